This design comes from an exercise in tuning for small area, a short achievable clock period and few clock cycles on the open sky130 flow, not from production work.
RTL that was checked went through simulation tests only; none was proved equivalent to the original.
Order is by start time. A run may have started before the one above it ended, and the first run may already hold edits.
Not every run is shown, and edits may drop behaviour that the tests do not exercise.
Only the layout flow was run in runs 3, 4, 6, 9, 10, 14, 15, 19, 20 and 22; the RTL was not checked for function there.
Power and IR drop assume default switching activity.

===== flow/run.sh =====
#!/bin/bash
# synth_recipe.tcl (not shown) runs the flow's synth.tcl, then flattens the netlist and writes it again
# the make line also repeats each setting of config.mk as NAME=value (left out here)
make -C /OpenROAD-flow-scripts/flow DESIGN_CONFIG=/design/flow/config.mk WORK_HOME=/design/flow/orfs CLKGATE_MAP_FILE= SYNTH_SCRIPT=/design/flow/synth_recipe.tcl finish

===== flow/config.mk =====
export PLATFORM = sky130hd
export DESIGN_NAME = sccpu
export DESIGN_NICKNAME = sccpu
export VERILOG_FILES = /design/flow/design.v
export SDC_FILE = /design/flow/constraint.sdc
export NUM_CORES = 8
export LEC_CHECK = 0
export CAP_MARGIN = 20
export CORE_MARGIN = 2
export CORE_UTILIZATION = 40
export SLEW_MARGIN = 20

===== flow/constraint.sdc =====
create_clock -name core_clock -period 15.0 [get_ports {clk}]
set_input_delay 3.0000 -clock core_clock [delete_from_list [all_inputs] [get_ports {clk}]]
set_output_delay 3.0000 -clock core_clock [all_outputs]
set_load 0.01 [all_outputs]

===== flow/design.v =====
module EXT( Imm16, EXTOp, Imm32 );
   input  [15:0] Imm16;
   input         EXTOp;
   output [31:0] Imm32;
   assign Imm32 = (EXTOp) ? {{16{Imm16[15]}}, Imm16} : {16'd0, Imm16};  
endmodule
module NPC(PC, NPCOp, PCJR, IMM, NPC);   
   input  [31:0] PC;         
   input  [1:0]  NPCOp;      
   input  [25:0] IMM;        
   input  [31:0] PCJR;
   output reg [31:0] NPC;    
   wire [31:0] PCPLUS4;
   assign PCPLUS4 = PC + 4;  
   always @(*) begin
      case (NPCOp)
          2'b00:  NPC = PCPLUS4;
          2'b01: NPC = PCPLUS4 + {{14{IMM[15]}}, IMM[15:0], 2'b00};
          2'b10:   NPC = {PCPLUS4[31:28], IMM[25:0], 2'b00};
		  2'b11:    NPC = PCJR;
          default:     NPC = PCPLUS4;
      endcase
   end  
endmodule
module PC( clk, rst, NPC, PC );
  input              clk;
  input              rst;
  input       [31:0] NPC;
  output reg  [31:0] PC;
  always @(posedge clk, posedge rst)
    if (rst) 
      PC <= 32'h0000_0000;
    else
      PC <= NPC;
endmodule
  module RF(   input         clk, 
               input         rst,
               input         RFWr, 
               input  [4:0]  A1, A2, A3, 
               input  [31:0] WD, 
               output [31:0] RD1, RD2);
  reg [31:0] rf[31:0];
  integer i;
  always @(posedge clk, posedge rst)
    if (rst) begin     
      for (i=1; i<32; i=i+1)
        rf[i] <= 0;  
    end
    else 
      if (RFWr) begin
        rf[A3] <= WD;
      end
  assign RD1 = (A1 != 0) ? rf[A1] : 0;
  assign RD2 = (A2 != 0) ? rf[A2] : 0;
endmodule 
module alu(A, B, ALUOp, C, Zero);
   input  signed [31:0] A, B;
   input         [3:0]  ALUOp;
   output signed [31:0] C;
   output Zero;
   reg signed [31:0] C;
   integer    i;
   always @( * ) begin
      case ( ALUOp )
          4'b0000:  C = A;                           
          4'b0001:  C = A + B;                       
          4'b0010:  C = A - B;                       
          4'b0011:  C = A & B;                       
          4'b0100:   C = A | B;                       
          4'b0101:  C = (A < B) ? 32'd1 : 32'd0;     
          4'b0110: C = ({1'b0, A} < {1'b0, B}) ? 32'd1 : 32'd0;
		  4'b0111:  C = ~(A | B);                    
		  4'b1000:  C = B << A; 	 	   			  
		  4'b1001:  C = B >> A;					  
		  4'b1010:  C = B >>> A;           		  
		  4'b1011: C = B << A[4:0];					  
		  4'b1100: C = B >> A[4:0]; 					  
		  4'b1101: C = B << 16; 					  
          default:   C = A;                           
      endcase
   end  
   assign Zero = (C == 32'b0);
endmodule
module ctrl(Op, Funct, Zero, 
            RegWrite, MemWrite,
            EXTOp, ALUOp, NPCOp, 
            ALUSrc, GPRSel, WDSel , ARegSel
            );
   input  [5:0] Op;        
   input  [5:0] Funct;     
   input        Zero;
   output       RegWrite;  
   output       MemWrite;  
   output       EXTOp;     
   output [3:0] ALUOp;     
   output [1:0] NPCOp;     
   output       ALUSrc;    
   output       ARegSel;
   output [1:0] GPRSel;    
   output [1:0] WDSel;     
   wire rtype  = ~|Op;
   wire i_add  = rtype& Funct[5]&~Funct[4]&~Funct[3]&~Funct[2]&~Funct[1]&~Funct[0];  
   wire i_sub  = rtype& Funct[5]&~Funct[4]&~Funct[3]&~Funct[2]& Funct[1]&~Funct[0];  
   wire i_and  = rtype& Funct[5]&~Funct[4]&~Funct[3]& Funct[2]&~Funct[1]&~Funct[0];  
   wire i_or   = rtype& Funct[5]&~Funct[4]&~Funct[3]& Funct[2]&~Funct[1]& Funct[0];  
   wire i_slt  = rtype& Funct[5]&~Funct[4]& Funct[3]&~Funct[2]& Funct[1]&~Funct[0];  
   wire i_sltu = rtype& Funct[5]&~Funct[4]& Funct[3]&~Funct[2]& Funct[1]& Funct[0];  
   wire i_addu = rtype& Funct[5]&~Funct[4]&~Funct[3]&~Funct[2]&~Funct[1]& Funct[0];  
   wire i_subu = rtype& Funct[5]&~Funct[4]&~Funct[3]&~Funct[2]& Funct[1]& Funct[0];  
   wire i_jr   = rtype&~Funct[5]&~Funct[4]& Funct[3]&~Funct[2]&~Funct[1]&~Funct[0];  
   wire i_jalr = rtype&~Funct[5]&~Funct[4]& Funct[3]&~Funct[2]&~Funct[1]& Funct[0];  
   wire i_nor  = rtype& Funct[5]&~Funct[4]&~Funct[3]& Funct[2]& Funct[1]& Funct[0];  
   wire i_sll  = rtype&~Funct[5]&~Funct[4]&~Funct[3]&~Funct[2]&~Funct[1]&~Funct[0];  
   wire i_srl  = rtype&~Funct[5]&~Funct[4]&~Funct[3]&~Funct[2]& Funct[1]&~Funct[0];  
   wire i_sra  = rtype&~Funct[5]&~Funct[4]&~Funct[3]&~Funct[2]& Funct[1]& Funct[0];  
   wire i_sllv = rtype&~Funct[5]&~Funct[4]&~Funct[3]& Funct[2]&~Funct[1]&~Funct[0];  
   wire i_srlv = rtype&~Funct[5]&~Funct[4]&~Funct[3]& Funct[2]& Funct[1]&~Funct[0];  
   wire i_addi = ~Op[5]&~Op[4]& Op[3]&~Op[2]&~Op[1]&~Op[0];  
   wire i_ori  = ~Op[5]&~Op[4]& Op[3]& Op[2]&~Op[1]& Op[0];  
   wire i_lw   =  Op[5]&~Op[4]&~Op[3]&~Op[2]& Op[1]& Op[0];  
   wire i_sw   =  Op[5]&~Op[4]& Op[3]&~Op[2]& Op[1]& Op[0];  
   wire i_beq  = ~Op[5]&~Op[4]&~Op[3]& Op[2]&~Op[1]&~Op[0];  
   wire i_bne  = ~Op[5]&~Op[4]&~Op[3]& Op[2]&~Op[1]& Op[0];  
   wire i_slti = ~Op[5]&~Op[4]& Op[3]&~Op[2]& Op[1]&~Op[0];  
   wire i_lui  = ~Op[5]&~Op[4]& Op[3]& Op[2]& Op[1]& Op[0];  
   wire i_andi = ~Op[5]&~Op[4]& Op[3]& Op[2]&~Op[1]&~Op[0];  
   wire i_j    = ~Op[5]&~Op[4]&~Op[3]&~Op[2]& Op[1]&~Op[0];   
   wire i_jal  = ~Op[5]&~Op[4]&~Op[3]&~Op[2]& Op[1]& Op[0];   
  assign RegWrite   = rtype | i_lw | i_addi | i_ori | i_jal | i_jalr | i_slti | i_lui | i_andi;  
  assign MemWrite   = i_sw;                            
  assign ALUSrc     = i_lw | i_sw | i_addi | i_ori | i_slti | i_lui | i_andi;    
  assign EXTOp      = i_addi | i_lw | i_sw | i_slti |i_lui;            
  assign ARegSel  = i_sll | i_srl | i_sra ;
  assign GPRSel[0] = i_lw | i_addi | i_ori | i_lui | i_andi | i_slti;
  assign GPRSel[1] = i_jal | i_jalr;
  assign WDSel[0] = i_lw;
  assign WDSel[1] = i_jal | i_jalr;
  assign NPCOp[0] = (i_beq & Zero) | (i_bne & ~Zero) | i_jr | i_jalr;
  assign NPCOp[1] = i_j | i_jal | i_jr | i_jalr;
  assign ALUOp[0] = i_add | i_lw | i_sw | i_addi | i_and | i_slt | i_addu | i_nor | i_srl | i_sllv | i_slti | i_lui | i_andi;
  assign ALUOp[1] = i_sub | i_beq | i_and | i_sltu | i_subu | i_bne | i_nor | i_sra | i_sllv | i_andi;
  assign ALUOp[2] = i_or | i_ori | i_slt | i_sltu | i_nor | i_srlv | i_slti | i_lui;
  assign ALUOp[3] = i_sll | i_sra | i_srl | i_sllv | i_srlv | i_lui;
endmodule
module mux2 #(parameter WIDTH = 8)
             (d0, d1,
              s, y);
    input  [WIDTH-1:0] d0, d1;
    input              s;
    output [WIDTH-1:0] y;
    assign y = ( s == 1'b1 ) ? d1:d0;
endmodule
module mux4 #(parameter WIDTH = 8)
             (d0, d1, d2, d3,
              s, y);
    input  [WIDTH-1:0] d0, d1, d2, d3;
    input  [1:0] s;
    output [WIDTH-1:0] y;
    reg [WIDTH-1:0] y_r;
    always @( * ) begin
        case ( s )
            2'b00: y_r = d0;
            2'b01: y_r = d1;
            2'b10: y_r = d2;
            2'b11: y_r = d3;
            default: ;
        endcase
    end  
    assign y = y_r;
endmodule
module mux8 #(parameter WIDTH = 8)
             (d0, d1, d2, d3,
              d4, d5, d6, d7,
              s, y);
    input  [WIDTH-1:0] d0, d1, d2, d3;
    input  [WIDTH-1:0] d4, d5, d6, d7;
    input  [2:0]       s;
    output [WIDTH-1:0] y;
    reg [WIDTH-1:0] y_r;
    always @( * ) begin
        case ( s )
            3'd0: y_r = d0;
            3'd1: y_r = d1;
            3'd2: y_r = d2;
            3'd3: y_r = d3;
            3'd4: y_r = d4;
            3'd5: y_r = d5;
            3'd6: y_r = d6;
            3'd7: y_r = d7;
            default: ;
        endcase
    end  
    assign y = y_r;
endmodule
module mux16 #(parameter WIDTH = 8)
             (d0, d1, d2, d3,
              d4, d5, d6, d7,
              d8, d9, d10, d11,
              d12, d13, d14, d15,
              s, y);
    input [WIDTH-1:0] d0, d1, d2, d3;
    input [WIDTH-1:0] d4, d5, d6, d7;
    input [WIDTH-1:0] d8, d9, d10, d11;
    input [WIDTH-1:0] d12, d13, d14, d15;
    input [3:0] s;
    output [WIDTH-1:0] y;
    reg [WIDTH-1:0] y_r;
    always @( * ) begin
        case ( s )
            4'd0:  y_r = d0;
            4'd1:  y_r = d1;
            4'd2:  y_r = d2;
            4'd3:  y_r = d3;
            4'd4:  y_r = d4;
            4'd5:  y_r = d5;
            4'd6:  y_r = d6;
            4'd7:  y_r = d7;
            4'd8:  y_r = d8;
            4'd9:  y_r = d9;
            4'd10: y_r = d10;
            4'd11: y_r = d11;
            4'd12: y_r = d12;
            4'd13: y_r = d13;
            4'd14: y_r = d14;
            4'd15: y_r = d15;
            default: ;
        endcase
    end  
    assign y = y_r;
endmodule
module sccpu( clk, rst, instr, readdata, PC, MemWrite, aluout, writedata);
   input      clk;           
   input      rst;           
   input [31:0]  instr;      
   input [31:0]  readdata;   
   output [31:0] PC;         
   output        MemWrite;   
   output [31:0] aluout;     
   output [31:0] writedata;  
   wire        RegWrite;     
   wire        EXTOp;        
   wire [3:0]  ALUOp;        
   wire [1:0]  NPCOp;        
   wire [1:0]  WDSel;        
   wire [1:0]  GPRSel;       
   wire        ALUSrc;       
   wire		   ARegSel;
   wire        Zero;         
   wire [31:0] NPC;          
   wire [4:0]  rs;           
   wire [4:0]  rt;           
   wire [4:0]  rd;           
   wire [5:0]  Op;           
   wire [5:0]  Funct;        
   wire [31:0] shamt;   
   wire [15:0] Imm16;        
   wire [31:0] Imm32;        
   wire [25:0] IMM;          
   wire [4:0]  A3;           
   wire [31:0] WD;           
   wire [31:0] RD1;          
   wire [31:0] B;            
   wire [31:0] A;
   assign Op = instr[31:26];   
   assign Funct = instr[5:0];  
   assign rs = instr[25:21];   
   assign rt = instr[20:16];   
   assign rd = instr[15:11];   
   assign shamt = {27'b0,instr[10:6]};
   assign Imm16 = instr[15:0]; 
   assign IMM = instr[25:0];   
   ctrl U_CTRL ( 
      .Op(Op), .Funct(Funct), .Zero(Zero),
      .RegWrite(RegWrite), .MemWrite(MemWrite),
      .EXTOp(EXTOp), .ALUOp(ALUOp), .NPCOp(NPCOp), 
      .ALUSrc(ALUSrc), .GPRSel(GPRSel), .WDSel(WDSel), .ARegSel(ARegSel)
   );
   PC U_PC (
      .clk(clk), .rst(rst), .NPC(NPC), .PC(PC)
   ); 
   NPC U_NPC ( 
      .PC(PC), .NPCOp(NPCOp), .PCJR(RD1), .IMM(IMM), .NPC(NPC) 
   );
   RF U_RF (
      .clk(clk), .rst(rst), .RFWr(RegWrite), 
      .A1(rs), .A2(rt), .A3(A3), 
      .WD(WD), 
      .RD1(RD1), .RD2(writedata)
   );
   mux4 #(5) U_MUX4_GPR_A3 (
      .d0(rd), .d1(rt), .d2(5'b11111), .d3(5'b0), .s(GPRSel), .y(A3)
   );
   mux4 #(32) U_MUX4_GPR_WD (
      .d0(aluout), .d1(readdata), .d2(PC + 4), .d3(32'b0), .s(WDSel), .y(WD)
   );
   EXT U_EXT ( 
      .Imm16(Imm16), .EXTOp(EXTOp), .Imm32(Imm32) 
   );
   mux2 #(32) U_MUX_ALU_B (
      .d0(writedata), .d1(Imm32), .s(ALUSrc), .y(B)
   );   
   mux2 #(32) U_MUX_ALU_A (
	  .d0(RD1), .d1(shamt), .s(ARegSel), .y(A)
   );
   alu U_ALU ( 
      .A(A), .B(B), .ALUOp(ALUOp), .C(aluout), .Zero(Zero)
   );
endmodule

==> flow_metrics.py, run 1 <==
metrics = {
    "outcome": {
        "status": "timing/DRC/antenna clean",
    },
    "timing": {
        "finClkSkew_ns": 0.0741,
        "hold_viol_final": 0,
        "rsz0062_at_grt": "false",
        "relSlewSlack_pct": 5.93,
        "worst_pin_slew_ns": 1.41,
        "drv_slew": 0,
        "period_needed_ns": 14.57,
        "setup_ws_ns": 0.433,
        "setup_viol": 0,
        "max_freq_mhz": 68.7,
        "fin_crit_sh_pct": 97.1,
    },
    "floorplan": {
        "die_area_um2": 166000,
        "start_util_pct": 40.2,
        "num_rows": 148,
        "core_um2": 162000,
        "dieHeight_um": 408,
        "die_w_um": 408,
        "ios": 163,
    },
    "placed_design": {
        "placed_cells": 9998,
        "portBuffers": 162,
        "place_congestion": 1.09,
        "post-place-ws_ns": 0.829,
        "dp_hpwl_um": 312000,
    },
    "worst_setup_path": {
        "path_max_fanout": 16,
        "crit_type": "in2out",
        "r2r_end": "U_PC.PC[23]",
        "worst-r2r-setup-slack_ns": 5.05,
        "reg2reg_from": "U_RF.rf[19][4]",
        "startpoint": "instr[24]",
        "start_kind": "input port",
        "critical_path.endpoint": "aluout[27]",
        "crit_path_end_kind": "output pin",
        "arrival_ns": 11.57,
        "required_ns": 12.00,
        "reg2regPathDepth": 28,
    },
    "detailed_routing": {
        "drc_errors": 0,
        "drtPass1Iterations": 9,
        "initialDrtViolationCount": 13600,
        "wl_um": 452000,
        "ant_nets": 0,
        "viasPerCell": 7.35,
        "vias": 75500,
        "wire_per_inst_um": 44.0,
    },
    "layout": {
        "nFillCells": 16100,
        "num-nets-final": 8139,
        "final_common_cell": "nand2_1",
        "mostFrequentLayoutCells": "nand2_1 (1453), o21ai_0 (1083), dfrtp_1 (1024), and3_1 (770), buf_4 (394)",
        "areaGrowthSynthToFinish_pct": 15.1,
        "seqCellArea_um2": 25600,
        "multiInputGateArea_um2": 37200,
        "utilization_pct": 46.2,
        "final_cells": 10300,
        "drive_above_1_share_pct": 10.8,
    },
    "yosys": {
        "synth_area_um2": 65200,
        "synth-edff-count": 0,
        "yosysSeqAreaShare_pct": 39.3,
        "ys_warn_count": 7,
        "synth_cell_types": 104,
        "ys_async_sr_fraction_pct": 100,
        "synth.avg_cell_area_um2": 8.14,
        "ys.flop_type": "dfrtp_1",
        "syn_inst": 8014,
        "ys_ff_latch": 1024,
    },
    "global_routing": {
        "grt_overflow": 0,
        "antenna_found_initial": 67,
        "grt_pass1_vias": 68400,
        "grt_pass1_wl_um": 606000,
        "grt_max_degree": 184,
        "grt_use_total_pct": 52.8,
    },
    "clock_tree": {
        "post_cts_resized": 0,
        "cts-root-buf": "clkbuf_16",
        "h-tree-depth": 3,
        "hold_buffers": 0,
        "clock_sinks": 1024,
        "numCtsBuffers": 113,
        "cts_setup_buffers": 0,
        "cts_buffer_depth": 3,
        "cts.clk_slew.worst_paths_ns": 0.06,
        "cts_tree": "done",
        "insertion_delay_ns": 0.83,
    },
    "pwr": {
        "p_leak_nw": 34.8,
        "ir_drop_mv": 0.103,
        "power_w": 0.00928,
        "power_density_nw_per_um2": 124,
    },
    "min_path": {
        "hp-class": "reg2reg",
    },
    "flow_run": {
        "cap_violations": 0,
    },
}
per-stage QoR:
stage	hold WS (ns)	area (µm²)	setup TNS (ns)
detailed placement	0.479	70800	0
CTS	0.493	74800	0
global placement	0.467	70800	0
floorplan	0.450	65200	-2164.67
finish	0.501	75100	0
global route	0.517	74900	0
logic make-up (layout without fill, tap and decap cells):
group,Yosys count,count (layout),synth area share [%]
multiplexers,145,145,2.42
XOR/XNOR,85,85,1.14
adder cells (fa/ha/maj),129,129,2.51
flip-flops,1024,1024,39.3
AO/OA/AOI/OAI,2439,2439,24.5
other,0,65,0
AND/OR/NAND/NOR,3298,3298,24.8
buffers and inverters,894,915,5.36
state kept, by name, indices dropped and copies added, names as in the netlist:
name and flops:
U_RF.rf 992, U_PC.PC 32
cells in the mapped netlist (44+ instances only):
| cell type | instances | area (µm²) |
|---|---|---|
| mux2i_1 | 114 | 1140 |
| dfrtp_1 | 1024 | 25600 |
| inv_1 | 128 | 480 |
| a21oi_1 | 169 | 846 |
| a22oi_1 | 342 | 2570 |
| nor2_1 | 313 | 1170 |
| o21ai_0 | 1094 | 5480 |
| nand4_1 | 102 | 638 |
| buf_2 | 44 | 220 |
| ha_1 | 126 | 1580 |
| a2111oi_0 | 194 | 1700 |
| and3_1 | 772 | 4830 |
| xnor2_1 | 48 | 420 |
| clkbuf_1 | 674 | 2530 |
| nor3_1 | 67 | 335 |
| and4_1 | 46 | 403 |
| o211ai_1 | 55 | 413 |
| nand3_1 | 228 | 1140 |
| nand2_1 | 1465 | 5500 |
| a221oi_1 | 93 | 815 |
cell type report:
type | count | share of cell area, %
Clock buffer | 153 | 4.21
Timing Repair Buffer | 575 | 6.52
Clock inverter | 53 | 1.09
Inverter | 134 | 0.681
Tap cell | 2175 | 3.62
Antenna cell | 65 | 0.217
Multi-Input combinational cell | 6096 | 49.5
Sequential cell | 1024 | 34.1
worst max-delay path, stage by stage:
cell and delay (ns):
clkdlybuf4s50_1 0.91, or3b_1 0.45, nor2_4 0.16, buf_4 0.34, a2111oi_0 0.74, and4_1 0.31, nand4_1 0.48, nand2_1 0.33
inv_1 0.09, ha_1 0.54, inv_1 0.24, a21oi_1 0.16, o41ai_1 0.11, buf_4 0.19, o211ai_1 0.30, nand2_1 0.21
o22ai_1 0.20, buf_4 0.16, a211oi_1 0.09, o21a_1 0.22, o41ai_1 0.60, a21o_1 0.21, a21oi_1 0.16, xnor2_1 0.24
a22oi_1 0.11, a31o_2 0.32, inv_1 0.11, clkdlybuf4s50_1 0.55
how the worst min path moves through the flow:
stage / endpoint / slack, ns / cells after the start / from
after floorplan: U_RF.rf[10][8] / 0.45 / 2 / U_RF.rf[10][8]
after global placement: U_RF.rf[10][8] / 0.47 / 2 / U_RF.rf[10][8]
after detailed placement: U_RF.rf[10][25] / 0.48 / 2 / U_RF.rf[10][25]
after CTS: U_RF.rf[10][25] / 0.49 / 2 / U_RF.rf[10][25]
after global routing: U_RF.rf[8][7] / 0.52 / 2 / U_RF.rf[8][7]
final: U_RF.rf[8][28] / 0.50 / 2 / U_RF.rf[8][28]
power by group:
group	switching, W	internal, W	total (W)
sequential	0.000312	0.00301	0.00332
combinational	0.00204	0.000858	0.00290
clock	0.00129	0.00177	0.00306
layer usage:
layer  up-vias  track usage, %  share of wire (%)
met5         -               0               0.13
met4        34            46.1                 11
met3      2404            22.1                 14
met2      7253            73.2                 40
met1     36500            62.3                 35
li1      29400               -                  -
Testbench counts, summed over its fixed seeds: cycles 63,280.
==> run 2: changes to the inputs <==
==> flow/design.v (replaced) <==
module RF(
   input         clk,
   input         rst,
   input         we,         
   input  [4:0]  A1, A2, A3,
   input  [31:0] WD,
   output reg [31:0] RD1, RD2
);
   wire [31:0] q [0:31];
   reg  [31:1] vld;
   assign q[0] = 32'd0;
   genvar g;
   generate
      for (g = 1; g < 32; g = g + 1) begin : r
         reg [31:0] d;
         always @(posedge clk)
            if (we && A3 == g)
               d <= WD;
         always @(posedge clk, posedge rst)
            if (rst)
               vld[g] <= 1'b0;
            else if (we && A3 == g)
               vld[g] <= 1'b1;
         assign q[g] = d;
      end
   endgenerate
   wire [31:0] s1 = (32'd1 << A1) & {vld, 1'b0};
   wire [31:0] s2 = (32'd1 << A2) & {vld, 1'b0};
   integer i;
   always @(*) begin
      RD1 = 32'd0;
      RD2 = 32'd0;
      for (i = 1; i < 32; i = i + 1) begin
         RD1 = RD1 | ({32{s1[i]}} & q[i]);
         RD2 = RD2 | ({32{s2[i]}} & q[i]);
      end
   end
endmodule
module sccpu( clk, rst, instr, readdata, PC, MemWrite, aluout, writedata);
   input         clk;
   input         rst;
   input  [31:0] instr;
   input  [31:0] readdata;
   output [31:0] PC;
   output        MemWrite;
   output [31:0] aluout;
   output [31:0] writedata;
   reg  [31:0] pc_r;
   reg         d_v;           
   reg  [31:0] d_ir;
   reg  [31:0] d_pc4;
   reg         e_we, e_ld, e_st, e_br, e_bne, e_pred, e_jr;
   reg  [4:0]  e_dst;
   reg  [31:0] e_a, e_b, e_sd, e_alt;
   reg  [4:0]  e_shamt;
   reg         e_shv;         
   reg         e_fa, e_fb, e_fsd;    
   reg         r_add, r_sub, r_and, r_or, r_nor, r_slt, r_sltu,
               r_sll, r_srl, r_sra, r_pb, r_pa;
   reg         m_we, m_ld, m_st;
   reg  [4:0]  m_dst;
   reg  [31:0] m_res, m_wd;
   assign PC = pc_r;
   wire [31:0] pc4 = pc_r + 32'd4;
   wire        f_j = (instr[31:27] == 5'b00001);           
   wire [31:0] f_jt = {pc4[31:28], instr[25:0], 2'b00};
   wire [5:0]  op = d_ir[31:26];
   wire [5:0]  fn = d_ir[5:0];
   wire [4:0]  rs = d_ir[25:21];
   wire [4:0]  rt = d_ir[20:16];
   wire [4:0]  rd = d_ir[15:11];
   wire [15:0] imm = d_ir[15:0];
   wire rtype  = (op == 6'h00);
   wire f_add  = rtype & (fn == 6'h20 | fn == 6'h21);
   wire f_sub  = rtype & (fn == 6'h22 | fn == 6'h23);
   wire f_and  = rtype & (fn == 6'h24);
   wire f_or   = rtype & (fn == 6'h25);
   wire f_nor  = rtype & (fn == 6'h27);
   wire f_slt  = rtype & (fn == 6'h2a);
   wire f_sltu = rtype & (fn == 6'h2b);
   wire f_sll  = rtype & (fn == 6'h00);
   wire f_srl  = rtype & (fn == 6'h02);
   wire f_sra  = rtype & (fn == 6'h03);
   wire f_sllv = rtype & (fn == 6'h04);
   wire f_srlv = rtype & (fn == 6'h06);
   wire f_jr   = rtype & (fn == 6'h08);
   wire f_jalr = rtype & (fn == 6'h09);
   wire f_pa   = rtype & ~(f_add | f_sub | f_and | f_or | f_nor | f_slt | f_sltu |
                           f_sll | f_srl | f_sra | f_sllv | f_srlv | f_jalr);
   wire i_addi = (op == 6'h08);
   wire i_andi = (op == 6'h0c);
   wire i_ori  = (op == 6'h0d);
   wire i_slti = (op == 6'h0a);
   wire i_lui  = (op == 6'h0f);
   wire i_lw   = (op == 6'h23);
   wire i_sw   = (op == 6'h2b);
   wire i_beq  = (op == 6'h04);
   wire i_bne  = (op == 6'h05);
   wire i_jal  = (op == 6'h03);
   wire use_imm  = i_addi | i_andi | i_ori | i_slti | i_lui | i_lw | i_sw;
   wire use_link = i_jal | f_jalr;
   wire sext     = i_addi | i_slti | i_lw | i_sw;
   wire wr_rt    = i_addi | i_andi | i_ori | i_slti | i_lui | i_lw;
   wire wr_31    = i_jal | f_jalr;
   wire regwr    = rtype | wr_rt | i_jal;
   wire [4:0] dst = wr_31 ? 5'd31 : (wr_rt ? rt : rd);
   wire rd_rs = ~(i_lui | i_jal | f_sll | f_srl | f_sra) &
                (rtype | use_imm | i_beq | i_bne);
   wire rd_rt = (rtype & ~(f_pa | f_jalr)) | i_sw | i_beq | i_bne;
   wire [31:0] rf1, rf2;
   wire [31:0] wval = m_ld ? readdata : m_res;
   RF U_RF (.clk(clk), .rst(rst), .we(m_we), .A1(rs), .A2(rt), .A3(m_dst),
            .WD(wval), .RD1(rf1), .RD2(rf2));
   wire [31:0] rsv = (m_we && m_dst == rs) ? wval : rf1;
   wire [31:0] rtv = (m_we && m_dst == rt) ? wval : rf2;
   wire [31:0] immx = i_lui ? {imm, 16'd0} :
                      sext  ? {{16{imm[15]}}, imm} : {16'd0, imm};
   wire [31:0] bsel = use_link ? d_pc4 : immx;
   wire [31:0] bval = (use_imm | use_link) ? bsel : rtv;
   wire        d_isbr = i_beq | i_bne;
   wire [31:0] d_bt   = d_pc4 + {{14{imm[15]}}, imm, 2'b00};
   wire stall = d_v & e_ld & ((rd_rs & e_dst == rs) | (rd_rt & e_dst == rt));
   wire [31:0] a  = e_fa  ? m_res : e_a;
   wire [31:0] b  = e_fb  ? m_res : e_b;
   wire [31:0] sd = e_fsd ? m_res : e_sd;
   wire [31:0] sum  = a + b;
   wire [32:0] dif  = {1'b0, a} - {1'b0, b};
   wire        ltu  = dif[32];
   wire        lts  = (a[31] ^ b[31]) ? a[31] : dif[31];
   wire [4:0]  sh   = e_shv ? a[4:0] : e_shamt;
   wire [31:0] shl  = b << sh;
   wire [31:0] shr  = b >> sh;
   wire signed [31:0] bs = b;
   wire [31:0] sra_ = bs >>> sh;
   wire [31:0] res = ({32{r_add}}  & sum)
                   | ({32{r_sub}}  & dif[31:0])
                   | ({32{r_and}}  & (a & b))
                   | ({32{r_or}}   & (a | b))
                   | ({32{r_nor}}  & ~(a | b))
                   | {31'd0, (r_slt & lts) | (r_sltu & ltu)}
                   | ({32{r_sll}}  & shl)
                   | ({32{r_srl}}  & shr)
                   | ({32{r_sra}}  & sra_)
                   | ({32{r_pb}}   & b)
                   | ({32{r_pa}}   & a);
   wire        taken    = (a == b) ^ e_bne;
   wire        mispred  = e_br & (taken ^ e_pred);
   wire        e_redir  = mispred | e_jr;
   wire [31:0] e_target = e_jr ? a : e_alt;
   wire        d_redir  = d_v & d_isbr & imm[15] & ~stall & ~e_redir;
   assign aluout    = m_res;
   assign writedata = m_wd;
   assign MemWrite  = m_st;
   always @(posedge clk, posedge rst)
      if (rst)
         pc_r <= 32'd0;
      else if (e_redir)
         pc_r <= e_target;
      else if (stall)
         pc_r <= pc_r;
      else if (d_redir)
         pc_r <= d_bt;
      else if (f_j)
         pc_r <= f_jt;
      else
         pc_r <= pc4;
   always @(posedge clk, posedge rst)
      if (rst)
         d_v <= 1'b0;
      else if (!stall)
         d_v <= ~(e_redir | d_redir);
   always @(posedge clk)
      if (!stall) begin
         d_ir  <= instr;
         d_pc4 <= pc4;
      end
   wire go = d_v & ~stall & ~e_redir;      
   always @(posedge clk, posedge rst)
      if (rst) begin
         e_we <= 1'b0; e_ld <= 1'b0; e_st <= 1'b0; e_br <= 1'b0; e_jr <= 1'b0;
      end else begin
         e_we <= go & regwr & (dst != 5'd0);
         e_ld <= go & i_lw;
         e_st <= go & i_sw;
         e_br <= go & d_isbr;
         e_jr <= go & (f_jr | f_jalr);
      end
   always @(posedge clk) begin
      e_dst   <= dst;
      e_bne   <= i_bne;
      e_pred  <= imm[15];
      e_alt   <= imm[15] ? d_pc4 : d_bt;
      e_a     <= rsv;
      e_b     <= bval;
      e_sd    <= rtv;
      e_shamt <= d_ir[10:6];
      e_shv   <= f_sllv | f_srlv;
      e_fa    <= e_we & (e_dst == rs);
      e_fb    <= e_we & (e_dst == rt) & ~(use_imm | use_link);
      e_fsd   <= e_we & (e_dst == rt);
      r_add   <= f_add | i_addi | i_lw | i_sw;
      r_sub   <= f_sub;
      r_and   <= f_and | i_andi;
      r_or    <= f_or | i_ori;
      r_nor   <= f_nor;
      r_slt   <= f_slt | i_slti;
      r_sltu  <= f_sltu;
      r_sll   <= f_sll | f_sllv;
      r_srl   <= f_srl | f_srlv;
      r_sra   <= f_sra;
      r_pb    <= i_lui | use_link;
      r_pa    <= f_pa;
   end
   always @(posedge clk, posedge rst)
      if (rst) begin
         m_we <= 1'b0; m_ld <= 1'b0; m_st <= 1'b0;
      end else begin
         m_we <= e_we;
         m_ld <= e_ld;
         m_st <= e_st;
      end
   always @(posedge clk) begin
      m_dst <= e_dst;
      m_res <= res;
      m_wd  <= sd;
   end
endmodule
==> run 2 against run 1 <==
  * Via count shrank 24%
  * Power grew 13%
  * Global-route usage shrank 15 points
  * Largest power group unchanged
  * Utilization shrank 0.19 points
  * Critical path type is now reg2reg
  * Fmax grew 120%
  * Critical path depth shrank 8
  * Final cell count shrank 25%
  * Die area grew 0.78%
==> flow_metrics.py, run 2 <==
metrics = {
    "timing": {
        "fin_tns_setup_ns": 0,
        "period_needed_ns": 6.53,
        "hold_viol_final": 0,
        "setup_ws_ns": 8.47,
        "max_freq_mhz": 153,
        "fin_crit_sh_pct": 43.5,
        "rsz0062_at_grt": "false",
        "drv_slew": 0,
        "setup_viol": 0,
        "finClkSkew_ns": 0.0403,
        "relSlewSlack_pct": 13.7,
        "worst_pin_slew_ns": 1.28,
    },
    "min_path": {
        "holdPathStages": 0,
        "hp-class": "reg2reg",
        "hold-path-endpoint": "m_st",
        "hp-start": "e_st",
    },
    "pwr": {
        "p_sw_w": 0.00317,
        "power_density_nw_per_um2": 140,
        "combinationalPowerShare_pct": 18.2,
        "intPower_w": 0.00734,
        "ir_drop_mv": 0.0960,
        "seq_power_share_pct": 44.8,
        "swShare_pct": 30.2,
        "p_leak_nw": 26.6,
        "power_frac_clock_pct": 37.1,
    },
    "worst_setup_path": {
        "crit_type": "reg2reg",
        "required_ns": 15.67,
        "crit_chain": "buf_4, mux2i_1, ha_1, nor2_1, a221oi_1, o21ai_0, a31oi_1, a31o_2, o21a_1, o21ai_0, or2_2, a21oi_1, o21bai_1, fa_1, a22oi_1, nand3_1, a221oi_1, o21ai_0, a21oi_1, o31ai_1",
        "reg2reg_from": "e_fb",
        "critical-path-max-stage-delay_ns": 0.74,
        "critical_path.top_delay_family": "compound AO/OA/AOI/OAI gates",
        "crit_path_end_kind": "flip-flop",
        "r2r_end": "m_res[31]",
        "arrival_ns": 7.20,
        "crit_slowest_cell": "mux2i_1",
        "reg2regPathDepth": 20,
        "cp_num_buf_inv": 1,
        "start_kind": "flip-flop",
        "worst-r2r-setup-slack_ns": 8.47,
        "path_common_cell": "o21ai_0",
        "path_max_fanout": 23,
    },
    "clock_tree": {
        "clock_sinks": 1353,
        "numCtsBuffers": 149,
        "cts_buffer_depth": 3,
        "cts_setup_buffers": 0,
        "cts_tree": "done",
        "cts.clk_slew.worst_paths_ns": 0.06,
        "cts-root-buf": "clkbuf_16",
        "post_cts_resized": 0,
        "insertion_delay_ns": 0.83,
        "hold_buffers": 0,
        "h-tree-depth": 4,
    },
    "detailed_routing": {
        "wl_um": 329000,
        "viasPerCell": 7.46,
        "drc_errors": 0,
        "vias": 57600,
        "wire_per_inst_um": 42.6,
        "initialDrtViolationCount": 11700,
        "drtPass1Iterations": 15,
        "ant_nets": 0,
    },
    "yosys": {
        "synth_area_um2": 65700,
        "ys_warn_count": 2,
        "synth_cell_types": 102,
        "syn_inst": 5389,
        "ys.flop_type": "edfxtp_1",
        "synth.avg_cell_area_um2": 12.2,
        "yosysSeqAreaShare_pct": 57.8,
        "synth_top_cell_by_area": "edfxtp_1",
        "ys_async_sr_fraction_pct": 5.32,
        "synth_most_common_cell": "edfxtp_1",
        "ys_ff_latch": 1353,
        "synth_area_leaders": "edfxtp_1 (48%), dfxtp_1 (6.9%), a221oi_1 (6.7%), a22o_1 (6.1%), dfrtp_1 (2.7%)",
        "synthTopCellsByCount": "edfxtp_1 (1056), a221oi_1 (505), a22o_1 (455), clkbuf_1 (381), nand2_1 (267)",
        "synth_top_area_share_pct": 48.2,
        "synth-edff-count": 1056,
    },
    "floorplan": {
        "die_area_um2": 168000,
        "dieHeight_um": 409,
        "ios": 163,
        "core_um2": 163000,
        "die_w_um": 409,
        "start_util_pct": 40.3,
        "num_rows": 148,
    },
    "placed_design": {
        "portBuffers": 162,
        "place_congestion": 1.01,
        "post-place-ws_ns": 8.71,
        "placed_cells": 7426,
        "dp_hpwl_um": 197000,
    },
    "layout": {
        "utilization_pct": 46.1,
        "mostFrequentLayoutCells": "edfxtp_1 (1056), a221oi_1 (505), a22o_1 (455), nand2_1 (267), a21oi_1 (248)",
        "final_common_cell": "edfxtp_1",
        "final_cells": 7721,
        "areaGrowthSynthToFinish_pct": 14.2,
        "largest-register": "U_RF.r.d",
        "largest_register_ffs": 992,
        "drive_above_1_share_pct": 12.4,
        "num-nets-final": 5599,
    },
    "global_routing": {
        "grt_pass1_vias": 53900,
        "grt_overflow": 0,
        "grt_use_total_pct": 37.9,
        "grt_pass1_wl_um": 445000,
        "antenna_found_initial": 16,
        "grt_max_degree": 72,
    },
    "flow_run": {
        "cap_violations": 0,
    },
    "outcome": {
        "status": "timing/DRC/antenna clean",
    },
}
## run 2: stage by stage
step,power (W),instance area (µm²),hold WS (ns)
detailed placement,0.00660,69900,0.387
floorplan,0.00576,65700,0.331
global placement,0.00659,69900,0.391
global route,0.0108,75000,0.405
CTS,0.0104,75000,0.391
finish,0.0105,75100,0.399
## run 2: layout make-up
class	instances	area (µm²)
Sequential cell	1353	38000
Fill cell	14600	87900
Clock inverter	101	1170
Antenna cell	18	45.0
Inverter	154	579
Timing Repair Buffer	330	2880
Clock buffer	175	3930
Tap cell	2175	2720
Multi-Input combinational cell	3415	25700
## run 2: logic make-up (layout without fill, tap and decap cells)
group                      count (synthesis)  in the layout  synth area share, %
other                                      0             18                    0
xor gates and xnor gates                  80             80                 1.07
and+or+nand+nor                         1105           1105                 8.49
DFF                                     1353           1353                 57.8
adders and majority gates                131            131                 2.54
buffers and inverters                    621            760                 3.75
AOI/OAI and AO/OA                       1823           1823                 21.8
muxes                                    276            276                 4.54
## run 2: power groups by stage
stage | combinational [W] | sequential (W) | clock (W)
after floorplan | 0.00112 | 0.00464 | 0
after global placement | 0.00182 | 0.00477 | 0
after detailed placement | 0.00183 | 0.00477 | 0
after CTS | 0.00184 | 0.00470 | 0.00388
after global routing | 0.00203 | 0.00472 | 0.00403
final | 0.00191 | 0.00471 | 0.00390
## run 2: worst max-delay path by stage
stage | start | to | slack [ns] | cells after the start
floorplan | e_fa | m_res[31] | 10.01 | 23
global placement | e_fa | pc_r[13] | 8.57 | 14
detailed placement | e_fb | m_res[31] | 8.71 | 20
CTS | e_fb | m_res[31] | 8.64 | 20
global route | e_fb | m_res[31] | 8.13 | 20
finish | e_fb | m_res[31] | 8.47 | 20
## run 2: per-layer routing
layer	up-vias	wire (µm)	global-route usage (%)
met3	1842	50800	15.4
li1	21900	-	-
met2	5872	135000	54.7
met5	-	373	1.12
met4	28	32600	28.4
met1	28000	111000	45.2
Testbench counts for the RTL of run 2, summed over its fixed seeds: cycles 79,578.
==> run 3: changes to the inputs <==
--- a/flow/design.v
+++ b/flow/design.v
@@ -51,12 +51,12 @@
    reg  [31:0] d_pc4;
    reg         e_we, e_ld, e_st, e_br, e_bne, e_pred, e_jr;
    reg  [4:0]  e_dst;
-   reg  [31:0] e_a, e_b, e_sd, e_alt;
+   reg  [31:0] e_a, e_b, e_sd;
    reg  [4:0]  e_shamt;
    reg         e_shv;         
    reg         e_fa, e_fb, e_fsd;    
    reg         r_add, r_sub, r_and, r_or, r_nor, r_slt, r_sltu,
-               r_sll, r_srl, r_sra, r_pb, r_pa;
+               r_sll, r_sh, r_sra, r_pb, r_pa;
    reg         m_we, m_ld, m_st;
    reg  [4:0]  m_dst;
    reg  [31:0] m_res, m_wd;
@@ -115,10 +115,12 @@
    wire [31:0] rtv = (m_we && m_dst == rt) ? wval : rf2;
    wire [31:0] immx = i_lui ? {imm, 16'd0} :
                       sext  ? {{16{imm[15]}}, imm} : {16'd0, imm};
-   wire [31:0] bsel = use_link ? d_pc4 : immx;
-   wire [31:0] bval = (use_imm | use_link) ? bsel : rtv;
    wire        d_isbr = i_beq | i_bne;
    wire [31:0] d_bt   = d_pc4 + {{14{imm[15]}}, imm, 2'b00};
+   wire [31:0] d_alt  = imm[15] ? d_pc4 : d_bt;
+   wire        use_rt = ~(use_imm | use_link | d_isbr);
+   wire [31:0] bsel = d_isbr ? d_alt : (use_link ? d_pc4 : immx);
+   wire [31:0] bval = use_rt ? rtv : bsel;
    wire stall = d_v & e_ld & ((rd_rs & e_dst == rs) | (rd_rt & e_dst == rt));
    wire [31:0] a  = e_fa  ? m_res : e_a;
    wire [31:0] b  = e_fb  ? m_res : e_b;
@@ -128,25 +130,31 @@
    wire        ltu  = dif[32];
    wire        lts  = (a[31] ^ b[31]) ? a[31] : dif[31];
    wire [4:0]  sh   = e_shv ? a[4:0] : e_shamt;
-   wire [31:0] shl  = b << sh;
-   wire [31:0] shr  = b >> sh;
-   wire signed [31:0] bs = b;
-   wire [31:0] sra_ = bs >>> sh;
+   wire [31:0] brev, srev, shr;
+   wire [31:0] shin = r_sll ? brev : b;
+   wire [63:0] shx  = {{32{r_sra & b[31]}}, shin} >> sh;
+   assign shr = shx[31:0];
+   genvar k;
+   generate
+      for (k = 0; k < 32; k = k + 1) begin : rv
+         assign brev[k] = b[31-k];
+         assign srev[k] = shr[31-k];
+      end
+   endgenerate
+   wire [31:0] shres = r_sll ? srev : shr;
    wire [31:0] res = ({32{r_add}}  & sum)
                    | ({32{r_sub}}  & dif[31:0])
                    | ({32{r_and}}  & (a & b))
                    | ({32{r_or}}   & (a | b))
                    | ({32{r_nor}}  & ~(a | b))
                    | {31'd0, (r_slt & lts) | (r_sltu & ltu)}
-                   | ({32{r_sll}}  & shl)
-                   | ({32{r_srl}}  & shr)
-                   | ({32{r_sra}}  & sra_)
+                   | ({32{r_sh}}   & shres)
                    | ({32{r_pb}}   & b)
                    | ({32{r_pa}}   & a);
-   wire        taken    = (a == b) ^ e_bne;
+   wire        taken    = (a == sd) ^ e_bne;
    wire        mispred  = e_br & (taken ^ e_pred);
    wire        e_redir  = mispred | e_jr;
-   wire [31:0] e_target = e_jr ? a : e_alt;
+   wire [31:0] e_target = e_jr ? a : e_b;
    wire        d_redir  = d_v & d_isbr & imm[15] & ~stall & ~e_redir;
    assign aluout    = m_res;
    assign writedata = m_wd;
@@ -189,14 +197,13 @@
       e_dst   <= dst;
       e_bne   <= i_bne;
       e_pred  <= imm[15];
-      e_alt   <= imm[15] ? d_pc4 : d_bt;
       e_a     <= rsv;
       e_b     <= bval;
       e_sd    <= rtv;
       e_shamt <= d_ir[10:6];
       e_shv   <= f_sllv | f_srlv;
       e_fa    <= e_we & (e_dst == rs);
-      e_fb    <= e_we & (e_dst == rt) & ~(use_imm | use_link);
+      e_fb    <= e_we & (e_dst == rt) & use_rt;
       e_fsd   <= e_we & (e_dst == rt);
       r_add   <= f_add | i_addi | i_lw | i_sw;
       r_sub   <= f_sub;
@@ -206,7 +213,7 @@
       r_slt   <= f_slt | i_slti;
       r_sltu  <= f_sltu;
       r_sll   <= f_sll | f_sllv;
-      r_srl   <= f_srl | f_srlv;
+      r_sh    <= f_sll | f_sllv | f_srl | f_srlv | f_sra;
       r_sra   <= f_sra;
       r_pb    <= i_lui | use_link;
       r_pa    <= f_pa;
==> flow/flow/run.sh (new file) <==
#!/bin/bash
# Own layout flow: the standard flow (standard.sh) unchanged, except that
# timing repair aims for a setup slack of MARGIN ns at the design's clock
# period, so the layout is optimised for a shorter period than 15 ns. The
# synthesis is the standard one, run first and on its own.
set -euo pipefail
MARGIN=10.5
bash standard.sh synth > synth.log 2>&1
bash standard.sh SETUP_SLACK_MARGIN=$MARGIN finish > layout.log 2>&1
==> flow/standard.sh (new file) <==
#!/bin/bash
# synth_recipe.tcl (not shown) runs the flow's synth.tcl, then flattens the netlist and writes it again
# the make line also repeats each setting of config.mk as NAME=value (left out here)
make -C /OpenROAD-flow-scripts/flow DESIGN_CONFIG=/design/flow/config.mk WORK_HOME=/design/flow/orfs CLKGATE_MAP_FILE= SYNTH_SCRIPT=/design/flow/synth_recipe.tcl "${@:-finish}"
removed: flow/run.sh
==> run 3 against run 2 <==
  * Area after synthesis is 1.1% lower
  * Largest power group unchanged
  * Critical endpoint unchanged
  * Register-to-register slack better by 1.6 ns
  * Worst setup slack better by 1.6 ns
  * First-iteration DRC count up 0.11%
  * Die area down 1.1%
  * Power increased by 2.0%
  * Combinational power up about 30%
  * Global-route usage increased by 1.5 points
  * Final cell count grew 0.44%
  * Utilization increased by 0.90 points
  * Clock power down 5%
  * Sequential share of layout area decreased by 1.0 points
==> flow_metrics.py, run 3 <==
metrics = {
    "outcome": {
        "status": "timing/DRC/antenna clean",
    },
    "yosys": {
        "synth-edff-count": 1056,
        "synth_top_cell_by_area": "edfxtp_1",
        "ys_warn_count": 2,
        "ys_async_sr_fraction_pct": 5.45,
        "synth_area_um2": 65000,
        "synth_top_area_share_pct": 48.8,
        "synth_most_common_cell": "edfxtp_1",
        "ys_ff_latch": 1321,
        "ys.flop_type": "edfxtp_1",
        "synth.avg_cell_area_um2": 12.2,
        "synthTopCellsByCount": "edfxtp_1 (1056), clkbuf_1 (352), a22oi_1 (323), a221oi_1 (316), nor2_1 (314)",
        "yosysSeqAreaShare_pct": 57.5,
        "synth_cell_types": 96,
        "synth_area_leaders": "edfxtp_1 (49%), dfxtp_1 (5.9%), a221oi_1 (4.3%), a22oi_1 (3.7%), a22o_1 (3.6%)",
        "syn_inst": 5337,
    },
    "worst_setup_path": {
        "crit_type": "reg2reg",
        "path_max_fanout": 6,
        "crit_path_end_kind": "flip-flop",
        "crit_slowest_cell": "fa_2",
        "startpoint": "e_fa",
        "reg2regPathDepth": 21,
        "arrival_ns": 5.48,
        "r2r_end": "m_res[31]",
        "crit_chain": "buf_12, buf_12, mux2i_4, buf_6, ha_4, nor2_2, o311a_4, nor4b_4, o21a_2, nor4_4, o41ai_2, buf_4, o41ai_4, a21oi_2, nor2_2, o41a_1, fa_2, a221oi_2, o221ai_1, a221oi_1, o221ai_1",
        "reg2reg_from": "e_fa",
        "start_kind": "flip-flop",
        "worst-r2r-setup-slack_ns": 10.11,
        "critical-path-max-stage-delay_ns": 0.43,
        "critical_path.endpoint": "m_res[31]",
        "required_ns": 15.59,
    },
    "layout": {
        "largest-register": "U_RF.r.d",
        "areaGrowthSynthToFinish_pct": 16.3,
        "utilization_pct": 47.0,
        "final_common_cell": "edfxtp_1",
        "num-nets-final": 5663,
        "fin_area_um2": 75600,
        "drive_above_1_share_pct": 17.2,
        "nFillCells": 14400,
        "largest_register_ffs": 992,
        "mostFrequentLayoutCells": "edfxtp_1 (1056), a22oi_1 (321), a221oi_1 (315), nor2_1 (280), a22o_1 (264)",
    },
    "placed_design": {
        "portBuffers": 162,
        "dp_hpwl_um": 199000,
        "place_congestion": 1.00,
        "place_area_um2": 69200,
    },
    "detailed_routing": {
        "viasPerCell": 7.49,
        "ant_nets": 0,
        "wl_um": 336000,
        "drtPass1Iterations": 11,
        "vias": 58100,
        "initialDrtViolationCount": 11700,
        "wire_per_inst_um": 43.3,
        "drc_errors": 0,
    },
    "floorplan": {
        "die_area_um2": 166000,
        "core_um2": 161000,
        "die_w_um": 407,
        "dieHeight_um": 407,
        "ios": 163,
        "num_rows": 147,
        "start_util_pct": 40.4,
    },
    "pwr": {
        "p_leak_nw": 26.7,
        "ir_drop_mv": 0.104,
        "seq_power_share_pct": 42.4,
        "p_sw_w": 0.00344,
        "intPower_w": 0.00729,
        "power_frac_clock_pct": 34.5,
        "combinationalPowerShare_pct": 23.1,
        "power_density_nw_per_um2": 142,
        "swShare_pct": 32.0,
    },
    "timing": {
        "fin_crit_sh_pct": 32.6,
        "drv_slew": 0,
        "hold_viol_final": 0,
        "max_freq_mhz": 204,
        "setup_viol": 0,
        "period_needed_ns": 4.89,
        "fin_tns_setup_ns": 0,
        "fin_hold_ws_ns": 0.348,
        "rsz0062_at_grt": "true",
        "worst_pin_slew_ns": 1.32,
        "finClkSkew_ns": 0.0650,
        "relSlewSlack_pct": 11.2,
    },
    "min_path": {
        "hp-class": "reg2reg",
    },
    "global_routing": {
        "grt_use_total_pct": 39.4,
        "grt_pass1_vias": 53400,
        "grt_max_degree": 73,
        "antenna_found_initial": 21,
        "grt_overflow": 0,
        "grt_pass1_wl_um": 448000,
    },
    "clock_tree": {
        "cts-root-buf": "clkbuf_16",
        "cts.clk_slew.worst_paths_ns": 0.06,
        "insertion_delay_ns": 0.82,
        "numCtsBuffers": 142,
        "clock_sinks": 1321,
        "h-tree-depth": 4,
        "cts_tree": "done",
        "cts_buffer_depth": 3,
        "hold_buffers": 0,
    },
    "flow_run": {
        "cap_violations": 0,
    },
}
-- run 3: worst max-delay path, delay by kind of cell (launching register included) --
kind / cells / cell delay, ns
and+or+nand+nor: 4 / 0.49
AOI/OAI and AO/OA: 10 / 2.31
muxes: 1 / 0.19
adders and majority gates: 2 / 0.68
DFF: 1 / 0.36
buffers and inverters: 4 / 0.61
-- run 3: cells by family (layout without fill, tap and decap cells) --
| logic type | after synthesis | in the layout | synth area share (%) |
|---|---|---|---|
| xor gates and xnor gates | 173 | 173 | 2.33 |
| adders and majority gates | 130 | 130 | 2.55 |
| muxes | 251 | 251 | 4.81 |
| DFF | 1321 | 1321 | 57.5 |
| AOI/OAI and AO/OA | 1717 | 1717 | 20.3 |
| and+or+nand+nor | 1169 | 1169 | 8.84 |
| buffers and inverters | 576 | 819 | 3.68 |
| other | 0 | 15 | 0 |
-- run 3: layout make-up --
cell class | instances | area [µm²] | share of cell area, %
clock buffers | 171 | 3810 | 5.04
multi-input cells | 3440 | 26400 | 34.9
repair buffers | 415 | 3520 | 4.66
well taps | 2160 | 2700 | 3.58
clock inverters | 86 | 1000 | 1.33
inverters | 147 | 561 | 0.742
diodes | 15 | 37.5 | 0.0497
flip-flops and latches | 1321 | 37500 | 49.7
-- run 3: metrics by stage --
| stage | power (W) | std cells | setup WS (ns) |
|---|---|---|---|
| after floorplan | 0.00581 | 5337 | 10.18 |
| after global placement | 0.00681 | 7392 | 8.84 |
| after detailed placement | 0.00682 | 7392 | 8.79 |
| after CTS | 0.0105 | 7725 | 9.98 |
| after global routing | 0.0110 | 7743 | 10.04 |
| final | 0.0107 | 7755 | 10.11 |
-- run 3: power by group through the flow --
| stage | registers [W] | clock network, W | logic (W) |
|---|---|---|---|
| 2_1_floorplan | 0.00451 | 0 | 0.00130 |
| 3_3_place_gp | 0.00465 | 0 | 0.00216 |
| 3_5_place_dp | 0.00465 | 0 | 0.00217 |
| 4_1_cts | 0.00453 | 0.00368 | 0.00234 |
| 5_1_grt | 0.00455 | 0.00382 | 0.00259 |
| 6_report | 0.00455 | 0.00370 | 0.00248 |
-- run 3: worst min-delay path by stage --
stage	start	end	slack, ns	cells past startpoint
floorplan	e_st	m_st	0.33	0
global placement	e_st	m_st	0.34	0
detailed placement	e_st	m_st	0.34	0
CTS	e_st	m_st	0.35	0
global route	e_st	m_st	0.37	0
finish	e_st	m_st	0.35	0
-- run 3: per-layer routing --
layer	share of wire, %	track usage (%)	up-vias
met5	0.11	0.297	-
met4	9.7	28.1	26
met3	16	15.9	1911
met2	41	56.4	6178
met1	33	47.9	28200
li1	-	-	21800
-- run 3: repair_timing --
| item | in CTS | in global routing |
|---|---|---|
| gates resized for setup | 370 | 93 |
| cloned | 4 | 1 |
| setup buffers | 72 | 12 |
| pin swaps | 13 | 11 |
| setup endpoints to repair | 147 | 62 |
==> run 4: changes to the inputs <==
--- a/flow/design.v
+++ b/flow/design.v
@@ -49,21 +49,29 @@
    reg         d_v;           
    reg  [31:0] d_ir;
    reg  [31:0] d_pc4;
+   reg         d_btb;         
    reg         e_we, e_ld, e_st, e_br, e_bne, e_pred, e_jr;
    reg  [4:0]  e_dst;
    reg  [31:0] e_a, e_b, e_sd;
    reg  [4:0]  e_shamt;
    reg         e_shv;         
-   reg         e_fa, e_fb, e_fsd;    
+   reg         e_fas, e_fbs, e_fsds;    
+   reg         e_fao, e_fbo, e_fsdo;    
    reg         r_add, r_sub, r_and, r_or, r_nor, r_slt, r_sltu,
                r_sll, r_sh, r_sra, r_pb, r_pa;
    reg         m_we, m_ld, m_st;
    reg  [4:0]  m_dst;
-   reg  [31:0] m_res, m_wd;
+   reg         m_add;         
+   reg  [31:0] m_sum, m_oth, m_wd;
    assign PC = pc_r;
    wire [31:0] pc4 = pc_r + 32'd4;
    wire        f_j = (instr[31:27] == 5'b00001);           
    wire [31:0] f_jt = {pc4[31:28], instr[25:0], 2'b00};
+   reg         btb_v;
+   reg  [9:0]  btb_tag;
+   reg  [13:0] btb_tl;
+   wire        f_hit = btb_v & (pc4[11:2] == btb_tag);
+   wire [31:0] f_bt  = {pc_r[31:14], btb_tl};
    wire [5:0]  op = d_ir[31:26];
    wire [5:0]  fn = d_ir[5:0];
    wire [4:0]  rs = d_ir[25:21];
@@ -104,27 +112,42 @@
    wire wr_31    = i_jal | f_jalr;
    wire regwr    = rtype | wr_rt | i_jal;
    wire [4:0] dst = wr_31 ? 5'd31 : (wr_rt ? rt : rd);
-   wire rd_rs = ~(i_lui | i_jal | f_sll | f_srl | f_sra) &
-                (rtype | use_imm | i_beq | i_bne);
-   wire rd_rt = (rtype & ~(f_pa | f_jalr)) | i_sw | i_beq | i_bne;
    wire [31:0] rf1, rf2;
+   wire [31:0] m_res = m_add ? m_sum : m_oth;
    wire [31:0] wval = m_ld ? readdata : m_res;
    RF U_RF (.clk(clk), .rst(rst), .we(m_we), .A1(rs), .A2(rt), .A3(m_dst),
             .WD(wval), .RD1(rf1), .RD2(rf2));
-   wire [31:0] rsv = (m_we && m_dst == rs) ? wval : rf1;
-   wire [31:0] rtv = (m_we && m_dst == rt) ? wval : rf2;
+   wire        m_rs = m_we && m_dst == rs;
+   wire        m_rt = m_we && m_dst == rt;
+   wire [31:0] rsv_r = (m_rs & ~m_ld) ? m_res : rf1;
+   wire [31:0] rtv_r = (m_rt & ~m_ld) ? m_res : rf2;
+   wire [31:0] rsv = (m_rs & m_ld) ? readdata : rsv_r;
+   wire [31:0] rtv = (m_rt & m_ld) ? readdata : rtv_r;
    wire [31:0] immx = i_lui ? {imm, 16'd0} :
                       sext  ? {{16{imm[15]}}, imm} : {16'd0, imm};
    wire        d_isbr = i_beq | i_bne;
    wire [31:0] d_bt   = d_pc4 + {{14{imm[15]}}, imm, 2'b00};
+   wire        d_bb   = d_isbr & imm[15];         
+   wire [31:0] d_nx   = d_bb ? d_bt : d_pc4;      
    wire [31:0] d_alt  = imm[15] ? d_pc4 : d_bt;
    wire        use_rt = ~(use_imm | use_link | d_isbr);
    wire [31:0] bsel = d_isbr ? d_alt : (use_link ? d_pc4 : immx);
-   wire [31:0] bval = use_rt ? rtv : bsel;
-   wire stall = d_v & e_ld & ((rd_rs & e_dst == rs) | (rd_rt & e_dst == rt));
-   wire [31:0] a  = e_fa  ? m_res : e_a;
-   wire [31:0] b  = e_fb  ? m_res : e_b;
-   wire [31:0] sd = e_fsd ? m_res : e_sd;
+   wire [31:0] bval = (use_rt & m_rt & m_ld) ? readdata : (use_rt ? rtv_r : bsel);
+   wire [5:0] fop = instr[31:26];
+   wire [5:0] ffn = instr[5:0];
+   wire f_rtype = (fop == 6'h00);
+   wire f_shimm = f_rtype & (ffn == 6'h00 | ffn == 6'h02 | ffn == 6'h03);
+   wire f_rdrt  = f_rtype & (ffn == 6'h20 | ffn == 6'h21 | ffn == 6'h22 | ffn == 6'h23 |
+                             ffn == 6'h24 | ffn == 6'h25 | ffn == 6'h27 | ffn == 6'h2a |
+                             ffn == 6'h2b | ffn == 6'h00 | ffn == 6'h02 | ffn == 6'h03 |
+                             ffn == 6'h04 | ffn == 6'h06);
+   wire f_uses_rs = (f_rtype & ~f_shimm) | fop == 6'h08 | fop == 6'h0c | fop == 6'h0d |
+                    fop == 6'h0a | fop == 6'h23 | fop == 6'h2b | fop == 6'h04 | fop == 6'h05;
+   wire f_uses_rt = f_rdrt | fop == 6'h2b | fop == 6'h04 | fop == 6'h05;
+   reg  stall;
+   wire [31:0] a  = e_fas  ? m_sum : e_fao  ? m_oth : e_a;
+   wire [31:0] b  = e_fbs  ? m_sum : e_fbo  ? m_oth : e_b;
+   wire [31:0] sd = e_fsds ? m_sum : e_fsdo ? m_oth : e_sd;
    wire [31:0] sum  = a + b;
    wire [32:0] dif  = {1'b0, a} - {1'b0, b};
    wire        ltu  = dif[32];
@@ -142,36 +165,34 @@
       end
    endgenerate
    wire [31:0] shres = r_sll ? srev : shr;
-   wire [31:0] res = ({32{r_add}}  & sum)
-                   | ({32{r_sub}}  & dif[31:0])
-                   | ({32{r_and}}  & (a & b))
-                   | ({32{r_or}}   & (a | b))
-                   | ({32{r_nor}}  & ~(a | b))
+   wire [31:0] res_o = ({32{r_and}}  & (a & b))
+                     | ({32{r_or}}   & (a | b))
+                     | ({32{r_nor}}  & ~(a | b))
+                     | ({32{r_sh}}   & shres)
+                     | ({32{r_pb}}   & b)
+                     | ({32{r_pa}}   & a);
+   wire [31:0] oth = ({32{r_sub}} & dif[31:0])
                    | {31'd0, (r_slt & lts) | (r_sltu & ltu)}
-                   | ({32{r_sh}}   & shres)
-                   | ({32{r_pb}}   & b)
-                   | ({32{r_pa}}   & a);
+                   | res_o;
    wire        taken    = (a == sd) ^ e_bne;
    wire        mispred  = e_br & (taken ^ e_pred);
    wire        e_redir  = mispred | e_jr;
    wire [31:0] e_target = e_jr ? a : e_b;
-   wire        d_redir  = d_v & d_isbr & imm[15] & ~stall & ~e_redir;
-   assign aluout    = m_res;
+   assign aluout    = m_sum;
    assign writedata = m_wd;
    assign MemWrite  = m_st;
+   wire        d_btbok = d_bb & (pc_r == d_bt);
+   wire        d_redir = d_v & ~stall & ~e_redir & (d_btb ? ~d_btbok : d_bb);
+   wire [31:0] pc_nj = e_redir ? e_target :
+                       stall   ? pc_r :
+                       d_redir ? d_nx :
+                       f_hit   ? f_bt : pc4;
+   wire        take_j = f_j & ~(e_redir | stall | d_redir);
    always @(posedge clk, posedge rst)
       if (rst)
          pc_r <= 32'd0;
-      else if (e_redir)
-         pc_r <= e_target;
-      else if (stall)
-         pc_r <= pc_r;
-      else if (d_redir)
-         pc_r <= d_bt;
-      else if (f_j)
-         pc_r <= f_jt;
       else
-         pc_r <= pc4;
+         pc_r <= take_j ? f_jt : pc_nj;
    always @(posedge clk, posedge rst)
       if (rst)
          d_v <= 1'b0;
@@ -181,8 +202,15 @@
       if (!stall) begin
          d_ir  <= instr;
          d_pc4 <= pc4;
+         d_btb <= f_hit & ~f_j;
       end
    wire go = d_v & ~stall & ~e_redir;      
+   always @(posedge clk, posedge rst)
+      if (rst)
+         stall <= 1'b0;
+      else
+         stall <= go & i_lw & (rt != 5'd0) &
+                  ((f_uses_rs & instr[25:21] == rt) | (f_uses_rt & instr[20:16] == rt));
    always @(posedge clk, posedge rst)
       if (rst) begin
          e_we <= 1'b0; e_ld <= 1'b0; e_st <= 1'b0; e_br <= 1'b0; e_jr <= 1'b0;
@@ -202,9 +230,12 @@
       e_sd    <= rtv;
       e_shamt <= d_ir[10:6];
       e_shv   <= f_sllv | f_srlv;
-      e_fa    <= e_we & (e_dst == rs);
-      e_fb    <= e_we & (e_dst == rt) & use_rt;
-      e_fsd   <= e_we & (e_dst == rt);
+      e_fas   <= e_we & (e_dst == rs) & r_add;
+      e_fbs   <= e_we & (e_dst == rt) & use_rt & r_add;
+      e_fsds  <= e_we & (e_dst == rt) & r_add;
+      e_fao   <= e_we & (e_dst == rs) & ~r_add;
+      e_fbo   <= e_we & (e_dst == rt) & use_rt & ~r_add;
+      e_fsdo  <= e_we & (e_dst == rt) & ~r_add;
       r_add   <= f_add | i_addi | i_lw | i_sw;
       r_sub   <= f_sub;
       r_and   <= f_and | i_andi;
@@ -228,7 +259,19 @@
       end
    always @(posedge clk) begin
       m_dst <= e_dst;
-      m_res <= res;
+      m_add <= r_add;
+      m_sum <= sum;
+      m_oth <= oth;
       m_wd  <= sd;
    end
+   always @(posedge clk, posedge rst)
+      if (rst)
+         btb_v <= 1'b0;
+      else if (go & d_bb)
+         btb_v <= 1'b1;
+   always @(posedge clk)
+      if (go & d_bb) begin
+         btb_tag <= d_pc4[11:2];
+         btb_tl  <= d_bt[13:0];
+      end
 endmodule
==> flow/flow/run.sh (replaced) <==
#!/bin/bash
# Own layout flow: the standard flow (standard.sh), with the standard
# synthesis run first and on its own. For the layout steps it changes only
# how timing is repaired:
#  - timing repair aims for a setup slack of MARGIN ns at the design's clock
#    period, so the layout is optimised for a shorter period than 15 ns;
#  - every port still gets a buffer, but a plain buffer rather than the delay
#    cell buffer_ports picks by default;
#  - gate sizing may use any cell of the same function, not only cells of the
#    same footprint.
set -euo pipefail
MARGIN=10.7
bash standard.sh synth > synth.log 2>&1
bash standard.sh SETUP_SLACK_MARGIN=$MARGIN MATCH_CELL_FOOTPRINT=0 \
   "BUFFER_PORTS_ARGS=-buffer_cell sky130_fd_sc_hd__buf_4" finish > layout.log 2>&1
--- a/flow/config.mk
+++ b/flow/config.mk
@@ -7,5 +7,5 @@
 export LEC_CHECK = 0
 export CAP_MARGIN = 20
 export CORE_MARGIN = 2
-export CORE_UTILIZATION = 40
+export CORE_UTILIZATION = 55
 export SLEW_MARGIN = 20
==> run 4 against run 3 <==
  * Final cell count rose by 1.2%
  * First-iteration DRC count increased by 13%
  * Die area down 22%
  * Worst setup slack improved by 0.14 ns
  * Clock skew decreased by 0.025 ns
  * Largest cell class unchanged
==> flow_metrics.py, run 4 <==
metrics = {
    "outcome": {
        "status": "timing/DRC/antenna clean",
    },
    "yosys": {
        "ys_ff_latch": 1384,
        "ys.flop_type": "edfxtp_1",
        "synth_top_area_share_pct": 46.8,
        "synth_area_um2": 69300,
        "synth_most_common_cell": "edfxtp_1",
        "ys_async_sr_fraction_pct": 5.35,
        "synth-edff-count": 1081,
        "ys_warn_count": 2,
        "synthTopCellsByCount": "edfxtp_1 (1081), clkbuf_1 (395), nand2_1 (378), a22oi_1 (346), nor2_1 (333)",
        "synth_area_leaders": "edfxtp_1 (47%), dfxtp_1 (6.6%), a221oi_1 (4.1%), a22oi_1 (3.7%), a22o_1 (3.6%)",
        "synth_top_cell_by_area": "edfxtp_1",
        "synth_cell_types": 101,
        "yosysSeqAreaShare_pct": 56.1,
        "syn_inst": 5888,
        "synth.avg_cell_area_um2": 11.8,
    },
    "timing": {
        "fin_tns_setup_ns": 0,
        "rsz0062_at_grt": "true",
        "relSlewSlack_pct": 15.8,
        "worst_pin_slew_ns": 1.25,
        "hold_viol_final": 0,
        "setup_ws_ns": 10.24,
        "finClkSkew_ns": 0.0403,
        "max_freq_mhz": 210,
        "setup_viol": 0,
        "fin_crit_sh_pct": 31.7,
        "drv_slew": 0,
        "period_needed_ns": 4.76,
        "fin_hold_ws_ns": 0.357,
    },
    "floorplan": {
        "ios": 163,
        "core_um2": 125000,
        "start_util_pct": 55.3,
        "num_rows": 130,
        "die_w_um": 359,
        "dieHeight_um": 359,
        "die_area_um2": 129000,
    },
    "global_routing": {
        "antenna_found_initial": 24,
        "grt_use_total_pct": 52.1,
        "grt_pass1_vias": 57700,
        "grt_max_degree": 71,
        "grt_overflow": 0,
        "grt_pass1_wl_um": 466000,
    },
    "clock_tree": {
        "cts-root-buf": "clkbuf_16",
        "cts_buffer_depth": 3,
        "cts_tree": "done",
        "numCtsBuffers": 149,
        "cts.clk_slew.worst_paths_ns": 0.06,
        "hold_buffers": 0,
        "clock_sinks": 1384,
        "insertion_delay_ns": 0.84,
        "h-tree-depth": 4,
    },
    "pwr": {
        "p_sw_w": 0.00366,
        "power_frac_clock_pct": 33.7,
        "ir_drop_mv": 0.129,
        "seq_power_share_pct": 40.9,
        "p_leak_nw": 28.7,
        "power_density_nw_per_um2": 140,
        "combinationalPowerShare_pct": 25.4,
        "swShare_pct": 32.3,
        "intPower_w": 0.00767,
    },
    "worst_setup_path": {
        "crit_type": "reg2reg",
        "crit_path_end_kind": "flip-flop",
        "arrival_ns": 5.47,
        "required_ns": 15.71,
        "start_kind": "flip-flop",
        "path_max_fanout": 6,
    },
    "detailed_routing": {
        "vias": 62800,
        "ant_nets": 0,
        "viasPerCell": 8.00,
        "wire_per_inst_um": 44.3,
        "drtPass1Iterations": 12,
        "initialDrtViolationCount": 13200,
        "drc_errors": 0,
        "wl_um": 347000,
    },
    "layout": {
        "num-nets-final": 6258,
        "largest-register": "U_RF.r.d",
        "largest_register_ffs": 992,
        "multiInputGateArea_um2": 29500,
        "areaGrowthSynthToFinish_pct": 16.5,
        "mostFrequentLayoutCells": "edfxtp_1 (1081), buf_4 (384), nand2_1 (373), a22oi_1 (344), a221oi_1 (323)",
        "seqCellArea_um2": 39100,
        "drive_above_1_share_pct": 21.0,
        "nFillCells": 9711,
        "final_common_cell": "edfxtp_1",
        "utilization_pct": 64.5,
    },
    "min_path": {
        "hp-class": "reg2reg",
    },
    "placed_design": {
        "dp_hpwl_um": 210000,
        "place_congestion": 1.03,
        "portBuffers": 162,
        "post-place-ws_ns": 9.24,
    },
    "flow_run": {
        "cap_violations": 0,
    },
}
run 4: cell types whose count changed after synthesis, sizes merged, moves of 25 or more:
| cell | before | now |
|---|---|---|
| nand2 | 220 | 378 |
| mux2i | 119 | 241 |
| o21ai | 149 | 235 |
| nand4 | 109 | 163 |
| mux2 | 100 | 52 |
| nand3 | 167 | 121 |
| dfxtp | 193 | 229 |
| clkbuf | 363 | 395 |
| o21a | 26 | 58 |
| buf | 66 | 97 |
| xnor2 | 109 | 140 |
| edfxtp | 1056 | 1081 |
run 4: critical path, cell delays in order, from the launching register on:
cell       delay [ns]
dfxtp_4          0.39
buf_12           0.17
mux2i_4          0.18
o21ai_2          0.22
inv_2            0.08
ha_4             0.23
o21bai_4         0.14
a21oi_2          0.09
o211ai_1         0.24
a21oi_2          0.09
buf_6            0.13
a2111oi_4        0.45
a21oi_2          0.14
o21ai_2          0.21
a21o_1           0.19
a311oi_2         0.13
o21bai_2         0.24
a21boi_1         0.10
o21bai_1         0.19
fa_2             0.47
a22oi_2          0.16
nand3_1          0.10
a221o_1          0.27
run 4: worst paths after layout:
check / from / end / cells after the start / slack (ns)
worst max-delay path: e_fao / m_oth[31] / 22 / 10.24
worst min-delay path: e_st / m_st / 0 / 0.36
worst max register to register: e_fao / m_oth[31] / 22 / 10.24
worst min register to register: e_st / m_st / 0 / 0.36
max in group asynchronous: rst / pc_r[11] / 3 / 11.51
min in group asynchronous: rst / U_RF.vld[7] / 2 / 2.32
run 4: what timing repair did:
action / in CTS / in global routing
endpoints found under the setup margin: 183 / 128
resized for setup: 321 / 136
setup buffers: 109 / 43
pin swaps: 29 / 73
cloned: 5 / 6
run 4: area by class of cell:
class                   count  share of cell area [%]
diodes                     11                  0.0341
clock inverters            89                    1.15
clock buffers             185                    4.99
flip-flops and latches   1384                    48.5
inverters                 131                   0.614
well taps                1650                    2.56
repair buffers            512                    5.66
multi-input cells        3884                    36.5
run 4: cell families (layout without fill, tap and decap cells):
group / after synthesis / in the layout / synth area share, %
AO/OA/AOI/OAI: 1817 / 1819 / 19.8
AND/OR/NAND/NOR: 1403 / 1404 / 9.93
flip-flops: 1384 / 1384 / 56.1
buffers and inverters: 623 / 917 / 3.57
multiplexers: 324 / 324 / 5.34
XOR/XNOR: 207 / 207 / 2.80
adder cells (fa/ha/maj): 130 / 130 / 2.39
other: 0 / 11 / 0
run 4: per-layer routing:
metal | share of wire (%) | global-route usage [%]
met2 | 40 | 73.3
met5 | 0.085 | 0.666
met3 | 17 | 23.0
met4 | 10 | 38.7
met1 | 32 | 63.0
run 4: per-stage QoR:
stage	std cells	area (µm²)	total power, W
final	7846	80700	0.0113
after global routing	7835	80700	0.0115
after CTS	7784	79500	0.0111
after detailed placement	7396	72700	0.00703
after global placement	7394	72600	0.00702
after floorplan	5888	69500	0.00609
run 4: power groups by stage:
stage / clock (W) / sequential [W] / combinational [W]
4_1_cts: 0.00379 / 0.00461 / 0.00267
3_5_place_dp: 0 / 0.00476 / 0.00227
5_1_grt: 0.00394 / 0.00463 / 0.00298
3_3_place_gp: 0 / 0.00476 / 0.00226
2_1_floorplan: 0 / 0.00458 / 0.00151
6_report: 0.00382 / 0.00463 / 0.00288
==> run 5: changes to the inputs <==
--- a/flow/design.v
+++ b/flow/design.v
@@ -49,29 +49,21 @@
    reg         d_v;           
    reg  [31:0] d_ir;
    reg  [31:0] d_pc4;
-   reg         d_btb;         
    reg         e_we, e_ld, e_st, e_br, e_bne, e_pred, e_jr;
    reg  [4:0]  e_dst;
    reg  [31:0] e_a, e_b, e_sd;
    reg  [4:0]  e_shamt;
    reg         e_shv;         
-   reg         e_fas, e_fbs, e_fsds;    
-   reg         e_fao, e_fbo, e_fsdo;    
+   reg         e_fa, e_fb, e_fsd;    
    reg         r_add, r_sub, r_and, r_or, r_nor, r_slt, r_sltu,
                r_sll, r_sh, r_sra, r_pb, r_pa;
    reg         m_we, m_ld, m_st;
    reg  [4:0]  m_dst;
-   reg         m_add;         
-   reg  [31:0] m_sum, m_oth, m_wd;
+   reg  [31:0] m_res, m_wd;
    assign PC = pc_r;
    wire [31:0] pc4 = pc_r + 32'd4;
    wire        f_j = (instr[31:27] == 5'b00001);           
    wire [31:0] f_jt = {pc4[31:28], instr[25:0], 2'b00};
-   reg         btb_v;
-   reg  [9:0]  btb_tag;
-   reg  [13:0] btb_tl;
-   wire        f_hit = btb_v & (pc4[11:2] == btb_tag);
-   wire [31:0] f_bt  = {pc_r[31:14], btb_tl};
    wire [5:0]  op = d_ir[31:26];
    wire [5:0]  fn = d_ir[5:0];
    wire [4:0]  rs = d_ir[25:21];
@@ -112,8 +104,10 @@
    wire wr_31    = i_jal | f_jalr;
    wire regwr    = rtype | wr_rt | i_jal;
    wire [4:0] dst = wr_31 ? 5'd31 : (wr_rt ? rt : rd);
+   wire rd_rs = ~(i_lui | i_jal | f_sll | f_srl | f_sra) &
+                (rtype | use_imm | i_beq | i_bne);
+   wire rd_rt = (rtype & ~(f_pa | f_jalr)) | i_sw | i_beq | i_bne;
    wire [31:0] rf1, rf2;
-   wire [31:0] m_res = m_add ? m_sum : m_oth;
    wire [31:0] wval = m_ld ? readdata : m_res;
    RF U_RF (.clk(clk), .rst(rst), .we(m_we), .A1(rs), .A2(rt), .A3(m_dst),
             .WD(wval), .RD1(rf1), .RD2(rf2));
@@ -127,27 +121,14 @@
                       sext  ? {{16{imm[15]}}, imm} : {16'd0, imm};
    wire        d_isbr = i_beq | i_bne;
    wire [31:0] d_bt   = d_pc4 + {{14{imm[15]}}, imm, 2'b00};
-   wire        d_bb   = d_isbr & imm[15];         
-   wire [31:0] d_nx   = d_bb ? d_bt : d_pc4;      
    wire [31:0] d_alt  = imm[15] ? d_pc4 : d_bt;
    wire        use_rt = ~(use_imm | use_link | d_isbr);
    wire [31:0] bsel = d_isbr ? d_alt : (use_link ? d_pc4 : immx);
    wire [31:0] bval = (use_rt & m_rt & m_ld) ? readdata : (use_rt ? rtv_r : bsel);
-   wire [5:0] fop = instr[31:26];
-   wire [5:0] ffn = instr[5:0];
-   wire f_rtype = (fop == 6'h00);
-   wire f_shimm = f_rtype & (ffn == 6'h00 | ffn == 6'h02 | ffn == 6'h03);
-   wire f_rdrt  = f_rtype & (ffn == 6'h20 | ffn == 6'h21 | ffn == 6'h22 | ffn == 6'h23 |
-                             ffn == 6'h24 | ffn == 6'h25 | ffn == 6'h27 | ffn == 6'h2a |
-                             ffn == 6'h2b | ffn == 6'h00 | ffn == 6'h02 | ffn == 6'h03 |
-                             ffn == 6'h04 | ffn == 6'h06);
-   wire f_uses_rs = (f_rtype & ~f_shimm) | fop == 6'h08 | fop == 6'h0c | fop == 6'h0d |
-                    fop == 6'h0a | fop == 6'h23 | fop == 6'h2b | fop == 6'h04 | fop == 6'h05;
-   wire f_uses_rt = f_rdrt | fop == 6'h2b | fop == 6'h04 | fop == 6'h05;
-   reg  stall;
-   wire [31:0] a  = e_fas  ? m_sum : e_fao  ? m_oth : e_a;
-   wire [31:0] b  = e_fbs  ? m_sum : e_fbo  ? m_oth : e_b;
-   wire [31:0] sd = e_fsds ? m_sum : e_fsdo ? m_oth : e_sd;
+   wire stall = d_v & e_ld & ((rd_rs & e_dst == rs) | (rd_rt & e_dst == rt));
+   wire [31:0] a  = e_fa  ? m_res : e_a;
+   wire [31:0] b  = e_fb  ? m_res : e_b;
+   wire [31:0] sd = e_fsd ? m_res : e_sd;
    wire [31:0] sum  = a + b;
    wire [32:0] dif  = {1'b0, a} - {1'b0, b};
    wire        ltu  = dif[32];
@@ -171,22 +152,21 @@
                      | ({32{r_sh}}   & shres)
                      | ({32{r_pb}}   & b)
                      | ({32{r_pa}}   & a);
-   wire [31:0] oth = ({32{r_sub}} & dif[31:0])
+   wire [31:0] res = ({32{r_add}} & sum)
+                   | ({32{r_sub}} & dif[31:0])
                    | {31'd0, (r_slt & lts) | (r_sltu & ltu)}
                    | res_o;
    wire        taken    = (a == sd) ^ e_bne;
    wire        mispred  = e_br & (taken ^ e_pred);
    wire        e_redir  = mispred | e_jr;
    wire [31:0] e_target = e_jr ? a : e_b;
-   assign aluout    = m_sum;
+   wire        d_redir  = d_v & d_isbr & imm[15] & ~stall & ~e_redir;
+   assign aluout    = m_res;
    assign writedata = m_wd;
    assign MemWrite  = m_st;
-   wire        d_btbok = d_bb & (pc_r == d_bt);
-   wire        d_redir = d_v & ~stall & ~e_redir & (d_btb ? ~d_btbok : d_bb);
    wire [31:0] pc_nj = e_redir ? e_target :
                        stall   ? pc_r :
-                       d_redir ? d_nx :
-                       f_hit   ? f_bt : pc4;
+                       d_redir ? d_bt : pc4;
    wire        take_j = f_j & ~(e_redir | stall | d_redir);
    always @(posedge clk, posedge rst)
       if (rst)
@@ -202,15 +182,8 @@
       if (!stall) begin
          d_ir  <= instr;
          d_pc4 <= pc4;
-         d_btb <= f_hit & ~f_j;
       end
    wire go = d_v & ~stall & ~e_redir;      
-   always @(posedge clk, posedge rst)
-      if (rst)
-         stall <= 1'b0;
-      else
-         stall <= go & i_lw & (rt != 5'd0) &
-                  ((f_uses_rs & instr[25:21] == rt) | (f_uses_rt & instr[20:16] == rt));
    always @(posedge clk, posedge rst)
       if (rst) begin
          e_we <= 1'b0; e_ld <= 1'b0; e_st <= 1'b0; e_br <= 1'b0; e_jr <= 1'b0;
@@ -230,12 +203,9 @@
       e_sd    <= rtv;
       e_shamt <= d_ir[10:6];
       e_shv   <= f_sllv | f_srlv;
-      e_fas   <= e_we & (e_dst == rs) & r_add;
-      e_fbs   <= e_we & (e_dst == rt) & use_rt & r_add;
-      e_fsds  <= e_we & (e_dst == rt) & r_add;
-      e_fao   <= e_we & (e_dst == rs) & ~r_add;
-      e_fbo   <= e_we & (e_dst == rt) & use_rt & ~r_add;
-      e_fsdo  <= e_we & (e_dst == rt) & ~r_add;
+      e_fa    <= e_we & (e_dst == rs);
+      e_fb    <= e_we & (e_dst == rt) & use_rt;
+      e_fsd   <= e_we & (e_dst == rt);
       r_add   <= f_add | i_addi | i_lw | i_sw;
       r_sub   <= f_sub;
       r_and   <= f_and | i_andi;
@@ -259,19 +229,7 @@
       end
    always @(posedge clk) begin
       m_dst <= e_dst;
-      m_add <= r_add;
-      m_sum <= sum;
-      m_oth <= oth;
+      m_res <= res;
       m_wd  <= sd;
    end
-   always @(posedge clk, posedge rst)
-      if (rst)
-         btb_v <= 1'b0;
-      else if (go & d_bb)
-         btb_v <= 1'b1;
-   always @(posedge clk)
-      if (go & d_bb) begin
-         btb_tag <= d_pc4[11:2];
-         btb_tl  <= d_bt[13:0];
-      end
 endmodule
==> run 5 against run 4 <==
  * Still clean
  * Die area fell by 5.3%
  * Synthesized cell count fell by 7.4%
  * Fmax grew 3.0%
  * Wire length decreased by 2.0%
  * Critical path depth decreased by 4
  * Clock power fell by 3%
  * Non-clock buffer count is 12 lower
  * Via count fell by 2.3%
==> flow_metrics.py, run 5 <==
metrics = {
    "clock_tree": {
        "h-tree-depth": 4,
        "cts-root-buf": "clkbuf_16",
        "cts.clk_slew.worst_paths_ns": 0.06,
        "clock_sinks": 1321,
        "insertion_delay_ns": 0.83,
        "cts_tree": "done",
        "cts_buffer_depth": 3,
        "numCtsBuffers": 141,
        "hold_buffers": 0,
    },
    "pwr": {
        "p_leak_nw": 27.7,
        "ir_drop_mv": 0.129,
        "power_density_nw_per_um2": 135,
    },
    "global_routing": {
        "grt_overflow": 0,
        "grt_pass1_wl_um": 457000,
        "grt_max_degree": 72,
        "grt_use_total_pct": 54.7,
        "antenna_found_initial": 35,
        "grt_pass1_vias": 55700,
    },
    "yosys": {
        "ys_async_sr_fraction_pct": 5.45,
        "ys_ff_latch": 1321,
        "synth-edff-count": 1056,
        "synth.avg_cell_area_um2": 12.0,
        "ys_warn_count": 2,
        "synth_most_common_cell": "edfxtp_1",
        "synth_top_area_share_pct": 48.4,
        "ys.flop_type": "edfxtp_1",
        "synth_top_cell_by_area": "edfxtp_1",
        "synth_area_leaders": "edfxtp_1 (48%), dfxtp_1 (5.9%), a221oi_1 (4.5%), a22oi_1 (4.2%), a22o_1 (3.6%)",
        "yosysSeqAreaShare_pct": 57.0,
        "synth_cell_types": 100,
        "synthTopCellsByCount": "edfxtp_1 (1056), a22oi_1 (365), clkbuf_1 (365), a221oi_1 (335), nor2_1 (279)",
        "syn_inst": 5454,
        "synth_area_um2": 65500,
    },
    "worst_setup_path": {
        "crit_slowest_cell": "fa_2",
        "arrival_ns": 5.27,
        "path_max_fanout": 5,
        "crit_chain": "clkbuf_16, mux2i_4, ha_4, o21bai_4, a21oi_2, o311ai_4, a21oi_4, a2111oi_4, o21ai_2, o41ai_4, buf_4, a21oi_2, o221ai_2, fa_2, a221oi_2, o21ai_1, a221oi_2, o221ai_1",
        "required_ns": 15.65,
        "start_kind": "flip-flop",
        "critical-path-max-stage-delay_ns": 0.48,
        "worst-r2r-setup-slack_ns": 10.38,
        "cp_num_buf_inv": 2,
        "crit_type": "reg2reg",
        "critical_path.top_delay_family": "compound AO/OA/AOI/OAI gates",
        "crit_path_end_kind": "flip-flop",
    },
    "timing": {
        "setup_ws_ns": 10.38,
        "period_needed_ns": 4.62,
        "hold_viol_final": 0,
        "fin_hold_ws_ns": 0.356,
        "finClkSkew_ns": 0.0583,
        "fin_tns_setup_ns": 0,
        "rsz0062_at_grt": "true",
        "max_freq_mhz": 216,
        "relSlewSlack_pct": 12.5,
        "drv_slew": 0,
        "worst_pin_slew_ns": 1.30,
        "setup_viol": 0,
        "fin_crit_sh_pct": 30.8,
    },
    "placed_design": {
        "dp_hpwl_um": 204000,
        "post-place-ws_ns": 8.40,
        "place_congestion": 1.05,
        "place_area_um2": 68900,
        "portBuffers": 162,
    },
    "layout": {
        "areaGrowthSynthToFinish_pct": 16.5,
        "mostFrequentLayoutCells": "edfxtp_1 (1056), buf_4 (416), a22oi_1 (365), a221oi_1 (333), a22o_1 (273)",
        "drive_above_1_share_pct": 20.0,
        "fin_area_um2": 76300,
        "largest_register_ffs": 992,
        "largest-register": "U_RF.r.d",
        "utilization_pct": 64.7,
        "num-nets-final": 5852,
        "final_common_cell": "edfxtp_1",
    },
    "floorplan": {
        "num_rows": 126,
        "die_area_um2": 122000,
        "core_um2": 118000,
        "ios": 163,
        "die_w_um": 349,
        "start_util_pct": 55.5,
        "dieHeight_um": 349,
    },
    "detailed_routing": {
        "vias": 61300,
        "drc_errors": 0,
        "drtPass1Iterations": 14,
        "wire_per_inst_um": 46.4,
        "wl_um": 340000,
        "viasPerCell": 8.36,
        "initialDrtViolationCount": 12800,
        "ant_nets": 0,
    },
    "min_path": {
        "hp-class": "reg2reg",
    },
    "outcome": {
        "status": "timing/DRC/antenna clean",
    },
    "flow_run": {
        "cap_violations": 0,
    },
}
-- run 5: changes by cell type after synthesis, sizes merged, moves of 27 or more --
cell | previous run | this run
nor2b | 35 | 71
o21a | 58 | 25
a21o | 21 | 75
mux2i | 241 | 123
nor2 | 334 | 280
o221ai | 4 | 33
o21ai | 235 | 174
dfxtp | 229 | 193
nand2 | 378 | 251
clkbuf | 395 | 366
o211ai | 18 | 45
-- run 5: timing repair --
| action | in CTS | in global routing |
|---|---|---|
| gates cloned | 5 | 2 |
| pin swaps | 16 | 18 |
| endpoints found under the setup margin | 133 | 111 |
| gates resized for setup | 254 | 47 |
| setup buffers | 111 | 33 |
-- run 5: metrics by stage --
stage	power, W	cells
final	0.0103	7337
after global routing	0.0105	7310
after global placement	0.00631	6897
after floorplan	0.00555	5454
after detailed placement	0.00631	6897
after CTS	0.0101	7273
-- run 5: worst paths after layout --
kind / from / end / cells past startpoint
min in group asynchronous: rst / pc_r[12] / 2
worst min register to register: e_st / m_st / 0
worst min-delay path: e_st / m_st / 0
max in group asynchronous: rst / m_ld / 3
worst max-delay path: e_fa / m_res[31] / 18
worst max register to register: e_fa / m_res[31] / 18
-- run 5: where the power goes --
group | switching (W) | internal [W]
Sequential | 0.000191 | 0.00422
Combinational | 0.00136 | 0.000858
Clock | 0.00160 | 0.00209
Total | 0.00315 | 0.00717
-- run 5: logic make-up (layout without fill, tap and decap cells) --
| family | after synthesis | in the layout | synth area share, % |
|---|---|---|---|
| buffers and inverters | 580 | 897 | 3.47 |
| and+or+nand+nor | 1202 | 1204 | 9.22 |
| xor gates and xnor gates | 172 | 172 | 2.30 |
| AOI/OAI and AO/OA | 1831 | 1831 | 21.4 |
| other | 0 | 28 | 0 |
| muxes | 218 | 218 | 4.09 |
| DFF | 1321 | 1321 | 57.0 |
| adders and majority gates | 130 | 130 | 2.53 |
-- run 5: area by class of cell --
class / count / area (µm²)
fill: 9049 / 41700
sequential: 1321 / 37500
multi-input combinational: 3555 / 27200
timing repair buffer: 500 / 4260
clock buffer: 173 / 3770
tap: 1536 / 1920
clock inverter: 87 / 1050
inverter: 137 / 527
antenna: 28 / 70.1
-- run 5: routing by layer --
metal / vias to the layer above / share of wire (%) / wire length, µm / GRT usage, %
met5: - / 0.26 / 899 / 1.92
met4: 57 / 12 / 40200 / 45.2
met3: 2465 / 17 / 59600 / 27.0
met2: 7237 / 39 / 134000 / 75.4
met1: 29100 / 31 / 106000 / 63.5
li1: 22400 / - / - / -
Testbench counts for the RTL of run 5, summed over its fixed seeds: cycles 79,578.
==> run 6: changes to the inputs <==
==> flow/design.v (replaced) <==
module RF(
   input         clk,
   input         rst,
   input         we,         
   input  [4:0]  A1, A2, A3,
   input  [31:0] WD,
   input         BP1, BP2,     
   input  [31:0] BV,
   output [31:0] RD1, RD2
);
   wire [31:0] q [0:31];
   reg  [31:1] vld;
   assign q[0] = 32'd0;
   genvar g;
   generate
      for (g = 1; g < 32; g = g + 1) begin : r
         reg [31:0] d;
         always @(posedge clk)
            if (we && A3 == g)
               d <= WD;
         always @(posedge clk, posedge rst)
            if (rst)
               vld[g] <= 1'b0;
            else if (we && A3 == g)
               vld[g] <= 1'b1;
         assign q[g] = d;
      end
   endgenerate
   wire [31:0] s1 = BP1 ? 32'd1 : ((32'd1 << A1) & {vld, 1'b0});
   wire [31:0] s2 = BP2 ? 32'd1 : ((32'd1 << A2) & {vld, 1'b0});
   genvar j;
   generate
      for (j = 0; j < 32; j = j + 1) begin : rdb
         wire [31:0] col;
         assign col[0] = BV[j];
         for (g = 1; g < 32; g = g + 1) begin : c
            assign col[g] = q[g][j];
         end
         RF_bit U1 (.s(s1), .d(col), .o(RD1[j]));
         RF_bit U2 (.s(s2), .d(col), .o(RD2[j]));
      end
   endgenerate
endmodule
module RF_bit(input [31:0] s, input [31:0] d, output o);
   assign o = |(s & d);
endmodule
module sccpu( clk, rst, instr, readdata, PC, MemWrite, aluout, writedata);
   input         clk;
   input         rst;
   input  [31:0] instr;
   input  [31:0] readdata;
   output [31:0] PC;
   output        MemWrite;
   output [31:0] aluout;
   output [31:0] writedata;
   reg  [31:0] pc_r;
   reg         btb_v;
   reg  [9:0]  btb_tag;       
   reg  [13:0] btb_tl;        
   reg         stall;         
   reg         d_v;           
   reg  [31:0] d_ir;
   reg  [31:0] d_pc4;
   reg         d_btb;         
   reg         e_we, e_ld, e_st, e_br, e_jr;
   reg         e_bne, e_pred;
   reg  [4:0]  e_dst;
   reg  [31:0] e_a, e_b, e_sd;
   reg         e_eq;          
   reg  [4:0]  e_shamt;
   reg         e_shv;         
   reg         e_fa, e_fb, e_fsd;    
   reg         r_as, r_inv, r_and, r_or, r_nor, r_slt, r_sltu,
               r_sll, r_sh, r_sra, r_pb, r_pa;
   reg         m_we, m_ld, m_st;
   reg  [4:0]  m_dst;
   reg  [31:0] m_res, m_wd;
   reg  [31:0] m_addr;        
   assign PC = pc_r;
   wire [31:0] pc4  = pc_r + 32'd4;
   wire        f_j  = (instr[31:27] == 5'b00001);           
   wire [31:0] f_jt = {pc4[31:28], instr[25:0], 2'b00};
   wire        f_hit = btb_v & (pc4[11:2] == btb_tag);
   wire [31:0] f_bt  = {pc_r[31:14], btb_tl};
   wire [5:0] fop = instr[31:26];
   wire [5:0] ffn = instr[5:0];
   wire f_rtype = (fop == 6'h00);
   wire f_shimm = f_rtype & (ffn == 6'h00 | ffn == 6'h02 | ffn == 6'h03);
   wire f_rdrt  = f_rtype & (ffn == 6'h20 | ffn == 6'h21 | ffn == 6'h22 | ffn == 6'h23 |
                             ffn == 6'h24 | ffn == 6'h25 | ffn == 6'h27 | ffn == 6'h2a |
                             ffn == 6'h2b | ffn == 6'h00 | ffn == 6'h02 | ffn == 6'h03 |
                             ffn == 6'h04 | ffn == 6'h06);
   wire f_br    = (fop == 6'h04) | (fop == 6'h05);
   wire f_uses_rs = (f_rtype & ~f_shimm) | fop == 6'h08 | fop == 6'h0c | fop == 6'h0d |
                    fop == 6'h0a | fop == 6'h23 | fop == 6'h2b | f_br;
   wire f_uses_rt = f_rdrt | fop == 6'h2b | f_br;
   wire [5:0]  op  = d_ir[31:26];
   wire [5:0]  fn  = d_ir[5:0];
   wire [4:0]  rs  = d_ir[25:21];
   wire [4:0]  rt  = d_ir[20:16];
   wire [4:0]  rd  = d_ir[15:11];
   wire [15:0] imm = d_ir[15:0];
   wire rtype  = (op == 6'h00);
   wire f_add  = rtype & (fn == 6'h20 | fn == 6'h21);
   wire f_sub  = rtype & (fn == 6'h22 | fn == 6'h23);
   wire f_and  = rtype & (fn == 6'h24);
   wire f_or   = rtype & (fn == 6'h25);
   wire f_nor  = rtype & (fn == 6'h27);
   wire f_slt  = rtype & (fn == 6'h2a);
   wire f_sltu = rtype & (fn == 6'h2b);
   wire f_sll  = rtype & (fn == 6'h00);
   wire f_srl  = rtype & (fn == 6'h02);
   wire f_sra  = rtype & (fn == 6'h03);
   wire f_sllv = rtype & (fn == 6'h04);
   wire f_srlv = rtype & (fn == 6'h06);
   wire f_jr   = rtype & (fn == 6'h08);
   wire f_jalr = rtype & (fn == 6'h09);
   wire f_pa   = rtype & ~(f_add | f_sub | f_and | f_or | f_nor | f_slt | f_sltu |
                           f_sll | f_srl | f_sra | f_sllv | f_srlv | f_jalr);
   wire i_addi = (op == 6'h08);
   wire i_andi = (op == 6'h0c);
   wire i_ori  = (op == 6'h0d);
   wire i_slti = (op == 6'h0a);
   wire i_lui  = (op == 6'h0f);
   wire i_lw   = (op == 6'h23);
   wire i_sw   = (op == 6'h2b);
   wire i_beq  = (op == 6'h04);
   wire i_bne  = (op == 6'h05);
   wire i_jal  = (op == 6'h03);
   wire use_imm  = i_addi | i_andi | i_ori | i_slti | i_lui | i_lw | i_sw;
   wire use_link = i_jal | f_jalr;
   wire sext     = i_addi | i_slti | i_lw | i_sw;
   wire wr_rt    = i_addi | i_andi | i_ori | i_slti | i_lui | i_lw;
   wire wr_31    = i_jal | f_jalr;
   wire regwr    = rtype | wr_rt | i_jal;
   wire [4:0] dst = wr_31 ? 5'd31 : (wr_rt ? rt : rd);
   wire [31:0] rf1, rf2;
   wire [31:0] wval = m_ld ? readdata : m_res;
   wire        m_rs  = m_we && m_dst == rs;
   wire        m_rt  = m_we && m_dst == rt;
   RF U_RF (.clk(clk), .rst(rst), .we(m_we), .A1(rs), .A2(rt), .A3(m_dst),
            .WD(wval), .BP1(m_rs & ~m_ld), .BP2(m_rt & ~m_ld), .BV(m_res),
            .RD1(rf1), .RD2(rf2));
   wire [31:0] rsv_r = rf1;
   wire [31:0] rtv_r = rf2;
   wire [31:0] rsv   = (m_rs & m_ld) ? readdata : rsv_r;
   wire [31:0] rtv   = (m_rt & m_ld) ? readdata : rtv_r;
   wire [31:0] immx = i_lui ? {imm, 16'd0} :
                      sext  ? {{16{imm[15]}}, imm} : {16'd0, imm};
   wire        d_isbr = i_beq | i_bne;
   wire [31:0] d_bt   = d_pc4 + {{14{imm[15]}}, imm, 2'b00};
   wire        d_bb   = d_isbr & imm[15];         
   wire [31:0] d_nx   = d_bb ? d_bt : d_pc4;      
   wire [31:0] d_alt  = imm[15] ? d_pc4 : d_bt;
   wire        use_rt = ~(use_imm | use_link | d_isbr);
   wire [31:0] bsel   = d_isbr ? d_alt : (use_link ? d_pc4 : immx);
   wire [31:0] bval   = (use_rt & m_rt & m_ld) ? readdata : (use_rt ? rtv_r : bsel);
   wire        d_eq;
   EQ32 U_DEQ (.a(rsv_r), .b(rtv_r), .y(d_eq));
   wire [31:0] a  = e_fa  ? m_res : e_a;
   wire [31:0] b  = e_fb  ? m_res : e_b;
   wire [31:0] sd = e_fsd ? m_res : e_sd;
   wire [32:0] s33;
   ADD33 U_ADD (.a(a), .b(b ^ {32{r_inv}}), .ci(r_inv), .s(s33));
   wire        ltu = ~s33[32];
   wire        lts = (a[31] ^ b[31]) ? a[31] : s33[31];
   wire [4:0]  sh  = e_shv ? a[4:0] : e_shamt;
   wire [31:0] brev, srev, shr;
   wire [31:0] shin = r_sll ? brev : b;
   wire [63:0] shx  = {{32{r_sra & b[31]}}, shin} >> sh;
   assign shr = shx[31:0];
   genvar k;
   generate
      for (k = 0; k < 32; k = k + 1) begin : rv
         assign brev[k] = b[31-k];
         assign srev[k] = shr[31-k];
      end
   endgenerate
   wire [31:0] shres = r_sll ? srev : shr;
   wire [31:0] res_o = {31'd0, (r_slt & lts) | (r_sltu & ltu)}
                   | ({32{r_and}} & (a & b))
                   | ({32{r_or}}  & (a | b))
                   | ({32{r_nor}} & ~(a | b))
                   | ({32{r_sh}}  & shres)
                   | ({32{r_pb}}  & b)
                   | ({32{r_pa}}  & a);
   wire [31:0] res;
   MUX32 U_RMUX (.s(r_as), .a(s33[31:0]), .b(res_o), .y(res));
   wire        eq = e_fa  ? (e_fsd ? 1'b1 : (m_res == e_sd)) :
                    e_fsd ? (e_a == m_res) : e_eq;
   wire        taken    = eq ^ e_bne;
   wire        mispred  = e_br & (taken ^ e_pred);
   wire        e_redir  = mispred | e_jr;
   wire [31:0] e_target = e_jr ? a : e_b;
   assign aluout    = m_addr;
   assign writedata = m_wd;
   assign MemWrite  = m_st;
   wire [31:0] ck_b = {{14{imm[15]}}, imm, 2'b00};
   wire [31:0] ck_k = d_pc4 ^ ck_b ^ pc_r;
   wire [31:0] ck_z = {(d_pc4[30:0] & ck_b[30:0]) | ((d_pc4[30:0] ^ ck_b[30:0]) & ~pc_r[30:0]), 1'b0};
   wire        d_btbok = d_bb & (ck_k == ck_z);
   wire        d_redir = d_v & ~stall & ~e_redir & (d_btb ? ~d_btbok : d_bb);
   wire [31:0] pc_nj = e_redir ? e_target :
                       stall   ? pc_r :
                       d_redir ? d_nx :
                       f_hit   ? f_bt : pc4;
   wire        take_j = f_j & ~(e_redir | stall | d_redir);
   wire [31:0] pc_next;
   MUX32 U_PMUX (.s(take_j), .a(f_jt), .b(pc_nj), .y(pc_next));
   always @(posedge clk, posedge rst)
      if (rst)
         pc_r <= 32'd0;
      else
         pc_r <= pc_next;
   always @(posedge clk, posedge rst)
      if (rst)
         d_v <= 1'b0;
      else if (!stall)
         d_v <= ~(e_redir | d_redir);
   always @(posedge clk)
      if (!stall) begin
         d_ir  <= instr;
         d_pc4 <= pc4;
         d_btb <= f_hit & ~f_j;
      end
   wire go = d_v & ~stall & ~e_redir;      
   wire next_br_ld = stall ? (d_isbr & (rs == e_dst | rt == e_dst)) :
                     (~e_redir & ~d_redir & f_br &
                      (instr[25:21] == e_dst | instr[20:16] == e_dst));
   always @(posedge clk, posedge rst)
      if (rst)
         stall <= 1'b0;
      else
         stall <= (go & i_lw & (rt != 5'd0) &
                   ((f_uses_rs & instr[25:21] == rt) | (f_uses_rt & instr[20:16] == rt))) |
                  (e_ld & next_br_ld);
   always @(posedge clk, posedge rst)
      if (rst) begin
         e_we <= 1'b0; e_ld <= 1'b0; e_st <= 1'b0; e_br <= 1'b0; e_jr <= 1'b0;
      end else begin
         e_we <= go & regwr & (dst != 5'd0);
         e_ld <= go & i_lw & (rt != 5'd0);
         e_st <= go & i_sw;
         e_br <= go & d_isbr;
         e_jr <= go & (f_jr | f_jalr);
      end
   always @(posedge clk) begin
      e_dst   <= dst;
      e_bne   <= i_bne;
      e_pred  <= imm[15];
      e_a     <= rsv;
      e_b     <= bval;
      e_sd    <= rtv;
      e_eq    <= d_eq;
      e_shamt <= d_ir[10:6];
      e_shv   <= f_sllv | f_srlv;
      e_fa    <= e_we & (e_dst == rs);
      e_fb    <= e_we & (e_dst == rt) & use_rt;
      e_fsd   <= e_we & (e_dst == rt);
      r_as    <= f_add | i_addi | i_lw | i_sw | f_sub;
      r_inv   <= f_sub | f_slt | i_slti | f_sltu;
      r_and   <= f_and | i_andi;
      r_or    <= f_or | i_ori;
      r_nor   <= f_nor;
      r_slt   <= f_slt | i_slti;
      r_sltu  <= f_sltu;
      r_sll   <= f_sll | f_sllv;
      r_sh    <= f_sll | f_sllv | f_srl | f_srlv | f_sra;
      r_sra   <= f_sra;
      r_pb    <= i_lui | use_link;
      r_pa    <= f_pa;
   end
   always @(posedge clk, posedge rst)
      if (rst) begin
         m_we <= 1'b0; m_ld <= 1'b0; m_st <= 1'b0;
      end else begin
         m_we <= e_we;
         m_ld <= e_ld;
         m_st <= e_st;
      end
   always @(posedge clk) begin
      m_dst <= e_dst;
      m_res <= res;
      m_addr <= s33[31:0];
      m_wd  <= sd;
   end
   wire btb_we = d_v & ~stall & d_bb;
   always @(posedge clk, posedge rst)
      if (rst)
         btb_v <= 1'b0;
      else if (btb_we)
         btb_v <= 1'b1;
   always @(posedge clk)
      if (btb_we) begin
         btb_tag <= d_pc4[11:2];
         btb_tl  <= d_bt[13:0];
      end
endmodule
module MUX32(input s, input [31:0] a, input [31:0] b, output [31:0] y);
   assign y = s ? a : b;
endmodule
module ADD33(input [31:0] a, input [31:0] b, input ci, output [32:0] s);
   assign s = {1'b0, a} + {1'b0, b} + {32'd0, ci};
endmodule
module EQ32(input [31:0] a, input [31:0] b, output y);
   assign y = (a == b);
endmodule
--- a/flow/config.mk
+++ b/flow/config.mk
@@ -8,4 +8,8 @@
 export CAP_MARGIN = 20
 export CORE_MARGIN = 2
 export CORE_UTILIZATION = 55
+export CTS_CLUSTER_DIAMETER = 80
+export CTS_CLUSTER_SIZE = 24
 export SLEW_MARGIN = 20
+export SYNTH_HIERARCHICAL = 1
+export TNS_END_PERCENT = 0
==> run 6 against run 5 <==
  * Combinational power grew 8%
  * Count of clock-buffer cells in the layout shrank 75
  * Global-route usage shrank 12 points
  * Highest routed layer unchanged
  * Critical path depth shrank 3
  * Non-clock buffer count shrank 150
  * Via count shrank 12%
  * Sequential share of layout area grew 2.6 points
  * Worst setup slack lost 0.012 ns
  * Clock power shrank 36%
  * Critical path type unchanged
==> flow_metrics.py, run 6 <==
metrics = {
    "timing": {
        "hold_viol_final": 0,
        "setup_ws_ns": 10.37,
        "worst_pin_slew_ns": 1.17,
        "fin_tns_setup_ns": 0,
        "period_needed_ns": 4.63,
        "drv_slew": 0,
        "relSlewSlack_pct": 21.5,
        "fin_crit_sh_pct": 30.9,
        "finClkSkew_ns": 0.0579,
        "max_freq_mhz": 216,
        "setup_viol": 0,
        "rsz0062_at_grt": "true",
        "fin_hold_ws_ns": 0.356,
    },
    "placed_design": {
        "post-place-ws_ns": 9.12,
        "dp_hpwl_um": 184000,
        "placed_cells": 7081,
        "portBuffers": 162,
        "place_congestion": 1.02,
    },
    "detailed_routing": {
        "wl_um": 274000,
        "vias": 54200,
        "ant_nets": 0,
        "viasPerCell": 7.48,
        "met3_length_um": 35100,
        "drtPass1Iterations": 7,
        "wl_met2_um": 122000,
        "wire_per_inst_um": 37.8,
        "initialDrtViolationCount": 9291,
        "drc_errors": 0,
        "routed.top_layer": "met5",
        "met1Wirelength_um": 99300,
    },
    "global_routing": {
        "antenna_found_initial": 30,
        "grt_pass1_vias": 49800,
        "grt_max_degree": 50,
        "grt_pass1_wl_um": 381000,
        "grt_use_total_pct": 42.4,
        "grt_overflow": 0,
    },
    "yosys": {
        "synth_most_common_cell": "edfxtp_1",
        "synth-edff-count": 1081,
        "ys_warn_count": 8,
        "synth_cell_types": 116,
        "synth_top_area_share_pct": 47.7,
        "synth_area_leaders": "edfxtp_1 (48%), a22oi_1 (11%), dfxtp_1 (6.7%), mux2_2 (2.9%), dfrtp_1 (2.7%)",
        "ys_async_sr_fraction_pct": 5.36,
        "ys_ff_latch": 1381,
        "synthTopCellsByCount": "edfxtp_1 (1081), a22oi_1 (970), nand4_1 (286), nor2_1 (242), dfxtp_1 (226)",
        "synth_area_um2": 68000,
        "synth_top_cell_by_area": "edfxtp_1",
        "synth.avg_cell_area_um2": 12.7,
        "yosysSeqAreaShare_pct": 57.1,
        "ys.flop_type": "edfxtp_1",
        "syn_inst": 5332,
    },
    "floorplan": {
        "num_rows": 128,
        "ios": 163,
        "die_w_um": 356,
        "dieHeight_um": 356,
        "start_util_pct": 55.6,
        "die_area_um2": 126000,
        "core_um2": 122000,
    },
    "clock_tree": {
        "cts_buffer_depth": 3,
        "h-tree-depth": 3,
        "hold_buffers": 0,
        "cts.clk_slew.worst_paths_ns": 0.10,
        "insertion_delay_ns": 0.73,
        "cts-root-buf": "clkbuf_16",
        "cts_tree": "done",
        "clock_sinks": 1381,
        "numCtsBuffers": 75,
    },
    "worst_setup_path": {
        "start_kind": "flip-flop",
        "arrival_ns": 5.28,
        "critical-path-max-stage-delay_ns": 0.83,
        "crit_slowest_cell": "or4_1",
        "crit_chain": "xor2_1, nor4_2, and3_1, nor2b_4, buf_12, and4bb_2, and3_1, buf_6, a22oi_1, nand4_1, or4_1, xor2_1, nor4_1, nand4_1, nor2_1",
        "required_ns": 15.64,
        "crit_type": "reg2reg",
        "crit_path_end_kind": "flip-flop",
        "path_max_fanout": 32,
    },
    "pwr": {
        "p_leak_nw": 26.1,
        "power_density_nw_per_um2": 128,
        "ir_drop_mv": 0.146,
    },
    "flow_run": {
        "cap_violations": 0,
    },
    "layout": {
        "final_common_cell": "edfxtp_1",
        "areaGrowthSynthToFinish_pct": 10.6,
        "largest-register": "U_RF.r.d",
        "mostFrequentLayoutCells": "edfxtp_1 (1081), a22oi_1 (968), buf_4 (318), nand4_1 (286), a21oi_1 (215)",
        "nFillCells": 9494,
        "drive_above_1_share_pct": 17.1,
        "largest_register_ffs": 992,
        "num-nets-final": 5731,
        "final_cells": 7249,
    },
    "outcome": {
        "status": "timing/DRC/antenna clean",
    },
    "min_path": {
        "hp-class": "reg2reg",
    },
}
[run 6: cell types whose count changed after synthesis, moves of 64 or more]
cell | previous run | this run
xor2_1 | 56 | 155
a222oi_1 | 77 | 2
a22oi_1 | 365 | 970
a22o_1 | 273 | 2
clkbuf_1 | 365 | 131
mux2_2 | 63 | 177
nand4_1 | 151 | 286
a221oi_1 | 335 | 7
or4_1 | 3 | 71
a22oi_2 | 0 | 64
[run 6: final cells by class]
class                   instances  area [µm²]  area share, %
clock buffers                  98        2040           2.71
repair buffers                350        3000           3.99
clock inverters                26         355          0.473
well taps                    1625        2030           2.70
diodes                          9        22.5         0.0300
flip-flops and latches       1381       38900           51.7
inverters                      92         345          0.459
multi-input cells            3668       28500           37.9
[run 6: logic make-up after synthesis]
logic type,share of synthesized area [%]
AO/OA/AOI/OAI,18.5
flip-flops,57.1
AND/OR/NAND/NOR,9.41
multiplexers,6.86
XOR/XNOR,3.98
buffers and inverters,1.91
adder cells (fa/ha/maj),2.15
other,0.00552
[run 6: modules after synthesis, one instance, submodules excluded]
module	cells	area [µm²]	flip-flops and latches	copies in the design
EQ32	43	347	0	1
RF_bit	21	158	0	64
MUX32	36	544	0	2
sccpu	2414	22900	358	1
RF	1200	31700	1023	1
ADD33	259	1850	0	1
[run 6: layer usage]
metal / global-route usage (%) / vias up
met4: 22.2 / 16
met3: 10.5 / 878
met1: 56.3 / 26700
met5: 0 / -
li1: - / 22200
met2: 64.5 / 4384
[run 6: per-stage QoR]
step / power, W / instance area, µm² / util [%]
after floorplan: 0.00625 / 68000 / -
after global placement: 0.00723 / 71700 / 58.7
after detailed placement: 0.00724 / 71700 / 58.7
after CTS: 0.00956 / 75000 / 61.4
after global routing: 0.00992 / 75200 / 61.5
final: 0.00966 / 75200 / 61.5
[run 6: worst max-delay path, delay by kind of cell, from the launching register on]
family	cells	cell delay, ns
xor+xnor	2	0.48
flops	1	0.49
compound gates	1	0.27
simple gates	10	2.92
buf+inv	2	0.33
[run 6: what timing repair did]
action	4_1_cts	5_1_grt
hold endpoints to repair	0	0
pin swaps	28	3
cloned	12	0
setup endpoints to repair	185	103
buffers inserted	21	2
resized for setup	128	19
[run 6: where the power goes]
part | switching [W] | internal, W | total, W
Combinational | 0.00149 | 0.000910 | 0.00240
Sequential | 0.000371 | 0.00453 | 0.00490
Clock | 0.00133 | 0.00104 | 0.00237
[run 6: path summary, 6_finish.rpt]
check / slack [ns] / cells past startpoint / from / end
hold reg to reg: 0.36 / 0 / e_st / m_st
setup / recovery: 10.37 / 15 / d_ir[16] / e_eq
min in group asynchronous: 2.42 / 3 / rst / U_RF.vld[28]
max in group asynchronous: 11.98 / 3 / rst / pc_r[5]
setup reg to reg: 10.37 / 15 / d_ir[16] / e_eq
hold / removal: 0.36 / 0 / e_st / m_st
==> run 7: changes to the inputs <==
--- a/flow/design.v
+++ b/flow/design.v
@@ -75,7 +75,6 @@
    reg         m_we, m_ld, m_st;
    reg  [4:0]  m_dst;
    reg  [31:0] m_res, m_wd;
-   reg  [31:0] m_addr;        
    assign PC = pc_r;
    wire [31:0] pc4  = pc_r + 32'd4;
    wire        f_j  = (instr[31:27] == 5'b00001);           
@@ -155,13 +154,10 @@
    wire        use_rt = ~(use_imm | use_link | d_isbr);
    wire [31:0] bsel   = d_isbr ? d_alt : (use_link ? d_pc4 : immx);
    wire [31:0] bval   = (use_rt & m_rt & m_ld) ? readdata : (use_rt ? rtv_r : bsel);
-   wire        d_eq;
-   EQ32 U_DEQ (.a(rsv_r), .b(rtv_r), .y(d_eq));
    wire [31:0] a  = e_fa  ? m_res : e_a;
    wire [31:0] b  = e_fb  ? m_res : e_b;
    wire [31:0] sd = e_fsd ? m_res : e_sd;
-   wire [32:0] s33;
-   ADD33 U_ADD (.a(a), .b(b ^ {32{r_inv}}), .ci(r_inv), .s(s33));
+   wire [32:0] s33 = {1'b0, a} + {1'b0, b ^ {32{r_inv}}} + {32'd0, r_inv};
    wire        ltu = ~s33[32];
    wire        lts = (a[31] ^ b[31]) ? a[31] : s33[31];
    wire [4:0]  sh  = e_shv ? a[4:0] : e_shamt;
@@ -177,22 +173,21 @@
       end
    endgenerate
    wire [31:0] shres = r_sll ? srev : shr;
-   wire [31:0] res_o = {31'd0, (r_slt & lts) | (r_sltu & ltu)}
+   wire [31:0] res = ({32{r_as}}  & s33[31:0])
+                   | {31'd0, (r_slt & lts) | (r_sltu & ltu)}
                    | ({32{r_and}} & (a & b))
                    | ({32{r_or}}  & (a | b))
                    | ({32{r_nor}} & ~(a | b))
                    | ({32{r_sh}}  & shres)
                    | ({32{r_pb}}  & b)
                    | ({32{r_pa}}  & a);
-   wire [31:0] res;
-   MUX32 U_RMUX (.s(r_as), .a(s33[31:0]), .b(res_o), .y(res));
    wire        eq = e_fa  ? (e_fsd ? 1'b1 : (m_res == e_sd)) :
                     e_fsd ? (e_a == m_res) : e_eq;
    wire        taken    = eq ^ e_bne;
    wire        mispred  = e_br & (taken ^ e_pred);
    wire        e_redir  = mispred | e_jr;
    wire [31:0] e_target = e_jr ? a : e_b;
-   assign aluout    = m_addr;
+   assign aluout    = m_res;
    assign writedata = m_wd;
    assign MemWrite  = m_st;
    wire [31:0] ck_b = {{14{imm[15]}}, imm, 2'b00};
@@ -205,13 +200,11 @@
                        d_redir ? d_nx :
                        f_hit   ? f_bt : pc4;
    wire        take_j = f_j & ~(e_redir | stall | d_redir);
-   wire [31:0] pc_next;
-   MUX32 U_PMUX (.s(take_j), .a(f_jt), .b(pc_nj), .y(pc_next));
    always @(posedge clk, posedge rst)
       if (rst)
          pc_r <= 32'd0;
       else
-         pc_r <= pc_next;
+         pc_r <= take_j ? f_jt : pc_nj;
    always @(posedge clk, posedge rst)
       if (rst)
          d_v <= 1'b0;
@@ -251,7 +244,7 @@
       e_a     <= rsv;
       e_b     <= bval;
       e_sd    <= rtv;
-      e_eq    <= d_eq;
+      e_eq    <= (rsv_r == rtv_r);
       e_shamt <= d_ir[10:6];
       e_shv   <= f_sllv | f_srlv;
       e_fa    <= e_we & (e_dst == rs);
@@ -281,27 +274,16 @@
    always @(posedge clk) begin
       m_dst <= e_dst;
       m_res <= res;
-      m_addr <= s33[31:0];
       m_wd  <= sd;
    end
-   wire btb_we = d_v & ~stall & d_bb;
    always @(posedge clk, posedge rst)
       if (rst)
          btb_v <= 1'b0;
-      else if (btb_we)
+      else if (go & d_bb)
          btb_v <= 1'b1;
    always @(posedge clk)
-      if (btb_we) begin
+      if (go & d_bb) begin
          btb_tag <= d_pc4[11:2];
          btb_tl  <= d_bt[13:0];
       end
 endmodule
-module MUX32(input s, input [31:0] a, input [31:0] b, output [31:0] y);
-   assign y = s ? a : b;
-endmodule
-module ADD33(input [31:0] a, input [31:0] b, input ci, output [32:0] s);
-   assign s = {1'b0, a} + {1'b0, b} + {32'd0, ci};
-endmodule
-module EQ32(input [31:0] a, input [31:0] b, output y);
-   assign y = (a == b);
-endmodule
==> run 7 against run 6 <==
  * Global-route usage down 0.58 points
  * Clock skew down 0.016 ns
  * First-iteration DRC count down 3.3%
  * Area after synthesis down 1.2%
  * Synthesized cell count up 0.17%
==> flow_metrics.py, run 7 <==
metrics = {
    "timing": {
        "fin_hold_ws_ns": 0.359,
        "fin_tns_setup_ns": 0,
        "fin_crit_sh_pct": 29.8,
        "hold_viol_final": 0,
        "finClkSkew_ns": 0.0420,
        "drv_slew": 0,
        "worst_pin_slew_ns": 1.12,
        "rsz0062_at_grt": "true",
        "max_freq_mhz": 223,
        "setup_ws_ns": 10.52,
        "relSlewSlack_pct": 24.7,
        "setup_viol": 0,
        "period_needed_ns": 4.48,
    },
    "layout": {
        "drive_above_1_share_pct": 16.7,
        "final_common_cell": "edfxtp_1",
        "num-nets-final": 5725,
        "areaGrowthSynthToFinish_pct": 10.3,
        "largest_register_ffs": 992,
        "final_cells": 7230,
        "fin_area_um2": 74100,
        "largest-register": "U_RF.r.d",
        "nFillCells": 9776,
        "mostFrequentLayoutCells": "edfxtp_1 (1081), a22oi_1 (957), buf_4 (316), nand4_1 (290), nor2_1 (207)",
    },
    "yosys": {
        "ys_warn_count": 8,
        "synth_simple_gate_area_share_pct": 9.66,
        "ys_async_sr_fraction_pct": 5.49,
        "ys.flop_type": "edfxtp_1",
        "yosysSeqAreaShare_pct": 56.9,
        "ys_ff_latch": 1349,
        "synth_cell_types": 106,
        "synth.area.mux_share_pct": 5.67,
        "synth_top_area_share_pct": 48.3,
        "synth.avg_cell_area_um2": 12.6,
        "synth_area_um2": 67200,
        "synth_compound_area_share_pct": 20.2,
        "synth_top_family_by_area": "compound AO/OA/AOI/OAI gates",
        "synth-edff-count": 1081,
        "synth_top_cell_by_area": "edfxtp_1",
        "synth-adder-area-share_pct": 2.13,
        "synth_area_leaders": "edfxtp_1 (48%), a22oi_1 (11%), dfxtp_1 (5.8%), mux2_2 (3.4%), dfrtp_1 (2.8%)",
        "synth_most_common_cell": "edfxtp_1",
        "synth_xor_area_share_pct": 3.72,
        "synthTopCellsByCount": "edfxtp_1 (1081), a22oi_1 (965), nand4_1 (290), nor2_1 (245), mux2_2 (204)",
        "syn_inst": 5341,
    },
    "clock_tree": {
        "cts_buffer_depth": 3,
        "cts_tree": "done",
        "cts-root-buf": "clkbuf_16",
        "h-tree-depth": 3,
        "hold_buffers": 0,
        "clock_sinks": 1349,
        "insertion_delay_ns": 0.69,
        "numCtsBuffers": 74,
        "cts.clk_slew.worst_paths_ns": 0.10,
    },
    "placed_design": {
        "place_area_um2": 71100,
        "portBuffers": 162,
        "placed_cells": 7084,
        "post-place-ws_ns": 9.35,
        "place_congestion": 1.04,
        "dp_hpwl_um": 184000,
    },
    "floorplan": {
        "ios": 163,
        "die_w_um": 354,
        "dieHeight_um": 354,
        "num_rows": 128,
        "die_area_um2": 125000,
        "start_util_pct": 55.3,
        "core_um2": 122000,
    },
    "global_routing": {
        "grt_overflow": 0,
        "grt_max_degree": 52,
        "grt_pass1_vias": 50100,
        "grt_pass1_wl_um": 376000,
        "grt_use_total_pct": 41.8,
        "antenna_found_initial": 31,
    },
    "detailed_routing": {
        "wl_um": 269000,
        "viasPerCell": 7.50,
        "drtPass1Iterations": 9,
        "wire_per_inst_um": 37.1,
        "drc_errors": 0,
        "initialDrtViolationCount": 8984,
        "vias": 54200,
        "ant_nets": 0,
    },
    "min_path": {
        "hp-class": "reg2reg",
        "hp-start": "e_st",
    },
    "pwr": {
        "power_density_nw_per_um2": 128,
        "ir_drop_mv": 0.116,
        "p_leak_nw": 25.6,
    },
    "worst_setup_path": {
        "start_kind": "flip-flop",
        "path_max_fanout": 22,
        "startpoint": "m_res[18]",
        "required_ns": 15.58,
        "reg2reg_from": "m_res[18]",
        "arrival_ns": 5.06,
        "crit_path_end_kind": "flip-flop",
        "crit_type": "reg2reg",
    },
    "outcome": {
        "status": "timing/DRC/antenna clean",
    },
    "flow_run": {
        "cap_violations": 0,
    },
}
[run 7: cell types whose count changed after synthesis, moves of 14 or more]
cell      previous run  this run
mux2_2             177       204
a221oi_1             7        21
nor3_1              81        58
mux2_4              60         4
mux2i_1            101        74
inv_1               90        76
dfxtp_1            226       194
o31ai_1             14        32
o21ai_0             90       115
a21oi_1            218       200
o22ai_1              8        27
xnor2_1            144       114
[run 7: power breakdown]
part	switching (W)	internal, W
registers	0.000397	0.00442
logic	0.00155	0.000851
clock network	0.00130	0.000993
[run 7: modules after synthesis, one instance, submodules excluded]
| module | cells | times used | flip-flops and latches | area, µm² |
|---|---|---|---|---|
| RF | 1200 | 1 | 1023 | 31700 |
| RF_bit | 21 | 64 | 0 | 158 |
| sccpu | 2797 | 1 | 326 | 25400 |
[run 7: worst paths after layout]
kind / cells after the start / slack (ns) / end
hold / removal: 0 / 0.36 / m_st
setup / recovery: 10 / 10.52 / pc_r[17]
setup reg to reg: 10 / 10.52 / pc_r[17]
max in group asynchronous: 3 / 12.07 / pc_r[15]
hold reg to reg: 0 / 0.36 / m_st
min in group asynchronous: 2 / 2.35 / e_jr
[run 7: cells by family after synthesis]
kind of cell | after synthesis
adder cells (fa/ha/maj) | 96
flip-flops | 1349
AND/OR/NAND/NOR | 1193
multiplexers | 313
buffers and inverters | 274
XOR/XNOR | 282
AO/OA/AOI/OAI | 1834
[run 7: layer usage]
metal	part of all wire [%]	GRT usage, %	up-vias
met5	0.059	0	-
met4	6.3	21.1	22
met3	13	10.2	688
met2	44	63.6	4187
met1	36	56.1	26900
li1	-	-	22400
[run 7: stage by stage]
| stage | utilization (%) | power (W) |
|---|---|---|
| floorplan | - | 0.00608 |
| global placement | 58.4 | 0.00711 |
| detailed placement | 58.5 | 0.00713 |
| CTS | 60.6 | 0.00937 |
| global route | 61.0 | 0.00976 |
| finish | 61.0 | 0.00951 |
[run 7: critical path, cell delays in order, from the launching register on]
cell and delay [ns]:
dfxtp_2 0.50, xor2_1 0.11, nor4_1 0.96, nand4_1 0.37, o211a_1 0.33, or2_1 0.30
o31ai_4 0.48, buf_4 0.38, or2_2 0.47, o21ai_0 0.20, o32ai_1 0.28
[run 7: final cells by class]
| cell class | count | area, µm² | area share (%) |
|---|---|---|---|
| antenna | 5 | 12.5 | 0.0169 |
| clock buffer | 87 | 1970 | 2.66 |
| clock inverter | 26 | 308 | 0.415 |
| inverter | 78 | 293 | 0.395 |
| multi-input combinational | 3719 | 28500 | 38.4 |
| sequential | 1349 | 38300 | 51.7 |
| tap | 1625 | 2030 | 2.74 |
| timing repair buffer | 341 | 2710 | 3.66 |
[run 7: timing repair]
item | CTS | global route
gates resized for setup | 68 | 77
pin swaps | 6 | 21
buffers inserted | 12 | 11
setup endpoints to repair | 159 | 142
gates cloned | 1 | 1
Testbench counts for the RTL of run 7, summed over its fixed seeds: cycles 75,828.
==> run 8: changes to the inputs <==
--- a/flow/config.mk
+++ b/flow/config.mk
@@ -7,7 +7,7 @@
 export LEC_CHECK = 0
 export CAP_MARGIN = 20
 export CORE_MARGIN = 2
-export CORE_UTILIZATION = 55
+export CORE_UTILIZATION = 62
 export CTS_CLUSTER_DIAMETER = 80
 export CTS_CLUSTER_SIZE = 24
 export SLEW_MARGIN = 20
==> run 8 against run 7 <==
  * Still clean on timing, DRC and antenna
  * Count of clock-buffer cells in the layout up 6
  * Sequential share of layout area fell by 0.11 points
  * Clock skew shrank 0.0042 ns
  * Area after synthesis did not move
  * Power down 1.8%
  * Flip-flop and latch count stayed put
  * Fmax shrank 3.2%
  * Die area fell by 11%
  * Clock power down 5%
  * Utilization up 8.3 points
  * Largest cell class unchanged
==> flow_metrics.py, run 8 <==
metrics = {
    "floorplan": {
        "core_um2": 107000,
        "start_util_pct": 62.7,
        "ios": 163,
        "dieHeight_um": 333,
        "num_rows": 120,
        "die_area_um2": 111000,
        "die_w_um": 333,
    },
    "yosys": {
        "synth-edff-count": 1081,
        "yosysSeqAreaShare_pct": 56.9,
        "synth.avg_cell_area_um2": 12.6,
        "synth_cell_types": 106,
        "synth_top_cell_by_area": "edfxtp_1",
        "ys_async_sr_fraction_pct": 5.49,
        "ys_ff_latch": 1349,
        "synthTopCellsByCount": "edfxtp_1 (1081), a22oi_1 (965), nand4_1 (290), nor2_1 (245), mux2_2 (204)",
        "ys.flop_type": "edfxtp_1",
        "ys_warn_count": 8,
        "synth_area_leaders": "edfxtp_1 (48%), a22oi_1 (11%), dfxtp_1 (5.8%), mux2_2 (3.4%), dfrtp_1 (2.8%)",
        "syn_inst": 5341,
        "synth_area_um2": 67200,
        "synth_top_area_share_pct": 48.3,
        "synth_most_common_cell": "edfxtp_1",
    },
    "layout": {
        "largest_register_ffs": 992,
        "mostFrequentLayoutCells": "edfxtp_1 (1081), a22oi_1 (948), buf_4 (296), nand4_1 (290), nor2_1 (207)",
        "drive_above_1_share_pct": 17.1,
        "num-nets-final": 5729,
        "fin_area_um2": 74300,
        "largest-register": "U_RF.r.d",
        "areaGrowthSynthToFinish_pct": 10.5,
        "final_common_cell": "edfxtp_1",
    },
    "min_path": {
        "hp-start": "e_st",
        "hp-class": "reg2reg",
    },
    "pwr": {
        "p_leak_nw": 25.7,
        "ir_drop_mv": 0.131,
        "swShare_pct": 33.7,
        "intPower_w": 0.00619,
        "seq_power_share_pct": 51.7,
        "p_sw_w": 0.00315,
        "combinationalPowerShare_pct": 25.0,
        "power_frac_clock_pct": 23.3,
        "power_density_nw_per_um2": 126,
    },
    "global_routing": {
        "grt_pass1_wl_um": 377000,
        "grt_max_degree": 52,
        "antenna_found_initial": 29,
        "grt_overflow": 0,
        "grt_use_total_pct": 47.2,
        "grt_pass1_vias": 51100,
    },
    "worst_setup_path": {
        "crit_path_end_kind": "flip-flop",
        "reg2regPathDepth": 15,
        "startpoint": "d_ir[17]",
        "start_kind": "flip-flop",
        "worst-r2r-setup-slack_ns": 10.38,
        "required_ns": 15.62,
        "path_max_fanout": 32,
        "reg2reg_from": "d_ir[17]",
        "r2r_end": "e_eq",
        "crit_type": "reg2reg",
        "critical_path.endpoint": "e_eq",
        "arrival_ns": 5.25,
    },
    "clock_tree": {
        "cts.clk_slew.worst_paths_ns": 0.10,
        "cts-root-buf": "clkbuf_16",
        "cts_buffer_depth": 3,
        "insertion_delay_ns": 0.70,
        "cts_tree": "done",
        "h-tree-depth": 3,
        "hold_buffers": 0,
        "clock_sinks": 1349,
        "numCtsBuffers": 70,
    },
    "detailed_routing": {
        "viasPerCell": 7.99,
        "wire_per_inst_um": 38.9,
        "drc_errors": 0,
        "ant_nets": 0,
        "initialDrtViolationCount": 10600,
        "drtPass1Iterations": 8,
        "vias": 56200,
        "wl_um": 273000,
    },
    "timing": {
        "fin_hold_ws_ns": 0.366,
        "relSlewSlack_pct": 16.9,
        "fin_crit_sh_pct": 30.8,
        "period_needed_ns": 4.62,
        "hold_viol_final": 0,
        "fin_tns_setup_ns": 0,
        "rsz0062_at_grt": "true",
        "finClkSkew_ns": 0.0378,
        "max_freq_mhz": 216,
        "drv_slew": 0,
        "worst_pin_slew_ns": 1.24,
        "setup_viol": 0,
    },
    "outcome": {
        "status": "timing/DRC/antenna clean",
    },
    "placed_design": {
        "dp_hpwl_um": 178000,
        "portBuffers": 162,
        "place_area_um2": 70700,
        "place_congestion": 1.07,
    },
    "flow_run": {
        "cap_violations": 0,
    },
}
## run 8: cell count changes in the layout (fill, tap and decap cells not counted), sizes merged
cell    previous run  this run
buf              339       336
clkinv            11         7
nor2             247       246
diode              5        25
clkbuf            89       107
inv               92        85
bufinv             1         0
## run 8: area by class of cell
class	count	area, µm²
diodes	25	62.6
flip-flops and latches	1349	38300
repair buffers	350	3180
multi-input cells	3718	28600
fillers	7751	32900
clock buffers	93	1900
well taps	1403	1760
clock inverters	14	183
inverters	78	293
## run 8: stage by stage
step / worst slack (ns) / total power [W] / util (%) / instances
6_report: 10.38 / 0.00934 / 69.3 / 7030
5_1_grt: 10.45 / 0.00954 / 69.2 / 7006
4_1_cts: 10.53 / 0.00916 / 68.3 / 6973
3_5_place_dp: 9.26 / 0.00705 / 65.9 / 6855
3_3_place_gp: 9.33 / 0.00702 / 65.9 / 6855
2_1_floorplan: 10.43 / 0.00608 / - / 5341
## run 8: logic make-up (layout without fill, tap and decap cells)
| logic type | Yosys count | count (layout) | synth area share [%] |
|---|---|---|---|
| adders and majority gates | 96 | 96 | 2.13 |
| and+or+nand+nor | 1193 | 1193 | 9.66 |
| buffers and inverters | 274 | 535 | 1.74 |
| DFF | 1349 | 1349 | 56.9 |
| xor gates and xnor gates | 282 | 282 | 3.72 |
| AOI/OAI and AO/OA | 1834 | 1834 | 20.2 |
| other | 0 | 25 | 0 |
| muxes | 313 | 313 | 5.67 |
## run 8: critical path, stage by stage, from the launching register on
cell and delay [ns]:
edfxtp_1 0.49, xor2_2 0.19, nor4_2 0.31, nand3_1 0.19
nor2_4 0.24, buf_12 0.15, and4bb_2 0.26, and3_1 0.20
buf_8 0.20, a22oi_1 0.27, nand4_1 0.30, or4_4 0.65
xor2_1 0.20, nor4_4 0.56, nand4_1 0.17, nor2_1 0.12
## run 8: worst min-delay path by stage
stage	slack (ns)	endpoint	depth (start not counted)
finish	0.37	m_st	0
floorplan	0.33	m_dst[0]	0
global route	0.39	m_st	0
CTS	0.37	m_st	0
global placement	0.34	m_st	0
detailed placement	0.34	m_st	0
## run 8: repair_timing
action / 4_1_cts / 5_1_grt
pin swaps: 12 / 52
cloned: 1 / 11
setup buffers: 10 / 19
resized for setup: 101 / 157
endpoints found under the setup margin: 190 / 128
## run 8: routing by layer
metal  routed length [µm]  up-vias  global-route usage (%)
met3                44700     1046                    15.5
met1                91900    27200                    62.4
met2               116000     5496                    68.9
met5                   64        -                       0
li1                     -    22400                       -
met4                20800       10                    26.2
## run 8: power groups by stage
stage	logic, W	registers, W	clock network (W)
2_1_floorplan	0.00140	0.00468	0
3_3_place_gp	0.00215	0.00486	0
3_5_place_dp	0.00218	0.00487	0
4_1_cts	0.00222	0.00479	0.00215
5_1_grt	0.00244	0.00483	0.00227
6_report	0.00234	0.00483	0.00217
## run 8: Yosys stat by module (local to each module, per instance)
module	times used	flops+latches	cell area, µm²
RF_bit	64	0	158
RF	1	1023	31700
sccpu	1	326	25400
==> run 9: changes to the inputs <==
--- a/flow/design.v
+++ b/flow/design.v
@@ -2,7 +2,9 @@
    input         clk,
    input         rst,
    input         we,         
-   input  [4:0]  A1, A2, A3,
+   input  [31:1] S1, S2,       
+   output [31:1] VN,           
+   input  [4:0]  A3,
    input  [31:0] WD,
    input         BP1, BP2,     
    input  [31:0] BV,
@@ -26,8 +28,10 @@
          assign q[g] = d;
       end
    endgenerate
-   wire [31:0] s1 = BP1 ? 32'd1 : ((32'd1 << A1) & {vld, 1'b0});
-   wire [31:0] s2 = BP2 ? 32'd1 : ((32'd1 << A2) & {vld, 1'b0});
+   wire [31:0] wdec = 32'd1 << A3;
+   assign VN = vld | (wdec[31:1] & {31{we}});
+   wire [31:0] sel1 = {S1, BP1};
+   wire [31:0] sel2 = {S2, BP2};
    genvar j;
    generate
       for (j = 0; j < 32; j = j + 1) begin : rdb
@@ -36,8 +40,8 @@
          for (g = 1; g < 32; g = g + 1) begin : c
             assign col[g] = q[g][j];
          end
-         RF_bit U1 (.s(s1), .d(col), .o(RD1[j]));
-         RF_bit U2 (.s(s2), .d(col), .o(RD2[j]));
+         RF_bit U1 (.s(sel1), .d(col), .o(RD1[j]));
+         RF_bit U2 (.s(sel2), .d(col), .o(RD2[j]));
       end
    endgenerate
 endmodule
@@ -58,6 +62,9 @@
    reg  [9:0]  btb_tag;       
    reg  [13:0] btb_tl;        
    reg         stall;         
+   reg  [31:1] p_s1, p_s2;    
+   reg         p_bp1, p_bp2;  
+   reg         p_ld1, p_ld2;  
    reg         d_v;           
    reg  [31:0] d_ir;
    reg  [31:0] d_pc4;
@@ -66,7 +73,6 @@
    reg         e_bne, e_pred;
    reg  [4:0]  e_dst;
    reg  [31:0] e_a, e_b, e_sd;
-   reg         e_eq;          
    reg  [4:0]  e_shamt;
    reg         e_shv;         
    reg         e_fa, e_fb, e_fsd;    
@@ -75,6 +81,7 @@
    reg         m_we, m_ld, m_st;
    reg  [4:0]  m_dst;
    reg  [31:0] m_res, m_wd;
+   reg  [31:0] m_addr;        
    assign PC = pc_r;
    wire [31:0] pc4  = pc_r + 32'd4;
    wire        f_j  = (instr[31:27] == 5'b00001);           
@@ -135,29 +142,30 @@
    wire [4:0] dst = wr_31 ? 5'd31 : (wr_rt ? rt : rd);
    wire [31:0] rf1, rf2;
    wire [31:0] wval = m_ld ? readdata : m_res;
-   wire        m_rs  = m_we && m_dst == rs;
-   wire        m_rt  = m_we && m_dst == rt;
-   RF U_RF (.clk(clk), .rst(rst), .we(m_we), .A1(rs), .A2(rt), .A3(m_dst),
-            .WD(wval), .BP1(m_rs & ~m_ld), .BP2(m_rt & ~m_ld), .BV(m_res),
+   wire [31:1] vn;
+   RF U_RF (.clk(clk), .rst(rst), .we(m_we), .S1(p_s1), .S2(p_s2), .VN(vn), .A3(m_dst),
+            .WD(wval), .BP1(p_bp1), .BP2(p_bp2), .BV(m_res),
             .RD1(rf1), .RD2(rf2));
    wire [31:0] rsv_r = rf1;
    wire [31:0] rtv_r = rf2;
-   wire [31:0] rsv   = (m_rs & m_ld) ? readdata : rsv_r;
-   wire [31:0] rtv   = (m_rt & m_ld) ? readdata : rtv_r;
+   wire [31:0] rsv   = p_ld1 ? readdata : rsv_r;
+   wire [31:0] rtv   = p_ld2 ? readdata : rtv_r;
    wire [31:0] immx = i_lui ? {imm, 16'd0} :
                       sext  ? {{16{imm[15]}}, imm} : {16'd0, imm};
    wire        d_isbr = i_beq | i_bne;
    wire [31:0] d_bt   = d_pc4 + {{14{imm[15]}}, imm, 2'b00};
    wire        d_bb   = d_isbr & imm[15];         
-   wire [31:0] d_nx   = d_bb ? d_bt : d_pc4;      
    wire [31:0] d_alt  = imm[15] ? d_pc4 : d_bt;
    wire        use_rt = ~(use_imm | use_link | d_isbr);
    wire [31:0] bsel   = d_isbr ? d_alt : (use_link ? d_pc4 : immx);
-   wire [31:0] bval   = (use_rt & m_rt & m_ld) ? readdata : (use_rt ? rtv_r : bsel);
+   wire [31:0] bval   = (use_rt & p_ld2) ? readdata : (use_rt ? rtv_r : bsel);
+   wire        d_eq;
+   EQ32 U_DEQ (.a(rsv_r), .b(rtv_r), .y(d_eq));
    wire [31:0] a  = e_fa  ? m_res : e_a;
    wire [31:0] b  = e_fb  ? m_res : e_b;
    wire [31:0] sd = e_fsd ? m_res : e_sd;
-   wire [32:0] s33 = {1'b0, a} + {1'b0, b ^ {32{r_inv}}} + {32'd0, r_inv};
+   wire [32:0] s33;
+   ADD33 U_ADD (.a(a), .b(b ^ {32{r_inv}}), .ci(r_inv), .s(s33));
    wire        ltu = ~s33[32];
    wire        lts = (a[31] ^ b[31]) ? a[31] : s33[31];
    wire [4:0]  sh  = e_shv ? a[4:0] : e_shamt;
@@ -173,38 +181,44 @@
       end
    endgenerate
    wire [31:0] shres = r_sll ? srev : shr;
-   wire [31:0] res = ({32{r_as}}  & s33[31:0])
-                   | {31'd0, (r_slt & lts) | (r_sltu & ltu)}
-                   | ({32{r_and}} & (a & b))
+   wire [31:0] res_o = ({32{r_and}} & (a & b))
                    | ({32{r_or}}  & (a | b))
                    | ({32{r_nor}} & ~(a | b))
                    | ({32{r_sh}}  & shres)
                    | ({32{r_pb}}  & b)
                    | ({32{r_pa}}  & a);
-   wire        eq = e_fa  ? (e_fsd ? 1'b1 : (m_res == e_sd)) :
-                    e_fsd ? (e_a == m_res) : e_eq;
+   wire [31:0] res_m;
+   MUX32 U_RMUX (.s(r_as), .a(s33[31:0]), .b(res_o), .y(res_m));
+   wire [31:0] res = {res_m[31:1], res_m[0] | (r_slt & lts) | (r_sltu & ltu)};
+   wire        eq = e_fa ? (e_fsd ? 1'b1 : (m_res == e_sd)) : (e_a == m_res);
    wire        taken    = eq ^ e_bne;
    wire        mispred  = e_br & (taken ^ e_pred);
    wire        e_redir  = mispred | e_jr;
    wire [31:0] e_target = e_jr ? a : e_b;
-   assign aluout    = m_res;
+   assign aluout    = m_addr;
    assign writedata = m_wd;
    assign MemWrite  = m_st;
+   wire        d_dep   = e_we & (e_dst == rs | e_dst == rt);
+   wire        d_res   = d_isbr & ~d_dep;
+   wire        want_bt = d_isbr & (d_res ? (d_eq ^ i_bne) : d_bb);
    wire [31:0] ck_b = {{14{imm[15]}}, imm, 2'b00};
    wire [31:0] ck_k = d_pc4 ^ ck_b ^ pc_r;
    wire [31:0] ck_z = {(d_pc4[30:0] & ck_b[30:0]) | ((d_pc4[30:0] ^ ck_b[30:0]) & ~pc_r[30:0]), 1'b0};
-   wire        d_btbok = d_bb & (ck_k == ck_z);
-   wire        d_redir = d_v & ~stall & ~e_redir & (d_btb ? ~d_btbok : d_bb);
-   wire [31:0] pc_nj = e_redir ? e_target :
-                       stall   ? pc_r :
-                       d_redir ? d_nx :
-                       f_hit   ? f_bt : pc4;
-   wire        take_j = f_j & ~(e_redir | stall | d_redir);
+   wire        got_bt  = d_btb & (ck_k == ck_z);
+   wire        d_redir = d_v & ~stall & ~e_redir & (want_bt ? ~got_bt : d_btb);
+   wire [31:0] d_nx    = want_bt ? d_bt : d_pc4;
+   wire        take_j = f_j & ~(e_redir | stall);
+   wire [31:0] pc_nd  = e_redir ? e_target :
+                        stall   ? pc_r :
+                        take_j  ? f_jt :
+                        f_hit   ? f_bt : pc4;
+   wire [31:0] pc_next;
+   MUX32 U_PMUX (.s(d_redir), .a(d_nx), .b(pc_nd), .y(pc_next));
    always @(posedge clk, posedge rst)
       if (rst)
          pc_r <= 32'd0;
       else
-         pc_r <= take_j ? f_jt : pc_nj;
+         pc_r <= pc_next;
    always @(posedge clk, posedge rst)
       if (rst)
          d_v <= 1'b0;
@@ -216,6 +230,20 @@
          d_pc4 <= pc4;
          d_btb <= f_hit & ~f_j;
       end
+   wire [4:0] nrs = stall ? rs : instr[25:21];
+   wire [4:0] nrt = stall ? rt : instr[20:16];
+   wire [31:0] oh1 = 32'd1 << nrs;
+   wire [31:0] oh2 = 32'd1 << nrt;
+   wire        bp1 = e_we & ~e_ld & (e_dst == nrs);
+   wire        bp2 = e_we & ~e_ld & (e_dst == nrt);
+   always @(posedge clk) begin
+      p_s1  <= oh1[31:1] & vn & {31{~bp1}};
+      p_s2  <= oh2[31:1] & vn & {31{~bp2}};
+      p_bp1 <= bp1;
+      p_bp2 <= bp2;
+      p_ld1 <= e_ld & (e_dst == nrs);
+      p_ld2 <= e_ld & (e_dst == nrt);
+      end
    wire go = d_v & ~stall & ~e_redir;      
    wire next_br_ld = stall ? (d_isbr & (rs == e_dst | rt == e_dst)) :
                      (~e_redir & ~d_redir & f_br &
@@ -234,7 +262,7 @@
          e_we <= go & regwr & (dst != 5'd0);
          e_ld <= go & i_lw & (rt != 5'd0);
          e_st <= go & i_sw;
-         e_br <= go & d_isbr;
+         e_br <= go & d_isbr & ~d_res;
          e_jr <= go & (f_jr | f_jalr);
       end
    always @(posedge clk) begin
@@ -244,7 +272,6 @@
       e_a     <= rsv;
       e_b     <= bval;
       e_sd    <= rtv;
-      e_eq    <= (rsv_r == rtv_r);
       e_shamt <= d_ir[10:6];
       e_shv   <= f_sllv | f_srlv;
       e_fa    <= e_we & (e_dst == rs);
@@ -274,16 +301,27 @@
    always @(posedge clk) begin
       m_dst <= e_dst;
       m_res <= res;
+      m_addr <= s33[31:0];
       m_wd  <= sd;
    end
+   wire btb_we = d_v & ~stall & d_bb;
    always @(posedge clk, posedge rst)
       if (rst)
          btb_v <= 1'b0;
-      else if (go & d_bb)
+      else if (btb_we)
          btb_v <= 1'b1;
    always @(posedge clk)
-      if (go & d_bb) begin
+      if (btb_we) begin
          btb_tag <= d_pc4[11:2];
          btb_tl  <= d_bt[13:0];
       end
 endmodule
+module MUX32(input s, input [31:0] a, input [31:0] b, output [31:0] y);
+   assign y = s ? a : b;
+endmodule
+module ADD33(input [31:0] a, input [31:0] b, input ci, output [32:0] s);
+   assign s = {1'b0, a} + {1'b0, b} + {32'd0, ci};
+endmodule
+module EQ32(input [31:0] a, input [31:0] b, output y);
+   assign y = (a == b);
+endmodule
--- a/flow/config.mk
+++ b/flow/config.mk
@@ -7,7 +7,7 @@
 export LEC_CHECK = 0
 export CAP_MARGIN = 20
 export CORE_MARGIN = 2
-export CORE_UTILIZATION = 62
+export CORE_UTILIZATION = 55
 export CTS_CLUSTER_DIAMETER = 80
 export CTS_CLUSTER_SIZE = 24
 export SLEW_MARGIN = 20
==> run 9 against run 8 <==
  * Critical path type unchanged
  * Sequential power grew 5.0%
  * First-iteration DRC count fell by 8.5%
  * Power up 9.6%
  * Largest power group unchanged
  * Fmax is essentially flat
  * Worst hold slack got worse by 0.0047 ns
  * Synthesized cell count grew 5.7%
  * Still clean
  * Non-clock buffer count grew 41
  * Sequential share of layout area is 0.78 points lower
  * Final cell count rose by 8.7%
  * Worst setup slack improved by 0.0020 ns
  * Utilization shrank 7.2 points
==> flow_metrics.py, run 9 <==
metrics = {
    "outcome": {
        "status": "timing/DRC/antenna clean",
    },
    "placed_design": {
        "dp_hpwl_um": 200000,
        "portBuffers": 162,
        "place_congestion": 1.09,
    },
    "worst_setup_path": {
        "reg2regPathDepth": 16,
        "crit_type": "reg2reg",
        "worst-r2r-setup-slack_ns": 10.38,
        "crit_slowest_cell": "or4_4",
        "critical_path.top_delay_family": "simple AND/OR/NAND/NOR gates",
        "required_ns": 15.64,
        "critical-path-max-stage-delay_ns": 0.67,
        "start_kind": "flip-flop",
        "r2r_end": "pc_r[28]",
        "reg2reg_from": "p_s2[17]",
        "arrival_ns": 5.26,
        "crit_chain": "buf_6, a22oi_2, nand4_1, or4_4, xor2_2, nor4_4, nand4_1, nor2_2, xnor2_1, nor2_2, mux2_4, mux2i_4, nor2b_4, buf_12, buf_6, mux2_4",
        "crit_path_end_kind": "flip-flop",
        "startpoint": "p_s2[17]",
        "path_max_fanout": 32,
        "cp_num_buf_inv": 3,
    },
    "yosys": {
        "synth_area_leaders": "edfxtp_1 (46%), a22oi_1 (10%), dfxtp_1 (8.2%), mux2_2 (2.9%), nand4_1 (2.7%)",
        "synth_top_cell_by_area": "edfxtp_1",
        "synth_cell_types": 115,
        "ys_async_sr_fraction_pct": 5.12,
        "ys_warn_count": 8,
        "synth_most_common_cell": "edfxtp_1",
        "ys.flop_type": "edfxtp_1",
        "synth_area_um2": 70700,
        "syn_inst": 5647,
        "ys_ff_latch": 1446,
        "synth-edff-count": 1081,
        "synth_top_area_share_pct": 45.9,
        "synthTopCellsByCount": "edfxtp_1 (1081), a22oi_1 (969), nand2_1 (302), nand4_1 (301), dfxtp_1 (291)",
        "synth.avg_cell_area_um2": 12.5,
        "yosysSeqAreaShare_pct": 56.8,
    },
    "detailed_routing": {
        "viasPerCell": 7.50,
        "ant_nets": 0,
        "vias": 57300,
        "drtPass1Iterations": 10,
        "wire_per_inst_um": 38.5,
        "drc_errors": 0,
        "wl_um": 294000,
        "initialDrtViolationCount": 9707,
    },
    "clock_tree": {
        "cts-root-buf": "clkbuf_16",
        "cts.clk_slew.worst_paths_ns": 0.10,
        "insertion_delay_ns": 0.77,
        "cts_tree": "done",
        "h-tree-depth": 3,
        "numCtsBuffers": 85,
        "hold_buffers": 0,
        "clock_sinks": 1446,
        "cts_buffer_depth": 3,
    },
    "timing": {
        "fin_crit_sh_pct": 30.8,
        "rsz0062_at_grt": "true",
        "worst_pin_slew_ns": 1.20,
        "relSlewSlack_pct": 19.7,
        "finClkSkew_ns": 0.0508,
        "drv_slew": 0,
        "hold_viol_final": 0,
        "setup_viol": 0,
        "period_needed_ns": 4.62,
        "max_freq_mhz": 216,
        "fin_tns_setup_ns": 0,
    },
    "pwr": {
        "ir_drop_mv": 0.0972,
        "p_leak_nw": 27.9,
        "power_w": 0.0102,
        "power_density_nw_per_um2": 129,
    },
    "layout": {
        "drive_above_1_share_pct": 17.5,
        "largest-register": "U_RF.r.d",
        "largest_register_ffs": 992,
        "num-nets-final": 6072,
        "final_common_cell": "edfxtp_1",
        "mostFrequentLayoutCells": "edfxtp_1 (1081), a22oi_1 (952), nand2_1 (302), buf_4 (302), nand4_1 (301)",
        "areaGrowthSynthToFinish_pct": 12.0,
    },
    "floorplan": {
        "dieHeight_um": 362,
        "die_w_um": 362,
        "num_rows": 131,
        "ios": 163,
        "core_um2": 128000,
        "die_area_um2": 131000,
        "start_util_pct": 55.4,
    },
    "min_path": {
        "hp-class": "reg2reg",
        "hold-path-endpoint": "m_st",
        "holdPathStages": 0,
        "hp-start": "e_st",
    },
    "global_routing": {
        "antenna_found_initial": 22,
        "grt_pass1_vias": 53000,
        "grt_max_degree": 60,
        "grt_use_total_pct": 43.3,
        "grt_pass1_wl_um": 404000,
        "grt_overflow": 0,
    },
    "flow_run": {
        "cap_violations": 0,
    },
}
run 9: cell count changes after synthesis, moves of 24 or more:
cell / previous run / this run
nand2_1: 194 / 302
inv_1: 76 / 104
mux2_4: 4 / 61
o21bai_1: 40 / 64
mux2i_1: 74 / 110
xnor2_1: 114 / 143
dfxtp_1: 194 / 291
run 9: timing repair:
| item | 4_1_cts | 5_1_grt |
|---|---|---|
| endpoints found under the setup margin | 131 | 133 |
| gates cloned | 9 | 7 |
| pin swaps | 12 | 40 |
| setup buffers | 9 | 17 |
| gates resized for setup | 104 | 180 |
run 9: cell families (layout without fill, tap and decap cells):
group                      Yosys count  in the layout  share of synthesized area [%]
buffers and inverters              325            647                           2.06
xor gates and xnor gates           293            293                           3.69
adders and majority gates           97             97                           2.06
DFF                               1446           1446                           56.8
other                                0              9                              0
muxes                              380            381                           6.57
AOI/OAI and AO/OA                 1824           1824                           19.3
and+or+nand+nor                   1282           1282                           9.56
run 9: worst register-to-register path: stages (launching register included):
cell	delay, ns
dfxtp_1	0.32
buf_6	0.22
a22oi_2	0.31
nand4_1	0.32
or4_4	0.68
xor2_2	0.23
nor4_4	0.37
nand4_1	0.21
nor2_2	0.20
xnor2_1	0.16
nor2_2	0.09
mux2_4	0.37
mux2i_4	0.23
nor2b_4	0.14
buf_12	0.14
buf_6	0.20
mux2_4	0.32
run 9: layout make-up:
class	count	area [µm²]
fillers	10000	48300
flip-flops and latches	1446	40200
multi-input cells	3877	29800
repair buffers	391	3780
clock buffers	107	2260
well taps	1662	2080
clock inverters	41	596
inverters	108	407
diodes	9	22.5
run 9: Yosys stat by module, one instance, submodules excluded:
module	cells	area, µm²
EQ32	43	347
MUX32	36	544
RF	1149	31400
sccpu	2780	25900
ADD33	259	1850
RF_bit	21	158
run 9: how the worst max path moves through the flow:
stage	endpoint	slack, ns	depth (start not counted)
after CTS	PC[11]	10.46	1
after global routing	pc_r[29]	10.41	15
final	pc_r[28]	10.38	16
after detailed placement	pc_r[29]	9.11	15
after floorplan	pc_r[28]	10.25	8
after global placement	pc_r[31]	9.26	15
run 9: stage by stage:
step / utilization [%] / cells / instance area, µm² / hold WS, ns / setup slack [ns]
after CTS: 61.3 / 7607 / 78200 / 0.366 / 10.46
after detailed placement: 58.6 / 7441 / 74700 / 0.346 / 9.11
after floorplan: - / 5647 / 70700 / 0.329 / 10.25
after global placement: 58.6 / 7441 / 74700 / 0.346 / 9.26
after global routing: 62.1 / 7632 / 79200 / 0.373 / 10.41
final: 62.1 / 7641 / 79200 / 0.361 / 10.38
run 9: per-layer routing:
layer	wire length, µm	vias to the layer above	GRT usage, %
met5	100	-	0.148
li1	-	23400	-
met3	38800	1005	10.9
met4	23800	14	26.5
met1	104000	28100	56.8
met2	128000	4776	65.0
run 9: report_power, final:
group / total (W) / internal [W] / switching, W
logic: 0.00252 / 0.000915 / 0.00160
clock network: 0.00265 / 0.00115 / 0.00150
registers: 0.00507 / 0.00470 / 0.000376
==> run 10: changes to the inputs <==
--- a/flow/design.v
+++ b/flow/design.v
@@ -159,8 +159,7 @@
    wire        use_rt = ~(use_imm | use_link | d_isbr);
    wire [31:0] bsel   = d_isbr ? d_alt : (use_link ? d_pc4 : immx);
    wire [31:0] bval   = (use_rt & p_ld2) ? readdata : (use_rt ? rtv_r : bsel);
-   wire        d_eq;
-   EQ32 U_DEQ (.a(rsv_r), .b(rtv_r), .y(d_eq));
+   wire        d_eq   = (rsv_r == rtv_r);
    wire [31:0] a  = e_fa  ? m_res : e_a;
    wire [31:0] b  = e_fb  ? m_res : e_b;
    wire [31:0] sd = e_fsd ? m_res : e_sd;
@@ -205,15 +204,17 @@
    wire [31:0] ck_k = d_pc4 ^ ck_b ^ pc_r;
    wire [31:0] ck_z = {(d_pc4[30:0] & ck_b[30:0]) | ((d_pc4[30:0] ^ ck_b[30:0]) & ~pc_r[30:0]), 1'b0};
    wire        got_bt  = d_btb & (ck_k == ck_z);
-   wire        d_redir = d_v & ~stall & ~e_redir & (want_bt ? ~got_bt : d_btb);
-   wire [31:0] d_nx    = want_bt ? d_bt : d_pc4;
+   wire        d_ok    = d_v & ~stall & ~e_redir;
+   wire        sel_bt  = d_ok & want_bt & ~got_bt;     
+   wire        sel_p4  = d_ok & ~want_bt & d_btb;      
+   wire        d_redir = sel_bt | sel_p4;
    wire        take_j = f_j & ~(e_redir | stall);
    wire [31:0] pc_nd  = e_redir ? e_target :
                         stall   ? pc_r :
                         take_j  ? f_jt :
                         f_hit   ? f_bt : pc4;
-   wire [31:0] pc_next;
-   MUX32 U_PMUX (.s(d_redir), .a(d_nx), .b(pc_nd), .y(pc_next));
+   wire [31:0] pc_next = ({32{sel_bt}} & d_bt) | ({32{sel_p4}} & d_pc4) |
+                         ({32{~d_redir}} & pc_nd);
    always @(posedge clk, posedge rst)
       if (rst)
          pc_r <= 32'd0;
@@ -322,6 +323,3 @@
 module ADD33(input [31:0] a, input [31:0] b, input ci, output [32:0] s);
    assign s = {1'b0, a} + {1'b0, b} + {32'd0, ci};
 endmodule
-module EQ32(input [31:0] a, input [31:0] b, output y);
-   assign y = (a == b);
-endmodule
==> run 10 against run 9 <==
  * Still clean on timing, DRC and antenna
  * Fmax is 2.6% higher
  * Power is 1.3% lower
  * Worst setup slack better by 0.12 ns
  * First-iteration DRC count is 8.5% lower
  * Largest cell class unchanged
==> flow_metrics.py, run 10 <==
metrics = {
    "timing": {
        "fin_crit_sh_pct": 30.0,
        "relSlewSlack_pct": 12.3,
        "drv_slew": 0,
        "period_needed_ns": 4.50,
        "fin_tns_setup_ns": 0,
        "setup_viol": 0,
        "rsz0062_at_grt": "true",
        "finClkSkew_ns": 0.0404,
        "max_freq_mhz": 222,
        "hold_viol_final": 0,
        "worst_pin_slew_ns": 1.30,
    },
    "layout": {
        "nFillCells": 9992,
        "final_common_cell": "edfxtp_1",
        "seqCellArea_um2": 40200,
        "num-nets-final": 5895,
        "mostFrequentLayoutCells": "edfxtp_1 (1081), a22oi_1 (970), buf_4 (301), nand4_1 (298), dfxtp_1 (276)",
        "largest-register": "U_RF.r.d",
        "areaGrowthSynthToFinish_pct": 11.0,
        "largest_register_ffs": 992,
        "drive_above_1_share_pct": 16.8,
        "multiInputGateArea_um2": 28800,
    },
    "pwr": {
        "ir_drop_mv": 0.0979,
        "p_leak_nw": 26.9,
        "swShare_pct": 33.6,
        "power_frac_clock_pct": 24.4,
        "combinationalPowerShare_pct": 25.1,
        "power_w": 0.0101,
        "seq_power_share_pct": 50.4,
        "p_sw_w": 0.00339,
        "intPower_w": 0.00672,
        "power_density_nw_per_um2": 131,
    },
    "worst_setup_path": {
        "start_kind": "flip-flop",
        "crit_path_end_kind": "flip-flop",
        "arrival_ns": 5.09,
        "path_max_fanout": 31,
        "crit_type": "reg2reg",
        "required_ns": 15.59,
    },
    "placed_design": {
        "portBuffers": 162,
        "dp_hpwl_um": 187000,
        "place_congestion": 1.03,
    },
    "clock_tree": {
        "h-tree-depth": 3,
        "cts_tree": "done",
        "numCtsBuffers": 78,
        "cts-root-buf": "clkbuf_16",
        "hold_buffers": 0,
        "cts.clk_slew.worst_paths_ns": 0.10,
        "cts_buffer_depth": 3,
        "insertion_delay_ns": 0.75,
        "clock_sinks": 1446,
    },
    "outcome": {
        "status": "timing/DRC/antenna clean",
    },
    "floorplan": {
        "core_um2": 126000,
        "dieHeight_um": 360,
        "num_rows": 130,
        "die_area_um2": 129000,
        "ios": 163,
        "die_w_um": 360,
        "start_util_pct": 55.4,
    },
    "detailed_routing": {
        "viasPerCell": 7.43,
        "drtPass1Iterations": 8,
        "vias": 55300,
        "wl_um": 278000,
        "wire_per_inst_um": 37.3,
        "ant_nets": 0,
        "drc_errors": 0,
        "initialDrtViolationCount": 8878,
    },
    "yosys": {
        "synthTopCellsByCount": "edfxtp_1 (1081), a22oi_1 (981), nand4_1 (298), dfxtp_1 (291), nor2_1 (267)",
        "synth-edff-count": 1081,
        "ys_async_sr_fraction_pct": 5.12,
        "synth_area_leaders": "edfxtp_1 (47%), a22oi_1 (11%), dfxtp_1 (8.4%), mux2_2 (2.9%), nand4_1 (2.7%)",
        "synth.avg_cell_area_um2": 12.7,
        "ys.flop_type": "edfxtp_1",
        "yosysSeqAreaShare_pct": 57.7,
        "synth_top_area_share_pct": 46.7,
        "ys_ff_latch": 1446,
        "synth_area_um2": 69500,
        "synth_cell_types": 110,
        "synth_top_cell_by_area": "edfxtp_1",
        "ys_warn_count": 8,
        "synth_most_common_cell": "edfxtp_1",
        "syn_inst": 5487,
    },
    "global_routing": {
        "grt_overflow": 0,
        "grt_pass1_wl_um": 383000,
        "grt_use_total_pct": 41.3,
        "grt_max_degree": 60,
        "antenna_found_initial": 16,
        "grt_pass1_vias": 51100,
    },
    "flow_run": {
        "cap_violations": 0,
    },
    "min_path": {
        "hp-class": "reg2reg",
    },
}
[run 10: kinds of logic after synthesis]
logic type      Yosys count  synth area share, %
buf+inv                 302                 1.84
xor+xnor                298                 3.79
simple gates           1192                 9.13
flops                  1446                 57.7
mux                     344                 6.09
fa+ha+maj                97                 2.09
compound gates         1808                 19.3
[run 10: metal layers]
metal  global-route usage [%]  vias to the layer above  part of all wire (%)
met4                     21.5                        8                   7.0
met2                     64.0                     4224                    45
li1                         -                    22800                     -
met1                     54.2                    27400                    36
met5                        0                        -                 0.015
met3                     9.74                      858                    12
[run 10: power by group through the flow]
stage | combinational [W] | clock (W) | sequential, W
6_report | 0.00254 | 0.00247 | 0.00510
2_1_floorplan | 0.00146 | 0 | 0.00502
3_3_place_gp | 0.00235 | 0 | 0.00518
5_1_grt | 0.00266 | 0.00260 | 0.00510
4_1_cts | 0.00244 | 0.00248 | 0.00508
3_5_place_dp | 0.00237 | 0 | 0.00518
[run 10: final timing paths]
check                      slack (ns)      endpoint     start  cells past startpoint
max                             10.50      pc_r[31]  p_s1[27]                     14
min in group asynchronous        2.35  U_RF.vld[26]       rst                      3
max in group asynchronous       11.97      pc_r[22]       rst                      3
max reg2reg                     10.50      pc_r[31]  p_s1[27]                     14
min                              0.37          m_st      e_st                      0
min reg2reg                      0.37          m_st      e_st                      0
[run 10: through the flow]
stage	worst slack, ns	hold WS (ns)	cell area [µm²]	utilization, %	std cells
final	10.50	0.371	77200	61.5	7443
after detailed placement	9.63	0.355	73600	58.6	7272
after CTS	10.57	0.377	76600	61.0	7415
after floorplan	10.64	0.329	69600	-	5487
after global placement	9.65	0.334	73600	58.6	7272
after global routing	10.49	0.390	77200	61.4	7439
[run 10: critical path: stages (launching register included)]
cell and delay, ns:
dfxtp_1 0.33, buf_4 0.29, a22oi_2 0.26, nand4_1 0.23
or4_4 0.61, xor2_4 0.21, nor4_4 0.44, nand2_2 0.15
or4_4 0.52, and3_4 0.22, nand2b_4 0.16, a21oi_4 0.18
buf_12 0.15, a211oi_1 0.04, or4_1 0.49
[run 10: area by class of cell]
type | instances | share of cell area, %
Antenna cell | 11 | 0.0357
Clock buffer | 102 | 2.72
Clock inverter | 28 | 0.511
Inverter | 101 | 0.493
Multi-Input combinational cell | 3739 | 37.3
Sequential cell | 1446 | 52.1
Tap cell | 1650 | 2.68
Timing Repair Buffer | 366 | 4.19
[run 10: modules after synthesis (local to each module, per instance)]
module / cell area, µm² / copies in the design
ADD33: 1850 / 1
MUX32: 544 / 1
RF: 31400 / 1
RF_bit: 158 / 64
sccpu: 25700 / 1
[run 10: repair_timing]
item	in CTS	in global routing
resized for setup	130	78
buffers inserted	12	10
cloned	1	7
endpoints found under the hold margin	0	0
setup endpoints to repair	106	128
pin swaps	23	26
==> run 11: changes to the inputs <==
==> flow/design.v: back to that of run 7 <==
--- a/flow/flow/run.sh
+++ b/flow/flow/run.sh
@@ -9,7 +9,7 @@
 #  - gate sizing may use any cell of the same function, not only cells of the
 #    same footprint.
 set -euo pipefail
-MARGIN=10.7
+MARGIN=11.0
 bash standard.sh synth > synth.log 2>&1
 bash standard.sh SETUP_SLACK_MARGIN=$MARGIN MATCH_CELL_FOOTPRINT=0 \
    "BUFFER_PORTS_ARGS=-buffer_cell sky130_fd_sc_hd__buf_4" finish > layout.log 2>&1
==> run 11 against run 10 <==
  * Critical path type unchanged
  * Final cell count is 1.7% lower
  * Largest cell class unchanged
  * Fmax is 1.8% lower
  * Power fell by 4.2%
  * Clock power shrank 6%
  * Sequential share of layout area down 1.4 points
  * Clock skew up 0.0023 ns
  * Die area is 3.4% lower
  * Still clean
  * Sequential power shrank 7.1%
  * Synthesized cell count down 2.7%
  * Count of clock-buffer cells in the layout shrank 1
==> flow_metrics.py, run 11 <==
metrics = {
    "global_routing": {
        "met1_usage_pct": 58.8,
        "grt_max_degree": 52,
        "busiest_layer": "met2",
        "grt_overflow": 0,
        "grt_pass1_vias": 50600,
        "antenna_found_initial": 22,
        "use_met3_pct": 12.8,
        "grt_use_total_pct": 43.5,
        "grt_pass1_wl_um": 389000,
        "met2_usage_pct": 64.2,
    },
    "layout": {
        "drive_above_1_share_pct": 19.1,
        "num-nets-final": 5794,
        "largest_register_ffs": 992,
        "multiInputGateArea_um2": 28900,
        "seqCellArea_um2": 38300,
        "largest-register": "U_RF.r.d",
        "nFillCells": 9463,
        "mostFrequentLayoutCells": "edfxtp_1 (1081), a22oi_1 (931), buf_4 (351), nand4_1 (290), nor2_1 (206)",
        "areaGrowthSynthToFinish_pct": 12.5,
        "final_common_cell": "edfxtp_1",
    },
    "placed_design": {
        "place_congestion": 1.05,
        "portBuffers": 162,
        "dp_hpwl_um": 186000,
        "post-place-ws_ns": 9.38,
    },
    "worst_setup_path": {
        "crit_chain": "buf_6, buf_12, xor2_1, nor4_1, nand3_1, nor3_1, o211ai_1, nand3_1, buf_4, nand3_1, o311ai_0, o22ai_1",
        "crit_type": "reg2reg",
        "required_ns": 15.56,
        "arrival_ns": 5.14,
        "crit_slowest_cell": "nor4_1",
        "critical-path-max-stage-delay_ns": 1.12,
        "path_max_fanout": 28,
        "path_common_cell": "nand3_1",
        "start_kind": "flip-flop",
        "crit_path_end_kind": "flip-flop",
    },
    "detailed_routing": {
        "viasPerCell": 7.61,
        "drc_errors": 0,
        "wl_um": 283000,
        "drtPass1Iterations": 6,
        "wire_per_inst_um": 38.7,
        "initialDrtViolationCount": 10300,
        "ant_nets": 0,
        "vias": 55600,
    },
    "clock_tree": {
        "cts_buffer_depth": 3,
        "cts_tree": "done",
        "h-tree-depth": 3,
        "clock_sinks": 1349,
        "cts-root-buf": "clkbuf_16",
        "insertion_delay_ns": 0.72,
        "numCtsBuffers": 75,
        "cts.clk_slew.worst_paths_ns": 0.09,
        "hold_buffers": 0,
    },
    "floorplan": {
        "die_w_um": 354,
        "ios": 163,
        "core_um2": 122000,
        "start_util_pct": 55.3,
        "num_rows": 128,
        "die_area_um2": 125000,
        "dieHeight_um": 354,
    },
    "timing": {
        "worst_pin_slew_ns": 1.34,
        "fin_crit_sh_pct": 30.6,
        "setup_ws_ns": 10.41,
        "relSlewSlack_pct": 9.74,
        "period_needed_ns": 4.59,
        "max_freq_mhz": 218,
        "rsz0062_at_grt": "true",
        "drv_slew": 0,
        "fin_tns_setup_ns": 0,
        "hold_viol_final": 0,
        "setup_viol": 0,
        "finClkSkew_ns": 0.0428,
    },
    "pwr": {
        "p_leak_nw": 26.1,
        "ir_drop_mv": 0.126,
        "power_density_nw_per_um2": 128,
    },
    "yosys": {
        "synth_top_cell_by_area": "edfxtp_1",
        "ys_warn_count": 8,
        "ys_async_sr_fraction_pct": 5.49,
        "synth_area_leaders": "edfxtp_1 (48%), a22oi_1 (11%), dfxtp_1 (5.8%), mux2_2 (3.4%), dfrtp_1 (2.8%)",
        "yosysSeqAreaShare_pct": 56.9,
        "synth_most_common_cell": "edfxtp_1",
        "syn_inst": 5341,
        "synth-edff-count": 1081,
        "synthTopCellsByCount": "edfxtp_1 (1081), a22oi_1 (965), nand4_1 (290), nor2_1 (245), mux2_2 (204)",
        "synth_top_area_share_pct": 48.3,
        "synth_cell_types": 106,
        "ys.flop_type": "edfxtp_1",
        "ys_ff_latch": 1349,
        "synth_area_um2": 67200,
        "synth.avg_cell_area_um2": 12.6,
    },
    "outcome": {
        "status": "timing/DRC/antenna clean",
    },
    "min_path": {
        "hp-class": "reg2reg",
    },
    "flow_run": {
        "cap_violations": 0,
    },
}
## run 11: cell types whose count changed after synthesis, moves of 26 or more
cell / delta
dfxtp_1: -97
mux2_2: +26
mux2_4: -26
mux2i_1: -28
xnor2_1: -70
xor2_1: +54
## run 11: final timing paths
| check | startpoint | to | slack [ns] | cells past startpoint |
|---|---|---|---|---|
| max | m_res[18] | pc_r[7] | 10.41 | 12 |
| min | e_st | m_st | 0.40 | 0 |
| max reg2reg | m_res[18] | pc_r[7] | 10.41 | 12 |
| min reg2reg | e_st | m_st | 0.40 | 0 |
| max in group asynchronous | rst | pc_r[4] | 11.93 | 3 |
| min in group asynchronous | rst | U_RF.vld[19] | 2.41 | 3 |
## run 11: routing by layer
layer / vias up / part of all wire [%]
met4: 22 / 6.8
met5: - / 0.052
met3: 796 / 15
met2: 4769 / 43
met1: 27500 / 36
li1: 22600 / -
## run 11: cell families after synthesis
group	synth area share, %
AO/OA/AOI/OAI	20.2
flip-flops	56.9
AND/OR/NAND/NOR	9.66
adder cells (fa/ha/maj)	2.13
multiplexers	5.67
XOR/XNOR	3.72
buffers and inverters	1.74
## run 11: report_power, final
part           switching, W  total [W]  internal, W
Clock               0.00133    0.00233      0.00100
Combinational       0.00169    0.00262     0.000928
Sequential         0.000309    0.00474      0.00443
Total               0.00333    0.00968      0.00636
## run 11: cell type report
type,count,area share (%)
repair buffers,409,4.82
diodes,8,0.0265
inverters,78,0.387
well taps,1625,2.69
multi-input cells,3719,38.2
flip-flops and latches,1349,50.8
clock buffers,101,2.70
clock inverters,26,0.421
## run 11: metrics by stage
| step | instance area [µm²] | utilization (%) | hold WS, ns | total power, W | instances |
|---|---|---|---|---|---|
| floorplan | 67200 | - | 0.329 | 0.00608 | 5341 |
| global placement | 71100 | 58.5 | 0.368 | 0.00711 | 7089 |
| detailed placement | 71100 | 58.5 | 0.372 | 0.00712 | 7089 |
| CTS | 74600 | 61.3 | 0.405 | 0.00952 | 7286 |
| global route | 75500 | 62.1 | 0.408 | 0.00992 | 7307 |
| finish | 75600 | 62.2 | 0.404 | 0.00968 | 7315 |
## run 11: per-module statistics from Yosys (local to each module, per instance)
module / flops+latches / area, µm² / copies in the design / cells
RF: 1023 / 31700 / 1 / 1200
sccpu: 326 / 25400 / 1 / 2797
RF_bit: 0 / 158 / 64 / 21
## run 11: repair_timing
item	CTS	global route
buffers inserted	65	11
setup endpoints to repair	241	226
gates resized for setup	170	148
pin swaps	16	68
cloned	5	10
## run 11: critical path, delay by kind of cell, from the launching register on
family / cells / cell delay (ns)
DFF: 1 / 0.32
xor gates and xnor gates: 1 / 0.17
buffers and inverters: 3 / 0.58
and+or+nand+nor: 5 / 2.46
AOI/OAI and AO/OA: 3 / 0.89
Testbench counts for the RTL of run 11, summed over its fixed seeds: cycles 75,828.
==> run 12: changes to the inputs <==
--- a/flow/flow/run.sh
+++ b/flow/flow/run.sh
@@ -9,7 +9,7 @@
 #  - gate sizing may use any cell of the same function, not only cells of the
 #    same footprint.
 set -euo pipefail
-MARGIN=11.0
+MARGIN=10.7
 bash standard.sh synth > synth.log 2>&1
 bash standard.sh SETUP_SLACK_MARGIN=$MARGIN MATCH_CELL_FOOTPRINT=0 \
    "BUFFER_PORTS_ARGS=-buffer_cell sky130_fd_sc_hd__buf_4" finish > layout.log 2>&1
--- a/flow/config.mk
+++ b/flow/config.mk
@@ -12,4 +12,3 @@
 export CTS_CLUSTER_SIZE = 24
 export SLEW_MARGIN = 20
 export SYNTH_HIERARCHICAL = 1
-export TNS_END_PERCENT = 0
==> run 12 against run 11 <==
  * Worst hold slack lost 0.050 ns
  * Critical path depth shrank 1
  * Fmax grew 5.0%
  * Largest cell class unchanged
  * Worst setup slack gained 0.22 ns
  * Clock skew grew 0.0034 ns
  * Largest power group unchanged
  * Sequential share of layout area grew 0.093 points
  * Utilization shrank 0.12 points
==> flow_metrics.py, run 12 <==
metrics = {
    "floorplan": {
        "start_util_pct": 55.3,
        "num_rows": 128,
        "ios": 163,
        "die_area_um2": 125000,
        "core_um2": 122000,
        "die_w_um": 354,
        "dieHeight_um": 354,
    },
    "layout": {
        "areaGrowthSynthToFinish_pct": 12.3,
        "final_common_cell": "edfxtp_1",
        "final_cells": 7310,
        "largest-register": "U_RF.r.d",
        "utilization_pct": 62.0,
        "largest_register_ffs": 992,
        "mostFrequentLayoutCells": "edfxtp_1 (1081), a22oi_1 (946), buf_4 (331), nand4_1 (290), nor2_1 (204)",
        "drive_above_1_share_pct": 18.8,
        "num-nets-final": 5791,
    },
    "timing": {
        "max_freq_mhz": 229,
        "fin_tns_setup_ns": 0,
        "rsz0062_at_grt": "true",
        "setup_ws_ns": 10.63,
        "finClkSkew_ns": 0.0462,
        "drv_slew": 0,
        "fin_crit_sh_pct": 29.1,
        "period_needed_ns": 4.37,
        "worst_pin_slew_ns": 1.15,
        "relSlewSlack_pct": 23.2,
        "hold_viol_final": 0,
        "setup_viol": 0,
    },
    "global_routing": {
        "grt_overflow": 0,
        "grt_pass1_wl_um": 385000,
        "grt_use_total_pct": 42.8,
        "grt_max_degree": 52,
        "antenna_found_initial": 27,
        "grt_pass1_vias": 51000,
    },
    "pwr": {
        "p_sw_w": 0.00327,
        "seq_power_share_pct": 49.1,
        "power_density_nw_per_um2": 128,
        "p_leak_nw": 26.1,
        "power_frac_clock_pct": 23.9,
        "ir_drop_mv": 0.127,
        "combinationalPowerShare_pct": 27.0,
        "swShare_pct": 33.9,
        "intPower_w": 0.00636,
    },
    "yosys": {
        "synth-edff-count": 1081,
        "synth_most_common_cell": "edfxtp_1",
        "yosysSeqAreaShare_pct": 56.9,
        "synth_area_leaders": "edfxtp_1 (48%), a22oi_1 (11%), dfxtp_1 (5.8%), mux2_2 (3.4%), dfrtp_1 (2.8%)",
        "synth.avg_cell_area_um2": 12.6,
        "ys_warn_count": 8,
        "ys_async_sr_fraction_pct": 5.49,
        "synth_area_um2": 67200,
        "ys.flop_type": "edfxtp_1",
        "ys_ff_latch": 1349,
        "synthTopCellsByCount": "edfxtp_1 (1081), a22oi_1 (965), nand4_1 (290), nor2_1 (245), mux2_2 (204)",
        "synth_top_cell_by_area": "edfxtp_1",
        "syn_inst": 5341,
        "synth_top_area_share_pct": 48.3,
        "synth_cell_types": 106,
    },
    "outcome": {
        "status": "timing/DRC/antenna clean",
    },
    "detailed_routing": {
        "vias": 55200,
        "viasPerCell": 7.55,
        "drc_errors": 0,
        "wire_per_inst_um": 38.0,
        "wl_um": 277000,
        "ant_nets": 0,
        "drtPass1Iterations": 8,
        "initialDrtViolationCount": 9690,
    },
    "worst_setup_path": {
        "crit_type": "reg2reg",
        "critical-path-max-stage-delay_ns": 0.90,
        "path_common_cell": "buf_4",
        "start_kind": "flip-flop",
        "required_ns": 15.59,
        "crit_slowest_cell": "nor4_1",
        "arrival_ns": 4.96,
        "crit_chain": "buf_4, xor2_1, nor4_1, nand4_1, o211a_1, or2_1, o31ai_4, buf_4, nor2_2, a221o_1, o32a_1",
        "crit_path_end_kind": "flip-flop",
        "path_max_fanout": 17,
    },
    "min_path": {
        "hp-class": "reg2reg",
    },
    "clock_tree": {
        "clock_sinks": 1349,
        "h-tree-depth": 3,
        "hold_buffers": 0,
        "cts.clk_slew.worst_paths_ns": 0.10,
        "cts_tree": "done",
        "cts_buffer_depth": 3,
        "numCtsBuffers": 74,
        "cts-root-buf": "clkbuf_16",
        "insertion_delay_ns": 0.71,
    },
    "placed_design": {
        "post-place-ws_ns": 9.57,
        "place_congestion": 1.06,
        "portBuffers": 162,
        "dp_hpwl_um": 186000,
        "placed_cells": 7084,
    },
    "flow_run": {
        "cap_violations": 0,
    },
}
-- run 12: power by group through the flow --
stage | combinational [W] | clock [W] | sequential, W
3_3_place_gp | 0.00221 | 0 | 0.00488
3_5_place_dp | 0.00222 | 0 | 0.00488
5_1_grt | 0.00273 | 0.00242 | 0.00473
2_1_floorplan | 0.00140 | 0 | 0.00468
6_report | 0.00260 | 0.00230 | 0.00472
4_1_cts | 0.00248 | 0.00230 | 0.00470
-- run 12: cell families (layout without fill, tap and decap cells) --
logic type      Yosys count  after routing  share of synthesized area, %
buf+inv                 274            600                          1.74
mux                     313            313                          5.67
xor+xnor                282            282                          3.72
compound gates         1834           1835                          20.2
simple gates           1193           1194                          9.66
other cells               0             16                             0
flops                  1349           1349                          56.9
fa+ha+maj                96             96                          2.13
-- run 12: per-stage QoR --
step / total power (W) / area, µm² / hold WS, ns
global placement: 0.00708 / 71100 / 0.347
finish: 0.00962 / 75400 / 0.354
CTS: 0.00948 / 74600 / 0.355
detailed placement: 0.00710 / 71100 / 0.336
floorplan: 0.00608 / 67300 / 0.329
global route: 0.00988 / 75400 / 0.360
-- run 12: final timing paths --
path	from	end	slack, ns	cells past startpoint
worst max-delay path	m_res[21]	pc_r[30]	10.63	11
worst min-delay path	e_st	m_st	0.35	0
worst max register to register	m_res[21]	pc_r[30]	10.63	11
worst min register to register	e_st	m_st	0.35	0
max in group asynchronous	rst	pc_r[2]	11.93	3
min in group asynchronous	rst	U_RF.vld[6]	2.43	3
-- run 12: what timing repair did --
item	in CTS	in global routing
gates resized for setup	169	150
endpoints found under the hold margin	0	0
cloned	3	7
pin swaps	14	51
setup buffers	75	9
setup endpoints to repair	144	44
-- run 12: cell type report --
class	instances	area (µm²)
fillers	9408	46100
flip-flops and latches	1349	38300
multi-input cells	3720	28800
repair buffers	406	3610
well taps	1625	2030
clock buffers	89	1970
clock inverters	27	339
inverters	78	293
diodes	16	40.0
-- run 12: critical path: cells and delay by family, from the launching register on --
kind | cells | cell delay, ns
AO/OA/AOI/OAI | 4 | 1.40
flip-flops | 1 | 0.37
XOR/XNOR | 1 | 0.18
buffers and inverters | 2 | 0.64
AND/OR/NAND/NOR | 4 | 1.66
-- run 12: per-layer routing --
metal | share of wire (%) | track usage (%) | vias to the layer above
met5 | 0.039 | 0 | -
met1 | 36 | 58.3 | 27300
met2 | 44 | 64.8 | 4428
met3 | 13 | 9.85 | 836
li1 | - | - | 22600
met4 | 6.9 | 21.3 | 16
-- run 12: Yosys stat by module (local to each module, per instance) --
module  times used  cells  flops+latches  cell area (µm²)
RF               1   1200           1023            31700
sccpu            1   2797            326            25400
RF_bit          64     21              0              158
==> run 13: changes to the inputs <==
--- a/flow/design.v
+++ b/flow/design.v
@@ -2,7 +2,9 @@
    input         clk,
    input         rst,
    input         we,         
-   input  [4:0]  A1, A2, A3,
+   input  [31:1] S1, S2,       
+   output [31:1] VN,           
+   input  [4:0]  A3,
    input  [31:0] WD,
    input         BP1, BP2,     
    input  [31:0] BV,
@@ -26,8 +28,10 @@
          assign q[g] = d;
       end
    endgenerate
-   wire [31:0] s1 = BP1 ? 32'd1 : ((32'd1 << A1) & {vld, 1'b0});
-   wire [31:0] s2 = BP2 ? 32'd1 : ((32'd1 << A2) & {vld, 1'b0});
+   wire [31:0] wdec = 32'd1 << A3;
+   assign VN = vld | (wdec[31:1] & {31{we}});
+   wire [31:0] sel1 = {S1, BP1};
+   wire [31:0] sel2 = {S2, BP2};
    genvar j;
    generate
       for (j = 0; j < 32; j = j + 1) begin : rdb
@@ -36,8 +40,8 @@
          for (g = 1; g < 32; g = g + 1) begin : c
             assign col[g] = q[g][j];
          end
-         RF_bit U1 (.s(s1), .d(col), .o(RD1[j]));
-         RF_bit U2 (.s(s2), .d(col), .o(RD2[j]));
+         RF_bit U1 (.s(sel1), .d(col), .o(RD1[j]));
+         RF_bit U2 (.s(sel2), .d(col), .o(RD2[j]));
       end
    endgenerate
 endmodule
@@ -58,6 +62,8 @@
    reg  [9:0]  btb_tag;       
    reg  [13:0] btb_tl;        
    reg         stall;         
+   reg  [31:1] p_s1, p_s2;    
+   reg         p_bp1, p_bp2;  
    reg         d_v;           
    reg  [31:0] d_ir;
    reg  [31:0] d_pc4;
@@ -66,33 +72,25 @@
    reg         e_bne, e_pred;
    reg  [4:0]  e_dst;
    reg  [31:0] e_a, e_b, e_sd;
+   reg  [31:0] e_addr;        
    reg         e_eq;          
    reg  [4:0]  e_shamt;
    reg         e_shv;         
    reg         e_fa, e_fb, e_fsd;    
    reg         r_as, r_inv, r_and, r_or, r_nor, r_slt, r_sltu,
                r_sll, r_sh, r_sra, r_pb, r_pa;
-   reg         m_we, m_ld, m_st;
+   reg         m_we;
    reg  [4:0]  m_dst;
-   reg  [31:0] m_res, m_wd;
+   reg  [31:0] m_res;
    assign PC = pc_r;
-   wire [31:0] pc4  = pc_r + 32'd4;
-   wire        f_j  = (instr[31:27] == 5'b00001);           
-   wire [31:0] f_jt = {pc4[31:28], instr[25:0], 2'b00};
+   wire [31:0] pc4   = pc_r + 32'd4;
+   wire        f_j   = (instr[31:27] == 5'b00001);          
+   wire [31:0] f_jt  = {pc4[31:28], instr[25:0], 2'b00};
    wire        f_hit = btb_v & (pc4[11:2] == btb_tag);
    wire [31:0] f_bt  = {pc_r[31:14], btb_tl};
-   wire [5:0] fop = instr[31:26];
-   wire [5:0] ffn = instr[5:0];
-   wire f_rtype = (fop == 6'h00);
-   wire f_shimm = f_rtype & (ffn == 6'h00 | ffn == 6'h02 | ffn == 6'h03);
-   wire f_rdrt  = f_rtype & (ffn == 6'h20 | ffn == 6'h21 | ffn == 6'h22 | ffn == 6'h23 |
-                             ffn == 6'h24 | ffn == 6'h25 | ffn == 6'h27 | ffn == 6'h2a |
-                             ffn == 6'h2b | ffn == 6'h00 | ffn == 6'h02 | ffn == 6'h03 |
-                             ffn == 6'h04 | ffn == 6'h06);
-   wire f_br    = (fop == 6'h04) | (fop == 6'h05);
-   wire f_uses_rs = (f_rtype & ~f_shimm) | fop == 6'h08 | fop == 6'h0c | fop == 6'h0d |
-                    fop == 6'h0a | fop == 6'h23 | fop == 6'h2b | f_br;
-   wire f_uses_rt = f_rdrt | fop == 6'h2b | f_br;
+   wire [5:0]  fop   = instr[31:26];
+   wire        f_mem = (fop == 6'h23) | (fop == 6'h2b);       
+   wire        f_sw  = (fop == 6'h2b);
    wire [5:0]  op  = d_ir[31:26];
    wire [5:0]  fn  = d_ir[5:0];
    wire [4:0]  rs  = d_ir[25:21];
@@ -133,17 +131,11 @@
    wire wr_31    = i_jal | f_jalr;
    wire regwr    = rtype | wr_rt | i_jal;
    wire [4:0] dst = wr_31 ? 5'd31 : (wr_rt ? rt : rd);
-   wire [31:0] rf1, rf2;
-   wire [31:0] wval = m_ld ? readdata : m_res;
-   wire        m_rs  = m_we && m_dst == rs;
-   wire        m_rt  = m_we && m_dst == rt;
-   RF U_RF (.clk(clk), .rst(rst), .we(m_we), .A1(rs), .A2(rt), .A3(m_dst),
-            .WD(wval), .BP1(m_rs & ~m_ld), .BP2(m_rt & ~m_ld), .BV(m_res),
-            .RD1(rf1), .RD2(rf2));
-   wire [31:0] rsv_r = rf1;
-   wire [31:0] rtv_r = rf2;
-   wire [31:0] rsv   = (m_rs & m_ld) ? readdata : rsv_r;
-   wire [31:0] rtv   = (m_rt & m_ld) ? readdata : rtv_r;
+   wire [31:0] rsv, rtv;
+   wire [31:1] vn;
+   RF U_RF (.clk(clk), .rst(rst), .we(m_we), .S1(p_s1), .S2(p_s2), .VN(vn), .A3(m_dst),
+            .WD(m_res), .BP1(p_bp1), .BP2(p_bp2), .BV(m_res),
+            .RD1(rsv), .RD2(rtv));
    wire [31:0] immx = i_lui ? {imm, 16'd0} :
                       sext  ? {{16{imm[15]}}, imm} : {16'd0, imm};
    wire        d_isbr = i_beq | i_bne;
@@ -153,10 +145,10 @@
    wire [31:0] d_alt  = imm[15] ? d_pc4 : d_bt;
    wire        use_rt = ~(use_imm | use_link | d_isbr);
    wire [31:0] bsel   = d_isbr ? d_alt : (use_link ? d_pc4 : immx);
-   wire [31:0] bval   = (use_rt & m_rt & m_ld) ? readdata : (use_rt ? rtv_r : bsel);
+   wire [31:0] bval   = use_rt ? rtv : bsel;
+   wire [31:0] addr   = rsv + {{16{imm[15]}}, imm};
    wire [31:0] a  = e_fa  ? m_res : e_a;
    wire [31:0] b  = e_fb  ? m_res : e_b;
-   wire [31:0] sd = e_fsd ? m_res : e_sd;
    wire [32:0] s33 = {1'b0, a} + {1'b0, b ^ {32{r_inv}}} + {32'd0, r_inv};
    wire        ltu = ~s33[32];
    wire        lts = (a[31] ^ b[31]) ? a[31] : s33[31];
@@ -187,9 +179,9 @@
    wire        mispred  = e_br & (taken ^ e_pred);
    wire        e_redir  = mispred | e_jr;
    wire [31:0] e_target = e_jr ? a : e_b;
-   assign aluout    = m_res;
-   assign writedata = m_wd;
-   assign MemWrite  = m_st;
+   assign aluout    = e_addr;
+   assign writedata = e_sd;
+   assign MemWrite  = e_st;
    wire [31:0] ck_b = {{14{imm[15]}}, imm, 2'b00};
    wire [31:0] ck_k = d_pc4 ^ ck_b ^ pc_r;
    wire [31:0] ck_z = {(d_pc4[30:0] & ck_b[30:0]) | ((d_pc4[30:0] ^ ck_b[30:0]) & ~pc_r[30:0]), 1'b0};
@@ -208,8 +200,10 @@
    always @(posedge clk, posedge rst)
       if (rst)
          d_v <= 1'b0;
+      else if (e_redir)
+         d_v <= 1'b0;
       else if (!stall)
-         d_v <= ~(e_redir | d_redir);
+         d_v <= ~d_redir;
    always @(posedge clk)
       if (!stall) begin
          d_ir  <= instr;
@@ -217,22 +211,31 @@
          d_btb <= f_hit & ~f_j;
       end
    wire go = d_v & ~stall & ~e_redir;      
-   wire next_br_ld = stall ? (d_isbr & (rs == e_dst | rt == e_dst)) :
-                     (~e_redir & ~d_redir & f_br &
-                      (instr[25:21] == e_dst | instr[20:16] == e_dst));
+   wire go_we = go & regwr & (dst != 5'd0);
+   wire [4:0]  nrs = stall ? rs : instr[25:21];
+   wire [4:0]  nrt = stall ? rt : instr[20:16];
+   wire [31:0] oh1 = 32'd1 << nrs;
+   wire [31:0] oh2 = 32'd1 << nrt;
+   wire        bp1 = e_we & (e_dst == nrs);
+   wire        bp2 = e_we & (e_dst == nrt);
+   always @(posedge clk) begin
+      p_s1  <= oh1[31:1] & vn & {31{~bp1}};
+      p_s2  <= oh2[31:1] & vn & {31{~bp2}};
+      p_bp1 <= bp1;
+      p_bp2 <= bp2;
+   end
    always @(posedge clk, posedge rst)
       if (rst)
          stall <= 1'b0;
       else
-         stall <= (go & i_lw & (rt != 5'd0) &
-                   ((f_uses_rs & instr[25:21] == rt) | (f_uses_rt & instr[20:16] == rt))) |
-                  (e_ld & next_br_ld);
+         stall <= go_we & ~d_redir &
+                  ((f_mem & instr[25:21] == dst) | (f_sw & instr[20:16] == dst));
    always @(posedge clk, posedge rst)
       if (rst) begin
          e_we <= 1'b0; e_ld <= 1'b0; e_st <= 1'b0; e_br <= 1'b0; e_jr <= 1'b0;
       end else begin
-         e_we <= go & regwr & (dst != 5'd0);
-         e_ld <= go & i_lw & (rt != 5'd0);
+         e_we <= go_we;
+         e_ld <= go & i_lw;
          e_st <= go & i_sw;
          e_br <= go & d_isbr;
          e_jr <= go & (f_jr | f_jalr);
@@ -244,7 +247,8 @@
       e_a     <= rsv;
       e_b     <= bval;
       e_sd    <= rtv;
-      e_eq    <= (rsv_r == rtv_r);
+      e_addr  <= addr;
+      e_eq    <= (rsv == rtv);
       e_shamt <= d_ir[10:6];
       e_shv   <= f_sllv | f_srlv;
       e_fa    <= e_we & (e_dst == rs);
@@ -264,25 +268,22 @@
       r_pa    <= f_pa;
    end
    always @(posedge clk, posedge rst)
-      if (rst) begin
-         m_we <= 1'b0; m_ld <= 1'b0; m_st <= 1'b0;
-      end else begin
+      if (rst)
+         m_we <= 1'b0;
+      else
          m_we <= e_we;
-         m_ld <= e_ld;
-         m_st <= e_st;
-      end
    always @(posedge clk) begin
       m_dst <= e_dst;
-      m_res <= res;
-      m_wd  <= sd;
+      m_res <= e_ld ? readdata : res;
    end
+   wire btb_we = d_v & ~stall & d_bb;
    always @(posedge clk, posedge rst)
       if (rst)
          btb_v <= 1'b0;
-      else if (go & d_bb)
+      else if (btb_we)
          btb_v <= 1'b1;
    always @(posedge clk)
-      if (go & d_bb) begin
+      if (btb_we) begin
          btb_tag <= d_pc4[11:2];
          btb_tl  <= d_bt[13:0];
       end
--- a/flow/config.mk
+++ b/flow/config.mk
@@ -12,3 +12,4 @@
 export CTS_CLUSTER_SIZE = 24
 export SLEW_MARGIN = 20
 export SYNTH_HIERARCHICAL = 1
+export TNS_END_PERCENT = 0
==> run 13 against run 12 <==
  * First-iteration DRC count grew 16%
  * Register-to-register slack got worse by 0.10 ns
  * Worst hold slack better by 0.12 ns
  * Synthesized cell count grew 4.9%
  * Power rose by 4.5%
  * Worst setup slack lost 0.14 ns
  * Combinational power barely moved
  * Largest cell class unchanged
==> flow_metrics.py, run 13 <==
metrics = {
    "outcome": {
        "status": "timing/DRC/antenna clean",
    },
    "pwr": {
        "intPower_w": 0.00658,
        "p_sw_w": 0.00348,
        "power_density_nw_per_um2": 132,
        "ir_drop_mv": 0.137,
        "power_w": 0.0101,
        "combinationalPowerShare_pct": 25.6,
        "seq_power_share_pct": 49.5,
        "swShare_pct": 34.6,
        "p_leak_nw": 26.3,
        "power_frac_clock_pct": 24.9,
    },
    "detailed_routing": {
        "drtPass1Iterations": 7,
        "initialDrtViolationCount": 11300,
        "drc_errors": 0,
        "vias": 57800,
        "ant_nets": 0,
        "wire_per_inst_um": 39.5,
        "wl_um": 299000,
        "viasPerCell": 7.65,
    },
    "clock_tree": {
        "hold_buffers": 0,
        "cts.clk_slew.worst_paths_ns": 0.10,
        "cts_buffer_depth": 3,
        "numCtsBuffers": 79,
        "insertion_delay_ns": 0.73,
        "h-tree-depth": 3,
        "cts-root-buf": "clkbuf_16",
        "cts_tree": "done",
        "clock_sinks": 1411,
    },
    "yosys": {
        "synth_most_common_cell": "edfxtp_1",
        "synth-adder-area-share_pct": 2.71,
        "synth_cell_types": 97,
        "synth-edff-count": 1081,
        "synth_top_family_by_area": "compound AO/OA/AOI/OAI gates",
        "synth.avg_cell_area_um2": 12.3,
        "ys_warn_count": 8,
        "ys_async_sr_fraction_pct": 5.10,
        "ys.flop_type": "edfxtp_1",
        "synth_area_leaders": "edfxtp_1 (47%), a22oi_1 (11%), dfxtp_1 (7.5%), xnor2_1 (2.8%), nand4_1 (2.7%)",
        "synth_compound_area_share_pct": 20.8,
        "synth_top_cell_by_area": "edfxtp_1",
        "yosysSeqAreaShare_pct": 57.4,
        "synth_xor_area_share_pct": 3.77,
        "synthTopCellsByCount": "edfxtp_1 (1081), a22oi_1 (965), nand4_1 (294), nor2_1 (288), dfxtp_1 (258)",
        "synth_area_um2": 68700,
        "syn_inst": 5603,
        "ys_ff_latch": 1411,
        "synth_top_area_share_pct": 47.2,
        "synth_simple_gate_area_share_pct": 9.79,
        "synth.area.mux_share_pct": 3.86,
    },
    "layout": {
        "areaGrowthSynthToFinish_pct": 10.9,
        "largest-register": "U_RF.r.d",
        "mostFrequentLayoutCells": "edfxtp_1 (1081), a22oi_1 (958), buf_4 (319), nand4_1 (294), nor2_1 (255)",
        "largest_register_ffs": 992,
        "final_common_cell": "edfxtp_1",
        "num-nets-final": 6064,
        "drive_above_1_share_pct": 13.6,
        "final_cells": 7564,
        "nFillCells": 9880,
    },
    "worst_setup_path": {
        "path_max_fanout": 2,
        "required_ns": 12.00,
        "start_kind": "flip-flop",
        "crit_path_end_kind": "output pin",
        "crit_slowest_cell": "dfxtp_1",
        "crit_chain": "buf_4",
        "crit_type": "reg2out",
        "critical_path.top_delay_family": "flip-flops",
        "critical-path-max-stage-delay_ns": 0.58,
        "arrival_ns": 1.51,
        "cp_num_buf_inv": 1,
    },
    "global_routing": {
        "grt_use_total_pct": 45.8,
        "grt_pass1_vias": 52600,
        "grt_overflow": 0,
        "grt_max_degree": 67,
        "grt_pass1_wl_um": 410000,
        "antenna_found_initial": 35,
    },
    "placed_design": {
        "portBuffers": 162,
        "placed_cells": 7415,
        "dp_hpwl_um": 199000,
        "place_congestion": 1.03,
    },
    "timing": {
        "worst_pin_slew_ns": 1.13,
        "setup_viol": 0,
        "fin_hold_ws_ns": 0.471,
        "hold_viol_final": 0,
        "rsz0062_at_grt": "true",
        "relSlewSlack_pct": 24.8,
        "finClkSkew_ns": 0.0317,
        "fin_tns_setup_ns": 0,
        "fin_crit_sh_pct": 30.1,
        "drv_slew": 0,
        "max_freq_mhz": 222,
        "period_needed_ns": 4.51,
    },
    "floorplan": {
        "core_um2": 124000,
        "start_util_pct": 55.5,
        "ios": 163,
        "die_w_um": 358,
        "die_area_um2": 128000,
        "num_rows": 129,
        "dieHeight_um": 358,
    },
    "flow_run": {
        "cap_violations": 0,
    },
    "min_path": {
        "hp-class": "reg2reg",
    },
}
## run 13: cell count changes in the layout (fill, tap and decap cells not counted), moves of 26 or more
cell	change
a21oi_1	+54
inv_1	+47
dfxtp_1	+60
o21ai_0	+32
xnor2_1	+102
nor2_1	+51
mux2i_1	+69
nand2_1	+46
mux2_2	-154
dfxtp_2	+28
o21bai_1	+26
xor2_1	-85
## run 13: metal layers
| metal | track usage [%] | wire, µm |
|---|---|---|
| met2 | 61.4 | 117000 |
| met4 | 21.9 | 19600 |
| met3 | 20.2 | 52500 |
| met5 | 0.852 | 499 |
| met1 | 63.1 | 109000 |
## run 13: area by class of cell
cell class | instances | area [µm²] | share of cell area (%)
diodes | 4 | 10.0 | 0.0131
clock buffers | 102 | 2140 | 2.80
clock inverters | 32 | 473 | 0.620
inverters | 124 | 465 | 0.610
multi-input cells | 3892 | 28700 | 37.6
flip-flops and latches | 1411 | 39500 | 51.8
well taps | 1637 | 2050 | 2.69
repair buffers | 362 | 2930 | 3.84
## run 13: logic make-up after synthesis
group | after synthesis
mux | 223
simple gates | 1280
compound gates | 1961
fa+ha+maj | 130
xor+xnor | 296
buf+inv | 302
flops | 1411
## run 13: Yosys stat by module, one instance, submodules excluded
module / cell area (µm²) / flip-flops and latches / cells
sccpu: 27300 / 388 / 3110
RF: 31400 / 1023 / 1149
RF_bit: 158 / 0 / 21
## run 13: worst register-to-register path, delay by kind of cell (launching register included)
kind	cells	cell delay [ns]
buf+inv	1	0.46
compound gates	6	1.98
xor+xnor	2	0.33
flops	1	0.58
fa+ha+maj	1	0.40
mux	1	0.34
simple gates	2	0.20
## run 13: through the flow
| step | setup WS, ns | cell area [µm²] | utilization [%] |
|---|---|---|---|
| after floorplan | 10.41 | 68800 | - |
| after global placement | 9.72 | 73000 | 59.0 |
| after detailed placement | 9.68 | 73000 | 59.0 |
| after CTS | 10.50 | 75800 | 61.3 |
| after global routing | 10.49 | 76200 | 61.6 |
| final | 10.49 | 76300 | 61.6 |
## run 13: timing repair
item,in CTS,in global routing
endpoints found under the setup margin,134,141
cloned,2,1
pin swaps,5,20
gates resized for setup,48,95
hold endpoints to repair,0,0
buffers inserted,2,6
## run 13: worst paths after layout
path / startpoint / endpoint / slack, ns / cells after the start
worst max-delay path: e_sd[7] / writedata[7] / 10.49 / 1
worst max register to register: m_res[5] / m_res[19] / 10.53 / 13
worst min register to register: U_RF.vld[8] / U_RF.vld[8] / 0.47 / 1
min in group asynchronous: rst / U_RF.vld[8] / 2.37 / 3
worst min-delay path: U_RF.vld[8] / U_RF.vld[8] / 0.47 / 1
max in group asynchronous: rst / pc_r[10] / 11.97 / 3
## run 13: power groups by stage
stage	clock network, W	logic, W	registers, W
after floorplan	0	0.00132	0.00498
after global placement	0	0.00240	0.00503
after detailed placement	0	0.00242	0.00503
after CTS	0.00250	0.00244	0.00495
after global routing	0.00263	0.00268	0.00499
final	0.00250	0.00258	0.00498
Testbench counts for the RTL of run 13, summed over its fixed seeds: cycles 71,888.
==> run 14: changes to the inputs <==
--- a/flow/design.v
+++ b/flow/design.v
@@ -46,7 +46,21 @@
    endgenerate
 endmodule
 module RF_bit(input [31:0] s, input [31:0] d, output o);
-   assign o = |(s & d);
+   wire [10:0] n;
+   genvar i;
+   generate
+      for (i = 0; i < 10; i = i + 1) begin : g
+         RF_aoi3 u (.s(s[3*i+2:3*i]), .d(d[3*i+2:3*i]), .y(n[i]));
+      end
+   endgenerate
+   RF_aoi2 u10 (.s(s[31:30]), .d(d[31:30]), .y(n[10]));
+   assign o = ~&n;
+endmodule
+module RF_aoi3(input [2:0] s, input [2:0] d, output y);
+   assign y = ~|(s & d);
+endmodule
+module RF_aoi2(input [1:0] s, input [1:0] d, output y);
+   assign y = ~|(s & d);
 endmodule
 module sccpu( clk, rst, instr, readdata, PC, MemWrite, aluout, writedata);
    input         clk;
@@ -73,7 +87,6 @@
    reg  [4:0]  e_dst;
    reg  [31:0] e_a, e_b, e_sd;
    reg  [31:0] e_addr;        
-   reg         e_eq;          
    reg  [4:0]  e_shamt;
    reg         e_shv;         
    reg         e_fa, e_fb, e_fsd;    
@@ -141,7 +154,6 @@
    wire        d_isbr = i_beq | i_bne;
    wire [31:0] d_bt   = d_pc4 + {{14{imm[15]}}, imm, 2'b00};
    wire        d_bb   = d_isbr & imm[15];         
-   wire [31:0] d_nx   = d_bb ? d_bt : d_pc4;      
    wire [31:0] d_alt  = imm[15] ? d_pc4 : d_bt;
    wire        use_rt = ~(use_imm | use_link | d_isbr);
    wire [31:0] bsel   = d_isbr ? d_alt : (use_link ? d_pc4 : immx);
@@ -166,15 +178,15 @@
    endgenerate
    wire [31:0] shres = r_sll ? srev : shr;
    wire [31:0] res = ({32{r_as}}  & s33[31:0])
-                   | {31'd0, (r_slt & lts) | (r_sltu & ltu)}
+                   | {31'd0, e_lt}
                    | ({32{r_and}} & (a & b))
                    | ({32{r_or}}  & (a | b))
                    | ({32{r_nor}} & ~(a | b))
                    | ({32{r_sh}}  & shres)
                    | ({32{r_pb}}  & b)
                    | ({32{r_pa}}  & a);
-   wire        eq = e_fa  ? (e_fsd ? 1'b1 : (m_res == e_sd)) :
-                    e_fsd ? (e_a == m_res) : e_eq;
+   wire        e_lt = (r_slt & lts) | (r_sltu & ltu);    
+   wire        eq = e_fa ? (e_fsd ? 1'b1 : (m_res == e_sd)) : (e_a == m_res);
    wire        taken    = eq ^ e_bne;
    wire        mispred  = e_br & (taken ^ e_pred);
    wire        e_redir  = mispred | e_jr;
@@ -182,21 +194,33 @@
    assign aluout    = e_addr;
    assign writedata = e_sd;
    assign MemWrite  = e_st;
+   wire        dep_rs  = e_we & (e_dst == rs);
+   wire        dep_rt  = e_we & (e_dst == rt);
+   wire        d_eq    = (rsv == rtv);
+   wire        d_slt   = (r_slt | r_sltu) & ((dep_rs & rt == 5'd0) | (dep_rt & rs == 5'd0));
+   wire        d_res   = d_isbr & ((~dep_rs & ~dep_rt) | d_slt);
+   wire        d_tk    = (d_slt ? ~e_lt : d_eq) ^ i_bne;
+   wire        want_bt = d_isbr & (d_res ? d_tk : d_bb);
    wire [31:0] ck_b = {{14{imm[15]}}, imm, 2'b00};
    wire [31:0] ck_k = d_pc4 ^ ck_b ^ pc_r;
    wire [31:0] ck_z = {(d_pc4[30:0] & ck_b[30:0]) | ((d_pc4[30:0] ^ ck_b[30:0]) & ~pc_r[30:0]), 1'b0};
-   wire        d_btbok = d_bb & (ck_k == ck_z);
-   wire        d_redir = d_v & ~stall & ~e_redir & (d_btb ? ~d_btbok : d_bb);
-   wire [31:0] pc_nj = e_redir ? e_target :
-                       stall   ? pc_r :
-                       d_redir ? d_nx :
-                       f_hit   ? f_bt : pc4;
-   wire        take_j = f_j & ~(e_redir | stall | d_redir);
+   wire        got_bt  = d_btb & (ck_k == ck_z);
+   wire        d_ok    = d_v & ~stall & ~e_redir;
+   wire        sel_bt  = d_ok & want_bt & ~got_bt;     
+   wire        sel_p4  = d_ok & ~want_bt & d_btb;      
+   wire        d_redir = sel_bt | sel_p4;
+   wire        take_j = f_j & ~(e_redir | stall);
+   wire [31:0] pc_nd  = e_redir ? e_target :
+                        stall   ? pc_r :
+                        take_j  ? f_jt :
+                        f_hit   ? f_bt : pc4;
+   wire [31:0] pc_next = ({32{sel_bt}} & d_bt) | ({32{sel_p4}} & d_pc4) |
+                         ({32{~d_redir}} & pc_nd);
    always @(posedge clk, posedge rst)
       if (rst)
          pc_r <= 32'd0;
       else
-         pc_r <= take_j ? f_jt : pc_nj;
+         pc_r <= pc_next;
    always @(posedge clk, posedge rst)
       if (rst)
          d_v <= 1'b0;
@@ -237,7 +261,7 @@
          e_we <= go_we;
          e_ld <= go & i_lw;
          e_st <= go & i_sw;
-         e_br <= go & d_isbr;
+         e_br <= go & d_isbr & ~d_res;
          e_jr <= go & (f_jr | f_jalr);
       end
    always @(posedge clk) begin
@@ -248,7 +272,6 @@
       e_b     <= bval;
       e_sd    <= rtv;
       e_addr  <= addr;
-      e_eq    <= (rsv == rtv);
       e_shamt <= d_ir[10:6];
       e_shv   <= f_sllv | f_srlv;
       e_fa    <= e_we & (e_dst == rs);
==> run 14 against run 13 <==
  * Highest routed layer unchanged
  * Clock skew up 0.027 ns
  * Synthesized cell count down 9.6%
  * Sequential power about the same
  * Final area down 2.0%
  * Clock power down 5%
  * Combinational power about the same
  * Flip-flop and latch count down 1
  * Largest power group unchanged
  * Wire length down 3.0%
  * First-iteration DRC count up 18%
==> flow_metrics.py, run 14 <==
metrics = {
    "outcome": {
        "status": "timing/DRC/antenna clean",
    },
    "layout": {
        "num-nets-final": 5584,
        "largest-register": "U_RF.r.d",
        "final_common_cell": "edfxtp_1",
        "final_cells": 7062,
        "mostFrequentLayoutCells": "edfxtp_1 (1081), a222oi_1 (640), buf_4 (348), a21oi_1 (262), nor2_1 (258)",
        "drive_above_1_share_pct": 16.3,
        "nFillCells": 9331,
        "areaGrowthSynthToFinish_pct": 13.0,
        "largest_register_ffs": 992,
    },
    "pwr": {
        "power_density_nw_per_um2": 132,
        "seq_power_share_pct": 50.1,
        "p_leak_nw": 26.4,
        "intPower_w": 0.00648,
        "ir_drop_mv": 0.129,
        "p_sw_w": 0.00341,
        "combinationalPowerShare_pct": 25.9,
        "swShare_pct": 34.5,
        "power_frac_clock_pct": 24.0,
    },
    "global_routing": {
        "grt_overflow": 0,
        "grt_use_total_pct": 46.1,
        "antenna_found_initial": 17,
        "grt_max_degree": 66,
        "grt_pass1_wl_um": 395000,
        "grt_pass1_vias": 50200,
    },
    "timing": {
        "worst_pin_slew_ns": 1.27,
        "fin_tns_setup_ns": 0,
        "hold_viol_final": 0,
        "max_freq_mhz": 202,
        "drv_slew": 0,
        "finClkSkew_ns": 0.0590,
        "fin_crit_sh_pct": 33.0,
        "setup_viol": 0,
        "period_needed_ns": 4.95,
        "setup_ws_ns": 10.06,
        "rsz0062_at_grt": "true",
        "relSlewSlack_pct": 14.8,
        "fin_hold_ws_ns": 0.469,
    },
    "worst_setup_path": {
        "required_ns": 15.61,
        "path_common_cell": "buf_4",
        "crit_chain": "buf_12, buf_4, a222oi_1, nand4_1, or3_4, buf_4, xnor2_1, nand4_1, nor4_4, o211ai_1, nor3_1, a21oi_1, o2111a_2, a21boi_4, a22o_4, buf_4, a21o_1, a211o_1",
        "start_kind": "flip-flop",
        "cp_num_buf_inv": 4,
        "arrival_ns": 5.55,
        "critical-path-max-stage-delay_ns": 0.54,
        "critical_path.top_delay_family": "compound AO/OA/AOI/OAI gates",
        "crit_path_end_kind": "flip-flop",
        "crit_type": "reg2reg",
        "path_max_fanout": 16,
        "crit_slowest_cell": "or3_4",
    },
    "yosys": {
        "yosysSeqAreaShare_pct": 59.6,
        "synth-adder-area-share_pct": 2.80,
        "synth_compound_area_share_pct": 19.9,
        "syn_inst": 5067,
        "ys_ff_latch": 1410,
        "synth_top_family_by_area": "compound AO/OA/AOI/OAI gates",
        "synth-edff-count": 1081,
        "synth_most_common_cell": "edfxtp_1",
        "synth_xor_area_share_pct": 4.25,
        "ys_async_sr_fraction_pct": 5.11,
        "synth_top_area_share_pct": 49.1,
        "synth_cell_types": 92,
        "synth_simple_gate_area_share_pct": 8.46,
        "synth.avg_cell_area_um2": 13.1,
        "synth.area.mux_share_pct": 3.12,
        "synth_area_leaders": "edfxtp_1 (49%), a222oi_1 (9.7%), dfxtp_1 (7.8%), dfrtp_1 (2.7%), xnor2_1 (2.3%)",
        "ys.flop_type": "edfxtp_1",
        "synth_top_cell_by_area": "edfxtp_1",
        "synthTopCellsByCount": "edfxtp_1 (1081), a222oi_1 (640), nor2_1 (291), a21oi_1 (272), dfxtp_1 (257)",
        "synth_area_um2": 66100,
        "ys_warn_count": 8,
    },
    "clock_tree": {
        "insertion_delay_ns": 0.73,
        "cts_tree": "done",
        "cts_buffer_depth": 3,
        "cts-root-buf": "clkbuf_16",
        "numCtsBuffers": 76,
        "hold_buffers": 0,
        "cts.clk_slew.worst_paths_ns": 0.10,
        "clock_sinks": 1410,
        "h-tree-depth": 3,
    },
    "detailed_routing": {
        "ant_nets": 0,
        "drtPass1Iterations": 14,
        "vias": 54800,
        "initialDrtViolationCount": 13300,
        "wire_per_inst_um": 41.0,
        "drc_errors": 0,
        "viasPerCell": 7.76,
        "wl_um": 290000,
    },
    "floorplan": {
        "ios": 163,
        "die_area_um2": 123000,
        "num_rows": 127,
        "dieHeight_um": 351,
        "core_um2": 120000,
        "start_util_pct": 55.3,
        "die_w_um": 351,
    },
    "placed_design": {
        "post-place-ws_ns": 8.26,
        "portBuffers": 162,
        "place_congestion": 1.03,
        "dp_hpwl_um": 183000,
        "placed_cells": 6860,
    },
    "min_path": {
        "hp-class": "reg2reg",
    },
    "flow_run": {
        "cap_violations": 0,
    },
}
[run 14: changes by cell type after synthesis, moves of 43 or more]
cell and delta:
a22oi_1 -943, xor2_1 +68, nand3_1 +44, a222oi_1 +630, or4_1 -66, nand4_1 -128, xnor2_1 -43, or3_1 +53
[run 14: repair_timing]
item | in CTS | in global routing
setup buffers | 45 | 2
endpoints found under the hold margin | 0 | 0
pin swaps | 123 | 22
gates cloned | 15 | 0
setup endpoints to repair | 167 | 184
resized for setup | 239 | 26
[run 14: cell type report]
type / instances / area, µm² / share of cell area, %
flip-flops and latches: 1410 / 39500 / 52.8
clock inverters: 24 / 339 / 0.454
multi-input cells: 3346 / 26600 / 35.6
diodes: 11 / 27.5 / 0.0368
repair buffers: 419 / 3710 / 4.96
well taps: 1612 / 2020 / 2.70
clock buffers: 103 / 2040 / 2.72
inverters: 137 / 515 / 0.690
[run 14: per-stage QoR]
stage                     area [µm²]  util (%)  total power [W]
after floorplan                66200         -          0.00623
after global placement         70400      58.9          0.00734
after detailed placement       70400      58.9          0.00736
after CTS                      74600      62.3          0.00972
after global routing           74700      62.5           0.0101
final                          74800      62.5          0.00989
[run 14: power by group through the flow]
| stage | registers, W | clock network, W | logic (W) |
|---|---|---|---|
| 2_1_floorplan | 0.00498 | 0 | 0.00125 |
| 3_3_place_gp | 0.00501 | 0 | 0.00233 |
| 3_5_place_dp | 0.00501 | 0 | 0.00235 |
| 4_1_cts | 0.00492 | 0.00237 | 0.00243 |
| 5_1_grt | 0.00495 | 0.00249 | 0.00267 |
| 6_report | 0.00496 | 0.00238 | 0.00256 |
[run 14: final timing paths]
check                                   from      endpoint  slack, ns  cells past startpoint
worst max-delay path                p_s1[15]      pc_r[31]      10.06                     18
worst min-delay path            U_RF.vld[12]  U_RF.vld[12]       0.47                      1
worst max register to register      p_s1[15]      pc_r[31]      10.06                     18
worst min register to register  U_RF.vld[12]  U_RF.vld[12]       0.47                      1
max in group asynchronous                rst          e_jr      12.02                      3
min in group asynchronous                rst   U_RF.vld[5]       2.38                      3
[run 14: per-module statistics from Yosys, one instance, submodules excluded]
module,cells,cell area (µm²)
RF_aoi2,1,12.5
RF_aoi3,1,10.0
RF_bit,4,23.8
sccpu,2958,26000
RF,1149,31400
[run 14: cells by family after synthesis]
logic type	Yosys count
muxes	164
DFF	1410
xor gates and xnor gates	321
and+or+nand+nor	1122
buffers and inverters	313
adders and majority gates	129
AOI/OAI and AO/OA	1608
[run 14: layer usage]
layer  track usage (%)  share of wire (%)  vias up
met1              62.1                 35    26900
li1                  -                  -    21900
met5                 0              0.023        -
met2              63.1                 40     5104
met4              22.1                5.8       12
met3              21.0                 19      902
[run 14: worst reg2reg max path: stages, from the launching register on]
cell	delay [ns]
dfxtp_4	0.38
buf_12	0.17
buf_4	0.16
a222oi_1	0.38
nand4_1	0.47
or3_4	0.55
buf_4	0.17
xnor2_1	0.12
nand4_1	0.16
nor4_4	0.39
o211ai_1	0.26
nor3_1	0.22
a21oi_1	0.06
o2111a_2	0.30
a21boi_4	0.16
a22o_4	0.31
buf_4	0.16
a21o_1	0.14
a211o_1	0.27
==> run 15: changes to the inputs <==
--- a/flow/design.v
+++ b/flow/design.v
@@ -196,26 +196,32 @@
    assign MemWrite  = e_st;
    wire        dep_rs  = e_we & (e_dst == rs);
    wire        dep_rt  = e_we & (e_dst == rt);
-   wire        d_eq    = (rsv == rtv);
+   wire        d_eq;
+   EQ32 U_DEQ (.a(rsv), .b(rtv), .y(d_eq));
    wire        d_slt   = (r_slt | r_sltu) & ((dep_rs & rt == 5'd0) | (dep_rt & rs == 5'd0));
    wire        d_res   = d_isbr & ((~dep_rs & ~dep_rt) | d_slt);
    wire        d_tk    = (d_slt ? ~e_lt : d_eq) ^ i_bne;
-   wire        want_bt = d_isbr & (d_res ? d_tk : d_bb);
    wire [31:0] ck_b = {{14{imm[15]}}, imm, 2'b00};
    wire [31:0] ck_k = d_pc4 ^ ck_b ^ pc_r;
    wire [31:0] ck_z = {(d_pc4[30:0] & ck_b[30:0]) | ((d_pc4[30:0] ^ ck_b[30:0]) & ~pc_r[30:0]), 1'b0};
    wire        got_bt  = d_btb & (ck_k == ck_z);
    wire        d_ok    = d_v & ~stall & ~e_redir;
-   wire        sel_bt  = d_ok & want_bt & ~got_bt;     
-   wire        sel_p4  = d_ok & ~want_bt & d_btb;      
-   wire        d_redir = sel_bt | sel_p4;
+   wire        want1   = d_isbr & (d_res | d_bb);
+   wire        want0   = d_isbr & ~d_res & d_bb;
+   wire        sel_bt1 = d_ok & want1 & ~got_bt;        
+   wire        sel_p41 = d_ok & ~want1 & d_btb;         
+   wire        sel_bt0 = d_ok & want0 & ~got_bt;
+   wire        sel_p40 = d_ok & ~want0 & d_btb;
+   wire        d_redir = d_tk ? (sel_bt1 | sel_p41) : (sel_bt0 | sel_p40);
    wire        take_j = f_j & ~(e_redir | stall);
    wire [31:0] pc_nd  = e_redir ? e_target :
                         stall   ? pc_r :
                         take_j  ? f_jt :
                         f_hit   ? f_bt : pc4;
-   wire [31:0] pc_next = ({32{sel_bt}} & d_bt) | ({32{sel_p4}} & d_pc4) |
-                         ({32{~d_redir}} & pc_nd);
+   wire [31:0] pc_x1 = sel_bt1 ? d_bt : sel_p41 ? d_pc4 : pc_nd;
+   wire [31:0] pc_x0 = sel_bt0 ? d_bt : sel_p40 ? d_pc4 : pc_nd;
+   wire [31:0] pc_next;
+   MUX32 U_PMUX (.s(d_tk), .a(pc_x1), .b(pc_x0), .y(pc_next));
    always @(posedge clk, posedge rst)
       if (rst)
          pc_r <= 32'd0;
@@ -311,3 +317,9 @@
          btb_tl  <= d_bt[13:0];
       end
 endmodule
+module MUX32(input s, input [31:0] a, input [31:0] b, output [31:0] y);
+   assign y = s ? a : b;
+endmodule
+module EQ32(input [31:0] a, input [31:0] b, output y);
+   assign y = (a == b);
+endmodule
==> run 15 against run 14 <==
  * Worst hold slack better by 0.0024 ns
  * Clock skew is 0.020 ns lower
  * Wire length is 4.9% higher
  * Critical endpoint is now pc_r[29]
  * Flip-flop and latch count stayed put
  * Critical path type unchanged
  * Area after synthesis is 2.8% higher
  * Combinational power is 13% higher
  * Utilization hardly changed
  * Count of clock-buffer cells in the layout is 7 higher
  * Largest power group unchanged
  * Critical path depth is 3 lower
  * Fmax is 0.15% lower
==> flow_metrics.py, run 15 <==
metrics = {
    "floorplan": {
        "dieHeight_um": 356,
        "start_util_pct": 55.6,
        "core_um2": 122000,
        "die_area_um2": 126000,
        "num_rows": 128,
        "die_w_um": 356,
        "ios": 163,
    },
    "yosys": {
        "syn_inst": 5274,
        "ys.flop_type": "edfxtp_1",
        "yosysSeqAreaShare_pct": 58.0,
        "synth_most_common_cell": "edfxtp_1",
        "synth_area_leaders": "edfxtp_1 (48%), a222oi_1 (9.4%), dfxtp_1 (7.6%), dfrtp_1 (2.6%), xnor2_1 (2.6%)",
        "synth-edff-count": 1081,
        "synth_simple_gate_area_share_pct": 8.61,
        "synth.area.mux_share_pct": 4.77,
        "ys_warn_count": 8,
        "synth_cell_types": 96,
        "synth_top_family_by_area": "compound AO/OA/AOI/OAI gates",
        "synth_area_um2": 68000,
        "ys_ff_latch": 1410,
        "synth_xor_area_share_pct": 4.20,
        "synth.avg_cell_area_um2": 12.9,
        "synth-adder-area-share_pct": 2.71,
        "synth_top_cell_by_area": "edfxtp_1",
        "ys_async_sr_fraction_pct": 5.11,
        "synth_compound_area_share_pct": 19.7,
        "synth_top_area_share_pct": 47.7,
        "synthTopCellsByCount": "edfxtp_1 (1081), a222oi_1 (641), a21oi_1 (292), nor2_1 (286), dfxtp_1 (257)",
    },
    "timing": {
        "drv_slew": 0,
        "relSlewSlack_pct": 23.5,
        "fin_tns_setup_ns": 0,
        "setup_viol": 0,
        "finClkSkew_ns": 0.0389,
        "max_freq_mhz": 202,
        "hold_viol_final": 0,
        "worst_pin_slew_ns": 1.12,
        "period_needed_ns": 4.95,
        "fin_crit_sh_pct": 33.0,
        "rsz0062_at_grt": "true",
    },
    "layout": {
        "fin_area_um2": 76300,
        "mostFrequentLayoutCells": "edfxtp_1 (1081), a222oi_1 (641), buf_4 (354), a21oi_1 (285), nor2_1 (249)",
        "final_common_cell": "edfxtp_1",
        "nFillCells": 9554,
        "drive_above_1_share_pct": 16.5,
        "largest_register_ffs": 992,
        "areaGrowthSynthToFinish_pct": 12.3,
        "largest-register": "U_RF.r.d",
        "num-nets-final": 5769,
    },
    "detailed_routing": {
        "ant_nets": 0,
        "met1Wirelength_um": 108000,
        "vias": 57700,
        "wire_per_inst_um": 41.8,
        "met3_length_um": 57000,
        "routed.top_layer": "met5",
        "viasPerCell": 7.93,
        "drc_errors": 0,
        "wl_um": 304000,
        "initialDrtViolationCount": 14600,
        "drtPass1Iterations": 12,
        "wl_met2_um": 120000,
    },
    "min_path": {
        "holdPathStages": 1,
        "hp-start": "U_RF.vld[4]",
        "hp-class": "reg2reg",
    },
    "pwr": {
        "power_density_nw_per_um2": 136,
        "p_leak_nw": 27.2,
        "swShare_pct": 35.3,
        "power_frac_clock_pct": 23.5,
        "ir_drop_mv": 0.155,
        "combinationalPowerShare_pct": 28.0,
        "intPower_w": 0.00670,
        "seq_power_share_pct": 48.5,
        "p_sw_w": 0.00366,
    },
    "worst_setup_path": {
        "arrival_ns": 5.55,
        "startpoint": "p_s2[8]",
        "critical-path-max-stage-delay_ns": 0.61,
        "crit_path_end_kind": "flip-flop",
        "reg2reg_from": "p_s2[8]",
        "crit_slowest_cell": "or3_4",
        "required_ns": 15.60,
        "cp_num_buf_inv": 4,
        "critical_path_depth": 15,
        "critical_path.top_delay_family": "simple AND/OR/NAND/NOR gates",
        "start_kind": "flip-flop",
        "reg2regPathDepth": 15,
        "path_max_fanout": 23,
        "crit_chain": "buf_4, buf_4, a222oi_1, nand4_1, or3_4, xor2_1, nor4_1, nand4_1, nor2_4, a22oi_2, o21ai_4, xnor2_2, inv_4, buf_12, mux2_2",
        "crit_type": "reg2reg",
    },
    "clock_tree": {
        "clock_sinks": 1410,
        "h-tree-depth": 3,
        "numCtsBuffers": 77,
        "hold_buffers": 0,
        "insertion_delay_ns": 0.73,
        "cts.clk_slew.worst_paths_ns": 0.10,
        "cts_buffer_depth": 3,
        "cts-root-buf": "clkbuf_16",
        "cts_tree": "done",
    },
    "flow_run": {
        "cap_violations": 0,
    },
    "global_routing": {
        "grt_max_degree": 80,
        "grt_overflow": 0,
        "antenna_found_initial": 31,
        "grt_pass1_wl_um": 413000,
        "grt_pass1_vias": 52800,
        "grt_use_total_pct": 46.7,
    },
    "outcome": {
        "status": "timing/DRC/antenna clean",
    },
    "placed_design": {
        "place_congestion": 1.01,
        "place_area_um2": 72300,
        "dp_hpwl_um": 197000,
        "portBuffers": 162,
    },
}
[run 15: kinds of logic after synthesis]
| group | Yosys count |
|---|---|
| AOI/OAI and AO/OA | 1663 |
| DFF | 1410 |
| and+or+nand+nor | 1170 |
| xor gates and xnor gates | 324 |
| buffers and inverters | 323 |
| muxes | 256 |
| adders and majority gates | 128 |
[run 15: routing by layer]
| metal | vias up | GRT usage, % |
|---|---|---|
| met5 | - | 0.943 |
| met4 | 26 | 21.2 |
| met3 | 981 | 20.8 |
| met2 | 5793 | 63.6 |
| met1 | 28200 | 63.7 |
| li1 | 22700 | - |
[run 15: power groups by stage]
stage	Clock, W	Combinational (W)	Sequential (W)
finish	0.00244	0.00290	0.00503
floorplan	0	0.00148	0.00504
global route	0.00254	0.00302	0.00502
detailed placement	0	0.00268	0.00507
CTS	0.00242	0.00275	0.00499
global placement	0	0.00265	0.00507
[run 15: layout make-up]
class / count / area (µm²) / area share, %
diodes: 13 / 32.5 / 0.0426
clock buffers: 110 / 2140 / 2.80
clock inverters: 26 / 307 / 0.402
inverters: 131 / 499 / 0.654
multi-input cells: 3543 / 28300 / 37.0
flip-flops and latches: 1410 / 39500 / 51.7
well taps: 1625 / 2030 / 2.66
repair buffers: 412 / 3570 / 4.67
[run 15: Yosys stat by module, one instance, submodules excluded]
module | cells inside | flops+latches | cell area (µm²) | times used
RF | 1149 | 1023 | 31400 | 1
sccpu | 3086 | 387 | 27000 | 1
MUX32 | 36 | 0 | 544 | 1
EQ32 | 43 | 0 | 347 | 1
RF_bit | 4 | 0 | 23.8 | 64
RF_aoi2 | 1 | 0 | 12.5 | 64
RF_aoi3 | 1 | 0 | 10.0 | 640
[run 15: worst paths after layout]
check	end	slack, ns
hold / removal	U_RF.vld[4]	0.47
setup / recovery	pc_r[29]	10.05
min in group asynchronous	U_RF.vld[31]	2.39
hold reg to reg	U_RF.vld[4]	0.47
max in group asynchronous	stall	11.96
setup reg to reg	pc_r[29]	10.05
[run 15: repair_timing]
item	in CTS	in global routing
cloned	8	3
pin swaps	47	29
endpoints found under the setup margin	154	144
setup buffers	20	15
resized for setup	191	78
[run 15: stage by stage]
step                util [%]  total power [W]  setup slack, ns  hold WS, ns  std cells
finish                  62.5           0.0104            10.05        0.472       7270
global route            62.4           0.0106            10.18        0.491       7259
CTS                     62.0           0.0102            10.34        0.471       7239
detailed placement      59.1          0.00775             9.14        0.448       7075
global placement        59.1          0.00773             9.22        0.445       7075
floorplan                  -          0.00652             9.83        0.417       5274
==> run 16: changes to the inputs <==
--- a/flow/design.v
+++ b/flow/design.v
@@ -87,6 +87,7 @@
    reg  [4:0]  e_dst;
    reg  [31:0] e_a, e_b, e_sd;
    reg  [31:0] e_addr;        
+   reg         e_eq;          
    reg  [4:0]  e_shamt;
    reg         e_shv;         
    reg         e_fa, e_fb, e_fsd;    
@@ -154,6 +155,7 @@
    wire        d_isbr = i_beq | i_bne;
    wire [31:0] d_bt   = d_pc4 + {{14{imm[15]}}, imm, 2'b00};
    wire        d_bb   = d_isbr & imm[15];         
+   wire [31:0] d_nx   = d_bb ? d_bt : d_pc4;      
    wire [31:0] d_alt  = imm[15] ? d_pc4 : d_bt;
    wire        use_rt = ~(use_imm | use_link | d_isbr);
    wire [31:0] bsel   = d_isbr ? d_alt : (use_link ? d_pc4 : immx);
@@ -178,15 +180,15 @@
    endgenerate
    wire [31:0] shres = r_sll ? srev : shr;
    wire [31:0] res = ({32{r_as}}  & s33[31:0])
-                   | {31'd0, e_lt}
+                   | {31'd0, (r_slt & lts) | (r_sltu & ltu)}
                    | ({32{r_and}} & (a & b))
                    | ({32{r_or}}  & (a | b))
                    | ({32{r_nor}} & ~(a | b))
                    | ({32{r_sh}}  & shres)
                    | ({32{r_pb}}  & b)
                    | ({32{r_pa}}  & a);
-   wire        e_lt = (r_slt & lts) | (r_sltu & ltu);    
-   wire        eq = e_fa ? (e_fsd ? 1'b1 : (m_res == e_sd)) : (e_a == m_res);
+   wire        eq = e_fa  ? (e_fsd ? 1'b1 : (m_res == e_sd)) :
+                    e_fsd ? (e_a == m_res) : e_eq;
    wire        taken    = eq ^ e_bne;
    wire        mispred  = e_br & (taken ^ e_pred);
    wire        e_redir  = mispred | e_jr;
@@ -194,39 +196,21 @@
    assign aluout    = e_addr;
    assign writedata = e_sd;
    assign MemWrite  = e_st;
-   wire        dep_rs  = e_we & (e_dst == rs);
-   wire        dep_rt  = e_we & (e_dst == rt);
-   wire        d_eq;
-   EQ32 U_DEQ (.a(rsv), .b(rtv), .y(d_eq));
-   wire        d_slt   = (r_slt | r_sltu) & ((dep_rs & rt == 5'd0) | (dep_rt & rs == 5'd0));
-   wire        d_res   = d_isbr & ((~dep_rs & ~dep_rt) | d_slt);
-   wire        d_tk    = (d_slt ? ~e_lt : d_eq) ^ i_bne;
    wire [31:0] ck_b = {{14{imm[15]}}, imm, 2'b00};
    wire [31:0] ck_k = d_pc4 ^ ck_b ^ pc_r;
    wire [31:0] ck_z = {(d_pc4[30:0] & ck_b[30:0]) | ((d_pc4[30:0] ^ ck_b[30:0]) & ~pc_r[30:0]), 1'b0};
-   wire        got_bt  = d_btb & (ck_k == ck_z);
-   wire        d_ok    = d_v & ~stall & ~e_redir;
-   wire        want1   = d_isbr & (d_res | d_bb);
-   wire        want0   = d_isbr & ~d_res & d_bb;
-   wire        sel_bt1 = d_ok & want1 & ~got_bt;        
-   wire        sel_p41 = d_ok & ~want1 & d_btb;         
-   wire        sel_bt0 = d_ok & want0 & ~got_bt;
-   wire        sel_p40 = d_ok & ~want0 & d_btb;
-   wire        d_redir = d_tk ? (sel_bt1 | sel_p41) : (sel_bt0 | sel_p40);
-   wire        take_j = f_j & ~(e_redir | stall);
-   wire [31:0] pc_nd  = e_redir ? e_target :
-                        stall   ? pc_r :
-                        take_j  ? f_jt :
-                        f_hit   ? f_bt : pc4;
-   wire [31:0] pc_x1 = sel_bt1 ? d_bt : sel_p41 ? d_pc4 : pc_nd;
-   wire [31:0] pc_x0 = sel_bt0 ? d_bt : sel_p40 ? d_pc4 : pc_nd;
-   wire [31:0] pc_next;
-   MUX32 U_PMUX (.s(d_tk), .a(pc_x1), .b(pc_x0), .y(pc_next));
+   wire        d_btbok = d_bb & (ck_k == ck_z);
+   wire        d_redir = d_v & ~stall & ~e_redir & (d_btb ? ~d_btbok : d_bb);
+   wire [31:0] pc_nj = e_redir ? e_target :
+                       stall   ? pc_r :
+                       d_redir ? d_nx :
+                       f_hit   ? f_bt : pc4;
+   wire        take_j = f_j & ~(e_redir | stall | d_redir);
    always @(posedge clk, posedge rst)
       if (rst)
          pc_r <= 32'd0;
       else
-         pc_r <= pc_next;
+         pc_r <= take_j ? f_jt : pc_nj;
    always @(posedge clk, posedge rst)
       if (rst)
          d_v <= 1'b0;
@@ -267,7 +251,7 @@
          e_we <= go_we;
          e_ld <= go & i_lw;
          e_st <= go & i_sw;
-         e_br <= go & d_isbr & ~d_res;
+         e_br <= go & d_isbr;
          e_jr <= go & (f_jr | f_jalr);
       end
    always @(posedge clk) begin
@@ -278,6 +262,7 @@
       e_b     <= bval;
       e_sd    <= rtv;
       e_addr  <= addr;
+      e_eq    <= (rsv == rtv);
       e_shamt <= d_ir[10:6];
       e_shv   <= f_sllv | f_srlv;
       e_fa    <= e_we & (e_dst == rs);
@@ -317,9 +302,3 @@
          btb_tl  <= d_bt[13:0];
       end
 endmodule
-module MUX32(input s, input [31:0] a, input [31:0] b, output [31:0] y);
-   assign y = s ? a : b;
-endmodule
-module EQ32(input [31:0] a, input [31:0] b, output y);
-   assign y = (a == b);
-endmodule
==> run 16 against run 15 <==
  * Clock power about the same
  * Worst setup slack improved by 0.45 ns
  * Wire length decreased by 4.7%
  * Global-route usage decreased by 1.9 points
  * Final cell count decreased by 1.3%
  * Area after synthesis decreased by 0.90%
  * Die area decreased by 0.89%
==> flow_metrics.py, run 16 <==
metrics = {
    "placed_design": {
        "place_area_um2": 71600,
        "placed_cells": 7016,
        "dp_hpwl_um": 194000,
        "place_congestion": 1.02,
        "portBuffers": 162,
    },
    "yosys": {
        "synth_cell_types": 97,
        "ys_ff_latch": 1411,
        "synth_simple_gate_area_share_pct": 9.16,
        "yosysSeqAreaShare_pct": 58.5,
        "synthTopCellsByCount": "edfxtp_1 (1081), a222oi_1 (650), nor2_1 (288), dfxtp_1 (258), a21oi_1 (255)",
        "ys_warn_count": 8,
        "synth_top_family_by_area": "compound AO/OA/AOI/OAI gates",
        "synth_top_area_share_pct": 48.2,
        "synth.area.mux_share_pct": 3.94,
        "syn_inst": 5219,
        "synth_xor_area_share_pct": 3.85,
        "synth_top_cell_by_area": "edfxtp_1",
        "synth-adder-area-share_pct": 2.76,
        "synth_area_leaders": "edfxtp_1 (48%), a222oi_1 (9.7%), dfxtp_1 (7.7%), xnor2_1 (2.8%), dfrtp_1 (2.7%)",
        "synth_most_common_cell": "edfxtp_1",
        "synth-edff-count": 1081,
        "synth.avg_cell_area_um2": 12.9,
        "synth_compound_area_share_pct": 20.0,
        "ys_async_sr_fraction_pct": 5.10,
        "ys.flop_type": "edfxtp_1",
        "synth_area_um2": 67400,
    },
    "floorplan": {
        "dieHeight_um": 354,
        "num_rows": 128,
        "core_um2": 122000,
        "die_w_um": 354,
        "start_util_pct": 55.4,
        "die_area_um2": 125000,
        "ios": 163,
    },
    "clock_tree": {
        "cts_buffer_depth": 3,
        "cts_tree": "done",
        "h-tree-depth": 3,
        "numCtsBuffers": 77,
        "insertion_delay_ns": 0.74,
        "clock_sinks": 1411,
        "cts-root-buf": "clkbuf_16",
        "cts.clk_slew.worst_paths_ns": 0.10,
    },
    "detailed_routing": {
        "drtPass1Iterations": 14,
        "drc_errors": 0,
        "initialDrtViolationCount": 13900,
        "wl_um": 290000,
        "viasPerCell": 7.84,
        "vias": 56200,
        "ant_nets": 0,
        "wire_per_inst_um": 40.4,
    },
    "timing": {
        "period_needed_ns": 4.50,
        "rsz0062_at_grt": "true",
        "fin_hold_ws_ns": 0.471,
        "hold_viol_final": 0,
        "fin_crit_sh_pct": 30.0,
        "max_freq_mhz": 222,
        "finClkSkew_ns": 0.0446,
        "worst_pin_slew_ns": 1.16,
        "drv_slew": 0,
        "relSlewSlack_pct": 22.6,
        "fin_tns_setup_ns": 0,
        "setup_viol": 0,
    },
    "layout": {
        "drive_above_1_share_pct": 14.9,
        "nFillCells": 9663,
        "num-nets-final": 5689,
        "largest-register": "U_RF.r.d",
        "mostFrequentLayoutCells": "edfxtp_1 (1081), a222oi_1 (650), buf_4 (349), nor2_1 (254), a21oi_1 (251)",
        "final_cells": 7172,
        "largest_register_ffs": 992,
        "final_common_cell": "edfxtp_1",
        "fin_area_um2": 74700,
        "utilization_pct": 61.4,
        "areaGrowthSynthToFinish_pct": 10.9,
    },
    "pwr": {
        "power_frac_clock_pct": 24.3,
        "intPower_w": 0.00653,
        "combinationalPowerShare_pct": 25.8,
        "seq_power_share_pct": 49.9,
        "ir_drop_mv": 0.149,
        "p_leak_nw": 26.2,
        "swShare_pct": 34.2,
        "power_density_nw_per_um2": 133,
        "p_sw_w": 0.00340,
    },
    "worst_setup_path": {
        "start_kind": "flip-flop",
        "cp_num_buf_inv": 1,
        "crit_path_end_kind": "output pin",
        "path_max_fanout": 1,
        "critical_path_depth": 1,
        "arrival_ns": 1.50,
        "critical-path-max-stage-delay_ns": 0.58,
        "critical_path.top_delay_family": "flip-flops",
        "reg2regPathDepth": 13,
        "crit_chain": "buf_4",
        "crit_type": "reg2out",
        "required_ns": 12.00,
        "crit_slowest_cell": "dfxtp_1",
    },
    "min_path": {
        "holdPathStages": 1,
        "hp-class": "reg2reg",
    },
    "global_routing": {
        "grt_use_total_pct": 44.8,
        "antenna_found_initial": 34,
        "grt_pass1_vias": 51000,
        "grt_pass1_wl_um": 396000,
        "grt_overflow": 0,
        "grt_max_degree": 68,
    },
    "outcome": {
        "status": "timing/DRC/antenna clean",
    },
    "flow_run": {
        "cap_violations": 0,
    },
}
## run 16: power groups by stage
stage | Combinational, W | Clock [W] | Sequential [W]
after floorplan | 0.00133 | 0 | 0.00498
after global placement | 0.00240 | 0 | 0.00502
after detailed placement | 0.00241 | 0 | 0.00502
after CTS | 0.00244 | 0.00241 | 0.00493
after global routing | 0.00267 | 0.00254 | 0.00496
final | 0.00257 | 0.00241 | 0.00496
## run 16: timing repair
action,CTS,global route
hold buffers,0,0
endpoints found under the setup margin,144,148
resized for setup,48,72
pin swaps,16,33
endpoints found under the hold margin,0,0
setup buffers,5,16
cloned,2,2
## run 16: metrics by stage
stage | setup slack (ns) | power [W]
after global placement | 9.76 | 0.00742
after detailed placement | 9.73 | 0.00743
after global routing | 10.53 | 0.0102
after CTS | 10.53 | 0.00978
after floorplan | 10.41 | 0.00631
final | 10.50 | 0.00994
## run 16: worst paths after layout
check	slack, ns	from	endpoint
max	10.50	e_addr[16]	aluout[16]
min in group asynchronous	2.35	rst	U_RF.vld[13]
max in group asynchronous	11.97	rst	pc_r[11]
min	0.47	U_RF.vld[4]	U_RF.vld[4]
min reg2reg	0.47	U_RF.vld[4]	U_RF.vld[4]
max reg2reg	10.50	p_s1[22]	e_addr[17]
## run 16: area by class of cell
cell class	instances	area (µm²)	area share (%)
diodes	4	10.0	0.0134
clock buffers	101	2080	2.79
clock inverters	26	352	0.470
inverters	124	469	0.628
multi-input cells	3508	27300	36.6
flip-flops and latches	1411	39500	52.9
well taps	1625	2030	2.72
repair buffers	373	2940	3.94
## run 16: layer usage
metal	wire length (µm)	part of all wire [%]	track usage (%)	up-vias
met2	115000	40	61.1	5204
met1	105000	36	62.1	27600
met5	276	0.095	0	-
met4	17100	5.9	20.1	40
met3	52300	18	18.6	834
li1	-	-	-	22500
## run 16: cell families (layout without fill, tap and decap cells)
kind of cell | after synthesis | count (layout)
and+or+nand+nor | 1216 | 1217
other | 0 | 4
DFF | 1411 | 1411
xor gates and xnor gates | 296 | 296
AOI/OAI and AO/OA | 1641 | 1642
buffers and inverters | 302 | 624
adders and majority gates | 130 | 130
muxes | 223 | 223
## run 16: modules after synthesis, one instance, submodules excluded
module   copies in the design  cell area (µm²)  cells  flops+latches
RF_aoi2                    64             12.5      1              0
RF                          1            31400   1149           1023
sccpu                       1            27300   3110            388
RF_aoi3                   640             10.0      1              0
RF_bit                     64             23.8      4              0
Testbench counts for the RTL of run 16, summed over its fixed seeds: cycles 71,888.
==> run 17: changes to the inputs <==
--- a/flow/flow/run.sh
+++ b/flow/flow/run.sh
@@ -7,9 +7,12 @@
 #  - every port still gets a buffer, but a plain buffer rather than the delay
 #    cell buffer_ports picks by default;
 #  - gate sizing may use any cell of the same function, not only cells of the
-#    same footprint.
+#    same footprint;
+#  - after floorplanning, the flip-flops that drive output ports are given
+#    drive strength 4 (flow/io_flops.tcl).
 set -euo pipefail
 MARGIN=10.7
 bash standard.sh synth > synth.log 2>&1
 bash standard.sh SETUP_SLACK_MARGIN=$MARGIN MATCH_CELL_FOOTPRINT=0 \
-   "BUFFER_PORTS_ARGS=-buffer_cell sky130_fd_sc_hd__buf_4" finish > layout.log 2>&1
+   "BUFFER_PORTS_ARGS=-buffer_cell sky130_fd_sc_hd__buf_4" \
+   POST_FLOORPLAN_TCL=$PWD/flow/io_flops.tcl finish > layout.log 2>&1
==> flow/flow/io_flops.tcl (new file) <==
# Upsize the flip-flops that drive output ports to drive strength 4 (same
# cell type, stronger drive): they drive long wires to the ports' buffers.
foreach port [get_ports -quiet *] {
  if {[get_property $port direction] != "output"} { continue }
  set net [get_nets -quiet -of_objects $port]
  if {$net == ""} { continue }
  foreach pin [get_pins -quiet -of_objects $net -filter "direction == output"] {
    set inst [get_property $pin instance]
    set master [get_property $inst ref_name]
    if {[regexp {^(sky130_fd_sc_hd__(dfxtp|dfrtp))_[12]$} $master -> base]} {
      replace_cell $inst ${base}_4
    }
  }
}
==> run 17 against run 16 <==
  * The flow now stops in 2_1_floorplan
  * Area after synthesis did not move
  * Synthesized cell count unchanged
==> flow_metrics.py, run 17 <==
metrics = {
    "yosys": {
        "synth_cell_types": 97,
        "syn_inst": 5219,
        "synth.avg_cell_area_um2": 12.9,
        "synth-edff-count": 1081,
        "yosysSeqAreaShare_pct": 58.5,
        "synth_top_area_share_pct": 48.2,
        "synth_area_leaders": "edfxtp_1 (48%), a222oi_1 (9.7%), dfxtp_1 (7.7%), xnor2_1 (2.8%), dfrtp_1 (2.7%)",
        "synth_top_cell_by_area": "edfxtp_1",
        "ys_async_sr_fraction_pct": 5.10,
        "ys_ff_latch": 1411,
        "synthTopCellsByCount": "edfxtp_1 (1081), a222oi_1 (650), nor2_1 (288), dfxtp_1 (258), a21oi_1 (255)",
        "synth_most_common_cell": "edfxtp_1",
        "synth_area_um2": 67400,
        "ys.flop_type": "edfxtp_1",
        "ys_warn_count": 8,
    },
    "floorplan": {
        "start_util_pct": 55.4,
        "die_w_um": 354,
        "num_rows": 128,
        "dieHeight_um": 354,
    },
    "outcome": {
        "stop_stage": "2_1_floorplan",
        "status": "aborted with a tool error",
        "firstError": "[ERROR STA-0100] unsupported object type Port.",
    },
}
-- run 17: cell families after synthesis --
family | Yosys count | synth area share (%)
compound gates | 1641 | 20.0
flops | 1411 | 58.5
simple gates | 1216 | 9.16
buf+inv | 302 | 1.79
xor+xnor | 296 | 3.85
mux | 223 | 3.94
fa+ha+maj | 130 | 2.76
-- run 17: modules after synthesis (local to each module, per instance) --
module   area, µm²  cells inside  flops+latches
RF           31400          1149           1023
sccpu        27300          3110            388
RF_bit        23.8             4              0
RF_aoi2       12.5             1              0
RF_aoi3       10.0             1              0
==> run 18: changes to the inputs <==
==> flow/flow/io_flops.tcl (replaced) <==
# Upsize the flip-flops that drive output ports to drive strength 4 (same
# cell type, stronger drive): they drive long wires to the ports' buffers.
set block [ord::get_db_block]
foreach bterm [$block getBTerms] {
  if {[$bterm getIoType] != "OUTPUT"} { continue }
  set net [$bterm getNet]
  if {$net == "NULL"} { continue }
  foreach iterm [$net getITerms] {
    if {![$iterm isOutputSignal]} { continue }
    set inst [$iterm getInst]
    set master [[$inst getMaster] getName]
    if {[regexp {^(sky130_fd_sc_hd__(dfxtp|dfrtp))_[12]$} $master -> base]} {
      replace_cell [$inst getName] ${base}_4
    }
  }
}
==> run 18 against run 17 <==
  * The run now finishes clean
  * Area after synthesis stayed put
  * Synthesized cell count stayed put
==> flow_metrics.py, run 18 <==
metrics = {
    "worst_setup_path": {
        "start_kind": "flip-flop",
        "crit_type": "reg2reg",
        "arrival_ns": 5.20,
        "reg2regPathDepth": 14,
        "required_ns": 15.63,
        "reg2reg_from": "p_s1[2]",
        "critical-path-max-stage-delay_ns": 0.61,
        "crit_path_end_kind": "flip-flop",
        "crit_chain": "buf_4, a222oi_1, nand4_1, or3_4, ha_1, o21ai_0, a211oi_2, o21ai_1, a211oi_2, o21ai_4, o2111ai_1, a21o_1, a21oi_1, xnor2_1",
        "r2r_end": "e_addr[28]",
        "path_max_fanout": 32,
        "worst-r2r-setup-slack_ns": 10.43,
        "crit_slowest_cell": "or3_4",
        "path_common_cell": "a211oi_2",
    },
    "pwr": {
        "ir_drop_mv": 0.151,
        "p_leak_nw": 26.3,
        "power_density_nw_per_um2": 134,
    },
    "floorplan": {
        "core_um2": 122000,
        "die_area_um2": 125000,
        "ios": 163,
        "num_rows": 128,
        "start_util_pct": 55.4,
        "die_w_um": 354,
        "dieHeight_um": 354,
    },
    "placed_design": {
        "dp_hpwl_um": 195000,
        "portBuffers": 162,
        "place_congestion": 1.00,
        "post-place-ws_ns": 9.51,
    },
    "min_path": {
        "holdPathStages": 1,
        "hold-path-endpoint": "btb_v",
        "hp-class": "reg2reg",
        "hp-start": "btb_v",
    },
    "yosys": {
        "yosysSeqAreaShare_pct": 58.5,
        "synth_area_um2": 67400,
        "ys_async_sr_fraction_pct": 5.10,
        "ys_ff_latch": 1411,
        "synthTopCellsByCount": "edfxtp_1 (1081), a222oi_1 (650), nor2_1 (288), dfxtp_1 (258), a21oi_1 (255)",
        "synth_top_area_share_pct": 48.2,
        "ys.flop_type": "edfxtp_1",
        "ys_warn_count": 8,
        "synth_cell_types": 97,
        "synth-edff-count": 1081,
        "synth_top_cell_by_area": "edfxtp_1",
        "syn_inst": 5219,
        "synth.avg_cell_area_um2": 12.9,
        "synth_most_common_cell": "edfxtp_1",
        "synth_area_leaders": "edfxtp_1 (48%), a222oi_1 (9.7%), dfxtp_1 (7.7%), xnor2_1 (2.8%), dfrtp_1 (2.7%)",
    },
    "timing": {
        "max_freq_mhz": 219,
        "fin_crit_sh_pct": 30.5,
        "setup_viol": 0,
        "fin_tns_setup_ns": 0,
        "rsz0062_at_grt": "true",
        "period_needed_ns": 4.57,
        "worst_pin_slew_ns": 1.27,
        "finClkSkew_ns": 0.0462,
        "setup_ws_ns": 10.43,
        "hold_viol_final": 0,
        "drv_slew": 0,
        "relSlewSlack_pct": 13.1,
    },
    "clock_tree": {
        "clock_sinks": 1411,
        "h-tree-depth": 3,
        "cts.clk_slew.worst_paths_ns": 0.10,
        "cts-root-buf": "clkbuf_16",
        "insertion_delay_ns": 0.75,
        "numCtsBuffers": 79,
        "cts_tree": "done",
        "cts_buffer_depth": 3,
    },
    "flow_run": {
        "cap_violations": 0,
    },
    "global_routing": {
        "grt_max_degree": 68,
        "antenna_found_initial": 20,
        "grt_overflow": 0,
        "grt_pass1_wl_um": 401000,
        "grt_use_total_pct": 45.4,
        "grt_pass1_vias": 50700,
    },
    "detailed_routing": {
        "drtPass1Iterations": 14,
        "wl_um": 294000,
        "initialDrtViolationCount": 14200,
        "ant_nets": 0,
        "viasPerCell": 7.86,
        "wire_per_inst_um": 40.9,
        "drc_errors": 0,
        "vias": 56400,
    },
    "layout": {
        "largest_register_ffs": 992,
        "num-nets-final": 5692,
        "mostFrequentLayoutCells": "edfxtp_1 (1081), a222oi_1 (650), buf_4 (354), nor2_1 (255), a21oi_1 (251)",
        "largest-register": "U_RF.r.d",
        "areaGrowthSynthToFinish_pct": 11.6,
        "final_common_cell": "edfxtp_1",
        "drive_above_1_share_pct": 16.3,
    },
    "outcome": {
        "status": "timing/DRC/antenna clean",
    },
}
## run 18: final cells by class
cell class              count  area [µm²]
clock inverters            31         449
inverters                 124         465
well taps                1625        2030
repair buffers            375        2940
clock buffers             107        2120
diodes                      4        10.0
multi-input cells        3507       27300
flip-flops and latches   1411       39900
fillers                  9632       46500
## run 18: metrics by stage
stage / std cells / area, µm² / util (%) / total power (W) / hold slack [ns]
2_1_floorplan: 5219 / 67400 / - / 0.00631 / 0.398
3_3_place_gp: 7018 / 72000 / 59.2 / 0.00747 / 0.445
3_5_place_dp: 7018 / 72000 / 59.2 / 0.00748 / 0.446
4_1_cts: 7179 / 75000 / 61.6 / 0.00993 / 0.469
5_1_grt: 7180 / 75200 / 61.8 / 0.0103 / 0.480
6_report: 7184 / 75200 / 61.8 / 0.0101 / 0.465
## run 18: power breakdown
group	total, W	switching, W	leakage [nW]	internal (W)
logic	0.00264	0.00172	12.0	0.000923
clock network	0.00247	0.00140	1.23	0.00107
registers	0.00498	0.000338	13.0	0.00464
## run 18: cells by family after synthesis
group	count (synthesis)	synth area share [%]
AO/OA/AOI/OAI	1641	20.0
flip-flops	1411	58.5
AND/OR/NAND/NOR	1216	9.16
XOR/XNOR	296	3.85
buffers and inverters	302	1.79
multiplexers	223	3.94
adder cells (fa/ha/maj)	130	2.76
## run 18: per-module statistics from Yosys (local to each module, per instance)
| module | times used | area [µm²] | flip-flops and latches |
|---|---|---|---|
| RF | 1 | 31400 | 1023 |
| RF_aoi2 | 64 | 12.5 | 0 |
| sccpu | 1 | 27300 | 388 |
| RF_aoi3 | 640 | 10.0 | 0 |
| RF_bit | 64 | 23.8 | 0 |
## run 18: critical path: cells and delay by family, from the launching register on
kind / cells / cell delay, ns
buffers and inverters: 1 / 0.30
and+or+nand+nor: 2 / 1.12
AOI/OAI and AO/OA: 9 / 2.19
adders and majority gates: 1 / 0.36
DFF: 1 / 0.31
xor gates and xnor gates: 1 / 0.13
## run 18: layer usage
| layer | vias to the layer above | global-route usage (%) | part of all wire [%] |
|---|---|---|---|
| li1 | 22600 | - | - |
| met1 | 27700 | 63.9 | 36 |
| met2 | 5336 | 61.3 | 39 |
| met3 | 801 | 19.3 | 19 |
| met4 | 20 | 19.3 | 5.8 |
| met5 | - | 0 | 0.038 |
## run 18: repair_timing
| item | in CTS | in global routing |
|---|---|---|
| gates resized for setup | 60 | 37 |
| setup buffers | 22 | 0 |
| pin swaps | 4 | 19 |
| cloned | 1 | 1 |
| setup endpoints to repair | 115 | 136 |
| hold buffers | 0 | 0 |
## run 18: how the worst max path moves through the flow
stage / startpoint / to / slack [ns] / cells past startpoint
after global routing: p_s1[23] / e_addr[30] / 10.42 / 14
final: p_s1[2] / e_addr[28] / 10.43 / 14
after floorplan: instr[28] / pc_r[31] / 10.41 / 9
after CTS: pc_r[23] / PC[23] / 10.57 / 1
after detailed placement: instr[28] / pc_r[28] / 9.51 / 7
after global placement: instr[28] / pc_r[28] / 9.56 / 7
==> run 19: changes to the inputs <==
--- a/flow/design.v
+++ b/flow/design.v
@@ -84,6 +84,7 @@
    reg         d_btb;         
    reg         e_we, e_ld, e_st, e_br, e_jr;
    reg         e_bne, e_pred;
+   reg         e_skip1;       
    reg  [4:0]  e_dst;
    reg  [31:0] e_a, e_b, e_sd;
    reg  [31:0] e_addr;        
@@ -138,6 +139,7 @@
    wire i_beq  = (op == 6'h04);
    wire i_bne  = (op == 6'h05);
    wire i_jal  = (op == 6'h03);
+   wire i_j    = (op == 6'h02);
    wire use_imm  = i_addi | i_andi | i_ori | i_slti | i_lui | i_lw | i_sw;
    wire use_link = i_jal | f_jalr;
    wire sext     = i_addi | i_slti | i_lw | i_sw;
@@ -191,7 +193,9 @@
                     e_fsd ? (e_a == m_res) : e_eq;
    wire        taken    = eq ^ e_bne;
    wire        mispred  = e_br & (taken ^ e_pred);
-   wire        e_redir  = mispred | e_jr;
+   wire        d_seq    = ~(i_j | i_jal) & ~d_btb & ~d_bb;
+   wire        skip1    = e_br & e_skip1 & taken & d_seq;
+   wire        e_redir  = (mispred & ~skip1) | e_jr;
    wire [31:0] e_target = e_jr ? a : e_b;
    assign aluout    = e_addr;
    assign writedata = e_sd;
@@ -224,7 +228,7 @@
          d_pc4 <= pc4;
          d_btb <= f_hit & ~f_j;
       end
-   wire go = d_v & ~stall & ~e_redir;      
+   wire go = d_v & ~stall & ~e_redir & ~skip1;    
    wire go_we = go & regwr & (dst != 5'd0);
    wire [4:0]  nrs = stall ? rs : instr[25:21];
    wire [4:0]  nrt = stall ? rt : instr[20:16];
@@ -258,6 +262,7 @@
       e_dst   <= dst;
       e_bne   <= i_bne;
       e_pred  <= imm[15];
+      e_skip1 <= (imm == 16'd1);
       e_a     <= rsv;
       e_b     <= bval;
       e_sd    <= rtv;
==> flow/flow/run.sh (replaced) <==
#!/bin/bash
# Own layout flow: the standard flow (standard.sh), with the standard
# synthesis run first and on its own. For the layout steps it changes only
# how timing is repaired:
#  - timing repair aims for a setup slack of MARGIN ns at the design's clock
#    period, so the layout is optimised for a shorter period than 15 ns;
#  - every port still gets a buffer, but a plain buffer rather than the delay
#    cell buffer_ports picks by default;
#  - gate sizing may use any cell of the same function, not only cells of the
#    same footprint.
set -euo pipefail
MARGIN=10.7
bash standard.sh synth > synth.log 2>&1
bash standard.sh SETUP_SLACK_MARGIN=$MARGIN MATCH_CELL_FOOTPRINT=0 \
   "BUFFER_PORTS_ARGS=-buffer_cell sky130_fd_sc_hd__buf_4" finish > layout.log 2>&1
removed: flow/flow/io_flops.tcl
==> run 19 against run 18 <==
  * Critical path depth down 13
  * Final area down 0.97%
  * Still clean
  * Flip-flop and latch count up 1
  * Count of clock-buffer cells in the layout down 9
  * Clock skew down 0.0051 ns
  * Die area down 0.24%
  * Sequential power down 1%
  * Area after synthesis down 0.25%
  * Fmax up 0.77%
  * Via count down 2.9%
  * Utilization down 0.52 points
  * Wire length down 7.0%
==> flow_metrics.py, run 19 <==
metrics = {
    "outcome": {
        "status": "timing/DRC/antenna clean",
    },
    "global_routing": {
        "grt_overflow": 0,
        "grt_use_total_pct": 42.1,
        "grt_pass1_vias": 50200,
        "antenna_found_initial": 8,
        "grt_max_degree": 62,
        "grt_pass1_wl_um": 378000,
    },
    "clock_tree": {
        "clock_sinks": 1412,
        "cts-root-buf": "clkbuf_16",
        "cts_buffer_depth": 3,
        "insertion_delay_ns": 0.73,
        "h-tree-depth": 3,
        "cts_tree": "done",
        "cts.clk_slew.worst_paths_ns": 0.10,
        "hold_buffers": 0,
        "numCtsBuffers": 77,
    },
    "placed_design": {
        "portBuffers": 162,
        "dp_hpwl_um": 186000,
        "placed_cells": 6965,
        "place_area_um2": 71500,
        "place_congestion": 1.02,
    },
    "detailed_routing": {
        "wl_um": 273000,
        "vias": 54800,
        "wire_per_inst_um": 38.4,
        "drtPass1Iterations": 14,
        "ant_nets": 0,
        "initialDrtViolationCount": 12600,
        "viasPerCell": 7.71,
        "drc_errors": 0,
    },
    "worst_setup_path": {
        "critical_path.endpoint": "PC[27]",
        "worst-r2r-setup-slack_ns": 10.48,
        "startpoint": "pc_r[27]",
        "cp_num_buf_inv": 1,
        "r2r_end": "m_res[8]",
        "critical_path.top_delay_family": "flip-flops",
        "arrival_ns": 1.53,
        "reg2reg_from": "m_res[0]",
        "crit_path_end_kind": "output pin",
        "critical-path-max-stage-delay_ns": 0.61,
        "reg2regPathDepth": 12,
        "required_ns": 12.00,
        "critical_path_depth": 1,
        "crit_type": "reg2out",
        "start_kind": "flip-flop",
        "crit_chain": "buf_4",
        "path_max_fanout": 6,
        "crit_slowest_cell": "dfrtp_1",
    },
    "yosys": {
        "synth_most_common_cell": "edfxtp_1",
        "yosysSeqAreaShare_pct": 58.7,
        "synth_top_area_share_pct": 48.3,
        "synth-edff-count": 1081,
        "ys_warn_count": 8,
        "syn_inst": 5152,
        "ys.flop_type": "edfxtp_1",
        "synth_top_cell_by_area": "edfxtp_1",
        "ys_ff_latch": 1412,
        "synth.avg_cell_area_um2": 13.0,
        "synthTopCellsByCount": "edfxtp_1 (1081), a222oi_1 (650), dfxtp_1 (259), nor2_1 (254), nand2_1 (251)",
        "ys_async_sr_fraction_pct": 5.10,
        "synth_area_um2": 67200,
        "synth_cell_types": 107,
        "synth_area_leaders": "edfxtp_1 (48%), a222oi_1 (9.7%), dfxtp_1 (7.7%), dfrtp_1 (2.7%), xor2_1 (2.0%)",
    },
    "layout": {
        "final_cells": 7108,
        "mostFrequentLayoutCells": "edfxtp_1 (1081), a222oi_1 (650), buf_4 (365), nand2_1 (251), dfxtp_1 (248)",
        "fin_area_um2": 74500,
        "largest_register_ffs": 992,
        "areaGrowthSynthToFinish_pct": 10.8,
        "drive_above_1_share_pct": 14.4,
        "final_common_cell": "edfxtp_1",
        "utilization_pct": 61.3,
        "num-nets-final": 5627,
        "largest-register": "U_RF.r.d",
    },
    "min_path": {
        "hp-start": "e_dst[1]",
        "hp-class": "reg2reg",
        "holdPathStages": 0,
    },
    "pwr": {
        "power_density_nw_per_um2": 131,
        "ir_drop_mv": 0.143,
        "p_leak_nw": 26.5,
    },
    "timing": {
        "finClkSkew_ns": 0.0411,
        "setup_viol": 0,
        "hold_viol_final": 0,
        "worst_pin_slew_ns": 1.24,
        "max_freq_mhz": 221,
        "fin_crit_sh_pct": 30.2,
        "fin_tns_setup_ns": 0,
        "period_needed_ns": 4.53,
        "drv_slew": 0,
        "relSlewSlack_pct": 16.5,
        "rsz0062_at_grt": "true",
        "fin_hold_ws_ns": 0.467,
    },
    "floorplan": {
        "start_util_pct": 55.3,
        "num_rows": 128,
        "die_area_um2": 125000,
        "dieHeight_um": 354,
        "core_um2": 122000,
        "ios": 163,
        "die_w_um": 354,
    },
    "flow_run": {
        "cap_violations": 0,
    },
}
## run 19: changes by cell type after synthesis, sizes merged, moves of 11 or more
| cell | delta |
|---|---|
| xor2 | +74 |
| xnor2 | -67 |
| nor2 | -35 |
| a21oi | -28 |
| mux2i | -21 |
| a221oi | +14 |
| nand3b | -12 |
| nand2 | +11 |
## run 19: metal layers
| layer | up-vias | GRT usage [%] | share of wire [%] |
|---|---|---|---|
| met5 | - | 0.981 | 0.090 |
| met4 | 12 | 16.6 | 5.0 |
| met3 | 605 | 11.9 | 16 |
| met2 | 4943 | 59.7 | 41 |
| met1 | 26900 | 61.0 | 38 |
| li1 | 22300 | - | - |
## run 19: how the worst min path moves through the flow
stage | endpoint | slack (ns)
floorplan | m_we | 0.40
global placement | btb_v | 0.45
detailed placement | U_RF.vld[4] | 0.45
CTS | U_RF.vld[4] | 0.47
global route | m_dst[1] | 0.47
finish | m_dst[1] | 0.47
## run 19: cell families after synthesis
group           count (synthesis)  share of synthesized area [%]
mux                           211                           3.83
compound gates               1622                           20.0
flops                        1412                           58.7
xor+xnor                      304                           3.98
fa+ha+maj                     129                           2.76
buf+inv                       295                           1.82
simple gates                 1179                           8.92
## run 19: area by class of cell
type / instances / area (µm²)
Antenna cell: 6 / 15.0
Clock buffer: 98 / 2060
Clock inverter: 25 / 343
Fill cell: 9486 / 47100
Inverter: 117 / 440
Multi-Input combinational cell: 3445 / 27200
Sequential cell: 1412 / 39500
Tap cell: 1625 / 2030
Timing Repair Buffer: 380 / 2940
## run 19: stage by stage
step / total power [W] / setup slack [ns]
floorplan: 0.00621 / 10.10
global placement: 0.00726 / 9.31
detailed placement: 0.00727 / 9.26
CTS: 0.00961 / 10.48
global route: 0.00999 / 10.41
finish: 0.00975 / 10.47
## run 19: power by group
group	internal, W	switching, W	leakage [nW]	total, W
clock network	0.00103	0.00136	1.16	0.00240
logic	0.000851	0.00160	12.3	0.00245
registers	0.00457	0.000341	13.1	0.00491
total	0.00645	0.00331	26.5	0.00975
## run 19: Yosys stat by module (local to each module, per instance)
| module | cells | times used | flops+latches | cell area (µm²) |
|---|---|---|---|---|
| RF_bit | 4 | 64 | 0 | 23.8 |
| RF | 1149 | 1 | 1023 | 31400 |
| RF_aoi2 | 1 | 64 | 0 | 12.5 |
| RF_aoi3 | 1 | 640 | 0 | 10.0 |
| sccpu | 3043 | 1 | 389 | 27100 |
## run 19: repair_timing
| item | in CTS | in global routing |
|---|---|---|
| setup endpoints to repair | 131 | 151 |
| pin swaps | 8 | 25 |
| resized for setup | 65 | 46 |
| buffers inserted | 11 | 3 |
==> run 20: changes to the inputs <==
--- a/flow/config.mk
+++ b/flow/config.mk
@@ -12,4 +12,3 @@
 export CTS_CLUSTER_SIZE = 24
 export SLEW_MARGIN = 20
 export SYNTH_HIERARCHICAL = 1
-export TNS_END_PERCENT = 0
==> run 20 against run 19 <==
  * Still clean
  * Clock skew grew 0.030 ns
  * Area after synthesis is the same
  * Sequential power shrank 0.8%
  * Die area is the same
  * Sequential share of layout area shrank 0.88 points
  * Utilization grew 1.2 points
==> flow_metrics.py, run 20 <==
metrics = {
    "clock_tree": {
        "insertion_delay_ns": 0.73,
        "cts_tree": "done",
        "cts-root-buf": "clkbuf_16",
        "cts_buffer_depth": 3,
        "h-tree-depth": 3,
        "clock_sinks": 1412,
        "cts.clk_slew.worst_paths_ns": 0.09,
        "numCtsBuffers": 77,
    },
    "floorplan": {
        "die_w_um": 354,
        "dieHeight_um": 354,
        "num_rows": 128,
        "ios": 163,
        "core_um2": 122000,
        "start_util_pct": 55.3,
        "die_area_um2": 125000,
    },
    "worst_setup_path": {
        "crit_type": "in2reg",
        "path_max_fanout": 4,
        "required_ns": 15.62,
        "start_kind": "input port",
        "arrival_ns": 5.05,
        "critical-path-max-stage-delay_ns": 0.40,
        "crit_path_end_kind": "flip-flop",
        "crit_chain": "buf_12, or3b_4, or3_4, a211oi_4, buf_6, o2111ai_4, o31a_1, a31o_2, o21ai_2",
        "crit_slowest_cell": "or3b_4",
    },
    "layout": {
        "final_common_cell": "edfxtp_1",
        "seqCellArea_um2": 39600,
        "multiInputGateArea_um2": 27500,
        "areaGrowthSynthToFinish_pct": 13.1,
        "drive_above_1_share_pct": 17.4,
        "utilization_pct": 62.5,
        "largest-register": "U_RF.r.d",
        "nFillCells": 9450,
        "largest_register_ffs": 992,
        "mostFrequentLayoutCells": "edfxtp_1 (1081), a222oi_1 (650), buf_4 (340), nand2_1 (251), a21oi_1 (220)",
        "num-nets-final": 5684,
    },
    "timing": {
        "relSlewSlack_pct": 11.9,
        "worst_pin_slew_ns": 1.28,
        "fin_tns_setup_ns": 0,
        "hold_viol_final": 0,
        "fin_crit_sh_pct": 29.5,
        "max_freq_mhz": 226,
        "period_needed_ns": 4.43,
        "finClkSkew_ns": 0.0707,
        "setup_viol": 0,
        "drv_slew": 0,
        "rsz0062_at_grt": "true",
    },
    "global_routing": {
        "grt_pass1_wl_um": 396000,
        "antenna_found_initial": 12,
        "grt_overflow": 0,
        "grt_pass1_vias": 51100,
        "grt_use_total_pct": 44.7,
        "grt_max_degree": 63,
    },
    "pwr": {
        "p_sw_w": 0.00342,
        "swShare_pct": 34.3,
        "seq_power_share_pct": 48.9,
        "p_leak_nw": 27.0,
        "power_density_nw_per_um2": 131,
        "ir_drop_mv": 0.144,
        "power_frac_clock_pct": 24.3,
        "combinationalPowerShare_pct": 26.9,
        "intPower_w": 0.00655,
    },
    "yosys": {
        "ys_async_sr_fraction_pct": 5.10,
        "ys.flop_type": "edfxtp_1",
        "synth_area_um2": 67200,
        "ys_ff_latch": 1412,
        "synth_cell_types": 107,
        "synth_area_leaders": "edfxtp_1 (48%), a222oi_1 (9.7%), dfxtp_1 (7.7%), dfrtp_1 (2.7%), xor2_1 (2.0%)",
        "synth_top_cell_by_area": "edfxtp_1",
        "synth.avg_cell_area_um2": 13.0,
        "yosysSeqAreaShare_pct": 58.7,
        "ys_warn_count": 8,
        "syn_inst": 5152,
        "synth_most_common_cell": "edfxtp_1",
        "synth-edff-count": 1081,
        "synth_top_area_share_pct": 48.3,
        "synthTopCellsByCount": "edfxtp_1 (1081), a222oi_1 (650), dfxtp_1 (259), nor2_1 (254), nand2_1 (251)",
    },
    "min_path": {
        "hp-class": "reg2reg",
    },
    "detailed_routing": {
        "wire_per_inst_um": 40.6,
        "drc_errors": 0,
        "initialDrtViolationCount": 13500,
        "viasPerCell": 7.90,
        "drtPass1Iterations": 11,
        "ant_nets": 0,
        "vias": 56700,
        "wl_um": 292000,
    },
    "outcome": {
        "status": "timing/DRC/antenna clean",
    },
    "placed_design": {
        "portBuffers": 162,
        "dp_hpwl_um": 189000,
        "place_congestion": 1.01,
    },
    "flow_run": {
        "cap_violations": 0,
    },
}
run 20: cell counts after synthesis:
No cell type changed its count.
run 20: area by class of cell:
class	instances	share of cell area, %
antenna	13	0.0428
clock buffer	98	2.70
clock inverter	33	0.537
inverter	117	0.588
multi-input combinational	3448	36.2
sequential	1412	52.1
tap	1625	2.68
timing repair buffer	434	5.14
run 20: layer usage:
layer,up-vias,share of wire (%),GRT usage (%)
li1,22500,-,-
met3,788,18,15.1
met2,5637,40,61.7
met4,4,5.8,20.2
met1,27800,36,63.7
met5,-,0.0093,0
run 20: cell families (layout without fill, tap and decap cells):
group,after synthesis,after routing,share of synthesized area (%)
fa+ha+maj,129,129,2.76
mux,211,211,3.83
compound gates,1622,1623,20.0
other cells,0,13,0
flops,1412,1412,58.7
simple gates,1179,1181,8.92
xor+xnor,304,304,3.98
buf+inv,295,682,1.82
run 20: path summary, 6_finish.rpt:
path | startpoint | end | slack (ns) | cells past startpoint
max | instr[30] | pc_r[25] | 10.57 | 9
min | U_RF.vld[8] | U_RF.vld[8] | 0.47 | 1
max reg2reg | m_res[2] | pc_r[18] | 10.60 | 11
min reg2reg | U_RF.vld[8] | U_RF.vld[8] | 0.47 | 1
max in group asynchronous | rst | pc_r[2] | 11.96 | 3
min in group asynchronous | rst | U_RF.vld[8] | 2.39 | 3
run 20: power groups by stage:
stage	clock, W	sequential, W	combinational [W]
after floorplan	0	0.00494	0.00128
after global placement	0	0.00497	0.00231
after detailed placement	0	0.00496	0.00233
after CTS	0.00240	0.00484	0.00251
after global routing	0.00253	0.00487	0.00278
final	0.00242	0.00487	0.00268
run 20: repair_timing:
item,4_1_cts,5_1_grt
setup endpoints to repair,136,97
endpoints found under the hold margin,0,0
buffers inserted,41,27
cloned,4,6
pin swaps,25,63
resized for setup,225,134
hold buffers,0,0
run 20: critical path, delay by kind of cell:
| kind | cells | cell delay (ns) |
|---|---|---|
| compound gates | 5 | 0.95 |
| buf+inv | 2 | 0.31 |
| simple gates | 2 | 0.77 |
run 20: metrics by stage:
stage	total power, W	instances	worst slack, ns	cell area [µm²]	hold slack [ns]
2_1_floorplan	0.00621	5152	10.11	67300	0.398
3_3_place_gp	0.00728	6957	9.32	71500	0.445
3_5_place_dp	0.00729	6957	9.23	71500	0.453
4_1_cts	0.00975	7133	10.59	75100	0.476
5_1_grt	0.0102	7167	10.50	76000	0.490
6_report	0.00996	7180	10.57	76000	0.473
run 20: Yosys stat by module, one instance, submodules excluded:
module	flip-flops and latches	cell area [µm²]	times used	cells inside
RF_aoi3	0	10.0	640	1
RF_aoi2	0	12.5	64	1
sccpu	389	27100	1	3043
RF_bit	0	23.8	64	4
RF	1023	31400	1	1149
==> run 21: changes to the inputs <==
--- a/flow/design.v
+++ b/flow/design.v
@@ -165,30 +165,12 @@
    wire [31:0] addr   = rsv + {{16{imm[15]}}, imm};
    wire [31:0] a  = e_fa  ? m_res : e_a;
    wire [31:0] b  = e_fb  ? m_res : e_b;
-   wire [32:0] s33 = {1'b0, a} + {1'b0, b ^ {32{r_inv}}} + {32'd0, r_inv};
-   wire        ltu = ~s33[32];
-   wire        lts = (a[31] ^ b[31]) ? a[31] : s33[31];
-   wire [4:0]  sh  = e_shv ? a[4:0] : e_shamt;
-   wire [31:0] brev, srev, shr;
-   wire [31:0] shin = r_sll ? brev : b;
-   wire [63:0] shx  = {{32{r_sra & b[31]}}, shin} >> sh;
-   assign shr = shx[31:0];
-   genvar k;
-   generate
-      for (k = 0; k < 32; k = k + 1) begin : rv
-         assign brev[k] = b[31-k];
-         assign srev[k] = shr[31-k];
-      end
-   endgenerate
-   wire [31:0] shres = r_sll ? srev : shr;
-   wire [31:0] res = ({32{r_as}}  & s33[31:0])
-                   | {31'd0, (r_slt & lts) | (r_sltu & ltu)}
-                   | ({32{r_and}} & (a & b))
-                   | ({32{r_or}}  & (a | b))
-                   | ({32{r_nor}} & ~(a | b))
-                   | ({32{r_sh}}  & shres)
-                   | ({32{r_pb}}  & b)
-                   | ({32{r_pa}}  & a);
+   wire [31:0] res;
+   wire        e_lt;
+   ALU U_ALU (.a(a), .b(b), .shamt(e_shamt), .shv(e_shv), .as(r_as), .inv(r_inv),
+              .andf(r_and), .orf(r_or), .norf(r_nor), .slt(r_slt), .sltu(r_sltu),
+              .sll(r_sll), .shf(r_sh), .sra(r_sra), .pb(r_pb), .pa(r_pa),
+              .res(res), .lt(e_lt));
    wire        eq = e_fa  ? (e_fsd ? 1'b1 : (m_res == e_sd)) :
                     e_fsd ? (e_a == m_res) : e_eq;
    wire        taken    = eq ^ e_bne;
@@ -307,3 +289,33 @@
          btb_tl  <= d_bt[13:0];
       end
 endmodule
+module ALU(input [31:0] a, input [31:0] b, input [4:0] shamt, input shv,
+           input as, input inv, input andf, input orf, input norf, input slt,
+           input sltu, input sll, input shf, input sra, input pb, input pa,
+           output [31:0] res, output lt);
+   wire [32:0] s33 = {1'b0, a} + {1'b0, b ^ {32{inv}}} + {32'd0, inv};
+   wire        ltu = ~s33[32];
+   wire        lts = (a[31] ^ b[31]) ? a[31] : s33[31];
+   assign lt = (slt & lts) | (sltu & ltu);
+   wire [4:0]  sh  = shv ? a[4:0] : shamt;
+   wire [31:0] brev, srev, shr;
+   wire [31:0] shin = sll ? brev : b;
+   wire [63:0] shx  = {{32{sra & b[31]}}, shin} >> sh;
+   assign shr = shx[31:0];
+   genvar k;
+   generate
+      for (k = 0; k < 32; k = k + 1) begin : rv
+         assign brev[k] = b[31-k];
+         assign srev[k] = shr[31-k];
+      end
+   endgenerate
+   wire [31:0] shres = sll ? srev : shr;
+   assign res = ({32{as}}   & s33[31:0])
+              | {31'd0, lt}
+              | ({32{andf}} & (a & b))
+              | ({32{orf}}  & (a | b))
+              | ({32{norf}} & ~(a | b))
+              | ({32{shf}}  & shres)
+              | ({32{pb}}   & b)
+              | ({32{pa}}   & a);
+endmodule
--- a/flow/config.mk
+++ b/flow/config.mk
@@ -12,3 +12,4 @@
 export CTS_CLUSTER_SIZE = 24
 export SLEW_MARGIN = 20
 export SYNTH_HIERARCHICAL = 1
+export TNS_END_PERCENT = 0
==> run 21 against run 20 <==
  * Critical path depth fell by 8
  * Critical endpoint is now writedata[19]
  * Final area fell by 2.7%
  * First-iteration DRC count rose by 1.4%
  * Final cell count fell by 3.1%
  * Global-route usage fell by 1.7 points
  * Worst hold slack got worse by 0.0043 ns
  * Register-to-register slack improved by 0.06 ns
==> flow_metrics.py, run 21 <==
metrics = {
    "outcome": {
        "status": "timing/DRC/antenna clean",
    },
    "yosys": {
        "ys_warn_count": 8,
        "synth.avg_cell_area_um2": 13.3,
        "synth_area_um2": 66800,
        "syn_inst": 5027,
    },
    "floorplan": {
        "core_um2": 120000,
        "die_area_um2": 124000,
        "dieHeight_um": 353,
        "ios": 163,
        "num_rows": 127,
        "die_w_um": 353,
        "start_util_pct": 55.5,
    },
    "placed_design": {
        "place_congestion": 1.03,
        "dp_hpwl_um": 181000,
        "portBuffers": 162,
        "post-place-ws_ns": 9.50,
        "placed_cells": 6800,
    },
    "worst_setup_path": {
        "critical-path-max-stage-delay_ns": 0.52,
        "cp_num_buf_inv": 1,
        "crit_type": "reg2out",
        "start_kind": "flip-flop",
        "reg2regPathDepth": 12,
        "crit_chain": "buf_4",
        "reg2reg_from": "e_fa",
        "path_max_fanout": 2,
        "arrival_ns": 1.42,
        "critical_path.top_delay_family": "flip-flops",
        "crit_slowest_cell": "dfxtp_1",
        "crit_path_end_kind": "output pin",
        "worst-r2r-setup-slack_ns": 10.66,
        "required_ns": 12.00,
        "r2r_end": "m_res[4]",
    },
    "clock_tree": {
        "insertion_delay_ns": 0.71,
        "cts.clk_slew.worst_paths_ns": 0.10,
        "numCtsBuffers": 76,
        "cts-root-buf": "clkbuf_16",
        "cts_tree": "done",
        "h-tree-depth": 3,
        "hold_buffers": 0,
        "clock_sinks": 1412,
        "cts_buffer_depth": 3,
    },
    "pwr": {
        "p_leak_nw": 26.2,
        "seq_power_share_pct": 49.6,
        "intPower_w": 0.00663,
        "power_density_nw_per_um2": 135,
        "swShare_pct": 33.7,
        "ir_drop_mv": 0.109,
        "power_frac_clock_pct": 24.1,
        "combinationalPowerShare_pct": 26.3,
        "p_sw_w": 0.00337,
    },
    "layout": {
        "nFillCells": 9511,
        "final_cells": 6956,
        "num-nets-final": 5485,
        "drive_above_1_share_pct": 16.3,
        "largest-register": "U_RF.r.d",
        "mostFrequentLayoutCells": "edfxtp_1 (1081), a222oi_1 (651), buf_4 (351), dfxtp_1 (228), nor2_1 (224)",
        "areaGrowthSynthToFinish_pct": 10.7,
        "largest_register_ffs": 992,
        "final_common_cell": "edfxtp_1",
        "seqCellArea_um2": 39500,
        "multiInputGateArea_um2": 26800,
    },
    "detailed_routing": {
        "ant_nets": 0,
        "drc_errors": 0,
        "vias": 54700,
        "drtPass1Iterations": 13,
        "wl_um": 276000,
        "viasPerCell": 7.87,
        "wire_per_inst_um": 39.7,
        "initialDrtViolationCount": 13600,
    },
    "timing": {
        "period_needed_ns": 4.43,
        "relSlewSlack_pct": 30.0,
        "rsz0062_at_grt": "true",
        "fin_tns_setup_ns": 0,
        "fin_crit_sh_pct": 29.5,
        "max_freq_mhz": 226,
        "setup_viol": 0,
        "finClkSkew_ns": 0.0354,
        "hold_viol_final": 0,
        "worst_pin_slew_ns": 1.04,
        "drv_slew": 0,
        "setup_ws_ns": 10.58,
    },
    "global_routing": {
        "grt_pass1_wl_um": 382000,
        "grt_overflow": 0,
        "grt_max_degree": 52,
        "grt_use_total_pct": 43.0,
        "grt_pass1_vias": 50500,
        "antenna_found_initial": 14,
    },
    "min_path": {
        "holdPathStages": 0,
        "hp-start": "e_dst[3]",
        "hold-path-endpoint": "m_dst[3]",
        "hp-class": "reg2reg",
    },
    "flow_run": {
        "cap_violations": 0,
    },
}
## run 21: worst max path at each step
stage,from,to,cells past startpoint
after floorplan,instr[28],pc_r[2],8
after CTS,e_fa,m_res[26],13
after global placement,instr[28],pc_r[31],10
after global routing,p_s1[4],e_addr[31],16
final,e_sd[19],writedata[19],1
after detailed placement,instr[28],pc_r[22],10
## run 21: final cells by class
cell class                 count  area share, %
clock buffer                  97           2.78
tap                         1612           2.73
sequential                  1412           53.4
inverter                      91          0.464
antenna                        6         0.0203
multi-input combinational   3341           36.2
timing repair buffer         369           3.87
clock inverter                28          0.496
## run 21: repair_timing
action | 4_1_cts | 5_1_grt
gates resized for setup | 59 | 65
cloned | 1 | 0
endpoints found under the setup margin | 137 | 142
setup buffers | 13 | 11
pin swaps | 9 | 23
## run 21: stage by stage
stage | total power, W | hold slack, ns | utilization, % | cell area (µm²)
final | 0.0100 | 0.469 | 61.5 | 74000
after global routing | 0.0102 | 0.476 | 61.5 | 73900
after CTS | 0.00984 | 0.466 | 61.2 | 73700
after detailed placement | 0.00749 | 0.451 | 59.0 | 70900
after global placement | 0.00748 | 0.446 | 59.0 | 70900
after floorplan | 0.00639 | 0.398 | - | 66800
## run 21: layer usage
layer / up-vias / wire (µm) / part of all wire, % / GRT usage, %
met1: 26800 / 100000 / 36 / 61.0
met5: - / 159 / 0.058 / 0
li1: 21900 / - / - / -
met4: 14 / 16000 / 5.8 / 19.7
met3: 770 / 47900 / 17 / 14.2
met2: 5227 / 112000 / 41 / 59.6
## run 21: power groups by stage
stage | logic, W | registers [W] | clock network, W
finish | 0.00263 | 0.00496 | 0.00241
global route | 0.00275 | 0.00496 | 0.00253
CTS | 0.00251 | 0.00493 | 0.00240
detailed placement | 0.00247 | 0.00502 | 0
global placement | 0.00246 | 0.00502 | 0
floorplan | 0.00139 | 0.00500 | 0
Testbench counts for the RTL of run 21, summed over its fixed seeds: cycles 70,900.
==> run 22: changes to the inputs <==
--- a/flow/design.v
+++ b/flow/design.v
@@ -171,13 +171,11 @@
               .andf(r_and), .orf(r_or), .norf(r_nor), .slt(r_slt), .sltu(r_sltu),
               .sll(r_sll), .shf(r_sh), .sra(r_sra), .pb(r_pb), .pa(r_pa),
               .res(res), .lt(e_lt));
-   wire        eq = e_fa  ? (e_fsd ? 1'b1 : (m_res == e_sd)) :
-                    e_fsd ? (e_a == m_res) : e_eq;
-   wire        taken    = eq ^ e_bne;
-   wire        mispred  = e_br & (taken ^ e_pred);
    wire        d_seq    = ~(i_j | i_jal) & ~d_btb & ~d_bb;
-   wire        skip1    = e_br & e_skip1 & taken & d_seq;
-   wire        e_redir  = (mispred & ~skip1) | e_jr;
+   wire        skip1, e_redir;
+   BRU U_BRU (.m_res(m_res), .e_a(e_a), .e_sd(e_sd), .fa(e_fa), .fsd(e_fsd),
+              .e_eq(e_eq), .bne(e_bne), .br(e_br), .pred(e_pred), .jr(e_jr),
+              .sk1(e_skip1), .seq(d_seq), .skip1(skip1), .redir(e_redir));
    wire [31:0] e_target = e_jr ? a : e_b;
    assign aluout    = e_addr;
    assign writedata = e_sd;
@@ -218,9 +216,11 @@
    wire [31:0] oh2 = 32'd1 << nrt;
    wire        bp1 = e_we & (e_dst == nrs);
    wire        bp2 = e_we & (e_dst == nrt);
+   wire [31:0] edec = 32'd1 << e_dst;
+   wire [31:1] smask = vn & ~(edec[31:1] & {31{e_we}});
    always @(posedge clk) begin
-      p_s1  <= oh1[31:1] & vn & {31{~bp1}};
-      p_s2  <= oh2[31:1] & vn & {31{~bp2}};
+      p_s1  <= oh1[31:1] & smask;
+      p_s2  <= oh2[31:1] & smask;
       p_bp1 <= bp1;
       p_bp2 <= bp2;
    end
@@ -319,3 +319,13 @@
               | ({32{pb}}   & b)
               | ({32{pa}}   & a);
 endmodule
+module BRU(input [31:0] m_res, input [31:0] e_a, input [31:0] e_sd,
+           input fa, input fsd, input e_eq, input bne, input br, input pred,
+           input jr, input sk1, input seq, output skip1, output redir);
+   wire eq      = fa  ? (fsd ? 1'b1 : (m_res == e_sd)) :
+                  fsd ? (e_a == m_res) : e_eq;
+   wire taken   = eq ^ bne;
+   wire mispred = br & (taken ^ pred);
+   assign skip1 = br & sk1 & taken & seq;
+   assign redir = (mispred & ~skip1) | jr;
+endmodule
==> run 22 against run 21 <==
  * Critical endpoint is now pc_r[18]
  * Still clean
  * Global-route usage increased by 0.49 points
  * Die area about the same
  * Flip-flop and latch count unchanged
  * Non-clock buffer count decreased by 23
  * Final cell count decreased by 0.33%
  * Critical path type is now in2reg
  * Via count decreased by 0.19%
  * Clock skew increased by 0.011 ns
  * Count of clock-buffer cells in the layout decreased by 1
  * Synthesized cell count increased by 0.18%
  * Sequential power about the same
  * Utilization decreased by 0.10 points
  * Worst setup slack got worse by 0.082 ns
  * Highest routed layer unchanged
  * Largest cell class unchanged
==> flow_metrics.py, run 22 <==
metrics = {
    "global_routing": {
        "antenna_found_initial": 21,
        "grt_overflow": 0,
        "grt_pass1_vias": 50500,
        "grt_max_degree": 51,
        "grt_pass1_wl_um": 385000,
        "grt_use_total_pct": 43.4,
    },
    "timing": {
        "period_needed_ns": 4.51,
        "hold_viol_final": 0,
        "drv_slew": 0,
        "setup_viol": 0,
        "finClkSkew_ns": 0.0463,
        "rsz0062_at_grt": "true",
        "relSlewSlack_pct": 18.1,
        "fin_tns_setup_ns": 0,
        "worst_pin_slew_ns": 1.20,
        "fin_crit_sh_pct": 30.1,
        "max_freq_mhz": 222,
    },
    "clock_tree": {
        "cts_tree": "done",
        "cts_buffer_depth": 3,
        "hold_buffers": 0,
        "numCtsBuffers": 75,
        "cts-root-buf": "clkbuf_16",
        "clock_sinks": 1412,
        "h-tree-depth": 3,
        "cts.clk_slew.worst_paths_ns": 0.10,
        "insertion_delay_ns": 0.71,
    },
    "worst_setup_path": {
        "cp_num_buf_inv": 3,
        "crit_path_end_kind": "flip-flop",
        "reg2reg_from": "p_s1[21]",
        "path_common_cell": "or3_4",
        "startpoint": "instr[28]",
        "start_kind": "input port",
        "path_max_fanout": 7,
        "required_ns": 15.64,
        "crit_slowest_cell": "or3b_4",
        "critical_path.top_delay_family": "simple AND/OR/NAND/NOR gates",
        "crit_type": "in2reg",
        "arrival_ns": 5.15,
        "crit_chain": "buf_4, or3b_4, or3_4, or3_4, a31oi_4, buf_12, o31ai_4, clkinvlp_4, o22ai_1, nor2_1",
        "critical-path-max-stage-delay_ns": 0.39,
    },
    "min_path": {
        "hp-start": "U_RF.vld[8]",
        "hp-class": "reg2reg",
    },
    "placed_design": {
        "place_congestion": 1.12,
        "dp_hpwl_um": 184000,
        "portBuffers": 162,
    },
    "floorplan": {
        "start_util_pct": 55.6,
        "die_area_um2": 124000,
        "num_rows": 127,
        "core_um2": 120000,
        "dieHeight_um": 352,
        "ios": 163,
        "die_w_um": 352,
    },
    "pwr": {
        "ir_drop_mv": 0.111,
        "p_leak_nw": 25.6,
        "power_density_nw_per_um2": 135,
    },
    "detailed_routing": {
        "initialDrtViolationCount": 12700,
        "drc_errors": 0,
        "drtPass1Iterations": 13,
        "ant_nets": 0,
        "viasPerCell": 7.88,
        "wire_per_inst_um": 40.3,
        "wl_um": 279000,
        "vias": 54600,
    },
    "flow_run": {
        "cap_violations": 0,
    },
    "layout": {
        "num-nets-final": 5468,
        "nFillCells": 9412,
        "utilization_pct": 61.4,
        "areaGrowthSynthToFinish_pct": 10.4,
        "drive_above_1_share_pct": 15.2,
        "largest-register": "U_RF.r.d",
        "largest_register_ffs": 992,
        "mostFrequentLayoutCells": "edfxtp_1 (1081), a222oi_1 (643), buf_4 (313), dfxtp_1 (236), nand2_1 (230)",
        "final_common_cell": "edfxtp_1",
    },
    "yosys": {
        "ys_warn_count": 8,
        "synth.avg_cell_area_um2": 13.3,
        "synth_area_um2": 66800,
        "syn_inst": 5036,
    },
    "outcome": {
        "status": "timing/DRC/antenna clean",
    },
}
[run 22: final cells by class]
cell class	count	area (µm²)	share of cell area (%)
antenna	6	15.0	0.0204
clock buffer	96	2000	2.71
clock inverter	22	307	0.416
inverter	87	329	0.446
multi-input combinational	3351	26800	36.3
sequential	1412	39500	53.6
tap	1612	2020	2.74
timing repair buffer	346	2760	3.74
timing repair inverter	1	7.51	0.0102
[run 22: per-stage QoR]
stage	cells	power [W]	hold WS (ns)	cell area [µm²]	setup WS, ns
floorplan	5036	0.00639	0.329	66800	9.95
global placement	6790	0.00752	0.442	70800	9.33
detailed placement	6790	0.00753	0.445	70800	9.31
CTS	6920	0.00981	0.467	73500	10.57
global route	6927	0.0102	0.484	73700	10.46
finish	6933	0.00997	0.466	73700	10.49
[run 22: final timing paths]
| path | to | slack (ns) | depth (start not counted) |
|---|---|---|---|
| setup / recovery | pc_r[18] | 10.49 | 10 |
| hold / removal | U_RF.vld[8] | 0.47 | 1 |
| setup reg to reg | e_addr[31] | 10.53 | 14 |
| hold reg to reg | U_RF.vld[8] | 0.47 | 1 |
| max in group asynchronous | pc_r[5] | 12.00 | 3 |
| min in group asynchronous | U_RF.vld[14] | 2.40 | 3 |
[run 22: metal layers]
layer,up-vias,share of wire [%],GRT usage (%)
met3,842,17,16.5
met5,-,0.048,0
li1,21900,-,-
met1,26700,36,59.7
met2,5215,41,60.4
met4,22,5.9,21.1
[run 22: where the power goes]
part           switching (W)  total [W]  internal (W)
logic                0.00174    0.00265      0.000915
clock network        0.00135    0.00235      0.000998
registers           0.000327    0.00496       0.00464
total                0.00342    0.00997       0.00655
[run 22: repair_timing]
action,in CTS,in global routing
setup buffers,9,6
gates cloned,3,0
gates resized for setup,70,41
setup endpoints to repair,110,126
pin swaps,6,16
[run 22: worst register-to-register path: stages (launching register included)]
cell      delay [ns]
dfxtp_1         0.32
buf_6           0.24
a222oi_1        0.46
nand4_1         0.41
or3_4           0.62
ha_1            0.28
a21o_1          0.20
a31oi_1         0.23
a21oi_1         0.13
o41a_1          0.50
o21ai_1         0.24
a31oi_1         0.17
a211o_1         0.28
a21oi_1         0.17
xnor2_1         0.13
==> run 23: changes to the inputs <==
--- a/flow/design.v
+++ b/flow/design.v
@@ -99,13 +99,11 @@
    reg  [31:0] m_res;
    assign PC = pc_r;
    wire [31:0] pc4   = pc_r + 32'd4;
-   wire        f_j   = (instr[31:27] == 5'b00001);          
+   wire        f_j, f_mem, f_sw;
+   FDEC U_FDEC (.op(instr[31:26]), .j(f_j), .mem(f_mem), .sw(f_sw));
    wire [31:0] f_jt  = {pc4[31:28], instr[25:0], 2'b00};
    wire        f_hit = btb_v & (pc4[11:2] == btb_tag);
    wire [31:0] f_bt  = {pc_r[31:14], btb_tl};
-   wire [5:0]  fop   = instr[31:26];
-   wire        f_mem = (fop == 6'h23) | (fop == 6'h2b);       
-   wire        f_sw  = (fop == 6'h2b);
    wire [5:0]  op  = d_ir[31:26];
    wire [5:0]  fn  = d_ir[5:0];
    wire [4:0]  rs  = d_ir[25:21];
@@ -190,11 +188,13 @@
                        d_redir ? d_nx :
                        f_hit   ? f_bt : pc4;
    wire        take_j = f_j & ~(e_redir | stall | d_redir);
+   wire [31:0] pc_next;
+   MUX32 U_PMUX (.s(take_j), .a(f_jt), .b(pc_nj), .y(pc_next));
    always @(posedge clk, posedge rst)
       if (rst)
          pc_r <= 32'd0;
       else
-         pc_r <= take_j ? f_jt : pc_nj;
+         pc_r <= pc_next;
    always @(posedge clk, posedge rst)
       if (rst)
          d_v <= 1'b0;
@@ -329,3 +329,11 @@
    assign skip1 = br & sk1 & taken & seq;
    assign redir = (mispred & ~skip1) | jr;
 endmodule
+module FDEC(input [5:0] op, output j, output mem, output sw);
+   assign j   = (op[5:1] == 5'b00001);
+   assign mem = (op == 6'h23) | (op == 6'h2b);
+   assign sw  = (op == 6'h2b);
+endmodule
+module MUX32(input s, input [31:0] a, input [31:0] b, output [31:0] y);
+   assign y = s ? a : b;
+endmodule
==> run 23 against run 22 <==
  * Sequential power about the same
  * Clock skew is 0.012 ns lower
  * Count of clock-buffer cells in the layout stayed put
  * Worst hold slack lost 0.0044 ns
  * Register-to-register slack gained 0.18 ns
  * Flip-flop and latch count did not move
  * Sequential share of layout area shrank 0.40 points
  * Still clean on timing, DRC and antenna
  * Fmax is 3.2% higher
  * Utilization shrank 0.087 points
  * Non-clock buffer count grew 25
  * Power increased by 0.44%
  * Highest routed layer unchanged
  * Final area up 0.91%
==> flow_metrics.py, run 23 <==
metrics = {
    "floorplan": {
        "die_area_um2": 125000,
        "start_util_pct": 55.3,
        "core_um2": 121000,
        "dieHeight_um": 353,
        "die_w_um": 353,
        "num_rows": 128,
        "ios": 163,
    },
    "detailed_routing": {
        "wl_met2_um": 117000,
        "met3_length_um": 49500,
        "vias": 54700,
        "drc_errors": 0,
        "viasPerCell": 7.84,
        "met1Wirelength_um": 100000,
        "routed.top_layer": "met5",
        "drtPass1Iterations": 13,
        "initialDrtViolationCount": 12500,
        "ant_nets": 0,
        "wl_um": 284000,
        "wire_per_inst_um": 40.7,
    },
    "global_routing": {
        "grt_max_degree": 44,
        "grt_use_total_pct": 44.1,
        "grt_overflow": 0,
        "grt_pass1_vias": 51100,
        "grt_pass1_wl_um": 391000,
        "antenna_found_initial": 8,
    },
    "clock_tree": {
        "cts_tree": "done",
        "h-tree-depth": 3,
        "hold_buffers": 0,
        "cts-root-buf": "clkbuf_16",
        "cts.clk_slew.worst_paths_ns": 0.08,
        "numCtsBuffers": 77,
        "cts_buffer_depth": 3,
        "insertion_delay_ns": 0.71,
        "clock_sinks": 1412,
    },
    "worst_setup_path": {
        "cp_num_buf_inv": 1,
        "critical-path-max-stage-delay_ns": 0.50,
        "crit_chain": "buf_4",
        "critical_path.top_delay_family": "flip-flops",
        "start_kind": "flip-flop",
        "startpoint": "pc_r[1]",
        "reg2reg_from": "m_res[2]",
        "crit_slowest_cell": "dfrtp_2",
        "crit_path_end_kind": "output pin",
        "required_ns": 12.00,
        "arrival_ns": 1.37,
        "crit_type": "reg2out",
        "path_max_fanout": 5,
    },
    "timing": {
        "hold_viol_final": 0,
        "max_freq_mhz": 229,
        "fin_crit_sh_pct": 29.1,
        "setup_viol": 0,
        "worst_pin_slew_ns": 1.14,
        "period_needed_ns": 4.37,
        "fin_tns_setup_ns": 0,
        "finClkSkew_ns": 0.0343,
        "setup_ws_ns": 10.63,
        "drv_slew": 0,
        "relSlewSlack_pct": 24.1,
        "rsz0062_at_grt": "true",
    },
    "flow_run": {
        "cap_violations": 0,
    },
    "layout": {
        "multiInputGateArea_um2": 27000,
        "num-nets-final": 5503,
        "mostFrequentLayoutCells": "edfxtp_1 (1081), a222oi_1 (647), buf_4 (333), nand2_1 (215), dfxtp_1 (214)",
        "seqCellArea_um2": 39600,
        "largest_register_ffs": 992,
        "drive_above_1_share_pct": 17.0,
        "final_common_cell": "edfxtp_1",
        "areaGrowthSynthToFinish_pct": 10.8,
        "largest-register": "U_RF.r.d",
        "nFillCells": 9718,
    },
    "min_path": {
        "hp-class": "reg2reg",
        "hp-start": "U_RF.vld[12]",
    },
    "placed_design": {
        "portBuffers": 162,
        "dp_hpwl_um": 182000,
        "place_congestion": 1.04,
        "post-place-ws_ns": 9.72,
    },
    "pwr": {
        "ir_drop_mv": 0.133,
        "p_leak_nw": 25.7,
        "power_density_nw_per_um2": 135,
    },
    "yosys": {
        "synth_area_um2": 67200,
        "syn_inst": 5042,
        "ys_warn_count": 8,
        "synth.avg_cell_area_um2": 13.3,
    },
    "outcome": {
        "status": "timing/DRC/antenna clean",
    },
}
-- run 23: cell type report --
class                           count  share of cell area (%)
Clock buffer                       96                    2.77
Sequential cell                  1412                    53.2
Antenna cell                        4                  0.0135
Clock inverter                     28                   0.504
Multi-Input combinational cell   3364                    36.3
Tap cell                         1625                    2.73
Timing Repair Buffer              371                    4.06
Inverter                           83                   0.425
-- run 23: stage by stage --
stage	cells	power [W]	util (%)	hold slack, ns	cell area [µm²]
detailed placement	6809	0.00744	58.6	0.447	71200
global placement	6809	0.00744	58.6	0.447	71200
finish	6983	0.0100	61.3	0.461	74400
CTS	6945	0.00981	60.8	0.466	73800
global route	6979	0.0103	61.3	0.471	74400
floorplan	5043	0.00635	-	0.329	67200
-- run 23: path summary, 6_finish.rpt --
| check | endpoint | slack, ns | cells after the start |
|---|---|---|---|
| worst max-delay path | PC[1] | 10.63 | 1 |
| worst min-delay path | U_RF.vld[12] | 0.46 | 1 |
| worst max register to register | pc_r[11] | 10.71 | 15 |
| worst min register to register | U_RF.vld[12] | 0.46 | 1 |
| max in group asynchronous | pc_r[7] | 11.91 | 3 |
| min in group asynchronous | U_RF.vld[19] | 2.40 | 3 |
-- run 23: power breakdown --
| part | leakage, nW | switching [W] | internal (W) |
|---|---|---|---|
| registers | 13.0 | 0.000315 | 0.00462 |
| logic | 11.5 | 0.00168 | 0.000978 |
| clock network | 1.18 | 0.00135 | 0.00107 |
| total | 25.7 | 0.00335 | 0.00666 |
-- run 23: what timing repair did --
| action | 4_1_cts | 5_1_grt |
|---|---|---|
| gates resized for setup | 55 | 76 |
| buffers inserted | 11 | 34 |
| gates cloned | 1 | 0 |
| pin swaps | 5 | 24 |
| endpoints found under the setup margin | 100 | 104 |
-- run 23: per-layer routing --
layer	vias up	global-route usage (%)
met4	4	20.7
met5	-	0
li1	21900	-
met3	831	15.9
met2	5142	62.1
met1	26800	60.7
Testbench counts for the RTL of run 23, summed over its fixed seeds: cycles 70,900.
==> run 24: changes to the inputs <==
--- a/flow/flow/run.sh
+++ b/flow/flow/run.sh
@@ -7,9 +7,12 @@
 #  - every port still gets a buffer, but a plain buffer rather than the delay
 #    cell buffer_ports picks by default;
 #  - gate sizing may use any cell of the same function, not only cells of the
-#    same footprint.
+#    same footprint;
+#  - after floorplanning, the flip-flops that drive output ports are given
+#    drive strength 4 (flow/io_flops.tcl).
 set -euo pipefail
 MARGIN=10.7
 bash standard.sh synth > synth.log 2>&1
 bash standard.sh SETUP_SLACK_MARGIN=$MARGIN MATCH_CELL_FOOTPRINT=0 \
-   "BUFFER_PORTS_ARGS=-buffer_cell sky130_fd_sc_hd__buf_4" finish > layout.log 2>&1
+   "BUFFER_PORTS_ARGS=-buffer_cell sky130_fd_sc_hd__buf_4" \
+   POST_FLOORPLAN_TCL=$PWD/flow/io_flops.tcl finish > layout.log 2>&1
==> flow/flow/io_flops.tcl (new file) <==
# Upsize the flip-flops that drive output ports to drive strength 4 (same
# cell type, stronger drive): they drive long wires to the ports' buffers.
set block [ord::get_db_block]
foreach bterm [$block getBTerms] {
  if {[$bterm getIoType] != "OUTPUT"} { continue }
  set net [$bterm getNet]
  if {$net == "NULL"} { continue }
  foreach iterm [$net getITerms] {
    if {![$iterm isOutputSignal]} { continue }
    set inst [$iterm getInst]
    set master [[$inst getMaster] getName]
    if {[regexp {^(sky130_fd_sc_hd__(dfxtp|dfrtp))_[12]$} $master -> base]} {
      replace_cell [$inst getName] ${base}_4
    }
  }
}
==> run 24 against run 23 <==
  * Still clean
  * Count of clock-buffer cells in the layout shrank 1
  * Area after synthesis unchanged
  * Sequential share of layout area grew 0.14 points
  * Non-clock buffer count rose by 5
  * Wire length shrank 1.2%
  * Via count down 0.39%
  * Clock power is essentially flat
  * Final area rose by 0.51%
  * Worst setup slack got worse by 0.040 ns
  * Critical endpoint is now PC[30]
  * Largest cell class unchanged
==> flow_metrics.py, run 24 <==
metrics = {
    "placed_design": {
        "portBuffers": 162,
        "place_congestion": 1.03,
        "place_area_um2": 71500,
        "dp_hpwl_um": 181000,
        "placed_cells": 6808,
    },
    "detailed_routing": {
        "wl_um": 281000,
        "wire_per_inst_um": 40.2,
        "ant_nets": 0,
        "drtPass1Iterations": 14,
        "initialDrtViolationCount": 12800,
        "viasPerCell": 7.80,
        "vias": 54500,
        "drc_errors": 0,
    },
    "layout": {
        "areaGrowthSynthToFinish_pct": 11.4,
        "drive_above_1_share_pct": 18.1,
        "fin_area_um2": 74800,
        "mostFrequentLayoutCells": "edfxtp_1 (1081), a222oi_1 (647), buf_4 (334), nand2_1 (215), a21oi_1 (202)",
        "final_cells": 6987,
        "utilization_pct": 61.6,
        "num-nets-final": 5506,
        "final_common_cell": "edfxtp_1",
        "largest-register": "U_RF.r.d",
        "nFillCells": 9531,
        "largest_register_ffs": 992,
    },
    "floorplan": {
        "start_util_pct": 55.3,
        "die_area_um2": 125000,
        "num_rows": 128,
        "die_w_um": 353,
        "core_um2": 121000,
        "dieHeight_um": 353,
        "ios": 163,
    },
    "pwr": {
        "intPower_w": 0.00670,
        "p_sw_w": 0.00333,
        "power_frac_clock_pct": 24.0,
        "seq_power_share_pct": 49.2,
        "ir_drop_mv": 0.143,
        "p_leak_nw": 25.7,
        "swShare_pct": 33.2,
        "power_density_nw_per_um2": 134,
        "combinationalPowerShare_pct": 26.7,
    },
    "clock_tree": {
        "clock_sinks": 1412,
        "insertion_delay_ns": 0.73,
        "numCtsBuffers": 75,
        "cts_buffer_depth": 3,
        "cts_tree": "done",
        "cts-root-buf": "clkbuf_16",
        "h-tree-depth": 3,
        "hold_buffers": 0,
        "cts.clk_slew.worst_paths_ns": 0.09,
    },
    "timing": {
        "rsz0062_at_grt": "true",
        "fin_tns_setup_ns": 0,
        "finClkSkew_ns": 0.0345,
        "worst_pin_slew_ns": 1.10,
        "period_needed_ns": 4.41,
        "fin_crit_sh_pct": 29.4,
        "drv_slew": 0,
        "hold_viol_final": 0,
        "relSlewSlack_pct": 26.6,
        "setup_viol": 0,
        "max_freq_mhz": 227,
    },
    "worst_setup_path": {
        "crit_chain": "buf_4",
        "critical-path-max-stage-delay_ns": 0.53,
        "path_max_fanout": 5,
        "crit_slowest_cell": "dfrtp_4",
        "required_ns": 12.00,
        "critical_path.top_delay_family": "flip-flops",
        "cp_num_buf_inv": 1,
        "start_kind": "flip-flop",
        "crit_path_end_kind": "output pin",
        "crit_type": "reg2out",
        "arrival_ns": 1.41,
    },
    "yosys": {
        "synth_area_um2": 67200,
        "ys_warn_count": 8,
        "syn_inst": 5042,
        "synth.avg_cell_area_um2": 13.3,
    },
    "flow_run": {
        "cap_violations": 0,
    },
    "global_routing": {
        "grt_max_degree": 57,
        "grt_pass1_wl_um": 383000,
        "grt_use_total_pct": 43.3,
        "antenna_found_initial": 13,
        "grt_overflow": 0,
        "grt_pass1_vias": 50400,
    },
    "outcome": {
        "status": "timing/DRC/antenna clean",
    },
    "min_path": {
        "hp-class": "reg2reg",
    },
}
run 24: per-layer routing:
metal	GRT usage (%)	wire length, µm	vias to the layer above
met5	0	61	-
met4	21.3	17300	10
met3	15.0	47400	813
met2	60.9	115000	5027
met1	59.8	101000	26800
li1	-	-	21900
run 24: cell type report:
type                            instances  area, µm²  area share [%]
Clock buffer                           95       2010            2.68
Multi-Input combinational cell       3364      27000            36.2
Sequential cell                      1412      39900            53.3
Tap cell                             1625       2030            2.72
Clock inverter                         28        419           0.560
Timing Repair Buffer                  376       3090            4.13
Antenna cell                            4       10.0          0.0134
Inverter                               83        317           0.423
run 24: power by group through the flow:
stage	Sequential (W)	Combinational (W)	Clock [W]
final	0.00494	0.00268	0.00241
after floorplan	0.00499	0.00136	0
after CTS	0.00493	0.00248	0.00241
after detailed placement	0.00504	0.00242	0
after global routing	0.00495	0.00280	0.00254
after global placement	0.00504	0.00242	0
run 24: final timing paths:
path                             startpoint     endpoint  slack, ns  cells after the start
worst max-delay path               pc_r[30]       PC[30]      10.59                      1
worst min-delay path            U_RF.vld[4]  U_RF.vld[4]       0.47                      1
worst max register to register    m_res[14]     pc_r[11]      10.64                     15
worst min register to register  U_RF.vld[4]  U_RF.vld[4]       0.47                      1
max in group asynchronous               rst         e_st      11.95                      3
min in group asynchronous               rst  U_RF.vld[6]       2.38                      3
run 24: through the flow:
stage / hold WS [ns] / total power [W] / setup slack (ns)
global placement: 0.446 / 0.00746 / 9.57
floorplan: 0.329 / 0.00635 / 10.66
global route: 0.480 / 0.0103 / 10.59
finish: 0.469 / 0.0100 / 10.59
detailed placement: 0.446 / 0.00746 / 9.44
CTS: 0.470 / 0.00981 / 10.57
run 24: timing repair:
| item | CTS | global route |
|---|---|---|
| hold endpoints to repair | 0 | 0 |
| gates cloned | 1 | 1 |
| buffers inserted | 16 | 34 |
| pin swaps | 4 | 18 |
| gates resized for setup | 31 | 81 |
| setup endpoints to repair | 103 | 107 |
==> run 25: changes to the inputs <==
==> flow/flow/run.sh (replaced) <==
#!/bin/bash
# Own layout flow: the standard flow (standard.sh), with the standard
# synthesis run first and on its own. For the layout steps it changes only
# how timing is repaired:
#  - timing repair aims for a setup slack of MARGIN ns at the design's clock
#    period, so the layout is optimised for a shorter period than 15 ns;
#  - every port still gets a buffer, but a plain buffer rather than the delay
#    cell buffer_ports picks by default;
#  - gate sizing may use any cell of the same function, not only cells of the
#    same footprint.
set -euo pipefail
MARGIN=10.7
bash standard.sh synth > synth.log 2>&1
bash standard.sh SETUP_SLACK_MARGIN=$MARGIN MATCH_CELL_FOOTPRINT=0 \
   "BUFFER_PORTS_ARGS=-buffer_cell sky130_fd_sc_hd__buf_4" finish > layout.log 2>&1
--- a/flow/config.mk
+++ b/flow/config.mk
@@ -7,7 +7,7 @@
 export LEC_CHECK = 0
 export CAP_MARGIN = 20
 export CORE_MARGIN = 2
-export CORE_UTILIZATION = 55
+export CORE_UTILIZATION = 60
 export CTS_CLUSTER_DIAMETER = 80
 export CTS_CLUSTER_SIZE = 24
 export SLEW_MARGIN = 20
removed: flow/flow/io_flops.tcl
==> run 25 against run 24 <==
  * Clock power fell by 3%
  * Fmax shrank 3.5%
  * Sequential power about the same
  * Still clean on timing, DRC and antenna
==> flow_metrics.py, run 25 <==
metrics = {
    "timing": {
        "drv_slew": 0,
        "finClkSkew_ns": 0.0564,
        "max_freq_mhz": 219,
        "setup_viol": 0,
        "worst_pin_slew_ns": 1.12,
        "relSlewSlack_pct": 24.5,
        "fin_crit_sh_pct": 30.4,
        "rsz0062_at_grt": "true",
        "setup_ws_ns": 10.43,
        "hold_viol_final": 0,
        "period_needed_ns": 4.57,
        "fin_tns_setup_ns": 0,
    },
    "worst_setup_path": {
        "path_max_fanout": 20,
        "crit_path_end_kind": "flip-flop",
        "start_kind": "flip-flop",
        "crit_slowest_cell": "or3_4",
        "critical_path.top_delay_family": "simple AND/OR/NAND/NOR gates",
        "crit_chain": "buf_8, buf_8, a222oi_1, nand4_1, or3_4, ha_4, nand4_1, nor3b_4, o311ai_4, a31oi_4, o22ai_4, o21bai_1, a21o_1, a21oi_2, xnor2_2",
        "arrival_ns": 5.13,
        "cp_num_buf_inv": 2,
        "required_ns": 15.57,
        "crit_type": "reg2reg",
        "critical-path-max-stage-delay_ns": 0.60,
    },
    "placed_design": {
        "dp_hpwl_um": 181000,
        "portBuffers": 162,
        "post-place-ws_ns": 9.68,
        "place_congestion": 1.03,
    },
    "detailed_routing": {
        "vias": 55200,
        "drc_errors": 0,
        "wire_per_inst_um": 39.7,
        "wl_um": 273000,
        "drtPass1Iterations": 17,
        "ant_nets": 0,
        "viasPerCell": 8.03,
        "initialDrtViolationCount": 14600,
    },
    "floorplan": {
        "dieHeight_um": 339,
        "die_area_um2": 115000,
        "start_util_pct": 60.6,
        "die_w_um": 339,
        "ios": 163,
        "core_um2": 111000,
        "num_rows": 122,
    },
    "pwr": {
        "p_leak_nw": 25.7,
        "power_w": 0.00986,
        "ir_drop_mv": 0.144,
        "power_density_nw_per_um2": 133,
    },
    "clock_tree": {
        "hold_buffers": 0,
        "cts.clk_slew.worst_paths_ns": 0.10,
        "cts-root-buf": "clkbuf_16",
        "cts_tree": "done",
        "insertion_delay_ns": 0.72,
        "cts_buffer_depth": 3,
        "numCtsBuffers": 73,
        "clock_sinks": 1412,
        "h-tree-depth": 3,
    },
    "yosys": {
        "syn_inst": 5042,
        "synth.avg_cell_area_um2": 13.3,
        "synth_area_um2": 67200,
        "ys_warn_count": 8,
    },
    "layout": {
        "nFillCells": 8186,
        "final_common_cell": "edfxtp_1",
        "largest_register_ffs": 992,
        "seqCellArea_um2": 39500,
        "drive_above_1_share_pct": 16.4,
        "areaGrowthSynthToFinish_pct": 10.7,
        "utilization_pct": 67.1,
        "mostFrequentLayoutCells": "edfxtp_1 (1081), a222oi_1 (647), buf_4 (337), dfxtp_1 (234), nand2_1 (215)",
        "num-nets-final": 5503,
        "multiInputGateArea_um2": 27200,
        "largest-register": "U_RF.r.d",
    },
    "outcome": {
        "status": "timing/DRC/antenna clean",
    },
    "global_routing": {
        "grt_pass1_vias": 51100,
        "grt_pass1_wl_um": 376000,
        "antenna_found_initial": 12,
        "grt_use_total_pct": 45.8,
        "grt_max_degree": 57,
        "grt_overflow": 0,
    },
    "flow_run": {
        "cap_violations": 0,
    },
    "min_path": {
        "hp-class": "reg2reg",
    },
}
==> run 25: routing by layer <==
| metal | vias up | track usage [%] | wire [µm] |
|---|---|---|---|
| met2 | 5686 | 61.2 | 107000 |
| met1 | 26600 | 63.8 | 95300 |
| li1 | 21900 | - | - |
| met4 | 8 | 22.7 | 17900 |
| met5 | - | 0.750 | 68 |
| met3 | 972 | 19.4 | 52900 |
==> run 25: path summary, 6_finish.rpt <==
path,slack (ns),depth (start not counted),startpoint,endpoint
hold / removal,0.47,1,U_RF.vld[4],U_RF.vld[4]
max in group asynchronous,11.99,3,rst,pc_r[4]
setup reg to reg,10.43,15,p_s1[4],e_addr[21]
setup / recovery,10.43,15,p_s1[4],e_addr[21]
hold reg to reg,0.47,1,U_RF.vld[4],U_RF.vld[4]
min in group asynchronous,2.37,3,rst,U_RF.vld[5]
==> run 25: what timing repair did <==
action	4_1_cts	5_1_grt
gates resized for setup	80	73
gates cloned	1	2
setup endpoints to repair	112	111
pin swaps	23	24
buffers inserted	16	15
==> run 25: through the flow <==
step                      instance area [µm²]  hold slack (ns)  std cells
after floorplan                         67200            0.329       5043
after global placement                  71100            0.444       6686
after detailed placement                71100            0.448       6688
after CTS                               73800            0.469       6840
after global routing                    74300            0.489       6857
final                                   74300            0.466       6868
==> run 25: worst register-to-register path, delay by kind of cell, from the launching register on <==
kind,cells,cell delay [ns]
AO/OA/AOI/OAI,7,1.51
buffers and inverters,2,0.42
AND/OR/NAND/NOR,4,1.55
flip-flops,1,0.34
adder cells (fa/ha/maj),1,0.33
XOR/XNOR,1,0.28
==> run 25: layout make-up <==
cell class | count | share of cell area [%]
clock inverter | 14 | 0.328
clock buffer | 121 | 2.78
tap | 1488 | 2.50
multi-input combinational | 3364 | 36.6
inverter | 83 | 0.426
antenna | 11 | 0.0370
sequential | 1412 | 53.2
timing repair buffer | 375 | 4.19
==> run 25: where the power goes <==
| part | leakage [nW] | internal (W) | switching (W) |
|---|---|---|---|
| logic | 11.6 | 0.000947 | 0.00166 |
| clock network | 1.10 | 0.00100 | 0.00133 |
| registers | 13.0 | 0.00461 | 0.000310 |
| total | 25.7 | 0.00656 | 0.00330 |
==> run 26: changes to the inputs <==
--- a/flow/config.mk
+++ b/flow/config.mk
@@ -7,7 +7,7 @@
 export LEC_CHECK = 0
 export CAP_MARGIN = 20
 export CORE_MARGIN = 2
-export CORE_UTILIZATION = 60
+export CORE_UTILIZATION = 50
 export CTS_CLUSTER_DIAMETER = 80
 export CTS_CLUSTER_SIZE = 24
 export SLEW_MARGIN = 20
==> run 26 against run 25 <==
  * Flip-flop and latch count stayed put
  * Wire length is 5.2% higher
  * Non-clock buffer count is 10 lower
  * Register-to-register slack better by 0.08 ns
  * Sequential power hardly changed
  * Final cell count is 3.9% higher
  * Synthesized cell count stayed put
  * Worst hold slack worse by 0.0025 ns
  * Still clean
  * Combinational power hardly changed
  * Sequential share of layout area is 0.33 points lower
  * Critical path depth is 2 lower
  * Critical path type unchanged
==> flow_metrics.py, run 26 <==
metrics = {
    "timing": {
        "worst_pin_slew_ns": 1.19,
        "drv_slew": 0,
        "finClkSkew_ns": 0.0653,
        "fin_tns_setup_ns": 0,
        "period_needed_ns": 4.49,
        "fin_hold_ws_ns": 0.463,
        "hold_viol_final": 0,
        "fin_crit_sh_pct": 29.9,
        "max_freq_mhz": 223,
        "rsz0062_at_grt": "true",
        "setup_viol": 0,
        "relSlewSlack_pct": 18.5,
    },
    "floorplan": {
        "die_w_um": 370,
        "dieHeight_um": 370,
        "ios": 163,
        "num_rows": 134,
        "core_um2": 133000,
        "start_util_pct": 50.3,
        "die_area_um2": 137000,
    },
    "global_routing": {
        "grt_max_degree": 57,
        "grt_pass1_wl_um": 394000,
        "grt_pass1_vias": 50200,
        "antenna_found_initial": 20,
        "busiest_layer": "met1",
        "met1_usage_pct": 57.5,
        "grt_use_total_pct": 40.7,
        "use_met3_pct": 14.2,
        "met2_usage_pct": 56.9,
        "grt_overflow": 0,
    },
    "layout": {
        "areaGrowthSynthToFinish_pct": 11.4,
        "utilization_pct": 56.0,
        "largest_register_ffs": 992,
        "nFillCells": 11200,
        "final_common_cell": "edfxtp_1",
        "drive_above_1_share_pct": 16.9,
        "mostFrequentLayoutCells": "edfxtp_1 (1081), a222oi_1 (647), buf_4 (327), dfxtp_1 (230), nand2_1 (215)",
        "largest-register": "U_RF.r.d",
        "num-nets-final": 5502,
    },
    "worst_setup_path": {
        "path_max_fanout": 32,
        "crit_path_end_kind": "flip-flop",
        "crit_type": "reg2reg",
        "start_kind": "flip-flop",
        "crit_chain": "buf_4, a222oi_1, nand4_1, or3_4, ha_1, inv_1, fa_1, nor2b_1, o21ai_0, a21oi_1, nor2_1, o21bai_1, xnor2_1",
        "startpoint": "p_bp1",
        "crit_slowest_cell": "xnor2_1",
        "arrival_ns": 5.01,
        "required_ns": 15.52,
        "critical-path-max-stage-delay_ns": 0.87,
        "reg2reg_from": "p_bp1",
    },
    "placed_design": {
        "dp_hpwl_um": 191000,
        "portBuffers": 162,
        "place_congestion": 1.03,
    },
    "detailed_routing": {
        "wire_per_inst_um": 40.2,
        "drtPass1Iterations": 12,
        "wl_um": 287000,
        "initialDrtViolationCount": 12300,
        "viasPerCell": 7.62,
        "vias": 54400,
        "ant_nets": 0,
        "drc_errors": 0,
    },
    "yosys": {
        "synth_area_um2": 67200,
        "ys_warn_count": 8,
        "synth.avg_cell_area_um2": 13.3,
        "syn_inst": 5042,
    },
    "clock_tree": {
        "clock_sinks": 1412,
        "cts.clk_slew.worst_paths_ns": 0.09,
        "hold_buffers": 0,
        "cts_buffer_depth": 3,
        "numCtsBuffers": 81,
        "cts_tree": "done",
        "h-tree-depth": 3,
        "cts-root-buf": "clkbuf_16",
        "insertion_delay_ns": 0.75,
    },
    "outcome": {
        "status": "timing/DRC/antenna clean",
    },
    "min_path": {
        "hp-start": "U_RF.vld[12]",
        "hp-class": "reg2reg",
    },
    "pwr": {
        "power_density_nw_per_um2": 135,
        "power_w": 0.0101,
        "ir_drop_mv": 0.119,
        "p_leak_nw": 25.8,
    },
    "flow_run": {
        "cap_violations": 0,
    },
}
## run 26: final cells by class
| type | instances | area, µm² | area share [%] |
|---|---|---|---|
| Antenna cell | 6 | 15.0 | 0.0201 |
| Inverter | 83 | 317 | 0.423 |
| Tap cell | 1768 | 2210 | 2.96 |
| Timing Repair Buffer | 365 | 2980 | 3.99 |
| Clock inverter | 42 | 523 | 0.699 |
| Multi-Input combinational cell | 3364 | 27100 | 36.2 |
| Sequential cell | 1412 | 39500 | 52.8 |
| Timing Repair inverter | 1 | 7.51 | 0.0100 |
| Clock buffer | 95 | 2130 | 2.85 |
## run 26: critical path, delay by kind of cell, from the launching register on
| family | cells | cell delay, ns |
|---|---|---|
| buf+inv | 2 | 0.40 |
| xor+xnor | 1 | 0.87 |
| compound gates | 4 | 0.95 |
| fa+ha+maj | 2 | 0.48 |
| flops | 1 | 0.31 |
| simple gates | 4 | 1.23 |
## run 26: worst paths after layout
kind	endpoint	slack [ns]	cells after the start
setup / recovery	e_addr[8]	10.51	13
max in group asynchronous	pc_r[20]	12.00	3
hold / removal	U_RF.vld[12]	0.46	1
min in group asynchronous	U_RF.vld[4]	2.35	3
hold reg to reg	U_RF.vld[12]	0.46	1
setup reg to reg	e_addr[8]	10.51	13
## run 26: report_power, final
part	switching [W]	total (W)	internal [W]	leakage [nW]
Sequential	0.000330	0.00494	0.00461	13.0
Clock	0.00141	0.00252	0.00111	1.27
Combinational	0.00169	0.00264	0.000949	11.5
## run 26: stage by stage
stage | cells | cell area [µm²] | setup slack [ns]
floorplan | 5043 | 67200 | 10.66
global placement | 6958 | 71400 | 9.73
detailed placement | 6959 | 71400 | 9.72
CTS | 7110 | 74400 | 10.53
global route | 7131 | 74800 | 10.51
finish | 7136 | 74800 | 10.51
## run 26: what timing repair did
action | 4_1_cts | 5_1_grt
cloned | 2 | 0
resized for setup | 74 | 62
pin swaps | 7 | 18
setup buffers | 12 | 20
endpoints found under the setup margin | 141 | 151
## run 26: per-layer routing
metal / up-vias / share of wire [%]
met5: - / 0.053
met4: 18 / 5.3
met3: 737 / 16
met2: 4813 / 41
met1: 26900 / 38
li1: 21900 / -
==> run 27: changes to the inputs <==
--- a/flow/flow/run.sh
+++ b/flow/flow/run.sh
@@ -9,7 +9,7 @@
 #  - gate sizing may use any cell of the same function, not only cells of the
 #    same footprint.
 set -euo pipefail
-MARGIN=10.7
+MARGIN=10.6
 bash standard.sh synth > synth.log 2>&1
 bash standard.sh SETUP_SLACK_MARGIN=$MARGIN MATCH_CELL_FOOTPRINT=0 \
    "BUFFER_PORTS_ARGS=-buffer_cell sky130_fd_sc_hd__buf_4" finish > layout.log 2>&1
--- a/flow/config.mk
+++ b/flow/config.mk
@@ -7,7 +7,7 @@
 export LEC_CHECK = 0
 export CAP_MARGIN = 20
 export CORE_MARGIN = 2
-export CORE_UTILIZATION = 50
+export CORE_UTILIZATION = 55
 export CTS_CLUSTER_DIAMETER = 80
 export CTS_CLUSTER_SIZE = 24
 export SLEW_MARGIN = 20
==> run 27 against run 26 <==
  * First-iteration DRC count shrank 1.3%
  * Fmax about the same
  * Count of clock-buffer cells in the layout up 3
  * Sequential power hardly changed
  * Critical endpoint is now PC[25]
  * Highest routed layer unchanged
==> flow_metrics.py, run 27 <==
metrics = {
    "layout": {
        "fin_area_um2": 73800,
        "drive_above_1_share_pct": 15.7,
        "final_common_cell": "edfxtp_1",
        "mostFrequentLayoutCells": "edfxtp_1 (1081), a222oi_1 (647), buf_4 (310), dfxtp_1 (220), nand2_1 (215)",
        "largest_register_ffs": 992,
        "areaGrowthSynthToFinish_pct": 9.85,
        "largest-register": "U_RF.r.d",
        "num-nets-final": 5463,
        "nFillCells": 9743,
    },
    "floorplan": {
        "start_util_pct": 55.3,
        "die_area_um2": 125000,
        "num_rows": 128,
        "core_um2": 121000,
        "dieHeight_um": 353,
        "ios": 163,
        "die_w_um": 353,
    },
    "worst_setup_path": {
        "crit_slowest_cell": "dfrtp_1",
        "startpoint": "pc_r[25]",
        "arrival_ns": 1.49,
        "crit_type": "reg2out",
        "reg2reg_from": "m_res[15]",
        "crit_path_end_kind": "output pin",
        "critical-path-max-stage-delay_ns": 0.57,
        "required_ns": 12.00,
        "crit_chain": "buf_4",
        "start_kind": "flip-flop",
        "cp_num_buf_inv": 1,
        "critical_path.top_delay_family": "flip-flops",
        "path_max_fanout": 7,
    },
    "global_routing": {
        "grt_use_total_pct": 43.8,
        "grt_pass1_vias": 50900,
        "grt_overflow": 0,
        "antenna_found_initial": 16,
        "grt_pass1_wl_um": 388000,
        "grt_max_degree": 63,
    },
    "detailed_routing": {
        "drc_errors": 0,
        "initialDrtViolationCount": 12200,
        "wire_per_inst_um": 40.6,
        "ant_nets": 0,
        "drtPass1Iterations": 13,
        "viasPerCell": 7.83,
        "wl_um": 282000,
        "vias": 54400,
    },
    "yosys": {
        "synth_area_um2": 67200,
        "ys_warn_count": 8,
        "synth.avg_cell_area_um2": 13.3,
        "syn_inst": 5042,
    },
    "clock_tree": {
        "cts-root-buf": "clkbuf_16",
        "numCtsBuffers": 76,
        "insertion_delay_ns": 0.74,
        "clock_sinks": 1412,
        "cts_buffer_depth": 3,
        "cts.clk_slew.worst_paths_ns": 0.09,
        "h-tree-depth": 3,
        "cts_tree": "done",
    },
    "pwr": {
        "swShare_pct": 33.8,
        "power_density_nw_per_um2": 133,
        "combinationalPowerShare_pct": 26.0,
        "intPower_w": 0.00652,
        "ir_drop_mv": 0.158,
        "p_sw_w": 0.00332,
        "seq_power_share_pct": 50.4,
        "power_w": 0.00984,
        "power_frac_clock_pct": 23.6,
        "p_leak_nw": 25.4,
    },
    "timing": {
        "setup_viol": 0,
        "worst_pin_slew_ns": 1.17,
        "max_freq_mhz": 223,
        "fin_tns_setup_ns": 0,
        "relSlewSlack_pct": 21.7,
        "hold_viol_final": 0,
        "rsz0062_at_grt": "true",
        "finClkSkew_ns": 0.0705,
        "fin_crit_sh_pct": 29.9,
        "drv_slew": 0,
        "period_needed_ns": 4.49,
        "fin_hold_ws_ns": 0.470,
    },
    "flow_run": {
        "cap_violations": 0,
    },
    "placed_design": {
        "place_congestion": 1.02,
        "dp_hpwl_um": 181000,
        "portBuffers": 162,
        "place_area_um2": 71100,
    },
    "outcome": {
        "status": "timing/DRC/antenna clean",
    },
    "min_path": {
        "hp-class": "reg2reg",
        "hp-start": "U_RF.vld[8]",
    },
}
-- run 27: worst paths after layout --
check	endpoint	slack, ns	cells after the start
setup / recovery	PC[25]	10.51	1
hold / removal	U_RF.vld[8]	0.47	1
setup reg to reg	pc_r[11]	10.52	14
hold reg to reg	U_RF.vld[8]	0.47	1
max in group asynchronous	e_jr	11.97	3
min in group asynchronous	U_RF.vld[12]	2.36	3
-- run 27: power groups by stage --
stage,Clock (W),Combinational (W),Sequential (W)
global placement,0,0.00241,0.00502
floorplan,0,0.00136,0.00499
finish,0.00233,0.00256,0.00496
global route,0.00245,0.00267,0.00496
detailed placement,0,0.00242,0.00502
CTS,0.00233,0.00244,0.00493
-- run 27: layout make-up --
cell class / instances / area (µm²) / share of cell area [%]
clock inverters: 27 / 312 / 0.422
clock buffers: 98 / 1980 / 2.69
diodes: 2 / 5.00 / 0.00678
repair buffers: 332 / 2590 / 3.52
well taps: 1625 / 2030 / 2.76
multi-input cells: 3364 / 27000 / 36.6
inverters: 83 / 317 / 0.429
flip-flops and latches: 1412 / 39500 / 53.6
-- run 27: timing repair --
action                     in CTS  in global routing
pin swaps                       5                 14
resized for setup              40                 38
hold buffers                    0                  0
gates cloned                    1                  0
setup endpoints to repair      78                 79
setup buffers                   4                  6
-- run 27: metal layers --
layer	global-route usage (%)	wire length (µm)	vias to the layer above	part of all wire [%]
met4	21.9	17100	12	6.1
met3	16.7	50400	823	18
li1	-	-	21800	-
met5	0.340	80	-	0.028
met2	60.1	114000	5124	40
met1	60.7	101000	26600	36
-- run 27: metrics by stage --
stage	util, %	std cells	setup slack, ns
6_report	60.8	6943	10.51
2_1_floorplan	-	5043	10.63
3_3_place_gp	58.6	6805	9.18
3_5_place_dp	58.6	6805	9.13
5_1_grt	60.8	6942	10.50
4_1_cts	60.6	6935	10.53
==> run 28: changes to the inputs <==
--- a/flow/flow/run.sh
+++ b/flow/flow/run.sh
@@ -9,7 +9,7 @@
 #  - gate sizing may use any cell of the same function, not only cells of the
 #    same footprint.
 set -euo pipefail
-MARGIN=10.6
+MARGIN=10.7
 bash standard.sh synth > synth.log 2>&1
 bash standard.sh SETUP_SLACK_MARGIN=$MARGIN MATCH_CELL_FOOTPRINT=0 \
    "BUFFER_PORTS_ARGS=-buffer_cell sky130_fd_sc_hd__buf_4" finish > layout.log 2>&1
--- a/flow/config.mk
+++ b/flow/config.mk
@@ -10,6 +10,7 @@
 export CORE_UTILIZATION = 55
 export CTS_CLUSTER_DIAMETER = 80
 export CTS_CLUSTER_SIZE = 24
+export PLACE_DENSITY = 0.7
 export SLEW_MARGIN = 20
 export SYNTH_HIERARCHICAL = 1
 export TNS_END_PERCENT = 0
==> run 28 against run 27 <==
  * Still clean on timing, DRC and antenna
  * Power rose by 1.7%
  * Sequential power is 1% lower
  * Flip-flop and latch count stayed put
  * Non-clock buffer count rose by 85
  * Combinational power is 8% higher
  * Highest routed layer unchanged
==> flow_metrics.py, run 28 <==
metrics = {
    "layout": {
        "largest-register": "U_RF.r.d",
        "drive_above_1_share_pct": 17.4,
        "mostFrequentLayoutCells": "edfxtp_1 (1081), a222oi_1 (647), buf_4 (381), dfxtp_1 (245), nand2_1 (215)",
        "largest_register_ffs": 992,
        "final_common_cell": "edfxtp_1",
        "num-nets-final": 5547,
        "areaGrowthSynthToFinish_pct": 11.3,
        "fin_area_um2": 74700,
    },
    "clock_tree": {
        "h-tree-depth": 3,
        "cts_buffer_depth": 3,
        "clock_sinks": 1412,
        "numCtsBuffers": 75,
        "cts-root-buf": "clkbuf_16",
        "cts_tree": "done",
        "cts.clk_slew.worst_paths_ns": 0.09,
        "insertion_delay_ns": 0.74,
    },
    "global_routing": {
        "grt_use_total_pct": 44.4,
        "grt_max_degree": 63,
        "grt_pass1_vias": 51800,
        "grt_pass1_wl_um": 393000,
        "antenna_found_initial": 15,
        "grt_overflow": 0,
    },
    "yosys": {
        "ys_warn_count": 8,
        "synth_area_um2": 67200,
        "synth.avg_cell_area_um2": 13.3,
        "syn_inst": 5042,
    },
    "timing": {
        "finClkSkew_ns": 0.0539,
        "rsz0062_at_grt": "true",
        "max_freq_mhz": 224,
        "relSlewSlack_pct": 24.2,
        "hold_viol_final": 0,
        "period_needed_ns": 4.47,
        "fin_tns_setup_ns": 0,
        "fin_crit_sh_pct": 29.8,
        "drv_slew": 0,
        "setup_viol": 0,
        "worst_pin_slew_ns": 1.13,
    },
    "placed_design": {
        "dp_hpwl_um": 190000,
        "portBuffers": 162,
        "place_area_um2": 71300,
        "place_congestion": 1.07,
    },
    "worst_setup_path": {
        "start_kind": "flip-flop",
        "path_max_fanout": 32,
        "crit_chain": "buf_4, a222oi_1, nand4_1, or3_1, ha_1, and3_1, nor3b_2, o21ai_0, o211ai_1, buf_4, o21ai_0, nor2b_1, xnor2_1",
        "critical-path-max-stage-delay_ns": 0.65,
        "arrival_ns": 5.02,
        "critical_path.top_delay_family": "simple AND/OR/NAND/NOR gates",
        "crit_type": "reg2reg",
        "crit_slowest_cell": "or3_1",
        "cp_num_buf_inv": 2,
        "crit_path_end_kind": "flip-flop",
        "required_ns": 15.55,
    },
    "detailed_routing": {
        "drc_errors": 0,
        "drtPass1Iterations": 15,
        "wl_um": 287000,
        "viasPerCell": 8.02,
        "wire_per_inst_um": 40.8,
        "vias": 56400,
        "ant_nets": 0,
        "initialDrtViolationCount": 15300,
    },
    "floorplan": {
        "dieHeight_um": 353,
        "core_um2": 121000,
        "die_w_um": 353,
        "die_area_um2": 125000,
        "start_util_pct": 55.3,
        "ios": 163,
        "num_rows": 128,
    },
    "flow_run": {
        "cap_violations": 0,
    },
    "pwr": {
        "power_density_nw_per_um2": 134,
        "ir_drop_mv": 0.129,
        "p_leak_nw": 25.9,
    },
    "outcome": {
        "status": "timing/DRC/antenna clean",
    },
    "min_path": {
        "hp-class": "reg2reg",
    },
}
-- run 28: changes by cell type in the layout (fill, tap and decap cells not counted), sizes merged --
cell,before,now
clkinvlp,5,4
clkinv,11,15
clkbuf,99,103
inv,94,91
diode,2,10
buf,331,413
-- run 28: worst reg2reg max path, stage by stage (launching register included) --
cell      delay (ns)
dfxtp_1         0.31
buf_4           0.36
a222oi_1        0.51
nand4_1         0.26
or3_1           0.66
ha_1            0.44
and3_1          0.20
nor3b_2         0.34
o21ai_0         0.19
o211ai_1        0.14
buf_4           0.23
o21ai_0         0.10
nor2b_1         0.15
xnor2_1         0.42
-- run 28: routing by layer --
layer / up-vias / routed length [µm] / global-route usage [%]
li1: 22000 / - / -
met5: - / 184 / 0.151
met2: 6131 / 111000 / 58.8
met4: 14 / 19100 / 22.5
met1: 27200 / 100000 / 61.6
met3: 1101 / 56000 / 19.4
-- run 28: worst paths after layout --
check	startpoint	endpoint	slack, ns	cells after the start
max reg2reg	p_s1[3]	e_addr[16]	10.53	13
max	p_s1[3]	e_addr[16]	10.53	13
min reg2reg	U_RF.vld[12]	U_RF.vld[12]	0.47	1
min	U_RF.vld[12]	U_RF.vld[12]	0.47	1
min in group asynchronous	rst	U_RF.vld[12]	2.36	3
max in group asynchronous	rst	e_jr	11.98	3
-- run 28: per-stage QoR --
stage	setup slack (ns)	hold slack (ns)	power (W)	utilization (%)	std cells
detailed placement	9.59	0.447	0.00746	58.7	6835
CTS	10.56	0.472	0.00973	60.9	6972
global route	10.60	0.486	0.0102	61.5	7027
floorplan	10.66	0.329	0.00635	-	5043
global placement	9.61	0.443	0.00745	58.7	6835
finish	10.53	0.472	0.0100	61.6	7037
-- run 28: cell type report --
cell class,count,area [µm²]
tap,1625,2030
clock inverter,27,273
sequential,1412,39500
clock buffer,99,2050
antenna,10,25.0
inverter,83,317
fill,9473,46700
multi-input combinational,3364,27100
timing repair buffer,417,3410
-- run 28: power breakdown --
| part | switching, W | total, W | leakage [nW] | internal, W |
|---|---|---|---|---|
| Combinational | 0.00176 | 0.00276 | 11.8 | 0.00100 |
| Clock | 0.00133 | 0.00233 | 1.12 | 0.000999 |
| Sequential | 0.000296 | 0.00491 | 13.0 | 0.00461 |
| Total | 0.00339 | 0.0100 | 25.9 | 0.00661 |
-- run 28: what timing repair did --
action | CTS | global route
setup endpoints to repair | 131 | 129
setup buffers | 10 | 52
gates cloned | 1 | 3
pin swaps | 5 | 16
hold buffers | 0 | 0
resized for setup | 67 | 86
==> run 29: changes to the inputs <==
--- a/flow/config.mk
+++ b/flow/config.mk
@@ -10,7 +10,6 @@
 export CORE_UTILIZATION = 55
 export CTS_CLUSTER_DIAMETER = 80
 export CTS_CLUSTER_SIZE = 24
-export PLACE_DENSITY = 0.7
 export SLEW_MARGIN = 20
 export SYNTH_HIERARCHICAL = 1
-export TNS_END_PERCENT = 0
+export TNS_END_PERCENT = 10
==> run 29 against run 28 <==
  * Still clean
  * Fmax rose by 1.2%
  * First-iteration DRC count fell by 17%
  * Non-clock buffer count fell by 54
  * Wire length fell by 1.0%
  * Clock power rose by 4%
  * Count of clock-buffer cells in the layout fell by 3
  * Clock skew fell by 0.019 ns
  * Critical endpoint is now pc_r[14]
  * Largest cell class unchanged
  * Largest power group unchanged
  * Highest routed layer unchanged
==> flow_metrics.py, run 29 <==
metrics = {
    "layout": {
        "final_common_cell": "edfxtp_1",
        "mostFrequentLayoutCells": "edfxtp_1 (1081), a222oi_1 (647), buf_4 (321), nand2_1 (215), dfxtp_1 (214)",
        "areaGrowthSynthToFinish_pct": 10.8,
        "fin_area_um2": 74400,
        "largest-register": "U_RF.r.d",
        "num-nets-final": 5495,
        "drive_above_1_share_pct": 16.9,
        "utilization_pct": 61.3,
        "largest_register_ffs": 992,
    },
    "pwr": {
        "power_density_nw_per_um2": 134,
        "p_leak_nw": 25.7,
        "ir_drop_mv": 0.136,
        "power_w": 0.00999,
    },
    "global_routing": {
        "grt_overflow": 0,
        "antenna_found_initial": 8,
        "grt_max_degree": 44,
        "grt_use_total_pct": 44.1,
        "grt_pass1_vias": 51200,
        "grt_pass1_wl_um": 391000,
    },
    "worst_setup_path": {
        "crit_path_end_kind": "flip-flop",
        "start_kind": "flip-flop",
        "path_max_fanout": 43,
        "crit_type": "reg2reg",
        "arrival_ns": 5.02,
        "required_ns": 15.60,
    },
    "timing": {
        "period_needed_ns": 4.42,
        "relSlewSlack_pct": 20.8,
        "max_freq_mhz": 226,
        "worst_pin_slew_ns": 1.18,
        "setup_viol": 0,
        "drv_slew": 0,
        "rsz0062_at_grt": "true",
        "fin_crit_sh_pct": 29.5,
        "hold_viol_final": 0,
        "finClkSkew_ns": 0.0345,
        "fin_tns_setup_ns": 0,
    },
    "floorplan": {
        "ios": 163,
        "start_util_pct": 55.3,
        "core_um2": 121000,
        "die_w_um": 353,
        "num_rows": 128,
        "die_area_um2": 125000,
        "dieHeight_um": 353,
    },
    "clock_tree": {
        "numCtsBuffers": 77,
        "cts.clk_slew.worst_paths_ns": 0.09,
        "cts_tree": "done",
        "hold_buffers": 0,
        "insertion_delay_ns": 0.71,
        "cts-root-buf": "clkbuf_16",
        "cts_buffer_depth": 3,
        "h-tree-depth": 3,
        "clock_sinks": 1412,
    },
    "placed_design": {
        "place_area_um2": 71200,
        "place_congestion": 1.04,
        "portBuffers": 162,
        "dp_hpwl_um": 182000,
    },
    "outcome": {
        "status": "timing/DRC/antenna clean",
    },
    "detailed_routing": {
        "drc_errors": 0,
        "wl_um": 284000,
        "wl_met2_um": 117000,
        "initialDrtViolationCount": 12800,
        "vias": 54700,
        "met1Wirelength_um": 101000,
        "wire_per_inst_um": 40.7,
        "drtPass1Iterations": 11,
        "viasPerCell": 7.84,
        "met3_length_um": 49500,
        "ant_nets": 0,
        "routed.top_layer": "met5",
    },
    "flow_run": {
        "cap_violations": 0,
    },
    "min_path": {
        "hp-class": "reg2reg",
    },
    "yosys": {
        "ys_warn_count": 8,
        "syn_inst": 5042,
        "synth.avg_cell_area_um2": 13.3,
        "synth_area_um2": 67200,
    },
}
[run 29: stage by stage]
| stage | hold WS, ns | worst slack [ns] | std cells |
|---|---|---|---|
| after global placement | 0.447 | 9.42 | 6809 |
| after global routing | 0.471 | 10.61 | 6971 |
| after CTS | 0.466 | 10.60 | 6949 |
| final | 0.462 | 10.58 | 6974 |
| after detailed placement | 0.447 | 9.72 | 6809 |
| after floorplan | 0.329 | 10.66 | 5043 |
[run 29: final timing paths]
check / from / to / slack, ns / depth (start not counted)
worst min-delay path: U_RF.vld[12] / U_RF.vld[12] / 0.46 / 1
worst min register to register: U_RF.vld[12] / U_RF.vld[12] / 0.46 / 1
min in group asynchronous: rst / U_RF.vld[19] / 2.40 / 3
max in group asynchronous: rst / pc_r[7] / 11.90 / 3
worst max-delay path: m_res[6] / pc_r[14] / 10.58 / 14
worst max register to register: m_res[6] / pc_r[14] / 10.58 / 14
[run 29: repair_timing]
action | 4_1_cts | 5_1_grt
resized for setup | 57 | 94
gates cloned | 1 | 0
buffers inserted | 15 | 22
pin swaps | 6 | 32
setup endpoints to repair | 100 | 104
[run 29: area by class of cell]
| type | instances | area (µm²) |
|---|---|---|
| Clock inverter | 28 | 375 |
| Multi-Input combinational cell | 3364 | 27100 |
| Fill cell | 9697 | 47000 |
| Tap cell | 1625 | 2030 |
| Inverter | 83 | 317 |
| Antenna cell | 3 | 7.51 |
| Sequential cell | 1412 | 39600 |
| Clock buffer | 96 | 2060 |
| Timing Repair Buffer | 363 | 3030 |
[run 29: metal layers]
metal | vias up | GRT usage (%)
met1 | 26800 | 60.7
met2 | 5109 | 62.0
met3 | 812 | 16.0
met5 | - | 0
met4 | 6 | 20.8
li1 | 21900 | -
[run 29: power by group]
group	switching [W]	internal, W
clock	0.00135	0.00107
combinational	0.00167	0.000966
sequential	0.000323	0.00462
total	0.00334	0.00665
[run 29: critical path, stage by stage (launching register included)]
cell and delay (ns):
dfxtp_1 0.32, buf_4 0.38, xnor2_1 0.19, nand4_1 0.13
nor4_2 0.27, nand2_1 0.14, a32oi_2 0.32, xnor2_2 0.19
mux2i_2 0.27, buf_6 0.22, clkinv_1 0.10, buf_4 0.32
a211oi_1 0.98, a21oi_1 0.10, mux2_4 0.32
==> run 30: changes to the inputs <==
--- a/flow/config.mk
+++ b/flow/config.mk
@@ -8,8 +8,8 @@
 export CAP_MARGIN = 20
 export CORE_MARGIN = 2
 export CORE_UTILIZATION = 55
-export CTS_CLUSTER_DIAMETER = 80
-export CTS_CLUSTER_SIZE = 24
+export CTS_CLUSTER_DIAMETER = 70
+export CTS_CLUSTER_SIZE = 20
 export SLEW_MARGIN = 20
 export SYNTH_HIERARCHICAL = 1
-export TNS_END_PERCENT = 10
+export TNS_END_PERCENT = 0
==> run 30 against run 29 <==
  * Still clean on timing, DRC and antenna
  * Largest cell class unchanged
  * Count of clock-buffer cells in the layout increased by 29
  * Sequential power barely moved
  * Power up 4.0%
  * Critical path type is now reg2out
==> flow_metrics.py, run 30 <==
metrics = {
    "detailed_routing": {
        "wl_um": 285000,
        "ant_nets": 0,
        "drtPass1Iterations": 15,
        "met1Wirelength_um": 100000,
        "viasPerCell": 7.82,
        "routed.top_layer": "met5",
        "drc_errors": 0,
        "met3_length_um": 50300,
        "vias": 54800,
        "wire_per_inst_um": 40.6,
        "initialDrtViolationCount": 13100,
        "wl_met2_um": 116000,
    },
    "worst_setup_path": {
        "start_kind": "flip-flop",
        "crit_path_end_kind": "output pin",
        "critical_path.top_delay_family": "flip-flops",
        "crit_slowest_cell": "dfrtp_2",
        "critical_path_depth": 1,
        "crit_type": "reg2out",
        "cp_num_buf_inv": 1,
        "crit_chain": "buf_4",
        "path_max_fanout": 6,
        "required_ns": 12.00,
        "worst-r2r-setup-slack_ns": 10.68,
        "reg2regPathDepth": 14,
        "arrival_ns": 1.38,
        "critical-path-max-stage-delay_ns": 0.50,
    },
    "yosys": {
        "synth_area_um2": 67200,
        "synth.avg_cell_area_um2": 13.3,
        "syn_inst": 5042,
        "ys_warn_count": 8,
    },
    "layout": {
        "drive_above_1_share_pct": 17.3,
        "num-nets-final": 5507,
        "nFillCells": 9607,
        "mostFrequentLayoutCells": "edfxtp_1 (1081), a222oi_1 (647), buf_4 (315), nand2_1 (215), dfxtp_1 (213)",
        "areaGrowthSynthToFinish_pct": 11.8,
        "utilization_pct": 61.9,
        "largest_register_ffs": 992,
        "largest-register": "U_RF.r.d",
        "final_common_cell": "edfxtp_1",
    },
    "floorplan": {
        "core_um2": 121000,
        "num_rows": 128,
        "die_w_um": 353,
        "start_util_pct": 55.3,
        "ios": 163,
        "dieHeight_um": 353,
        "die_area_um2": 125000,
    },
    "timing": {
        "drv_slew": 0,
        "max_freq_mhz": 228,
        "period_needed_ns": 4.38,
        "setup_viol": 0,
        "rsz0062_at_grt": "true",
        "fin_tns_setup_ns": 0,
        "hold_viol_final": 0,
        "relSlewSlack_pct": 24.1,
        "fin_crit_sh_pct": 29.2,
        "finClkSkew_ns": 0.0482,
        "worst_pin_slew_ns": 1.14,
    },
    "pwr": {
        "intPower_w": 0.00694,
        "ir_drop_mv": 0.123,
        "p_sw_w": 0.00346,
        "seq_power_share_pct": 47.5,
        "p_leak_nw": 26.0,
        "power_frac_clock_pct": 27.0,
        "swShare_pct": 33.3,
        "power_density_nw_per_um2": 138,
        "combinationalPowerShare_pct": 25.5,
    },
    "clock_tree": {
        "h-tree-depth": 3,
        "clock_sinks": 1412,
        "numCtsBuffers": 95,
        "cts_tree": "done",
        "hold_buffers": 0,
        "cts-root-buf": "clkbuf_16",
        "cts_buffer_depth": 3,
        "cts.clk_slew.worst_paths_ns": 0.08,
        "insertion_delay_ns": 0.75,
    },
    "global_routing": {
        "grt_overflow": 0,
        "grt_use_total_pct": 44.2,
        "grt_pass1_wl_um": 392000,
        "grt_max_degree": 44,
        "antenna_found_initial": 9,
        "grt_pass1_vias": 51300,
    },
    "min_path": {
        "holdPathStages": 1,
        "hp-class": "reg2reg",
    },
    "outcome": {
        "status": "timing/DRC/antenna clean",
    },
    "flow_run": {
        "cap_violations": 0,
    },
    "placed_design": {
        "place_congestion": 1.04,
        "portBuffers": 162,
        "dp_hpwl_um": 182000,
    },
}
[run 30: cell types whose count changed in the layout (fill, tap and decap cells not counted), sizes merged]
cell | previous run | this run
clkbuf | 96 | 126
clkinv | 11 | 20
buf | 363 | 356
inv | 95 | 98
clkinvlp | 2 | 4
diode | 3 | 5
[run 30: cell type report]
| type | instances | area (µm²) | area share (%) |
|---|---|---|---|
| clock inverter | 42 | 512 | 0.681 |
| sequential | 1412 | 39600 | 52.7 |
| inverter | 83 | 317 | 0.422 |
| multi-input combinational | 3364 | 27000 | 36.0 |
| antenna | 5 | 12.5 | 0.0167 |
| timing repair buffer | 357 | 2970 | 3.96 |
| tap | 1625 | 2030 | 2.71 |
| clock buffer | 125 | 2680 | 3.57 |
[run 30: path summary, 6_finish.rpt]
kind,endpoint,start
hold / removal,U_RF.vld[12],U_RF.vld[12]
min in group asynchronous,U_RF.vld[19],rst
max in group asynchronous,pc_r[7],rst
setup reg to reg,e_addr[31],p_s1[23]
setup / recovery,PC[12],pc_r[12]
hold reg to reg,U_RF.vld[12],U_RF.vld[12]
[run 30: power groups by stage]
| stage | Sequential, W | Clock, W | Combinational [W] |
|---|---|---|---|
| 2_1_floorplan | 0.00499 | 0 | 0.00136 |
| 3_3_place_gp | 0.00502 | 0 | 0.00242 |
| 3_5_place_dp | 0.00502 | 0 | 0.00242 |
| 4_1_cts | 0.00492 | 0.00280 | 0.00249 |
| 5_1_grt | 0.00495 | 0.00295 | 0.00275 |
| 6_report | 0.00494 | 0.00281 | 0.00265 |
[run 30: worst reg2reg max path: cells and delay by family, from the launching register on]
family	cells	cell delay [ns]
AO/OA/AOI/OAI	7	1.90
XOR/XNOR	1	0.13
adder cells (fa/ha/maj)	1	0.35
buffers and inverters	1	0.27
flip-flops	1	0.32
AND/OR/NAND/NOR	4	1.26
[run 30: metrics by stage]
stage,instances,setup slack (ns),cell area [µm²],hold WS [ns],power [W]
CTS,6995,10.62,74700,0.464,0.0102
global route,7008,10.61,75100,0.470,0.0106
finish,7013,10.62,75100,0.461,0.0104
floorplan,5043,10.66,67200,0.329,0.00635
global placement,6809,9.42,71200,0.447,0.00744
detailed placement,6809,9.72,71200,0.447,0.00744
[run 30: layer usage]
metal  track usage, %  vias up
met1             60.9    26700
met5            0.264        -
met4             22.8       10
li1                 -    22000
met2             61.6     5250
met3             15.7      862
[run 30: timing repair]
action / CTS / global route
pin swaps: 5 / 19
gates resized for setup: 63 / 77
setup buffers: 18 / 12
cloned: 1 / 1
endpoints found under the setup margin: 114 / 114

[static timing again, ports no longer ideal]
Ports are ideal in the flow. The routed layouts listed here were re-timed in OpenROAD. Step 1 sets driving cells, clkbuf_16 on the clock port and buf_2 on the other inputs (assumed; they add their load-dependent delay and slew). Step 2 also shifts input and output timing later by t, the mid clock arrival at the registers, as if the neighbouring blocks saw the same clock. Slacks: ideal / step 1 / step 2; pairs: ideal / step 1.
run | shift t [ns] | slack for setup (ns) | clock arrival spread, ns | worst register clock-pin slew, ns | worst data-port slew with drivers (ns)
run 1 | 0.880 | 0.433 / 0.408 / 0.408 | 0.074 / 0.074 | 0.07 / 0.07 | 0.13
run 2 | 0.892 | 8.473 / 8.473 / 8.473 | 0.046 / 0.046 | 0.07 / 0.07 | 0.06
run 3 | 0.873 | 10.106 / 10.106 / 9.591 | 0.066 / 0.066 | 0.07 / 0.07 | 0.07
run 4 | 0.895 | 10.241 / 10.241 / 9.883 | 0.043 / 0.043 | 0.07 / 0.07 | 0.08
run 5 | 0.883 | 10.381 / 10.381 / 9.811 | 0.062 / 0.062 | 0.07 / 0.07 | 0.15
run 6 | 0.778 | 10.369 / 10.369 / 9.926 | 0.059 / 0.059 | 0.10 / 0.10 | 0.24
run 7 | 0.746 | 10.524 / 10.501 / 9.994 | 0.048 / 0.049 | 0.10 / 0.10 | 0.18
run 8 | 0.757 | 10.378 / 10.378 / 9.841 | 0.038 / 0.038 | 0.11 / 0.11 | 0.17
run 9 | 0.826 | 10.380 / 10.380 / 9.712 | 0.051 / 0.051 | 0.11 / 0.11 | 0.17
run 10 | 0.810 | 10.498 / 10.498 / 9.848 | 0.040 / 0.041 | 0.10 / 0.10 | 0.18
run 11 | 0.772 | 10.414 / 10.414 / 9.929 | 0.045 / 0.045 | 0.11 / 0.11 | 0.20
run 12 | 0.770 | 10.630 / 10.629 / 10.033 | 0.047 / 0.047 | 0.11 / 0.11 | 0.20
run 13 | 0.796 | 10.492 / 10.412 / 9.848 | 0.032 / 0.033 | 0.10 / 0.10 | 0.10
run 14 | 0.791 | 10.055 / 10.055 / 9.478 | 0.062 / 0.061 | 0.11 / 0.11 | 0.08
run 15 | 0.788 | 10.048 / 10.048 / 9.530 | 0.040 / 0.041 | 0.10 / 0.10 | 0.07
run 16 | 0.804 | 10.499 / 10.411 / 9.854 | 0.045 / 0.045 | 0.11 / 0.11 | 0.07
run 18 | 0.807 | 10.431 / 10.431 / 9.828 | 0.048 / 0.049 | 0.11 / 0.11 | 0.09
run 19 | 0.796 | 10.466 / 10.381 / 9.753 | 0.041 / 0.041 | 0.10 / 0.10 | 0.07
run 20 | 0.776 | 10.571 / 10.552 / 9.826 | 0.071 / 0.071 | 0.11 / 0.11 | 0.07
run 21 | 0.784 | 10.575 / 10.488 / 9.901 | 0.036 / 0.037 | 0.10 / 0.10 | 0.05
run 22 | 0.764 | 10.493 / 10.502 / 9.787 | 0.048 / 0.049 | 0.10 / 0.10 | 0.06
run 23 | 0.778 | 10.634 / 10.550 / 10.039 | 0.036 / 0.037 | 0.10 / 0.10 | 0.09
run 24 | 0.792 | 10.595 / 10.512 / 10.105 | 0.041 / 0.041 | 0.11 / 0.11 | 0.07
run 25 | 0.768 | 10.433 / 10.433 / 9.961 | 0.057 / 0.057 | 0.10 / 0.10 | 0.06
run 26 | 0.797 | 10.512 / 10.479 / 10.091 | 0.066 / 0.066 | 0.10 / 0.10 | 0.05
run 27 | 0.793 | 10.514 / 10.427 / 9.988 | 0.071 / 0.071 | 0.10 / 0.10 | 0.11
run 28 | 0.802 | 10.529 / 10.522 / 10.297 | 0.054 / 0.054 | 0.11 / 0.11 | 0.06
run 29 | 0.780 | 10.581 / 10.533 / 10.164 | 0.037 / 0.036 | 0.10 / 0.10 | 0.09
run 30 | 0.806 | 10.622 / 10.536 / 10.038 | 0.050 / 0.050 | 0.09 / 0.09 | 0.10
After both steps every run listed still meets setup and hold. For run 20, which loses most, drivers alone change the setup slack by -0.019 ns; drivers and shift together by -0.745 ns.
